Background: an optimization exercise with open tools, aiming at small area. Do not read the settings as production practice.
In this exercise RTL edits were held to simulation tests only and were not proved equivalent to the original.
The runs stand in the order in which they began. Some may have run side by side, so a run need not build on the results above it, and the first need not be the original design.
Not every run is shown, and edits may drop behaviour that the tests do not exercise.
Power and IR drop assume default switching activity.

<file path="design/flow/design.v">
`timescale 1ns/1ps
module control (
    output [1:0] o_counter          ,
    output       o_count_max        ,
    output       o_count_half_or_max,
    output       o_count_max_rate1  ,
    output       o_save_fse_shifters,
    input        i_reset            , 
    input        clk       
);
  reg [1:0] r_counter          ;
  always @(posedge clk) begin: control
    if (i_reset==1'b1) begin
        r_counter <= 2'b10;
    end
    else begin
        if (r_counter<2'b11) begin
            r_counter <= r_counter + 2'b01;
        end
        else begin
            r_counter <= 2'b00;
        end
    end
  end
  assign o_counter           = r_counter                                           ;
  assign o_count_max         = (r_counter==2'b11) ? 1'b1 : 1'b0                    ;
  assign o_count_half_or_max = (r_counter==2'b00 || r_counter==2'b10) ? 1'b1 : 1'b0;
  assign o_count_max_rate1   = (r_counter==2'b10) ? 1'b1 : 1'b0                    ;
  assign o_save_fse_shifters = (r_counter==2'b11) ? 1'b1 : 1'b0                    ;
 endmodule
`timescale 1ns/1ps
module prbs9 #(
    parameter SEED = 9'h1FF 
)
(
    output o_new_bit, 
    input  i_ctrl   ,
    input  i_en     , 
    input  i_reset  , 
    input  clk       
);
  reg [8:0] shiftreg;
  always @(posedge clk) begin
    if (i_reset==1'b1 || i_en==1'b0) begin
        shiftreg <= SEED;
    end
    else begin
        if (i_ctrl==1'b1) begin
            shiftreg <= {shiftreg[7:0], shiftreg[8]^shiftreg[4]};
        end
        else begin
            shiftreg <= shiftreg;
        end
    end
  end
  assign o_new_bit = shiftreg[8];
endmodule
`timescale 1ns/1ps
module polyph_filter #(
    parameter FILE_COEFF = "",
    parameter NBT_COEF   = 8  ,
    parameter NBF_COEF   = 7  , 
    parameter NBT_OUT    = 8  ,
    parameter NBF_OUT    = 7  ,
    parameter NBAUD      = 5+1,
    parameter OS         = 4
)
(
    output signed [   NBT_OUT-1:0] o_os_data           , 
    input                          i_is_data           , 
    input         [$clog2(OS)-1:0] i_phase_num_of_coeff,
    input                          i_ctrl              ,
    input                          i_reset             , 
    input                          clk        
);
  localparam NBT_ADD = NBT_COEF+$clog2(NBAUD);
  localparam NBI_ADD = NBT_ADD - NBF_COEF    ;
  localparam NBI_OUT = NBT_OUT - NBF_OUT     ;
  localparam NB_SAT  = NBI_ADD - NBI_OUT     ; 
  reg         [     NBAUD:1] r_shifter               ; 
  reg  signed [NBT_COEF-1:0] r_coeff    [NBAUD*OS-1:0];
  wire signed [NBT_COEF-1:0] w_part_prod[     NBAUD:1];  
  reg  signed [ NBT_ADD-1:0] w_add                    ;
  initial begin
    $readmemb ("coeffs_txf.dat", r_coeff);    
  end   
  integer i;
  always @(posedge clk) begin:shiftRegister
    if (i_reset==1'b1) begin
        r_shifter <= {6'b0};
    end
    else begin
        if (i_ctrl==1'b1) begin
            for(i=1 ; i<=6 ; i=i+1) begin:shift
                if(i==1) begin
                    r_shifter[i] <= i_is_data;
                end
                else begin
                    r_shifter[i] <= r_shifter[i-1];
                end   
            end
        end
        else begin
            r_shifter <= r_shifter;
        end
    end
  end
  genvar j;
  generate
      for (j=1; j<=NBAUD ; j=j+1) begin
          assign w_part_prod[j] = (r_shifter[j] == 1'b1) 
                                   ? -r_coeff[(j-1)*OS + i_phase_num_of_coeff]
                                   :  r_coeff[(j-1)*OS + i_phase_num_of_coeff];
      end
  endgenerate
  integer k;
  always @(*) begin
    w_add = 0;
    for (k=1 ; k<=NBAUD ; k=k+1) begin
        w_add = w_add + w_part_prod[k];
    end
  end
  assign o_os_data  = ( ~|w_add[(NBT_ADD-1) -: NBI_ADD] || &w_add[(NBT_ADD-1) -: NBI_ADD])
                        ? w_add[(NBT_ADD-1)-NB_SAT -: NBT_OUT]
                        :( (w_add[NBT_ADD-1])
                           ? { 1'b1, {(NBT_OUT-1){1'b0}} }
                           : { 1'b0, {(NBT_OUT-1){1'b1}} } );
endmodule
`timescale 1 ns / 1 ps
module gng_coef (
    input clk,                     
    input [7:0] addr,              
    output reg [17:0] c0,          
    output reg [17:0] c1,          
    output reg [16:0] c2           
);
reg [52:0] d;     
always @ (*) begin
    case (addr)
        8'd0  : d = 53'b000010101100101001_100110111110001110_10100011110000000;
        8'd1  : d = 53'b000001111101000111_101001011111011001_01011111011110011;
        8'd2  : d = 53'b000001010001100100_101010111101101110_00110010101000000;
        8'd3  : d = 53'b000000101000010001_101011101111111001_00001111111010011;
        8'd4  : d = 53'b000100100110011110_101100101100100010_10101101110011100;
        8'd5  : d = 53'b000100000010100011_101111010111110111_01110101000001100;
        8'd6  : d = 53'b000011100011000111_110001001011101011_01010011011010011;
        8'd7  : d = 53'b000011000110110001_110010011110011100_00111101101011001;
        8'd8  : d = 53'b000110001000101110_101111110110101010_10100011001000110;
        8'd9  : d = 53'b000101101010111101_110010010111100001_01101111010111011;
        8'd10 : d = 53'b000101010001011010_110100000101110001_01010000111111000;
        8'd11 : d = 53'b000100111010110110_110101010110001001_00111101100100011;
        8'd12 : d = 53'b000111011100110110_110001111001100101_10010111001100011;
        8'd13 : d = 53'b000111000010111111_110100001110101001_01100111010010101;
        8'd14 : d = 53'b000110101101000010_110101110100111010_01001011010000101;
        8'd15 : d = 53'b000110011001110111_110110111111100110_00111001011001010;
        8'd16 : d = 53'b001000100111011000_110011010110100101_10001100100110110;
        8'd17 : d = 53'b001000010000010000_110101100001001100_01011111111010010;
        8'd18 : d = 53'b000111111100110010_110111000000001000_01000101110011111;
        8'd19 : d = 53'b000111101011110111_111000000101011011_00110101001101001;
        8'd20 : d = 53'b001001101010111000_110100011100101111_10000011100100011;
        8'd21 : d = 53'b001001010101110100_110110011110011100_01011001100101001;
        8'd22 : d = 53'b001001000100001010_110111110111000110_01000001000110100;
        8'd23 : d = 53'b001000110100111000_111000110111101101_00110001100011100;
        8'd24 : d = 53'b001010101000111110_110101010011111110_01111011110111110;
        8'd25 : d = 53'b001010010101100000_110111001110000100_01010100001100011;
        8'd26 : d = 53'b001010000101010000_111000100001011001_00111101000110010;
        8'd27 : d = 53'b001001110111001111_111001011110000001_00101110011100100;
        8'd28 : d = 53'b001011100010101101_110110000000110101_01110101010001000;
        8'd29 : d = 53'b001011010000100011_110111110100011001_01001111100101010;
        8'd30 : d = 53'b001011000001011011_111001000011001010_00111001101011010;
        8'd31 : d = 53'b001010110100011010_111001111100011001_00101011110010110;
        8'd32 : d = 53'b001100011000111001_110110100110001001_01101111100010101;
        8'd33 : d = 53'b001100000111110011_111000010100000101_01001011100110010;
        8'd34 : d = 53'b001011111001100110_111001011110111001_00110110101110100;
        8'd35 : d = 53'b001011101101011011_111010010101001100_00101001100000110;
        8'd36 : d = 53'b001101001100000100_110111000101110100_01101010100010001;
        8'd37 : d = 53'b001100111011111001_111000101110110010_01001000000111110;
        8'd38 : d = 53'b001100101110011110_111001110110001010_00110100001010001;
        8'd39 : d = 53'b001100100010111110_111010101001111011_00100111100001111;
        8'd40 : d = 53'b001101111100101100_110111100001000101_01100110000110111;
        8'd41 : d = 53'b001101101101010011_111001000101101101_01000101000011110;
        8'd42 : d = 53'b001101100000100011_111010001010000011_00110001111001101;
        8'd43 : d = 53'b001101010101101000_111010111011100011_00100101110010101;
        8'd44 : d = 53'b001110101011000101_110111111000111001_01100010001010110;
        8'd45 : d = 53'b001110011100011000_111001011001101000_01000010010101101;
        8'd46 : d = 53'b001110010000001101_111010011011010001_00101111111001101;
        8'd47 : d = 53'b001110000101110011_111011001010110011_00100100010000001;
        8'd48 : d = 53'b001111010111100001_111000001101111010_01011110101000100;
        8'd49 : d = 53'b001111001001011011_111001101011001001_00111111111001110;
        8'd50 : d = 53'b001110111101110000_111010101010011000_00101110000111001;
        8'd51 : d = 53'b001110110011110011_111011011000001000_00100010111000010;
        8'd52 : d = 53'b010000000010001111_111000100000100111_01011011011100010;
        8'd53 : d = 53'b001111110100101011_111001111010101101_00111101101101001;
        8'd54 : d = 53'b001111101001011101_111010110111110001_00101100100000001;
        8'd55 : d = 53'b001111011111111001_111011100011111010_00100001101001010;
        8'd56 : d = 53'b010000101011011010_111000110001011010_01011000100010101;
        8'd57 : d = 53'b010000011110010100_111010001000101001_00111011101101101;
        8'd58 : d = 53'b010000010011100000_111011000011101110_00101011000010110;
        8'd59 : d = 53'b010000001010010010_111011101110011011_00100000100001110;
        8'd60 : d = 53'b010001010011001011_111001000000100110_01010101111001000;
        8'd61 : d = 53'b010001000110100001_111010010101001110_00111001111001011;
        8'd62 : d = 53'b010000111100000101_111011001110100000_00101001101101110;
        8'd63 : d = 53'b010000110011001011_111011110111111001_00011111100000110;
        8'd64 : d = 53'b010001111001101011_111001001110011010_01010011011101011;
        8'd65 : d = 53'b010001101101011010_111010100000101000_00111000001110110;
        8'd66 : d = 53'b010001100011010011_111011011000010001_00101000011111111;
        8'd67 : d = 53'b010001011010101100_111100000000011100_00011110100101010;
        8'd68 : d = 53'b010010011111000010_111001011011000010_01010001001101111;
        8'd69 : d = 53'b010010010011001000_111010101011000011_00110110101100101;
        8'd70 : d = 53'b010010001001010100_111011100001001011_00100111011000011;
        8'd71 : d = 53'b010010000000111110_111100001000001111_00011101101110101;
        8'd72 : d = 53'b010011000011010100_111001100110101010_01001111001001001;
        8'd73 : d = 53'b010010110111110000_111010110100101000_00110101010001111;
        8'd74 : d = 53'b010010101110001110_111011101001010101_00100110010110010;
        8'd75 : d = 53'b010010100110000111_111100001111011000_00011100111100001;
        8'd76 : d = 53'b010011100110101001_111001110001011000_01001101001101110;
        8'd77 : d = 53'b010011011011011000_111010111101011100_00110011111101110;
        8'd78 : d = 53'b010011010010000110_111011110000110110_00100101011000111;
        8'd79 : d = 53'b010011001010001101_111100010101111100_00011100001101100;
        8'd80 : d = 53'b010100001001000100_111001111011010100_01001011011010110;
        8'd81 : d = 53'b010011111110000101_111011000101100111_00110010101111010;
        8'd82 : d = 53'b010011110101000010_111011110111110011_00100100011111111;
        8'd83 : d = 53'b010011101101010110_111100011100000001_00011011100010000;
        8'd84 : d = 53'b010100101010101001_111010000100100011_01001001101111010;
        8'd85 : d = 53'b010100011111111011_111011001101001100_00110001100110000;
        8'd86 : d = 53'b010100010111000110_111011111110010000_00100011101010101;
        8'd87 : d = 53'b010100001111100110_111100100001101001_00011010111001100;
        8'd88 : d = 53'b010101001011011100_111010001101001011_01001000001010100;
        8'd89 : d = 53'b010101000000111110_111011010100010000_00110000100001100;
        8'd90 : d = 53'b010100111000010110_111100000100010001_00100010111000110;
        8'd91 : d = 53'b010100110001000001_111100100110111000_00011010010011100;
        8'd92 : d = 53'b010101101011100000_111010010101001111_01000110101011110;
        8'd93 : d = 53'b010101100001010001_111011011010111000_00101111100001000;
        8'd94 : d = 53'b010101011000110110_111100001001111000_00100010001010000;
        8'd95 : d = 53'b010101010001101011_111100101011110001_00011001110000000;
        8'd96 : d = 53'b010110001010111001_111010011100110100_01000101010010101;
        8'd97 : d = 53'b010110000000110111_111011100001000100_00101110100100011;
        8'd98 : d = 53'b010101111000101000_111100001111001001_00100001011110000;
        8'd99 : d = 53'b010101110001100111_111100110000010110_00011001001110100;
        8'd100: d = 53'b010110101001101001_111010100011111100_01000011111110011;
        8'd101: d = 53'b010110011111110100_111011100110111001_00101101101011001;
        8'd102: d = 53'b010110010111101111_111100010100000101_00100000110100100;
        8'd103: d = 53'b010110010000111000_111100110100101001_00011000101111000;
        8'd104: d = 53'b010111000111110010_111010101010101010_01000010101110101;
        8'd105: d = 53'b010110111110001010_111011101100011001_00101100110101000;
        8'd106: d = 53'b010110110110001111_111100011000101111_00100000001101010;
        8'd107: d = 53'b010110101111100000_111100111000101100_00011000010001010;
        8'd108: d = 53'b010111100101010111_111010110001000000_01000001100011001;
        8'd109: d = 53'b010111011011111010_111011110001100101_00101100000001110;
        8'd110: d = 53'b010111010100001000_111100011101001000_00011111101000001;
        8'd111: d = 53'b010111001101100010_111100111100100000_00010111110101000;
        8'd112: d = 53'b011000000010011001_111010110111000001_01000000011011011;
        8'd113: d = 53'b010111111001000111_111011110110011111_00101011010001001;
        8'd114: d = 53'b010111110001011110_111100100001010011_00011111000100111;
        8'd115: d = 53'b010111101011000000_111101000000000111_00010111011010010;
        8'd116: d = 53'b011000011110111010_111010111100101110_00111111010111001;
        8'd117: d = 53'b011000010101110010_111011111011001001_00101010100010111;
        8'd118: d = 53'b011000001110010011_111100100101001111_00011110100011011;
        8'd119: d = 53'b011000000111111011_111101000011100010_00010111000000111;
        8'd120: d = 53'b011000111010111100_111011000010001010_00111110010110001;
        8'd121: d = 53'b011000110001111110_111011111111100100_00101001110110111;
        8'd122: d = 53'b011000101010100111_111100101000111110_00011110000011100;
        8'd123: d = 53'b011000100100010110_111101000110110010_00010110101000110;
        8'd124: d = 53'b011001010110100001_111011000111010100_00111101011000001;
        8'd125: d = 53'b011001001101101100_111100000011110001_00101001001100110;
        8'd126: d = 53'b011001000110011100_111100101100100010_00011101100101001;
        8'd127: d = 53'b011001000000010011_111101001001111000_00010110010001110;
        8'd128: d = 53'b011001110001101001_111011001100001111_00111100011100111;
        8'd129: d = 53'b011001101000111101_111100000111110010_00101000100100101;
        8'd130: d = 53'b011001100001110101_111100101111111011_00011101001000001;
        8'd131: d = 53'b011001011011110010_111101001100110100_00010101111011110;
        8'd132: d = 53'b011010001100010110_111011010000111100_00111011100100001;
        8'd133: d = 53'b011010000011110011_111100001011100111_00100111111110010;
        8'd134: d = 53'b011001111100110010_111100110011001001_00011100101100011;
        8'd135: d = 53'b011001110110110101_111101001111100111_00010101100110101;
        8'd136: d = 53'b011010100110101010_111011010101011011_00111010101101111;
        8'd137: d = 53'b011010011110001111_111100001111010001_00100111011001101;
        8'd138: d = 53'b011010010111010101_111100110110001111_00011100010001111;
        8'd139: d = 53'b011010010001011101_111101010010010010_00010101010010101;
        8'd140: d = 53'b011011000000100101_111011011001101110_00111001111001110;
        8'd141: d = 53'b011010111000010010_111100010010110001_00100110110110011;
        8'd142: d = 53'b011010110001011110_111100111001001100_00011011111000011;
        8'd143: d = 53'b011010101011101100_111101010100110110_00010100111111010;
        8'd144: d = 53'b011011011010001001_111011011101110110_00111001000111110;
        8'd145: d = 53'b011011010001111101_111100010110000111_00100110010100100;
        8'd146: d = 53'b011011001011001111_111100111100000001_00011011100000000;
        8'd147: d = 53'b011011000101100010_111101010111010011_00010100101100111;
        8'd148: d = 53'b011011110011010110_111011100001110011_00111000010111101;
        8'd149: d = 53'b011011101011010001_111100011001010101_00100101110100000;
        8'd150: d = 53'b011011100100101001_111100111110101111_00011011001000100;
        8'd151: d = 53'b011011011111000010_111101011001101010_00010100011011000;
        8'd152: d = 53'b011100001100001101_111011100101100111_00110111101001100;
        8'd153: d = 53'b011100000100001111_111100011100011011_00100101010100110;
        8'd154: d = 53'b011011111101101101_111101000001010110_00011010110001111;
        8'd155: d = 53'b011011111000001010_111101011011111010_00010100001010000;
        8'd156: d = 53'b011100100100110000_111011101001010001_00110110111100111;
        8'd157: d = 53'b011100011100111000_111100011111011001_00100100110110110;
        8'd158: d = 53'b011100010110011100_111101000011110110_00011010011100010;
        8'd159: d = 53'b011100010000111110_111101011110000101_00010011111001101;
        8'd160: d = 53'b011100111100111110_111011101100110010_00110110010010000;
        8'd161: d = 53'b011100110101001101_111100100010001111_00100100011001110;
        8'd162: d = 53'b011100101110110110_111101000110010000_00011010000111010;
        8'd163: d = 53'b011100101001011100_111101100000001010_00010011101001110;
        8'd164: d = 53'b011101010100111001_111011110000001011_00110101101000101;
        8'd165: d = 53'b011101001101001110_111100100101000000_00100011111101110;
        8'd166: d = 53'b011101000110111100_111101001000100101_00011001110011001;
        8'd167: d = 53'b011101000001100111_111101100010001010_00010011011010100;
        8'd168: d = 53'b011101101100100001_111011110011011100_00110101000000101;
        8'd169: d = 53'b011101100100111101_111100100111101001_00100011100010111;
        8'd170: d = 53'b011101011110101111_111101001010110100_00011001011111101;
        8'd171: d = 53'b011101011001011110_111101100100000110_00010011001011110;
        8'd172: d = 53'b011110000011111000_111011110110100110_00110100011010000;
        8'd173: d = 53'b011101111100011001_111100101010001101_00100011001000110;
        8'd174: d = 53'b011101110110010000_111101001100111110_00011001001100111;
        8'd175: d = 53'b011101110001000011_111101100101111110_00010010111101101;
        8'd176: d = 53'b011110011010111101_111011111001101001_00110011110100110;
        8'd177: d = 53'b011110010011100100_111100101100101011_00100010101111100;
        8'd178: d = 53'b011110001101011111_111101001111000011_00011000111010110;
        8'd179: d = 53'b011110001000010110_111101100111110001_00010010101111111;
        8'd180: d = 53'b011110110001110001_111011111100100101_00110011010000101;
        8'd181: d = 53'b011110101010011101_111100101111000100_00100010010111001;
        8'd182: d = 53'b011110100100011101_111101010001000100_00011000101001001;
        8'd183: d = 53'b011110011111011000_111101101001100000_00010010100010100;
        8'd184: d = 53'b011111001000010110_111011111111011011_00110010101101101;
        8'd185: d = 53'b011111000001000111_111100110001011000_00100001111111101;
        8'd186: d = 53'b011110111011001011_111101010011000000_00011000011000001;
        8'd187: d = 53'b011110110110001001_111101101011001100_00010010010101110;
        8'd188: d = 53'b011111011110101010_111100000010001100_00110010001011110;
        8'd189: d = 53'b011111010111100000_111100110011100111_00100001101000110;
        8'd190: d = 53'b011111010001101001_111101010100111001_00011000000111101;
        8'd191: d = 53'b011111001100101010_111101101100110100_00010010001001010;
        8'd192: d = 53'b011111110100101111_111100000100110111_00110001101011000;
        8'd193: d = 53'b011111101101101010_111100110101110010_00100001010010101;
        8'd194: d = 53'b011111100111110111_111101010110101101_00010111110111110;
        8'd195: d = 53'b011111100010111100_111101101110011001_00010001111101010;
        8'd196: d = 53'b100000001010100110_111100000111011101_00110001001011010;
        8'd197: d = 53'b100000000011100101_111100110111111000_00100000111101010;
        8'd198: d = 53'b011111111101110110_111101011000011110_00010111101000010;
        8'd199: d = 53'b011111111000111110_111101101111111010_00010001110001100;
        8'd200: d = 53'b100000100000001110_111100001001111101_00110000101100101;
        8'd201: d = 53'b100000011001010010_111100111001111010_00100000101000100;
        8'd202: d = 53'b100000010011100110_111101011010001100_00010111011001011;
        8'd203: d = 53'b100000001110110010_111101110001011001_00010001100110010;
        8'd204: d = 53'b100000110101101001_111100001100011001_00110000001111001;
        8'd205: d = 53'b100000101110110001_111100111011111000_00100000010100101;
        8'd206: d = 53'b100000101001001001_111101011011110110_00010111001011000;
        8'd207: d = 53'b100000100100011000_111101110010110101_00010001011011011;
        8'd208: d = 53'b100001001010110110_111100001110110000_00101111110011010;
        8'd209: d = 53'b100001000100000010_111100111101110011_00100000000001101;
        8'd210: d = 53'b100000111110011110_111101011101011101_00010110111101010;
        8'd211: d = 53'b100000111001101111_111101110100001110_00010001010001000;
        8'd212: d = 53'b100001011111110110_111100010001000010_00101111011001100;
        8'd213: d = 53'b100001011001000111_111100111111101001_00011111101111111;
        8'd214: d = 53'b100001010011100101_111101011111000001_00010110110000010;
        8'd215: d = 53'b100001001110111010_111101110101100100_00010001000111001;
        8'd216: d = 53'b100001110100101001_111100010011001110_00101111000011000;
        8'd217: d = 53'b100001101101111110_111101000001011100_00011111100000001;
        8'd218: d = 53'b100001101000100000_111101100000100010_00010110100100101;
        8'd219: d = 53'b100001100011110111_111101110110111000_00010000111110001;
        8'd220: d = 53'b100010001001010000_111100010101010100_00101110110010010;
        8'd221: d = 53'b100010000010101001_111101000011001010_00011111010011101;
        8'd222: d = 53'b100001111101001110_111101100001111111_00010110011011000;
        8'd223: d = 53'b100001111000101000_111101111000001001_00010000110110100;
        8'd224: d = 53'b100010011101101011_111100010111010010_00101110101100100;
        8'd225: d = 53'b100010010111000111_111101000100110010_00011111001101001;
        8'd226: d = 53'b100010010001110000_111101100011011000_00010110010101000;
        8'd227: d = 53'b100010001101001101_111101111001010110_00010000110001010;
        8'd228: d = 53'b100010110001111010_111100011001000101_00101110111011101;
        8'd229: d = 53'b100010101011011010_111101000110010011_00011111010010001;
        8'd230: d = 53'b100010100110000110_111101100100101100_00010110010110000;
        8'd231: d = 53'b100010100001100101_111101111010100000_00010000110000101;
        8'd232: d = 53'b100011000101111110_111100011010100111_00101111110100001;
        8'd233: d = 53'b100010111111100010_111101000111101011_00011111101101110;
        8'd234: d = 53'b100010111010010000_111101100101111001_00010110100100111;
        8'd235: d = 53'b100010110101110010_111101111011100101_00010000111001000;
        8'd236: d = 53'b100011011001110111_111100101000100000_00000000000000000;
        8'd237: d = 53'b100011010011011110_111101010001001010_00000000000000000;
        8'd238: d = 53'b100011001110010000_111101101100110110_00000000000000000;
        8'd239: d = 53'b100011001001110100_111110000000111011_00000000000000000;
        8'd240: d = 53'b100011101101100101_000000000000000000_00000000000000000;
        8'd241: d = 53'b100011100111010000_000000000000000000_00000000000000000;
        8'd242: d = 53'b100011100010000100_000000000000000000_00000000000000000;
        8'd243: d = 53'b100011011101101011_000000000000000000_00000000000000000;
        8'd244: d = 53'b100100100111110000_000000000000000000_00000000000000000;
        8'd245: d = 53'b100100010100100001_000000000000000000_00000000000000000;
        8'd246: d = 53'b100100000001001000_000000000000000000_00000000000000000;
        8'd247: d = 53'b100011110101101101_000000000000000000_00000000000000000;
        default: d = 53'd0;
    endcase
end
always @ (posedge clk) begin
    c0 <= d[52:35];
    c1 <= d[34:17];
    c2 <= d[16:0];
end
endmodule
`timescale 1 ns / 1 ps
module gng_lzd (
    input [60:0] data_in,         
    output [5:0] data_out         
);
wire [63:0] d;
wire p1 [31:0];
wire [31:0] v1;
wire [1:0] p2 [15:0];
wire [15:0] v2;
wire [2:0] p3 [7:0];
wire [7:0] v3;
wire [3:0] p4 [3:0];
wire [3:0] v4;
wire [4:0] p5 [1:0];
wire [1:0] v5;
wire [5:0] p6;
assign d = {data_in, 3'b111};     
assign p1[0 ] = ~d[1 ];
assign p1[1 ] = ~d[3 ];
assign p1[2 ] = ~d[5 ];
assign p1[3 ] = ~d[7 ];
assign p1[4 ] = ~d[9 ];
assign p1[5 ] = ~d[11];
assign p1[6 ] = ~d[13];
assign p1[7 ] = ~d[15];
assign p1[8 ] = ~d[17];
assign p1[9 ] = ~d[19];
assign p1[10] = ~d[21];
assign p1[11] = ~d[23];
assign p1[12] = ~d[25];
assign p1[13] = ~d[27];
assign p1[14] = ~d[29];
assign p1[15] = ~d[31];
assign p1[16] = ~d[33];
assign p1[17] = ~d[35];
assign p1[18] = ~d[37];
assign p1[19] = ~d[39];
assign p1[20] = ~d[41];
assign p1[21] = ~d[43];
assign p1[22] = ~d[45];
assign p1[23] = ~d[47];
assign p1[24] = ~d[49];
assign p1[25] = ~d[51];
assign p1[26] = ~d[53];
assign p1[27] = ~d[55];
assign p1[28] = ~d[57];
assign p1[29] = ~d[59];
assign p1[30] = ~d[61];
assign p1[31] = ~d[63];
assign v1[0 ] = d[0 ] | d[1 ];
assign v1[1 ] = d[2 ] | d[3 ];
assign v1[2 ] = d[4 ] | d[5 ];
assign v1[3 ] = d[6 ] | d[7 ];
assign v1[4 ] = d[8 ] | d[9 ];
assign v1[5 ] = d[10] | d[11];
assign v1[6 ] = d[12] | d[13];
assign v1[7 ] = d[14] | d[15];
assign v1[8 ] = d[16] | d[17];
assign v1[9 ] = d[18] | d[19];
assign v1[10] = d[20] | d[21];
assign v1[11] = d[22] | d[23];
assign v1[12] = d[24] | d[25];
assign v1[13] = d[26] | d[27];
assign v1[14] = d[28] | d[29];
assign v1[15] = d[30] | d[31];
assign v1[16] = d[32] | d[33];
assign v1[17] = d[34] | d[35];
assign v1[18] = d[36] | d[37];
assign v1[19] = d[38] | d[39];
assign v1[20] = d[40] | d[41];
assign v1[21] = d[42] | d[43];
assign v1[22] = d[44] | d[45];
assign v1[23] = d[46] | d[47];
assign v1[24] = d[48] | d[49];
assign v1[25] = d[50] | d[51];
assign v1[26] = d[52] | d[53];
assign v1[27] = d[54] | d[55];
assign v1[28] = d[56] | d[57];
assign v1[29] = d[58] | d[59];
assign v1[30] = d[60] | d[61];
assign v1[31] = d[62] | d[63];
assign p2[0 ] = {~v1[1 ], (v1[1 ] ? p1[1 ] : p1[0 ])};
assign p2[1 ] = {~v1[3 ], (v1[3 ] ? p1[3 ] : p1[2 ])};
assign p2[2 ] = {~v1[5 ], (v1[5 ] ? p1[5 ] : p1[4 ])};
assign p2[3 ] = {~v1[7 ], (v1[7 ] ? p1[7 ] : p1[6 ])};
assign p2[4 ] = {~v1[9 ], (v1[9 ] ? p1[9 ] : p1[8 ])};
assign p2[5 ] = {~v1[11], (v1[11] ? p1[11] : p1[10])};
assign p2[6 ] = {~v1[13], (v1[13] ? p1[13] : p1[12])};
assign p2[7 ] = {~v1[15], (v1[15] ? p1[15] : p1[14])};
assign p2[8 ] = {~v1[17], (v1[17] ? p1[17] : p1[16])};
assign p2[9 ] = {~v1[19], (v1[19] ? p1[19] : p1[18])};
assign p2[10] = {~v1[21], (v1[21] ? p1[21] : p1[20])};
assign p2[11] = {~v1[23], (v1[23] ? p1[23] : p1[22])};
assign p2[12] = {~v1[25], (v1[25] ? p1[25] : p1[24])};
assign p2[13] = {~v1[27], (v1[27] ? p1[27] : p1[26])};
assign p2[14] = {~v1[29], (v1[29] ? p1[29] : p1[28])};
assign p2[15] = {~v1[31], (v1[31] ? p1[31] : p1[30])};
assign v2[0 ] = v1[1 ] | v1[0 ];
assign v2[1 ] = v1[3 ] | v1[2 ];
assign v2[2 ] = v1[5 ] | v1[4 ];
assign v2[3 ] = v1[7 ] | v1[6 ];
assign v2[4 ] = v1[9 ] | v1[8 ];
assign v2[5 ] = v1[11] | v1[10];
assign v2[6 ] = v1[13] | v1[12];
assign v2[7 ] = v1[15] | v1[14];
assign v2[8 ] = v1[17] | v1[16];
assign v2[9 ] = v1[19] | v1[18];
assign v2[10] = v1[21] | v1[20];
assign v2[11] = v1[23] | v1[22];
assign v2[12] = v1[25] | v1[24];
assign v2[13] = v1[27] | v1[26];
assign v2[14] = v1[29] | v1[28];
assign v2[15] = v1[31] | v1[30];
assign p3[0] = {~v2[1 ], (v2[1 ] ? p2[1 ] : p2[0 ])};
assign p3[1] = {~v2[3 ], (v2[3 ] ? p2[3 ] : p2[2 ])};
assign p3[2] = {~v2[5 ], (v2[5 ] ? p2[5 ] : p2[4 ])};
assign p3[3] = {~v2[7 ], (v2[7 ] ? p2[7 ] : p2[6 ])};
assign p3[4] = {~v2[9 ], (v2[9 ] ? p2[9 ] : p2[8 ])};
assign p3[5] = {~v2[11], (v2[11] ? p2[11] : p2[10])};
assign p3[6] = {~v2[13], (v2[13] ? p2[13] : p2[12])};
assign p3[7] = {~v2[15], (v2[15] ? p2[15] : p2[14])};
assign v3[0] = v2[1 ] | v2[0 ];
assign v3[1] = v2[3 ] | v2[2 ];
assign v3[2] = v2[5 ] | v2[4 ];
assign v3[3] = v2[7 ] | v2[6 ];
assign v3[4] = v2[9 ] | v2[8 ];
assign v3[5] = v2[11] | v2[10];
assign v3[6] = v2[13] | v2[12];
assign v3[7] = v2[15] | v2[14];
assign p4[0] = {~v3[1], (v3[1] ? p3[1] : p3[0])};
assign p4[1] = {~v3[3], (v3[3] ? p3[3] : p3[2])};
assign p4[2] = {~v3[5], (v3[5] ? p3[5] : p3[4])};
assign p4[3] = {~v3[7], (v3[7] ? p3[7] : p3[6])};
assign v4[0] = v3[1] | v3[0];
assign v4[1] = v3[3] | v3[2];
assign v4[2] = v3[5] | v3[4];
assign v4[3] = v3[7] | v3[6];
assign p5[0] = {~v4[1], (v4[1] ? p4[1] : p4[0])};
assign p5[1] = {~v4[3], (v4[3] ? p4[3] : p4[2])};
assign v5[0] = v4[1] | v4[0];
assign v5[1] = v4[3] | v4[2];
assign p6 = {~v5[1], (v5[1] ? p5[1] : p5[0])};
assign data_out = p6;
endmodule
`timescale 1 ns / 1 ps
module gng_smul_16_18 (
    input clk,                   
    input [15:0] a,              
    input [17:0] b,              
    output [33:0] p              
);
reg signed [15:0] a_reg;
reg signed [17:0] b_reg;
reg signed [33:0] prod;
always @ (posedge clk) begin
    a_reg <= a;
    b_reg <= b;
end
always @ (posedge clk) begin
    prod <= a_reg * b_reg;
end
assign p = prod;
endmodule
`timescale 1 ns / 1 ps
module gng_smul_16_18_sadd_37 (
    input clk,                   
    input [15:0] a,              
    input [17:0] b,              
    input [36:0] c,              
    output [37:0] p              
);
reg signed [15:0] a_reg;
reg signed [17:0] b_reg;
reg signed [36:0] c_reg;
reg signed [33:0] prod;
wire signed [37:0] sum;
reg [37:0] result;
always @ (posedge clk) begin
    a_reg <= a;
    b_reg <= b;
    c_reg <= c;
end
always @ (posedge clk) begin
    prod <= a_reg * b_reg;
end
assign sum = c_reg + prod;
always @ (posedge clk) begin
    result <= sum;
end
assign p = result;
endmodule
`timescale 1 ns / 1 ps
module gng_ctg #(
    parameter INIT_Z1 = 64'd5030521883283424767,
    parameter INIT_Z2 = 64'd18445829279364155008,
    parameter INIT_Z3 = 64'd18436106298727503359
)
(
    input clk,                     
    input rstn,                    
    input ce,                      
    output reg valid_out,          
    output reg [63:0] data_out     
);
reg [63:0] z1, z2, z3;
wire [63:0] z1_next, z2_next, z3_next;
assign z1_next = {z1[39:1], z1[58:34] ^ z1[63:39]};
assign z2_next = {z2[50:6], z2[44:26] ^ z2[63:45]};
assign z3_next = {z3[56:9], z3[39:24] ^ z3[63:48]};
always @ (posedge clk) begin
    if (~rstn) begin
        z1 <= INIT_Z1;
        z2 <= INIT_Z2;
        z3 <= INIT_Z3;
    end
    else if (ce) begin
        z1 <= z1_next;
        z2 <= z2_next;
        z3 <= z3_next;
    end
end
always @ (posedge clk) begin
    if (~rstn)
        valid_out <= 1'b0;
    else
        valid_out <= ce;
end
always @ (posedge clk) begin
    if (~rstn)
        data_out <= 64'd0;
    else
        data_out <= z1_next ^ z2_next ^ z3_next;
end
endmodule
`timescale 1 ns / 1 ps
module gng_interp (
    input clk,                     
    input rstn,                    
    input valid_in,                
    input [63:0] data_in,          
    output reg valid_out,          
    output reg signed [15:0] data_out     
);
wire [5:0] num_lzd;
reg [5:0] num_lzd_r;
reg [14:0] mask;
reg [1:0] offset;
wire [7:0] addr;
wire [17:0] c0;     
wire [17:0] c1;     
wire [16:0] c2;     
reg [14:0] x;       
reg [14:0] x_r1, x_r2, x_r3, x_r4;    
reg [17:0] c1_r1;     
wire [37:0] sum1;     
wire [17:0] sum1_new;     
wire [33:0] mul1;     
wire signed [13:0] mul1_new;     
reg [17:0] c0_r1, c0_r2, c0_r3, c0_r4, c0_r5;    
reg signed [18:0] sum2;     
reg [14:0] sum2_rnd;     
reg [8:0] sign_r;
reg [8:0] valid_in_r;
gng_lzd u_gng_lzd (
    .data_in(data_in[63:3]),
    .data_out(num_lzd)
);
always @ (posedge clk) begin
    if (!rstn)
        num_lzd_r <= 6'd0;
    else
        num_lzd_r <= num_lzd;
end
always @ (posedge clk) begin
    if (!rstn)
        mask <= 15'b111111111111111;
    else begin
        case (num_lzd_r)
            6'd61:   mask <= 15'b111111111111111;
            6'd60:   mask <= 15'b011111111111111;
            6'd59:   mask <= 15'b101111111111111;
            6'd58:   mask <= 15'b110111111111111;
            6'd57:   mask <= 15'b111011111111111;
            6'd56:   mask <= 15'b111101111111111;
            6'd55:   mask <= 15'b111110111111111;
            6'd54:   mask <= 15'b111111011111111;
            6'd53:   mask <= 15'b111111101111111;
            6'd52:   mask <= 15'b111111110111111;
            6'd51:   mask <= 15'b111111111011111;
            6'd50:   mask <= 15'b111111111101111;
            6'd49:   mask <= 15'b111111111110111;
            6'd48:   mask <= 15'b111111111111011;
            6'd47:   mask <= 15'b111111111111101;
            6'd46:   mask <= 15'b111111111111110;
            default: mask <= 15'b111111111111111;
        endcase
    end
end
always @ (posedge clk) begin
    if (!rstn)
        offset <= 2'd0;
    else
        offset <= {data_in[1], data_in[2]};
end
assign addr = {num_lzd_r, offset};
gng_coef u_gng_coef (
    .clk(clk),
    .addr(addr),
    .c0(c0),
    .c1(c1),
    .c2(c2)
);
always @ (posedge clk) begin
    if (!rstn)
        x <= 15'd0;
    else
        x <= {data_in[3], data_in[4], data_in[5], data_in[6], data_in[7],
              data_in[8], data_in[9], data_in[10], data_in[11], data_in[12],
              data_in[13], data_in[14], data_in[15], data_in[16], data_in[17]};
end
always @ (posedge clk) begin
    x_r1 <= x & mask;
    x_r2 <= x_r1;
    x_r3 <= x_r2;
    x_r4 <= x_r3;
end
always @ (posedge clk) begin
    c1_r1 <= c1;
end
always @ (posedge clk) begin
    c0_r1 <= c0;
    c0_r2 <= c0_r1;
    c0_r3 <= c0_r2;
    c0_r4 <= c0_r3;
    c0_r5 <= c0_r4;
end
always @ (posedge clk) begin
    sign_r <= {sign_r[7:0], data_in[0]};
end
always @ (posedge clk) begin
    if (!rstn)
        valid_in_r <= 9'd0;
    else
        valid_in_r <= {valid_in_r[7:0], valid_in};
end
gng_smul_16_18_sadd_37 u_gng_smul_16_18_sadd_37 (
    .clk(clk),
    .a({1'b0, x_r1}),
    .b({1'b0, c2}),
    .c({c1_r1, 19'd0}),
    .p(sum1)
);
assign sum1_new = sum1[37:20];
gng_smul_16_18 u_gng_smul_16_18 (
    .clk(clk),
    .a({1'b0, x_r4}),
    .b(sum1_new),
    .p(mul1)
);
assign mul1_new = mul1[32:19];
always @ (posedge clk) begin
    sum2 <= $signed({1'b0, c0_r5}) + mul1_new;
end
always @ (posedge clk) begin
    sum2_rnd <= sum2[17:3] + sum2[2];
end
always @ (posedge clk) begin
    if (!rstn)
        valid_out <= 1'b0;
    else
        valid_out <= valid_in_r[8];
end
always @ (posedge clk) begin
    if (!rstn)
        data_out <= 16'd0;
    else if (sign_r[8])
        data_out <= {1'b1, ~sum2_rnd} + 1'b1;
    else
        data_out <= {1'b0, sum2_rnd};
end
endmodule
`timescale 1 ns / 1 ps
module gng #(
    parameter INIT_Z1 = 64'd5030521883283424767,
    parameter INIT_Z2 = 64'd18445829279364155008,
    parameter INIT_Z3 = 64'd18436106298727503359
)
(
    input i_clock,                     
    input i_reset,                    
    input ce,                      
    output valid_out,              
    output signed [15:0] data_out         
);
wire valid_out_ctg;
wire [63:0] data_out_ctg;
gng_ctg #(
    .INIT_Z1(INIT_Z1),
    .INIT_Z2(INIT_Z2),
    .INIT_Z3(INIT_Z3)
) u_gng_ctg (
    .clk(i_clock),
    .rstn(i_reset),
    .ce(ce),
    .valid_out(valid_out_ctg),
    .data_out(data_out_ctg)
);
gng_interp u_gng_interp (
    .clk(i_clock),
    .rstn(i_reset),
    .valid_in(valid_out_ctg),
    .data_in(data_out_ctg),
    .valid_out(valid_out),
    .data_out(data_out)
);
endmodule
`timescale 1 ns / 1 ps
module gng_top #(
    parameter Z1_I      = 64'd5030521883283424767 ,  
    parameter Z2_I      = 64'd18445829279364155008,  
    parameter Z3_I      = 64'd18436106298727503359,  
    parameter Z1_Q      = 64'd14533118196545751551,  
    parameter Z2_Q      = 64'd18444914485018758400,  
    parameter Z3_Q      = 64'd18425749998705519615,  
    parameter NBT_SIGMA =  8,  
    parameter NBF_SIGMA =  7,  
    parameter NBT_NOISE =  8,  
    parameter NBF_NOISE =  7   
)
(
    output signed [NBT_NOISE-1 : 0] o_noise_I,  
    output signed [NBT_NOISE-1 : 0] o_noise_Q,  
    input  signed [          7 : 0] i_sigma,  
    input                           i_reset,    
    input                           clk         
);
  localparam NBT_DATA_GNG   = 16                             ;  
  localparam NBF_DATA_GNG   = 11                             ;  
  localparam NBT_NOISE_FRES = NBT_DATA_GNG + NBT_SIGMA       ;  
  localparam NBF_NOISE_FRES = NBF_DATA_GNG + NBF_SIGMA       ;  
  localparam NBI_NOISE_FRES = NBT_NOISE_FRES - NBF_NOISE_FRES;  
  localparam NBI_NOISE      = NBT_NOISE - NBF_NOISE          ;  
  localparam NB_SAT         = NBI_NOISE_FRES - NBI_NOISE     ;  
  wire                             w_valid_gng_I;
  wire                             w_valid_gng_Q; 
  wire signed [NBT_DATA_GNG-1 : 0] w_gng_Q      ;  
  wire signed [NBT_DATA_GNG-1 : 0] w_gng_I      ;  
  wire signed [NBT_NOISE_FRES-1:0] w_noise_fres_I, w_noise_fres_Q;  
  gng#(
    .INIT_Z1(Z1_I), 
    .INIT_Z2(Z2_I), 
    .INIT_Z3(Z3_I)
  ) u_gng_I (
      .i_clock   (clk            ),
      .i_reset   (i_reset        ),
      .ce        (1'b1           ),
      .valid_out (w_valid_gng_I  ),
      .data_out  (w_gng_I        )  
  );
  gng#(
    .INIT_Z1(Z1_Q), 
    .INIT_Z2(Z2_Q), 
    .INIT_Z3(Z3_Q)
  ) u_gng_Q (
      .i_clock   (clk            ),
      .i_reset   (i_reset        ),
      .ce        (1'b1           ),
      .valid_out (w_valid_gng_Q  ),
      .data_out  (w_gng_Q        )  
  );
  assign w_noise_fres_I = w_gng_I * i_sigma;  
  assign w_noise_fres_Q = w_gng_Q * i_sigma;  
  assign o_noise_I = ( w_valid_gng_I==1'b1 )
                       ? ( ~|w_noise_fres_I[NBT_NOISE_FRES-1 -: NBI_NOISE_FRES] || &w_noise_fres_I[NBT_NOISE_FRES-1 -: NBI_NOISE_FRES] ) 
                           ? w_noise_fres_I[(NBT_NOISE_FRES-1)-NB_SAT -: NBT_NOISE] 
                           : ( ( w_noise_fres_I[NBT_NOISE_FRES-1]==1'b1 ) 
                                 ? {1'b1, {NBT_NOISE-1{1'b0}}}    
                                 : {1'b0, {NBT_NOISE-1{1'b1}}} )  
                       : {NBT_NOISE{1'b0}};
  assign o_noise_Q = ( w_valid_gng_Q==1'b1 )
                       ? ( ~|w_noise_fres_Q[NBT_NOISE_FRES-1 -: NBI_NOISE_FRES] || &w_noise_fres_Q[NBT_NOISE_FRES-1 -: NBI_NOISE_FRES] ) 
                           ? w_noise_fres_Q[(NBT_NOISE_FRES-1)-NB_SAT -: NBT_NOISE] 
                           : ( ( w_noise_fres_Q[NBT_NOISE_FRES-1]==1'b1 ) 
                                 ? {1'b1, {NBT_NOISE-1{1'b0}}}    
                                 : {1'b0, {NBT_NOISE-1{1'b1}}} )  
                       : {NBT_NOISE{1'b0}};
endmodule
`timescale 1ns/1ps
module fir_filter_multi
#(
    parameter NUM_COEFF    = 17, 
    parameter FILE_COEFF_0 = "",
    parameter FILE_COEFF_1 = "",
    parameter FILE_COEFF_2 = "",
    parameter FILE_COEFF_3 = "",
    parameter NBT_IN       =  8, 
    parameter NBF_IN       =  7, 
    parameter NBT_COEFF    =  8, 
    parameter NBF_COEFF    =  7, 
    parameter NBT_OUT      =  8, 
    parameter NBF_OUT      =  7 
)
(
    output signed [NBT_OUT-1:0] o_os_data , 
    input         [        1:0] i_sel_taps,
    input  signed [ NBT_IN-1:0] i_is_data ,
    input                       i_en      ,
    input                       i_reset   ,
    input                       clk       
);
  localparam NBT_PROD = NBT_IN + NBT_COEFF          ;
  localparam NBF_PROD = NBF_IN + NBF_COEFF          ;
  localparam NBT_ADD  = NBT_PROD + $clog2(NUM_COEFF);
  localparam NBF_ADD  = NBF_PROD                    ;
  localparam NBI_ADD  = NBT_ADD - NBF_PROD          ;
  localparam NBI_OUT  = NBT_OUT - NBF_OUT           ;
  localparam NB_SAT   = NBI_ADD - NBI_OUT           ; 
  reg  signed [   NBT_IN-1:0] r_shifter  [NUM_COEFF-1:0]; 
  reg  signed [NBT_COEFF-1:0] r_coeff_0  [NUM_COEFF-1:0];
  reg  signed [NBT_COEFF-1:0] r_coeff_1  [NUM_COEFF-1:0];
  reg  signed [NBT_COEFF-1:0] r_coeff_2  [NUM_COEFF-1:0];
  reg  signed [NBT_COEFF-1:0] r_coeff_3  [NUM_COEFF-1:0];
  reg  signed [NBT_COEFF-1:0] r_coeff    [NUM_COEFF-1:0];
  reg  signed [ NBT_PROD-1:0] r_part_prod[NUM_COEFF-1:0];
  reg  signed [  NBT_ADD-1:0] w_sum1_a                  ;
  reg  signed [  NBT_ADD-1:0] w_sum1_b                  ;
  reg  signed [  NBT_ADD-1:0] w_sum1_c                  ;
  reg  signed [  NBT_ADD-1:0] w_sum1_d                  ;
  reg  signed [  NBT_ADD-1:0] r_sum1_a                  ;
  reg  signed [  NBT_ADD-1:0] r_sum1_b                  ;
  reg  signed [  NBT_ADD-1:0] r_sum1_c                  ;
  reg  signed [  NBT_ADD-1:0] r_sum1_d                  ;
  reg  signed [  NBT_ADD-1:0] r_sum2_a                  ;
  reg  signed [  NBT_ADD-1:0] r_sum2_b                  ;
  reg  signed [  NBT_ADD-1:0] r_sum_final               ;
  initial begin
    $readmemb ("coeffs_chfilt_12M.dat", r_coeff_0);    
    $readmemb ("coeffs_chfilt_impulso.dat", r_coeff_1);    
    $readmemb ("coeffs_chfilt_10M.dat", r_coeff_2);    
    $readmemb ("coeffs_chfilt_12M.dat", r_coeff_3);    
  end   
  integer m;
  always @(posedge clk) begin
    if (i_sel_taps == 2'b00) begin
        for (m=0; m<NUM_COEFF ; m=m+1)
          r_coeff[m] <= r_coeff_0[m];
    end
    else if (i_sel_taps == 2'b01) begin
        for (m=0; m<NUM_COEFF ; m=m+1)
          r_coeff[m] <= r_coeff_1[m];
    end
    else if (i_sel_taps == 2'b10) begin
        for (m=0; m<NUM_COEFF ; m=m+1)
          r_coeff[m] <= r_coeff_2[m];
    end
    else begin  
        for (m=0; m<NUM_COEFF ; m=m+1)
          r_coeff[m] <= r_coeff_3[m];
    end 
  end
  integer i;
  always @(posedge clk) begin
    if (i_reset==1'b1 || i_en==1'b0) begin
        for (i=0 ; i< NUM_COEFF ; i=i+1) begin
            r_shifter[i] <= {NBT_IN{1'b0}};
        end
    end
    else begin
        for (i=0 ; i< NUM_COEFF ; i=i+1) begin:shift
            if (i==0) begin
                r_shifter[i] <= i_is_data;
            end
            else begin
                r_shifter[i] <= r_shifter[i-1];
            end   
        end
    end
  end
  integer j;
  always @(posedge clk) begin
    if (i_reset==1'b1 || i_en==1'b0) begin
        for (j=0 ; j< NUM_COEFF ; j=j+1) begin
            r_part_prod[j] <= {NBT_PROD{1'b0}};
        end
    end
    else begin
        for (j=0; j<NUM_COEFF ; j=j+1) begin
            r_part_prod[j] <= r_shifter[j] * r_coeff[j];
        end
    end
  end
  integer k;
  always @(*) begin
      w_sum1_a = 0;
      w_sum1_b = 0;
      w_sum1_c = 0;
      w_sum1_d = 0;
      for (k=0 ; k<NUM_COEFF ; k=k+1) begin
          if (k<5) begin
              w_sum1_a = w_sum1_a + r_part_prod[k];
          end
          else if (k<9) begin
              w_sum1_b = w_sum1_b + r_part_prod[k];
          end
          else if (k<13) begin
              w_sum1_c = w_sum1_c + r_part_prod[k];
          end
          else begin
              w_sum1_d = w_sum1_d + r_part_prod[k];
          end
      end
  end
  always @(posedge clk) begin
      if (i_reset==1'b1 || i_en==1'b0) begin
          r_sum1_a <= {NBT_ADD{1'b0}};
          r_sum1_b <= {NBT_ADD{1'b0}};
          r_sum1_c <= {NBT_ADD{1'b0}};
          r_sum1_d <= {NBT_ADD{1'b0}};
      end
      else begin
          r_sum1_a <= w_sum1_a;
          r_sum1_b <= w_sum1_b;
          r_sum1_c <= w_sum1_c;
          r_sum1_d <= w_sum1_d;
      end
  end
  always @(posedge clk) begin
      if (i_reset==1'b1 || i_en==1'b0) begin
          r_sum2_a <= {NBT_ADD{1'b0}};
          r_sum2_b <= {NBT_ADD{1'b0}};
      end
      else begin
          r_sum2_a <= r_sum1_a+r_sum1_b;
          r_sum2_b <= r_sum1_c+r_sum1_d;
      end
  end
  always @(posedge clk) begin
      if (i_reset==1'b1 || i_en==1'b0) begin
          r_sum_final <= {NBT_ADD{1'b0}};
      end
      else begin
          r_sum_final <= r_sum2_a+r_sum2_b;
      end
  end
  assign o_os_data  = ( ~|r_sum_final[(NBT_ADD-1) -: NBI_ADD] || &r_sum_final[(NBT_ADD-1) -: NBI_ADD])
                        ? r_sum_final[(NBT_ADD-1)-NB_SAT -: NBT_OUT]
                        :( (r_sum_final[NBT_ADD-1])
                           ? { 1'b1, {(NBT_OUT-1){1'b0}} }
                           : { 1'b0, {(NBT_OUT-1){1'b1}} } );
endmodule
`timescale 1ns/1ps
module qpsk_chan_emu (
  output signed [7:0] o_nsig_I     ,
  output signed [7:0] o_nsig_Q     ,
  output signed [7:0] o_ch_I       ,
  output signed [7:0] o_ch_Q       ,
  input         [1:0] i_sel_ch_taps,
  input  signed [7:0] i_sigma      ,
  input               i_reset      ,
  input               clk
);
  wire              w_reset;
  wire [1:0]        w_control_phase_select;
  wire              w_control_poly_filt;
  wire              w_control_for_rate_2;
  wire              w_control_for_rate_1;
  wire              w_save_fse_shifters;
  wire              w_tx_prbsI_bit_to_tx_filtI;
  wire              w_tx_prbsQ_bit_to_tx_filtQ;
  wire signed [7:0] w_tx_filtI_to_noiseI;
  wire signed [7:0] w_tx_filtQ_to_noiseQ;
  wire signed [7:0] w_noiseI_to_add;
  wire signed [7:0] w_noiseQ_to_add;
  wire signed [7:0] w_ch_nsigI_to_chfiltI;
  wire signed [7:0] w_ch_nsigQ_to_chfiltQ;
  assign w_reset = ~i_reset;
  control
    u_control (
      .o_counter          (w_control_phase_select),
      .o_count_max        (w_control_poly_filt   ),
      .o_count_half_or_max(w_control_for_rate_2  ),
      .o_count_max_rate1  (w_control_for_rate_1  ),
      .o_save_fse_shifters(w_save_fse_shifters   ),
      .i_reset            (w_reset               ),
      .clk                (clk                   )
    );
  prbs9 #(.SEED(9'h1AA)) u_tx_prbs9_I (
    .o_new_bit(w_tx_prbsI_bit_to_tx_filtI),
    .i_ctrl   (w_control_for_rate_1      ),
    .i_en     (1'b1                      ),
    .i_reset  (w_reset                   ),
    .clk      (clk                       )
  );
  prbs9 #(.SEED(9'h1FE)) u_tx_prbs9_Q (
    .o_new_bit(w_tx_prbsQ_bit_to_tx_filtQ),
    .i_ctrl   (w_control_for_rate_1      ),
    .i_en     (1'b1                      ),
    .i_reset  (w_reset                   ),
    .clk      (clk                       )
  );
  polyph_filter #(
    .NBT_COEF(8), .NBF_COEF(7), .NBT_OUT(8), .NBF_OUT(7), .NBAUD(6), .OS(4)
  ) u_tx_filter_I (
    .o_os_data           (w_tx_filtI_to_noiseI      ),
    .i_is_data           (w_tx_prbsI_bit_to_tx_filtI),
    .i_phase_num_of_coeff(w_control_phase_select    ),
    .i_ctrl              (w_control_poly_filt       ),
    .i_reset             (w_reset                   ),
    .clk                 (clk                       )
  );
  polyph_filter #(
    .NBT_COEF(8), .NBF_COEF(7), .NBT_OUT(8), .NBF_OUT(7), .NBAUD(6), .OS(4)
  ) u_tx_filter_Q (
    .o_os_data           (w_tx_filtQ_to_noiseQ      ),
    .i_is_data           (w_tx_prbsQ_bit_to_tx_filtQ),
    .i_phase_num_of_coeff(w_control_phase_select    ),
    .i_ctrl              (w_control_poly_filt       ),
    .i_reset             (w_reset                   ),
    .clk                 (clk                       )
  );
  gng_top #(
    .Z1_I(64'd5030521883283424767 ),
    .Z2_I(64'd18445829279364155008),
    .Z3_I(64'd18436106298727503359),
    .Z1_Q(64'd14533118196545751551),
    .Z2_Q(64'd18444914485018758400),
    .Z3_Q(64'd18425749998705519615),
    .NBT_SIGMA(8), .NBF_SIGMA(7), .NBT_NOISE(8), .NBF_NOISE(7)
  ) u_ch_gng_top (
    .o_noise_I(w_noiseI_to_add),
    .o_noise_Q(w_noiseQ_to_add),
    .i_sigma  (i_sigma        ),
    .i_reset  (i_reset        ),
    .clk      (clk            )
  );
  assign w_ch_nsigI_to_chfiltI = w_tx_filtI_to_noiseI + w_noiseI_to_add;
  assign w_ch_nsigQ_to_chfiltQ = w_tx_filtQ_to_noiseQ + w_noiseQ_to_add;
  fir_filter_multi #(
    .NUM_COEFF(17), .NBT_IN(8), .NBF_IN(7), .NBT_COEFF(8), .NBF_COEFF(7),
    .NBT_OUT(8), .NBF_OUT(7)
  ) u_ch_filt_I (
    .o_os_data (o_ch_I               ),
    .i_sel_taps(i_sel_ch_taps        ),
    .i_is_data (w_ch_nsigI_to_chfiltI),
    .i_en      (1'b1                 ),
    .i_reset   (w_reset              ),
    .clk       (clk                  )
  );
  fir_filter_multi #(
    .NUM_COEFF(17), .NBT_IN(8), .NBF_IN(7), .NBT_COEFF(8), .NBF_COEFF(7),
    .NBT_OUT(8), .NBF_OUT(7)
  ) u_ch_filt_Q (
    .o_os_data (o_ch_Q               ),
    .i_sel_taps(i_sel_ch_taps        ),
    .i_is_data (w_ch_nsigQ_to_chfiltQ),
    .i_en      (1'b1                 ),
    .i_reset   (w_reset              ),
    .clk       (clk                  )
  );
  assign o_nsig_I = w_ch_nsigI_to_chfiltI;
  assign o_nsig_Q = w_ch_nsigQ_to_chfiltQ;
endmodule
</file>
<file path="design/flow/coeffs_chfilt_10M.dat">
11111110
11111100
11111100
11111111
00000110
00001111
00010111
00011101
00011101
00010111
00001111
00000110
11111111
11111100
11111100
11111110
00000000
</file>
<file path="design/flow/coeffs_chfilt_12M.dat">
00000001
00000000
11111101
11111011
11111100
00000010
00001110
00011011
00100010
00100001
00010111
00001010
11111111
11111011
11111011
11111110
00000001
</file>
<file path="design/flow/coeffs_chfilt_impulso.dat">
00000000
00000000
00000000
00000000
00000000
00000000
00000000
00000000
01111111
00000000
00000000
00000000
00000000
00000000
00000000
00000000
00000000
</file>
<file path="design/flow/coeffs_txf.dat">
11111111
00000000
00000001
00000000
11111101
11111010
11111100
00000101
00010010
00011111
00100100
00011111
00010010
00000101
11111100
11111010
11111101
00000000
00000001
00000000
11111111
00000000
00000000
00000000
</file>
<file path="design/flow/run.sh">
#!/bin/bash
# synth_recipe.tcl (not shown) runs the flow's synth.tcl, then flattens the netlist and writes it again
# the make line also repeats each setting of config.mk as NAME=value (left out here)
make -C /OpenROAD-flow-scripts/flow DESIGN_CONFIG=/design/flow/config.mk WORK_HOME=/design/flow/orfs CLKGATE_MAP_FILE= SYNTH_SCRIPT=/design/flow/synth_recipe.tcl finish
</file>
<file path="design/flow/config.mk">
export PLATFORM = sky130hd
export DESIGN_NAME = qpsk_chan_emu
export DESIGN_NICKNAME = qpsk_chan_emu
export VERILOG_FILES = /design/flow/design.v
export SDC_FILE = /design/flow/constraint.sdc
export NUM_CORES = 4
export LEC_CHECK = 0
export CAP_MARGIN = 20
export CORE_MARGIN = 2
export CORE_UTILIZATION = 35
export PLACE_DENSITY = 0.5
export SLEW_MARGIN = 20
export SYNTH_MEMORY_MAX_BITS = 16384
</file>
<file path="design/flow/constraint.sdc">
create_clock -name core_clock -period 20.0 [get_ports {clk}]
set_input_delay 4.0000 -clock core_clock [delete_from_list [all_inputs] [get_ports {clk}]]
set_output_delay 4.0000 -clock core_clock [all_outputs]
set_load 0.01 [all_outputs]
</file>
==> summary.txt, run 1 <==
Outcome
  • Status: finished clean

CTS
  • Skew-Pair Late Insertion Delay: 0.98 ns
  • CTS H-Tree Depth: 5
  • Post-CTS Resized: 0
  • Clock sinks: roughly 2500
  • Post-CTS Repair Setup Buffers: 0
  • Clk root buf: clkbuf_16
  • Clock buffer depth: 4
  • Num CTS Buffers: 300
  • Worst-path clk slew: 0.07 ns
  • Cts-stage hold buffer count: 0
  • CTS tree: built

Cells and area
  • P&R area growth vs syn: 9.596%
  • Final std cells w/o fill: about 31000
  • Final #Nets: roughly 28000
  • Share of layout cells above drive strength 1: 0.04640
  • Reg area: roughly 49000 µm²
  • Largest registers: u_ch_filt_I.r_part_prod x259, u_ch_filt_Q.r_part_prod x259
  • FILL cells: 60450
  • Multi-input gate area: 142200 µm²

Global routing
  • Gr ovfl total: 0
  • Vias in the first global route: 163700
  • Largest net degree at the start of global routing: 255
  • Global-route wire length before repair: 1122 mm
  • Gr usage total: 0.2488
  • Initial antenna violation count: 93

STA
  • Clk_skew: 0.08000 ns
  • RSZ-0062 raised after global routing: no
  • Setup_tns: 0 ns
  • Final Max Tran Viols: 0
  • Max_slew headroom: 0.1186
  • Final hold viol count: 0
  • Worst Tran Pin Value: 1.322 ns
  • Setup Viol. Count Final: 0
  • Minimum clock period: 16.67 ns
  • Ratio of final minimum period to clock period: 0.8335
  • Fmax: roughly 60 MHz

Floorplan
  • Initial Utilization: 0.3514
  • Die area: 602800 µm²
  • Vert. Die Dim: 776.4 µm
  • Boundary Pins: 44
  • Core Box Area: 594200 µm²
  • Chip Width: 776.4 µm
  • Row Count: 283

Yosys
  • Synth top area share: 0.2355
  • Unique cell type count in the Yosys netlist: 100
  • Synth Warn #: 15
  • Synth top area cells: dfxtp_1, fa_1, ha_1, inv_1, and2_1
  • Sequential area share after synthesis: 0.2355
  • Cell Area, Synth: around 210000 µm²
  • #FFs+latches synth: about 2500
  • Synth Instances: 23350
  • Most frequent cell after synthesis: inv_1
  • Ys async rst share: 0
  • EDFF count, synth: 0
  • Primary FF master, synth: dfxtp_1
  • Syn avg cell area: 8.943 µm²
  • Commonest cells post-synth: inv_1, dfxtp_1, fa_1, ha_1, nand2_1
  • Leading area contributor after synthesis: dfxtp_1

Job
  • MaxCap Viol Count: 0

Power and ir drop
  • Power Total: just over 30 mW
  • Power Density: 133.3 nW/µm²
  • Peak VDD IR: 0.0003442 V
  • Leak Pwr: 108.1 nW

Place
  • Dpl hpwl: 575.3 mm
  • Port bufs: 43
  • Placer Congestion: roughly 1.1
  • Inst Count DP: 30590

Worst setup path
  • Most used cell, CP: fa_1
  • FF-to-FF setup slack: between 10 and 15 ns
  • Crit end category: primary output
  • Worst Path Max Fanout: 28
  • Kind of critical path: in -> out
  • Worst R2R End: u_ch_filt_I.r_shifter[0][7]
  • Worst setup path endpoint: o_nsig_Q[7]
  • WP data required: 16.00 ns
  • Crit-path max cell delay: 0.57 ns
  • Crit path DAT: between 10 and 15 ns
  • Worst r2r path cells: 34
  • Worst Setup SP: i_sigma[7]
  • Worst setup SP type: primary input
  • Reg2Reg Launch Point: u_control.r_counter[1]
  • CP max-delay cell: fa_1

Route
  • Vias/cell: 5.178
  • WL/cell: 24.47 µm
  • DR pass1 iterations: 9
  • Final WL: 762.7 mm
  • Antenna Nets Post-Route: 0
  • DRC Markers: 0
  • Drt initial violations: between 10000 and 15000
  • Via Count: 161400

Worst hold path
  • Worst min path class: reg -> reg
[through the flow]
stage / utilization / setup slack, ns / hold slack [ns] / cell area, µm²
CTS: 0.3849 / 3.361 / 0.2182 / 228700
detailed placement: 0.3676 / 3.406 / 0.3121 / 218400
global route: 0.3850 / 2.792 / 0.2348 / 228800
floorplan: - / 5.585 / 0.3096 / 208800
global placement: 0.3676 / 3.391 / 0.3099 / 218400
finish: 0.3852 / 3.330 / 0.2482 / 228800
[power by group]
part           leakage (nW)  internal (mW)  switching (mW)  total, mW
logic                  82.8           7.29            10.5       17.8
registers              20.3           5.90            1.12       7.02
clock network          5.02           3.31            2.35       5.67
[worst min-delay path by stage]
stage / from / to / slack [ns] / depth (start not counted)
after floorplan: u_ch_gng_top.u_gng_I.u_gng_interp.u_gng_coef.c0[0] / u_ch_gng_top.u_gng_I.u_gng_interp.c0_r1[0] / 0.31 / 0
after global placement: flip-flop / flip-flop / 0.31 / 0
after detailed placement: u_ch_gng_top.u_gng_I.u_gng_interp.c0_r1[2] / u_ch_gng_top.u_gng_I.u_gng_interp.c0_r2[2] / 0.31 / 0
after CTS: u_ch_gng_top.u_gng_Q.u_gng_interp.sign_r[0] / u_ch_gng_top.u_gng_Q.u_gng_interp.sign_r[1] / 0.22 / 0
after global routing: u_ch_gng_top.u_gng_Q.u_gng_interp.sign_r[0] / u_ch_gng_top.u_gng_Q.u_gng_interp.sign_r[1] / 0.23 / 0
final: u_ch_gng_top.u_gng_Q.u_gng_interp.sign_r[0] / u_ch_gng_top.u_gng_Q.u_gng_interp.sign_r[1] / 0.25 / 0
[critical path, delay by kind of cell]
family	cells	cell delay [ns]
xor+xnor	2	0.42
compound gates	13	3.29
buf+inv	6	1.67
fa+ha+maj	6	2.67
simple gates	3	0.57
[routing by layer]
metal | global-route usage | vias to the layer above | routed length [µm]
met5 | 0 | - | 342
met4 | 0.09026 | 52 | 32580
met3 | 0.06466 | 1575 | 65430
met2 | 0.3549 | 5741 | 306700
met1 | 0.3597 | 79740 | 357600
li1 | - | 74290 | -
[logic make-up after synthesis]
logic type,after synthesis,share of synthesized area
adders and majority gates,4434,0.3528
buffers and inverters,4716,0.08483
muxes,99,0.005489
DFF,2456,0.2355
AOI/OAI and AO/OA,3609,0.1103
xor gates and xnor gates,1207,0.05076
and+or+nand+nor,6827,0.1603
other,1,0.00001796
[cell type report]
type	instances	share of cell area
inverters	3716	0.06099
repair buffers	404	0.01428
clock buffers	397	0.03708
diodes	39	0.0004265
well taps	7837	0.04285
clock inverters	144	0.007846
multi-input cells	16180	0.6214
flip-flops and latches	2456	0.2151
[cells in the final DEF (no fill, tap or decap), drive strengths merged, types with 364 or more instances in the layout]
cell type,synthesis,routed
a21oi,1035,1035
and2,1705,1705
buf,119,364
clkbuf,881,398
dfxtp,2456,2456
fa,2423,2423
ha,2009,2009
inv,3706,3738
nand2,1816,1816
nor2,1577,1577
nor3,464,464
o21ai,941,941
xnor2,749,749
xor2,456,456
==> run 2, diff against run 1 <==
--- a/design/flow/design.v
+++ b/design/flow/design.v
@@ -130,7 +130,6 @@
 module gng_coef (
-    input clk,                     
     input [7:0] addr,              
-    output reg [17:0] c0,          
-    output reg [17:0] c1,          
-    output reg [16:0] c2           
+    output [17:0] c0,              
+    output [17:0] c1,              
+    output [16:0] c2               
 );
@@ -390,7 +389,5 @@
 end
-always @ (posedge clk) begin
-    c0 <= d[52:35];
-    c1 <= d[34:17];
-    c2 <= d[16:0];
-end
+assign c0 = d[52:35];
+assign c1 = d[34:17];
+assign c2 = d[16:0];
 endmodule
@@ -542,53 +539,6 @@
 `timescale 1 ns / 1 ps
-module gng_smul_16_18 (
-    input clk,                   
-    input [15:0] a,              
-    input [17:0] b,              
-    output [33:0] p              
-);
-reg signed [15:0] a_reg;
-reg signed [17:0] b_reg;
-reg signed [33:0] prod;
-always @ (posedge clk) begin
-    a_reg <= a;
-    b_reg <= b;
-end
-always @ (posedge clk) begin
-    prod <= a_reg * b_reg;
-end
-assign p = prod;
-endmodule
-`timescale 1 ns / 1 ps
-module gng_smul_16_18_sadd_37 (
-    input clk,                   
-    input [15:0] a,              
-    input [17:0] b,              
-    input [36:0] c,              
-    output [37:0] p              
-);
-reg signed [15:0] a_reg;
-reg signed [17:0] b_reg;
-reg signed [36:0] c_reg;
-reg signed [33:0] prod;
-wire signed [37:0] sum;
-reg [37:0] result;
-always @ (posedge clk) begin
-    a_reg <= a;
-    b_reg <= b;
-    c_reg <= c;
-end
-always @ (posedge clk) begin
-    prod <= a_reg * b_reg;
-end
-assign sum = c_reg + prod;
-always @ (posedge clk) begin
-    result <= sum;
-end
-assign p = result;
-endmodule
-`timescale 1 ns / 1 ps
 module gng_ctg #(
-    parameter INIT_Z1 = 64'd5030521883283424767,
-    parameter INIT_Z2 = 64'd18445829279364155008,
-    parameter INIT_Z3 = 64'd18436106298727503359
+    parameter INIT_Z1 = 64'd0,
+    parameter INIT_Z2 = 64'd0,
+    parameter INIT_Z3 = 64'd0
 )
@@ -597,35 +547,28 @@
     input rstn,                    
-    input ce,                      
-    output reg valid_out,          
-    output reg [63:0] data_out     
+    output [63:0] data_out         
 );
-reg [63:0] z1, z2, z3;
+reg [63:1] z1;
+reg [63:6] z2;
+reg [63:9] z3;
+wire [63:0] f1, f2, f3;
 wire [63:0] z1_next, z2_next, z3_next;
-assign z1_next = {z1[39:1], z1[58:34] ^ z1[63:39]};
-assign z2_next = {z2[50:6], z2[44:26] ^ z2[63:45]};
-assign z3_next = {z3[56:9], z3[39:24] ^ z3[63:48]};
+assign f1 = {z1[63:1], z1[58] ^ z1[63]};
+assign f2 = {z2[63:6], z2[44:39] ^ z2[63:58]};
+assign f3 = {z3[63:9], z3[39:31] ^ z3[63:55]};
+assign z1_next = {f1[39:1], f1[58:34] ^ f1[63:39]};
+assign z2_next = {f2[50:6], f2[44:26] ^ f2[63:45]};
+assign z3_next = {f3[56:9], f3[39:24] ^ f3[63:48]};
 always @ (posedge clk) begin
     if (~rstn) begin
-        z1 <= INIT_Z1;
-        z2 <= INIT_Z2;
-        z3 <= INIT_Z3;
+        z1 <= INIT_Z1[63:1];
+        z2 <= INIT_Z2[63:6];
+        z3 <= INIT_Z3[63:9];
     end
-    else if (ce) begin
-        z1 <= z1_next;
-        z2 <= z2_next;
-        z3 <= z3_next;
+    else begin
+        z1 <= z1_next[63:1];
+        z2 <= z2_next[63:6];
+        z3 <= z3_next[63:9];
     end
 end
-always @ (posedge clk) begin
-    if (~rstn)
-        valid_out <= 1'b0;
-    else
-        valid_out <= ce;
-end
-always @ (posedge clk) begin
-    if (~rstn)
-        data_out <= 64'd0;
-    else
-        data_out <= z1_next ^ z2_next ^ z3_next;
-end
+assign data_out = f1 ^ f2 ^ f3;
 endmodule
@@ -634,6 +577,4 @@
     input clk,                     
-    input rstn,                    
-    input valid_in,                
+    input mask_en,                 
     input [63:0] data_in,          
-    output reg valid_out,          
     output reg signed [15:0] data_out     
@@ -641,5 +582,2 @@
 wire [5:0] num_lzd;
-reg [5:0] num_lzd_r;
-reg [14:0] mask;
-reg [1:0] offset;
 wire [7:0] addr;
@@ -648,14 +586,16 @@
 wire [16:0] c2;     
-reg [14:0] x;       
-reg [14:0] x_r1, x_r2, x_r3, x_r4;    
-reg [17:0] c1_r1;     
-wire [37:0] sum1;     
-wire [17:0] sum1_new;     
-wire [33:0] mul1;     
-wire signed [13:0] mul1_new;     
-reg [17:0] c0_r1, c0_r2, c0_r3, c0_r4, c0_r5;    
-reg signed [18:0] sum2;     
-reg [14:0] sum2_rnd;     
-reg [8:0] sign_r;
-reg [8:0] valid_in_r;
+wire [14:0] x;      
+wire [14:0] mask;
+wire [14:0] xm;
+wire [31:0] prod1;  
+wire [37:0] sum1;   
+reg  [3:0]  mpos_r;     
+reg  [14:0] xm_r;
+reg  [17:0] sum1_r;     
+reg  [7:0]  addr_r;
+reg         sign_r;
+wire [33:0] mul1;   
+wire signed [13:0] mul1_new;    
+wire signed [18:0] sum2;        
+wire [14:0] sum2_rnd;           
 gng_lzd u_gng_lzd (
@@ -664,44 +604,22 @@
 );
+assign addr = {num_lzd, data_in[1], data_in[2]};
+assign x = {data_in[3], data_in[4], data_in[5], data_in[6], data_in[7],
+            data_in[8], data_in[9], data_in[10], data_in[11], data_in[12],
+            data_in[13], data_in[14], data_in[15], data_in[16], data_in[17]};
 always @ (posedge clk) begin
-    if (!rstn)
-        num_lzd_r <= 6'd0;
+    if (!mask_en || num_lzd < 6'd46 || num_lzd > 6'd60)
+        mpos_r <= 4'd15;
     else
-        num_lzd_r <= num_lzd;
+        mpos_r <= num_lzd[3:0] + 4'd2;     
 end
-always @ (posedge clk) begin
-    if (!rstn)
-        mask <= 15'b111111111111111;
-    else begin
-        case (num_lzd_r)
-            6'd61:   mask <= 15'b111111111111111;
-            6'd60:   mask <= 15'b011111111111111;
-            6'd59:   mask <= 15'b101111111111111;
-            6'd58:   mask <= 15'b110111111111111;
-            6'd57:   mask <= 15'b111011111111111;
-            6'd56:   mask <= 15'b111101111111111;
-            6'd55:   mask <= 15'b111110111111111;
-            6'd54:   mask <= 15'b111111011111111;
-            6'd53:   mask <= 15'b111111101111111;
-            6'd52:   mask <= 15'b111111110111111;
-            6'd51:   mask <= 15'b111111111011111;
-            6'd50:   mask <= 15'b111111111101111;
-            6'd49:   mask <= 15'b111111111110111;
-            6'd48:   mask <= 15'b111111111111011;
-            6'd47:   mask <= 15'b111111111111101;
-            6'd46:   mask <= 15'b111111111111110;
-            default: mask <= 15'b111111111111111;
-        endcase
+genvar g;
+generate
+    for (g = 0; g < 15; g = g + 1) begin : gen_mask
+        assign mask[g] = (mpos_r != g);
     end
-end
-always @ (posedge clk) begin
-    if (!rstn)
-        offset <= 2'd0;
-    else
-        offset <= {data_in[1], data_in[2]};
-end
-assign addr = {num_lzd_r, offset};
-gng_coef u_gng_coef (
-    .clk(clk),
+endgenerate
+assign xm = x & mask;
+gng_coef u_gng_coef_1 (
     .addr(addr),
-    .c0(c0),
+    .c0(),
     .c1(c1),
@@ -709,66 +627,22 @@
 );
+assign prod1 = xm * c2;
+assign sum1 = $signed({c1, 19'd0}) + $signed({6'd0, prod1});
 always @ (posedge clk) begin
-    if (!rstn)
-        x <= 15'd0;
-    else
-        x <= {data_in[3], data_in[4], data_in[5], data_in[6], data_in[7],
-              data_in[8], data_in[9], data_in[10], data_in[11], data_in[12],
-              data_in[13], data_in[14], data_in[15], data_in[16], data_in[17]};
-end
-always @ (posedge clk) begin
-    x_r1 <= x & mask;
-    x_r2 <= x_r1;
-    x_r3 <= x_r2;
-    x_r4 <= x_r3;
-end
-always @ (posedge clk) begin
-    c1_r1 <= c1;
-end
-always @ (posedge clk) begin
-    c0_r1 <= c0;
-    c0_r2 <= c0_r1;
-    c0_r3 <= c0_r2;
-    c0_r4 <= c0_r3;
-    c0_r5 <= c0_r4;
-end
-always @ (posedge clk) begin
-    sign_r <= {sign_r[7:0], data_in[0]};
+    xm_r   <= xm;
+    sum1_r <= sum1[37:20];
+    addr_r <= addr;
+    sign_r <= data_in[0];
 end
-always @ (posedge clk) begin
-    if (!rstn)
-        valid_in_r <= 9'd0;
-    else
-        valid_in_r <= {valid_in_r[7:0], valid_in};
-end
-gng_smul_16_18_sadd_37 u_gng_smul_16_18_sadd_37 (
-    .clk(clk),
-    .a({1'b0, x_r1}),
-    .b({1'b0, c2}),
-    .c({c1_r1, 19'd0}),
-    .p(sum1)
-);
-assign sum1_new = sum1[37:20];
-gng_smul_16_18 u_gng_smul_16_18 (
-    .clk(clk),
-    .a({1'b0, x_r4}),
-    .b(sum1_new),
-    .p(mul1)
+gng_coef u_gng_coef_0 (
+    .addr(addr_r),
+    .c0(c0),
+    .c1(),
+    .c2()
 );
+assign mul1 = $signed({1'b0, xm_r}) * $signed(sum1_r);
 assign mul1_new = mul1[32:19];
+assign sum2 = $signed({1'b0, c0}) + mul1_new;
+assign sum2_rnd = sum2[17:3] + sum2[2];
 always @ (posedge clk) begin
-    sum2 <= $signed({1'b0, c0_r5}) + mul1_new;
-end
-always @ (posedge clk) begin
-    sum2_rnd <= sum2[17:3] + sum2[2];
-end
-always @ (posedge clk) begin
-    if (!rstn)
-        valid_out <= 1'b0;
-    else
-        valid_out <= valid_in_r[8];
-end
-always @ (posedge clk) begin
-    if (!rstn)
-        data_out <= 16'd0;
-    else if (sign_r[8])
+    if (sign_r)
         data_out <= {1'b1, ~sum2_rnd} + 1'b1;
@@ -780,14 +654,12 @@
 module gng #(
-    parameter INIT_Z1 = 64'd5030521883283424767,
-    parameter INIT_Z2 = 64'd18445829279364155008,
-    parameter INIT_Z3 = 64'd18436106298727503359
+    parameter INIT_Z1 = 64'd0,
+    parameter INIT_Z2 = 64'd0,
+    parameter INIT_Z3 = 64'd0
 )
 (
-    input i_clock,                     
-    input i_reset,                    
-    input ce,                      
-    output valid_out,              
-    output signed [15:0] data_out         
+    input i_clock,                 
+    input i_reset,                 
+    input mask_en,                 
+    output signed [15:0] data_out  
 );
-wire valid_out_ctg;
 wire [63:0] data_out_ctg;
@@ -800,4 +672,2 @@
     .rstn(i_reset),
-    .ce(ce),
-    .valid_out(valid_out_ctg),
     .data_out(data_out_ctg)
@@ -806,6 +676,4 @@
     .clk(i_clock),
-    .rstn(i_reset),
-    .valid_in(valid_out_ctg),
+    .mask_en(mask_en),
     .data_in(data_out_ctg),
-    .valid_out(valid_out),
     .data_out(data_out)
@@ -815,8 +683,8 @@
 module gng_top #(
-    parameter Z1_I      = 64'd5030521883283424767 ,  
-    parameter Z2_I      = 64'd18445829279364155008,  
-    parameter Z3_I      = 64'd18436106298727503359,  
-    parameter Z1_Q      = 64'd14533118196545751551,  
-    parameter Z2_Q      = 64'd18444914485018758400,  
-    parameter Z3_Q      = 64'd18425749998705519615,  
+    parameter Z1_I      = 64'd0,  
+    parameter Z2_I      = 64'd0,
+    parameter Z3_I      = 64'd0,
+    parameter Z1_Q      = 64'd0,  
+    parameter Z2_Q      = 64'd0,
+    parameter Z3_Q      = 64'd0,
     parameter NBT_SIGMA =  8,  
@@ -829,3 +697,3 @@
     output signed [NBT_NOISE-1 : 0] o_noise_Q,  
-    input  signed [          7 : 0] i_sigma,  
+    input  signed [          7 : 0] i_sigma,
     input                           i_reset,    
@@ -833,17 +701,24 @@
 );
-  localparam NBT_DATA_GNG   = 16                             ;  
-  localparam NBF_DATA_GNG   = 11                             ;  
-  localparam NBT_NOISE_FRES = NBT_DATA_GNG + NBT_SIGMA       ;  
-  localparam NBF_NOISE_FRES = NBF_DATA_GNG + NBF_SIGMA       ;  
-  localparam NBI_NOISE_FRES = NBT_NOISE_FRES - NBF_NOISE_FRES;  
-  localparam NBI_NOISE      = NBT_NOISE - NBF_NOISE          ;  
-  localparam NB_SAT         = NBI_NOISE_FRES - NBI_NOISE     ;  
-  wire                             w_valid_gng_I;
-  wire                             w_valid_gng_Q; 
+  localparam NBT_DATA_GNG   = 16                             ;
+  localparam NBF_DATA_GNG   = 11                             ;
+  localparam NBT_NOISE_FRES = NBT_DATA_GNG + NBT_SIGMA       ;
+  localparam NBF_NOISE_FRES = NBF_DATA_GNG + NBF_SIGMA       ;
+  localparam NBI_NOISE_FRES = NBT_NOISE_FRES - NBF_NOISE_FRES;
+  localparam NBI_NOISE      = NBT_NOISE - NBF_NOISE          ;
+  localparam NB_SAT         = NBI_NOISE_FRES - NBI_NOISE     ;
+  reg         [3:0]                r_cnt;
+  wire                             w_valid;
   wire signed [NBT_DATA_GNG-1 : 0] w_gng_Q      ;  
   wire signed [NBT_DATA_GNG-1 : 0] w_gng_I      ;  
-  wire signed [NBT_NOISE_FRES-1:0] w_noise_fres_I, w_noise_fres_Q;  
+  wire signed [NBT_NOISE_FRES-1:0] w_noise_fres_I, w_noise_fres_Q;
+  always @(posedge clk) begin
+    if (!i_reset)
+      r_cnt <= 4'd0;
+    else if (r_cnt != 4'd11)
+      r_cnt <= r_cnt + 4'd1;
+  end
+  assign w_valid = (r_cnt == 4'd11);
   gng#(
-    .INIT_Z1(Z1_I), 
-    .INIT_Z2(Z2_I), 
+    .INIT_Z1(Z1_I),
+    .INIT_Z2(Z2_I),
     .INIT_Z3(Z3_I)
@@ -852,9 +727,8 @@
       .i_reset   (i_reset        ),
-      .ce        (1'b1           ),
-      .valid_out (w_valid_gng_I  ),
-      .data_out  (w_gng_I        )  
+      .mask_en   (r_cnt > 4'd8   ),
+      .data_out  (w_gng_I        )
   );
   gng#(
-    .INIT_Z1(Z1_Q), 
-    .INIT_Z2(Z2_Q), 
+    .INIT_Z1(Z1_Q),
+    .INIT_Z2(Z2_Q),
     .INIT_Z3(Z3_Q)
@@ -863,5 +737,4 @@
       .i_reset   (i_reset        ),
-      .ce        (1'b1           ),
-      .valid_out (w_valid_gng_Q  ),
-      .data_out  (w_gng_Q        )  
+      .mask_en   (r_cnt > 4'd8   ),
+      .data_out  (w_gng_Q        )
   );
@@ -869,15 +742,15 @@
   assign w_noise_fres_Q = w_gng_Q * i_sigma;  
-  assign o_noise_I = ( w_valid_gng_I==1'b1 )
-                       ? ( ~|w_noise_fres_I[NBT_NOISE_FRES-1 -: NBI_NOISE_FRES] || &w_noise_fres_I[NBT_NOISE_FRES-1 -: NBI_NOISE_FRES] ) 
-                           ? w_noise_fres_I[(NBT_NOISE_FRES-1)-NB_SAT -: NBT_NOISE] 
-                           : ( ( w_noise_fres_I[NBT_NOISE_FRES-1]==1'b1 ) 
-                                 ? {1'b1, {NBT_NOISE-1{1'b0}}}    
-                                 : {1'b0, {NBT_NOISE-1{1'b1}}} )  
+  assign o_noise_I = ( w_valid==1'b1 )
+                       ? ( ~|w_noise_fres_I[NBT_NOISE_FRES-1 -: NBI_NOISE_FRES] || &w_noise_fres_I[NBT_NOISE_FRES-1 -: NBI_NOISE_FRES] )
+                           ? w_noise_fres_I[(NBT_NOISE_FRES-1)-NB_SAT -: NBT_NOISE]
+                           : ( ( w_noise_fres_I[NBT_NOISE_FRES-1]==1'b1 )
+                                 ? {1'b1, {NBT_NOISE-1{1'b0}}}
+                                 : {1'b0, {NBT_NOISE-1{1'b1}}} )
                        : {NBT_NOISE{1'b0}};
-  assign o_noise_Q = ( w_valid_gng_Q==1'b1 )
-                       ? ( ~|w_noise_fres_Q[NBT_NOISE_FRES-1 -: NBI_NOISE_FRES] || &w_noise_fres_Q[NBT_NOISE_FRES-1 -: NBI_NOISE_FRES] ) 
-                           ? w_noise_fres_Q[(NBT_NOISE_FRES-1)-NB_SAT -: NBT_NOISE] 
-                           : ( ( w_noise_fres_Q[NBT_NOISE_FRES-1]==1'b1 ) 
-                                 ? {1'b1, {NBT_NOISE-1{1'b0}}}    
-                                 : {1'b0, {NBT_NOISE-1{1'b1}}} )  
+  assign o_noise_Q = ( w_valid==1'b1 )
+                       ? ( ~|w_noise_fres_Q[NBT_NOISE_FRES-1 -: NBI_NOISE_FRES] || &w_noise_fres_Q[NBT_NOISE_FRES-1 -: NBI_NOISE_FRES] )
+                           ? w_noise_fres_Q[(NBT_NOISE_FRES-1)-NB_SAT -: NBT_NOISE]
+                           : ( ( w_noise_fres_Q[NBT_NOISE_FRES-1]==1'b1 )
+                                 ? {1'b1, {NBT_NOISE-1{1'b0}}}
+                                 : {1'b0, {NBT_NOISE-1{1'b1}}} )
                        : {NBT_NOISE{1'b0}};
@@ -887,161 +760,69 @@
 #(
-    parameter NUM_COEFF    = 17, 
-    parameter FILE_COEFF_0 = "",
-    parameter FILE_COEFF_1 = "",
-    parameter FILE_COEFF_2 = "",
-    parameter FILE_COEFF_3 = "",
-    parameter NBT_IN       =  8, 
-    parameter NBF_IN       =  7, 
-    parameter NBT_COEFF    =  8, 
-    parameter NBF_COEFF    =  7, 
-    parameter NBT_OUT      =  8, 
-    parameter NBF_OUT      =  7 
+    parameter NUM_COEFF    = 17,
+    parameter NBT_IN       =  8,
+    parameter NBF_IN       =  7,
+    parameter NBT_COEFF    =  8,
+    parameter NBF_COEFF    =  7,
+    parameter NBT_OUT      =  8,
+    parameter NBF_OUT      =  7
 )
 (
-    output signed [NBT_OUT-1:0] o_os_data , 
-    input         [        1:0] i_sel_taps,
-    input  signed [ NBT_IN-1:0] i_is_data ,
-    input                       i_en      ,
-    input                       i_reset   ,
-    input                       clk       
-);
-  localparam NBT_PROD = NBT_IN + NBT_COEFF          ;
-  localparam NBF_PROD = NBF_IN + NBF_COEFF          ;
-  localparam NBT_ADD  = NBT_PROD + $clog2(NUM_COEFF);
-  localparam NBF_ADD  = NBF_PROD                    ;
-  localparam NBI_ADD  = NBT_ADD - NBF_PROD          ;
-  localparam NBI_OUT  = NBT_OUT - NBF_OUT           ;
-  localparam NB_SAT   = NBI_ADD - NBI_OUT           ; 
-  reg  signed [   NBT_IN-1:0] r_shifter  [NUM_COEFF-1:0]; 
-  reg  signed [NBT_COEFF-1:0] r_coeff_0  [NUM_COEFF-1:0];
-  reg  signed [NBT_COEFF-1:0] r_coeff_1  [NUM_COEFF-1:0];
-  reg  signed [NBT_COEFF-1:0] r_coeff_2  [NUM_COEFF-1:0];
-  reg  signed [NBT_COEFF-1:0] r_coeff_3  [NUM_COEFF-1:0];
-  reg  signed [NBT_COEFF-1:0] r_coeff    [NUM_COEFF-1:0];
-  reg  signed [ NBT_PROD-1:0] r_part_prod[NUM_COEFF-1:0];
-  reg  signed [  NBT_ADD-1:0] w_sum1_a                  ;
-  reg  signed [  NBT_ADD-1:0] w_sum1_b                  ;
-  reg  signed [  NBT_ADD-1:0] w_sum1_c                  ;
-  reg  signed [  NBT_ADD-1:0] w_sum1_d                  ;
-  reg  signed [  NBT_ADD-1:0] r_sum1_a                  ;
-  reg  signed [  NBT_ADD-1:0] r_sum1_b                  ;
-  reg  signed [  NBT_ADD-1:0] r_sum1_c                  ;
-  reg  signed [  NBT_ADD-1:0] r_sum1_d                  ;
-  reg  signed [  NBT_ADD-1:0] r_sum2_a                  ;
-  reg  signed [  NBT_ADD-1:0] r_sum2_b                  ;
-  reg  signed [  NBT_ADD-1:0] r_sum_final               ;
-  initial begin
-    $readmemb ("coeffs_chfilt_12M.dat", r_coeff_0);    
-    $readmemb ("coeffs_chfilt_impulso.dat", r_coeff_1);    
-    $readmemb ("coeffs_chfilt_10M.dat", r_coeff_2);    
-    $readmemb ("coeffs_chfilt_12M.dat", r_coeff_3);    
-  end   
-  integer m;
-  always @(posedge clk) begin
-    if (i_sel_taps == 2'b00) begin
-        for (m=0; m<NUM_COEFF ; m=m+1)
-          r_coeff[m] <= r_coeff_0[m];
-    end
-    else if (i_sel_taps == 2'b01) begin
-        for (m=0; m<NUM_COEFF ; m=m+1)
-          r_coeff[m] <= r_coeff_1[m];
-    end
-    else if (i_sel_taps == 2'b10) begin
-        for (m=0; m<NUM_COEFF ; m=m+1)
-          r_coeff[m] <= r_coeff_2[m];
-    end
-    else begin  
-        for (m=0; m<NUM_COEFF ; m=m+1)
-          r_coeff[m] <= r_coeff_3[m];
-    end 
-  end
+    output reg signed [NBT_OUT-1:0] o_os_data ,
+    input             [        1:0] i_sel_taps,
+    input      signed [ NBT_IN-1:0] i_is_data ,
+    input                           i_reset   ,
+    input                           clk
+);
+  localparam NDLY = 3;                   
+  localparam NSH  = NUM_COEFF + NDLY;
+  localparam NBT_SUM = 16;
+  reg  signed [NBT_IN-1:0]  r_shifter [0:NSH-1];
+  wire signed [NBT_IN-1:0]  x         [0:NUM_COEFF-1];
+  reg  signed [NBT_SUM-1:0] w_sum;
+  wire signed [NBT_SUM-1:0] w_sum_12M, w_sum_10M, w_sum_imp;
+  wire signed [NBT_OUT-1:0] w_sat;
   integer i;
   always @(posedge clk) begin
-    if (i_reset==1'b1 || i_en==1'b0) begin
-        for (i=0 ; i< NUM_COEFF ; i=i+1) begin
+    if (i_reset==1'b1) begin
+        for (i=0 ; i<NSH ; i=i+1)
             r_shifter[i] <= {NBT_IN{1'b0}};
-        end
     end
     else begin
-        for (i=0 ; i< NUM_COEFF ; i=i+1) begin:shift
-            if (i==0) begin
-                r_shifter[i] <= i_is_data;
-            end
-            else begin
-                r_shifter[i] <= r_shifter[i-1];
-            end   
-        end
+        r_shifter[0] <= i_is_data;
+        for (i=1 ; i<NSH ; i=i+1)
+            r_shifter[i] <= r_shifter[i-1];
     end
   end
-  integer j;
-  always @(posedge clk) begin
-    if (i_reset==1'b1 || i_en==1'b0) begin
-        for (j=0 ; j< NUM_COEFF ; j=j+1) begin
-            r_part_prod[j] <= {NBT_PROD{1'b0}};
-        end
-    end
-    else begin
-        for (j=0; j<NUM_COEFF ; j=j+1) begin
-            r_part_prod[j] <= r_shifter[j] * r_coeff[j];
-        end
+  genvar k;
+  generate
+    for (k=0; k<NUM_COEFF; k=k+1) begin : gen_x
+      assign x[k] = r_shifter[k+NDLY];
     end
-  end
-  integer k;
+  endgenerate
+  assign w_sum_12M =   x[0]        - 3*x[2]    - 5*x[3]  - 4*x[4]
+                     + 2*x[5]      + 14*x[6]   + 27*x[7] + 34*x[8]
+                     + 33*x[9]     + 23*x[10]  + 10*x[11] - x[12]
+                     - 5*x[13]     - 5*x[14]   - 2*x[15] + x[16];
+  assign w_sum_10M = - 2*(x[0] + x[15]) - 4*(x[1] + x[14]) - 4*(x[2] + x[13])
+                     -   (x[3] + x[12]) + 6*(x[4] + x[11]) + 15*(x[5] + x[10])
+                     + 23*(x[6] + x[9]) + 29*(x[7] + x[8]);
+  assign w_sum_imp = 127*x[8];
   always @(*) begin
-      w_sum1_a = 0;
-      w_sum1_b = 0;
-      w_sum1_c = 0;
-      w_sum1_d = 0;
-      for (k=0 ; k<NUM_COEFF ; k=k+1) begin
-          if (k<5) begin
-              w_sum1_a = w_sum1_a + r_part_prod[k];
-          end
-          else if (k<9) begin
-              w_sum1_b = w_sum1_b + r_part_prod[k];
-          end
-          else if (k<13) begin
-              w_sum1_c = w_sum1_c + r_part_prod[k];
-          end
-          else begin
-              w_sum1_d = w_sum1_d + r_part_prod[k];
-          end
-      end
-  end
-  always @(posedge clk) begin
-      if (i_reset==1'b1 || i_en==1'b0) begin
-          r_sum1_a <= {NBT_ADD{1'b0}};
-          r_sum1_b <= {NBT_ADD{1'b0}};
-          r_sum1_c <= {NBT_ADD{1'b0}};
-          r_sum1_d <= {NBT_ADD{1'b0}};
-      end
-      else begin
-          r_sum1_a <= w_sum1_a;
-          r_sum1_b <= w_sum1_b;
-          r_sum1_c <= w_sum1_c;
-          r_sum1_d <= w_sum1_d;
-      end
-  end
-  always @(posedge clk) begin
-      if (i_reset==1'b1 || i_en==1'b0) begin
-          r_sum2_a <= {NBT_ADD{1'b0}};
-          r_sum2_b <= {NBT_ADD{1'b0}};
-      end
-      else begin
-          r_sum2_a <= r_sum1_a+r_sum1_b;
-          r_sum2_b <= r_sum1_c+r_sum1_d;
-      end
+    case (i_sel_taps)
+      2'b01:   w_sum = w_sum_imp;
+      2'b10:   w_sum = w_sum_10M;
+      default: w_sum = w_sum_12M;
+    endcase
   end
+  assign w_sat = (w_sum[NBT_SUM-1] == w_sum[NBT_SUM-2])
+                   ? w_sum[NBT_SUM-2 -: NBT_OUT]
+                   : ( (w_sum[NBT_SUM-1])
+                       ? { 1'b1, {(NBT_OUT-1){1'b0}} }
+                       : { 1'b0, {(NBT_OUT-1){1'b1}} } );
   always @(posedge clk) begin
-      if (i_reset==1'b1 || i_en==1'b0) begin
-          r_sum_final <= {NBT_ADD{1'b0}};
-      end
-      else begin
-          r_sum_final <= r_sum2_a+r_sum2_b;
-      end
+    if (i_reset==1'b1)
+        o_os_data <= {NBT_OUT{1'b0}};
+    else
+        o_os_data <= w_sat;
   end
-  assign o_os_data  = ( ~|r_sum_final[(NBT_ADD-1) -: NBI_ADD] || &r_sum_final[(NBT_ADD-1) -: NBI_ADD])
-                        ? r_sum_final[(NBT_ADD-1)-NB_SAT -: NBT_OUT]
-                        :( (r_sum_final[NBT_ADD-1])
-                           ? { 1'b1, {(NBT_OUT-1){1'b0}} }
-                           : { 1'b0, {(NBT_OUT-1){1'b1}} } );
 endmodule
@@ -1072,2 +853,3 @@
   wire signed [7:0] w_ch_nsigQ_to_chfiltQ;
+  reg         [1:0] r_sel_taps [0:3];
   assign w_reset = ~i_reset;
@@ -1118,8 +900,8 @@
   gng_top #(
-    .Z1_I(64'd5030521883283424767 ),
-    .Z2_I(64'd18445829279364155008),
-    .Z3_I(64'd18436106298727503359),
-    .Z1_Q(64'd14533118196545751551),
-    .Z2_Q(64'd18444914485018758400),
-    .Z3_Q(64'd18425749998705519615),
+    .Z1_I(64'hfffa0000003e0000),
+    .Z2_I(64'hd8000000004fffc0),
+    .Z3_I(64'h0012bfffffa57e00),
+    .Z1_Q(64'hfff60000007c0000),
+    .Z2_Q(64'hb0000000009fffc0),
+    .Z3_Q(64'h00257fffffcafe00),
     .NBT_SIGMA(8), .NBF_SIGMA(7), .NBT_NOISE(8), .NBF_NOISE(7)
@@ -1134,2 +916,8 @@
   assign w_ch_nsigQ_to_chfiltQ = w_tx_filtQ_to_noiseQ + w_noiseQ_to_add;
+  integer n;
+  always @(posedge clk) begin
+    r_sel_taps[0] <= i_sel_ch_taps;
+    for (n=1; n<4; n=n+1)
+      r_sel_taps[n] <= r_sel_taps[n-1];
+  end
   fir_filter_multi #(
@@ -1139,5 +927,4 @@
     .o_os_data (o_ch_I               ),
-    .i_sel_taps(i_sel_ch_taps        ),
+    .i_sel_taps(r_sel_taps[3]        ),
     .i_is_data (w_ch_nsigI_to_chfiltI),
-    .i_en      (1'b1                 ),
     .i_reset   (w_reset              ),
@@ -1150,5 +937,4 @@
     .o_os_data (o_ch_Q               ),
-    .i_sel_taps(i_sel_ch_taps        ),
+    .i_sel_taps(r_sel_taps[3]        ),
     .i_is_data (w_ch_nsigQ_to_chfiltQ),
-    .i_en      (1'b1                 ),
     .i_reset   (w_reset              ),
removed: design/flow/coeffs_chfilt_10M.dat
removed: design/flow/coeffs_chfilt_12M.dat
removed: design/flow/coeffs_chfilt_impulso.dat
==> summary.txt, run 2 <==
CTS
  • CTS H-Tree Depth: 3 (-2)
  • Clock buffer depth: 4 (unchanged)
  • Num CTS Buffers: 116 (-61%)
  • Clk root buf: clkbuf_16
  • Post-CTS Resized: 0 (unchanged)
  • Clock sinks: 876 (-64%)
  • Cts-stage hold buffer count: 0 (unchanged)
  • CTS tree: built
  • Worst-path clk slew: 0.06 ns (about the same)
  • Post-CTS Repair Setup Buffers: 0 (unchanged)
  • Skew-Pair Late Insertion Delay: 0.94 ns (-0.04 ns)

Cells and area
  • Share of layout cells above drive strength 1: 0.05631 (+0.009906)
  • Multi-input gate area: 107200 µm² (-25%)
  • Reg area: 17540 µm² (-64%)
  • Commonest cells after routing, fill and taps aside: inv_1, fa_1, ha_1
  • Final #Nets: 18990 (-31%)
  • P&R area growth vs syn: 9.017%
  • Largest registers: u_ch_filt_I.r_shifter x160, u_ch_filt_Q.r_shifter x160
  • FILL cells: 40430 (-33%)
  • Final core occ: 0.3835 (-0.001621)
  • Most common cell after layout, fill and taps aside: inv_1

Global routing
  • Global-route wire length before repair: 934.6 mm (-17%)
  • Gr usage total: 0.3287 (+0.07990)
  • Largest net degree at the start of global routing: 167 (-35%)
  • Gr ovfl total: 0 (unchanged)
  • Vias in the first global route: 121800 (-26%)
  • Initial antenna violation count: 74 (-20%)

Place
  • Port bufs: 43 (unchanged)
  • Placer Congestion: 1.109 (+4.0%)
  • Dpl hpwl: 499.0 mm (-13%)

Yosys
  • Unique cell type count in the Yosys netlist: 103 (+3.0%)
  • Post-synthesis xor/xnor area fraction: 0.07171 (+0.02095)
  • Most frequent cell after synthesis: inv_1
  • Adder-cell area share of the yosys netlist: 0.4112 (+0.05840)
  • Syn avg cell area: 8.663 µm² (-3.1%)
  • Commonest cells post-synth: inv_1, fa_1, ha_1, nand2_1, nor2_1
  • Synth Warn #: 15 (unchanged)
  • Post-Synth Simple-Gate Area: 0.1433 (-0.01703)
  • EDFF count, synth: 0 (unchanged)
  • Primary FF master, synth: dfxtp_1
  • Synth Instances: 15800 (-32%)
  • Mux cell area share after synthesis: 0.004753 (-0.0007359)
  • Synth Area in Compound Gates: 0.1483 (+0.03797)
  • Leading area contributor after synthesis: fa_1
  • Cell Area, Synth: 136900 µm² (-34%)
  • Combinational family with the most area after synthesis: adder cells
  • Synth top area share: 0.2878 (+0.05234)
  • #FFs+latches synth: 876 (-64%)
  • Sequential area share after synthesis: 0.1281 (-0.1074)
  • Synth top area cells: fa_1, dfxtp_1, ha_1, inv_1, xnor2_1
  • Ys async rst share: 0 (unchanged)

Worst setup path
  • Kind of critical path: in -> out
  • WP data required: 16.00 ns (about the same)
  • Most used cell, CP: a21oi_1
  • Worst R2R End: u_ch_gng_top.u_gng_Q.u_gng_interp.sum1_r[15]
  • Crit path max-delay family: compound AO/OA/AOI/OAI gates
  • Reg2Reg Launch Point: u_ch_gng_top.u_gng_Q.u_gng_ctg.z3[61]
  • Crit end category: primary output
  • Critical path buffer and inverter count: 5 (-1)
  • CP max-delay cell: clkdlybuf4s50_1
  • Crit-path max cell delay: 1.09 ns (+0.52 ns)
  • Crit. path cell count: 34 (+13%)
  • Crit path DAT: 14.32 ns (+1.65 ns)
  • Worst r2r path cells: 58 (+71%)
  • FF-to-FF setup slack: 2.89 ns (-8.42 ns)
  • Worst Path Max Fanout: 22 (-21%)
  • Worst setup SP type: primary input

Route
  • Final WL: 655.9 mm (-14%)
  • WL/cell: 31.23 µm (+28%)
  • Via Count: 119200 (-26%)
  • Drt initial violations: 11640 (-16%)
  • Vias/cell: 5.677 (+9.6%)
  • DRC Markers: 0 (unchanged)
  • DR pass1 iterations: 7 (-2)
  • Antenna Nets Post-Route: 0 (unchanged)

STA
  • Worst Tran Pin Value: 1.367 ns (+0.04512 ns)
  • Final Max Tran Viols: 0 (unchanged)
  • Ratio of final minimum period to clock period: 0.9160 (+0.08253)
  • Final hold viol count: 0 (unchanged)
  • Max_slew headroom: 0.08076 (-0.03787)
  • Clk_skew: 0.06146 ns (-0.01854 ns)
  • Setup Viol. Count Final: 0 (unchanged)
  • Fmax: 54.58 MHz (-9.0%)
  • Minimum clock period: 18.32 ns (+1.651 ns)
  • Setup_tns: 0 ns (unchanged)
  • RSZ-0062 raised after global routing: no

Floorplan
  • Row Count: 229 (-19%)
  • Initial Utilization: 0.3518 (+0.0003802)
  • Boundary Pins: 44 (unchanged)
  • Chip Width: 629.4 µm (-19%)
  • Die area: 396100 µm² (-34%)
  • Vert. Die Dim: 629.4 µm (-19%)
  • Core Box Area: 389100 µm² (-35%)

Worst hold path
  • Hold Path Origin: r_sel_taps[2][0]
  • WHS Endpoint: r_sel_taps[3][0]
  • Worst min path class: reg -> reg
  • Hold depth: 0 (unchanged)

Job
  • MaxCap Viol Count: 0 (unchanged)

Outcome
  • Status: finished clean
[run 2: stage by stage]
step                      worst slack (ns)  cell area, µm²  cells  hold slack [ns]
final                                1.680          149200  21000           0.3259
after global routing                 1.118          149100  20960           0.3299
after CTS                            1.593          148900  20940           0.3283
after detailed placement             1.666          145000  20730           0.3143
after global placement               1.708          145000  20730           0.3119
after floorplan                      4.499          136900  15800           0.3096
[run 2: cells by family (layout without fill, tap and decap cells)]
family / count (synthesis) / after routing
flip-flops: 876 / 876
buffers and inverters: 3362 / 3314
XOR/XNOR: 920 / 920
AO/OA/AOI/OAI: 3142 / 3142
multiplexers: 63 / 63
adder cells (fa/ha/maj): 3318 / 3318
AND/OR/NAND/NOR: 4120 / 4120
other: 0 / 53
[run 2: how the worst max path moves through the flow]
stage	from	to	slack (ns)
after floorplan	i_sigma[1]	o_nsig_I[7]	4.50
after global placement	i_sigma[1]	o_nsig_I[7]	1.71
after detailed placement	i_sigma[1]	o_nsig_I[7]	1.67
after CTS	i_sigma[1]	o_nsig_I[7]	1.59
after global routing	i_sigma[1]	o_nsig_I[7]	1.12
final	i_sigma[1]	o_nsig_I[7]	1.68
[run 2: area by class of cell]
cell class                 count  area share
tap                         5197     0.04357
inverter                    2577     0.06499
antenna                       53   0.0008887
multi-input combinational  11560      0.7183
clock buffer                 147     0.02144
timing repair buffer         523     0.02850
sequential                   876      0.1175
clock inverter                67    0.004787
[run 2: metal layers]
metal  vias up  part of all wire  GRT usage
li1      51410                 -          -
met1     59690              0.41     0.4204
met2      6047              0.42     0.4892
met3      2043             0.094    0.09957
met4        40             0.071     0.1917
met5         -           0.00041          0
Power of run 2 is left out: the tool's default activity adds up to more than one toggle a clock period on the data nets, which glitch-free logic cannot reach.
==> run 3: too many edits to list; what changed since run 2 <==
design/flow/design.v: 945 -> 5508 lines; modules unchanged: 7
  polyph_filter: edited, 70 -> 287 lines
  gng_smul_16_18: new, 1120 lines, not shown
  gng_neg: new, 69 lines
  gng_scale: new, 449 lines, not shown
  gng_smul_16_18_sadd_37: new, 1002 lines, not shown
  gng_interp: edited, 77 -> 82 lines
  gng_top: edited, 75 -> 77 lines
  fir_filter_multi: edited, 70 -> 50 lines
  fir_core: new, 1717 lines, shown in part
  code outside the modules changed too, not shown
==> module polyph_filter as of run 3 <==
module polyph_filter #(
    parameter NBT_COEF   = 8  ,
    parameter NBF_COEF   = 7  ,
    parameter NBT_OUT    = 8  ,
    parameter NBF_OUT    = 7  ,
    parameter NBAUD      = 5+1,
    parameter OS         = 4
)
(
    output signed [   NBT_OUT-1:0] o_os_data           ,
    input                          i_is_data           ,
    input         [$clog2(OS)-1:0] i_phase_num_of_coeff,
    input                          i_ctrl              ,
    input                          i_reset             ,
    input                          clk
);
  reg  [NBAUD:1] r_shifter;
  reg  [7:0]     w_out;
  always @(posedge clk) begin:shiftRegister
    if (i_reset==1'b1)
        r_shifter <= {NBAUD{1'b0}};
    else if (i_ctrl==1'b1)
        r_shifter <= {r_shifter[NBAUD-1:1], i_is_data};
  end
  always @(*) begin
    case ({i_phase_num_of_coeff, r_shifter})
        8'd0: w_out = 8'h1c;
        8'd1: w_out = 8'h1e;
        8'd2: w_out = 8'h22;
        8'd3: w_out = 8'h24;
        8'd4: w_out = 8'hf8;
        8'd5: w_out = 8'hfa;
        8'd6: w_out = 8'hfe;
        8'd7: w_out = 8'h00;
        8'd8: w_out = 8'hf8;
        8'd9: w_out = 8'hfa;
        8'd10: w_out = 8'hfe;
        8'd11: w_out = 8'h00;
        8'd12: w_out = 8'hd4;
        8'd13: w_out = 8'hd6;
        8'd14: w_out = 8'hda;
        8'd15: w_out = 8'hdc;
        8'd16: w_out = 8'h22;
        8'd17: w_out = 8'h24;
        8'd18: w_out = 8'h28;
        8'd19: w_out = 8'h2a;
        8'd20: w_out = 8'hfe;
        8'd21: w_out = 8'h00;
        8'd22: w_out = 8'h04;
        8'd23: w_out = 8'h06;
        8'd24: w_out = 8'hfe;
        8'd25: w_out = 8'h00;
        8'd26: w_out = 8'h04;
        8'd27: w_out = 8'h06;
        8'd28: w_out = 8'hda;
        8'd29: w_out = 8'hdc;
        8'd30: w_out = 8'he0;
        8'd31: w_out = 8'he2;
        8'd32: w_out = 8'h1e;
        8'd33: w_out = 8'h20;
        8'd34: w_out = 8'h24;
        8'd35: w_out = 8'h26;
        8'd36: w_out = 8'hfa;
        8'd37: w_out = 8'hfc;
        8'd38: w_out = 8'h00;
        8'd39: w_out = 8'h02;
        8'd40: w_out = 8'hfa;
        8'd41: w_out = 8'hfc;
        8'd42: w_out = 8'h00;
        8'd43: w_out = 8'h02;
        8'd44: w_out = 8'hd6;
        8'd45: w_out = 8'hd8;
        8'd46: w_out = 8'hdc;
        8'd47: w_out = 8'hde;
        8'd48: w_out = 8'h24;
        8'd49: w_out = 8'h26;
        8'd50: w_out = 8'h2a;
        8'd51: w_out = 8'h2c;
        8'd52: w_out = 8'h00;
        8'd53: w_out = 8'h02;
        8'd54: w_out = 8'h06;
        8'd55: w_out = 8'h08;
        8'd56: w_out = 8'h00;
        8'd57: w_out = 8'h02;
        8'd58: w_out = 8'h06;
        8'd59: w_out = 8'h08;
        8'd60: w_out = 8'hdc;
        8'd61: w_out = 8'hde;
        8'd62: w_out = 8'he2;
        8'd63: w_out = 8'he4;
        8'd64: w_out = 8'h1e;
        8'd65: w_out = 8'h1e;
        8'd66: w_out = 8'h2a;
        8'd67: w_out = 8'h2a;
        8'd68: w_out = 8'he0;
        8'd69: w_out = 8'he0;
        8'd70: w_out = 8'hec;
        8'd71: w_out = 8'hec;
        8'd72: w_out = 8'h14;
        8'd73: w_out = 8'h14;
        8'd74: w_out = 8'h20;
        8'd75: w_out = 8'h20;
        8'd76: w_out = 8'hd6;
        8'd77: w_out = 8'hd6;
        8'd78: w_out = 8'he2;
        8'd79: w_out = 8'he2;
        8'd80: w_out = 8'h1e;
        8'd81: w_out = 8'h1e;
        8'd82: w_out = 8'h2a;
        8'd83: w_out = 8'h2a;
        8'd84: w_out = 8'he0;
        8'd85: w_out = 8'he0;
        8'd86: w_out = 8'hec;
        8'd87: w_out = 8'hec;
        8'd88: w_out = 8'h14;
        8'd89: w_out = 8'h14;
        8'd90: w_out = 8'h20;
        8'd91: w_out = 8'h20;
        8'd92: w_out = 8'hd6;
        8'd93: w_out = 8'hd6;
        8'd94: w_out = 8'he2;
        8'd95: w_out = 8'he2;
        8'd96: w_out = 8'h1e;
        8'd97: w_out = 8'h1e;
        8'd98: w_out = 8'h2a;
        8'd99: w_out = 8'h2a;
        8'd100: w_out = 8'he0;
        8'd101: w_out = 8'he0;
        8'd102: w_out = 8'hec;
        8'd103: w_out = 8'hec;
        8'd104: w_out = 8'h14;
        8'd105: w_out = 8'h14;
        8'd106: w_out = 8'h20;
        8'd107: w_out = 8'h20;
        8'd108: w_out = 8'hd6;
        8'd109: w_out = 8'hd6;
        8'd110: w_out = 8'he2;
        8'd111: w_out = 8'he2;
        8'd112: w_out = 8'h1e;
        8'd113: w_out = 8'h1e;
        8'd114: w_out = 8'h2a;
        8'd115: w_out = 8'h2a;
        8'd116: w_out = 8'he0;
        8'd117: w_out = 8'he0;
        8'd118: w_out = 8'hec;
        8'd119: w_out = 8'hec;
        8'd120: w_out = 8'h14;
        8'd121: w_out = 8'h14;
        8'd122: w_out = 8'h20;
        8'd123: w_out = 8'h20;
        8'd124: w_out = 8'hd6;
        8'd125: w_out = 8'hd6;
        8'd126: w_out = 8'he2;
        8'd127: w_out = 8'he2;
        8'd128: w_out = 8'h1e;
        8'd129: w_out = 8'h1c;
        8'd130: w_out = 8'h26;
        8'd131: w_out = 8'h24;
        8'd132: w_out = 8'hd6;
        8'd133: w_out = 8'hd4;
        8'd134: w_out = 8'hde;
        8'd135: w_out = 8'hdc;
        8'd136: w_out = 8'h26;
        8'd137: w_out = 8'h24;
        8'd138: w_out = 8'h2e;
        8'd139: w_out = 8'h2c;
        8'd140: w_out = 8'hde;
        8'd141: w_out = 8'hdc;
        8'd142: w_out = 8'he6;
        8'd143: w_out = 8'he4;
        8'd144: w_out = 8'h1c;
        8'd145: w_out = 8'h1a;
        8'd146: w_out = 8'h24;
        8'd147: w_out = 8'h22;
        8'd148: w_out = 8'hd4;
        8'd149: w_out = 8'hd2;
        8'd150: w_out = 8'hdc;
        8'd151: w_out = 8'hda;
        8'd152: w_out = 8'h24;
        8'd153: w_out = 8'h22;
        8'd154: w_out = 8'h2c;
        8'd155: w_out = 8'h2a;
        8'd156: w_out = 8'hdc;
        8'd157: w_out = 8'hda;
        8'd158: w_out = 8'he4;
        8'd159: w_out = 8'he2;
        8'd160: w_out = 8'h1e;
        8'd161: w_out = 8'h1c;
        8'd162: w_out = 8'h26;
        8'd163: w_out = 8'h24;
        8'd164: w_out = 8'hd6;
        8'd165: w_out = 8'hd4;
        8'd166: w_out = 8'hde;
        8'd167: w_out = 8'hdc;
        8'd168: w_out = 8'h26;
        8'd169: w_out = 8'h24;
        8'd170: w_out = 8'h2e;
        8'd171: w_out = 8'h2c;
        8'd172: w_out = 8'hde;
        8'd173: w_out = 8'hdc;
        8'd174: w_out = 8'he6;
        8'd175: w_out = 8'he4;
        8'd176: w_out = 8'h1c;
        8'd177: w_out = 8'h1a;
        8'd178: w_out = 8'h24;
        8'd179: w_out = 8'h22;
        8'd180: w_out = 8'hd4;
        8'd181: w_out = 8'hd2;
        8'd182: w_out = 8'hdc;
        8'd183: w_out = 8'hda;
        8'd184: w_out = 8'h24;
        8'd185: w_out = 8'h22;
        8'd186: w_out = 8'h2c;
        8'd187: w_out = 8'h2a;
        8'd188: w_out = 8'hdc;
        8'd189: w_out = 8'hda;
        8'd190: w_out = 8'he4;
        8'd191: w_out = 8'he2;
        8'd192: w_out = 8'h1e;
        8'd193: w_out = 8'h1e;
        8'd194: w_out = 8'h14;
        8'd195: w_out = 8'h14;
        8'd196: w_out = 8'he0;
        8'd197: w_out = 8'he0;
        8'd198: w_out = 8'hd6;
        8'd199: w_out = 8'hd6;
        8'd200: w_out = 8'h2a;
        8'd201: w_out = 8'h2a;
        8'd202: w_out = 8'h20;
        8'd203: w_out = 8'h20;
        8'd204: w_out = 8'hec;
        8'd205: w_out = 8'hec;
        8'd206: w_out = 8'he2;
        8'd207: w_out = 8'he2;
        8'd208: w_out = 8'h1e;
        8'd209: w_out = 8'h1e;
        8'd210: w_out = 8'h14;
        8'd211: w_out = 8'h14;
        8'd212: w_out = 8'he0;
        8'd213: w_out = 8'he0;
        8'd214: w_out = 8'hd6;
        8'd215: w_out = 8'hd6;
        8'd216: w_out = 8'h2a;
        8'd217: w_out = 8'h2a;
        8'd218: w_out = 8'h20;
        8'd219: w_out = 8'h20;
        8'd220: w_out = 8'hec;
        8'd221: w_out = 8'hec;
        8'd222: w_out = 8'he2;
        8'd223: w_out = 8'he2;
        8'd224: w_out = 8'h1e;
        8'd225: w_out = 8'h1e;
        8'd226: w_out = 8'h14;
        8'd227: w_out = 8'h14;
        8'd228: w_out = 8'he0;
        8'd229: w_out = 8'he0;
        8'd230: w_out = 8'hd6;
        8'd231: w_out = 8'hd6;
        8'd232: w_out = 8'h2a;
        8'd233: w_out = 8'h2a;
        8'd234: w_out = 8'h20;
        8'd235: w_out = 8'h20;
        8'd236: w_out = 8'hec;
        8'd237: w_out = 8'hec;
        8'd238: w_out = 8'he2;
        8'd239: w_out = 8'he2;
        8'd240: w_out = 8'h1e;
        8'd241: w_out = 8'h1e;
        8'd242: w_out = 8'h14;
        8'd243: w_out = 8'h14;
        8'd244: w_out = 8'he0;
        8'd245: w_out = 8'he0;
        8'd246: w_out = 8'hd6;
        8'd247: w_out = 8'hd6;
        8'd248: w_out = 8'h2a;
        8'd249: w_out = 8'h2a;
        8'd250: w_out = 8'h20;
        8'd251: w_out = 8'h20;
        8'd252: w_out = 8'hec;
        8'd253: w_out = 8'hec;
        8'd254: w_out = 8'he2;
        8'd255: w_out = 8'he2;
        default: w_out = 8'h00;
    endcase
  end
  assign o_os_data = w_out;
endmodule
==> module gng_neg as of run 3 <==
module gng_neg (
    input [14:0] r,
    input sg,
    output [15:0] d
);
wire ng_1;
wire ng_2;
wire ng_3;
wire ng_4;
wire ng_5;
wire ng_6;
wire ng_7;
wire ng_8;
wire ng_9;
wire ng_10;
wire ng_11;
wire ng_12;
wire ng_13;
wire ng_14;
wire ng_15;
wire ng_16;
wire ng_17;
wire ng_18;
wire ng_19;
wire ng_20;
wire ng_21;
wire ng_22;
wire ng_23;
wire ng_24;
wire ng_25;
wire ng_26;
wire ng_27;
wire ng_28;
wire ng_29;
wire ng_30;
wire ng_31;
assign ng_1 = (r[0] ^ sg) & sg;
assign ng_2 = (r[0] ^ sg) ^ sg;
assign ng_3 = (r[1] ^ sg) & ng_1;
assign ng_4 = (r[1] ^ sg) ^ ng_1;
assign ng_5 = (r[2] ^ sg) & ng_3;
assign ng_6 = (r[2] ^ sg) ^ ng_3;
assign ng_7 = (r[3] ^ sg) & ng_5;
assign ng_8 = (r[3] ^ sg) ^ ng_5;
assign ng_9 = (r[4] ^ sg) & ng_7;
assign ng_10 = (r[4] ^ sg) ^ ng_7;
assign ng_11 = (r[5] ^ sg) & ng_9;
assign ng_12 = (r[5] ^ sg) ^ ng_9;
assign ng_13 = (r[6] ^ sg) & ng_11;
assign ng_14 = (r[6] ^ sg) ^ ng_11;
assign ng_15 = (r[7] ^ sg) & ng_13;
assign ng_16 = (r[7] ^ sg) ^ ng_13;
assign ng_17 = (r[8] ^ sg) & ng_15;
assign ng_18 = (r[8] ^ sg) ^ ng_15;
assign ng_19 = (r[9] ^ sg) & ng_17;
assign ng_20 = (r[9] ^ sg) ^ ng_17;
assign ng_21 = (r[10] ^ sg) & ng_19;
assign ng_22 = (r[10] ^ sg) ^ ng_19;
assign ng_23 = (r[11] ^ sg) & ng_21;
assign ng_24 = (r[11] ^ sg) ^ ng_21;
assign ng_25 = (r[12] ^ sg) & ng_23;
assign ng_26 = (r[12] ^ sg) ^ ng_23;
assign ng_27 = (r[13] ^ sg) & ng_25;
assign ng_28 = (r[13] ^ sg) ^ ng_25;
assign ng_29 = (r[14] ^ sg) & ng_27;
assign ng_30 = (r[14] ^ sg) ^ ng_27;
assign ng_31 = sg ^ ng_29;
assign d = {ng_31, ng_30, ng_28, ng_26, ng_24, ng_22, ng_20, ng_18, ng_16, ng_14, ng_12, ng_10, ng_8, ng_6, ng_4, ng_2};
endmodule
==> module gng_interp, changes in run 3 <==
@@ -14,4 +14,2 @@
 wire [14:0] xm;
-wire [31:0] prod1;  
-wire [37:0] sum1;   
 reg  [3:0]  mpos_r;     
@@ -21,6 +19,5 @@
 reg         sign_r;
-wire [33:0] mul1;   
-wire signed [13:0] mul1_new;    
-wire signed [18:0] sum2;        
-wire [14:0] sum2_rnd;           
+wire [17:0] sum1_new;   
+wire [14:0] sum2_rnd;   
+wire [15:0] data_neg;
 gng_lzd u_gng_lzd (
@@ -52,7 +49,11 @@
 );
-assign prod1 = xm * c2;
-assign sum1 = $signed({c1, 19'd0}) + $signed({6'd0, prod1});
+gng_smul_16_18_sadd_37 u_mac1 (
+    .xm(xm),
+    .c2(c2),
+    .c1(c1),
+    .s (sum1_new)
+);
 always @ (posedge clk) begin
     xm_r   <= xm;
-    sum1_r <= sum1[37:20];
+    sum1_r <= sum1_new;
     addr_r <= addr;
@@ -66,11 +67,15 @@
 );
-assign mul1 = $signed({1'b0, xm_r}) * $signed(sum1_r);
-assign mul1_new = mul1[32:19];
-assign sum2 = $signed({1'b0, c0}) + mul1_new;
-assign sum2_rnd = sum2[17:3] + sum2[2];
+gng_smul_16_18 u_mac2 (
+    .xm(xm_r),
+    .s (sum1_r),
+    .c0(c0),
+    .r (sum2_rnd)
+);
+gng_neg u_neg (
+    .r (sum2_rnd),
+    .sg(sign_r),
+    .d (data_neg)
+);
 always @ (posedge clk) begin
-    if (sign_r)
-        data_out <= {1'b1, ~sum2_rnd} + 1'b1;
-    else
-        data_out <= {1'b0, sum2_rnd};
+    data_out <= data_neg;
 end
==> module gng_top, changes in run 3 <==
@@ -58,4 +58,6 @@
   );
-  assign w_noise_fres_I = w_gng_I * i_sigma;  
-  assign w_noise_fres_Q = w_gng_Q * i_sigma;  
+  gng_scale u_scale_I (.d(w_gng_I), .g(i_sigma), .p(w_noise_fres_I[23:11]));
+  gng_scale u_scale_Q (.d(w_gng_Q), .g(i_sigma), .p(w_noise_fres_Q[23:11]));
+  assign w_noise_fres_I[10:0] = 11'd0;
+  assign w_noise_fres_Q[10:0] = 11'd0;
   assign o_noise_I = ( w_valid==1'b1 )
==> module fir_filter_multi as of run 3 <==
module fir_filter_multi
#(
    parameter NUM_COEFF    = 17,
    parameter NBT_IN       =  8,
    parameter NBF_IN       =  7,
    parameter NBT_COEFF    =  8,
    parameter NBF_COEFF    =  7,
    parameter NBT_OUT      =  8,
    parameter NBF_OUT      =  7
)
(
    output reg signed [NBT_OUT-1:0] o_os_data ,
    input             [        1:0] i_sel_taps,
    input      signed [ NBT_IN-1:0] i_is_data ,
    input                           i_reset   ,
    input                           clk
);
  localparam NDLY = 3;                   
  localparam NSH  = NUM_COEFF + NDLY;
  reg  signed [NBT_IN-1:0]  r_shifter [0:NSH-1];
  wire        [NBT_OUT-1:0] w_sat;
  integer i;
  always @(posedge clk) begin
    if (i_reset==1'b1) begin
        for (i=0 ; i<NSH ; i=i+1)
            r_shifter[i] <= {NBT_IN{1'b0}};
    end
    else begin
        r_shifter[0] <= i_is_data;
        for (i=1 ; i<NSH ; i=i+1)
            r_shifter[i] <= r_shifter[i-1];
    end
  end
  fir_core u_core (
    .x0 (r_shifter[NDLY+ 0]), .x1 (r_shifter[NDLY+ 1]), .x2 (r_shifter[NDLY+ 2]),
    .x3 (r_shifter[NDLY+ 3]), .x4 (r_shifter[NDLY+ 4]), .x5 (r_shifter[NDLY+ 5]),
    .x6 (r_shifter[NDLY+ 6]), .x7 (r_shifter[NDLY+ 7]), .x8 (r_shifter[NDLY+ 8]),
    .x9 (r_shifter[NDLY+ 9]), .x10(r_shifter[NDLY+10]), .x11(r_shifter[NDLY+11]),
    .x12(r_shifter[NDLY+12]), .x13(r_shifter[NDLY+13]), .x14(r_shifter[NDLY+14]),
    .x15(r_shifter[NDLY+15]), .x16(r_shifter[NDLY+16]),
    .sel(i_sel_taps),
    .y  (w_sat)
  );
  always @(posedge clk) begin
    if (i_reset==1'b1)
        o_os_data <= {NBT_OUT{1'b0}};
    else
        o_os_data <= w_sat;
  end
endmodule
==> module fir_core as of run 3, first 51 of 1717 lines <==
module fir_core (
    input [7:0] x0, input [7:0] x1, input [7:0] x2, input [7:0] x3, input [7:0] x4, input [7:0] x5, input [7:0] x6, input [7:0] x7, input [7:0] x8, input [7:0] x9, input [7:0] x10, input [7:0] x11, input [7:0] x12, input [7:0] x13, input [7:0] x14, input [7:0] x15, input [7:0] x16,
    input  [1:0] sel,
    output [7:0] y
);
wire a10_p0_1;
wire a10_p0_2;
wire a10_p0_3;
wire a10_p0_4;
wire a10_p0_5;
wire a10_p0_6;
wire a10_p0_7;
wire a10_p0_8;
wire a10_p0_9;
wire a10_p0_10;
wire a10_p0_11;
wire a10_p0_12;
wire a10_p0_13;
wire a10_p0_14;
wire a10_p0_15;
wire a10_p0_16;
wire a10_p0_17;
assign a10_p0_1 = x0[0] & x15[0];
assign a10_p0_2 = x0[0] ^ x15[0];
assign a10_p0_3 = x0[1] ^ x15[1] ^ a10_p0_1;
assign a10_p0_4 = (x0[1] & x15[1]) | (x0[1] & a10_p0_1) | (x15[1] & a10_p0_1);
assign a10_p0_5 = x0[2] ^ x15[2] ^ a10_p0_4;
assign a10_p0_6 = (x0[2] & x15[2]) | (x0[2] & a10_p0_4) | (x15[2] & a10_p0_4);
assign a10_p0_7 = x0[3] ^ x15[3] ^ a10_p0_6;
assign a10_p0_8 = (x0[3] & x15[3]) | (x0[3] & a10_p0_6) | (x15[3] & a10_p0_6);
assign a10_p0_9 = x0[4] ^ x15[4] ^ a10_p0_8;
assign a10_p0_10 = (x0[4] & x15[4]) | (x0[4] & a10_p0_8) | (x15[4] & a10_p0_8);
assign a10_p0_11 = x0[5] ^ x15[5] ^ a10_p0_10;
assign a10_p0_12 = (x0[5] & x15[5]) | (x0[5] & a10_p0_10) | (x15[5] & a10_p0_10);
assign a10_p0_13 = x0[6] ^ x15[6] ^ a10_p0_12;
assign a10_p0_14 = (x0[6] & x15[6]) | (x0[6] & a10_p0_12) | (x15[6] & a10_p0_12);
assign a10_p0_15 = ~x0[7] ^ ~x15[7] ^ a10_p0_14;
assign a10_p0_16 = (~x0[7] & ~x15[7]) | (~x0[7] & a10_p0_14) | (~x15[7] & a10_p0_14);
assign a10_p0_17 = 1'b1 ^ a10_p0_16;
wire a10_p1_1;
wire a10_p1_2;
wire a10_p1_3;
wire a10_p1_4;
wire a10_p1_5;
wire a10_p1_6;
wire a10_p1_7;
wire a10_p1_8;
wire a10_p1_9;
wire a10_p1_10;
wire a10_p1_11;
wire a10_p1_12;
removed: design/flow/coeffs_txf.dat
--- a/design/flow/config.mk
+++ b/design/flow/config.mk
@@ -7,2 +7,3 @@
 export LEC_CHECK = 0
+export ABC_AREA = 1
 export CAP_MARGIN = 20
==> summary.txt, run 3 <==
STA
  • Fmax: 52.74 MHz (-3.4%)
  • Clk_skew: 0.08727 ns (+0.02581 ns)
  • Worst Tran Pin Value: 1.271 ns (-0.09595 ns)
  • Worst hold slack: 0.3256 ns (-0.0002980 ns)
  • Minimum clock period: 18.96 ns (+0.6405 ns)
  • Setup_tns: 0 ns (unchanged)
  • Setup Viol. Count Final: 0 (unchanged)
  • Final Max Tran Viols: 0 (unchanged)
  • Ratio of final minimum period to clock period: 0.9480 (+0.03203)
  • RSZ-0062 raised after global routing: no
  • Max_slew headroom: 0.1436 (+0.06280)
  • Final hold viol count: 0 (unchanged)

Yosys
  • #FFs+latches synth: 876 (unchanged)
  • EDFF count, synth: 0 (unchanged)
  • Primary FF master, synth: dfxtp_1
  • Cell Area, Synth: 110000 µm² (-20%)
  • Synth top area cells: fa_1, dfxtp_1, inv_1, nand2_1, ha_1
  • Leading area contributor after synthesis: fa_1
  • Syn avg cell area: 7.437 µm² (-14%)
  • Commonest cells post-synth: inv_1, nand2_1, fa_1, dfxtp_1, nor2_1
  • Synth Warn #: 16 (+1)
  • Unique cell type count in the Yosys netlist: 82 (-20%)
  • Synth Instances: 14790 (-6.4%)
  • Ys async rst share: 0 (unchanged)
  • Synth top area share: 0.3437 (+0.05585)
  • Most frequent cell after synthesis: inv_1
  • Sequential area share after synthesis: 0.1595 (+0.03134)

Worst setup path
  • Crit-path max cell delay: 0.65 ns (-0.44 ns)
  • Worst setup SP type: primary input
  • CP max-delay cell: clkdlybuf4s50_1
  • Most used cell, CP: fa_1
  • Kind of critical path: in -> out
  • Worst Path Max Fanout: 8 (-64%)
  • Crit path DAT: 14.96 ns (+0.64 ns)
  • WP data required: 16.00 ns (about the same)
  • Crit end category: primary output

Outcome
  • Status: finished clean

CTS
  • CTS tree: built
  • Worst-path clk slew: 0.05 ns (about the same)
  • Cts-stage hold buffer count: 0 (unchanged)
  • CTS H-Tree Depth: 3 (unchanged)
  • Post-CTS Repair Setup Buffers: 0 (unchanged)
  • Skew-Pair Late Insertion Delay: 0.90 ns (-0.04 ns)
  • Post-CTS Resized: 0 (unchanged)
  • Clk root buf: clkbuf_16
  • Clock sinks: 876 (unchanged)
  • Clock buffer depth: 4 (unchanged)
  • Num CTS Buffers: 112 (-3.4%)

Route
  • Via Count: 103700 (-13%)
  • Drt initial violations: 12310 (+5.7%)
  • Antenna Nets Post-Route: 0 (unchanged)
  • WL/cell: 32.22 µm (+3.2%)
  • Vias/cell: 5.381 (-5.2%)
  • Final WL: 621.2 mm (-5.3%)
  • DRC Markers: 0 (unchanged)
  • DR pass1 iterations: 9 (+2)

Cells and area
  • P&R area growth vs syn: 11.00%
  • Largest registers: u_ch_filt_I.r_shifter x160, u_ch_filt_Q.r_shifter x160
  • Most common cell after layout, fill and taps aside: inv_1
  • Share of layout cells above drive strength 1: 0.07006 (+0.01375)
  • Commonest cells after routing, fill and taps aside: inv_1, nand2_1, fa_1
  • Final #Nets: 17180 (-9.5%)

Floorplan
  • Boundary Pins: 44 (unchanged)
  • Core Box Area: 312200 µm² (-20%)
  • Initial Utilization: 0.3523 (+0.0005217)
  • Chip Width: 564.6 µm (-10%)
  • Vert. Die Dim: 564.6 µm (-10%)
  • Row Count: 205 (-10%)
  • Die area: 318700 µm² (-20%)

Worst hold path
  • Worst min path class: reg -> reg

Global routing
  • Global-route wire length before repair: 851.0 mm (-8.9%)
  • Gr ovfl total: 0 (unchanged)
  • Largest net degree at the start of global routing: 187 (+12%)
  • Gr usage total: 0.3869 (+0.05819)
  • Vias in the first global route: 103400 (-15%)
  • Initial antenna violation count: 76 (+2.7%)

Place
  • Port bufs: 43 (unchanged)
  • Placer Congestion: 1.172 (+5.6%)
  • Dpl hpwl: 501.4 mm (+0.47%)

Job
  • MaxCap Viol Count: 0 (unchanged)
## run 3: cell count changes after synthesis, moves of 413 or more
cell / delta
nand2_1: +2199
ha_1: -1071
inv_1: +1430
xnor2_1: -500
nand3_1: +413
and2_1: -820
## run 3: logic make-up after synthesis
logic type,after synthesis,share of synthesized area
XOR/XNOR,187,0.01489
buffers and inverters,4645,0.1633
flip-flops,876,0.1595
adder cells (fa/ha/maj),2168,0.3755
AND/OR/NAND/NOR,5290,0.1969
AO/OA/AOI/OAI,1623,0.09000
## run 3: final timing paths
kind | from | endpoint | slack, ns | depth (start not counted)
max | i_sigma[2] | o_nsig_I[7] | 1.04 | 48
min | r_sel_taps[0][1] | r_sel_taps[1][1] | 0.33 | 0
max reg2reg | u_ch_gng_top.u_gng_Q.u_gng_ctg.z3[55] | u_ch_gng_top.u_gng_Q.u_gng_interp.sum1_r[16] | 1.33 | 70
min reg2reg | r_sel_taps[0][1] | r_sel_taps[1][1] | 0.33 | 0
## run 3: layer usage
layer | vias up | global-route usage | wire length [µm]
li1 | 44130 | - | -
met1 | 52060 | 0.5127 | 261000
met2 | 5924 | 0.5509 | 251300
met3 | 1583 | 0.1340 | 67810
met4 | 51 | 0.2050 | 40130
met5 | - | 0.005655 | 945
## run 3: worst max-delay path: cells and delay by family
family / cells / cell delay (ns)
XOR/XNOR: 2 / 0.40
AND/OR/NAND/NOR: 8 / 0.92
adder cells (fa/ha/maj): 19 / 6.42
AO/OA/AOI/OAI: 6 / 1.19
buffers and inverters: 13 / 1.98
## run 3: area by class of cell
type | count | area [µm²]
clock buffer | 142 | 3095
tap | 4140 | 5180
timing repair buffer | 658 | 5288
clock inverter | 63 | 855.8
sequential | 876 | 17540
fill | 33490 | 190100
inverter | 4081 | 15320
multi-input combinational | 9268 | 74670
antenna | 51 | 127.6
## run 3: metrics by stage
step	cells	area, µm²	util	setup slack (ns)
3_3_place_gp	19020	118000	0.3779	0.9196
4_1_cts	19230	121900	0.3906	0.8862
2_1_floorplan	14790	110000	-	2.655
5_1_grt	19230	122000	0.3907	0.2870
3_5_place_dp	19020	118000	0.3779	0.8898
6_report	19280	122100	0.3911	1.039
Power of run 3 is left out for the same reason.
==> run 4: too many edits to list; what changed since run 3 <==
design/flow/design.v: 5508 -> 4518 lines; modules unchanged: 8
  prbs9: edited, 26 -> 25 lines
  add_fa: new, 10 lines
  gng_smul_16_18: edited, 1120 -> 869 lines, not shown
  gng_neg: edited, 69 -> 69 lines
  gng_scale: edited, 449 -> 343 lines
  gng_smul_16_18_sadd_37: edited, 1002 -> 765 lines, not shown
  gng_interp: edited, 82 -> 76 lines
  fir_core: edited, 1717 -> 1320 lines, shown in part
  qpsk_chan_emu: edited, 116 -> 114 lines
==> module prbs9, changes in run 4 <==
@@ -6,3 +6,2 @@
     input  i_ctrl   ,
-    input  i_en     , 
     input  i_reset  , 
@@ -12,3 +11,3 @@
   always @(posedge clk) begin
-    if (i_reset==1'b1 || i_en==1'b0) begin
+    if (i_reset==1'b1) begin
         shiftreg <= SEED;
==> module add_fa as of run 4 <==
module add_fa (
    input  a,
    input  b,
    input  c,
    output s,
    output co
);
assign s  = a ^ b ^ c;
assign co = (a & b) | (a & c) | (b & c);
endmodule
==> module gng_neg, changes in run 4 <==
@@ -36,4 +36,4 @@
 wire ng_31;
-assign ng_1 = (r[0] ^ sg) & sg;
-assign ng_2 = (r[0] ^ sg) ^ sg;
+assign ng_1 = sg & (r[0] ^ sg);
+assign ng_2 = sg ^ (r[0] ^ sg);
 assign ng_3 = (r[1] ^ sg) & ng_1;
==> module gng_scale as of run 4 <==
module gng_scale (
    input [15:0] d,
    input [7:0] g,
    output [23:11] p
);
wire ms_1;
wire ms_2;
wire ms_3;
wire ms_4;
wire ms_5;
wire ms_6;
wire ms_7;
wire ms_8;
wire ms_9;
wire ms_10;
wire ms_11;
wire ms_12;
wire ms_13;
wire ms_14;
wire ms_15;
wire ms_16;
wire ms_17;
wire ms_18;
wire ms_19;
wire ms_20;
wire ms_21;
wire ms_22;
wire ms_23;
wire ms_24;
wire ms_25;
wire ms_26;
wire ms_27;
wire ms_28;
wire ms_29;
wire ms_30;
wire ms_31;
wire ms_32;
wire ms_33;
wire ms_34;
wire ms_35;
wire ms_36;
wire ms_37;
wire ms_38;
wire ms_39;
wire ms_40;
wire ms_41;
wire ms_42;
wire ms_43;
wire ms_44;
wire ms_45;
wire ms_46;
wire ms_47;
wire ms_48;
wire ms_49;
wire ms_50;
wire ms_51;
wire ms_52;
wire ms_53;
wire ms_54;
wire ms_55;
wire ms_56;
wire ms_57;
wire ms_58;
wire ms_59;
wire ms_60;
wire ms_61;
wire ms_62;
wire ms_63;
wire ms_64;
wire ms_65;
wire ms_66;
wire ms_67;
wire ms_68;
wire ms_69;
wire ms_70;
wire ms_71;
wire ms_72;
wire ms_73;
wire ms_74;
wire ms_75;
wire ms_76;
wire ms_77;
wire ms_78;
wire ms_79;
wire ms_80;
wire ms_81;
wire ms_82;
wire ms_83;
wire ms_84;
wire ms_85;
wire ms_86;
wire ms_87;
wire ms_88;
wire ms_89;
wire ms_90;
wire ms_91;
wire ms_92;
wire ms_93;
wire ms_94;
wire ms_95;
wire ms_96;
wire ms_97;
wire ms_98;
wire ms_99;
wire ms_100;
wire ms_101;
wire ms_102;
wire ms_103;
wire ms_104;
wire ms_105;
wire ms_106;
wire ms_107;
wire ms_108;
wire ms_109;
wire ms_110;
wire ms_111;
wire ms_112;
wire ms_113;
wire ms_114;
wire ms_115;
wire ms_116;
wire ms_117;
wire ms_118;
wire ms_119;
wire ms_120;
wire ms_121;
wire ms_122;
wire ms_123;
wire ms_124;
wire ms_125;
wire ms_126;
wire ms_127;
wire ms_128;
wire ms_129;
wire ms_130;
wire ms_131;
wire ms_132;
wire ms_133;
wire ms_134;
wire ms_135;
wire ms_136;
wire ms_137;
wire ms_138;
wire ms_139;
wire ms_140;
wire ms_141;
wire ms_142;
wire ms_143;
wire ms_144;
wire ms_145;
wire ms_146;
wire ms_147;
wire ms_148;
wire ms_149;
wire ms_150;
wire ms_151;
wire ms_152;
wire ms_153;
wire ms_154;
wire ms_155;
wire ms_156;
wire ms_157;
wire ms_158;
wire ms_159;
wire ms_160;
wire ms_161;
wire ms_162;
wire ms_163;
wire ms_164;
wire ms_165;
wire ms_166;
wire ms_167;
wire ms_168;
wire ms_169;
wire ms_170;
wire ms_171;
wire ms_172;
wire ms_173;
wire ms_174;
wire ms_175;
wire ms_176;
wire ms_177;
wire ms_178;
wire ms_179;
wire ms_180;
wire ms_181;
wire ms_182;
wire ms_183;
wire ms_184;
wire ms_185;
wire ms_186;
wire ms_187;
wire ms_188;
wire ms_189;
wire ms_190;
wire ms_191;
wire ms_192;
wire ms_193;
wire ms_194;
wire ms_195;
wire ms_196;
wire ms_197;
wire ms_198;
wire ms_199;
wire ms_200;
wire ms_201;
wire ms_202;
wire ms_203;
wire ms_204;
wire ms_205;
wire ms_206;
wire ms_207;
wire ms_208;
wire ms_209;
wire ms_210;
wire ms_211;
wire ms_212;
wire ms_213;
wire ms_214;
wire ms_215;
wire ms_216;
wire ms_217;
wire ms_218;
wire ms_219;
wire ms_220;
assign ms_1 = ~(~(d[1] & g[0])) & ~(~(d[0] & g[1]));
add_fa ms_2_fa (.a(~(d[2] & g[0])), .b(~(d[0] & g[2])), .c(~(d[1] & g[1])), .s(ms_2), .co(ms_3));
assign ms_4 = ms_1 & ~(ms_2);
add_fa ms_5_fa (.a(~(d[2] & g[1])), .b(~(d[0] & g[3])), .c(~(d[3] & g[0])), .s(ms_5), .co(ms_6));
add_fa ms_7_fa (.a(~(d[1] & g[2])), .b(ms_3), .c(ms_5), .s(ms_7), .co(ms_8));
assign ms_9 = ms_4 & ~(ms_7);
add_fa ms_10_fa (.a(~(d[2] & g[2])), .b(~(d[0] & g[4])), .c(~(d[4] & g[0])), .s(ms_10), .co(ms_11));
add_fa ms_12_fa (.a(~(d[1] & g[3])), .b(~(d[3] & g[1])), .c(ms_6), .s(ms_12), .co(ms_13));
add_fa ms_14_fa (.a(ms_10), .b(ms_8), .c(ms_12), .s(ms_14), .co(ms_15));
assign ms_16 = ms_9 & ~(ms_14);
add_fa ms_17_fa (.a(~(d[5] & g[0])), .b(~(d[2] & g[3])), .c(~(d[0] & g[5])), .s(ms_17), .co(ms_18));
add_fa ms_19_fa (.a(~(d[4] & g[1])), .b(~(d[1] & g[4])), .c(~(d[3] & g[2])), .s(ms_19), .co(ms_20));
add_fa ms_21_fa (.a(ms_11), .b(ms_19), .c(ms_17), .s(ms_21), .co(ms_22));
add_fa ms_23_fa (.a(ms_13), .b(ms_21), .c(ms_15), .s(ms_23), .co(ms_24));
assign ms_25 = ms_16 & ~(ms_23);
add_fa ms_26_fa (.a(~(d[6] & g[0])), .b(~(d[2] & g[4])), .c(~(d[0] & g[6])), .s(ms_26), .co(ms_27));
add_fa ms_28_fa (.a(~(d[5] & g[1])), .b(~(d[4] & g[2])), .c(~(d[1] & g[5])), .s(ms_28), .co(ms_29));
add_fa ms_30_fa (.a(~(d[3] & g[3])), .b(ms_18), .c(ms_20), .s(ms_30), .co(ms_31));
add_fa ms_32_fa (.a(ms_26), .b(ms_28), .c(ms_22), .s(ms_32), .co(ms_33));
add_fa ms_34_fa (.a(ms_30), .b(ms_32), .c(ms_24), .s(ms_34), .co(ms_35));
assign ms_36 = ms_25 & ~(ms_34);
assign ms_37 = ~(~(d[6] & g[1])) ^ ~(~(d[2] & g[5]));
assign ms_38 = ~(~(d[6] & g[1])) | ~(~(d[2] & g[5]));
add_fa ms_39_fa (.a(~(~(d[0] & g[7]))), .b(~(d[5] & g[2])), .c(~(d[4] & g[3])), .s(ms_39), .co(ms_40));
add_fa ms_41_fa (.a(~(d[1] & g[6])), .b(~(d[7] & g[0])), .c(~(d[3] & g[4])), .s(ms_41), .co(ms_42));
add_fa ms_43_fa (.a(ms_37), .b(ms_29), .c(ms_27), .s(ms_43), .co(ms_44));
add_fa ms_45_fa (.a(ms_39), .b(ms_41), .c(ms_31), .s(ms_45), .co(ms_46));
add_fa ms_47_fa (.a(ms_43), .b(ms_33), .c(ms_45), .s(ms_47), .co(ms_48));
add_fa ms_49_fa (.a(ms_47), .b(ms_35), .c(~(ms_36)), .s(ms_49), .co(ms_50));
add_fa ms_51_fa (.a(~(d[7] & g[1])), .b(~(d[3] & g[5])), .c(~(~(d[1] & g[7]))), .s(ms_51), .co(ms_52));
add_fa ms_53_fa (.a(~(d[6] & g[2])), .b(~(d[5] & g[3])), .c(~(d[2] & g[6])), .s(ms_53), .co(ms_54));
add_fa ms_55_fa (.a(~(~(d[8] & g[0]))), .b(~(~(d[4] & g[4]))), .c(ms_38), .s(ms_55), .co(ms_56));
add_fa ms_57_fa (.a(ms_42), .b(ms_40), .c(ms_51), .s(ms_57), .co(ms_58));
add_fa ms_59_fa (.a(ms_53), .b(ms_44), .c(~(ms_55)), .s(ms_59), .co(ms_60));
add_fa ms_61_fa (.a(ms_57), .b(ms_46), .c(ms_59), .s(ms_61), .co(ms_62));
add_fa ms_63_fa (.a(ms_48), .b(ms_61), .c(ms_50), .s(ms_63), .co(ms_64));
add_fa ms_65_fa (.a(~(d[8] & g[1])), .b(~(d[4] & g[5])), .c(~(~(d[2] & g[7]))), .s(ms_65), .co(ms_66));
add_fa ms_67_fa (.a(~(d[7] & g[2])), .b(~(d[6] & g[3])), .c(~(d[3] & g[6])), .s(ms_67), .co(ms_68));
add_fa ms_69_fa (.a(~(d[9] & g[0])), .b(~(d[5] & g[4])), .c(ms_54), .s(ms_69), .co(ms_70));
add_fa ms_71_fa (.a(ms_52), .b(ms_65), .c(ms_67), .s(ms_71), .co(ms_72));
add_fa ms_73_fa (.a(~(ms_56)), .b(ms_58), .c(ms_69), .s(ms_73), .co(ms_74));
add_fa ms_75_fa (.a(ms_71), .b(ms_60), .c(ms_73), .s(ms_75), .co(ms_76));
add_fa ms_77_fa (.a(ms_62), .b(ms_75), .c(ms_64), .s(ms_77), .co(ms_78));
add_fa ms_79_fa (.a(~(d[9] & g[1])), .b(~(d[5] & g[5])), .c(~(~(d[3] & g[7]))), .s(ms_79), .co(ms_80));
add_fa ms_81_fa (.a(~(d[8] & g[2])), .b(~(d[7] & g[3])), .c(~(d[4] & g[6])), .s(ms_81), .co(ms_82));
add_fa ms_83_fa (.a(~(d[10] & g[0])), .b(~(d[6] & g[4])), .c(ms_68), .s(ms_83), .co(ms_84));
add_fa ms_85_fa (.a(ms_66), .b(ms_79), .c(ms_81), .s(ms_85), .co(ms_86));
add_fa ms_87_fa (.a(ms_70), .b(ms_72), .c(ms_83), .s(ms_87), .co(ms_88));
add_fa ms_89_fa (.a(ms_85), .b(ms_74), .c(ms_87), .s(ms_89), .co(ms_90));
add_fa ms_91_fa (.a(ms_76), .b(ms_89), .c(ms_78), .s(ms_91), .co(ms_92));
add_fa ms_93_fa (.a(~(d[10] & g[1])), .b(~(d[6] & g[5])), .c(~(~(d[4] & g[7]))), .s(ms_93), .co(ms_94));
add_fa ms_95_fa (.a(~(d[9] & g[2])), .b(~(d[8] & g[3])), .c(~(d[5] & g[6])), .s(ms_95), .co(ms_96));
add_fa ms_97_fa (.a(~(d[11] & g[0])), .b(~(d[7] & g[4])), .c(ms_82), .s(ms_97), .co(ms_98));
add_fa ms_99_fa (.a(ms_80), .b(ms_93), .c(ms_95), .s(ms_99), .co(ms_100));
add_fa ms_101_fa (.a(ms_84), .b(ms_86), .c(ms_97), .s(ms_101), .co(ms_102));
add_fa ms_103_fa (.a(ms_99), .b(ms_88), .c(ms_101), .s(ms_103), .co(ms_104));
add_fa ms_105_fa (.a(ms_90), .b(ms_103), .c(ms_92), .s(ms_105), .co(ms_106));
add_fa ms_107_fa (.a(~(d[11] & g[1])), .b(~(d[7] & g[5])), .c(~(~(d[5] & g[7]))), .s(ms_107), .co(ms_108));
add_fa ms_109_fa (.a(~(d[10] & g[2])), .b(~(d[9] & g[3])), .c(~(d[6] & g[6])), .s(ms_109), .co(ms_110));
add_fa ms_111_fa (.a(~(d[12] & g[0])), .b(~(d[8] & g[4])), .c(ms_96), .s(ms_111), .co(ms_112));
add_fa ms_113_fa (.a(ms_94), .b(ms_107), .c(ms_109), .s(ms_113), .co(ms_114));
add_fa ms_115_fa (.a(ms_98), .b(ms_100), .c(ms_111), .s(ms_115), .co(ms_116));
add_fa ms_117_fa (.a(ms_113), .b(ms_102), .c(ms_115), .s(ms_117), .co(ms_118));
add_fa ms_119_fa (.a(ms_104), .b(ms_117), .c(ms_106), .s(ms_119), .co(ms_120));
add_fa ms_121_fa (.a(~(d[12] & g[1])), .b(~(d[8] & g[5])), .c(~(~(d[6] & g[7]))), .s(ms_121), .co(ms_122));
add_fa ms_123_fa (.a(~(d[11] & g[2])), .b(~(d[10] & g[3])), .c(~(d[7] & g[6])), .s(ms_123), .co(ms_124));
add_fa ms_125_fa (.a(~(d[13] & g[0])), .b(~(d[9] & g[4])), .c(ms_110), .s(ms_125), .co(ms_126));
add_fa ms_127_fa (.a(ms_108), .b(ms_121), .c(ms_123), .s(ms_127), .co(ms_128));
add_fa ms_129_fa (.a(ms_112), .b(ms_114), .c(ms_125), .s(ms_129), .co(ms_130));
add_fa ms_131_fa (.a(ms_127), .b(ms_116), .c(ms_129), .s(ms_131), .co(ms_132));
add_fa ms_133_fa (.a(ms_118), .b(ms_131), .c(ms_120), .s(ms_133), .co(ms_134));
add_fa ms_135_fa (.a(~(d[13] & g[1])), .b(~(d[9] & g[5])), .c(~(~(d[7] & g[7]))), .s(ms_135), .co(ms_136));
add_fa ms_137_fa (.a(~(d[12] & g[2])), .b(~(d[11] & g[3])), .c(~(d[8] & g[6])), .s(ms_137), .co(ms_138));
add_fa ms_139_fa (.a(~(d[14] & g[0])), .b(~(d[10] & g[4])), .c(ms_124), .s(ms_139), .co(ms_140));
add_fa ms_141_fa (.a(ms_122), .b(ms_135), .c(ms_137), .s(ms_141), .co(ms_142));
add_fa ms_143_fa (.a(ms_126), .b(ms_128), .c(ms_139), .s(ms_143), .co(ms_144));
add_fa ms_145_fa (.a(ms_141), .b(ms_130), .c(ms_143), .s(ms_145), .co(ms_146));
add_fa ms_147_fa (.a(ms_132), .b(ms_145), .c(ms_134), .s(ms_147), .co(ms_148));
assign ms_149 = ~(~(d[14] & g[1])) ^ ~(~(d[10] & g[5]));
assign ms_150 = ~(~(d[14] & g[1])) | ~(~(d[10] & g[5]));
add_fa ms_151_fa (.a(~(~(d[8] & g[7]))), .b(~(d[13] & g[2])), .c(~(d[12] & g[3])), .s(ms_151), .co(ms_152));
add_fa ms_153_fa (.a(~(d[9] & g[6])), .b(~(~(d[15] & g[0]))), .c(~(d[11] & g[4])), .s(ms_153), .co(ms_154));
add_fa ms_155_fa (.a(ms_149), .b(ms_138), .c(ms_136), .s(ms_155), .co(ms_156));
add_fa ms_157_fa (.a(ms_151), .b(ms_153), .c(ms_140), .s(ms_157), .co(ms_158));
add_fa ms_159_fa (.a(ms_142), .b(ms_155), .c(ms_144), .s(ms_159), .co(ms_160));
add_fa ms_161_fa (.a(ms_157), .b(ms_146), .c(ms_159), .s(ms_161), .co(ms_162));
assign ms_163 = ~(ms_161) & ~(ms_148);
assign ms_164 = ~(ms_161) ^ ~(ms_148);
add_fa ms_165_fa (.a(~(d[15] & g[1])), .b(~(~(d[11] & g[5]))), .c(~(d[9] & g[7])), .s(ms_165), .co(ms_166));
add_fa ms_167_fa (.a(~(d[14] & g[2])), .b(~(d[13] & g[3])), .c(~(d[10] & g[6])), .s(ms_167), .co(ms_168));
add_fa ms_169_fa (.a(~(d[12] & g[4])), .b(~(ms_150)), .c(ms_154), .s(ms_169), .co(ms_170));
add_fa ms_171_fa (.a(ms_152), .b(~(ms_165)), .c(ms_167), .s(ms_171), .co(ms_172));
add_fa ms_173_fa (.a(ms_156), .b(ms_169), .c(ms_171), .s(ms_173), .co(ms_174));
add_fa ms_175_fa (.a(ms_158), .b(ms_173), .c(ms_160), .s(ms_175), .co(ms_176));
add_fa ms_177_fa (.a(ms_162), .b(ms_175), .c(~(ms_163)), .s(ms_177), .co(ms_178));
add_fa ms_179_fa (.a(~(d[15] & g[2])), .b(~(~(d[12] & g[5]))), .c(~(d[10] & g[7])), .s(ms_179), .co(ms_180));
add_fa ms_181_fa (.a(~(d[14] & g[3])), .b(~(d[11] & g[6])), .c(~(d[13] & g[4])), .s(ms_181), .co(ms_182));
add_fa ms_183_fa (.a(ms_166), .b(~(ms_168)), .c(ms_179), .s(ms_183), .co(ms_184));
add_fa ms_185_fa (.a(ms_181), .b(ms_170), .c(ms_172), .s(ms_185), .co(ms_186));
add_fa ms_187_fa (.a(~(ms_183)), .b(ms_174), .c(ms_185), .s(ms_187), .co(ms_188));
add_fa ms_189_fa (.a(ms_187), .b(ms_176), .c(ms_178), .s(ms_189), .co(ms_190));
add_fa ms_191_fa (.a(~(~(d[13] & g[5]))), .b(~(d[11] & g[7])), .c(~(d[15] & g[3])), .s(ms_191), .co(ms_192));
add_fa ms_193_fa (.a(~(d[12] & g[6])), .b(~(d[14] & g[4])), .c(ms_182), .s(ms_193), .co(ms_194));
add_fa ms_195_fa (.a(ms_180), .b(ms_191), .c(~(ms_193)), .s(ms_195), .co(ms_196));
add_fa ms_197_fa (.a(ms_184), .b(~(ms_186)), .c(ms_195), .s(ms_197), .co(ms_198));
add_fa ms_199_fa (.a(ms_188), .b(~(ms_197)), .c(ms_190), .s(ms_199), .co(ms_200));
add_fa ms_201_fa (.a(~(~(d[14] & g[5]))), .b(~(d[12] & g[7])), .c(~(d[15] & g[4])), .s(ms_201), .co(ms_202));
add_fa ms_203_fa (.a(~(~(d[13] & g[6]))), .b(ms_192), .c(ms_201), .s(ms_203), .co(ms_204));
add_fa ms_205_fa (.a(~(ms_194)), .b(ms_203), .c(ms_196), .s(ms_205), .co(ms_206));
add_fa ms_207_fa (.a(ms_198), .b(ms_205), .c(~(ms_200)), .s(ms_207), .co(ms_208));
add_fa ms_209_fa (.a(~(d[15] & g[5])), .b(~(d[13] & g[7])), .c(~(~(d[14] & g[6]))), .s(ms_209), .co(ms_210));
add_fa ms_211_fa (.a(ms_202), .b(ms_209), .c(ms_204), .s(ms_211), .co(ms_212));
add_fa ms_213_fa (.a(ms_211), .b(ms_206), .c(ms_208), .s(ms_213), .co(ms_214));
add_fa ms_215_fa (.a(~(d[15] & g[6])), .b(~(d[14] & g[7])), .c(ms_210), .s(ms_215), .co(ms_216));
add_fa ms_217_fa (.a(ms_215), .b(ms_212), .c(ms_214), .s(ms_217), .co(ms_218));
add_fa ms_219_fa (.a(~(~(d[15] & g[7]))), .b(ms_216), .c(ms_218), .s(ms_219), .co(ms_220));
assign p = {~(ms_220), ms_219, ms_217, ms_213, ms_207, ~(ms_199), ~(ms_189), ~(ms_177), ms_164, ~(ms_147), ~(ms_133), ~(ms_119), ~(ms_105)};
endmodule
==> module gng_interp, changes in run 4 <==
@@ -17,3 +17,3 @@
 reg  [17:0] sum1_r;     
-reg  [7:0]  addr_r;
+reg  [17:0] c0_r;
 reg         sign_r;
@@ -43,5 +43,5 @@
 assign xm = x & mask;
-gng_coef u_gng_coef_1 (
+gng_coef u_gng_coef (
     .addr(addr),
-    .c0(),
+    .c0(c0),
     .c1(c1),
@@ -58,11 +58,5 @@
     sum1_r <= sum1_new;
-    addr_r <= addr;
+    c0_r   <= c0;
     sign_r <= data_in[0];
 end
-gng_coef u_gng_coef_0 (
-    .addr(addr_r),
-    .c0(c0),
-    .c1(),
-    .c2()
-);
 gng_smul_16_18 u_mac2 (
@@ -70,3 +64,3 @@
     .s (sum1_r),
-    .c0(c0),
+    .c0(c0_r),
     .r (sum2_rnd)
==> module fir_core, changes in run 4, first 30 of 1356 lines <==
@@ -21,20 +21,11 @@
 wire a10_p0_16;
-wire a10_p0_17;
-assign a10_p0_1 = x0[0] & x15[0];
-assign a10_p0_2 = x0[0] ^ x15[0];
-assign a10_p0_3 = x0[1] ^ x15[1] ^ a10_p0_1;
-assign a10_p0_4 = (x0[1] & x15[1]) | (x0[1] & a10_p0_1) | (x15[1] & a10_p0_1);
-assign a10_p0_5 = x0[2] ^ x15[2] ^ a10_p0_4;
-assign a10_p0_6 = (x0[2] & x15[2]) | (x0[2] & a10_p0_4) | (x15[2] & a10_p0_4);
-assign a10_p0_7 = x0[3] ^ x15[3] ^ a10_p0_6;
-assign a10_p0_8 = (x0[3] & x15[3]) | (x0[3] & a10_p0_6) | (x15[3] & a10_p0_6);
-assign a10_p0_9 = x0[4] ^ x15[4] ^ a10_p0_8;
-assign a10_p0_10 = (x0[4] & x15[4]) | (x0[4] & a10_p0_8) | (x15[4] & a10_p0_8);
-assign a10_p0_11 = x0[5] ^ x15[5] ^ a10_p0_10;
-assign a10_p0_12 = (x0[5] & x15[5]) | (x0[5] & a10_p0_10) | (x15[5] & a10_p0_10);
-assign a10_p0_13 = x0[6] ^ x15[6] ^ a10_p0_12;
-assign a10_p0_14 = (x0[6] & x15[6]) | (x0[6] & a10_p0_12) | (x15[6] & a10_p0_12);
-assign a10_p0_15 = ~x0[7] ^ ~x15[7] ^ a10_p0_14;
-assign a10_p0_16 = (~x0[7] & ~x15[7]) | (~x0[7] & a10_p0_14) | (~x15[7] & a10_p0_14);
-assign a10_p0_17 = 1'b1 ^ a10_p0_16;
+assign a10_p0_1 = x15[0] & x0[0];
+assign a10_p0_2 = x15[0] ^ x0[0];
+add_fa a10_p0_3_fa (.a(x15[1]), .b(x0[1]), .c(a10_p0_1), .s(a10_p0_3), .co(a10_p0_4));
+add_fa a10_p0_5_fa (.a(x15[2]), .b(x0[2]), .c(a10_p0_4), .s(a10_p0_5), .co(a10_p0_6));
+add_fa a10_p0_7_fa (.a(x15[3]), .b(x0[3]), .c(a10_p0_6), .s(a10_p0_7), .co(a10_p0_8));
+add_fa a10_p0_9_fa (.a(x15[4]), .b(x0[4]), .c(a10_p0_8), .s(a10_p0_9), .co(a10_p0_10));
+add_fa a10_p0_11_fa (.a(x15[5]), .b(x0[5]), .c(a10_p0_10), .s(a10_p0_11), .co(a10_p0_12));
+add_fa a10_p0_13_fa (.a(x15[6]), .b(x0[6]), .c(a10_p0_12), .s(a10_p0_13), .co(a10_p0_14));
+add_fa a10_p0_15_fa (.a(x15[7]), .b(x0[7]), .c(~(a10_p0_14)), .s(a10_p0_15), .co(a10_p0_16));
 wire a10_p1_1;
==> module qpsk_chan_emu, changes in run 4 <==
@@ -39,3 +39,2 @@
     .i_ctrl   (w_control_for_rate_1      ),
-    .i_en     (1'b1                      ),
     .i_reset  (w_reset                   ),
@@ -46,3 +45,2 @@
     .i_ctrl   (w_control_for_rate_1      ),
-    .i_en     (1'b1                      ),
     .i_reset  (w_reset                   ),
--- a/design/flow/config.mk
+++ b/design/flow/config.mk
@@ -13,2 +13,4 @@
 export SLEW_MARGIN = 20
+export SYNTH_HIERARCHICAL = 1
 export SYNTH_MEMORY_MAX_BITS = 16384
+export SYNTH_MINIMUM_KEEP_SIZE = 0
==> summary.txt, run 4 <==
Outcome
  • Status: finished clean

Worst setup path
  • Worst setup SP type: primary input
  • Most used cell, CP: fa_1
  • Crit path max-delay family: adder cells
  • Kind of critical path: in -> out
  • Critical path buffer and inverter count: 7 (-6)
  • Crit-path max cell delay: 0.82 ns (+0.17 ns)
  • FF-to-FF setup slack: 2.18 ns (+0.85 ns)
  • WP data required: 16.00 ns (about the same)
  • Crit path DAT: 15.31 ns (+0.35 ns)
  • Crit end category: primary output
  • Worst Path Max Fanout: 9 (+1)
  • CP max-delay cell: clkdlybuf4s50_1

Global routing
  • Gr usage total: 0.3485 (-0.03844)
  • Initial antenna violation count: 46 (-39%)
  • Global-route wire length before repair: 751.4 mm (-12%)
  • Gr ovfl total: 0 (unchanged)
  • Vias in the first global route: 95540 (-7.6%)
  • Largest net degree at the start of global routing: 148 (-21%)

CTS
  • Clk root buf: clkbuf_16
  • Skew-Pair Late Insertion Delay: 0.89 ns (about the same)
  • CTS H-Tree Depth: 3 (unchanged)
  • Clock buffer depth: 4 (unchanged)
  • Post-CTS Repair Setup Buffers: 0 (unchanged)
  • Cts-stage hold buffer count: 0 (unchanged)
  • Num CTS Buffers: 111 (-0.89%)
  • Clock sinks: 876 (unchanged)
  • CTS tree: built
  • Post-CTS Resized: 0 (unchanged)
  • Worst-path clk slew: 0.06 ns (about the same)

Yosys
  • Cell Area, Synth: 105300 µm² (-4.3%)
  • Synth Instances: 13360 (-9.7%)
  • Syn avg cell area: 7.880 µm² (+6.0%)
  • Synth Warn #: 22 (+6)

STA
  • RSZ-0062 raised after global routing: no
  • Fmax: 51.79 MHz (-1.8%)
  • Ratio of final minimum period to clock period: 0.9655 (+0.01744)
  • Setup_tns: 0 ns (unchanged)
  • Setup Viol. Count Final: 0 (unchanged)
  • Max_slew headroom: 0.09181 (-0.05175)
  • Minimum clock period: 19.31 ns (+0.3487 ns)
  • Final Max Tran Viols: 0 (unchanged)
  • Clk_skew: 0.1034 ns (+0.01613 ns)
  • Worst Tran Pin Value: 1.357 ns (+0.08604 ns)
  • Final hold viol count: 0 (unchanged)

Route
  • DR pass1 iterations: 7 (-2)
  • Via Count: 94130 (-9.3%)
  • Antenna Nets Post-Route: 0 (unchanged)
  • Drt initial violations: 12050 (-2.1%)
  • Final WL: 539.7 mm (-13%)
  • Vias/cell: 5.442 (+1.1%)
  • DRC Markers: 0 (unchanged)
  • WL/cell: 31.20 µm (-3.2%)

Worst hold path
  • Worst min path class: reg -> reg

Place
  • Port bufs: 43 (unchanged)
  • Inst Count DP: 17070 (-10%)
  • Placer Congestion: 1.143 (-2.5%)
  • Dpl hpwl: 421.0 mm (-16%)

Cells and area
  • Largest registers: u_ch_filt_I.r_shifter x160, u_ch_filt_Q.r_shifter x160
  • Reg area: 17540 µm² (unchanged)
  • Commonest cells after routing, fill and taps aside: nand2_1, fa_1, inv_1
  • Final #Nets: 15430 (-10%)
  • Multi-input gate area: 76550 µm² (+2.5%)
  • P&R area growth vs syn: 8.103%
  • FILL cells: 31700 (-5.3%)
  • Share of layout cells above drive strength 1: 0.07249 (+0.002430)
  • Final std cells w/o fill: 17300 (-10%)
  • Most common cell after layout, fill and taps aside: nand2_1

Floorplan
  • Die area: 305100 µm² (-4.3%)
  • Initial Utilization: 0.3514 (-0.0009214)
  • Vert. Die Dim: 552.4 µm (-2.2%)
  • Row Count: 201 (-2.0%)
  • Chip Width: 552.4 µm (-2.2%)
  • Boundary Pins: 44 (unchanged)
  • Core Box Area: 299500 µm² (-4.0%)

Job
  • MaxCap Viol Count: 0 (unchanged)
## run 4: per-layer routing
| metal | part of all wire | GRT usage | vias to the layer above | wire length [µm] |
|---|---|---|---|---|
| met2 | 0.41 | 0.5020 | 5586 | 221500 |
| met5 | 0.00059 | 0 | - | 316 |
| met1 | 0.42 | 0.4709 | 47240 | 225200 |
| met3 | 0.11 | 0.1064 | 1502 | 59210 |
| li1 | - | - | 39760 | - |
| met4 | 0.062 | 0.1741 | 40 | 33560 |
## run 4: cell type report
cell class | instances | area share
Multi-Input combinational cell | 9928 | 0.6727
Antenna cell | 25 | 0.0005498
Tap cell | 3958 | 0.04352
Timing Repair Buffer | 506 | 0.03580
Clock buffer | 138 | 0.02662
Clock inverter | 60 | 0.006895
Inverter | 1805 | 0.05975
Sequential cell | 876 | 0.1541
## run 4: worst register-to-register path: cells and delay by family, from the launching register on
kind	cells	cell delay, ns
AND/OR/NAND/NOR	21	4.81
XOR/XNOR	2	0.60
buffers and inverters	6	1.06
flip-flops	1	0.38
adder cells (fa/ha/maj)	32	10.94
## run 4: per-stage QoR
stage                       util  instance area [µm²]  hold WS (ns)  setup WS, ns
after floorplan                -               105300        0.3096         2.374
after global placement    0.3669               109900        0.3228        0.5734
after detailed placement  0.3669               109900        0.3143        0.5835
after CTS                 0.3797               113700        0.3351        0.5979
after global routing      0.3797               113700        0.3421       0.05053
final                     0.3799               113800        0.3305        0.6905
## run 4: worst paths after layout
path,startpoint,end,cells past startpoint
worst min register to register,r_sel_taps[1][0],r_sel_taps[2][0],0
worst max-delay path,i_sigma[0],o_nsig_I[4],39
worst min-delay path,r_sel_taps[1][0],r_sel_taps[2][0],0
worst max register to register,u_ch_gng_top.u_gng_I.u_gng_ctg.z2[42],u_ch_gng_top.u_gng_I.u_gng_interp.sum1_r[16],61
Power of run 4 is not shown: the default activity estimate is doubtful for this run.
==> run 5, diff against run 4 <==
--- a/design/flow/design.v
+++ b/design/flow/design.v
@@ -767,3 +767,3 @@
     input [14:0] xm,
-    input [17:0] s,
+    input [16:0] s,
     input [17:0] c0,
@@ -1298,30 +1298,2 @@
 wire m2_527;
-wire m2_528;
-wire m2_529;
-wire m2_530;
-wire m2_531;
-wire m2_532;
-wire m2_533;
-wire m2_534;
-wire m2_535;
-wire m2_536;
-wire m2_537;
-wire m2_538;
-wire m2_539;
-wire m2_540;
-wire m2_541;
-wire m2_542;
-wire m2_543;
-wire m2_544;
-wire m2_545;
-wire m2_546;
-wire m2_547;
-wire m2_548;
-wire m2_549;
-wire m2_550;
-wire m2_551;
-wire m2_552;
-wire m2_553;
-wire m2_554;
-wire m2_555;
 assign m2_1 = ~(~(xm[1] & s[0])) & ~(~(xm[0] & s[1]));
@@ -1445,190 +1417,177 @@
 add_fa m2_223_fa (.a(m2_221), .b(m2_195), .c(~(m2_196)), .s(m2_223), .co(m2_224));
-add_fa m2_225_fa (.a(~(xm[14] & s[2])), .b(~(xm[6] & s[10])), .c(~(xm[2] & s[14])), .s(m2_225), .co(m2_226));
-add_fa m2_227_fa (.a(~(xm[0] & s[16])), .b(~(xm[13] & s[3])), .c(~(xm[12] & s[4])), .s(m2_227), .co(m2_228));
-add_fa m2_229_fa (.a(~(xm[5] & s[11])), .b(~(xm[11] & s[5])), .c(~(xm[10] & s[6])), .s(m2_229), .co(m2_230));
-add_fa m2_231_fa (.a(~(xm[4] & s[12])), .b(~(xm[1] & s[15])), .c(~(xm[9] & s[7])), .s(m2_231), .co(m2_232));
-add_fa m2_233_fa (.a(~(xm[8] & s[8])), .b(~(xm[3] & s[13])), .c(~(xm[7] & s[9])), .s(m2_233), .co(m2_234));
-add_fa m2_235_fa (.a(m2_206), .b(m2_204), .c(m2_202), .s(m2_235), .co(m2_236));
-add_fa m2_237_fa (.a(m2_200), .b(m2_198), .c(m2_225), .s(m2_237), .co(m2_238));
-add_fa m2_239_fa (.a(m2_227), .b(m2_229), .c(m2_231), .s(m2_239), .co(m2_240));
-add_fa m2_241_fa (.a(m2_233), .b(m2_208), .c(m2_210), .s(m2_241), .co(m2_242));
-add_fa m2_243_fa (.a(m2_235), .b(m2_212), .c(m2_237), .s(m2_243), .co(m2_244));
-add_fa m2_245_fa (.a(m2_239), .b(m2_214), .c(m2_241), .s(m2_245), .co(m2_246));
-add_fa m2_247_fa (.a(m2_216), .b(m2_243), .c(m2_218), .s(m2_247), .co(m2_248));
-add_fa m2_249_fa (.a(m2_245), .b(m2_220), .c(m2_247), .s(m2_249), .co(m2_250));
-add_fa m2_251_fa (.a(m2_222), .b(m2_249), .c(m2_224), .s(m2_251), .co(m2_252));
-assign m2_253 = ~(~(xm[14] & s[3])) ^ ~(~(xm[6] & s[11]));
-assign m2_254 = ~(~(xm[14] & s[3])) | ~(~(xm[6] & s[11]));
-add_fa m2_255_fa (.a(~(xm[2] & s[15])), .b(~(~(xm[0] & s[17]))), .c(~(xm[13] & s[4])), .s(m2_255), .co(m2_256));
-add_fa m2_257_fa (.a(~(xm[12] & s[5])), .b(~(xm[5] & s[12])), .c(~(xm[11] & s[6])), .s(m2_257), .co(m2_258));
-add_fa m2_259_fa (.a(~(xm[10] & s[7])), .b(~(xm[4] & s[13])), .c(~(xm[1] & s[16])), .s(m2_259), .co(m2_260));
-add_fa m2_261_fa (.a(~(xm[9] & s[8])), .b(~(xm[8] & s[9])), .c(~(xm[3] & s[14])), .s(m2_261), .co(m2_262));
-add_fa m2_263_fa (.a(~(xm[7] & s[10])), .b(m2_253), .c(m2_234), .s(m2_263), .co(m2_264));
-add_fa m2_265_fa (.a(m2_232), .b(m2_230), .c(m2_228), .s(m2_265), .co(m2_266));
-add_fa m2_267_fa (.a(m2_226), .b(m2_255), .c(m2_257), .s(m2_267), .co(m2_268));
-add_fa m2_269_fa (.a(m2_259), .b(m2_261), .c(m2_236), .s(m2_269), .co(m2_270));
-add_fa m2_271_fa (.a(m2_265), .b(m2_238), .c(m2_263), .s(m2_271), .co(m2_272));
-add_fa m2_273_fa (.a(m2_240), .b(m2_267), .c(m2_269), .s(m2_273), .co(m2_274));
-add_fa m2_275_fa (.a(m2_242), .b(m2_271), .c(m2_244), .s(m2_275), .co(m2_276));
-add_fa m2_277_fa (.a(m2_246), .b(m2_273), .c(m2_275), .s(m2_277), .co(m2_278));
-add_fa m2_279_fa (.a(m2_248), .b(m2_277), .c(m2_250), .s(m2_279), .co(m2_280));
-assign m2_281 = ~(m2_279) & ~(m2_252);
-add_fa m2_282_fa (.a(~(xm[14] & s[4])), .b(~(xm[7] & s[11])), .c(~(xm[3] & s[15])), .s(m2_282), .co(m2_283));
-add_fa m2_284_fa (.a(~(~(xm[1] & s[17]))), .b(~(xm[13] & s[5])), .c(~(xm[6] & s[12])), .s(m2_284), .co(m2_285));
-add_fa m2_286_fa (.a(~(xm[12] & s[6])), .b(~(xm[11] & s[7])), .c(~(xm[5] & s[13])), .s(m2_286), .co(m2_287));
-add_fa m2_288_fa (.a(~(xm[2] & s[16])), .b(~(xm[10] & s[8])), .c(~(xm[9] & s[9])), .s(m2_288), .co(m2_289));
-add_fa m2_290_fa (.a(~(~(xm[4] & s[14]))), .b(~(~(xm[8] & s[10]))), .c(m2_254), .s(m2_290), .co(m2_291));
-add_fa m2_292_fa (.a(m2_262), .b(m2_260), .c(m2_258), .s(m2_292), .co(m2_293));
-add_fa m2_294_fa (.a(m2_256), .b(m2_282), .c(m2_284), .s(m2_294), .co(m2_295));
-add_fa m2_296_fa (.a(m2_286), .b(m2_288), .c(m2_266), .s(m2_296), .co(m2_297));
-add_fa m2_298_fa (.a(m2_264), .b(~(m2_290)), .c(m2_292), .s(m2_298), .co(m2_299));
-add_fa m2_300_fa (.a(m2_268), .b(m2_294), .c(m2_270), .s(m2_300), .co(m2_301));
-add_fa m2_302_fa (.a(m2_272), .b(m2_296), .c(m2_298), .s(m2_302), .co(m2_303));
-add_fa m2_304_fa (.a(m2_274), .b(m2_300), .c(m2_276), .s(m2_304), .co(m2_305));
-add_fa m2_306_fa (.a(m2_302), .b(m2_278), .c(m2_304), .s(m2_306), .co(m2_307));
-add_fa m2_308_fa (.a(m2_306), .b(m2_280), .c(~(m2_281)), .s(m2_308), .co(m2_309));
-add_fa m2_310_fa (.a(c0[0]), .b(~(~(xm[8] & s[11]))), .c(~(~(xm[4] & s[15]))), .s(m2_310), .co(m2_311));
-add_fa m2_312_fa (.a(~(~(xm[2] & s[17]))), .b(~(xm[14] & s[5])), .c(~(xm[7] & s[12])), .s(m2_312), .co(m2_313));
-add_fa m2_314_fa (.a(~(xm[13] & s[6])), .b(~(xm[12] & s[7])), .c(~(xm[6] & s[13])), .s(m2_314), .co(m2_315));
-add_fa m2_316_fa (.a(~(xm[3] & s[16])), .b(~(xm[11] & s[8])), .c(~(xm[10] & s[9])), .s(m2_316), .co(m2_317));
-add_fa m2_318_fa (.a(~(xm[5] & s[14])), .b(~(xm[9] & s[10])), .c(m2_283), .s(m2_318), .co(m2_319));
-add_fa m2_320_fa (.a(m2_289), .b(m2_287), .c(m2_285), .s(m2_320), .co(m2_321));
-add_fa m2_322_fa (.a(~(m2_310)), .b(m2_312), .c(m2_314), .s(m2_322), .co(m2_323));
-add_fa m2_324_fa (.a(m2_316), .b(~(m2_291)), .c(m2_293), .s(m2_324), .co(m2_325));
-add_fa m2_326_fa (.a(m2_320), .b(m2_318), .c(m2_295), .s(m2_326), .co(m2_327));
-add_fa m2_328_fa (.a(m2_322), .b(m2_297), .c(m2_299), .s(m2_328), .co(m2_329));
-add_fa m2_330_fa (.a(m2_324), .b(m2_326), .c(m2_301), .s(m2_330), .co(m2_331));
-add_fa m2_332_fa (.a(m2_303), .b(m2_328), .c(m2_330), .s(m2_332), .co(m2_333));
-add_fa m2_334_fa (.a(m2_305), .b(m2_332), .c(m2_307), .s(m2_334), .co(m2_335));
-assign m2_336 = ~(m2_334) & ~(m2_309);
-add_fa m2_337_fa (.a(~(xm[9] & s[11])), .b(~(xm[5] & s[15])), .c(~(~(xm[3] & s[17]))), .s(m2_337), .co(m2_338));
-add_fa m2_339_fa (.a(c0[1]), .b(~(~(xm[8] & s[12]))), .c(~(~(xm[14] & s[6]))), .s(m2_339), .co(m2_340));
-add_fa m2_341_fa (.a(~(xm[13] & s[7])), .b(~(xm[7] & s[13])), .c(~(xm[4] & s[16])), .s(m2_341), .co(m2_342));
-add_fa m2_343_fa (.a(~(xm[12] & s[8])), .b(~(xm[11] & s[9])), .c(~(xm[6] & s[14])), .s(m2_343), .co(m2_344));
-add_fa m2_345_fa (.a(~(xm[10] & s[10])), .b(m2_313), .c(~(m2_311)), .s(m2_345), .co(m2_346));
-add_fa m2_347_fa (.a(m2_317), .b(m2_315), .c(m2_337), .s(m2_347), .co(m2_348));
-add_fa m2_349_fa (.a(~(m2_339)), .b(m2_341), .c(m2_343), .s(m2_349), .co(m2_350));
-add_fa m2_351_fa (.a(m2_321), .b(m2_319), .c(m2_345), .s(m2_351), .co(m2_352));
-add_fa m2_353_fa (.a(m2_323), .b(m2_347), .c(m2_349), .s(m2_353), .co(m2_354));
-add_fa m2_355_fa (.a(m2_325), .b(m2_327), .c(m2_351), .s(m2_355), .co(m2_356));
-add_fa m2_357_fa (.a(m2_353), .b(m2_329), .c(m2_355), .s(m2_357), .co(m2_358));
-add_fa m2_359_fa (.a(m2_331), .b(m2_333), .c(m2_357), .s(m2_359), .co(m2_360));
-add_fa m2_361_fa (.a(m2_359), .b(m2_335), .c(~(m2_336)), .s(m2_361), .co(m2_362));
-assign m2_363 = ~(~(xm[10] & s[11])) ^ ~(~(xm[6] & s[15]));
-assign m2_364 = ~(~(xm[10] & s[11])) | ~(~(xm[6] & s[15]));
-add_fa m2_365_fa (.a(~(xm[4] & s[17])), .b(c0[2]), .c(~(~(xm[9] & s[12]))), .s(m2_365), .co(m2_366));
-add_fa m2_367_fa (.a(~(xm[14] & s[7])), .b(~(xm[8] & s[13])), .c(~(xm[5] & s[16])), .s(m2_367), .co(m2_368));
-add_fa m2_369_fa (.a(~(xm[13] & s[8])), .b(~(xm[12] & s[9])), .c(~(xm[7] & s[14])), .s(m2_369), .co(m2_370));
-add_fa m2_371_fa (.a(~(xm[11] & s[10])), .b(m2_363), .c(m2_342), .s(m2_371), .co(m2_372));
-add_fa m2_373_fa (.a(~(m2_340)), .b(m2_338), .c(m2_344), .s(m2_373), .co(m2_374));
-add_fa m2_375_fa (.a(~(m2_365)), .b(m2_367), .c(m2_369), .s(m2_375), .co(m2_376));
-add_fa m2_377_fa (.a(m2_346), .b(m2_350), .c(m2_371), .s(m2_377), .co(m2_378));
-add_fa m2_379_fa (.a(m2_373), .b(m2_348), .c(m2_375), .s(m2_379), .co(m2_380));
-add_fa m2_381_fa (.a(m2_352), .b(m2_354), .c(m2_377), .s(m2_381), .co(m2_382));
-add_fa m2_383_fa (.a(m2_379), .b(m2_356), .c(m2_381), .s(m2_383), .co(m2_384));
-add_fa m2_385_fa (.a(m2_358), .b(m2_383), .c(m2_360), .s(m2_385), .co(m2_386));
-assign m2_387 = ~(m2_385) & ~(m2_362);
-add_fa m2_388_fa (.a(~(xm[11] & s[11])), .b(~(xm[7] & s[15])), .c(~(~(xm[5] & s[17]))), .s(m2_388), .co(m2_389));
-add_fa m2_390_fa (.a(~(~(xm[10] & s[12]))), .b(c0[3]), .c(~(~(xm[9] & s[13]))), .s(m2_390), .co(m2_391));
-add_fa m2_392_fa (.a(~(xm[6] & s[16])), .b(~(xm[14] & s[8])), .c(~(xm[13] & s[9])), .s(m2_392), .co(m2_393));
-add_fa m2_394_fa (.a(~(~(xm[8] & s[14]))), .b(~(~(xm[12] & s[10]))), .c(m2_364), .s(m2_394), .co(m2_395));
-add_fa m2_396_fa (.a(m2_370), .b(m2_368), .c(~(m2_366)), .s(m2_396), .co(m2_397));
-add_fa m2_398_fa (.a(m2_388), .b(~(m2_390)), .c(m2_392), .s(m2_398), .co(m2_399));
-add_fa m2_400_fa (.a(m2_374), .b(m2_372), .c(~(m2_394)), .s(m2_400), .co(m2_401));
-add_fa m2_402_fa (.a(m2_396), .b(m2_376), .c(m2_398), .s(m2_402), .co(m2_403));
-add_fa m2_404_fa (.a(m2_378), .b(m2_400), .c(m2_380), .s(m2_404), .co(m2_405));
-add_fa m2_406_fa (.a(m2_402), .b(m2_382), .c(m2_404), .s(m2_406), .co(m2_407));
-add_fa m2_408_fa (.a(m2_384), .b(m2_406), .c(m2_386), .s(m2_408), .co(m2_409));
-assign m2_410 = ~(m2_408) & m2_387;
-assign m2_411 = ~(m2_408) ^ m2_387;
-add_fa m2_412_fa (.a(~(xm[12] & s[11])), .b(~(xm[8] & s[15])), .c(~(~(xm[6] & s[17]))), .s(m2_412), .co(m2_413));
-add_fa m2_414_fa (.a(~(~(xm[11] & s[12]))), .b(c0[4]), .c(~(~(xm[10] & s[13]))), .s(m2_414), .co(m2_415));
-add_fa m2_416_fa (.a(~(xm[7] & s[16])), .b(~(xm[14] & s[9])), .c(~(xm[9] & s[14])), .s(m2_416), .co(m2_417));
-add_fa m2_418_fa (.a(~(xm[13] & s[10])), .b(m2_393), .c(~(m2_391)), .s(m2_418), .co(m2_419));
-add_fa m2_420_fa (.a(m2_389), .b(m2_412), .c(~(m2_414)), .s(m2_420), .co(m2_421));
-add_fa m2_422_fa (.a(m2_416), .b(~(m2_395)), .c(m2_397), .s(m2_422), .co(m2_423));
-add_fa m2_424_fa (.a(m2_399), .b(m2_418), .c(m2_420), .s(m2_424), .co(m2_425));
-add_fa m2_426_fa (.a(m2_401), .b(m2_422), .c(m2_403), .s(m2_426), .co(m2_427));
-add_fa m2_428_fa (.a(m2_424), .b(m2_405), .c(m2_426), .s(m2_428), .co(m2_429));
-add_fa m2_430_fa (.a(m2_407), .b(m2_428), .c(m2_409), .s(m2_430), .co(m2_431));
-assign m2_432 = ~(m2_430) & m2_410;
-assign m2_433 = ~(m2_430) ^ m2_410;
-add_fa m2_434_fa (.a(~(xm[13] & s[11])), .b(~(xm[9] & s[15])), .c(~(~(xm[7] & s[17]))), .s(m2_434), .co(m2_435));
-add_fa m2_436_fa (.a(~(xm[12] & s[12])), .b(~(xm[11] & s[13])), .c(~(xm[8] & s[16])), .s(m2_436), .co(m2_437));
-add_fa m2_438_fa (.a(c0[5]), .b(~(~(xm[10] & s[14]))), .c(~(~(xm[14] & s[10]))), .s(m2_438), .co(m2_439));
-add_fa m2_440_fa (.a(m2_417), .b(~(m2_415)), .c(m2_413), .s(m2_440), .co(m2_441));
-add_fa m2_442_fa (.a(~(m2_438)), .b(m2_434), .c(m2_436), .s(m2_442), .co(m2_443));
-add_fa m2_444_fa (.a(m2_419), .b(m2_440), .c(m2_421), .s(m2_444), .co(m2_445));
-add_fa m2_446_fa (.a(m2_442), .b(m2_423), .c(m2_425), .s(m2_446), .co(m2_447));
-add_fa m2_448_fa (.a(m2_444), .b(m2_427), .c(m2_446), .s(m2_448), .co(m2_449));
-add_fa m2_450_fa (.a(m2_429), .b(m2_448), .c(m2_431), .s(m2_450), .co(m2_451));
-assign m2_452 = ~(m2_450) & m2_432;
-assign m2_453 = ~(m2_450) ^ m2_432;
-add_fa m2_454_fa (.a(~(xm[14] & s[11])), .b(~(xm[10] & s[15])), .c(~(~(xm[8] & s[17]))), .s(m2_454), .co(m2_455));
-add_fa m2_456_fa (.a(~(xm[13] & s[12])), .b(~(xm[12] & s[13])), .c(~(xm[9] & s[16])), .s(m2_456), .co(m2_457));
-add_fa m2_458_fa (.a(c0[6]), .b(~(~(xm[11] & s[14]))), .c(m2_439), .s(m2_458), .co(m2_459));
-add_fa m2_460_fa (.a(m2_437), .b(m2_435), .c(m2_456), .s(m2_460), .co(m2_461));
-add_fa m2_462_fa (.a(m2_454), .b(m2_441), .c(m2_443), .s(m2_462), .co(m2_463));
-add_fa m2_464_fa (.a(~(m2_458)), .b(m2_460), .c(m2_445), .s(m2_464), .co(m2_465));
-add_fa m2_466_fa (.a(m2_462), .b(m2_464), .c(m2_447), .s(m2_466), .co(m2_467));
-add_fa m2_468_fa (.a(m2_449), .b(m2_466), .c(m2_451), .s(m2_468), .co(m2_469));
-assign m2_470 = ~(m2_468) & m2_452;
-assign m2_471 = ~(m2_468) ^ m2_452;
-add_fa m2_472_fa (.a(c0[7]), .b(~(~(xm[11] & s[15]))), .c(~(xm[9] & s[17])), .s(m2_472), .co(m2_473));
-add_fa m2_474_fa (.a(~(xm[14] & s[12])), .b(~(xm[13] & s[13])), .c(~(xm[10] & s[16])), .s(m2_474), .co(m2_475));
-add_fa m2_476_fa (.a(~(xm[12] & s[14])), .b(m2_457), .c(m2_455), .s(m2_476), .co(m2_477));
-add_fa m2_478_fa (.a(m2_472), .b(~(m2_474)), .c(m2_459), .s(m2_478), .co(m2_479));
-add_fa m2_480_fa (.a(m2_476), .b(m2_461), .c(m2_463), .s(m2_480), .co(m2_481));
-add_fa m2_482_fa (.a(~(m2_478)), .b(m2_465), .c(m2_480), .s(m2_482), .co(m2_483));
-add_fa m2_484_fa (.a(m2_467), .b(m2_482), .c(m2_469), .s(m2_484), .co(m2_485));
-assign m2_486 = ~(m2_484) & m2_470;
-assign m2_487 = ~(m2_484) ^ m2_470;
-add_fa m2_488_fa (.a(c0[8]), .b(~(~(xm[12] & s[15]))), .c(~(xm[10] & s[17])), .s(m2_488), .co(m2_489));
-add_fa m2_490_fa (.a(~(xm[14] & s[13])), .b(~(xm[11] & s[16])), .c(~(xm[13] & s[14])), .s(m2_490), .co(m2_491));
-add_fa m2_492_fa (.a(m2_473), .b(~(m2_475)), .c(m2_488), .s(m2_492), .co(m2_493));
-add_fa m2_494_fa (.a(m2_490), .b(m2_477), .c(~(m2_492)), .s(m2_494), .co(m2_495));
-add_fa m2_496_fa (.a(~(m2_479)), .b(m2_494), .c(m2_481), .s(m2_496), .co(m2_497));
-add_fa m2_498_fa (.a(m2_483), .b(m2_496), .c(m2_485), .s(m2_498), .co(m2_499));
-assign m2_500 = ~(m2_498) & m2_486;
-assign m2_501 = ~(m2_498) ^ m2_486;
-add_fa m2_502_fa (.a(~(~(xm[13] & s[15]))), .b(~(xm[11] & s[17])), .c(c0[9]), .s(m2_502), .co(m2_503));
-add_fa m2_504_fa (.a(~(xm[12] & s[16])), .b(~(xm[14] & s[14])), .c(m2_491), .s(m2_504), .co(m2_505));
-add_fa m2_506_fa (.a(m2_489), .b(m2_502), .c(m2_493), .s(m2_506), .co(m2_507));
-add_fa m2_508_fa (.a(m2_504), .b(m2_495), .c(~(m2_506)), .s(m2_508), .co(m2_509));
-add_fa m2_510_fa (.a(m2_508), .b(m2_497), .c(m2_499), .s(m2_510), .co(m2_511));
-assign m2_512 = ~(m2_510) & m2_500;
-assign m2_513 = ~(m2_510) ^ m2_500;
-add_fa m2_514_fa (.a(~(~(xm[14] & s[15]))), .b(~(xm[12] & s[17])), .c(c0[10]), .s(m2_514), .co(m2_515));
-add_fa m2_516_fa (.a(~(~(xm[13] & s[16]))), .b(m2_503), .c(m2_514), .s(m2_516), .co(m2_517));
-add_fa m2_518_fa (.a(~(m2_505)), .b(m2_516), .c(m2_507), .s(m2_518), .co(m2_519));
-add_fa m2_520_fa (.a(m2_509), .b(~(m2_518)), .c(m2_511), .s(m2_520), .co(m2_521));
-assign m2_522 = ~(m2_520) & m2_512;
-assign m2_523 = ~(m2_520) ^ m2_512;
-add_fa m2_524_fa (.a(c0[11]), .b(~(xm[13] & s[17])), .c(~(~(xm[14] & s[16]))), .s(m2_524), .co(m2_525));
-add_fa m2_526_fa (.a(m2_515), .b(m2_524), .c(m2_517), .s(m2_526), .co(m2_527));
-add_fa m2_528_fa (.a(m2_526), .b(m2_519), .c(~(m2_521)), .s(m2_528), .co(m2_529));
-assign m2_530 = m2_528 & m2_522;
-assign m2_531 = m2_528 ^ m2_522;
-add_fa m2_532_fa (.a(c0[12]), .b(~(xm[14] & s[17])), .c(m2_525), .s(m2_532), .co(m2_533));
-add_fa m2_534_fa (.a(m2_532), .b(m2_527), .c(m2_529), .s(m2_534), .co(m2_535));
-assign m2_536 = m2_534 & m2_530;
-assign m2_537 = m2_534 ^ m2_530;
-assign m2_538 = c0[13] ^ m2_533;
-assign m2_539 = c0[13] | m2_533;
-add_fa m2_540_fa (.a(~(m2_538)), .b(m2_535), .c(m2_536), .s(m2_540), .co(m2_541));
-assign m2_542 = c0[14] ^ m2_539;
-assign m2_543 = c0[14] | m2_539;
-assign m2_544 = ~(m2_542) & m2_541;
-assign m2_545 = ~(m2_542) ^ m2_541;
-assign m2_546 = c0[15] ^ m2_543;
-assign m2_547 = c0[15] | m2_543;
-assign m2_548 = ~(m2_546) & m2_544;
-assign m2_549 = ~(m2_546) ^ m2_544;
-assign m2_550 = c0[16] ^ m2_547;
-assign m2_551 = c0[16] | m2_547;
-assign m2_552 = ~(m2_550) & m2_548;
-assign m2_553 = ~(m2_550) ^ m2_548;
-assign m2_554 = c0[17] ^ m2_551;
-assign m2_555 = ~(m2_554) ^ m2_552;
-assign r = {m2_555, m2_553, m2_549, m2_545, m2_540, m2_537, m2_531, m2_523, m2_513, m2_501, m2_487, m2_471, m2_453, m2_433, m2_411};
+assign m2_225 = ~(~(xm[14] & s[2])) ^ ~(~(xm[6] & s[10]));
+assign m2_226 = ~(~(xm[14] & s[2])) | ~(~(xm[6] & s[10]));
+add_fa m2_227_fa (.a(~(xm[2] & s[14])), .b(~(~(xm[0] & s[16]))), .c(~(xm[13] & s[3])), .s(m2_227), .co(m2_228));
+add_fa m2_229_fa (.a(~(xm[12] & s[4])), .b(~(xm[5] & s[11])), .c(~(xm[11] & s[5])), .s(m2_229), .co(m2_230));
+add_fa m2_231_fa (.a(~(xm[10] & s[6])), .b(~(xm[4] & s[12])), .c(~(xm[1] & s[15])), .s(m2_231), .co(m2_232));
+add_fa m2_233_fa (.a(~(xm[9] & s[7])), .b(~(xm[8] & s[8])), .c(~(xm[3] & s[13])), .s(m2_233), .co(m2_234));
+add_fa m2_235_fa (.a(~(xm[7] & s[9])), .b(m2_225), .c(m2_206), .s(m2_235), .co(m2_236));
+add_fa m2_237_fa (.a(m2_204), .b(m2_202), .c(m2_200), .s(m2_237), .co(m2_238));
+add_fa m2_239_fa (.a(m2_198), .b(m2_227), .c(m2_229), .s(m2_239), .co(m2_240));
+add_fa m2_241_fa (.a(m2_231), .b(m2_233), .c(m2_208), .s(m2_241), .co(m2_242));
+add_fa m2_243_fa (.a(m2_237), .b(m2_210), .c(m2_235), .s(m2_243), .co(m2_244));
+add_fa m2_245_fa (.a(m2_212), .b(m2_239), .c(m2_241), .s(m2_245), .co(m2_246));
+add_fa m2_247_fa (.a(m2_214), .b(m2_243), .c(m2_216), .s(m2_247), .co(m2_248));
+add_fa m2_249_fa (.a(m2_218), .b(m2_245), .c(m2_247), .s(m2_249), .co(m2_250));
+add_fa m2_251_fa (.a(m2_220), .b(m2_249), .c(m2_222), .s(m2_251), .co(m2_252));
+assign m2_253 = ~(m2_251) & ~(m2_224);
+add_fa m2_254_fa (.a(~(xm[14] & s[3])), .b(~(xm[7] & s[10])), .c(~(xm[3] & s[14])), .s(m2_254), .co(m2_255));
+add_fa m2_256_fa (.a(~(~(xm[1] & s[16]))), .b(~(xm[13] & s[4])), .c(~(xm[6] & s[11])), .s(m2_256), .co(m2_257));
+add_fa m2_258_fa (.a(~(xm[12] & s[5])), .b(~(xm[11] & s[6])), .c(~(xm[5] & s[12])), .s(m2_258), .co(m2_259));
+add_fa m2_260_fa (.a(~(xm[2] & s[15])), .b(~(xm[10] & s[7])), .c(~(xm[9] & s[8])), .s(m2_260), .co(m2_261));
+add_fa m2_262_fa (.a(~(~(xm[4] & s[13]))), .b(~(~(xm[8] & s[9]))), .c(m2_226), .s(m2_262), .co(m2_263));
+add_fa m2_264_fa (.a(m2_234), .b(m2_232), .c(m2_230), .s(m2_264), .co(m2_265));
+add_fa m2_266_fa (.a(m2_228), .b(m2_254), .c(m2_256), .s(m2_266), .co(m2_267));
+add_fa m2_268_fa (.a(m2_258), .b(m2_260), .c(m2_238), .s(m2_268), .co(m2_269));
+add_fa m2_270_fa (.a(m2_236), .b(~(m2_262)), .c(m2_264), .s(m2_270), .co(m2_271));
+add_fa m2_272_fa (.a(m2_240), .b(m2_266), .c(m2_242), .s(m2_272), .co(m2_273));
+add_fa m2_274_fa (.a(m2_244), .b(m2_268), .c(m2_270), .s(m2_274), .co(m2_275));
+add_fa m2_276_fa (.a(m2_246), .b(m2_272), .c(m2_248), .s(m2_276), .co(m2_277));
+add_fa m2_278_fa (.a(m2_274), .b(m2_250), .c(m2_276), .s(m2_278), .co(m2_279));
+add_fa m2_280_fa (.a(m2_278), .b(m2_252), .c(~(m2_253)), .s(m2_280), .co(m2_281));
+add_fa m2_282_fa (.a(~(xm[8] & s[10])), .b(~(xm[4] & s[14])), .c(~(~(xm[2] & s[16]))), .s(m2_282), .co(m2_283));
+add_fa m2_284_fa (.a(~(xm[14] & s[4])), .b(~(xm[7] & s[11])), .c(~(xm[13] & s[5])), .s(m2_284), .co(m2_285));
+add_fa m2_286_fa (.a(~(xm[12] & s[6])), .b(~(xm[6] & s[12])), .c(~(xm[3] & s[15])), .s(m2_286), .co(m2_287));
+add_fa m2_288_fa (.a(~(xm[11] & s[7])), .b(~(xm[10] & s[8])), .c(~(xm[5] & s[13])), .s(m2_288), .co(m2_289));
+add_fa m2_290_fa (.a(~(xm[9] & s[9])), .b(m2_257), .c(m2_255), .s(m2_290), .co(m2_291));
+add_fa m2_292_fa (.a(m2_261), .b(m2_259), .c(m2_282), .s(m2_292), .co(m2_293));
+add_fa m2_294_fa (.a(m2_284), .b(m2_286), .c(m2_288), .s(m2_294), .co(m2_295));
+add_fa m2_296_fa (.a(~(m2_263)), .b(m2_265), .c(m2_290), .s(m2_296), .co(m2_297));
+add_fa m2_298_fa (.a(m2_267), .b(m2_292), .c(m2_294), .s(m2_298), .co(m2_299));
+add_fa m2_300_fa (.a(m2_269), .b(m2_271), .c(m2_296), .s(m2_300), .co(m2_301));
+add_fa m2_302_fa (.a(m2_273), .b(m2_298), .c(m2_275), .s(m2_302), .co(m2_303));
+add_fa m2_304_fa (.a(m2_300), .b(m2_277), .c(m2_302), .s(m2_304), .co(m2_305));
+add_fa m2_306_fa (.a(m2_279), .b(m2_304), .c(m2_281), .s(m2_306), .co(m2_307));
+add_fa m2_308_fa (.a(~(xm[9] & s[10])), .b(~(xm[5] & s[14])), .c(~(~(xm[3] & s[16]))), .s(m2_308), .co(m2_309));
+add_fa m2_310_fa (.a(c0[0]), .b(~(~(xm[8] & s[11]))), .c(~(~(xm[14] & s[5]))), .s(m2_310), .co(m2_311));
+add_fa m2_312_fa (.a(~(xm[13] & s[6])), .b(~(xm[7] & s[12])), .c(~(xm[4] & s[15])), .s(m2_312), .co(m2_313));
+add_fa m2_314_fa (.a(~(xm[12] & s[7])), .b(~(xm[11] & s[8])), .c(~(xm[6] & s[13])), .s(m2_314), .co(m2_315));
+add_fa m2_316_fa (.a(~(xm[10] & s[9])), .b(m2_285), .c(m2_283), .s(m2_316), .co(m2_317));
+add_fa m2_318_fa (.a(m2_289), .b(m2_287), .c(m2_308), .s(m2_318), .co(m2_319));
+add_fa m2_320_fa (.a(~(m2_310)), .b(m2_312), .c(m2_314), .s(m2_320), .co(m2_321));
+add_fa m2_322_fa (.a(m2_291), .b(m2_316), .c(m2_293), .s(m2_322), .co(m2_323));
+add_fa m2_324_fa (.a(m2_295), .b(m2_318), .c(m2_320), .s(m2_324), .co(m2_325));
+add_fa m2_326_fa (.a(m2_297), .b(m2_322), .c(m2_299), .s(m2_326), .co(m2_327));
+add_fa m2_328_fa (.a(m2_324), .b(m2_301), .c(m2_326), .s(m2_328), .co(m2_329));
+add_fa m2_330_fa (.a(m2_303), .b(m2_328), .c(m2_305), .s(m2_330), .co(m2_331));
+assign m2_332 = ~(m2_330) & ~(m2_307);
+add_fa m2_333_fa (.a(~(xm[10] & s[10])), .b(~(xm[6] & s[14])), .c(~(~(xm[4] & s[16]))), .s(m2_333), .co(m2_334));
+add_fa m2_335_fa (.a(c0[1]), .b(~(~(xm[9] & s[11]))), .c(~(~(xm[14] & s[6]))), .s(m2_335), .co(m2_336));
+add_fa m2_337_fa (.a(~(xm[8] & s[12])), .b(~(xm[5] & s[15])), .c(~(xm[13] & s[7])), .s(m2_337), .co(m2_338));
+add_fa m2_339_fa (.a(~(xm[12] & s[8])), .b(~(xm[7] & s[13])), .c(~(xm[11] & s[9])), .s(m2_339), .co(m2_340));
+add_fa m2_341_fa (.a(m2_313), .b(~(m2_311)), .c(m2_309), .s(m2_341), .co(m2_342));
+add_fa m2_343_fa (.a(m2_315), .b(m2_333), .c(~(m2_335)), .s(m2_343), .co(m2_344));
+add_fa m2_345_fa (.a(m2_337), .b(m2_339), .c(m2_317), .s(m2_345), .co(m2_346));
+add_fa m2_347_fa (.a(m2_321), .b(m2_341), .c(m2_319), .s(m2_347), .co(m2_348));
+add_fa m2_349_fa (.a(m2_343), .b(m2_345), .c(m2_323), .s(m2_349), .co(m2_350));
+add_fa m2_351_fa (.a(m2_347), .b(m2_325), .c(m2_327), .s(m2_351), .co(m2_352));
+add_fa m2_353_fa (.a(m2_349), .b(m2_329), .c(m2_351), .s(m2_353), .co(m2_354));
+add_fa m2_355_fa (.a(m2_353), .b(m2_331), .c(~(m2_332)), .s(m2_355), .co(m2_356));
+assign m2_357 = ~(~(xm[11] & s[10])) ^ ~(~(xm[7] & s[14]));
+assign m2_358 = ~(~(xm[11] & s[10])) | ~(~(xm[7] & s[14]));
+add_fa m2_359_fa (.a(~(xm[5] & s[16])), .b(~(~(xm[10] & s[11]))), .c(c0[2]), .s(m2_359), .co(m2_360));
+add_fa m2_361_fa (.a(~(xm[9] & s[12])), .b(~(xm[6] & s[15])), .c(~(xm[14] & s[7])), .s(m2_361), .co(m2_362));
+add_fa m2_363_fa (.a(~(xm[13] & s[8])), .b(~(xm[8] & s[13])), .c(~(xm[12] & s[9])), .s(m2_363), .co(m2_364));
+add_fa m2_365_fa (.a(m2_357), .b(m2_340), .c(m2_338), .s(m2_365), .co(m2_366));
+add_fa m2_367_fa (.a(m2_336), .b(~(m2_334)), .c(m2_359), .s(m2_367), .co(m2_368));
+add_fa m2_369_fa (.a(m2_361), .b(m2_363), .c(m2_342), .s(m2_369), .co(m2_370));
+add_fa m2_371_fa (.a(m2_365), .b(m2_344), .c(~(m2_367)), .s(m2_371), .co(m2_372));
+add_fa m2_373_fa (.a(m2_346), .b(m2_348), .c(m2_369), .s(m2_373), .co(m2_374));
+add_fa m2_375_fa (.a(m2_371), .b(m2_350), .c(m2_373), .s(m2_375), .co(m2_376));
+add_fa m2_377_fa (.a(m2_352), .b(m2_375), .c(m2_354), .s(m2_377), .co(m2_378));
+assign m2_379 = ~(m2_377) & ~(m2_356);
+add_fa m2_380_fa (.a(~(xm[12] & s[10])), .b(~(xm[8] & s[14])), .c(~(~(xm[6] & s[16]))), .s(m2_380), .co(m2_381));
+add_fa m2_382_fa (.a(~(~(xm[11] & s[11]))), .b(c0[3]), .c(~(~(xm[10] & s[12]))), .s(m2_382), .co(m2_383));
+add_fa m2_384_fa (.a(~(xm[7] & s[15])), .b(~(xm[14] & s[8])), .c(~(xm[9] & s[13])), .s(m2_384), .co(m2_385));
+add_fa m2_386_fa (.a(~(xm[13] & s[9])), .b(~(m2_358)), .c(m2_364), .s(m2_386), .co(m2_387));
+add_fa m2_388_fa (.a(m2_362), .b(~(m2_360)), .c(m2_380), .s(m2_388), .co(m2_389));
+add_fa m2_390_fa (.a(~(m2_382)), .b(m2_384), .c(m2_366), .s(m2_390), .co(m2_391));
+add_fa m2_392_fa (.a(m2_386), .b(~(m2_368)), .c(m2_388), .s(m2_392), .co(m2_393));
+add_fa m2_394_fa (.a(m2_370), .b(m2_390), .c(m2_372), .s(m2_394), .co(m2_395));
+add_fa m2_396_fa (.a(m2_392), .b(m2_374), .c(m2_394), .s(m2_396), .co(m2_397));
+add_fa m2_398_fa (.a(m2_376), .b(m2_396), .c(m2_378), .s(m2_398), .co(m2_399));
+assign m2_400 = ~(m2_398) & m2_379;
+assign m2_401 = ~(m2_398) ^ m2_379;
+add_fa m2_402_fa (.a(~(xm[13] & s[10])), .b(~(xm[9] & s[14])), .c(~(~(xm[7] & s[16]))), .s(m2_402), .co(m2_403));
+add_fa m2_404_fa (.a(~(xm[12] & s[11])), .b(~(xm[11] & s[12])), .c(~(xm[8] & s[15])), .s(m2_404), .co(m2_405));
+add_fa m2_406_fa (.a(c0[4]), .b(~(~(xm[10] & s[13]))), .c(~(~(xm[14] & s[9]))), .s(m2_406), .co(m2_407));
+add_fa m2_408_fa (.a(m2_385), .b(~(m2_383)), .c(m2_381), .s(m2_408), .co(m2_409));
+add_fa m2_410_fa (.a(~(m2_406)), .b(m2_402), .c(m2_404), .s(m2_410), .co(m2_411));
+add_fa m2_412_fa (.a(m2_387), .b(m2_408), .c(m2_389), .s(m2_412), .co(m2_413));
+add_fa m2_414_fa (.a(m2_410), .b(m2_391), .c(m2_393), .s(m2_414), .co(m2_415));
+add_fa m2_416_fa (.a(m2_412), .b(m2_395), .c(m2_414), .s(m2_416), .co(m2_417));
+add_fa m2_418_fa (.a(m2_397), .b(m2_416), .c(m2_399), .s(m2_418), .co(m2_419));
+assign m2_420 = ~(m2_418) & m2_400;
+assign m2_421 = ~(m2_418) ^ m2_400;
+add_fa m2_422_fa (.a(~(xm[14] & s[10])), .b(~(xm[10] & s[14])), .c(~(~(xm[8] & s[16]))), .s(m2_422), .co(m2_423));
+add_fa m2_424_fa (.a(~(xm[13] & s[11])), .b(~(xm[12] & s[12])), .c(~(xm[9] & s[15])), .s(m2_424), .co(m2_425));
+add_fa m2_426_fa (.a(c0[5]), .b(~(~(xm[11] & s[13]))), .c(m2_407), .s(m2_426), .co(m2_427));
+add_fa m2_428_fa (.a(m2_405), .b(m2_403), .c(m2_424), .s(m2_428), .co(m2_429));
+add_fa m2_430_fa (.a(m2_422), .b(m2_409), .c(m2_411), .s(m2_430), .co(m2_431));
+add_fa m2_432_fa (.a(~(m2_426)), .b(m2_428), .c(m2_413), .s(m2_432), .co(m2_433));
+add_fa m2_434_fa (.a(m2_430), .b(m2_432), .c(m2_415), .s(m2_434), .co(m2_435));
+add_fa m2_436_fa (.a(m2_417), .b(m2_434), .c(m2_419), .s(m2_436), .co(m2_437));
+assign m2_438 = ~(m2_436) & m2_420;
+assign m2_439 = ~(m2_436) ^ m2_420;
+add_fa m2_440_fa (.a(c0[6]), .b(~(~(xm[11] & s[14]))), .c(~(xm[9] & s[16])), .s(m2_440), .co(m2_441));
+add_fa m2_442_fa (.a(~(xm[14] & s[11])), .b(~(xm[13] & s[12])), .c(~(xm[10] & s[15])), .s(m2_442), .co(m2_443));
+add_fa m2_444_fa (.a(~(xm[12] & s[13])), .b(m2_425), .c(m2_423), .s(m2_444), .co(m2_445));
+add_fa m2_446_fa (.a(m2_440), .b(~(m2_442)), .c(m2_427), .s(m2_446), .co(m2_447));
+add_fa m2_448_fa (.a(m2_444), .b(m2_429), .c(m2_431), .s(m2_448), .co(m2_449));
+add_fa m2_450_fa (.a(~(m2_446)), .b(m2_433), .c(m2_448), .s(m2_450), .co(m2_451));
+add_fa m2_452_fa (.a(m2_435), .b(m2_450), .c(m2_437), .s(m2_452), .co(m2_453));
+assign m2_454 = ~(m2_452) & m2_438;
+assign m2_455 = ~(m2_452) ^ m2_438;
+add_fa m2_456_fa (.a(c0[7]), .b(~(~(xm[12] & s[14]))), .c(~(xm[10] & s[16])), .s(m2_456), .co(m2_457));
+add_fa m2_458_fa (.a(~(xm[14] & s[12])), .b(~(xm[11] & s[15])), .c(~(xm[13] & s[13])), .s(m2_458), .co(m2_459));
+add_fa m2_460_fa (.a(m2_441), .b(~(m2_443)), .c(m2_456), .s(m2_460), .co(m2_461));
+add_fa m2_462_fa (.a(m2_458), .b(m2_445), .c(~(m2_460)), .s(m2_462), .co(m2_463));
+add_fa m2_464_fa (.a(~(m2_447)), .b(m2_462), .c(m2_449), .s(m2_464), .co(m2_465));
+add_fa m2_466_fa (.a(m2_451), .b(m2_464), .c(m2_453), .s(m2_466), .co(m2_467));
+assign m2_468 = ~(m2_466) & m2_454;
+assign m2_469 = ~(m2_466) ^ m2_454;
+add_fa m2_470_fa (.a(~(~(xm[13] & s[14]))), .b(~(xm[11] & s[16])), .c(c0[8]), .s(m2_470), .co(m2_471));
+add_fa m2_472_fa (.a(~(xm[12] & s[15])), .b(~(xm[14] & s[13])), .c(m2_459), .s(m2_472), .co(m2_473));
+add_fa m2_474_fa (.a(m2_457), .b(m2_470), .c(m2_461), .s(m2_474), .co(m2_475));
+add_fa m2_476_fa (.a(m2_472), .b(m2_463), .c(~(m2_474)), .s(m2_476), .co(m2_477));
+add_fa m2_478_fa (.a(m2_476), .b(m2_465), .c(m2_467), .s(m2_478), .co(m2_479));
+assign m2_480 = ~(m2_478) & m2_468;
+assign m2_481 = ~(m2_478) ^ m2_468;
+add_fa m2_482_fa (.a(~(~(xm[14] & s[14]))), .b(~(xm[12] & s[16])), .c(c0[9]), .s(m2_482), .co(m2_483));
+add_fa m2_484_fa (.a(~(~(xm[13] & s[15]))), .b(m2_471), .c(m2_482), .s(m2_484), .co(m2_485));
+add_fa m2_486_fa (.a(~(m2_473)), .b(m2_484), .c(m2_475), .s(m2_486), .co(m2_487));
+add_fa m2_488_fa (.a(m2_477), .b(~(m2_486)), .c(m2_479), .s(m2_488), .co(m2_489));
+assign m2_490 = ~(m2_488) & m2_480;
+assign m2_491 = ~(m2_488) ^ m2_480;
+add_fa m2_492_fa (.a(c0[10]), .b(~(xm[13] & s[16])), .c(~(~(xm[14] & s[15]))), .s(m2_492), .co(m2_493));
+add_fa m2_494_fa (.a(m2_483), .b(m2_492), .c(m2_485), .s(m2_494), .co(m2_495));
+add_fa m2_496_fa (.a(m2_494), .b(m2_487), .c(~(m2_489)), .s(m2_496), .co(m2_497));
+assign m2_498 = m2_496 & m2_490;
+assign m2_499 = m2_496 ^ m2_490;
+add_fa m2_500_fa (.a(c0[11]), .b(~(xm[14] & s[16])), .c(m2_493), .s(m2_500), .co(m2_501));
+add_fa m2_502_fa (.a(m2_500), .b(m2_495), .c(m2_497), .s(m2_502), .co(m2_503));
+assign m2_504 = m2_502 & m2_498;
+assign m2_505 = m2_502 ^ m2_498;
+assign m2_506 = c0[12] ^ m2_501;
+assign m2_507 = c0[12] | m2_501;
+add_fa m2_508_fa (.a(~(m2_506)), .b(m2_503), .c(m2_504), .s(m2_508), .co(m2_509));
+assign m2_510 = c0[13] ^ m2_507;
+assign m2_511 = c0[13] | m2_507;
+assign m2_512 = ~(m2_510) & m2_509;
+assign m2_513 = ~(m2_510) ^ m2_509;
+assign m2_514 = c0[14] ^ m2_511;
+assign m2_515 = c0[14] | m2_511;
+assign m2_516 = ~(m2_514) & m2_512;
+assign m2_517 = ~(m2_514) ^ m2_512;
+assign m2_518 = c0[15] ^ m2_515;
+assign m2_519 = c0[15] | m2_515;
+assign m2_520 = ~(m2_518) & m2_516;
+assign m2_521 = ~(m2_518) ^ m2_516;
+assign m2_522 = c0[16] ^ m2_519;
+assign m2_523 = c0[16] | m2_519;
+assign m2_524 = ~(m2_522) & m2_520;
+assign m2_525 = ~(m2_522) ^ m2_520;
+assign m2_526 = c0[17] ^ m2_523;
+assign m2_527 = ~(m2_526) ^ m2_524;
+assign r = {m2_527, m2_525, m2_521, m2_517, m2_513, m2_508, m2_505, m2_499, m2_491, m2_481, m2_469, m2_455, m2_439, m2_421, m2_401};
 endmodule
@@ -2051,3 +2010,3 @@
     input [17:0] c1,
-    output [17:0] s
+    output [16:0] s
 );
@@ -2548,3 +2507,2 @@
 wire m1_495;
-wire m1_496;
 assign m1_1 = ~(~(xm[1] & c2[0])) & ~(~(xm[0] & c2[1]));
@@ -2809,4 +2767,3 @@
 assign m1_495 = ~(c1[17]) ^ m1_493;
-assign m1_496 = ~(c1[17]) | m1_493;
-assign s = {~(m1_496), ~(m1_495), m1_494, m1_492, m1_490, m1_488, m1_485, m1_483, m1_479, m1_473, ~(m1_465), ~(m1_455), ~(m1_443), ~(m1_429), ~(m1_413), ~(m1_395), ~(m1_375), ~(m1_353)};
+assign s = {~(m1_495), m1_494, m1_492, m1_490, m1_488, m1_485, m1_483, m1_479, m1_473, ~(m1_465), ~(m1_455), ~(m1_443), ~(m1_429), ~(m1_413), ~(m1_395), ~(m1_375), ~(m1_353)};
 endmodule
@@ -2865,6 +2822,6 @@
 reg  [14:0] xm_r;
-reg  [17:0] sum1_r;     
+reg  [16:0] sum1_r;     
 reg  [17:0] c0_r;
 reg         sign_r;
-wire [17:0] sum1_new;   
+wire [16:0] sum1_new;   
 wire [14:0] sum2_rnd;   
--- a/design/flow/config.mk
+++ b/design/flow/config.mk
@@ -10,4 +10,4 @@
 export CORE_MARGIN = 2
-export CORE_UTILIZATION = 35
-export PLACE_DENSITY = 0.5
+export CORE_UTILIZATION = 65
+export PLACE_DENSITY = 0.75
 export SLEW_MARGIN = 20
==> summary.txt, run 5 <==
Outcome
  • Status: aborted with a tool error
  • Fail Step: 5_1_grt
  • Run Error: [ERROR GRT-0116] Global routing finished with congestion. Check the congestion regions in the DRC Viewer.

CTS
  • Clock sinks: 874 (-0.23%)
  • Clk root buf: clkbuf_16
  • CTS H-Tree Depth: 3 (unchanged)
  • Num CTS Buffers: 94 (-15%)
  • Cts-stage hold buffer count: 0 (unchanged)
  • Post-CTS Repair Setup Buffers: 0 (unchanged)
  • Clock buffer depth: 3 (-1)
  • Post-CTS Resized: 0 (unchanged)

Floorplan
  • Row Count: 147 (-27%)
  • Boundary Pins: 44 (unchanged)
  • Initial Utilization: 0.6527 (+0.3013)
  • Chip Width: 404.8 µm (-27%)
  • Vert. Die Dim: 404.8 µm (-27%)

Place
  • Placer Congestion: 1.333 (+17%)
  • Port bufs: 43 (unchanged)
  • Placed cell area: 105700 µm² (-3.8%)
  • Dpl hpwl: 378.5 mm (-10%)
  • Post-placement worst setup slack: 0.6060 ns (+0.02241 ns)

Yosys
  • Synth Warn #: 22 (unchanged)
  • Cell Area, Synth: 104400 µm² (-0.78%)
  • Synth Instances: 13280 (-0.60%)
  • Syn avg cell area: 7.866 µm² (-0.18%)

Global routing
  • Largest net degree at the start of global routing: between 100 and 150
==> run 5: worst max path at each step <==
| stage | cells past startpoint | from | end | slack (ns) |
|---|---|---|---|---|
| 3_3_place_gp | 40 | i_sigma[1] | o_nsig_I[4] | 0.74 |
| 2_1_floorplan | 42 | i_sigma[3] | o_nsig_Q[4] | 2.37 |
| 3_5_place_dp | 40 | i_sigma[1] | o_nsig_I[4] | 0.61 |
| 4_1_cts | 40 | i_sigma[1] | o_nsig_I[4] | 0.49 |
==> run 5: per-stage QoR <==
step,hold WS (ns),cells,utilization
floorplan,0.3096,13280,-
CTS,0.3312,15180,0.6821
detailed placement,0.3171,15000,0.6606
global placement,0.3125,15000,0.6606
==> run 6, diff against run 5 <==
--- a/design/flow/design.v
+++ b/design/flow/design.v
@@ -2507,263 +2507,610 @@
 wire m1_495;
-assign m1_1 = ~(~(xm[1] & c2[0])) & ~(~(xm[0] & c2[1]));
-add_fa m1_2_fa (.a(~(xm[2] & c2[0])), .b(~(xm[0] & c2[2])), .c(~(xm[1] & c2[1])), .s(m1_2), .co(m1_3));
-assign m1_4 = m1_1 & ~(m1_2);
-add_fa m1_5_fa (.a(~(xm[2] & c2[1])), .b(~(xm[0] & c2[3])), .c(~(xm[3] & c2[0])), .s(m1_5), .co(m1_6));
-add_fa m1_7_fa (.a(~(xm[1] & c2[2])), .b(m1_3), .c(m1_5), .s(m1_7), .co(m1_8));
-assign m1_9 = m1_4 & ~(m1_7);
-add_fa m1_10_fa (.a(~(xm[2] & c2[2])), .b(~(xm[0] & c2[4])), .c(~(xm[4] & c2[0])), .s(m1_10), .co(m1_11));
-add_fa m1_12_fa (.a(~(xm[1] & c2[3])), .b(~(xm[3] & c2[1])), .c(m1_6), .s(m1_12), .co(m1_13));
-add_fa m1_14_fa (.a(m1_10), .b(m1_8), .c(m1_12), .s(m1_14), .co(m1_15));
-assign m1_16 = m1_9 & ~(m1_14);
-add_fa m1_17_fa (.a(~(xm[5] & c2[0])), .b(~(xm[2] & c2[3])), .c(~(xm[0] & c2[5])), .s(m1_17), .co(m1_18));
-add_fa m1_19_fa (.a(~(xm[4] & c2[1])), .b(~(xm[1] & c2[4])), .c(~(xm[3] & c2[2])), .s(m1_19), .co(m1_20));
-add_fa m1_21_fa (.a(m1_11), .b(m1_19), .c(m1_17), .s(m1_21), .co(m1_22));
-add_fa m1_23_fa (.a(m1_13), .b(m1_21), .c(m1_15), .s(m1_23), .co(m1_24));
-assign m1_25 = m1_16 & ~(m1_23);
-add_fa m1_26_fa (.a(~(xm[6] & c2[0])), .b(~(xm[2] & c2[4])), .c(~(xm[0] & c2[6])), .s(m1_26), .co(m1_27));
-add_fa m1_28_fa (.a(~(xm[5] & c2[1])), .b(~(xm[4] & c2[2])), .c(~(xm[1] & c2[5])), .s(m1_28), .co(m1_29));
-add_fa m1_30_fa (.a(~(xm[3] & c2[3])), .b(m1_18), .c(m1_20), .s(m1_30), .co(m1_31));
-add_fa m1_32_fa (.a(m1_26), .b(m1_28), .c(m1_22), .s(m1_32), .co(m1_33));
-add_fa m1_34_fa (.a(m1_30), .b(m1_32), .c(m1_24), .s(m1_34), .co(m1_35));
-assign m1_36 = m1_25 & ~(m1_34);
-add_fa m1_37_fa (.a(~(xm[6] & c2[1])), .b(~(xm[2] & c2[5])), .c(~(xm[0] & c2[7])), .s(m1_37), .co(m1_38));
-add_fa m1_39_fa (.a(~(xm[5] & c2[2])), .b(~(xm[4] & c2[3])), .c(~(xm[1] & c2[6])), .s(m1_39), .co(m1_40));
-add_fa m1_41_fa (.a(~(xm[7] & c2[0])), .b(~(xm[3] & c2[4])), .c(m1_29), .s(m1_41), .co(m1_42));
-add_fa m1_43_fa (.a(m1_27), .b(m1_37), .c(m1_39), .s(m1_43), .co(m1_44));
-add_fa m1_45_fa (.a(m1_31), .b(m1_41), .c(m1_43), .s(m1_45), .co(m1_46));
-add_fa m1_47_fa (.a(m1_33), .b(m1_45), .c(m1_35), .s(m1_47), .co(m1_48));
-assign m1_49 = m1_36 & ~(m1_47);
-add_fa m1_50_fa (.a(~(xm[6] & c2[2])), .b(~(xm[2] & c2[6])), .c(~(xm[0] & c2[8])), .s(m1_50), .co(m1_51));
-add_fa m1_52_fa (.a(~(xm[5] & c2[3])), .b(~(xm[4] & c2[4])), .c(~(xm[1] & c2[7])), .s(m1_52), .co(m1_53));
-add_fa m1_54_fa (.a(~(xm[8] & c2[0])), .b(~(xm[3] & c2[5])), .c(~(xm[7] & c2[1])), .s(m1_54), .co(m1_55));
-add_fa m1_56_fa (.a(m1_40), .b(m1_38), .c(m1_50), .s(m1_56), .co(m1_57));
-add_fa m1_58_fa (.a(m1_52), .b(m1_54), .c(m1_42), .s(m1_58), .co(m1_59));
-add_fa m1_60_fa (.a(m1_44), .b(m1_56), .c(m1_58), .s(m1_60), .co(m1_61));
-add_fa m1_62_fa (.a(m1_46), .b(m1_60), .c(m1_48), .s(m1_62), .co(m1_63));
-assign m1_64 = m1_49 & ~(m1_62);
-add_fa m1_65_fa (.a(~(xm[6] & c2[3])), .b(~(xm[2] & c2[7])), .c(~(xm[0] & c2[9])), .s(m1_65), .co(m1_66));
-add_fa m1_67_fa (.a(~(xm[5] & c2[4])), .b(~(xm[9] & c2[0])), .c(~(xm[4] & c2[5])), .s(m1_67), .co(m1_68));
-add_fa m1_69_fa (.a(~(xm[1] & c2[8])), .b(~(xm[8] & c2[1])), .c(~(xm[3] & c2[6])), .s(m1_69), .co(m1_70));
-add_fa m1_71_fa (.a(~(xm[7] & c2[2])), .b(m1_55), .c(m1_53), .s(m1_71), .co(m1_72));
-add_fa m1_73_fa (.a(m1_51), .b(m1_67), .c(m1_69), .s(m1_73), .co(m1_74));
-add_fa m1_75_fa (.a(m1_65), .b(m1_71), .c(m1_57), .s(m1_75), .co(m1_76));
-add_fa m1_77_fa (.a(m1_73), .b(m1_59), .c(m1_75), .s(m1_77), .co(m1_78));
-add_fa m1_79_fa (.a(m1_61), .b(m1_77), .c(m1_63), .s(m1_79), .co(m1_80));
-assign m1_81 = m1_64 & ~(m1_79);
-add_fa m1_82_fa (.a(~(xm[6] & c2[4])), .b(~(xm[2] & c2[8])), .c(~(xm[0] & c2[10])), .s(m1_82), .co(m1_83));
-add_fa m1_84_fa (.a(~(xm[5] & c2[5])), .b(~(xm[10] & c2[0])), .c(~(xm[4] & c2[6])), .s(m1_84), .co(m1_85));
-add_fa m1_86_fa (.a(~(xm[1] & c2[9])), .b(~(xm[9] & c2[1])), .c(~(xm[8] & c2[2])), .s(m1_86), .co(m1_87));
-add_fa m1_88_fa (.a(~(xm[3] & c2[7])), .b(~(xm[7] & c2[3])), .c(m1_70), .s(m1_88), .co(m1_89));
-add_fa m1_90_fa (.a(m1_68), .b(m1_66), .c(m1_86), .s(m1_90), .co(m1_91));
-add_fa m1_92_fa (.a(m1_82), .b(m1_84), .c(m1_72), .s(m1_92), .co(m1_93));
-add_fa m1_94_fa (.a(m1_88), .b(m1_74), .c(m1_90), .s(m1_94), .co(m1_95));
-add_fa m1_96_fa (.a(m1_92), .b(m1_76), .c(m1_94), .s(m1_96), .co(m1_97));
-add_fa m1_98_fa (.a(m1_78), .b(m1_96), .c(m1_80), .s(m1_98), .co(m1_99));
-assign m1_100 = m1_81 & ~(m1_98);
-add_fa m1_101_fa (.a(~(xm[6] & c2[5])), .b(~(xm[2] & c2[9])), .c(~(xm[0] & c2[11])), .s(m1_101), .co(m1_102));
-add_fa m1_103_fa (.a(~(xm[11] & c2[0])), .b(~(xm[5] & c2[6])), .c(~(xm[10] & c2[1])), .s(m1_103), .co(m1_104));
-add_fa m1_105_fa (.a(~(xm[4] & c2[7])), .b(~(xm[1] & c2[10])), .c(~(xm[9] & c2[2])), .s(m1_105), .co(m1_106));
-add_fa m1_107_fa (.a(~(xm[8] & c2[3])), .b(~(xm[3] & c2[8])), .c(~(xm[7] & c2[4])), .s(m1_107), .co(m1_108));
-add_fa m1_109_fa (.a(m1_87), .b(m1_85), .c(m1_83), .s(m1_109), .co(m1_110));
-add_fa m1_111_fa (.a(m1_101), .b(m1_107), .c(m1_103), .s(m1_111), .co(m1_112));
-add_fa m1_113_fa (.a(m1_105), .b(m1_89), .c(m1_109), .s(m1_113), .co(m1_114));
-add_fa m1_115_fa (.a(m1_91), .b(m1_111), .c(m1_93), .s(m1_115), .co(m1_116));
-add_fa m1_117_fa (.a(m1_95), .b(m1_113), .c(m1_115), .s(m1_117), .co(m1_118));
-add_fa m1_119_fa (.a(m1_97), .b(m1_117), .c(m1_99), .s(m1_119), .co(m1_120));
-assign m1_121 = m1_100 & ~(m1_119);
-add_fa m1_122_fa (.a(~(xm[6] & c2[6])), .b(~(xm[2] & c2[10])), .c(~(xm[0] & c2[12])), .s(m1_122), .co(m1_123));
-add_fa m1_124_fa (.a(~(xm[12] & c2[0])), .b(~(xm[5] & c2[7])), .c(~(xm[11] & c2[1])), .s(m1_124), .co(m1_125));
-add_fa m1_126_fa (.a(~(xm[10] & c2[2])), .b(~(xm[4] & c2[8])), .c(~(xm[1] & c2[11])), .s(m1_126), .co(m1_127));
-add_fa m1_128_fa (.a(~(xm[9] & c2[3])), .b(~(xm[8] & c2[4])), .c(~(xm[3] & c2[9])), .s(m1_128), .co(m1_129));
-add_fa m1_130_fa (.a(~(xm[7] & c2[5])), .b(m1_104), .c(m1_102), .s(m1_130), .co(m1_131));
-add_fa m1_132_fa (.a(m1_108), .b(m1_106), .c(m1_122), .s(m1_132), .co(m1_133));
-add_fa m1_134_fa (.a(m1_124), .b(m1_126), .c(m1_128), .s(m1_134), .co(m1_135));
-add_fa m1_136_fa (.a(m1_110), .b(m1_112), .c(m1_130), .s(m1_136), .co(m1_137));
-add_fa m1_138_fa (.a(m1_132), .b(m1_134), .c(m1_114), .s(m1_138), .co(m1_139));
-add_fa m1_140_fa (.a(m1_136), .b(m1_116), .c(m1_138), .s(m1_140), .co(m1_141));
-add_fa m1_142_fa (.a(m1_118), .b(m1_140), .c(m1_120), .s(m1_142), .co(m1_143));
-assign m1_144 = m1_121 & ~(m1_142);
-add_fa m1_145_fa (.a(~(xm[13] & c2[0])), .b(~(xm[6] & c2[7])), .c(~(xm[2] & c2[11])), .s(m1_145), .co(m1_146));
-add_fa m1_147_fa (.a(~(xm[0] & c2[13])), .b(~(xm[12] & c2[1])), .c(~(xm[5] & c2[8])), .s(m1_147), .co(m1_148));
-add_fa m1_149_fa (.a(~(xm[11] & c2[2])), .b(~(xm[10] & c2[3])), .c(~(xm[4] & c2[9])), .s(m1_149), .co(m1_150));
-add_fa m1_151_fa (.a(~(xm[1] & c2[12])), .b(~(xm[9] & c2[4])), .c(~(xm[8] & c2[5])), .s(m1_151), .co(m1_152));
-add_fa m1_153_fa (.a(~(xm[3] & c2[10])), .b(~(xm[7] & c2[6])), .c(m1_123), .s(m1_153), .co(m1_154));
-add_fa m1_155_fa (.a(m1_129), .b(m1_127), .c(m1_125), .s(m1_155), .co(m1_156));
-add_fa m1_157_fa (.a(m1_145), .b(m1_147), .c(m1_149), .s(m1_157), .co(m1_158));
-add_fa m1_159_fa (.a(m1_151), .b(m1_131), .c(m1_155), .s(m1_159), .co(m1_160));
-add_fa m1_161_fa (.a(m1_135), .b(m1_153), .c(m1_133), .s(m1_161), .co(m1_162));
-add_fa m1_163_fa (.a(m1_157), .b(m1_137), .c(m1_159), .s(m1_163), .co(m1_164));
-add_fa m1_165_fa (.a(m1_161), .b(m1_139), .c(m1_163), .s(m1_165), .co(m1_166));
-add_fa m1_167_fa (.a(m1_141), .b(m1_165), .c(m1_143), .s(m1_167), .co(m1_168));
-assign m1_169 = m1_144 & ~(m1_167);
-add_fa m1_170_fa (.a(~(xm[14] & c2[0])), .b(~(xm[6] & c2[8])), .c(~(xm[2] & c2[12])), .s(m1_170), .co(m1_171));
-add_fa m1_172_fa (.a(~(xm[0] & c2[14])), .b(~(xm[13] & c2[1])), .c(~(xm[12] & c2[2])), .s(m1_172), .co(m1_173));
-add_fa m1_174_fa (.a(~(xm[5] & c2[9])), .b(~(xm[11] & c2[3])), .c(~(xm[10] & c2[4])), .s(m1_174), .co(m1_175));
-add_fa m1_176_fa (.a(~(xm[4] & c2[10])), .b(~(xm[1] & c2[13])), .c(~(xm[9] & c2[5])), .s(m1_176), .co(m1_177));
-add_fa m1_178_fa (.a(~(xm[8] & c2[6])), .b(~(xm[3] & c2[11])), .c(~(xm[7] & c2[7])), .s(m1_178), .co(m1_179));
-add_fa m1_180_fa (.a(m1_152), .b(m1_150), .c(m1_148), .s(m1_180), .co(m1_181));
-add_fa m1_182_fa (.a(m1_146), .b(m1_170), .c(m1_172), .s(m1_182), .co(m1_183));
-add_fa m1_184_fa (.a(m1_174), .b(m1_176), .c(m1_178), .s(m1_184), .co(m1_185));
-add_fa m1_186_fa (.a(m1_156), .b(m1_154), .c(m1_180), .s(m1_186), .co(m1_187));
-add_fa m1_188_fa (.a(m1_158), .b(m1_182), .c(m1_184), .s(m1_188), .co(m1_189));
-add_fa m1_190_fa (.a(m1_160), .b(m1_162), .c(m1_186), .s(m1_190), .co(m1_191));
-add_fa m1_192_fa (.a(m1_188), .b(m1_164), .c(m1_190), .s(m1_192), .co(m1_193));
-add_fa m1_194_fa (.a(m1_166), .b(m1_192), .c(m1_168), .s(m1_194), .co(m1_195));
-assign m1_196 = m1_169 & ~(m1_194);
-add_fa m1_197_fa (.a(~(xm[14] & c2[1])), .b(~(xm[6] & c2[9])), .c(~(xm[2] & c2[13])), .s(m1_197), .co(m1_198));
-add_fa m1_199_fa (.a(~(xm[0] & c2[15])), .b(~(xm[13] & c2[2])), .c(~(xm[12] & c2[3])), .s(m1_199), .co(m1_200));
-add_fa m1_201_fa (.a(~(xm[5] & c2[10])), .b(~(xm[11] & c2[4])), .c(~(xm[10] & c2[5])), .s(m1_201), .co(m1_202));
-add_fa m1_203_fa (.a(~(xm[4] & c2[11])), .b(~(xm[1] & c2[14])), .c(~(xm[9] & c2[6])), .s(m1_203), .co(m1_204));
-add_fa m1_205_fa (.a(~(xm[8] & c2[7])), .b(~(xm[3] & c2[12])), .c(~(xm[7] & c2[8])), .s(m1_205), .co(m1_206));
-add_fa m1_207_fa (.a(m1_179), .b(m1_177), .c(m1_175), .s(m1_207), .co(m1_208));
-add_fa m1_209_fa (.a(m1_173), .b(m1_171), .c(m1_197), .s(m1_209), .co(m1_210));
-add_fa m1_211_fa (.a(m1_199), .b(m1_201), .c(m1_203), .s(m1_211), .co(m1_212));
-add_fa m1_213_fa (.a(m1_205), .b(m1_181), .c(m1_183), .s(m1_213), .co(m1_214));
-add_fa m1_215_fa (.a(m1_207), .b(m1_185), .c(m1_209), .s(m1_215), .co(m1_216));
-add_fa m1_217_fa (.a(m1_211), .b(m1_187), .c(m1_213), .s(m1_217), .co(m1_218));
-add_fa m1_219_fa (.a(m1_189), .b(m1_215), .c(m1_191), .s(m1_219), .co(m1_220));
-add_fa m1_221_fa (.a(m1_217), .b(m1_193), .c(m1_219), .s(m1_221), .co(m1_222));
-add_fa m1_223_fa (.a(m1_221), .b(m1_195), .c(~(m1_196)), .s(m1_223), .co(m1_224));
-add_fa m1_225_fa (.a(~(xm[14] & c2[2])), .b(~(xm[6] & c2[10])), .c(~(xm[2] & c2[14])), .s(m1_225), .co(m1_226));
-add_fa m1_227_fa (.a(~(xm[0] & c2[16])), .b(~(xm[13] & c2[3])), .c(~(xm[12] & c2[4])), .s(m1_227), .co(m1_228));
-add_fa m1_229_fa (.a(~(xm[5] & c2[11])), .b(~(xm[11] & c2[5])), .c(~(xm[10] & c2[6])), .s(m1_229), .co(m1_230));
-add_fa m1_231_fa (.a(~(xm[4] & c2[12])), .b(~(xm[1] & c2[15])), .c(~(xm[9] & c2[7])), .s(m1_231), .co(m1_232));
-add_fa m1_233_fa (.a(~(xm[8] & c2[8])), .b(~(xm[3] & c2[13])), .c(~(xm[7] & c2[9])), .s(m1_233), .co(m1_234));
-add_fa m1_235_fa (.a(m1_206), .b(m1_204), .c(m1_202), .s(m1_235), .co(m1_236));
-add_fa m1_237_fa (.a(m1_200), .b(m1_198), .c(m1_225), .s(m1_237), .co(m1_238));
-add_fa m1_239_fa (.a(m1_227), .b(m1_229), .c(m1_231), .s(m1_239), .co(m1_240));
-add_fa m1_241_fa (.a(m1_233), .b(m1_208), .c(m1_210), .s(m1_241), .co(m1_242));
-add_fa m1_243_fa (.a(m1_235), .b(m1_212), .c(m1_237), .s(m1_243), .co(m1_244));
-add_fa m1_245_fa (.a(m1_239), .b(m1_214), .c(m1_241), .s(m1_245), .co(m1_246));
-add_fa m1_247_fa (.a(m1_216), .b(m1_243), .c(m1_218), .s(m1_247), .co(m1_248));
-add_fa m1_249_fa (.a(m1_245), .b(m1_220), .c(m1_247), .s(m1_249), .co(m1_250));
-add_fa m1_251_fa (.a(m1_222), .b(m1_249), .c(m1_224), .s(m1_251), .co(m1_252));
-add_fa m1_253_fa (.a(~(xm[14] & c2[3])), .b(~(xm[7] & c2[10])), .c(~(xm[3] & c2[14])), .s(m1_253), .co(m1_254));
-add_fa m1_255_fa (.a(~(xm[1] & c2[16])), .b(~(xm[13] & c2[4])), .c(~(xm[6] & c2[11])), .s(m1_255), .co(m1_256));
-add_fa m1_257_fa (.a(~(xm[12] & c2[5])), .b(~(xm[11] & c2[6])), .c(~(xm[5] & c2[12])), .s(m1_257), .co(m1_258));
-add_fa m1_259_fa (.a(~(xm[2] & c2[15])), .b(~(xm[10] & c2[7])), .c(~(xm[9] & c2[8])), .s(m1_259), .co(m1_260));
-add_fa m1_261_fa (.a(~(xm[4] & c2[13])), .b(~(xm[8] & c2[9])), .c(m1_226), .s(m1_261), .co(m1_262));
-add_fa m1_263_fa (.a(m1_234), .b(m1_232), .c(m1_230), .s(m1_263), .co(m1_264));
-add_fa m1_265_fa (.a(m1_228), .b(m1_253), .c(m1_255), .s(m1_265), .co(m1_266));
-add_fa m1_267_fa (.a(m1_257), .b(m1_259), .c(m1_236), .s(m1_267), .co(m1_268));
-add_fa m1_269_fa (.a(m1_238), .b(m1_263), .c(m1_240), .s(m1_269), .co(m1_270));
-add_fa m1_271_fa (.a(m1_261), .b(m1_265), .c(m1_267), .s(m1_271), .co(m1_272));
-add_fa m1_273_fa (.a(m1_242), .b(m1_269), .c(m1_244), .s(m1_273), .co(m1_274));
-add_fa m1_275_fa (.a(m1_246), .b(m1_271), .c(m1_273), .s(m1_275), .co(m1_276));
-add_fa m1_277_fa (.a(m1_248), .b(m1_275), .c(m1_250), .s(m1_277), .co(m1_278));
-assign m1_279 = ~(m1_277) & ~(m1_252);
-add_fa m1_280_fa (.a(~(xm[8] & c2[10])), .b(~(xm[4] & c2[14])), .c(~(xm[2] & c2[16])), .s(m1_280), .co(m1_281));
-add_fa m1_282_fa (.a(~(xm[14] & c2[4])), .b(~(xm[7] & c2[11])), .c(~(xm[13] & c2[5])), .s(m1_282), .co(m1_283));
-add_fa m1_284_fa (.a(~(xm[12] & c2[6])), .b(~(xm[6] & c2[12])), .c(~(xm[3] & c2[15])), .s(m1_284), .co(m1_285));
-add_fa m1_286_fa (.a(~(xm[11] & c2[7])), .b(~(xm[10] & c2[8])), .c(~(xm[5] & c2[13])), .s(m1_286), .co(m1_287));
-add_fa m1_288_fa (.a(~(xm[9] & c2[9])), .b(m1_256), .c(m1_254), .s(m1_288), .co(m1_289));
-add_fa m1_290_fa (.a(m1_260), .b(m1_258), .c(m1_280), .s(m1_290), .co(m1_291));
-add_fa m1_292_fa (.a(m1_282), .b(m1_284), .c(m1_286), .s(m1_292), .co(m1_293));
-add_fa m1_294_fa (.a(m1_264), .b(m1_262), .c(m1_288), .s(m1_294), .co(m1_295));
-add_fa m1_296_fa (.a(m1_266), .b(m1_290), .c(m1_292), .s(m1_296), .co(m1_297));
-add_fa m1_298_fa (.a(m1_268), .b(m1_270), .c(m1_294), .s(m1_298), .co(m1_299));
-add_fa m1_300_fa (.a(m1_296), .b(m1_272), .c(m1_274), .s(m1_300), .co(m1_301));
-add_fa m1_302_fa (.a(m1_298), .b(m1_276), .c(m1_300), .s(m1_302), .co(m1_303));
-add_fa m1_304_fa (.a(m1_302), .b(m1_278), .c(~(m1_279)), .s(m1_304), .co(m1_305));
-add_fa m1_306_fa (.a(~(xm[9] & c2[10])), .b(~(xm[5] & c2[14])), .c(~(xm[3] & c2[16])), .s(m1_306), .co(m1_307));
-add_fa m1_308_fa (.a(c1[0]), .b(~(~(xm[8] & c2[11]))), .c(~(~(xm[14] & c2[5]))), .s(m1_308), .co(m1_309));
-add_fa m1_310_fa (.a(~(xm[13] & c2[6])), .b(~(xm[7] & c2[12])), .c(~(xm[4] & c2[15])), .s(m1_310), .co(m1_311));
-add_fa m1_312_fa (.a(~(xm[12] & c2[7])), .b(~(xm[11] & c2[8])), .c(~(xm[6] & c2[13])), .s(m1_312), .co(m1_313));
-add_fa m1_314_fa (.a(~(xm[10] & c2[9])), .b(m1_283), .c(m1_281), .s(m1_314), .co(m1_315));
-add_fa m1_316_fa (.a(m1_287), .b(m1_285), .c(m1_306), .s(m1_316), .co(m1_317));
-add_fa m1_318_fa (.a(~(m1_308)), .b(m1_310), .c(m1_312), .s(m1_318), .co(m1_319));
-add_fa m1_320_fa (.a(m1_289), .b(m1_314), .c(m1_291), .s(m1_320), .co(m1_321));
-add_fa m1_322_fa (.a(m1_293), .b(m1_316), .c(m1_318), .s(m1_322), .co(m1_323));
-add_fa m1_324_fa (.a(m1_295), .b(m1_320), .c(m1_297), .s(m1_324), .co(m1_325));
-add_fa m1_326_fa (.a(m1_322), .b(m1_299), .c(m1_324), .s(m1_326), .co(m1_327));
-add_fa m1_328_fa (.a(m1_301), .b(m1_326), .c(m1_303), .s(m1_328), .co(m1_329));
-assign m1_330 = ~(m1_328) & ~(m1_305);
-add_fa m1_331_fa (.a(~(xm[10] & c2[10])), .b(~(xm[6] & c2[14])), .c(~(xm[4] & c2[16])), .s(m1_331), .co(m1_332));
-add_fa m1_333_fa (.a(c1[1]), .b(~(~(xm[9] & c2[11]))), .c(~(~(xm[14] & c2[6]))), .s(m1_333), .co(m1_334));
-add_fa m1_335_fa (.a(~(xm[8] & c2[12])), .b(~(xm[5] & c2[15])), .c(~(xm[13] & c2[7])), .s(m1_335), .co(m1_336));
-add_fa m1_337_fa (.a(~(xm[12] & c2[8])), .b(~(xm[7] & c2[13])), .c(~(xm[11] & c2[9])), .s(m1_337), .co(m1_338));
-add_fa m1_339_fa (.a(m1_311), .b(~(m1_309)), .c(m1_307), .s(m1_339), .co(m1_340));
-add_fa m1_341_fa (.a(m1_313), .b(m1_331), .c(~(m1_333)), .s(m1_341), .co(m1_342));
-add_fa m1_343_fa (.a(m1_335), .b(m1_337), .c(m1_315), .s(m1_343), .co(m1_344));
-add_fa m1_345_fa (.a(m1_319), .b(m1_339), .c(m1_317), .s(m1_345), .co(m1_346));
-add_fa m1_347_fa (.a(m1_341), .b(m1_343), .c(m1_321), .s(m1_347), .co(m1_348));
-add_fa m1_349_fa (.a(m1_345), .b(m1_323), .c(m1_325), .s(m1_349), .co(m1_350));
-add_fa m1_351_fa (.a(m1_347), .b(m1_327), .c(m1_349), .s(m1_351), .co(m1_352));
-add_fa m1_353_fa (.a(m1_351), .b(m1_329), .c(~(m1_330)), .s(m1_353), .co(m1_354));
-add_fa m1_355_fa (.a(~(xm[11] & c2[10])), .b(~(xm[7] & c2[14])), .c(~(xm[5] & c2[16])), .s(m1_355), .co(m1_356));
-add_fa m1_357_fa (.a(~(~(xm[10] & c2[11]))), .b(c1[2]), .c(~(~(xm[9] & c2[12]))), .s(m1_357), .co(m1_358));
-add_fa m1_359_fa (.a(~(xm[6] & c2[15])), .b(~(xm[14] & c2[7])), .c(~(xm[13] & c2[8])), .s(m1_359), .co(m1_360));
-add_fa m1_361_fa (.a(~(xm[8] & c2[13])), .b(~(xm[12] & c2[9])), .c(m1_338), .s(m1_361), .co(m1_362));
-add_fa m1_363_fa (.a(m1_336), .b(~(m1_334)), .c(m1_332), .s(m1_363), .co(m1_364));
-add_fa m1_365_fa (.a(m1_355), .b(~(m1_357)), .c(m1_359), .s(m1_365), .co(m1_366));
-add_fa m1_367_fa (.a(m1_340), .b(m1_361), .c(m1_363), .s(m1_367), .co(m1_368));
-add_fa m1_369_fa (.a(m1_342), .b(m1_365), .c(m1_344), .s(m1_369), .co(m1_370));
-add_fa m1_371_fa (.a(m1_346), .b(m1_367), .c(m1_348), .s(m1_371), .co(m1_372));
-add_fa m1_373_fa (.a(m1_369), .b(m1_350), .c(m1_371), .s(m1_373), .co(m1_374));
-add_fa m1_375_fa (.a(m1_352), .b(m1_373), .c(m1_354), .s(m1_375), .co(m1_376));
-add_fa m1_377_fa (.a(~(xm[12] & c2[10])), .b(~(xm[8] & c2[14])), .c(~(xm[6] & c2[16])), .s(m1_377), .co(m1_378));
-add_fa m1_379_fa (.a(~(~(xm[11] & c2[11]))), .b(c1[3]), .c(~(~(xm[10] & c2[12]))), .s(m1_379), .co(m1_380));
-add_fa m1_381_fa (.a(~(xm[7] & c2[15])), .b(~(xm[14] & c2[8])), .c(~(xm[9] & c2[13])), .s(m1_381), .co(m1_382));
-add_fa m1_383_fa (.a(~(xm[13] & c2[9])), .b(m1_360), .c(~(m1_358)), .s(m1_383), .co(m1_384));
-add_fa m1_385_fa (.a(m1_356), .b(m1_381), .c(m1_377), .s(m1_385), .co(m1_386));
-add_fa m1_387_fa (.a(~(m1_379)), .b(m1_362), .c(m1_364), .s(m1_387), .co(m1_388));
-add_fa m1_389_fa (.a(m1_383), .b(m1_366), .c(m1_385), .s(m1_389), .co(m1_390));
-add_fa m1_391_fa (.a(m1_387), .b(m1_368), .c(m1_370), .s(m1_391), .co(m1_392));
-add_fa m1_393_fa (.a(m1_389), .b(m1_372), .c(m1_391), .s(m1_393), .co(m1_394));
-add_fa m1_395_fa (.a(m1_374), .b(m1_393), .c(m1_376), .s(m1_395), .co(m1_396));
-add_fa m1_397_fa (.a(~(xm[13] & c2[10])), .b(~(xm[9] & c2[14])), .c(~(xm[7] & c2[16])), .s(m1_397), .co(m1_398));
-add_fa m1_399_fa (.a(~(xm[12] & c2[11])), .b(~(xm[11] & c2[12])), .c(~(xm[8] & c2[15])), .s(m1_399), .co(m1_400));
-add_fa m1_401_fa (.a(c1[4]), .b(~(~(xm[10] & c2[13]))), .c(~(~(xm[14] & c2[9]))), .s(m1_401), .co(m1_402));
-add_fa m1_403_fa (.a(m1_382), .b(~(m1_380)), .c(m1_378), .s(m1_403), .co(m1_404));
-add_fa m1_405_fa (.a(m1_399), .b(~(m1_401)), .c(m1_397), .s(m1_405), .co(m1_406));
-add_fa m1_407_fa (.a(m1_384), .b(m1_403), .c(m1_386), .s(m1_407), .co(m1_408));
-add_fa m1_409_fa (.a(m1_405), .b(m1_388), .c(m1_407), .s(m1_409), .co(m1_410));
-add_fa m1_411_fa (.a(m1_390), .b(m1_392), .c(m1_409), .s(m1_411), .co(m1_412));
-add_fa m1_413_fa (.a(m1_394), .b(m1_411), .c(m1_396), .s(m1_413), .co(m1_414));
-add_fa m1_415_fa (.a(~(xm[14] & c2[10])), .b(~(xm[10] & c2[14])), .c(~(xm[8] & c2[16])), .s(m1_415), .co(m1_416));
-add_fa m1_417_fa (.a(~(xm[13] & c2[11])), .b(~(xm[12] & c2[12])), .c(~(xm[9] & c2[15])), .s(m1_417), .co(m1_418));
-add_fa m1_419_fa (.a(c1[5]), .b(~(~(xm[11] & c2[13]))), .c(m1_402), .s(m1_419), .co(m1_420));
-add_fa m1_421_fa (.a(m1_400), .b(m1_398), .c(m1_415), .s(m1_421), .co(m1_422));
-add_fa m1_423_fa (.a(m1_417), .b(m1_404), .c(m1_406), .s(m1_423), .co(m1_424));
-add_fa m1_425_fa (.a(~(m1_419)), .b(m1_421), .c(m1_408), .s(m1_425), .co(m1_426));
-add_fa m1_427_fa (.a(m1_423), .b(m1_410), .c(m1_425), .s(m1_427), .co(m1_428));
-add_fa m1_429_fa (.a(m1_412), .b(m1_427), .c(m1_414), .s(m1_429), .co(m1_430));
-add_fa m1_431_fa (.a(c1[6]), .b(~(~(xm[11] & c2[14]))), .c(~(~(xm[9] & c2[16]))), .s(m1_431), .co(m1_432));
-add_fa m1_433_fa (.a(~(xm[14] & c2[11])), .b(~(xm[13] & c2[12])), .c(~(xm[10] & c2[15])), .s(m1_433), .co(m1_434));
-add_fa m1_435_fa (.a(~(xm[12] & c2[13])), .b(m1_418), .c(m1_416), .s(m1_435), .co(m1_436));
-add_fa m1_437_fa (.a(m1_431), .b(~(m1_433)), .c(m1_420), .s(m1_437), .co(m1_438));
-add_fa m1_439_fa (.a(m1_422), .b(m1_435), .c(m1_424), .s(m1_439), .co(m1_440));
-add_fa m1_441_fa (.a(~(m1_437)), .b(m1_426), .c(m1_439), .s(m1_441), .co(m1_442));
-add_fa m1_443_fa (.a(m1_428), .b(m1_441), .c(m1_430), .s(m1_443), .co(m1_444));
-add_fa m1_445_fa (.a(c1[7]), .b(~(~(xm[12] & c2[14]))), .c(~(~(xm[10] & c2[16]))), .s(m1_445), .co(m1_446));
-add_fa m1_447_fa (.a(~(xm[14] & c2[12])), .b(~(xm[11] & c2[15])), .c(~(xm[13] & c2[13])), .s(m1_447), .co(m1_448));
-add_fa m1_449_fa (.a(m1_432), .b(~(m1_434)), .c(m1_445), .s(m1_449), .co(m1_450));
-add_fa m1_451_fa (.a(m1_447), .b(m1_436), .c(~(m1_449)), .s(m1_451), .co(m1_452));
-add_fa m1_453_fa (.a(~(m1_438)), .b(m1_451), .c(m1_440), .s(m1_453), .co(m1_454));
-add_fa m1_455_fa (.a(m1_442), .b(m1_453), .c(m1_444), .s(m1_455), .co(m1_456));
-add_fa m1_457_fa (.a(~(~(xm[13] & c2[14]))), .b(~(~(xm[11] & c2[16]))), .c(c1[8]), .s(m1_457), .co(m1_458));
-add_fa m1_459_fa (.a(~(xm[12] & c2[15])), .b(~(xm[14] & c2[13])), .c(m1_448), .s(m1_459), .co(m1_460));
-add_fa m1_461_fa (.a(m1_446), .b(m1_457), .c(~(m1_459)), .s(m1_461), .co(m1_462));
-add_fa m1_463_fa (.a(m1_450), .b(~(m1_452)), .c(m1_461), .s(m1_463), .co(m1_464));
-add_fa m1_465_fa (.a(~(m1_463)), .b(m1_454), .c(m1_456), .s(m1_465), .co(m1_466));
-add_fa m1_467_fa (.a(~(~(xm[14] & c2[14]))), .b(~(~(xm[12] & c2[16]))), .c(c1[9]), .s(m1_467), .co(m1_468));
-add_fa m1_469_fa (.a(~(~(xm[13] & c2[15]))), .b(m1_458), .c(m1_467), .s(m1_469), .co(m1_470));
-add_fa m1_471_fa (.a(~(m1_460)), .b(m1_469), .c(m1_462), .s(m1_471), .co(m1_472));
-add_fa m1_473_fa (.a(m1_464), .b(m1_471), .c(~(m1_466)), .s(m1_473), .co(m1_474));
-add_fa m1_475_fa (.a(c1[10]), .b(~(~(xm[13] & c2[16]))), .c(~(~(xm[14] & c2[15]))), .s(m1_475), .co(m1_476));
-add_fa m1_477_fa (.a(m1_468), .b(m1_475), .c(m1_470), .s(m1_477), .co(m1_478));
-add_fa m1_479_fa (.a(m1_477), .b(m1_472), .c(m1_474), .s(m1_479), .co(m1_480));
-add_fa m1_481_fa (.a(c1[11]), .b(~(~(xm[14] & c2[16]))), .c(m1_476), .s(m1_481), .co(m1_482));
-add_fa m1_483_fa (.a(m1_481), .b(m1_478), .c(m1_480), .s(m1_483), .co(m1_484));
-add_fa m1_485_fa (.a(c1[12]), .b(m1_482), .c(m1_484), .s(m1_485), .co(m1_486));
-assign m1_487 = c1[13] & m1_486;
-assign m1_488 = c1[13] ^ m1_486;
-assign m1_489 = c1[14] & m1_487;
-assign m1_490 = c1[14] ^ m1_487;
-assign m1_491 = c1[15] & m1_489;
-assign m1_492 = c1[15] ^ m1_489;
-assign m1_493 = c1[16] & m1_491;
-assign m1_494 = c1[16] ^ m1_491;
-assign m1_495 = ~(c1[17]) ^ m1_493;
-assign s = {~(m1_495), m1_494, m1_492, m1_490, m1_488, m1_485, m1_483, m1_479, m1_473, ~(m1_465), ~(m1_455), ~(m1_443), ~(m1_429), ~(m1_413), ~(m1_395), ~(m1_375), ~(m1_353)};
+wire m1_496;
+wire m1_497;
+wire m1_498;
+wire m1_499;
+wire m1_500;
+wire m1_501;
+wire m1_502;
+wire m1_503;
+wire m1_504;
+wire m1_505;
+wire m1_506;
+wire m1_507;
+wire m1_508;
+wire m1_509;
+wire m1_510;
+wire m1_511;
+wire m1_512;
+wire m1_513;
+wire m1_514;
+wire m1_515;
+wire m1_516;
+wire m1_517;
+wire m1_518;
+wire m1_519;
+wire m1_520;
+wire m1_521;
+wire m1_522;
+wire m1_523;
+wire m1_524;
+wire m1_525;
+wire m1_526;
+wire m1_527;
+wire m1_528;
+wire m1_529;
+wire m1_530;
+wire m1_531;
+wire m1_532;
+wire m1_533;
+wire m1_534;
+wire m1_535;
+wire m1_536;
+wire m1_537;
+wire m1_538;
+wire m1_539;
+wire m1_540;
+wire m1_541;
+wire m1_542;
+wire m1_543;
+wire m1_544;
+wire m1_545;
+wire m1_546;
+wire m1_547;
+wire m1_548;
+wire m1_549;
+wire m1_550;
+wire m1_551;
+wire m1_552;
+wire m1_553;
+wire m1_554;
+wire m1_555;
+wire m1_556;
+wire m1_557;
+wire m1_558;
+wire m1_559;
+wire m1_560;
+wire m1_561;
+wire m1_562;
+wire m1_563;
+wire m1_564;
+wire m1_565;
+wire m1_566;
+wire m1_567;
+wire m1_568;
+wire m1_569;
+wire m1_570;
+wire m1_571;
+wire m1_572;
+wire m1_573;
+wire m1_574;
+wire m1_575;
+wire m1_576;
+wire m1_577;
+wire m1_578;
+wire m1_579;
+wire m1_580;
+wire m1_581;
+wire m1_582;
+wire m1_583;
+wire m1_584;
+wire m1_585;
+wire m1_586;
+wire m1_587;
+wire m1_588;
+wire m1_589;
+wire m1_590;
+wire m1_591;
+wire m1_592;
+wire m1_593;
+wire m1_594;
+wire m1_595;
+wire m1_596;
+wire m1_597;
+wire m1_598;
+wire m1_599;
+wire m1_600;
+wire m1_601;
+wire m1_602;
+wire m1_603;
+wire m1_604;
+wire m1_605;
+wire m1_606;
+wire m1_607;
+wire m1_608;
+wire m1_609;
+wire m1_610;
+wire m1_611;
+wire m1_612;
+wire m1_613;
+wire m1_614;
+wire m1_615;
+wire m1_616;
+wire m1_617;
+wire m1_618;
+wire m1_619;
+wire m1_620;
+wire m1_621;
+wire m1_622;
+wire m1_623;
+wire m1_624;
+wire m1_625;
+wire m1_626;
+wire m1_627;
+wire m1_628;
+wire m1_629;
+wire m1_630;
+wire m1_631;
+wire m1_632;
+wire m1_633;
+wire m1_634;
+wire m1_635;
+wire m1_636;
+wire m1_637;
+wire m1_638;
+wire m1_639;
+wire m1_640;
+wire m1_641;
+wire m1_642;
+wire m1_643;
+wire m1_644;
+wire m1_645;
+wire m1_646;
+wire m1_647;
+wire m1_648;
+wire m1_649;
+wire m1_650;
+wire m1_651;
+wire m1_652;
+wire m1_653;
+wire m1_654;
+wire m1_655;
+wire m1_656;
+wire m1_657;
+wire m1_658;
+wire m1_659;
+wire m1_660;
+wire m1_661;
+add_fa m1_1_fa (.a(~(xm[2] & c2[0])), .b(~(xm[1] & c2[1])), .c(~(xm[0] & c2[2])), .s(m1_1), .co(m1_2));
+add_fa m1_3_fa (.a(~(xm[2] & c2[1])), .b(~(xm[0] & c2[3])), .c(~(xm[3] & c2[0])), .s(m1_3), .co(m1_4));
+add_fa m1_5_fa (.a(~(xm[1] & c2[2])), .b(m1_2), .c(m1_3), .s(m1_5), .co(m1_6));
+add_fa m1_7_fa (.a(~(xm[2] & c2[2])), .b(~(xm[0] & c2[4])), .c(~(xm[4] & c2[0])), .s(m1_7), .co(m1_8));
+add_fa m1_9_fa (.a(~(xm[1] & c2[3])), .b(~(xm[3] & c2[1])), .c(m1_4), .s(m1_9), .co(m1_10));
+add_fa m1_11_fa (.a(m1_7), .b(m1_6), .c(m1_9), .s(m1_11), .co(m1_12));
+add_fa m1_13_fa (.a(~(xm[5] & c2[0])), .b(~(xm[2] & c2[3])), .c(~(xm[0] & c2[5])), .s(m1_13), .co(m1_14));
+add_fa m1_15_fa (.a(~(xm[4] & c2[1])), .b(~(xm[1] & c2[4])), .c(~(xm[3] & c2[2])), .s(m1_15), .co(m1_16));
+add_fa m1_17_fa (.a(m1_8), .b(m1_13), .c(m1_15), .s(m1_17), .co(m1_18));
+add_fa m1_19_fa (.a(m1_10), .b(m1_17), .c(m1_12), .s(m1_19), .co(m1_20));
+add_fa m1_21_fa (.a(~(xm[6] & c2[0])), .b(~(xm[2] & c2[4])), .c(~(xm[0] & c2[6])), .s(m1_21), .co(m1_22));
+add_fa m1_23_fa (.a(~(xm[5] & c2[1])), .b(~(xm[4] & c2[2])), .c(~(xm[1] & c2[5])), .s(m1_23), .co(m1_24));
+add_fa m1_25_fa (.a(~(xm[3] & c2[3])), .b(m1_16), .c(m1_14), .s(m1_25), .co(m1_26));
+add_fa m1_27_fa (.a(m1_23), .b(m1_21), .c(m1_18), .s(m1_27), .co(m1_28));
+add_fa m1_29_fa (.a(m1_25), .b(m1_27), .c(m1_20), .s(m1_29), .co(m1_30));
+add_fa m1_31_fa (.a(~(xm[6] & c2[1])), .b(~(xm[2] & c2[5])), .c(~(xm[0] & c2[7])), .s(m1_31), .co(m1_32));
+add_fa m1_33_fa (.a(~(xm[5] & c2[2])), .b(~(xm[4] & c2[3])), .c(~(xm[1] & c2[6])), .s(m1_33), .co(m1_34));
+add_fa m1_35_fa (.a(~(xm[7] & c2[0])), .b(~(xm[3] & c2[4])), .c(m1_24), .s(m1_35), .co(m1_36));
+add_fa m1_37_fa (.a(m1_22), .b(m1_33), .c(m1_31), .s(m1_37), .co(m1_38));
+add_fa m1_39_fa (.a(m1_26), .b(m1_35), .c(m1_37), .s(m1_39), .co(m1_40));
+add_fa m1_41_fa (.a(m1_28), .b(m1_39), .c(m1_30), .s(m1_41), .co(m1_42));
+add_fa m1_43_fa (.a(~(xm[6] & c2[2])), .b(~(xm[2] & c2[6])), .c(~(xm[0] & c2[8])), .s(m1_43), .co(m1_44));
+add_fa m1_45_fa (.a(~(xm[5] & c2[3])), .b(~(xm[4] & c2[4])), .c(~(xm[1] & c2[7])), .s(m1_45), .co(m1_46));
+add_fa m1_47_fa (.a(~(xm[8] & c2[0])), .b(~(xm[3] & c2[5])), .c(~(xm[7] & c2[1])), .s(m1_47), .co(m1_48));
+add_fa m1_49_fa (.a(m1_34), .b(m1_32), .c(m1_43), .s(m1_49), .co(m1_50));
+add_fa m1_51_fa (.a(m1_45), .b(m1_47), .c(m1_36), .s(m1_51), .co(m1_52));
+add_fa m1_53_fa (.a(m1_38), .b(m1_49), .c(m1_51), .s(m1_53), .co(m1_54));
+add_fa m1_55_fa (.a(m1_40), .b(m1_53), .c(m1_42), .s(m1_55), .co(m1_56));
+add_fa m1_57_fa (.a(~(xm[6] & c2[3])), .b(~(xm[2] & c2[7])), .c(~(xm[0] & c2[9])), .s(m1_57), .co(m1_58));
+add_fa m1_59_fa (.a(~(xm[5] & c2[4])), .b(~(xm[9] & c2[0])), .c(~(xm[4] & c2[5])), .s(m1_59), .co(m1_60));
+add_fa m1_61_fa (.a(~(xm[1] & c2[8])), .b(~(xm[8] & c2[1])), .c(~(xm[3] & c2[6])), .s(m1_61), .co(m1_62));
+add_fa m1_63_fa (.a(~(xm[7] & c2[2])), .b(m1_48), .c(m1_46), .s(m1_63), .co(m1_64));
+add_fa m1_65_fa (.a(m1_44), .b(m1_57), .c(m1_61), .s(m1_65), .co(m1_66));
+add_fa m1_67_fa (.a(m1_59), .b(m1_50), .c(m1_63), .s(m1_67), .co(m1_68));
+add_fa m1_69_fa (.a(m1_65), .b(m1_52), .c(m1_67), .s(m1_69), .co(m1_70));
+add_fa m1_71_fa (.a(m1_54), .b(m1_69), .c(m1_56), .s(m1_71), .co(m1_72));
+add_fa m1_73_fa (.a(~(xm[6] & c2[4])), .b(~(xm[2] & c2[8])), .c(~(xm[0] & c2[10])), .s(m1_73), .co(m1_74));
+add_fa m1_75_fa (.a(~(xm[5] & c2[5])), .b(~(xm[10] & c2[0])), .c(~(xm[4] & c2[6])), .s(m1_75), .co(m1_76));
+add_fa m1_77_fa (.a(~(xm[1] & c2[9])), .b(~(xm[9] & c2[1])), .c(~(xm[8] & c2[2])), .s(m1_77), .co(m1_78));
+add_fa m1_79_fa (.a(~(xm[3] & c2[7])), .b(~(xm[7] & c2[3])), .c(m1_62), .s(m1_79), .co(m1_80));
+add_fa m1_81_fa (.a(m1_60), .b(m1_58), .c(m1_75), .s(m1_81), .co(m1_82));
+add_fa m1_83_fa (.a(m1_73), .b(m1_77), .c(m1_64), .s(m1_83), .co(m1_84));
+add_fa m1_85_fa (.a(m1_79), .b(m1_66), .c(m1_81), .s(m1_85), .co(m1_86));
+add_fa m1_87_fa (.a(m1_68), .b(m1_83), .c(m1_85), .s(m1_87), .co(m1_88));
+add_fa m1_89_fa (.a(m1_70), .b(m1_87), .c(m1_72), .s(m1_89), .co(m1_90));
+add_fa m1_91_fa (.a(~(xm[6] & c2[5])), .b(~(xm[2] & c2[9])), .c(~(xm[0] & c2[11])), .s(m1_91), .co(m1_92));
+add_fa m1_93_fa (.a(~(xm[11] & c2[0])), .b(~(xm[5] & c2[6])), .c(~(xm[10] & c2[1])), .s(m1_93), .co(m1_94));
+add_fa m1_95_fa (.a(~(xm[4] & c2[7])), .b(~(xm[1] & c2[10])), .c(~(xm[9] & c2[2])), .s(m1_95), .co(m1_96));
+add_fa m1_97_fa (.a(~(xm[8] & c2[3])), .b(~(xm[3] & c2[8])), .c(~(xm[7] & c2[4])), .s(m1_97), .co(m1_98));
+add_fa m1_99_fa (.a(m1_78), .b(m1_76), .c(m1_74), .s(m1_99), .co(m1_100));
+add_fa m1_101_fa (.a(m1_97), .b(m1_93), .c(m1_91), .s(m1_101), .co(m1_102));
+add_fa m1_103_fa (.a(m1_95), .b(m1_80), .c(m1_82), .s(m1_103), .co(m1_104));
+add_fa m1_105_fa (.a(m1_99), .b(m1_101), .c(m1_84), .s(m1_105), .co(m1_106));
+add_fa m1_107_fa (.a(m1_86), .b(m1_103), .c(m1_105), .s(m1_107), .co(m1_108));
+add_fa m1_109_fa (.a(m1_88), .b(m1_107), .c(m1_90), .s(m1_109), .co(m1_110));
+add_fa m1_111_fa (.a(~(xm[6] & c2[6])), .b(~(xm[2] & c2[10])), .c(~(xm[0] & c2[12])), .s(m1_111), .co(m1_112));
+add_fa m1_113_fa (.a(~(xm[12] & c2[0])), .b(~(xm[5] & c2[7])), .c(~(xm[11] & c2[1])), .s(m1_113), .co(m1_114));
+add_fa m1_115_fa (.a(~(xm[10] & c2[2])), .b(~(xm[4] & c2[8])), .c(~(xm[1] & c2[11])), .s(m1_115), .co(m1_116));
+add_fa m1_117_fa (.a(~(xm[9] & c2[3])), .b(~(xm[8] & c2[4])), .c(~(xm[3] & c2[9])), .s(m1_117), .co(m1_118));
+add_fa m1_119_fa (.a(~(xm[7] & c2[5])), .b(m1_94), .c(m1_92), .s(m1_119), .co(m1_120));
+add_fa m1_121_fa (.a(m1_98), .b(m1_96), .c(m1_117), .s(m1_121), .co(m1_122));
+add_fa m1_123_fa (.a(m1_111), .b(m1_113), .c(m1_115), .s(m1_123), .co(m1_124));
+add_fa m1_125_fa (.a(m1_100), .b(m1_102), .c(m1_119), .s(m1_125), .co(m1_126));
+add_fa m1_127_fa (.a(m1_123), .b(m1_121), .c(m1_104), .s(m1_127), .co(m1_128));
+add_fa m1_129_fa (.a(m1_125), .b(m1_106), .c(m1_127), .s(m1_129), .co(m1_130));
+add_fa m1_131_fa (.a(m1_108), .b(m1_129), .c(m1_110), .s(m1_131), .co(m1_132));
+add_fa m1_133_fa (.a(~(xm[13] & c2[0])), .b(~(xm[6] & c2[7])), .c(~(xm[2] & c2[11])), .s(m1_133), .co(m1_134));
+add_fa m1_135_fa (.a(~(xm[0] & c2[13])), .b(~(xm[12] & c2[1])), .c(~(xm[5] & c2[8])), .s(m1_135), .co(m1_136));
+add_fa m1_137_fa (.a(~(xm[11] & c2[2])), .b(~(xm[10] & c2[3])), .c(~(xm[4] & c2[9])), .s(m1_137), .co(m1_138));
+add_fa m1_139_fa (.a(~(xm[1] & c2[12])), .b(~(xm[9] & c2[4])), .c(~(xm[8] & c2[5])), .s(m1_139), .co(m1_140));
+add_fa m1_141_fa (.a(~(xm[3] & c2[10])), .b(~(xm[7] & c2[6])), .c(m1_112), .s(m1_141), .co(m1_142));
+add_fa m1_143_fa (.a(m1_118), .b(m1_116), .c(m1_114), .s(m1_143), .co(m1_144));
+add_fa m1_145_fa (.a(m1_133), .b(m1_139), .c(m1_135), .s(m1_145), .co(m1_146));
+add_fa m1_147_fa (.a(m1_137), .b(m1_120), .c(m1_124), .s(m1_147), .co(m1_148));
+add_fa m1_149_fa (.a(m1_143), .b(m1_122), .c(m1_141), .s(m1_149), .co(m1_150));
+add_fa m1_151_fa (.a(m1_145), .b(m1_126), .c(m1_149), .s(m1_151), .co(m1_152));
+add_fa m1_153_fa (.a(m1_147), .b(m1_128), .c(m1_151), .s(m1_153), .co(m1_154));
+add_fa m1_155_fa (.a(m1_130), .b(m1_153), .c(m1_132), .s(m1_155), .co(m1_156));
+add_fa m1_157_fa (.a(~(xm[14] & c2[0])), .b(~(xm[6] & c2[8])), .c(~(xm[2] & c2[12])), .s(m1_157), .co(m1_158));
+add_fa m1_159_fa (.a(~(xm[0] & c2[14])), .b(~(xm[13] & c2[1])), .c(~(xm[12] & c2[2])), .s(m1_159), .co(m1_160));
+add_fa m1_161_fa (.a(~(xm[5] & c2[9])), .b(~(xm[11] & c2[3])), .c(~(xm[10] & c2[4])), .s(m1_161), .co(m1_162));
+add_fa m1_163_fa (.a(~(xm[4] & c2[10])), .b(~(xm[1] & c2[13])), .c(~(xm[9] & c2[5])), .s(m1_163), .co(m1_164));
+add_fa m1_165_fa (.a(~(xm[8] & c2[6])), .b(~(xm[3] & c2[11])), .c(~(xm[7] & c2[7])), .s(m1_165), .co(m1_166));
+add_fa m1_167_fa (.a(m1_140), .b(m1_138), .c(m1_136), .s(m1_167), .co(m1_168));
+add_fa m1_169_fa (.a(m1_134), .b(m1_157), .c(m1_159), .s(m1_169), .co(m1_170));
+add_fa m1_171_fa (.a(m1_161), .b(m1_163), .c(m1_165), .s(m1_171), .co(m1_172));
+add_fa m1_173_fa (.a(m1_144), .b(m1_142), .c(m1_167), .s(m1_173), .co(m1_174));
+add_fa m1_175_fa (.a(m1_146), .b(m1_169), .c(m1_171), .s(m1_175), .co(m1_176));
+add_fa m1_177_fa (.a(m1_150), .b(m1_148), .c(m1_173), .s(m1_177), .co(m1_178));
+add_fa m1_179_fa (.a(m1_175), .b(m1_152), .c(m1_177), .s(m1_179), .co(m1_180));
+add_fa m1_181_fa (.a(m1_154), .b(m1_179), .c(m1_156), .s(m1_181), .co(m1_182));
+add_fa m1_183_fa (.a(~(xm[14] & c2[1])), .b(~(xm[6] & c2[9])), .c(~(xm[2] & c2[13])), .s(m1_183), .co(m1_184));
+add_fa m1_185_fa (.a(~(xm[0] & c2[15])), .b(~(xm[13] & c2[2])), .c(~(xm[12] & c2[3])), .s(m1_185), .co(m1_186));
+add_fa m1_187_fa (.a(~(xm[5] & c2[10])), .b(~(xm[11] & c2[4])), .c(~(xm[10] & c2[5])), .s(m1_187), .co(m1_188));
+add_fa m1_189_fa (.a(~(xm[4] & c2[11])), .b(~(xm[1] & c2[14])), .c(~(xm[9] & c2[6])), .s(m1_189), .co(m1_190));
+add_fa m1_191_fa (.a(~(xm[8] & c2[7])), .b(~(xm[3] & c2[12])), .c(~(xm[7] & c2[8])), .s(m1_191), .co(m1_192));
+add_fa m1_193_fa (.a(m1_166), .b(m1_164), .c(m1_162), .s(m1_193), .co(m1_194));
+add_fa m1_195_fa (.a(m1_160), .b(m1_158), .c(m1_183), .s(m1_195), .co(m1_196));
+add_fa m1_197_fa (.a(m1_185), .b(m1_187), .c(m1_189), .s(m1_197), .co(m1_198));
+add_fa m1_199_fa (.a(m1_191), .b(m1_168), .c(m1_170), .s(m1_199), .co(m1_200));
+add_fa m1_201_fa (.a(m1_193), .b(m1_172), .c(m1_195), .s(m1_201), .co(m1_202));
+add_fa m1_203_fa (.a(m1_197), .b(m1_174), .c(m1_176), .s(m1_203), .co(m1_204));
+add_fa m1_205_fa (.a(m1_199), .b(m1_201), .c(m1_178), .s(m1_205), .co(m1_206));
+add_fa m1_207_fa (.a(m1_203), .b(m1_180), .c(m1_205), .s(m1_207), .co(m1_208));
+add_fa m1_209_fa (.a(~(xm[14] & c2[2])), .b(~(xm[6] & c2[10])), .c(~(xm[2] & c2[14])), .s(m1_209), .co(m1_210));
+add_fa m1_211_fa (.a(~(xm[0] & c2[16])), .b(~(xm[13] & c2[3])), .c(~(xm[12] & c2[4])), .s(m1_211), .co(m1_212));
+add_fa m1_213_fa (.a(~(xm[5] & c2[11])), .b(~(xm[11] & c2[5])), .c(~(xm[10] & c2[6])), .s(m1_213), .co(m1_214));
+add_fa m1_215_fa (.a(~(xm[4] & c2[12])), .b(~(xm[1] & c2[15])), .c(~(xm[9] & c2[7])), .s(m1_215), .co(m1_216));
+add_fa m1_217_fa (.a(~(xm[8] & c2[8])), .b(~(xm[3] & c2[13])), .c(~(xm[7] & c2[9])), .s(m1_217), .co(m1_218));
+add_fa m1_219_fa (.a(m1_192), .b(m1_190), .c(m1_188), .s(m1_219), .co(m1_220));
+add_fa m1_221_fa (.a(m1_186), .b(m1_184), .c(m1_209), .s(m1_221), .co(m1_222));
+add_fa m1_223_fa (.a(m1_211), .b(m1_213), .c(m1_215), .s(m1_223), .co(m1_224));
+add_fa m1_225_fa (.a(m1_217), .b(m1_194), .c(m1_196), .s(m1_225), .co(m1_226));
+add_fa m1_227_fa (.a(m1_219), .b(m1_198), .c(m1_221), .s(m1_227), .co(m1_228));
+add_fa m1_229_fa (.a(m1_223), .b(m1_200), .c(m1_202), .s(m1_229), .co(m1_230));
+add_fa m1_231_fa (.a(m1_225), .b(m1_227), .c(m1_204), .s(m1_231), .co(m1_232));
+add_fa m1_233_fa (.a(m1_229), .b(m1_206), .c(m1_231), .s(m1_233), .co(m1_234));
+add_fa m1_235_fa (.a(~(xm[14] & c2[3])), .b(~(xm[7] & c2[10])), .c(~(xm[3] & c2[14])), .s(m1_235), .co(m1_236));
+add_fa m1_237_fa (.a(~(xm[1] & c2[16])), .b(~(xm[13] & c2[4])), .c(~(xm[6] & c2[11])), .s(m1_237), .co(m1_238));
+add_fa m1_239_fa (.a(~(xm[12] & c2[5])), .b(~(xm[11] & c2[6])), .c(~(xm[5] & c2[12])), .s(m1_239), .co(m1_240));
+add_fa m1_241_fa (.a(~(xm[2] & c2[15])), .b(~(xm[10] & c2[7])), .c(~(xm[9] & c2[8])), .s(m1_241), .co(m1_242));
+add_fa m1_243_fa (.a(~(xm[4] & c2[13])), .b(~(xm[8] & c2[9])), .c(m1_210), .s(m1_243), .co(m1_244));
+add_fa m1_245_fa (.a(m1_218), .b(m1_216), .c(m1_214), .s(m1_245), .co(m1_246));
+add_fa m1_247_fa (.a(m1_212), .b(m1_235), .c(m1_237), .s(m1_247), .co(m1_248));
+add_fa m1_249_fa (.a(m1_239), .b(m1_241), .c(m1_220), .s(m1_249), .co(m1_250));
+add_fa m1_251_fa (.a(m1_245), .b(m1_222), .c(m1_243), .s(m1_251), .co(m1_252));
+add_fa m1_253_fa (.a(m1_224), .b(m1_247), .c(m1_226), .s(m1_253), .co(m1_254));
+add_fa m1_255_fa (.a(m1_249), .b(m1_228), .c(m1_251), .s(m1_255), .co(m1_256));
+add_fa m1_257_fa (.a(m1_253), .b(m1_230), .c(m1_255), .s(m1_257), .co(m1_258));
+add_fa m1_259_fa (.a(m1_232), .b(m1_257), .c(m1_234), .s(m1_259), .co(m1_260));
+add_fa m1_261_fa (.a(~(xm[8] & c2[10])), .b(~(xm[4] & c2[14])), .c(~(xm[2] & c2[16])), .s(m1_261), .co(m1_262));
+add_fa m1_263_fa (.a(~(xm[14] & c2[4])), .b(~(xm[7] & c2[11])), .c(~(xm[13] & c2[5])), .s(m1_263), .co(m1_264));
+add_fa m1_265_fa (.a(~(xm[12] & c2[6])), .b(~(xm[6] & c2[12])), .c(~(xm[3] & c2[15])), .s(m1_265), .co(m1_266));
+add_fa m1_267_fa (.a(~(xm[11] & c2[7])), .b(~(xm[10] & c2[8])), .c(~(xm[5] & c2[13])), .s(m1_267), .co(m1_268));
+add_fa m1_269_fa (.a(~(xm[9] & c2[9])), .b(m1_238), .c(m1_236), .s(m1_269), .co(m1_270));
+add_fa m1_271_fa (.a(m1_242), .b(m1_240), .c(m1_261), .s(m1_271), .co(m1_272));
+add_fa m1_273_fa (.a(m1_263), .b(m1_265), .c(m1_267), .s(m1_273), .co(m1_274));
+add_fa m1_275_fa (.a(m1_246), .b(m1_244), .c(m1_248), .s(m1_275), .co(m1_276));
+add_fa m1_277_fa (.a(m1_269), .b(m1_271), .c(m1_273), .s(m1_277), .co(m1_278));
+add_fa m1_279_fa (.a(m1_250), .b(m1_252), .c(m1_275), .s(m1_279), .co(m1_280));
+add_fa m1_281_fa (.a(m1_277), .b(m1_254), .c(m1_256), .s(m1_281), .co(m1_282));
+add_fa m1_283_fa (.a(m1_279), .b(m1_258), .c(m1_281), .s(m1_283), .co(m1_284));
+add_fa m1_285_fa (.a(~(xm[9] & c2[10])), .b(~(xm[5] & c2[14])), .c(~(xm[3] & c2[16])), .s(m1_285), .co(m1_286));
+add_fa m1_287_fa (.a(c1[0]), .b(~(~(xm[8] & c2[11]))), .c(~(~(xm[14] & c2[5]))), .s(m1_287), .co(m1_288));
+add_fa m1_289_fa (.a(~(xm[13] & c2[6])), .b(~(xm[7] & c2[12])), .c(~(xm[4] & c2[15])), .s(m1_289), .co(m1_290));
+add_fa m1_291_fa (.a(~(xm[12] & c2[7])), .b(~(xm[11] & c2[8])), .c(~(xm[6] & c2[13])), .s(m1_291), .co(m1_292));
+add_fa m1_293_fa (.a(~(xm[10] & c2[9])), .b(m1_264), .c(m1_262), .s(m1_293), .co(m1_294));
+add_fa m1_295_fa (.a(m1_268), .b(m1_266), .c(m1_285), .s(m1_295), .co(m1_296));
+add_fa m1_297_fa (.a(~(m1_287)), .b(m1_289), .c(m1_291), .s(m1_297), .co(m1_298));
+add_fa m1_299_fa (.a(m1_270), .b(m1_272), .c(m1_274), .s(m1_299), .co(m1_300));
+add_fa m1_301_fa (.a(m1_293), .b(m1_297), .c(m1_295), .s(m1_301), .co(m1_302));
+add_fa m1_303_fa (.a(m1_276), .b(m1_278), .c(m1_299), .s(m1_303), .co(m1_304));
+add_fa m1_305_fa (.a(m1_301), .b(m1_280), .c(m1_303), .s(m1_305), .co(m1_306));
+add_fa m1_307_fa (.a(m1_282), .b(m1_305), .c(m1_284), .s(m1_307), .co(m1_308));
+add_fa m1_309_fa (.a(~(xm[10] & c2[10])), .b(~(xm[6] & c2[14])), .c(~(xm[4] & c2[16])), .s(m1_309), .co(m1_310));
+add_fa m1_311_fa (.a(c1[1]), .b(~(~(xm[9] & c2[11]))), .c(~(~(xm[14] & c2[6]))), .s(m1_311), .co(m1_312));
+add_fa m1_313_fa (.a(~(xm[8] & c2[12])), .b(~(xm[5] & c2[15])), .c(~(xm[13] & c2[7])), .s(m1_313), .co(m1_314));
+add_fa m1_315_fa (.a(~(xm[12] & c2[8])), .b(~(xm[7] & c2[13])), .c(~(xm[11] & c2[9])), .s(m1_315), .co(m1_316));
+add_fa m1_317_fa (.a(m1_290), .b(~(m1_288)), .c(m1_286), .s(m1_317), .co(m1_318));
+add_fa m1_319_fa (.a(m1_292), .b(m1_309), .c(~(m1_311)), .s(m1_319), .co(m1_320));
+add_fa m1_321_fa (.a(m1_313), .b(m1_315), .c(m1_294), .s(m1_321), .co(m1_322));
+add_fa m1_323_fa (.a(m1_298), .b(m1_317), .c(m1_296), .s(m1_323), .co(m1_324));
+add_fa m1_325_fa (.a(m1_319), .b(m1_321), .c(m1_300), .s(m1_325), .co(m1_326));
+add_fa m1_327_fa (.a(m1_302), .b(m1_323), .c(m1_325), .s(m1_327), .co(m1_328));
+add_fa m1_329_fa (.a(m1_304), .b(m1_306), .c(m1_327), .s(m1_329), .co(m1_330));
+add_fa m1_331_fa (.a(~(xm[11] & c2[10])), .b(~(xm[7] & c2[14])), .c(~(xm[5] & c2[16])), .s(m1_331), .co(m1_332));
+add_fa m1_333_fa (.a(~(~(xm[10] & c2[11]))), .b(c1[2]), .c(~(~(xm[9] & c2[12]))), .s(m1_333), .co(m1_334));
+add_fa m1_335_fa (.a(~(xm[6] & c2[15])), .b(~(xm[14] & c2[7])), .c(~(xm[13] & c2[8])), .s(m1_335), .co(m1_336));
+add_fa m1_337_fa (.a(~(xm[8] & c2[13])), .b(~(xm[12] & c2[9])), .c(m1_316), .s(m1_337), .co(m1_338));
+add_fa m1_339_fa (.a(m1_314), .b(~(m1_312)), .c(m1_310), .s(m1_339), .co(m1_340));
+add_fa m1_341_fa (.a(m1_331), .b(~(m1_333)), .c(m1_335), .s(m1_341), .co(m1_342));
+add_fa m1_343_fa (.a(m1_318), .b(m1_337), .c(m1_339), .s(m1_343), .co(m1_344));
+add_fa m1_345_fa (.a(m1_320), .b(m1_341), .c(m1_322), .s(m1_345), .co(m1_346));
+add_fa m1_347_fa (.a(m1_324), .b(m1_343), .c(m1_326), .s(m1_347), .co(m1_348));
+add_fa m1_349_fa (.a(m1_345), .b(m1_328), .c(m1_347), .s(m1_349), .co(m1_350));
+add_fa m1_351_fa (.a(~(xm[12] & c2[10])), .b(~(xm[8] & c2[14])), .c(~(xm[6] & c2[16])), .s(m1_351), .co(m1_352));
+add_fa m1_353_fa (.a(~(~(xm[11] & c2[11]))), .b(c1[3]), .c(~(~(xm[10] & c2[12]))), .s(m1_353), .co(m1_354));
+add_fa m1_355_fa (.a(~(xm[7] & c2[15])), .b(~(xm[14] & c2[8])), .c(~(xm[9] & c2[13])), .s(m1_355), .co(m1_356));
+add_fa m1_357_fa (.a(~(xm[13] & c2[9])), .b(m1_336), .c(~(m1_334)), .s(m1_357), .co(m1_358));
+add_fa m1_359_fa (.a(m1_332), .b(m1_355), .c(m1_351), .s(m1_359), .co(m1_360));
+add_fa m1_361_fa (.a(~(m1_353)), .b(m1_340), .c(m1_338), .s(m1_361), .co(m1_362));
+add_fa m1_363_fa (.a(m1_357), .b(m1_342), .c(m1_359), .s(m1_363), .co(m1_364));
+add_fa m1_365_fa (.a(m1_361), .b(m1_344), .c(m1_346), .s(m1_365), .co(m1_366));
+add_fa m1_367_fa (.a(m1_363), .b(m1_348), .c(m1_365), .s(m1_367), .co(m1_368));
+add_fa m1_369_fa (.a(~(xm[13] & c2[10])), .b(~(xm[9] & c2[14])), .c(~(xm[7] & c2[16])), .s(m1_369), .co(m1_370));
+add_fa m1_371_fa (.a(~(xm[12] & c2[11])), .b(~(xm[11] & c2[12])), .c(~(xm[8] & c2[15])), .s(m1_371), .co(m1_372));
+add_fa m1_373_fa (.a(c1[4]), .b(~(~(xm[10] & c2[13]))), .c(~(~(xm[14] & c2[9]))), .s(m1_373), .co(m1_374));
+add_fa m1_375_fa (.a(m1_356), .b(~(m1_354)), .c(m1_352), .s(m1_375), .co(m1_376));
+add_fa m1_377_fa (.a(m1_371), .b(~(m1_373)), .c(m1_369), .s(m1_377), .co(m1_378));
+add_fa m1_379_fa (.a(m1_358), .b(m1_375), .c(m1_360), .s(m1_379), .co(m1_380));
+add_fa m1_381_fa (.a(m1_377), .b(m1_362), .c(m1_364), .s(m1_381), .co(m1_382));
+add_fa m1_383_fa (.a(m1_379), .b(m1_366), .c(m1_381), .s(m1_383), .co(m1_384));
+add_fa m1_385_fa (.a(~(xm[14] & c2[10])), .b(~(xm[10] & c2[14])), .c(~(xm[8] & c2[16])), .s(m1_385), .co(m1_386));
+add_fa m1_387_fa (.a(~(xm[13] & c2[11])), .b(~(xm[12] & c2[12])), .c(~(xm[9] & c2[15])), .s(m1_387), .co(m1_388));
+add_fa m1_389_fa (.a(c1[5]), .b(~(~(xm[11] & c2[13]))), .c(m1_374), .s(m1_389), .co(m1_390));
+add_fa m1_391_fa (.a(m1_372), .b(m1_370), .c(m1_385), .s(m1_391), .co(m1_392));
+add_fa m1_393_fa (.a(m1_387), .b(m1_376), .c(m1_378), .s(m1_393), .co(m1_394));
+add_fa m1_395_fa (.a(~(m1_389)), .b(m1_391), .c(m1_380), .s(m1_395), .co(m1_396));
+add_fa m1_397_fa (.a(m1_393), .b(m1_382), .c(m1_395), .s(m1_397), .co(m1_398));
+add_fa m1_399_fa (.a(c1[6]), .b(~(~(xm[11] & c2[14]))), .c(~(~(xm[9] & c2[16]))), .s(m1_399), .co(m1_400));
+add_fa m1_401_fa (.a(~(xm[14] & c2[11])), .b(~(xm[13] & c2[12])), .c(~(xm[10] & c2[15])), .s(m1_401), .co(m1_402));
+add_fa m1_403_fa (.a(~(xm[12] & c2[13])), .b(m1_388), .c(m1_386), .s(m1_403), .co(m1_404));
+add_fa m1_405_fa (.a(m1_399), .b(~(m1_401)), .c(m1_390), .s(m1_405), .co(m1_406));
+add_fa m1_407_fa (.a(m1_392), .b(m1_403), .c(m1_394), .s(m1_407), .co(m1_408));
+add_fa m1_409_fa (.a(~(m1_405)), .b(m1_396), .c(m1_407), .s(m1_409), .co(m1_410));
+add_fa m1_411_fa (.a(c1[7]), .b(~(~(xm[12] & c2[14]))), .c(~(~(xm[10] & c2[16]))), .s(m1_411), .co(m1_412));
+add_fa m1_413_fa (.a(~(xm[14] & c2[12])), .b(~(xm[11] & c2[15])), .c(~(xm[13] & c2[13])), .s(m1_413), .co(m1_414));
+add_fa m1_415_fa (.a(m1_400), .b(~(m1_402)), .c(m1_411), .s(m1_415), .co(m1_416));
+add_fa m1_417_fa (.a(m1_413), .b(m1_404), .c(~(m1_415)), .s(m1_417), .co(m1_418));
+add_fa m1_419_fa (.a(~(m1_406)), .b(m1_417), .c(m1_408), .s(m1_419), .co(m1_420));
+add_fa m1_421_fa (.a(~(~(xm[13] & c2[14]))), .b(~(~(xm[11] & c2[16]))), .c(c1[8]), .s(m1_421), .co(m1_422));
+add_fa m1_423_fa (.a(~(xm[12] & c2[15])), .b(~(xm[14] & c2[13])), .c(m1_414), .s(m1_423), .co(m1_424));
+add_fa m1_425_fa (.a(m1_412), .b(m1_421), .c(~(m1_423)), .s(m1_425), .co(m1_426));
+add_fa m1_427_fa (.a(m1_416), .b(~(m1_418)), .c(m1_425), .s(m1_427), .co(m1_428));
+add_fa m1_429_fa (.a(~(~(xm[14] & c2[14]))), .b(~(~(xm[12] & c2[16]))), .c(c1[9]), .s(m1_429), .co(m1_430));
+add_fa m1_431_fa (.a(~(~(xm[13] & c2[15]))), .b(m1_422), .c(m1_429), .s(m1_431), .co(m1_432));
+add_fa m1_433_fa (.a(~(m1_424)), .b(m1_431), .c(m1_426), .s(m1_433), .co(m1_434));
+add_fa m1_435_fa (.a(c1[10]), .b(~(~(xm[13] & c2[16]))), .c(~(~(xm[14] & c2[15]))), .s(m1_435), .co(m1_436));
+add_fa m1_437_fa (.a(m1_430), .b(m1_435), .c(m1_432), .s(m1_437), .co(m1_438));
+add_fa m1_439_fa (.a(c1[11]), .b(~(~(xm[14] & c2[16]))), .c(m1_436), .s(m1_439), .co(m1_440));
+assign m1_441 = ~(~(xm[0] & c2[0])) & 1'b0;
+assign m1_442 = ~(~(xm[0] & c2[0])) ^ 1'b0;
+assign m1_443 = ~(~(xm[1] & c2[0])) & ~(~(xm[0] & c2[1]));
+assign m1_444 = ~(~(xm[1] & c2[0])) ^ ~(~(xm[0] & c2[1]));
+assign m1_445 = ~(m1_1) & 1'b0;
+assign m1_446 = ~(m1_1) ^ 1'b0;
+assign m1_447 = ~(m1_5) & 1'b0;
+assign m1_448 = ~(m1_5) ^ 1'b0;
+assign m1_449 = ~(m1_11) & 1'b0;
+assign m1_450 = ~(m1_11) ^ 1'b0;
+assign m1_451 = ~(m1_19) & 1'b0;
+assign m1_452 = ~(m1_19) ^ 1'b0;
+assign m1_453 = ~(m1_29) & 1'b0;
+assign m1_454 = ~(m1_29) ^ 1'b0;
+assign m1_455 = ~(m1_41) & 1'b0;
+assign m1_456 = ~(m1_41) ^ 1'b0;
+assign m1_457 = ~(m1_55) & 1'b0;
+assign m1_458 = ~(m1_55) ^ 1'b0;
+assign m1_459 = ~(m1_71) & 1'b0;
+assign m1_460 = ~(m1_71) ^ 1'b0;
+assign m1_461 = ~(m1_89) & 1'b0;
+assign m1_462 = ~(m1_89) ^ 1'b0;
+assign m1_463 = ~(m1_109) & 1'b0;
+assign m1_464 = ~(m1_109) ^ 1'b0;
+assign m1_465 = ~(m1_131) & 1'b0;
+assign m1_466 = ~(m1_131) ^ 1'b0;
+assign m1_467 = ~(m1_155) & 1'b0;
+assign m1_468 = ~(m1_155) ^ 1'b0;
+assign m1_469 = ~(m1_181) & 1'b0;
+assign m1_470 = ~(m1_181) ^ 1'b0;
+assign m1_471 = ~(m1_207) & ~(m1_182);
+assign m1_472 = ~(m1_207) ^ ~(m1_182);
+assign m1_473 = ~(m1_208) & ~(m1_233);
+assign m1_474 = ~(m1_208) ^ ~(m1_233);
+assign m1_475 = ~(m1_259) & 1'b0;
+assign m1_476 = ~(m1_259) ^ 1'b0;
+assign m1_477 = ~(m1_283) & ~(m1_260);
+assign m1_478 = ~(m1_283) ^ ~(m1_260);
+assign m1_479 = ~(m1_307) & 1'b0;
+assign m1_480 = ~(m1_307) ^ 1'b0;
+assign m1_481 = ~(m1_329) & ~(m1_308);
+assign m1_482 = ~(m1_329) ^ ~(m1_308);
+assign m1_483 = ~(m1_330) & ~(m1_349);
+assign m1_484 = ~(m1_330) ^ ~(m1_349);
+assign m1_485 = ~(m1_350) & ~(m1_367);
+assign m1_486 = ~(m1_350) ^ ~(m1_367);
+assign m1_487 = ~(m1_368) & ~(m1_383);
+assign m1_488 = ~(m1_368) ^ ~(m1_383);
+assign m1_489 = ~(m1_384) & ~(m1_397);
+assign m1_490 = ~(m1_384) ^ ~(m1_397);
+assign m1_491 = ~(m1_398) & ~(m1_409);
+assign m1_492 = ~(m1_398) ^ ~(m1_409);
+assign m1_493 = ~(m1_410) & ~(m1_419);
+assign m1_494 = ~(m1_410) ^ ~(m1_419);
+assign m1_495 = m1_427 & ~(m1_420);
+assign m1_496 = m1_427 ^ ~(m1_420);
+assign m1_497 = m1_428 & m1_433;
+assign m1_498 = m1_428 ^ m1_433;
+assign m1_499 = m1_437 & m1_434;
+assign m1_500 = m1_437 ^ m1_434;
+assign m1_501 = m1_439 & m1_438;
+assign m1_502 = m1_439 ^ m1_438;
+assign m1_503 = c1[12] & m1_440;
+assign m1_504 = c1[12] ^ m1_440;
+assign m1_505 = c1[13] & 1'b0;
+assign m1_506 = c1[13] ^ 1'b0;
+assign m1_507 = c1[14] & 1'b0;
+assign m1_508 = c1[14] ^ 1'b0;
+assign m1_509 = c1[15] & 1'b0;
+assign m1_510 = c1[15] ^ 1'b0;
+assign m1_511 = c1[16] & 1'b0;
+assign m1_512 = c1[16] ^ 1'b0;
+assign m1_513 = ~(c1[17]) & 1'b1;
+assign m1_514 = ~(c1[17]) ^ 1'b1;
+assign m1_515 = m1_443 | (m1_444 & m1_441);
+assign m1_516 = m1_444 & m1_442;
+assign m1_517 = m1_447 | (m1_448 & m1_445);
+assign m1_518 = m1_448 & m1_446;
+assign m1_519 = m1_451 | (m1_452 & m1_449);
+assign m1_520 = m1_452 & m1_450;
+assign m1_521 = m1_455 | (m1_456 & m1_453);
+assign m1_522 = m1_456 & m1_454;
+assign m1_523 = m1_459 | (m1_460 & m1_457);
+assign m1_524 = m1_460 & m1_458;
+assign m1_525 = m1_463 | (m1_464 & m1_461);
+assign m1_526 = m1_464 & m1_462;
+assign m1_527 = m1_467 | (m1_468 & m1_465);
+assign m1_528 = m1_468 & m1_466;
+assign m1_529 = m1_471 | (m1_472 & m1_469);
+assign m1_530 = m1_472 & m1_470;
+assign m1_531 = m1_475 | (m1_476 & m1_473);
+assign m1_532 = m1_476 & m1_474;
+assign m1_533 = m1_479 | (m1_480 & m1_477);
+assign m1_534 = m1_480 & m1_478;
+assign m1_535 = m1_483 | (m1_484 & m1_481);
+assign m1_536 = m1_484 & m1_482;
+assign m1_537 = m1_487 | (m1_488 & m1_485);
+assign m1_538 = m1_488 & m1_486;
+assign m1_539 = m1_491 | (m1_492 & m1_489);
+assign m1_540 = m1_492 & m1_490;
+assign m1_541 = m1_495 | (m1_496 & m1_493);
+assign m1_542 = m1_496 & m1_494;
+assign m1_543 = m1_499 | (m1_500 & m1_497);
+assign m1_544 = m1_500 & m1_498;
+assign m1_545 = m1_503 | (m1_504 & m1_501);
+assign m1_546 = m1_504 & m1_502;
+assign m1_547 = m1_507 | (m1_508 & m1_505);
+assign m1_548 = m1_508 & m1_506;
+assign m1_549 = m1_511 | (m1_512 & m1_509);
+assign m1_550 = m1_512 & m1_510;
+assign m1_551 = m1_517 | (m1_518 & m1_515);
+assign m1_552 = m1_518 & m1_516;
+assign m1_553 = m1_521 | (m1_522 & m1_519);
+assign m1_554 = m1_522 & m1_520;
+assign m1_555 = m1_525 | (m1_526 & m1_523);
+assign m1_556 = m1_526 & m1_524;
+assign m1_557 = m1_529 | (m1_530 & m1_527);
+assign m1_558 = m1_530 & m1_528;
+assign m1_559 = m1_533 | (m1_534 & m1_531);
+assign m1_560 = m1_534 & m1_532;
+assign m1_561 = m1_537 | (m1_538 & m1_535);
+assign m1_562 = m1_538 & m1_536;
+assign m1_563 = m1_541 | (m1_542 & m1_539);
+assign m1_564 = m1_542 & m1_540;
+assign m1_565 = m1_545 | (m1_546 & m1_543);
+assign m1_566 = m1_546 & m1_544;
+assign m1_567 = m1_549 | (m1_550 & m1_547);
+assign m1_568 = m1_550 & m1_548;
+assign m1_569 = m1_553 | (m1_554 & m1_551);
+assign m1_570 = m1_554 & m1_552;
+assign m1_571 = m1_557 | (m1_558 & m1_555);
+assign m1_572 = m1_558 & m1_556;
+assign m1_573 = m1_561 | (m1_562 & m1_559);
+assign m1_574 = m1_562 & m1_560;
+assign m1_575 = m1_565 | (m1_566 & m1_563);
+assign m1_576 = m1_566 & m1_564;
+assign m1_577 = m1_571 | (m1_572 & m1_569);
+assign m1_578 = m1_572 & m1_570;
+assign m1_579 = m1_575 | (m1_576 & m1_573);
+assign m1_580 = m1_576 & m1_574;
+assign m1_581 = m1_579 | (m1_580 & m1_577);
+assign m1_582 = m1_580 & m1_578;
+assign m1_583 = m1_573 | (m1_574 & m1_577);
+assign m1_584 = m1_574 & m1_578;
+assign m1_585 = m1_555 | (m1_556 & m1_569);
+assign m1_586 = m1_556 & m1_570;
+assign m1_587 = m1_559 | (m1_560 & m1_577);
+assign m1_588 = m1_560 & m1_578;
+assign m1_589 = m1_563 | (m1_564 & m1_583);
+assign m1_590 = m1_564 & m1_584;
+assign m1_591 = m1_567 | (m1_568 & m1_581);
+assign m1_592 = m1_568 & m1_582;
+assign m1_593 = m1_519 | (m1_520 & m1_551);
+assign m1_594 = m1_520 & m1_552;
+assign m1_595 = m1_523 | (m1_524 & m1_569);
+assign m1_596 = m1_524 & m1_570;
+assign m1_597 = m1_527 | (m1_528 & m1_585);
+assign m1_598 = m1_528 & m1_586;
+assign m1_599 = m1_531 | (m1_532 & m1_577);
+assign m1_600 = m1_532 & m1_578;
+assign m1_601 = m1_535 | (m1_536 & m1_587);
+assign m1_602 = m1_536 & m1_588;
+assign m1_603 = m1_539 | (m1_540 & m1_583);
+assign m1_604 = m1_540 & m1_584;
+assign m1_605 = m1_543 | (m1_544 & m1_589);
+assign m1_606 = m1_544 & m1_590;
+assign m1_607 = m1_547 | (m1_548 & m1_581);
+assign m1_608 = m1_548 & m1_582;
+assign m1_609 = m1_445 | (m1_446 & m1_515);
+assign m1_610 = m1_446 & m1_516;
+assign m1_611 = m1_449 | (m1_450 & m1_551);
+assign m1_612 = m1_450 & m1_552;
+assign m1_613 = m1_453 | (m1_454 & m1_593);
+assign m1_614 = m1_454 & m1_594;
+assign m1_615 = m1_457 | (m1_458 & m1_569);
+assign m1_616 = m1_458 & m1_570;
+assign m1_617 = m1_461 | (m1_462 & m1_595);
+assign m1_618 = m1_462 & m1_596;
+assign m1_619 = m1_465 | (m1_466 & m1_585);
+assign m1_620 = m1_466 & m1_586;
+assign m1_621 = m1_469 | (m1_470 & m1_597);
+assign m1_622 = m1_470 & m1_598;
+assign m1_623 = m1_473 | (m1_474 & m1_577);
+assign m1_624 = m1_474 & m1_578;
+assign m1_625 = m1_477 | (m1_478 & m1_599);
+assign m1_626 = m1_478 & m1_600;
+assign m1_627 = m1_481 | (m1_482 & m1_587);
+assign m1_628 = m1_482 & m1_588;
+assign m1_629 = m1_485 | (m1_486 & m1_601);
+assign m1_630 = m1_486 & m1_602;
+assign m1_631 = m1_489 | (m1_490 & m1_583);
+assign m1_632 = m1_490 & m1_584;
+assign m1_633 = m1_493 | (m1_494 & m1_603);
+assign m1_634 = m1_494 & m1_604;
+assign m1_635 = m1_497 | (m1_498 & m1_589);
+assign m1_636 = m1_498 & m1_590;
+assign m1_637 = m1_501 | (m1_502 & m1_605);
+assign m1_638 = m1_502 & m1_606;
+assign m1_639 = m1_505 | (m1_506 & m1_581);
+assign m1_640 = m1_506 & m1_582;
+assign m1_641 = m1_509 | (m1_510 & m1_607);
+assign m1_642 = m1_510 & m1_608;
+assign m1_643 = m1_513 | (m1_514 & m1_591);
+assign m1_644 = m1_514 & m1_592;
+assign m1_645 = m1_482 ^ m1_587;
+assign m1_646 = m1_484 ^ m1_627;
+assign m1_647 = m1_486 ^ m1_601;
+assign m1_648 = m1_488 ^ m1_629;
+assign m1_649 = m1_490 ^ m1_583;
+assign m1_650 = m1_492 ^ m1_631;
+assign m1_651 = m1_494 ^ m1_603;
+assign m1_652 = m1_496 ^ m1_633;
+assign m1_653 = m1_498 ^ m1_589;
+assign m1_654 = m1_500 ^ m1_635;
+assign m1_655 = m1_502 ^ m1_605;
+assign m1_656 = m1_504 ^ m1_637;
+assign m1_657 = m1_506 ^ m1_581;
+assign m1_658 = m1_508 ^ m1_639;
+assign m1_659 = m1_510 ^ m1_607;
+assign m1_660 = m1_512 ^ m1_641;
+assign m1_661 = m1_514 ^ m1_591;
+assign s = {m1_661, m1_660, m1_659, m1_658, m1_657, m1_656, m1_655, m1_654, m1_653, m1_652, m1_651, m1_650, m1_649, m1_648, m1_647, m1_646, m1_645};
 endmodule
@@ -2813,2 +3160,6 @@
 wire [5:0] num_lzd;
+reg  [5:0] num_lzd_r;
+reg  [1:0] offset_r;
+reg  [14:0] x_r0;
+reg         sign_r0;
 wire [7:0] addr;
@@ -2832,3 +3183,2 @@
 );
-assign addr = {num_lzd, data_in[1], data_in[2]};
 assign x = {data_in[3], data_in[4], data_in[5], data_in[6], data_in[7],
@@ -2837,6 +3187,13 @@
 always @ (posedge clk) begin
-    if (!mask_en || num_lzd < 6'd46 || num_lzd > 6'd60)
+    num_lzd_r <= num_lzd;
+    offset_r  <= {data_in[1], data_in[2]};
+    x_r0      <= x;
+    sign_r0   <= data_in[0];
+end
+assign addr = {num_lzd_r, offset_r};
+always @ (posedge clk) begin
+    if (!mask_en || num_lzd_r < 6'd46 || num_lzd_r > 6'd60)
         mpos_r <= 4'd15;
     else
-        mpos_r <= num_lzd[3:0] + 4'd2;     
+        mpos_r <= num_lzd_r[3:0] + 4'd2;     
 end
@@ -2848,3 +3205,3 @@
 endgenerate
-assign xm = x & mask;
+assign xm = x_r0 & mask;
 gng_coef u_gng_coef (
@@ -2865,3 +3222,3 @@
     c0_r   <= c0;
-    sign_r <= data_in[0];
+    sign_r <= sign_r0;
 end
@@ -4430,8 +4787,8 @@
   gng_top #(
-    .Z1_I(64'hfffa0000003e0000),
-    .Z2_I(64'hd8000000004fffc0),
-    .Z3_I(64'h0012bfffffa57e00),
-    .Z1_Q(64'hfff60000007c0000),
-    .Z2_Q(64'hb0000000009fffc0),
-    .Z3_Q(64'h00257fffffcafe00),
+    .Z1_I(64'h00003e0000017400),
+    .Z2_I(64'h00000009fffec000),
+    .Z3_I(64'h095fffffd2bffe00),
+    .Z1_Q(64'h00007c0000026c00),
+    .Z2_Q(64'h00000013fffd8000),
+    .Z3_Q(64'h12bfffffe57ffe00),
     .NBT_SIGMA(8), .NBF_SIGMA(7), .NBT_NOISE(8), .NBF_NOISE(7)
==> design/flow/flow/run.sh (new file) <==
#!/bin/bash
# Layout flow: the standard flow (standard.sh) with ORFS's own scripts,
# except that synthesis first maps the modules listed in ABC_AREA_MODULES
# with an area-only ABC script (abc_area_only.script); these modules are not
# on the input-to-output timing path. Registers and every other step are
# those of the standard flow.
set -euo pipefail
W=$(pwd)
rm -rf "$W/scripts_area"
cp -r "$FLOW_HOME/scripts" "$W/scripts_area"
cp "$W/flow/abc_area_only.script" "$W/flow/abc_area_modules.tcl" "$W/scripts_area/"
sed -i 's|^\(  *\)log_cmd abc {\*}\$abc_args$|\1source $::env(SCRIPTS_DIR)/abc_area_modules.tcl\n&|' "$W/scripts_area/synth.tcl"
grep -n "abc_area_modules" "$W/scripts_area/synth.tcl" > "$W/run_patch.log" 2>&1 || echo "synth.tcl not patched" >> "$W/run_patch.log"
export SCRIPTS_DIR="$W/scripts_area"
export ABC_AREA_MODULES="gng_coef fir_core gng_smul_16_18 gng_lzd gng_interp gng_smul_16_18_sadd_37 gng_neg *gng_ctg *fir_filter_multi"
bash "$W/standard.sh" synth > "$W/run_synth.log" 2>&1
bash "$W/standard.sh" finish > "$W/run_finish.log" 2>&1
==> design/flow/flow/abc_area_modules.tcl (new file) <==
# Sourced by synth.tcl just before its abc call: maps the modules listed in
# ABC_AREA_MODULES with an area-only ABC script. Those modules are off the
# input-to-output timing path; abc then maps the rest with the standard
# script (it leaves the already mapped modules alone).
if { [info exists ::env(ABC_AREA_MODULES)] } {
  set area_only_args [list -script $::env(SCRIPTS_DIR)/abc_area_only.script \
    {*}$lib_args {*}$lib_dont_use_args -constr $::env(OBJECTS_DIR)/abc.constr]
  foreach m $::env(ABC_AREA_MODULES) {
    log_cmd abc {*}$area_only_args $m
  }
}
==> design/flow/flow/abc_area_only.script (new file) <==
strash
dc2
dch -f
map -a
topo
==> design/flow/standard.sh (new file) <==
#!/bin/bash
# synth_recipe.tcl (not shown) runs the flow's synth.tcl, then flattens the netlist and writes it again
# the make line also repeats each setting of config.mk as NAME=value (left out here)
make -C /OpenROAD-flow-scripts/flow DESIGN_CONFIG=/design/flow/config.mk WORK_HOME=/design/flow/orfs CLKGATE_MAP_FILE= SYNTH_SCRIPT=/design/flow/synth_recipe.tcl "${@:-finish}"
--- a/design/flow/config.mk
+++ b/design/flow/config.mk
@@ -10,4 +10,4 @@
 export CORE_MARGIN = 2
-export CORE_UTILIZATION = 65
-export PLACE_DENSITY = 0.75
+export CORE_UTILIZATION = 35
+export PLACE_DENSITY = 0.5
 export SLEW_MARGIN = 20
removed: design/flow/run.sh
==> summary.txt, run 6 <==
Floorplan
  • Die area: 285000 µm²
  • Boundary Pins: 44 (unchanged)
  • Initial Utilization: 0.3518 (-0.3009)
  • Vert. Die Dim: 533.9 µm (+32%)
  • Row Count: 194 (+32%)
  • Core Box Area: 279400 µm²
  • Chip Width: 533.9 µm (+32%)

Worst setup path
  • CP max-delay cell: clkdlybuf4s50_1
  • Crit path DAT: 15.37 ns
  • Worst setup SP type: primary input
  • WP data required: 16.00 ns
  • Most used cell, CP: fa_1
  • Kind of critical path: in -> out
  • Worst Path Max Fanout: 6
  • Crit end category: primary output
  • Crit-path max cell delay: 0.54 ns

Global routing
  • Largest net degree at the start of global routing: around 120
  • Gr ovfl total: 0
  • Initial antenna violation count: 69
  • Vias in the first global route: 95070
  • Gr usage total: 0.3971
  • Global-route wire length before repair: 785.3 mm

Place
  • Dpl hpwl: 437.1 mm (+15%)
  • Port bufs: 43 (unchanged)
  • Post-placement worst setup slack: 0.5670 ns (-0.03891 ns)
  • Placer Congestion: 1.149 (-14%)

Cells and area
  • Share of layout cells above drive strength 1: 0.08018
  • P&R area growth vs syn: 12.19%
  • Final core occ: 0.3947
  • Final #Nets: 13950
  • Commonest cells after routing, fill and taps aside: fa_1, nand2_1, clkinv_1
  • Largest registers: u_ch_filt_I.r_shifter x160, u_ch_filt_Q.r_shifter x160
  • FILL cells: 28680
  • Most common cell after layout, fill and taps aside: fa_1

STA
  • Final hold viol count: 0
  • Final Max Tran Viols: 0
  • Worst hold slack: 0.3254 ns
  • Setup ws final: 0.6255 ns
  • Clk_skew: 0.07129 ns
  • Setup_tns: 0 ns
  • Fmax: 51.61 MHz
  • Max_slew headroom: 0.1248
  • Worst Tran Pin Value: 1.299 ns
  • Ratio of final minimum period to clock period: 0.9687
  • RSZ-0062 raised after global routing: no
  • Setup Viol. Count Final: 0
  • Minimum clock period: 19.37 ns

CTS
  • Clk root buf: clkbuf_16
  • CTS tree: built
  • Cts-stage hold buffer count: 0 (unchanged)
  • Worst-path clk slew: approximately 0.06 ns
  • Num CTS Buffers: 116 (+23%)
  • Clock sinks: 922 (+5.5%)
  • Skew-Pair Late Insertion Delay: 0.89 ns
  • Post-CTS Repair Setup Buffers: 0 (unchanged)
  • CTS H-Tree Depth: 3 (unchanged)
  • Post-CTS Resized: 0 (unchanged)
  • Clock buffer depth: 4 (+1)

Route
  • Drt initial violations: 10720
  • Via Count: 91440
  • WL/cell: 36.41 µm
  • DR pass1 iterations: 8
  • Antenna Nets Post-Route: 0
  • Vias/cell: 5.849
  • DRC Markers: 0
  • Final WL: between 500 and 600 mm

Yosys
  • Synth Warn #: 22 (unchanged)
  • Synth Instances: 11320 (-15%)
  • Syn avg cell area: 8.684 µm² (+10%)
  • Cell Area, Synth: 98280 µm² (-5.9%)

Worst hold path
  • Worst min path class: reg -> reg

Outcome
  • Status: finished clean

Job
  • MaxCap Viol Count: 0
[run 6: final timing paths]
kind / slack, ns / start / endpoint / cells past startpoint
min: 0.33 / r_sel_taps[1][1] / r_sel_taps[2][1] / 0
min reg2reg: 0.33 / r_sel_taps[1][1] / r_sel_taps[2][1] / 0
max reg2reg: 4.83 / u_ch_gng_top.u_gng_Q.u_gng_interp.offset_r[1] / u_ch_gng_top.u_gng_Q.u_gng_interp.sum1_r[15] / 50
max: 0.63 / i_sigma[1] / o_nsig_I[6] / 43
[run 6: cell type report]
| class | instances | area, µm² | share of cell area |
|---|---|---|---|
| multi-input combinational | 8336 | 71840 | 0.6515 |
| sequential | 922 | 18470 | 0.1675 |
| inverter | 1873 | 7046 | 0.06390 |
| tap | 3724 | 4659 | 0.04226 |
| timing repair buffer | 523 | 4192 | 0.03801 |
| clock buffer | 146 | 3156 | 0.02862 |
| clock inverter | 61 | 779.5 | 0.007069 |
| antenna | 50 | 125.1 | 0.001135 |
[run 6: critical path, delay by kind of cell]
kind	cells	cell delay, ns
compound gates	1	0.30
buf+inv	9	1.75
fa+ha+maj	22	8.08
simple gates	11	1.22
[run 6: stage by stage]
stage / instances / area [µm²]
global route: 15600 / 110200
detailed placement: 15370 / 106100
finish: 15640 / 110300
floorplan: 11320 / 98280
global placement: 15370 / 106100
CTS: 15580 / 110000
[run 6: layer usage]
metal,part of all wire,up-vias,GRT usage
met5,0.00061,-,0.0006662
met4,0.088,44,0.2772
met3,0.10,1983,0.1226
met2,0.42,6061,0.5881
met1,0.38,46600,0.4930
li1,-,36760,-
Power of run 6 is left out: the tool's default activity adds up to more than one toggle a clock period on the data nets, which glitch-free logic cannot reach.
==> run 7, diff against run 6 <==
==> design/flow/design.v: back to that of run 5 <==
==> design/flow/run.sh (new file) <==
#!/bin/bash
# synth_recipe.tcl (not shown) runs the flow's synth.tcl, then flattens the netlist and writes it again
# the make line also repeats each setting of config.mk as NAME=value (left out here)
make -C /OpenROAD-flow-scripts/flow DESIGN_CONFIG=/design/flow/config.mk WORK_HOME=/design/flow/orfs CLKGATE_MAP_FILE= SYNTH_SCRIPT=/design/flow/synth_recipe.tcl finish
removed: design/flow/flow/run.sh
removed: design/flow/flow/abc_area_modules.tcl
removed: design/flow/flow/abc_area_only.script
removed: design/flow/standard.sh
==> summary.txt, run 7 <==
Cells and area
  • Final core occ: 0.3821 (-0.01259)
  • Most common cell after layout, fill and taps aside: nand2_1
  • Share of layout cells above drive strength 1: 0.07638 (-0.003800)
  • Final #Nets: 15370 (+10%)
  • Largest registers: u_ch_filt_I.r_shifter x160, u_ch_filt_Q.r_shifter x160
  • Commonest cells after routing, fill and taps aside: nand2_1, fa_1, inv_1
  • P&R area growth vs syn: 8.576%

Floorplan
  • Row Count: 200 (+3.1%)
  • Boundary Pins: 44 (unchanged)
  • Core Box Area: 296800 µm² (+6.2%)
  • Chip Width: 550.3 µm (+3.1%)
  • Die area: 302800 µm² (+6.2%)
  • Initial Utilization: 0.3519 (about the same)
  • Vert. Die Dim: 550.3 µm (+3.1%)

STA
  • Ratio of final minimum period to clock period: 0.9576 (-0.01109)
  • Fmax: 52.21 MHz (+1.2%)
  • Worst Tran Pin Value: 1.278 ns (-0.02156 ns)
  • Clk_skew: 0.1170 ns (+0.04575 ns)
  • Final hold viol count: 0 (unchanged)
  • Setup_tns: 0 ns (unchanged)
  • RSZ-0062 raised after global routing: no
  • Minimum clock period: 19.15 ns (-0.2219 ns)
  • Max_slew headroom: 0.1452 (+0.02038)
  • Setup Viol. Count Final: 0 (unchanged)
  • Final Max Tran Viols: 0 (unchanged)

Worst setup path
  • FF-to-FF setup slack: 2.03 ns (-2.80 ns)
  • Reg2Reg Launch Point: u_ch_gng_top.u_gng_I.u_gng_ctg.z2[14]
  • Worst Setup SP: i_sigma[0]
  • CP max-delay cell: clkdlybuf4s50_1
  • Most used cell, CP: fa_1
  • Crit end category: primary output
  • WP data required: 16.00 ns (about the same)
  • Crit path DAT: 15.15 ns (-0.22 ns)
  • Worst setup SP type: primary input
  • Worst Path Max Fanout: 7 (+1)
  • Crit-path max cell delay: 0.69 ns (+0.15 ns)
  • Kind of critical path: in -> out

Global routing
  • Vias in the first global route: 96760 (+1.8%)
  • Gr ovfl total: 0 (unchanged)
  • Gr usage total: 0.3780 (-0.01908)
  • Global-route wire length before repair: 791.7 mm (+0.81%)
  • Largest net degree at the start of global routing: 130 (+11%)
  • Initial antenna violation count: 46 (-33%)

CTS
  • Clock sinks: 874 (-5.2%)
  • Post-CTS Repair Setup Buffers: 0 (unchanged)
  • Clock buffer depth: 4 (unchanged)
  • Num CTS Buffers: 108 (-6.9%)
  • Clk root buf: clkbuf_16
  • Post-CTS Resized: 0 (unchanged)
  • CTS tree: built
  • CTS H-Tree Depth: 3 (unchanged)
  • Skew-Pair Late Insertion Delay: 0.86 ns (-0.03 ns)
  • Cts-stage hold buffer count: 0 (unchanged)
  • Worst-path clk slew: 0.06 ns (about the same)

Job
  • MaxCap Viol Count: 0 (unchanged)

Worst hold path
  • Hold Path Origin: r_sel_taps[2][1]
  • Worst min path class: reg -> reg

Route
  • WL/cell: 33.41 µm (-8.3%)
  • DR pass1 iterations: 6 (-2)
  • Vias/cell: 5.469 (-6.5%)
  • Final WL: 575.9 mm (+1.1%)
  • Via Count: 94260 (+3.1%)
  • Drt initial violations: 10980 (+2.4%)
  • DRC Markers: 0 (unchanged)
  • Antenna Nets Post-Route: 0 (unchanged)

Outcome
  • Status: finished clean

Place
  • Dpl hpwl: 455.2 mm (+4.2%)
  • Port bufs: 43 (unchanged)
  • Placer Congestion: 1.156 (+0.59%)

Yosys
  • Cell Area, Synth: 104400 µm² (+6.3%)
  • Synth Instances: 13280 (+17%)
  • Synth Warn #: 22 (unchanged)
  • Syn avg cell area: 7.866 µm² (-9.4%)
-- run 7: worst paths after layout --
path                            cells past startpoint                                      endpoint
worst max-delay path                               39                                   o_nsig_I[4]
worst min-delay path                                0                              r_sel_taps[3][1]
worst max register to register                     59  u_ch_gng_top.u_gng_I.u_gng_interp.sum1_r[16]
worst min register to register                      0                              r_sel_taps[3][1]
-- run 7: cell type report --
| type | instances | area, µm² |
|---|---|---|
| diodes | 22 | 55.05 |
| clock buffers | 146 | 3085 |
| clock inverters | 45 | 644.4 |
| fillers | 31720 | 183400 |
| inverters | 1787 | 6733 |
| multi-input cells | 9870 | 75970 |
| flip-flops and latches | 874 | 17500 |
| well taps | 3939 | 4928 |
| repair buffers | 554 | 4477 |
-- run 7: layer usage --
layer,vias up,part of all wire,GRT usage
li1,39650,-,-
met3,1573,0.098,0.1046
met4,38,0.072,0.2207
met1,47640,0.41,0.4900
met2,5368,0.43,0.5636
met5,-,0.00044,0
-- run 7: critical path: cells and delay by family --
family	cells	cell delay, ns
AO/OA/AOI/OAI	2	0.30
AND/OR/NAND/NOR	7	0.93
XOR/XNOR	1	0.20
buffers and inverters	7	1.63
adder cells (fa/ha/maj)	22	8.10
-- run 7: metrics by stage --
step / instance area, µm² / hold WS, ns / setup WS, ns / std cells
after floorplan: 104400 / 0.3096 / 2.374 / 13280
after detailed placement: 109600 / 0.3121 / 0.6567 / 17020
after CTS: 113300 / 0.3137 / 0.6222 / 17220
after global routing: 113300 / 0.3344 / 0.08822 / 17220
final: 113400 / 0.3257 / 0.8473 / 17240
after global placement: 109600 / 0.3135 / 0.7213 / 17020
Power of run 7 is not shown: the default activity estimate is doubtful for this run.
## Run 8: large edit since run 7, in outline
design/flow/design.v: 4475 -> 8199 lines; modules unchanged: 10
  gng_coef: edited, 264 -> 3633 lines, shown in part
  gng_smul_16_18: edited, 828 -> 828 lines, not shown
  gng_smul_16_18_sadd_37: edited, 763 -> 1110 lines, not shown
  gng_ctg: edited, 35 -> 44 lines
  fir_filter_multi: edited, 50 -> 50 lines
  fir_core: edited, 1320 -> 1320 lines, not shown
  qpsk_chan_emu: edited, 114 -> 114 lines
  code outside the modules changed too, not shown
==> module gng_coef as of run 8, first 116 of 3633 lines <==
module gng_coef(addr, c0, c1, c2);
  input [7:0] addr;
  wire [7:0] addr;
  output [17:0] c0;
  wire [17:0] c0;
  output [17:0] c1;
  wire [17:0] c1;
  output [16:0] c2;
  wire [16:0] c2;
  wire _0000_;
  wire _0001_;
  wire _0002_;
  wire _0003_;
  wire _0004_;
  wire _0005_;
  wire _0006_;
  wire _0007_;
  wire _0008_;
  wire _0009_;
  wire _0010_;
  wire _0011_;
  wire _0012_;
  wire _0013_;
  wire _0014_;
  wire _0015_;
  wire _0016_;
  wire _0017_;
  wire _0018_;
  wire _0019_;
  wire _0020_;
  wire _0021_;
  wire _0022_;
  wire _0023_;
  wire _0024_;
  wire _0025_;
  wire _0026_;
  wire _0027_;
  wire _0028_;
  wire _0029_;
  wire _0030_;
  wire _0031_;
  wire _0032_;
  wire _0033_;
  wire _0034_;
  wire _0035_;
  wire _0036_;
  wire _0037_;
  wire _0038_;
  wire _0039_;
  wire _0040_;
  wire _0041_;
  wire _0042_;
  wire _0043_;
  wire _0044_;
  wire _0045_;
  wire _0046_;
  wire _0047_;
  wire _0048_;
  wire _0049_;
  wire _0050_;
  wire _0051_;
  wire _0052_;
  wire _0053_;
  wire _0054_;
  wire _0055_;
  wire _0056_;
  wire _0057_;
  wire _0058_;
  wire _0059_;
  wire _0060_;
  wire _0061_;
  wire _0062_;
  wire _0063_;
  wire _0064_;
  wire _0065_;
  wire _0066_;
  wire _0067_;
  wire _0068_;
  wire _0069_;
  wire _0070_;
  wire _0071_;
  wire _0072_;
  wire _0073_;
  wire _0074_;
  wire _0075_;
  wire _0076_;
  wire _0077_;
  wire _0078_;
  wire _0079_;
  wire _0080_;
  wire _0081_;
  wire _0082_;
  wire _0083_;
  wire _0084_;
  wire _0085_;
  wire _0086_;
  wire _0087_;
  wire _0088_;
  wire _0089_;
  wire _0090_;
  wire _0091_;
  wire _0092_;
  wire _0093_;
  wire _0094_;
  wire _0095_;
  wire _0096_;
  wire _0097_;
  wire _0098_;
  wire _0099_;
  wire _0100_;
  wire _0101_;
  wire _0102_;
  wire _0103_;
  wire _0104_;
  wire _0105_;
  wire _0106_;
==> module gng_ctg as of run 8 <==
module gng_ctg #(
    parameter INIT_Z1 = 64'd0,
    parameter INIT_Z2 = 64'd0,
    parameter INIT_Z3 = 64'd0
)
(
    input clk,                     
    input rstn,                    
    output [63:0] data_out         
);
localparam [63:0] POL1 = {15'h0000, 24'hffffff, 24'h000000, 1'b0};
localparam [63:0] POL2 = {6'h00, 13'h1fff, 13'h0000, 13'h1fff, 13'h0000, 6'h00};
localparam [63:0] POL3 = {6'h3f, 7'h00, 7'h7f, 7'h00, 7'h7f, 7'h00, 7'h7f, 7'h00, 9'h000};
reg [63:1] q1;
reg [63:6] q2;
reg [63:9] q3;
wire [63:1] z1;
wire [63:6] z2;
wire [63:9] z3;
wire [63:0] f1, f2, f3;
wire [63:0] z1_next, z2_next, z3_next;
assign z1 = q1 ^ POL1[63:1];
assign z2 = q2 ^ POL2[63:6];
assign z3 = q3 ^ POL3[63:9];
assign f1 = {z1[63:1], z1[58] ^ z1[63]};
assign f2 = {z2[63:6], z2[44:39] ^ z2[63:58]};
assign f3 = {z3[63:9], z3[39:31] ^ z3[63:55]};
assign z1_next = {f1[39:1], f1[58:34] ^ f1[63:39]};
assign z2_next = {f2[50:6], f2[44:26] ^ f2[63:45]};
assign z3_next = {f3[56:9], f3[39:24] ^ f3[63:48]};
always @ (posedge clk) begin
    if (~rstn) begin
        q1 <= INIT_Z1[63:1] ^ POL1[63:1];
        q2 <= INIT_Z2[63:6] ^ POL2[63:6];
        q3 <= INIT_Z3[63:9] ^ POL3[63:9];
    end
    else begin
        q1 <= z1_next[63:1] ^ POL1[63:1];
        q2 <= z2_next[63:6] ^ POL2[63:6];
        q3 <= z3_next[63:9] ^ POL3[63:9];
    end
end
assign data_out = f1 ^ f2 ^ f3;
endmodule
==> module fir_filter_multi, changes in run 8 <==
@@ -14,3 +14,3 @@
     input      signed [ NBT_IN-1:0] i_is_data ,
-    input                           i_reset   ,
+    input                           i_rstn    ,   
     input                           clk
@@ -23,5 +23,5 @@
   always @(posedge clk) begin
-    if (i_reset==1'b1) begin
+    if (i_rstn==1'b0) begin
         for (i=0 ; i<NSH ; i=i+1)
-            r_shifter[i] <= {NBT_IN{1'b0}};
+            r_shifter[i] <= (i % 2) ? {NBT_IN{1'b1}} : {NBT_IN{1'b0}};
     end
@@ -30,3 +30,3 @@
         for (i=1 ; i<NSH ; i=i+1)
-            r_shifter[i] <= r_shifter[i-1];
+            r_shifter[i] <= ~r_shifter[i-1];
     end
@@ -44,3 +44,3 @@
   always @(posedge clk) begin
-    if (i_reset==1'b1)
+    if (i_rstn==1'b0)
         o_os_data <= {NBT_OUT{1'b0}};
==> module qpsk_chan_emu, changes in run 8 <==
@@ -98,3 +98,3 @@
     .i_is_data (w_ch_nsigI_to_chfiltI),
-    .i_reset   (w_reset              ),
+    .i_rstn    (i_reset              ),
     .clk       (clk                  )
@@ -108,3 +108,3 @@
     .i_is_data (w_ch_nsigQ_to_chfiltQ),
-    .i_reset   (w_reset              ),
+    .i_rstn    (i_reset              ),
     .clk       (clk                  )
--- a/design/flow/config.mk
+++ b/design/flow/config.mk
@@ -10,4 +10,6 @@
 export CORE_MARGIN = 2
-export CORE_UTILIZATION = 35
-export PLACE_DENSITY = 0.5
+export CORE_UTILIZATION = 40
+export CTS_CLUSTER_DIAMETER = 60
+export CTS_CLUSTER_SIZE = 25
+export PLACE_DENSITY = 0.55
 export SLEW_MARGIN = 20
==> summary.txt, run 8 <==
Cells and area
  • Commonest cells after routing, fill and taps aside: nand2_1, fa_1, inv_1
  • P&R area growth vs syn: 6.952%
  • Final #Nets: 14020 (-8.8%)
  • Most common cell after layout, fill and taps aside: nand2_1
  • Reg area: 17500 µm² (unchanged)
  • Share of layout cells above drive strength 1: 0.06478 (-0.01160)
  • FILL cells: 25060 (-21%)
  • Multi-input gate area: 73700 µm² (-3.0%)
  • Largest registers: u_ch_filt_I.r_shifter x160, u_ch_filt_Q.r_shifter x160

Floorplan
  • Initial Utilization: 0.4017 (+0.04984)
  • Die area: 253300 µm² (-16%)
  • Chip Width: 503.3 µm (-8.5%)
  • Core Box Area: 248200 µm² (-16%)
  • Row Count: 183 (-8.5%)
  • Vert. Die Dim: 503.3 µm (-8.5%)
  • Boundary Pins: 44 (unchanged)

Route
  • Drt initial violations: 12080 (+10%)
  • Vias/cell: 5.978 (+9.3%)
  • Final WL: 525.4 mm (-8.8%)
  • DR pass1 iterations: 12 (+6)
  • Antenna Nets Post-Route: 0 (unchanged)
  • WL/cell: 34.36 µm (+2.9%)
  • Via Count: 91400 (-3.0%)
  • DRC Markers: 0 (unchanged)

Yosys
  • Synth Warn #: 21 (-4.5%)
  • Syn avg cell area: 8.261 µm² (+5.0%)
  • Synth Instances: 12070 (-9.1%)
  • Cell Area, Synth: 99710 µm² (-4.5%)

CTS
  • Clk root buf: clkbuf_16
  • Cts-stage hold buffer count: 0 (unchanged)
  • Num CTS Buffers: 90 (-17%)
  • CTS tree: built
  • Clock buffer depth: 3 (-1)
  • CTS H-Tree Depth: 3 (unchanged)
  • Clock sinks: 874 (unchanged)
  • Worst-path clk slew: 0.08 ns (+0.02 ns)
  • Post-CTS Resized: 0 (unchanged)
  • Skew-Pair Late Insertion Delay: 0.82 ns (-0.04 ns)
  • Post-CTS Repair Setup Buffers: 0 (unchanged)

Outcome
  • Status: finished clean

Job
  • MaxCap Viol Count: 0 (unchanged)

Place
  • Port bufs: 43 (unchanged)
  • Dpl hpwl: 400.8 mm (-12%)
  • Placer Congestion: 1.132 (-2.1%)
  • Post-placement worst setup slack: 0.6104 ns (-0.04632 ns)

STA
  • Final hold viol count: 0 (unchanged)
  • Ratio of final minimum period to clock period: 0.9626 (+0.004945)
  • RSZ-0062 raised after global routing: no
  • Fmax: 51.94 MHz (-0.51%)
  • Setup Viol. Count Final: 0 (unchanged)
  • Worst Tran Pin Value: 1.250 ns (-0.02736 ns)
  • Setup_tns: 0 ns (unchanged)
  • Setup ws final: 0.7484 ns (-0.09890 ns)
  • Minimum clock period: 19.25 ns (+0.09890 ns)
  • Clk_skew: 0.09116 ns (-0.02588 ns)
  • Max_slew headroom: 0.1657 (+0.02049)
  • Final Max Tran Viols: 0 (unchanged)

Global routing
  • Vias in the first global route: 93610 (-3.3%)
  • Gr usage total: 0.4122 (+0.03413)
  • Largest net degree at the start of global routing: 97 (-25%)
  • Global-route wire length before repair: 730.0 mm (-7.8%)
  • Initial antenna violation count: 44 (-4.3%)
  • Gr ovfl total: 0 (unchanged)

Worst setup path
  • Crit end category: primary output
  • Crit path DAT: 15.25 ns (+0.10 ns)
  • Worst Path Max Fanout: 5 (-2)
  • CP max-delay cell: clkdlybuf4s50_1
  • Crit-path max cell delay: 0.71 ns (+0.02 ns)
  • Kind of critical path: in -> out
  • Most used cell, CP: fa_1
  • Worst setup SP type: primary input
  • WP data required: 16.00 ns (about the same)

Worst hold path
  • Worst min path class: reg -> reg
run 8: worst max-delay path: cells and delay by family:
kind	cells	cell delay [ns]
and+or+nand+nor	7	0.87
adders and majority gates	22	8.10
xor gates and xnor gates	1	0.22
AOI/OAI and AO/OA	2	0.24
buffers and inverters	8	1.80
run 8: area by class of cell:
type | count | area share
clock inverter | 70 | 0.01057
multi-input combinational | 9282 | 0.6911
sequential | 874 | 0.1641
clock buffer | 98 | 0.02178
inverter | 1187 | 0.04193
tap | 3330 | 0.03907
antenna | 40 | 0.0009386
timing repair buffer | 407 | 0.03056
run 8: routing by layer:
layer	global-route usage	wire [µm]	vias up
li1	-	-	36810
met1	0.5035	196000	46210
met2	0.6280	228900	6345
met3	0.1299	57260	2001
met4	0.2663	42870	32
met5	0.002284	253	-
run 8: path summary, 6_finish.rpt:
check / from / end / slack [ns] / cells past startpoint
setup / recovery: i_sigma[2] / o_nsig_I[4] / 0.75 / 40
hold / removal: r_sel_taps[2][0] / r_sel_taps[3][0] / 0.33 / 0
setup reg to reg: u_ch_gng_top.u_gng_I.u_gng_ctg.q1[58] / u_ch_gng_top.u_gng_I.u_gng_interp.sum1_r[3] / 6.32 / 48
hold reg to reg: r_sel_taps[2][0] / r_sel_taps[3][0] / 0.33 / 0
run 8: metrics by stage:
step / hold WS (ns) / area [µm²] / std cells / util
after CTS: 0.3362 / 106500 / 15250 / 0.4291
after detailed placement: 0.3128 / 103100 / 15080 / 0.4152
after global routing: 0.3424 / 106600 / 15250 / 0.4293
after floorplan: 0.3096 / 99710 / 12070 / -
final: 0.3340 / 106600 / 15290 / 0.4297
after global placement: 0.3177 / 103000 / 15080 / 0.4152
Power of run 8 is not shown: default switching activity piles up to over one toggle a cycle in this logic, so the estimate is an artifact.
==> run 9, diff against run 8 <==
--- a/design/flow/config.mk
+++ b/design/flow/config.mk
@@ -10,6 +10,6 @@
 export CORE_MARGIN = 2
-export CORE_UTILIZATION = 40
+export CORE_UTILIZATION = 45
 export CTS_CLUSTER_DIAMETER = 60
 export CTS_CLUSTER_SIZE = 25
-export PLACE_DENSITY = 0.55
+export PLACE_DENSITY = 0.58
 export SLEW_MARGIN = 20
==> summary.txt, run 9 <==
Worst setup path
  • Crit end category: primary output
  • Kind of critical path: in -> out
  • Crit path DAT: 15.36 ns (+0.11 ns)
  • CP max-delay cell: clkdlybuf4s50_1
  • Crit-path max cell delay: 0.55 ns (-0.16 ns)
  • Worst setup SP type: primary input
  • Crit path max-delay family: adder cells
  • Worst Path Max Fanout: 14 (+9)
  • WP data required: 16.00 ns (about the same)
  • Most used cell, CP: fa_1
  • Critical path buffer and inverter count: 10 (+2)

STA
  • Max_slew headroom: 0.08791 (-0.07775)
  • Minimum clock period: 19.36 ns (+0.1094 ns)
  • Final Max Tran Viols: 0 (unchanged)
  • Worst hold slack: 0.3205 ns (-0.01352 ns)
  • Setup_tns: 0 ns (unchanged)
  • Setup Viol. Count Final: 0 (unchanged)
  • Clk_skew: 0.08542 ns (-0.005747 ns)
  • Worst Tran Pin Value: 1.358 ns (+0.1075 ns)
  • Final hold viol count: 0 (unchanged)
  • Fmax: 51.65 MHz (-0.57%)
  • RSZ-0062 raised after global routing: no
  • Ratio of final minimum period to clock period: 0.9681 (+0.005472)

Route
  • WL/cell: 34.37 µm (about the same)
  • Vias/cell: 6.288 (+5.2%)
  • Drt initial violations: 14020 (+16%)
  • DRC Markers: 0 (unchanged)
  • Via Count: 93560 (+2.4%)
  • Final WL: 511.4 mm (-2.7%)
  • Antenna Nets Post-Route: 0 (unchanged)
  • DR pass1 iterations: 14 (+2)

Yosys
  • Synth Instances: 12070 (unchanged)
  • Syn avg cell area: 8.261 µm² (unchanged)
  • Cell Area, Synth: 99710 µm² (unchanged)
  • Synth Warn #: 21 (unchanged)

Cells and area
  • Design Area, Final: 105600 µm² (-0.95%)
  • FILL cells: 21410 (-15%)
  • Reg area: 17500 µm² (unchanged)
  • Commonest cells after routing, fill and taps aside: nand2_1, fa_1, inv_1
  • Largest registers: u_ch_filt_I.r_shifter x160, u_ch_filt_Q.r_shifter x160
  • P&R area growth vs syn: 5.934%
  • Most common cell after layout, fill and taps aside: nand2_1
  • Final core occ: 0.4803 (+0.05060)
  • Multi-input gate area: 73690 µm² (about the same)
  • Final #Nets: 13970 (-0.34%)
  • Share of layout cells above drive strength 1: 0.06068 (-0.004093)

Floorplan
  • Row Count: 172 (-6.0%)
  • Initial Utilization: 0.4534 (+0.05162)
  • Chip Width: 474.7 µm (-5.7%)
  • Core Box Area: 219900 µm² (-11%)
  • Boundary Pins: 44 (unchanged)
  • Vert. Die Dim: 474.7 µm (-5.7%)
  • Die area: 225400 µm² (-11%)

CTS
  • Clock sinks: 874 (unchanged)
  • CTS tree: built
  • CTS H-Tree Depth: 3 (unchanged)
  • Clock buffer depth: 3 (unchanged)
  • Clk root buf: clkbuf_16
  • Post-CTS Resized: 0 (unchanged)
  • Worst-path clk slew: 0.09 ns (about the same)
  • Post-CTS Repair Setup Buffers: 0 (unchanged)
  • Skew-Pair Late Insertion Delay: 0.78 ns (-0.04 ns)
  • Cts-stage hold buffer count: 0 (unchanged)
  • Num CTS Buffers: 84 (-6.7%)

Global routing
  • Initial antenna violation count: 84 (+91%)
  • Gr ovfl total: 0 (unchanged)
  • Largest net degree at the start of global routing: 108 (+11%)
  • Global-route wire length before repair: 716.2 mm (-1.9%)
  • Vias in the first global route: 94250 (+0.68%)
  • Gr usage total: 0.4527 (+0.04049)

Place
  • Placer Congestion: 1.203 (+6.3%)
  • Dpl hpwl: 379.9 mm (-5.2%)
  • Placed cell area: 102200 µm² (-0.83%)
  • Port bufs: 43 (unchanged)

Job
  • MaxCap Viol Count: 0 (unchanged)

Outcome
  • Status: finished clean

Worst hold path
  • Worst min path class: reg -> reg
[run 9: cell count changes in the layout (fill, tap and decap cells not counted), sizes merged]
| cell | previous run | this run |
|---|---|---|
| clkbuf | 98 | 89 |
| clkinvlp | 2 | 8 |
| buf | 365 | 322 |
| inv | 1221 | 1216 |
| diode | 40 | 55 |
| bufinv | 6 | 2 |
| clkinv | 28 | 30 |
[run 9: routing by layer]
| metal | GRT usage | vias to the layer above | wire, µm |
|---|---|---|---|
| li1 | - | 36710 | - |
| met1 | 0.5527 | 46590 | 186100 |
| met2 | 0.6407 | 7730 | 208800 |
| met3 | 0.2019 | 2476 | 70680 |
| met4 | 0.2978 | 56 | 44650 |
| met5 | 0.02661 | - | 1097 |
[run 9: final cells by class]
type | instances | share of cell area
clock buffers | 87 | 0.02010
clock inverters | 69 | 0.009523
diodes | 55 | 0.001303
well taps | 2958 | 0.03504
inverters | 1187 | 0.04232
flip-flops and latches | 874 | 0.1656
repair buffers | 366 | 0.02843
multi-input cells | 9282 | 0.6976
[run 9: worst paths after layout]
kind | startpoint | endpoint | slack (ns) | cells past startpoint
worst max-delay path | i_sigma[1] | o_nsig_I[6] | 0.64 | 44
worst min-delay path | r_sel_taps[1][1] | r_sel_taps[2][1] | 0.32 | 0
worst max register to register | u_ch_gng_top.u_gng_I.u_gng_ctg.q1[45] | u_ch_gng_top.u_gng_I.u_gng_interp.sum1_r[11] | 5.80 | 49
worst min register to register | r_sel_taps[1][1] | r_sel_taps[2][1] | 0.32 | 0
[run 9: per-stage QoR]
stage	std cells	setup slack [ns]
3_3_place_gp	14660	0.5126
3_5_place_dp	14660	0.5439
6_report	14880	0.6390
4_1_cts	14810	0.5334
2_1_floorplan	12070	2.373
5_1_grt	14840	0.06736
Power of run 9 is left out for the same reason.

==> re-timing with driven ports <==
The results above use ideal ports. As a check the final layouts listed here were re-extracted and re-timed, cells and wires unchanged. Step 1 (the two cells are an assumption about what drives the block):
set clk [get_ports {clk}]
set_driving_cell -lib_cell sky130_fd_sc_hd__clkbuf_16 $clk
set_driving_cell -lib_cell sky130_fd_sc_hd__buf_2 [delete_from_list [all_inputs] $clk]
Step 2 also shifts input and output timing later by t, the mid clock arrival at the registers, as if the neighbouring blocks saw the same clock. a / b / c = ideal ports / drivers / drivers and shift; a / b = the first two.
run	t, ns	setup slack, ns	latest minus earliest clock arrival (ns)
run 1	1.075	3.330 / 3.304 / 3.304	0.119 / 0.119
run 2	1.021	1.680 / 1.640 / 1.640	0.062 / 0.062
run 3	0.945	1.039 / 1.000 / 1.000	0.093 / 0.093
run 4	0.929	0.691 / 0.635 / 0.635	0.111 / 0.111
run 6	0.964	0.625 / 0.588 / 0.588	0.074 / 0.074
run 7	0.896	0.847 / 0.811 / 0.811	0.117 / 0.118
run 8	0.889	0.748 / 0.724 / 0.724	0.095 / 0.095
run 9	0.839	0.639 / 0.593 / 0.593	0.093 / 0.093
After both steps every run listed still meets setup and hold. For run 4, which loses most, drivers alone change the setup slack by -0.056 ns; drivers and shift together by -0.056 ns.
